Source: an optimization exercise on an open RTL-to-GDS flow (aim: small area and a short achievable clock period). Production flows keep margins and buffers that such runs may drop. RTL that was checked went through simulation tests only; none was proved equivalent to the original. Order is by start time. A run may have started before the one above it ended, and the first run may already hold edits. Not every run is shown, and edits may drop behaviour that the tests do not exercise. Function not checked in runs 7, 10 to 12 and 14: the RTL went through the layout flow alone. Power is estimated from default activity; no workload was simulated.

**flow/run.sh**
```bash
#!/bin/bash
# synth_recipe.tcl (not shown) runs the flow's synth.tcl, then flattens the netlist and writes it again
# the make line also repeats each setting of config.mk as NAME=value (left out here)
make -C /OpenROAD-flow-scripts/flow DESIGN_CONFIG=/design/flow/config.mk WORK_HOME=/design/flow/orfs CLKGATE_MAP_FILE= SYNTH_SCRIPT=/design/flow/synth_recipe.tcl finish
```
**flow/config.mk**
```make
export PLATFORM = sky130hd
export DESIGN_NAME = ALU
export DESIGN_NICKNAME = ALU
export VERILOG_FILES = /design/flow/design.v
export SDC_FILE = /design/flow/constraint.sdc
export NUM_CORES = 4
export LEC_CHECK = 0
export CAP_MARGIN = 20
export CORE_MARGIN = 2
export CORE_UTILIZATION = 40
export PLACE_DENSITY = 0.6
export SLEW_MARGIN = 20
```
**flow/constraint.sdc**
```tcl
create_clock -name core_clock -period 9.0 [get_ports {clk}]
set_input_delay 1.8000 -clock core_clock [delete_from_list [all_inputs] [get_ports {clk}]]
set_output_delay 1.8000 -clock core_clock [all_outputs]
set_load 0.01 [all_outputs]
```
**flow/design.v**
```verilog
module ALU (
    input         clk,         
    input         rst,         
    input         i_vld,       
    input  [31:0] i_a,         
    input  [31:0] i_b,         
    input         opcode,      
    output reg [31:0] o_res,   
    output reg    o_res_vld,   
    output reg    overflow     
);
reg         i_vld_stage1;
reg [31:0]  i_a_stage1, i_b_stage1;
reg         opcode_stage1;
always @(posedge clk or posedge rst) begin
    if (rst) begin
        i_vld_stage1  <= 1'b0;
        i_a_stage1    <= 32'b0;
        i_b_stage1    <= 32'b0;
        opcode_stage1 <= 1'b0;
    end else begin
        i_vld_stage1  <= i_vld;
        i_a_stage1    <= i_a;
        i_b_stage1    <= i_b;
        opcode_stage1 <= opcode;
    end
end
reg         opcode_stage2, opcode_stage3, opcode_stage4;
always @(posedge clk or posedge rst) begin
    if (rst) begin
        opcode_stage2 <= 1'b0;
        opcode_stage3 <= 1'b0;
        opcode_stage4 <= 1'b0;
    end else begin
        opcode_stage2 <= opcode_stage1;
        opcode_stage3 <= opcode_stage2;
        opcode_stage4 <= opcode_stage3;
    end
end
wire [31:0] add_res, mul_res;
wire        add_vld, mul_vld;
wire        add_ovf,  mul_ovf;
adder_32bit adder_inst (
    .clk        (clk),
    .rst        (rst),
    .i_vld      (i_vld_stage1),
    .i_a        (i_a_stage1),
    .i_b        (i_b_stage1),
    .o_res      (add_res),
    .o_res_vld  (add_vld),
    .overflow   (add_ovf)
);
multiplier_32bit multiplier_inst (
    .clk        (clk),
    .rst        (rst),
    .i_vld      (i_vld_stage1),
    .i_a        (i_a_stage1),
    .i_b        (i_b_stage1),
    .o_res      (mul_res),
    .o_res_vld  (mul_vld),
    .overflow   (mul_ovf)
);
always @(posedge clk or posedge rst) begin
    if (rst) begin
        o_res     <= 32'b0;
        o_res_vld <= 1'b0;
        overflow  <= 1'b0;
    end else begin
        case (opcode_stage4)
            1'b0: begin   
                o_res     <= add_res;
                o_res_vld <= add_vld;
                overflow  <= add_ovf;
            end
            1'b1: begin   
                o_res     <= mul_res;
                o_res_vld <= mul_vld;
                overflow  <= mul_ovf;
            end
            default: begin
                o_res     <= 32'b0;
                o_res_vld <= 1'b0;
                overflow  <= 1'b0;
            end
        endcase
    end
end
endmodule
module adder_32bit (
    input         clk,
    input         rst,
    input  [31:0] i_a,
    input  [31:0] i_b,
    input         i_vld,
    output reg [31:0] o_res,
    output reg    o_res_vld,
    output reg    overflow
);
wire        sign_a, sign_b;
wire [7:0]  exp_a, exp_b;
wire [23:0] man_a, man_b;   
assign sign_a = i_a[31];
assign sign_b = i_b[31];
assign exp_a  = i_a[30:23];
assign exp_b  = i_b[30:23];
assign man_a = (exp_a == 8'b0) ? {1'b0, i_a[22:0]} : {1'b1, i_a[22:0]};
assign man_b = (exp_b == 8'b0) ? {1'b0, i_b[22:0]} : {1'b1, i_b[22:0]};
wire is_nan_a  = (exp_a == 8'hFF) && (|i_a[22:0]);
wire is_nan_b  = (exp_b == 8'hFF) && (|i_b[22:0]);
wire is_inf_a  = (exp_a == 8'hFF) && (i_a[22:0] == 23'b0);
wire is_inf_b  = (exp_b == 8'hFF) && (i_b[22:0] == 23'b0);
wire is_zero_a = (i_a[30:0] == 31'b0);
wire is_zero_b = (i_b[30:0] == 31'b0);
reg         i_vld_r;
reg         sign_a_r, sign_b_r;
reg  [7:0]  exp_a_r, exp_b_r;
reg  [23:0] man_a_r, man_b_r;
reg         is_nan_a_r, is_nan_b_r;
reg         is_inf_a_r, is_inf_b_r;
reg         is_zero_a_r, is_zero_b_r;
always @(posedge clk or posedge rst) begin
    if (rst) begin
        i_vld_r     <= 1'b0;
        sign_a_r    <= 1'b0; sign_b_r    <= 1'b0;
        exp_a_r     <= 8'b0; exp_b_r     <= 8'b0;
        man_a_r     <= 24'b0; man_b_r    <= 24'b0;
        is_nan_a_r  <= 1'b0; is_nan_b_r  <= 1'b0;
        is_inf_a_r  <= 1'b0; is_inf_b_r  <= 1'b0;
        is_zero_a_r <= 1'b0; is_zero_b_r <= 1'b0;
    end else begin
        i_vld_r     <= i_vld;
        sign_a_r    <= sign_a;    sign_b_r    <= sign_b;
        exp_a_r     <= exp_a;     exp_b_r     <= exp_b;
        man_a_r     <= man_a;     man_b_r     <= man_b;
        is_nan_a_r  <= is_nan_a;  is_nan_b_r  <= is_nan_b;
        is_inf_a_r  <= is_inf_a;  is_inf_b_r  <= is_inf_b;
        is_zero_a_r <= is_zero_a; is_zero_b_r <= is_zero_b;
    end
end
wire [7:0]  exp_diff;
wire [7:0]  shift_amt;
wire [23:0] man_a_aligned, man_b_aligned;
assign exp_diff = (exp_a_r > exp_b_r) ? (exp_a_r - exp_b_r) : (exp_b_r - exp_a_r);
assign shift_amt = (exp_diff > 8'd23) ? 8'd23 : exp_diff;   
assign man_a_aligned = (exp_a_r > exp_b_r) ? man_a_r : (man_a_r >> shift_amt);
assign man_b_aligned = (exp_a_r > exp_b_r) ? (man_b_r >> shift_amt) : man_b_r;
wire [7:0]  exp_larger = (exp_a_r > exp_b_r) ? exp_a_r : exp_b_r;
wire        op_add_sub;   
wire [24:0] sum_raw;      
wire        sign_sum;
assign op_add_sub = sign_a_r ^ sign_b_r;   
assign sum_raw = (sign_a_r == sign_b_r) ? 
                 {1'b0, man_a_aligned} + {1'b0, man_b_aligned} :   
                 (man_a_aligned >= man_b_aligned) ? 
                 {1'b0, man_a_aligned - man_b_aligned} :           
                 {1'b0, man_b_aligned - man_a_aligned};            
assign sign_sum = (sign_a_r == sign_b_r) ? sign_a_r :            
                  (man_a_aligned >= man_b_aligned) ? sign_a_r :  
                  sign_b_r;                                      
wire        add_nan = is_nan_a_r || is_nan_b_r ||
                      ((is_inf_a_r && is_inf_b_r) && (sign_a_r != sign_b_r));
reg         i_vld_r2;
reg [24:0]  sum_raw_r;
reg         sign_sum_r;
reg [7:0]   exp_larger_r;
reg         is_nan_r, is_inf_r, is_zero_r;
always @(posedge clk or posedge rst) begin
    if (rst) begin
        i_vld_r2    <= 1'b0;
        sum_raw_r   <= 25'b0;
        sign_sum_r  <= 1'b0;
        exp_larger_r <= 8'b0;
        is_nan_r    <= 1'b0;
        is_inf_r    <= 1'b0;
        is_zero_r   <= 1'b0;
    end else begin
        i_vld_r2    <= i_vld_r;
        sum_raw_r   <= sum_raw;
        sign_sum_r  <= sign_sum;
        exp_larger_r <= exp_larger;
        is_nan_r    <= add_nan;
        is_inf_r    <= (is_inf_a_r || is_inf_b_r) && !add_nan;
        is_zero_r   <= is_zero_a_r && is_zero_b_r;
    end
end
reg  [23:0] man_norm;
reg  [7:0]  exp_norm;
reg         overflow_norm;
always @(*) begin
    man_norm    = sum_raw_r[23:0];
    exp_norm    = exp_larger_r;
    overflow_norm = 1'b0;
    if (sum_raw_r[24:0] == 25'b0) begin
        man_norm = 24'b0;
        exp_norm = 8'b0;
    end
    else if (~sum_raw_r[24] && ~sum_raw_r[23]) begin   
        if (sum_raw_r[22]) begin
            man_norm = sum_raw_r[23:0] << 1;
            exp_norm = exp_larger_r - 1;
        end else if (sum_raw_r[21]) begin
            man_norm = sum_raw_r[23:0] << 2;
            exp_norm = exp_larger_r - 2;
        end else if (sum_raw_r[20]) begin
            man_norm = sum_raw_r[23:0] << 3;
            exp_norm = exp_larger_r - 3;
        end else if (sum_raw_r[19]) begin
            man_norm = sum_raw_r[23:0] << 4;
            exp_norm = exp_larger_r - 4;
        end else if (sum_raw_r[18]) begin
            man_norm = sum_raw_r[23:0] << 5;
            exp_norm = exp_larger_r - 5;
        end else if (sum_raw_r[17]) begin
            man_norm = sum_raw_r[23:0] << 6;
            exp_norm = exp_larger_r - 6;
        end else begin
            man_norm = sum_raw_r[23:0] << 7;
            exp_norm = exp_larger_r - 7;
        end
    end
    else if (sum_raw_r[24]) begin
        man_norm = sum_raw_r[24:1];
        exp_norm = exp_larger_r + 1;
        overflow_norm = (exp_norm == 8'hFF);   
    end
    if (exp_norm == 8'hFF) overflow_norm = 1'b1;
end
always @(posedge clk or posedge rst) begin
    if (rst) begin
        o_res     <= 32'b0;
        o_res_vld <= 1'b0;
        overflow  <= 1'b0;
    end else if (i_vld_r2) begin
        if (is_nan_r) begin
            o_res <= 32'h7FC0_0000;   
            overflow <= 1'b1;
        end
        else if (is_inf_r) begin
            o_res <= {sign_sum_r, 8'hFF, 23'b0};   
            overflow <= 1'b1;
        end
        else if (is_zero_r) begin
            o_res <= {sign_sum_r, 31'b0};   
            overflow <= 1'b0;
        end
        else if (overflow_norm) begin
            o_res <= {sign_sum_r, 8'hFF, 23'b0};   
            overflow <= 1'b1;
        end
        else begin
            o_res <= {sign_sum_r, exp_norm, man_norm[22:0]};
            overflow <= 1'b0;
        end
        o_res_vld <= 1'b1;
    end else begin
        o_res_vld <= 1'b0;
        o_res     <= 32'b0;
        overflow  <= 1'b0;
    end
end
endmodule
module multiplier_32bit (
    input         clk,
    input         rst,
    input  [31:0] i_a,
    input  [31:0] i_b,
    input         i_vld,
    output reg [31:0] o_res,
    output reg    o_res_vld,
    output reg    overflow
);
wire        sign_a, sign_b;
wire [7:0]  exp_a, exp_b;
wire [23:0] man_a, man_b;
assign sign_a = i_a[31];
assign sign_b = i_b[31];
assign exp_a  = i_a[30:23];
assign exp_b  = i_b[30:23];
assign man_a  = (exp_a == 8'b0) ? {1'b0, i_a[22:0]} : {1'b1, i_a[22:0]};
assign man_b  = (exp_b == 8'b0) ? {1'b0, i_b[22:0]} : {1'b1, i_b[22:0]};
wire is_nan_a  = (exp_a == 8'hFF) && (|i_a[22:0]);
wire is_nan_b  = (exp_b == 8'hFF) && (|i_b[22:0]);
wire is_inf_a  = (exp_a == 8'hFF) && (i_a[22:0] == 23'b0);
wire is_inf_b  = (exp_b == 8'hFF) && (i_b[22:0] == 23'b0);
wire is_zero_a = (i_a[30:0] == 31'b0);
wire is_zero_b = (i_b[30:0] == 31'b0);
reg         i_vld_r;
reg         sign_a_r, sign_b_r;
reg  [7:0]  exp_a_r, exp_b_r;
reg  [23:0] man_a_r, man_b_r;
reg         is_nan_a_r, is_nan_b_r;
reg         is_inf_a_r, is_inf_b_r;
reg         is_zero_a_r, is_zero_b_r;
always @(posedge clk or posedge rst) begin
    if (rst) begin
        i_vld_r     <= 1'b0;
        sign_a_r    <= 1'b0; sign_b_r    <= 1'b0;
        exp_a_r     <= 8'b0; exp_b_r     <= 8'b0;
        man_a_r     <= 24'b0; man_b_r    <= 24'b0;
        is_nan_a_r  <= 1'b0; is_nan_b_r  <= 1'b0;
        is_inf_a_r  <= 1'b0; is_inf_b_r  <= 1'b0;
        is_zero_a_r <= 1'b0; is_zero_b_r <= 1'b0;
    end else begin
        i_vld_r     <= i_vld;
        sign_a_r    <= sign_a;    sign_b_r    <= sign_b;
        exp_a_r     <= exp_a;     exp_b_r     <= exp_b;
        man_a_r     <= man_a;     man_b_r     <= man_b;
        is_nan_a_r  <= is_nan_a;  is_nan_b_r  <= is_nan_b;
        is_inf_a_r  <= is_inf_a;  is_inf_b_r  <= is_inf_b;
        is_zero_a_r <= is_zero_a; is_zero_b_r <= is_zero_b;
    end
end
wire [47:0] product_raw;   
wire        sign_res;
wire [7:0]  exp_raw;
wire [7:0]  exp_calc;
wire        overflow_calc;
wire [23:0] man_rounded;
wire [22:0] man_final;
assign sign_res = sign_a_r ^ sign_b_r;   
assign product_raw = man_a_r * man_b_r;  
assign exp_raw = exp_a_r + exp_b_r - 8'd127;
wire product_msb = product_raw[47];   
wire [47:0] product_shifted = product_msb ? product_raw >> 1 : product_raw;
assign exp_calc = product_msb ? exp_raw + 1 : exp_raw;
wire guard_bit    = product_shifted[23];
wire sticky_bit   = |product_shifted[22:0];
wire round_up     = guard_bit && (sticky_bit || product_shifted[24]);
assign man_rounded = product_shifted[47:24] + round_up;
wire carry_round = man_rounded[23];   
assign man_final = carry_round ? man_rounded[23:1] : man_rounded[22:0];
wire [7:0] exp_final = carry_round ? exp_calc + 1 : exp_calc;
assign overflow_calc = (exp_final == 8'hFF) || (exp_raw > 8'd254);
wire        mul_nan = is_nan_a_r || is_nan_b_r ||
                      ((is_inf_a_r && is_zero_b_r) || (is_zero_a_r && is_inf_b_r));
reg         i_vld_r2;
reg         sign_res_r;
reg [7:0]   exp_final_r;
reg [22:0]  man_final_r;
reg         overflow_calc_r;
reg         is_nan_r, is_inf_r, is_zero_r;
always @(posedge clk or posedge rst) begin
    if (rst) begin
        i_vld_r2        <= 1'b0;
        sign_res_r      <= 1'b0;
        exp_final_r     <= 8'b0;
        man_final_r     <= 23'b0;
        overflow_calc_r <= 1'b0;
        is_nan_r        <= 1'b0;
        is_inf_r        <= 1'b0;
        is_zero_r       <= 1'b0;
    end else begin
        i_vld_r2        <= i_vld_r;
        sign_res_r      <= sign_res;
        exp_final_r     <= exp_final;
        man_final_r     <= man_final;
        overflow_calc_r <= overflow_calc;
        is_nan_r        <= mul_nan;
        is_inf_r        <= (is_inf_a_r || is_inf_b_r) && !mul_nan;
        is_zero_r       <= is_zero_a_r || is_zero_b_r;
    end
end
always @(posedge clk or posedge rst) begin
    if (rst) begin
        o_res     <= 32'b0;
        o_res_vld <= 1'b0;
        overflow  <= 1'b0;
    end else if (i_vld_r2) begin
        if (is_nan_r) begin
            o_res <= 32'h7FC0_0000;   
            overflow <= 1'b1;
        end
        else if (is_inf_r) begin
            o_res <= {sign_res_r, 8'hFF, 23'b0};   
            overflow <= 1'b1;
        end
        else if (is_zero_r) begin
            o_res <= {sign_res_r, 31'b0};   
            overflow <= 1'b0;
        end
        else if (overflow_calc_r) begin
            o_res <= {sign_res_r, 8'hFF, 23'b0};   
            overflow <= 1'b1;
        end
        else begin
            o_res <= {sign_res_r, exp_final_r, man_final_r};
            overflow <= 1'b0;
        end
        o_res_vld <= 1'b1;
    end else begin
        o_res_vld <= 1'b0;
        o_res     <= 32'b0;
        overflow  <= 1'b0;
    end
end
endmodule
```
==> results of run 1 <==
## logic make-up (layout without fill, tap and decap cells)
group	count (synthesis)	count (layout)	synth area share
other	0	2	0
xor gates and xnor gates	105	105	0.0227
buffers and inverters	977	1120	0.0909
adders and majority gates	777	777	0.328
and+or+nand+nor	1583	1584	0.189
muxes	148	148	0.0381
DFF	317	317	0.195
AOI/OAI and AO/OA	845	845	0.136
## worst paths after layout
path,cells past startpoint,from,endpoint
setup / recovery,31,adder_inst.man_a_r[9]$_DFF_PP0_,multiplier_inst.overflow_calc_r$_DFF_PP0_
min in group asynchronous,2,rst,adder_inst.o_res[14]$_DFF_PP0_
hold / removal,0,i_b_stage1[22]$_DFF_PP0_,adder_inst.man_b_r[22]$_DFF_PP0_
setup reg to reg,31,adder_inst.man_a_r[9]$_DFF_PP0_,multiplier_inst.overflow_calc_r$_DFF_PP0_
hold reg to reg,0,i_b_stage1[22]$_DFF_PP0_,adder_inst.man_b_r[22]$_DFF_PP0_
max in group asynchronous,4,rst,i_a_stage1[31]$_DFF_PP0_
## synthesized netlist by cell type, drive strengths merged, types with 11 or more instances
master	instances
inv	657
nand2	632
fa	488
and2	338
dfrtp	317
ha	289
clkbuf	265
a21oi	255
nor2	255
o21ai	175
mux2i	91
xnor2	75
nand3	65
nor3	62
mux2	57
buf	53
a21o	43
nand4	42
a31oi	39
and3	35
nor4	34
o21bai	34
xor2	30
o211ai	23
a22oi	22
nand2b	21
o21a	21
o22ai	18
or3	18
a211oi	17
a221oi	17
nor2b	17
or2	17
a32oi	16
a311oi	14
a21boi	13
o31ai	13
a22o	12
and4	12
o211a	11
## metrics by stage
step           std cells  worst slack (ns)   util  hold WS (ns)  TNS (ns)
3_5_place_dp        6198            0.0773  0.440         0.335         0
6_report            6266             0.309  0.454         0.341         0
2_1_floorplan       4752            0.0224      -         0.331         0
4_1_cts             6256            0.0558  0.451         0.348         0
5_1_grt             6264          -0.00389  0.454         0.360  -0.00389
3_3_place_gp        6198             0.204  0.440         0.333         0
## area by class of cell
| type | count | area [sq um] | share of cell area |
|---|---|---|---|
| Sequential cell | 317 | 7970 | 0.173 |
| Antenna cell | 2 | 5.00 | 0.000109 |
| Clock inverter | 10 | 113 | 0.00245 |
| Timing Repair Buffer | 403 | 3470 | 0.0754 |
| Inverter | 659 | 2480 | 0.0538 |
| Multi-Input combinational cell | 3459 | 29300 | 0.636 |
| Tap cell | 1368 | 1710 | 0.0372 |
| Clock buffer | 48 | 985 | 0.0214 |
## placed cells by master (no fill, tap or decap), types with 22 or more instances in the layout
master and count:
nand2_1 631, clkbuf_16 35, clkdlybuf4s50_1 101, o21ai_0 152, a21oi_1 251, and2_1 337
mux2_2 57, dfrtp_2 31, nor4_1 33, o21bai_1 34, a21o_1 43, a22oi_1 22
fa_1 488, mux2i_1 90, ha_1 288, nand4_1 41, and3_1 35, o211ai_1 22
xor2_1 29, xnor2_1 71, dfrtp_1 286, buf_4 281, nor2_1 254, nand3_1 64
a31oi_1 37, nor3_1 60, inv_1 655
## layer usage
layer / global-route usage / share of wire / vias up
met3: 0.0445 / 0.078 / 215
li1: - / - / 15700
met5: 0 / 0 / -
met1: 0.359 / 0.45 / 17000
met2: 0.377 / 0.43 / 1357
met4: 0.0841 / 0.037 / 0
## registers in the layout, summed over array words and instances (netlist names), 8 cells and up
| name | count |
|---|---|
| multiplier_inst.o_res | 32 |
| adder_inst.sum_raw_r | 25 |
| adder_inst.man_a_r | 24 |
| multiplier_inst.exp_a_r | 8 |
| multiplier_inst.exp_final_r | 8 |
| i_b_stage1 | 32 |
| multiplier_inst.man_final_r | 23 |
| adder_inst.exp_larger_r | 8 |
| adder_inst.man_b_r | 24 |
| o_res | 32 |
| adder_inst.o_res | 32 |
| i_a_stage1 | 32 |
| multiplier_inst.exp_b_r | 8 |
## critical path, delay by kind of cell (launching register included)
kind            cells  cell delay (ns)
compound gates      4             1.04
simple gates        8             1.40
mux                 1             0.36
fa+ha+maj           8             3.86
flops               1             0.52
buf+inv             9             1.21
xor+xnor            1             0.18
## repair_timing
| action | 4_1_cts | 5_1_grt |
|---|---|---|
| resized for setup | 0 | 60 |
| endpoints found under the setup margin | 0 | 38 |
| setup buffers | 0 | 7 |
==> qor.csv, run 1 <==
metric,value,unit
status,"complete, no violations",
drc,0,
core-area,101000,sq um
place_hpwl,104,mm
rows,117,
endpoint_kind,register,
synth_top_area_share,0.240,
startpoint_type,register,
cap_violations,0,
arrival,9.14,ns
grt_remaining_overflow,0,
worstPathRequired,9.45,ns
syn-cell-area,40800,sq um
clock.fmax,115,MHz
placed_area,44700,sq um
via_per_inst,5.46,
tightest_slew,1.19,ns
period_minus_slack,8.69,ns
critical-path-max-stage-delay,0.56,ns
crit_fanout,14,
cts.sinks,317,
finalWirelength,129,mm
syn_inst,4752,
cts_tree,yes,
synth_flop_cell,dfrtp_1,
grt_pass1_vias,33900,
grt_antenna_before_repair,0,
post_drt_wl_per_cell,20.6,um
crit_type,reg2reg,
numCtsBuffers,35,
worst_clock_skew,0.0418,ns
slowest_stage,fa_1,
vias,34200,
die_height,323,um
grt_max_degree,156,
track_usage,0.249,
routabilityCongestion,0.988,
n_fill_cell,9936,
dr.pass1.iters,6,
ys_async_sr_fraction,1.00,
first_iter_violations,2861,
htree_levels,2,
drt.antenna.violating_nets,0,
path_clk_slew,0.07,ns
die_x,323,um
avgSynthCellArea,8.58,sq um
finalHoldViolCount,0,
clock_path_buffers,3,
drv_slew,0,
clk_latency,0.60,ns
yosys_warnings,3,
fin_nets,5720,
hold_buffers,0,
initial_utilization,0.402,
drive_gt1_frac,0.106,
synth-edff-count,0,
ys_types,105,
yosys.area.top_type,fa_1,
ff2ff_setup_slack,0.31,ns
hold_class,reg2reg,
syn-num-nets,5597,
min_period_over_period,0.966,
port-buffer-count,101,
final_area,46000,sq um
setup_violations,0,
ys_seq_elements,317,
yosysSeqAreaShare,0.195,
slew_headroom,0.210,
synth_area_leaders,"fa_1 24%, dfrtp_1 19%, ha_1 8.9%",
root_buffer,clkbuf_16,
ios,102,
area_delta_synth_final,12.9,%
crit_top_cell,fa_1,
die-area,104000,sq um
grt_pass1_wl,202,mm
Power of run 1 is not shown: default switching activity piles up to over one toggle a cycle in this logic, so the estimate is an artifact.
==> run 2: too many edits to list; what changed since run 1 <==
flow/design.v: 396 -> 2263 lines; modules unchanged: 0
  ALU: edited, 88 -> 2263 lines, shown in part
  removed: adder_32bit, multiplier_32bit
==> module ALU, changes in run 2, first 56 of 2338 lines <==
@@ -1,87 +1,2262 @@
 module ALU (
-    input         clk,         
-    input         rst,         
-    input         i_vld,       
-    input  [31:0] i_a,         
-    input  [31:0] i_b,         
-    input         opcode,      
-    output reg [31:0] o_res,   
-    output reg    o_res_vld,   
-    output reg    overflow     
+    input             clk,
+    input             rst,
+    input             i_vld,
+    input      [31:0] i_a,
+    input      [31:0] i_b,
+    input             opcode,
+    output reg [31:0] o_res,
+    output reg        o_res_vld,
+    output reg        overflow
 );
-reg         i_vld_stage1;
-reg [31:0]  i_a_stage1, i_b_stage1;
-reg         opcode_stage1;
-always @(posedge clk or posedge rst) begin
+reg        vld1, vld2, vld3;
+reg [31:0] a1, b1;
+reg        op1;
+always @(posedge clk or posedge rst)
     if (rst) begin
-        i_vld_stage1  <= 1'b0;
-        i_a_stage1    <= 32'b0;
-        i_b_stage1    <= 32'b0;
-        opcode_stage1 <= 1'b0;
+        vld1 <= 1'b0; vld2 <= 1'b0; vld3 <= 1'b0; o_res_vld <= 1'b0;
     end else begin
-        i_vld_stage1  <= i_vld;
-        i_a_stage1    <= i_a;
-        i_b_stage1    <= i_b;
-        opcode_stage1 <= opcode;
+        vld1 <= i_vld; vld2 <= vld1; vld3 <= vld2; o_res_vld <= vld3;
     end
+always @(posedge clk) begin
+    a1 <= i_a; b1 <= i_b; op1 <= opcode;
 end
-reg         opcode_stage2, opcode_stage3, opcode_stage4;
-always @(posedge clk or posedge rst) begin
-    if (rst) begin
-        opcode_stage2 <= 1'b0;
-        opcode_stage3 <= 1'b0;
-        opcode_stage4 <= 1'b0;
+wire        sa = a1[31], sb = b1[31];
+wire [7:0]  ea = a1[30:23], eb = b1[30:23];
+wire [22:0] fa = a1[22:0], fb = b1[22:0];
+wire        ha = |ea, hb = |eb;
+wire [23:0] ma1 = {ha, fa};
==> run 2 against run 1 <==
Clock skew rose by 0.017 ns. Non-clock buffer count fell by 168. Sequential cell count rose by 111. Sequential share of layout area rose by 4.0 points. Area after synthesis fell by 9.7%. Critical path depth fell by 15. Highest routed layer is now met5. Critical endpoint is now p3[22]$_DFF_P_. Largest cell class unchanged. Clock-buffer cell count rose by 21. Setup slack improved by 3.0 ns.
==> qor.csv, run 2 <==
metric,value,unit
n_fill_cell,9066,
die_x,307,um
largest_register,t2,
critical-path-max-stage-delay,0.74,ns
final_cell_mix,"424 x a21oi_1, 418 x nor2_1, 394 x dfxtp_1",
cts.sinks,428,
rows,111,
ys_seq_elements,428,
place_hpwl,95.7,mm
status,"complete, no violations",
clk_latency,0.65,ns
drc,0,
setup_slack,3.31,ns
core-area,91400,sq um
root_buffer,clkbuf_16,
first_iter_violations,4374,
post_drt_wl_per_cell,24.8,um
min_period_over_period,0.632,
cts_resized,0,
port-buffer-count,101,
syn_inst,4560,
die-area,94400,sq um
yosysMostFrequentCell,nor2_1,
slew_headroom,0.209,
syn-num-nets,5070,
synth-edff-count,0,
path_clk_slew,0.06,ns
yosys_warnings,1,
largest_reg_flops,179,
register_area,8630,sq um
via_per_inst,6.21,
crit_chain,inv_1 -> fa_1 -> fa_1 -> inv_1 -> ha_1 -> a21oi_1 -> o21ai_0 -> a31oi_1 -> nand2_1 -> a311oi_1 -> o31ai_1 -> a221oi_1 -> o21ai_0 -> a211oi_1 -> mux2i_1 -> o2111ai_1,
yosysSeqAreaShare,0.233,
final_common_cell,a21oi_1,
avgSynthCellArea,8.07,sq um
cap_violations,0,
final_cells,5622,
routabilityCongestion,0.970,
rsz0062_at_grt,no,
dr.pass1.iters,10,
vias,34900,
ys_async_sr_fraction,0.00935,
initial_utilization,0.403,
path_delay_family,compound AO/OA/AOI/OAI gates,
htree_levels,2,
post-place-ws,3.54,ns
syn-cell-area,36800,sq um
die_height,307,um
ys_types,87,
track_usage,0.291,
fin_util,0.442,
crit_type,reg2reg,
area_delta_synth_final,9.75,%
numCtsBuffers,48,
endpoint_kind,register,
post-cts-setup-buffer-count,0,
worst_clock_skew,0.0593,ns
critPathBufInv,2,
tightest_slew,1.18,ns
synth_flop_cell,dfxtp_1,
grt_pass1_vias,33500,
finalSetupTns,0,ns
grt_max_degree,86,
finalHoldViolCount,0,
hold_class,reg2reg,
drv_slew,0,
cts_tree,yes,
grt_pass1_wl,211,mm
yosys.area.top_type,dfxtp_1,
grt_antenna_before_repair,3,
dp_cells,5532,
fin_nets,4906,
hold_buffers,0,
period_minus_slack,5.69,ns
grt_remaining_overflow,0,
synth_top_area_share,0.231,
arrival,6.18,ns
slowest_stage,a311oi_1,
synth_common_cells,"430 x nor2_1, 424 x a21oi_1, 424 x dfxtp_1",
finalWirelength,140,mm
ios,102,
startpoint_type,register,
drive_gt1_frac,0.0692,
clock_path_buffers,3,
drt.antenna.violating_nets,0,
worstPathRequired,9.49,ns
multi_input_area,25200,sq um
crit_fanout,7,
clock.fmax,176,MHz
setup_violations,0,
synth_area_leaders,"dfxtp_1 23%, fa_1 14%, ha_1 6.4%",
[run 2: cell types whose count changed after synthesis, moves of 173 or more]
cell,before,now
dfxtp_1,0,424
nand2_1,631,238
dfrtp_1,317,4
and2_1,337,25
inv_1,656,372
fa_1,488,253
o21ai_0,157,339
nor2_1,255,430
a22oi_1,22,195
[run 2: through the flow]
stage          hold slack [ns]  area, sq um
2_1_floorplan            0.310        36800
3_3_place_gp             0.311        38700
3_5_place_dp             0.313        38700
4_1_cts                  0.326        40400
5_1_grt                  0.329        40400
6_report                 0.325        40400
[run 2: logic make-up after synthesis]
logic type	Yosys count	synth area share
buf+inv	832	0.0851
mux	160	0.0470
compound gates	1565	0.274
flops	428	0.233
fa+ha+maj	450	0.204
simple gates	943	0.113
xor+xnor	182	0.0435
[run 2: cell type report]
type / instances / area share
clock inverters: 20 / 0.00716
well taps: 1186 / 0.0367
clock buffers: 69 / 0.0339
inverters: 383 / 0.0356
diodes: 1 / 0.0000620
multi-input cells: 3300 / 0.623
flip-flops and latches: 428 / 0.214
repair buffers: 235 / 0.0499
[run 2: worst reg2reg max path, delay by kind of cell (launching register included)]
kind	cells	cell delay, ns
adder cells (fa/ha/maj)	3	1.48
AND/OR/NAND/NOR	1	0.09
AO/OA/AOI/OAI	9	3.29
flip-flops	1	0.32
multiplexers	1	0.25
buffers and inverters	2	0.12
[run 2: worst paths after layout]
check                            startpoint             endpoint  slack, ns  cells after the start
max in group asynchronous               rst       vld1$_DFF_PP0_       7.50                      2
min                        expL2[1]$_DFF_P_     expL3[1]$_DFF_P_       0.33                      0
max                          t2[71]$_DFF_P_       p3[22]$_DFF_P_       3.31                     16
min in group asynchronous               rst  o_res_vld$_DFF_PP0_       1.36                      2
min reg2reg                expL2[1]$_DFF_P_     expL3[1]$_DFF_P_       0.33                      0
max reg2reg                  t2[71]$_DFF_P_       p3[22]$_DFF_P_       3.31                     16
[run 2: routing by layer]
layer | track usage | up-vias | routed length [um]
met5 | 0 | - | 24
met4 | 0.171 | 4 | 9340
met1 | 0.370 | 16600 | 54800
met2 | 0.452 | 2037 | 61000
met3 | 0.0655 | 509 | 14600
li1 | - | 15800 | -
Power of run 2 is not shown: the default activity estimate is doubtful for this run.
==> run 3: changes to the inputs <==
--- a/flow/config.mk
+++ b/flow/config.mk
@@ -10,3 +10,4 @@
 export CORE_UTILIZATION = 40
 export PLACE_DENSITY = 0.6
+export SETUP_SLACK_MARGIN = 5
 export SLEW_MARGIN = 20
==> run 3 against run 2 <==
Global-route usage rose by 0.35 points. Sequential share of layout area down 1.1 points. First-iteration DRC count is 8.3% higher. Routed wire length grew 3.5%. Fmax is 24% higher. Design area up 5.8%. Clock skew fell by 0.037 ns. Register-to-register slack gained 1.1 ns.
==> qor.csv, run 3 <==
metric,value,unit
cap_violations,0,
yosys_warnings,1,
path_clk_slew,0.06,ns
yosysSeqAreaShare,0.233,
synth_compound_area_frac,0.274,
grt_pass1_vias,33700,
ys_types,87,
worst_clock_skew,0.0226,ns
met2_usage,0.467,
place_hpwl,94.8,mm
slew_headroom,0.308,
crit_top_cell,or4_1,
port-buffer-count,101,
initial_utilization,0.403,
setup_slack,4.41,ns
setup_violations,0,
worstPathRequired,9.53,ns
use_met1,0.370,
synth_simple_gate_area_share,0.113,
hold_buffers,0,
slowest_stage,or4_1,
first_iter_violations,4735,
dr.pass1.iters,13,
synth_top_family_by_area,compound AO/OA/AOI/OAI gates,
yosysMostFrequentCell,nor2_1,
startpoint_type,register,
cts_tree,yes,
grt_antenna_before_repair,5,
core-area,91400,sq um
synthMuxAreaShare,0.0470,
fin_nets,5012,
hold_ws,0.326,ns
vias,35700,
finalHoldViolCount,0,
path_delay_family,simple AND/OR/NAND/NOR gates,
post-place-ws,4.00,ns
synth_top_area_share,0.231,
syn-cell-area,36800,sq um
largest_register,t2,
numCtsBuffers,47,
rows,111,
clock_path_buffers,3,
critical-path-max-stage-delay,0.52,ns
synth-edff-count,0,
tightest_slew,1.04,ns
via_per_inst,6.23,
root_buffer,clkbuf_16,
yosys.area_share.adder,0.204,
ys_seq_elements,428,
avgSynthCellArea,8.07,sq um
final_cells,5727,
status,"complete, no violations",
grt_max_degree,76,
synth-xor-area-share,0.0435,
clk_latency,0.62,ns
final_common_cell,a21oi_1,
die_x,307,um
crit_chain,nor3_4 -> buf_4 -> nand2_1 -> nor3_4 -> nor2_1 -> xnor2_1 -> ha_1 -> o21a_1 -> o21a_1 -> o21ai_1 -> o21ba_4 -> o31ai_4 -> xor2_1 -> or4_1 -> or4_1 -> or4_1 -> or4b_4 -> nor4b_2,
drv_slew,0,
clock.fmax,218,MHz
syn_inst,4560,
hold_class,reg2reg,
post_drt_wl_per_cell,25.2,um
rsz0062_at_grt,yes,
grt_remaining_overflow,0,
busiest_layer,met2,
synth_area_leaders,"dfxtp_1 23%, fa_1 14%, ha_1 6.4%",
final_cell_mix,"410 x a21oi_1, 407 x nor2_1, 374 x dfxtp_1",
largest_reg_flops,179,
drc,0,
drt.antenna.violating_nets,0,
grt_pass1_wl,213,mm
crit_type,reg2reg,
track_usage,0.294,
synth_flop_cell,dfxtp_1,
period_minus_slack,4.59,ns
critPathBufInv,1,
ios,102,
yosys.area.top_type,dfxtp_1,
dp_cells,5525,
synth_common_cells,"430 x nor2_1, 424 x a21oi_1, 424 x dfxtp_1",
cts.sinks,428,
area_delta_synth_final,16.1,%
min_period_over_period,0.510,
endpoint_kind,register,
die-area,94400,sq um
finalWirelength,145,mm
finalSetupTns,0,ns
ys_async_sr_fraction,0.00935,
arrival,5.12,ns
routabilityCongestion,0.960,
met3_usage,0.0729,
htree_levels,2,
crit_fanout,4,
die_height,307,um
drive_gt1_frac,0.131,
syn-num-nets,5070,
[run 3: worst paths after layout]
kind	startpoint	end	slack, ns	cells after the start
worst max-delay path	S2[4]$_DFF_P_	sz3$_DFF_P_	4.41	18
worst min-delay path	op2$_DFF_P_	op3$_DFF_P_	0.33	0
worst max register to register	S2[4]$_DFF_P_	sz3$_DFF_P_	4.41	18
worst min register to register	op2$_DFF_P_	op3$_DFF_P_	0.33	0
max in group asynchronous	rst	o_res_vld$_DFF_PP0_	7.49	2
min in group asynchronous	rst	vld2$_DFF_PP0_	1.37	2
[run 3: area by class of cell]
type | count | area (sq um)
Fill cell | 8758 | 48600
Multi-Input combinational cell | 3301 | 26300
Sequential cell | 428 | 8670
Timing Repair Buffer | 341 | 3140
Tap cell | 1186 | 1480
Inverter | 383 | 1460
Clock buffer | 70 | 1450
Clock inverter | 17 | 216
Antenna cell | 1 | 2.50
[run 3: routing by layer]
metal	share of wire	up-vias
li1	-	16000
met2	0.44	2206
met5	0.00013	-
met3	0.10	534
met4	0.063	2
met1	0.39	17000
[run 3: kinds of logic after synthesis]
family,after synthesis
muxes,160
xor gates and xnor gates,182
AOI/OAI and AO/OA,1565
adders and majority gates,450
DFF,428
buffers and inverters,832
and+or+nand+nor,943
[run 3: what timing repair did]
item | CTS | global route
pin swaps | 54 | 89
gates cloned | 4 | 8
gates resized for setup | 130 | 157
setup buffers | 39 | 63
setup endpoints to repair | 161 | 124
[run 3: stage by stage]
| stage | util | area [sq um] |
|---|---|---|
| floorplan | - | 36900 |
| detailed placement | 0.424 | 38700 |
| global route | 0.468 | 42700 |
| global placement | 0.424 | 38700 |
| CTS | 0.454 | 41500 |
| finish | 0.468 | 42700 |
[run 3: worst reg2reg max path: stages, from the launching register on]
cell and delay (ns):
dfxtp_2 0.34, nor3_4 0.20, buf_4 0.13, nand2_1 0.09, nor3_4 0.27, nor2_1 0.09
xnor2_1 0.14, ha_1 0.35, o21a_1 0.13, o21a_1 0.16, o21ai_1 0.14, o21ba_4 0.20
o31ai_4 0.07, xor2_1 0.17, or4_1 0.52, or4_1 0.41, or4_1 0.42, or4b_4 0.49
nor4b_2 0.20
Power of run 3 is not shown: the default activity estimate is doubtful for this run.
==> run 4: changes to the inputs <==
--- a/flow/config.mk
+++ b/flow/config.mk
@@ -6,4 +6,5 @@
 export NUM_CORES = 4
 export LEC_CHECK = 0
+export ABC_AREA = 1
 export CAP_MARGIN = 20
 export CORE_MARGIN = 2
==> run 4 against run 3 <==
Design area decreased by 14%. Fmax increased by 14%. Worst hold slack got worse by 0.00071 ns. Utilization decreased by 1.2 points. Synthesized cell count decreased by 11%. Final cell count decreased by 9.6%. Die area decreased by 11%.
==> qor.csv, run 4 <==
metric,value,unit
status,"complete, no violations",
via_per_inst,5.61,
crit_fanout,12,
hold_class,reg2reg,
final_cell_mix,"584 x nand2_1, 524 x inv_1, 421 x dfxtp_1",
setup_violations,0,
arrival,4.51,ns
routabilityCongestion,0.976,
synth_flop_cell,dfxtp_1,
port-buffer-count,101,
endpoint_kind,register,
cap_violations,0,
syn-cell-area,32600,sq um
worstPathRequired,9.49,ns
wl_met2,50.9,mm
initial_utilization,0.405,
dr.pass1.iters,7,
cts.sinks,428,
startpoint_type,register,
syn-num-nets,4569,
finalSetupTns,0,ns
clk_latency,0.63,ns
vias,29000,
ios,102,
tightest_slew,1.20,ns
clock_path_buffers,3,
worst_clock_skew,0.0161,ns
rr_startpoint,b1[14]$_DFF_P_,
die-area,83800,sq um
clock.fmax,248,MHz
syn_inst,4059,
synth-edff-count,0,
grt_pass1_wl,174,mm
ys_async_sr_fraction,0.00935,
grt_pass1_vias,28600,
yosysSeqAreaShare,0.263,
track_usage,0.275,
register_area,8590,sq um
n_fill_cell,7970,
place_hpwl,81.3,mm
finalHoldViolCount,0,
grt_remaining_overflow,0,
yosys.area.top_type,dfxtp_1,
post_drt_wl_per_cell,22.4,um
wl_met1,47.9,mm
top_layer_used,met5,
area_delta_synth_final,12.6,%
synth_area_leaders,"dfxtp_1 26%, fa_1 16%, xor2_1 10%",
met3_length,11.7,mm
drt.antenna.violating_nets,0,
final_common_cell,nand2_1,
largest_reg_flops,179,
slew_headroom,0.199,
yosysMostFrequentCell,nand2_1,
antennaDiodeCount,0,
ff2ff_setup_slack,4.97,ns
die_height,289,um
fin_util,0.456,
drive_gt1_frac,0.0705,
rsz0062_at_grt,yes,
path_clk_slew,0.06,ns
cts_tree,yes,
period_minus_slack,4.03,ns
grt_max_degree,54,
crit_path_end,t2[86]$_DFF_P_,
critical_path.startpoint,b1[14]$_DFF_P_,
yosys_warnings,1,
worstReg2RegEnd,t2[86]$_DFF_P_,
largest_register,t2,
min_period_over_period,0.447,
core-area,80500,sq um
drc,0,
numCtsBuffers,51,
avgSynthCellArea,8.03,sq um
die_x,289,um
grt_antenna_before_repair,2,
synth_common_cells,"586 x nand2_1, 528 x inv_1, 424 x dfxtp_1",
first_iter_violations,3077,
ys_types,63,
root_buffer,clkbuf_16,
fin_nets,4584,
crit_type,reg2reg,
finalWirelength,116,mm
reg2reg_depth,10,
hold_buffers,0,
ys_seq_elements,428,
htree_levels,2,
rows,104,
multi_input_area,21200,sq um
synth_top_area_share,0.260,
drv_slew,0,
[run 4: per-stage QoR]
step / instances / setup slack [ns] / hold slack, ns / instance area, sq um
2_1_floorplan: 4059 / 5.61 / 0.310 / 32600
5_1_grt: 5176 / 4.87 / 0.327 / 36700
4_1_cts: 5164 / 5.00 / 0.326 / 36500
6_report: 5176 / 4.97 / 0.325 / 36700
3_3_place_gp: 5067 / 4.35 / 0.311 / 34600
3_5_place_dp: 5067 / 4.25 / 0.312 / 34600
[run 4: final cells by class]
| cell class | count | area share |
|---|---|---|
| Clock inverter | 25 | 0.00965 |
| Multi-Input combinational cell | 2849 | 0.577 |
| Timing Repair Buffer | 166 | 0.0419 |
| Inverter | 576 | 0.0598 |
| Clock buffer | 70 | 0.0406 |
| Tap cell | 1060 | 0.0361 |
| Timing Repair inverter | 2 | 0.000409 |
| Sequential cell | 428 | 0.234 |
[run 4: kinds of logic (layout without fill, tap and decap cells)]
logic type      after synthesis  after routing  synth area share
fa+ha+maj                   442            442             0.228
compound gates              795            798             0.145
flops                       428            428             0.263
simple gates               1189           1191             0.158
buf+inv                     787            839            0.0935
xor+xnor                    414            414             0.111
mux                           4              4           0.00123
[run 4: critical path: stages (launching register included)]
cell and delay [ns]:
dfxtp_1 0.69, nor2_1 0.21, nor2_1 0.61, clkinvlp_4 0.19, buf_4 0.24, o22ai_1 0.20, xor2_1 0.21, fa_1 0.49
fa_1 0.55, inv_1 0.05, fa_1 0.45
[run 4: per-layer routing]
layer / GRT usage / vias up
met5: 0 / -
met4: 0.115 / 4
met3: 0.0631 / 355
met2: 0.437 / 1538
met1: 0.359 / 13800
li1: - / 13300
[run 4: repair_timing]
action,4_1_cts,5_1_grt
resized for setup,11,42
buffers inserted,0,6
pin swaps,2,2
endpoints found under the setup margin,90,122
gates cloned,2,5
[run 4: worst min-delay path by stage]
stage                     start          endpoint  slack (ns)  cells past startpoint
3_5_place_dp   expL2[6]$_DFF_P_  expL3[6]$_DFF_P_        0.31                      0
2_1_floorplan  expL2[0]$_DFF_P_  expL3[0]$_DFF_P_        0.31                      0
6_report       expm2[7]$_DFF_P_  expm3[7]$_DFF_P_        0.32                      0
4_1_cts             op2$_DFF_P_       op3$_DFF_P_        0.33                      0
5_1_grt             op2$_DFF_P_       op3$_DFF_P_        0.33                      0
3_3_place_gp       inf2$_DFF_P_      inf3$_DFF_P_        0.31                      0
Power of run 4 is not shown: the default activity estimate is doubtful for this run.
==> run 5: changes to the inputs <==
--- a/flow/config.mk
+++ b/flow/config.mk
@@ -9,6 +9,6 @@
 export CAP_MARGIN = 20
 export CORE_MARGIN = 2
-export CORE_UTILIZATION = 40
-export PLACE_DENSITY = 0.6
+export CORE_UTILIZATION = 55
+export PLACE_DENSITY = 0.7
 export SETUP_SLACK_MARGIN = 5
 export SLEW_MARGIN = 20
==> run 5 against run 4 <==
Sequential share of layout area is 0.26 points higher. Critical endpoint is now t2[74]$_DFF_P_. Synthesized cell count stayed put. Still clean on timing, DRC and antenna. Routed wire length is 7.4% lower.
==> qor.csv, run 5 <==
metric,value,unit
synth_common_cells,"586 x nand2_1, 528 x inv_1, 424 x dfxtp_1",
final_cells,4886,
die_x,247,um
ff2ff_setup_slack,4.92,ns
final_common_cell,nand2_1,
first_iter_violations,2982,
synth_compound_area_frac,0.145,
syn-num-nets,4569,
cts_tree,yes,
tightest_slew,1.15,ns
dr.pass1.iters,7,
path_clk_slew,0.07,ns
initial_utilization,0.554,
setup_violations,0,
drive_gt1_frac,0.0715,
hold_buffers,0,
final_cell_mix,"580 x nand2_1, 524 x inv_1, 420 x dfxtp_1",
finalSetupTns,0,ns
routabilityCongestion,1.03,
core-area,58800,sq um
largest_register,t2,
placed_area,34200,sq um
clk_latency,0.60,ns
yosys_warnings,1,
via_per_inst,5.96,
worstReg2RegEnd,t2[74]$_DFF_P_,
final_area,36300,sq um
yosys.area_share.adder,0.228,
ys_seq_elements,428,
crit_chain,buf_4 -> nor2_1 -> nor2_1 -> clkinvlp_2 -> o22ai_1 -> xor2_1 -> ha_1 -> inv_1 -> fa_1 -> inv_1 -> fa_1,
rows,89,
syn_inst,4059,
drv_slew,0,
grt_pass1_wl,163,mm
synth_area_leaders,"dfxtp_1 26%, fa_1 16%, xor2_1 10%",
rr_startpoint,b1[13]$_DFF_P_,
grt_antenna_before_repair,0,
status,"complete, no violations",
synth_top_family_by_area,adder cells,
vias,29100,
grt_pass1_vias,28700,
slew_headroom,0.228,
largest_reg_flops,179,
cap_violations,0,
worstPathRequired,9.48,ns
yosysMostFrequentCell,nand2_1,
reg2reg_depth,11,
synthMuxAreaShare,0.00123,
synth_flop_cell,dfxtp_1,
crit_type,reg2reg,
critical-path-max-stage-delay,0.77,ns
area_delta_synth_final,11.4,%
clock.fmax,245,MHz
rsz0062_at_grt,yes,
min_period_over_period,0.453,
drt.antenna.violating_nets,0,
startpoint_type,register,
path_delay_family,adder cells,
place_hpwl,74.4,mm
setup_slack,4.92,ns
root_buffer,clkbuf_16,
worstHoldStart,nan2$_DFF_P_,
arrival,4.56,ns
avgSynthCellArea,8.03,sq um
post-place-ws,4.14,ns
track_usage,0.349,
syn-cell-area,32600,sq um
endpoint_kind,register,
cts.sinks,428,
multi_input_area,21200,sq um
synth-edff-count,0,
htree_levels,2,
register_area,8590,sq um
port-buffer-count,101,
die-area,61200,sq um
critPathBufInv,4,
finalWirelength,108,mm
ys_async_sr_fraction,0.00935,
crit_fanout,16,
yosysSeqAreaShare,0.263,
die_height,247,um
n_fill_cell,5216,
synth_top_area_share,0.260,
slowest_stage,clkinvlp_2,
dp_cells,4781,
hold_depth,0,
finalHoldViolCount,0,
clock_path_buffers,3,
ys_types,63,
synth-xor-area-share,0.111,
hold_class,reg2reg,
drc,0,
fin_nets,4587,
antennaDiodeCount,0,
worst_clock_skew,0.0209,ns
grt_remaining_overflow,0,
hold-path-endpoint,nan3$_DFF_P_,
synth_simple_gate_area_share,0.158,
ios,102,
numCtsBuffers,46,
grt_max_degree,77,
yosys.area.top_type,dfxtp_1,
post_drt_wl_per_cell,22.0,um
period_minus_slack,4.08,ns
==> run 5: per-stage QoR <==
| step | hold WS, ns | util |
|---|---|---|
| floorplan | 0.310 | - |
| global placement | 0.311 | 0.581 |
| detailed placement | 0.312 | 0.582 |
| CTS | 0.320 | 0.612 |
| global route | 0.325 | 0.618 |
| finish | 0.315 | 0.618 |
==> run 5: cell families (layout without fill, tap and decap cells) <==
group                      Yosys count  in the layout
xor gates and xnor gates           414            414
adders and majority gates          442            442
buffers and inverters              787            836
muxes                                4              4
and+or+nand+nor                   1189           1191
DFF                                428            428
AOI/OAI and AO/OA                  795            798
==> run 5: final cells by class <==
| cell class | instances | share of cell area |
|---|---|---|
| multi-input cells | 2849 | 0.585 |
| flip-flops and latches | 428 | 0.237 |
| inverters | 576 | 0.0603 |
| repair buffers | 173 | 0.0449 |
| clock buffers | 61 | 0.0363 |
| well taps | 773 | 0.0266 |
| clock inverters | 23 | 0.00975 |
| repair inverters | 3 | 0.000482 |
==> run 5: worst reg2reg max path, cell delays in order, from the launching register on <==
cell and delay [ns]:
dfxtp_1 0.33, buf_4 0.33, nor2_1 0.17, nor2_1 0.48, clkinvlp_2 0.77, o22ai_1 0.43
xor2_1 0.11, ha_1 0.30, inv_1 0.05, fa_1 0.50, inv_1 0.05, fa_1 0.44
==> run 5: repair_timing <==
item	in CTS	in global routing
endpoints found under the setup margin	82	106
resized for setup	23	36
pin swaps	3	10
buffers inserted	1	9
cloned	1	8
==> run 5: worst max-delay path by stage <==
stage                    from              end  slack, ns  cells past startpoint
5_1_grt         S2[0]$_DFF_P_      sz3$_DFF_P_       4.87                     22
2_1_floorplan  b1[15]$_DFF_P_  t2[106]$_DFF_P_       5.61                     10
4_1_cts        t2[75]$_DFF_P_   p3[21]$_DFF_P_       5.02                     15
3_5_place_dp   t2[75]$_DFF_P_   p3[21]$_DFF_P_       4.14                     15
3_3_place_gp   t2[71]$_DFF_P_   p3[21]$_DFF_P_       4.11                     15
6_report       b1[13]$_DFF_P_   t2[74]$_DFF_P_       4.92                     11
==> run 5: metal layers <==
layer / routed length, um / vias to the layer above / global-route usage
met5: 0 / - / 0
met4: 8370 / 0 / 0.232
met3: 11600 / 476 / 0.0768
met2: 47400 / 1717 / 0.555
met1: 40300 / 13600 / 0.425
li1: - / 13300 / -
Power of run 5 is not shown: the default activity estimate is doubtful for this run.
==> run 6: changes to the inputs <==
--- a/flow/config.mk
+++ b/flow/config.mk
@@ -9,6 +9,7 @@
 export CAP_MARGIN = 20
 export CORE_MARGIN = 2
-export CORE_UTILIZATION = 55
-export PLACE_DENSITY = 0.7
+export CORE_UTILIZATION = 40
+export CTS_BUF_LIST = sky130_fd_sc_hd__clkbuf_4 sky130_fd_sc_hd__clkbuf_8
+export PLACE_DENSITY = 0.6
 export SETUP_SLACK_MARGIN = 5
 export SLEW_MARGIN = 20
==> run 6 against run 5 <==
Utilization is 16 points lower. Clock-buffer cell count up 54. Routed wire length is 9.1% higher. Critical path depth decreased by 1. Design area up 0.84%. Non-clock buffer count decreased by 4. Die area grew 37%. Fmax up 0.59%. Still clean. Sequential cell count is the same.
==> qor.csv, run 6 <==
metric,value,unit
yosysMostFrequentCell,nand2_1,
n_fill_cell,8001,
rows,104,
initial_utilization,0.405,
largest_register,t2,
numCtsBuffers,79,
worstHoldStart,expm2[7]$_DFF_P_,
drv_slew,0,
crit_top_cell,fa_1,
avgSynthCellArea,8.03,sq um
core-area,80500,sq um
period_minus_slack,4.05,ns
reg2reg_depth,10,
via_per_inst,5.59,
synth_common_cells,"586 x nand2_1, 528 x inv_1, 424 x dfxtp_1",
area_delta_synth_final,12.3,%
syn-num-nets,4569,
final_cell_mix,"584 x nand2_1, 524 x inv_1, 421 x dfxtp_1",
cts.sinks,428,
critPathBufInv,3,
drc,0,
rsz0062_at_grt,yes,
die_x,289,um
post_drt_wl_per_cell,22.5,um
tightest_slew,1.18,ns
critical-path-max-stage-delay,0.83,ns
slowest_stage,a21oi_4,
hold_class,reg2reg,
finalWirelength,117,mm
port-buffer-count,101,
worstPathRequired,9.57,ns
drive_gt1_frac,0.0837,
dr.pass1.iters,6,
crit_type,reg2reg,
startpoint_type,register,
synth-edff-count,0,
yosys.area.top_type,dfxtp_1,
clk_latency,0.73,ns
yosysSeqAreaShare,0.263,
grt_antenna_before_repair,3,
setup_violations,0,
track_usage,0.278,
min_period_over_period,0.450,
final_common_cell,nand2_1,
clock.fmax,247,MHz
worstReg2RegEnd,t2[118]$_DFF_P_,
grt_pass1_vias,28900,
clock_path_buffers,3,
hold_depth,0,
crit_fanout,23,
syn-cell-area,32600,sq um
ff2ff_setup_slack,4.95,ns
synth_top_area_share,0.260,
finalSetupTns,0,ns
largest_reg_flops,179,
cap_violations,0,
grt_max_degree,54,
grt_remaining_overflow,0,
ios,102,
synth_area_leaders,"dfxtp_1 26%, fa_1 16%, xor2_1 10%",
first_iter_violations,2878,
cts_tree,yes,
endpoint_kind,register,
hold_buffers,0,
die-area,83800,sq um
yosys_warnings,1,
finalHoldViolCount,0,
root_buffer,clkbuf_8,
grt_pass1_wl,176,mm
fin_nets,4617,
htree_levels,3,
place_hpwl,81.3,mm
status,"complete, no violations",
ys_async_sr_fraction,0.00935,
worst_clock_skew,0.0607,ns
synth_flop_cell,dfxtp_1,
vias,29300,
register_area,8590,sq um
rr_startpoint,b1[7]$_DFF_P_,
syn_inst,4059,
arrival,4.62,ns
routabilityCongestion,0.976,
drt.antenna.violating_nets,0,
path_clk_slew,0.06,ns
die_height,289,um
ys_types,63,
ys_seq_elements,428,
crit_chain,buf_4 -> nor2_1 -> a21oi_4 -> o22ai_1 -> xor2_1 -> fa_1 -> inv_1 -> fa_1 -> inv_1 -> fa_1,
multi_input_area,21200,sq um
slew_headroom,0.211,
path_delay_family,adder cells,
hold-path-endpoint,expm3[7]$_DFF_P_,
==> run 6: cell counts after synthesis <==
No cell type changed its count.
==> run 6: worst max path at each step <==
stage              startpoint  depth (start not counted)  slack (ns)              end
4_1_cts        a1[24]$_DFF_P_                         10        5.00  t2[114]$_DFF_P_
2_1_floorplan  b1[15]$_DFF_P_                         10        5.61  t2[106]$_DFF_P_
6_report        b1[7]$_DFF_P_                         10        4.95  t2[118]$_DFF_P_
5_1_grt        b1[10]$_DFF_P_                         11        4.87  t2[118]$_DFF_P_
3_3_place_gp   b1[23]$_DFF_P_                         17        4.35    L2[3]$_DFF_P_
3_5_place_dp   b1[23]$_DFF_P_                         17        4.25    S2[9]$_DFF_P_
==> run 6: timing repair <==
action,CTS,global route
setup endpoints to repair,88,126
gates resized for setup,11,43
setup buffers,0,9
pin swaps,2,2
endpoints found under the hold margin,0,0
cloned,2,7
==> run 6: metrics by stage <==
| step | util | instances | area, sq um | hold WS, ns | worst slack (ns) |
|---|---|---|---|---|---|
| final | 0.455 | 5232 | 36600 | 0.325 | 4.95 |
| after detailed placement | 0.429 | 5067 | 34600 | 0.312 | 4.25 |
| after CTS | 0.451 | 5211 | 36300 | 0.327 | 5.00 |
| after global placement | 0.429 | 5067 | 34600 | 0.311 | 4.35 |
| after global routing | 0.455 | 5230 | 36600 | 0.329 | 4.87 |
| after floorplan | - | 4059 | 32600 | 0.310 | 5.61 |
==> run 6: cell families after synthesis <==
family | share of synthesized area
buffers and inverters | 0.0935
AND/OR/NAND/NOR | 0.158
multiplexers | 0.00123
XOR/XNOR | 0.111
adder cells (fa/ha/maj) | 0.228
flip-flops | 0.263
AO/OA/AOI/OAI | 0.145
==> run 6: area by class of cell <==
| cell class | count | share of cell area |
|---|---|---|
| diodes | 4 | 0.000273 |
| flip-flops and latches | 428 | 0.235 |
| clock inverters | 27 | 0.00557 |
| inverters | 576 | 0.0599 |
| well taps | 1060 | 0.0362 |
| multi-input cells | 2850 | 0.579 |
| repair buffers | 169 | 0.0426 |
| clock buffers | 115 | 0.0408 |
| repair inverters | 3 | 0.000615 |
==> run 6: layer usage <==
layer	GRT usage	part of all wire	vias up
li1	-	-	13400
met1	0.359	0.41	13900
met2	0.438	0.44	1589
met3	0.0691	0.10	360
met4	0.125	0.050	2
met5	0	0.000068	-
Power of run 6 is not shown: the default activity estimate is doubtful for this run.
==> run 7: changes to the inputs <==
--- a/flow/design.v
+++ b/flow/design.v
@@ -22,4 +22,25 @@
     a1 <= i_a; b1 <= i_b; op1 <= opcode;
 end
+wire [8:0]  dab_i = {1'b0, i_a[30:23]} - {1'b0, i_b[30:23]};
+wire [7:0]  dba_i = i_b[30:23] - i_a[30:23];
+wire [7:0]  dif_i = dab_i[8] ? dba_i : dab_i[7:0];
+reg         gt1, eqe1, big1;
+reg  [4:0]  sh1r;
+always @(posedge clk) begin
+    gt1  <= ~dab_i[8] & (|dab_i[7:0]);                  
+    eqe1 <= ~|dab_i[7:0];                               
+    big1 <= (|dif_i[7:5]) | (&dif_i[4:3]);              
+    sh1r <= dif_i[4:0];
+end
+wire [25:0] bx = {1'b0, |i_b[30:23], i_b[22:0], 1'b0};    
+reg  [35:0] benc1;
+integer k;
+always @(posedge clk)
+    for (k = 0; k < 12; k = k + 1) begin
+        benc1[3*k]   <= bx[2*k+2];                                   
+        benc1[3*k+1] <= bx[2*k+1] ^ bx[2*k];                         
+        benc1[3*k+2] <= (bx[2*k+2] & ~bx[2*k+1] & ~bx[2*k]) |
+                        (~bx[2*k+2] & bx[2*k+1] & bx[2*k]);          
+    end
 wire        sa = a1[31], sb = b1[31];
 wire [7:0]  ea = a1[30:23], eb = b1[30:23];
@@ -38,12 +59,8 @@
 wire inf1  = (inf_a | inf_b) & ~nan1;
 wire zero1 = op1 ? (zero_a | zero_b) : (zero_a & zero_b);
-wire [8:0]  dab = {1'b0, ea} - {1'b0, eb};
-wire [7:0]  dba = eb - ea;
-wire        gt  = ~dab[8] & (|dab[7:0]);         
-wire        eqe = ~|dab[7:0];
-wire [7:0]  diff = dab[8] ? dba : dab[7:0];
+wire        gt = gt1, eqe = eqe1, big = big1;
+wire [4:0]  diff = sh1r;
 wire [23:0] Lp = gt ? ma1 : mb1;
 wire [23:0] Sp = gt ? mb1 : ma1;
-wire        big = (|diff[7:5]) | (&diff[4:3]);
 wire [23:0] sh0 = diff[0] ? {1'b0, Sp[23:1]} : Sp;
 wire [23:0] sh1 = diff[1] ? {2'b0, sh0[23:2]} : sh0;
@@ -61,7 +78,4 @@
 wire        mul_sign = sa ^ sb;
 wire [7:0]  exp_raw = ea + eb - 8'd127;
-wire bneg0;
-wire bone0;
-wire btwo0;
 wire pp0_0;
 wire pp0_1;
@@ -90,7 +104,4 @@
 wire pp0_24;
 wire pps0;
-wire bneg1;
-wire bone1;
-wire btwo1;
 wire pp1_0;
 wire pp1_1;
@@ -119,7 +130,4 @@
 wire pp1_24;
 wire pps1;
-wire bneg2;
-wire bone2;
-wire btwo2;
 wire pp2_0;
 wire pp2_1;
@@ -148,7 +156,4 @@
 wire pp2_24;
 wire pps2;
-wire bneg3;
-wire bone3;
-wire btwo3;
 wire pp3_0;
 wire pp3_1;
@@ -177,7 +182,4 @@
 wire pp3_24;
 wire pps3;
-wire bneg4;
-wire bone4;
-wire btwo4;
 wire pp4_0;
 wire pp4_1;
@@ -206,7 +208,4 @@
 wire pp4_24;
 wire pps4;
-wire bneg5;
-wire bone5;
-wire btwo5;
 wire pp5_0;
 wire pp5_1;
@@ -235,7 +234,4 @@
 wire pp5_24;
 wire pps5;
-wire bneg6;
-wire bone6;
-wire btwo6;
 wire pp6_0;
 wire pp6_1;
@@ -264,7 +260,4 @@
 wire pp6_24;
 wire pps6;
-wire bneg7;
-wire bone7;
-wire btwo7;
 wire pp7_0;
 wire pp7_1;
@@ -293,7 +286,4 @@
 wire pp7_24;
 wire pps7;
-wire bneg8;
-wire bone8;
-wire btwo8;
 wire pp8_0;
 wire pp8_1;
@@ -322,7 +312,4 @@
 wire pp8_24;
 wire pps8;
-wire bneg9;
-wire bone9;
-wire btwo9;
 wire pp9_0;
 wire pp9_1;
@@ -351,7 +338,4 @@
 wire pp9_24;
 wire pps9;
-wire bneg10;
-wire bone10;
-wire btwo10;
 wire pp10_0;
 wire pp10_1;
@@ -380,7 +364,4 @@
 wire pp10_24;
 wire pps10;
-wire bneg11;
-wire bone11;
-wire btwo11;
 wire pp11_0;
 wire pp11_1;
@@ -1029,352 +1010,316 @@
 wire s595;
 wire c596;
-assign bneg0 = mb1[1];
-assign bone0 = mb1[0] ^ 1'b0;
-assign btwo0 = (mb1[1] & ~mb1[0] & ~1'b0) | (~mb1[1] & mb1[0] & 1'b0);
-assign pp0_0 = ((bone0 & ma1[0]) | (btwo0 & 1'b0)) ^ bneg0;
-assign pp0_1 = ((bone0 & ma1[1]) | (btwo0 & ma1[0])) ^ bneg0;
-assign pp0_2 = ((bone0 & ma1[2]) | (btwo0 & ma1[1])) ^ bneg0;
-assign pp0_3 = ((bone0 & ma1[3]) | (btwo0 & ma1[2])) ^ bneg0;
-assign pp0_4 = ((bone0 & ma1[4]) | (btwo0 & ma1[3])) ^ bneg0;
-assign pp0_5 = ((bone0 & ma1[5]) | (btwo0 & ma1[4])) ^ bneg0;
-assign pp0_6 = ((bone0 & ma1[6]) | (btwo0 & ma1[5])) ^ bneg0;
-assign pp0_7 = ((bone0 & ma1[7]) | (btwo0 & ma1[6])) ^ bneg0;
-assign pp0_8 = ((bone0 & ma1[8]) | (btwo0 & ma1[7])) ^ bneg0;
-assign pp0_9 = ((bone0 & ma1[9]) | (btwo0 & ma1[8])) ^ bneg0;
-assign pp0_10 = ((bone0 & ma1[10]) | (btwo0 & ma1[9])) ^ bneg0;
-assign pp0_11 = ((bone0 & ma1[11]) | (btwo0 & ma1[10])) ^ bneg0;
-assign pp0_12 = ((bone0 & ma1[12]) | (btwo0 & ma1[11])) ^ bneg0;
-assign pp0_13 = ((bone0 & ma1[13]) | (btwo0 & ma1[12])) ^ bneg0;
-assign pp0_14 = ((bone0 & ma1[14]) | (btwo0 & ma1[13])) ^ bneg0;
-assign pp0_15 = ((bone0 & ma1[15]) | (btwo0 & ma1[14])) ^ bneg0;
-assign pp0_16 = ((bone0 & ma1[16]) | (btwo0 & ma1[15])) ^ bneg0;
-assign pp0_17 = ((bone0 & ma1[17]) | (btwo0 & ma1[16])) ^ bneg0;
-assign pp0_18 = ((bone0 & ma1[18]) | (btwo0 & ma1[17])) ^ bneg0;
-assign pp0_19 = ((bone0 & ma1[19]) | (btwo0 & ma1[18])) ^ bneg0;
-assign pp0_20 = ((bone0 & ma1[20]) | (btwo0 & ma1[19])) ^ bneg0;
-assign pp0_21 = ((bone0 & ma1[21]) | (btwo0 & ma1[20])) ^ bneg0;
-assign pp0_22 = ((bone0 & ma1[22]) | (btwo0 & ma1[21])) ^ bneg0;
-assign pp0_23 = ((bone0 & ma1[23]) | (btwo0 & ma1[22])) ^ bneg0;
-assign pp0_24 = ((bone0 & 1'b0) | (btwo0 & ma1[23])) ^ bneg0;
-assign pps0 = ~bneg0;
-assign bneg1 = mb1[3];
-assign bone1 = mb1[2] ^ mb1[1];
-assign btwo1 = (mb1[3] & ~mb1[2] & ~mb1[1]) | (~mb1[3] & mb1[2] & mb1[1]);
-assign pp1_0 = ((bone1 & ma1[0]) | (btwo1 & 1'b0)) ^ bneg1;
-assign pp1_1 = ((bone1 & ma1[1]) | (btwo1 & ma1[0])) ^ bneg1;
-assign pp1_2 = ((bone1 & ma1[2]) | (btwo1 & ma1[1])) ^ bneg1;
-assign pp1_3 = ((bone1 & ma1[3]) | (btwo1 & ma1[2])) ^ bneg1;
-assign pp1_4 = ((bone1 & ma1[4]) | (btwo1 & ma1[3])) ^ bneg1;
-assign pp1_5 = ((bone1 & ma1[5]) | (btwo1 & ma1[4])) ^ bneg1;
-assign pp1_6 = ((bone1 & ma1[6]) | (btwo1 & ma1[5])) ^ bneg1;
-assign pp1_7 = ((bone1 & ma1[7]) | (btwo1 & ma1[6])) ^ bneg1;
-assign pp1_8 = ((bone1 & ma1[8]) | (btwo1 & ma1[7])) ^ bneg1;
-assign pp1_9 = ((bone1 & ma1[9]) | (btwo1 & ma1[8])) ^ bneg1;
-assign pp1_10 = ((bone1 & ma1[10]) | (btwo1 & ma1[9])) ^ bneg1;
-assign pp1_11 = ((bone1 & ma1[11]) | (btwo1 & ma1[10])) ^ bneg1;
-assign pp1_12 = ((bone1 & ma1[12]) | (btwo1 & ma1[11])) ^ bneg1;
-assign pp1_13 = ((bone1 & ma1[13]) | (btwo1 & ma1[12])) ^ bneg1;
-assign pp1_14 = ((bone1 & ma1[14]) | (btwo1 & ma1[13])) ^ bneg1;
-assign pp1_15 = ((bone1 & ma1[15]) | (btwo1 & ma1[14])) ^ bneg1;
-assign pp1_16 = ((bone1 & ma1[16]) | (btwo1 & ma1[15])) ^ bneg1;
-assign pp1_17 = ((bone1 & ma1[17]) | (btwo1 & ma1[16])) ^ bneg1;
-assign pp1_18 = ((bone1 & ma1[18]) | (btwo1 & ma1[17])) ^ bneg1;
-assign pp1_19 = ((bone1 & ma1[19]) | (btwo1 & ma1[18])) ^ bneg1;
-assign pp1_20 = ((bone1 & ma1[20]) | (btwo1 & ma1[19])) ^ bneg1;
-assign pp1_21 = ((bone1 & ma1[21]) | (btwo1 & ma1[20])) ^ bneg1;
-assign pp1_22 = ((bone1 & ma1[22]) | (btwo1 & ma1[21])) ^ bneg1;
-assign pp1_23 = ((bone1 & ma1[23]) | (btwo1 & ma1[22])) ^ bneg1;
-assign pp1_24 = ((bone1 & 1'b0) | (btwo1 & ma1[23])) ^ bneg1;
-assign pps1 = ~bneg1;
-assign bneg2 = mb1[5];
-assign bone2 = mb1[4] ^ mb1[3];
-assign btwo2 = (mb1[5] & ~mb1[4] & ~mb1[3]) | (~mb1[5] & mb1[4] & mb1[3]);
-assign pp2_0 = ((bone2 & ma1[0]) | (btwo2 & 1'b0)) ^ bneg2;
-assign pp2_1 = ((bone2 & ma1[1]) | (btwo2 & ma1[0])) ^ bneg2;
-assign pp2_2 = ((bone2 & ma1[2]) | (btwo2 & ma1[1])) ^ bneg2;
-assign pp2_3 = ((bone2 & ma1[3]) | (btwo2 & ma1[2])) ^ bneg2;
-assign pp2_4 = ((bone2 & ma1[4]) | (btwo2 & ma1[3])) ^ bneg2;
-assign pp2_5 = ((bone2 & ma1[5]) | (btwo2 & ma1[4])) ^ bneg2;
-assign pp2_6 = ((bone2 & ma1[6]) | (btwo2 & ma1[5])) ^ bneg2;
-assign pp2_7 = ((bone2 & ma1[7]) | (btwo2 & ma1[6])) ^ bneg2;
-assign pp2_8 = ((bone2 & ma1[8]) | (btwo2 & ma1[7])) ^ bneg2;
-assign pp2_9 = ((bone2 & ma1[9]) | (btwo2 & ma1[8])) ^ bneg2;
-assign pp2_10 = ((bone2 & ma1[10]) | (btwo2 & ma1[9])) ^ bneg2;
-assign pp2_11 = ((bone2 & ma1[11]) | (btwo2 & ma1[10])) ^ bneg2;
-assign pp2_12 = ((bone2 & ma1[12]) | (btwo2 & ma1[11])) ^ bneg2;
-assign pp2_13 = ((bone2 & ma1[13]) | (btwo2 & ma1[12])) ^ bneg2;
-assign pp2_14 = ((bone2 & ma1[14]) | (btwo2 & ma1[13])) ^ bneg2;
-assign pp2_15 = ((bone2 & ma1[15]) | (btwo2 & ma1[14])) ^ bneg2;
-assign pp2_16 = ((bone2 & ma1[16]) | (btwo2 & ma1[15])) ^ bneg2;
-assign pp2_17 = ((bone2 & ma1[17]) | (btwo2 & ma1[16])) ^ bneg2;
-assign pp2_18 = ((bone2 & ma1[18]) | (btwo2 & ma1[17])) ^ bneg2;
-assign pp2_19 = ((bone2 & ma1[19]) | (btwo2 & ma1[18])) ^ bneg2;
-assign pp2_20 = ((bone2 & ma1[20]) | (btwo2 & ma1[19])) ^ bneg2;
-assign pp2_21 = ((bone2 & ma1[21]) | (btwo2 & ma1[20])) ^ bneg2;
-assign pp2_22 = ((bone2 & ma1[22]) | (btwo2 & ma1[21])) ^ bneg2;
-assign pp2_23 = ((bone2 & ma1[23]) | (btwo2 & ma1[22])) ^ bneg2;
-assign pp2_24 = ((bone2 & 1'b0) | (btwo2 & ma1[23])) ^ bneg2;
-assign pps2 = ~bneg2;
-assign bneg3 = mb1[7];
-assign bone3 = mb1[6] ^ mb1[5];
-assign btwo3 = (mb1[7] & ~mb1[6] & ~mb1[5]) | (~mb1[7] & mb1[6] & mb1[5]);
-assign pp3_0 = ((bone3 & ma1[0]) | (btwo3 & 1'b0)) ^ bneg3;
-assign pp3_1 = ((bone3 & ma1[1]) | (btwo3 & ma1[0])) ^ bneg3;
-assign pp3_2 = ((bone3 & ma1[2]) | (btwo3 & ma1[1])) ^ bneg3;
-assign pp3_3 = ((bone3 & ma1[3]) | (btwo3 & ma1[2])) ^ bneg3;
-assign pp3_4 = ((bone3 & ma1[4]) | (btwo3 & ma1[3])) ^ bneg3;
-assign pp3_5 = ((bone3 & ma1[5]) | (btwo3 & ma1[4])) ^ bneg3;
-assign pp3_6 = ((bone3 & ma1[6]) | (btwo3 & ma1[5])) ^ bneg3;
-assign pp3_7 = ((bone3 & ma1[7]) | (btwo3 & ma1[6])) ^ bneg3;
-assign pp3_8 = ((bone3 & ma1[8]) | (btwo3 & ma1[7])) ^ bneg3;
-assign pp3_9 = ((bone3 & ma1[9]) | (btwo3 & ma1[8])) ^ bneg3;
-assign pp3_10 = ((bone3 & ma1[10]) | (btwo3 & ma1[9])) ^ bneg3;
-assign pp3_11 = ((bone3 & ma1[11]) | (btwo3 & ma1[10])) ^ bneg3;
-assign pp3_12 = ((bone3 & ma1[12]) | (btwo3 & ma1[11])) ^ bneg3;
-assign pp3_13 = ((bone3 & ma1[13]) | (btwo3 & ma1[12])) ^ bneg3;
-assign pp3_14 = ((bone3 & ma1[14]) | (btwo3 & ma1[13])) ^ bneg3;
-assign pp3_15 = ((bone3 & ma1[15]) | (btwo3 & ma1[14])) ^ bneg3;
-assign pp3_16 = ((bone3 & ma1[16]) | (btwo3 & ma1[15])) ^ bneg3;
-assign pp3_17 = ((bone3 & ma1[17]) | (btwo3 & ma1[16])) ^ bneg3;
-assign pp3_18 = ((bone3 & ma1[18]) | (btwo3 & ma1[17])) ^ bneg3;
-assign pp3_19 = ((bone3 & ma1[19]) | (btwo3 & ma1[18])) ^ bneg3;
-assign pp3_20 = ((bone3 & ma1[20]) | (btwo3 & ma1[19])) ^ bneg3;
-assign pp3_21 = ((bone3 & ma1[21]) | (btwo3 & ma1[20])) ^ bneg3;
-assign pp3_22 = ((bone3 & ma1[22]) | (btwo3 & ma1[21])) ^ bneg3;
-assign pp3_23 = ((bone3 & ma1[23]) | (btwo3 & ma1[22])) ^ bneg3;
-assign pp3_24 = ((bone3 & 1'b0) | (btwo3 & ma1[23])) ^ bneg3;
-assign pps3 = ~bneg3;
-assign bneg4 = mb1[9];
-assign bone4 = mb1[8] ^ mb1[7];
-assign btwo4 = (mb1[9] & ~mb1[8] & ~mb1[7]) | (~mb1[9] & mb1[8] & mb1[7]);
-assign pp4_0 = ((bone4 & ma1[0]) | (btwo4 & 1'b0)) ^ bneg4;
-assign pp4_1 = ((bone4 & ma1[1]) | (btwo4 & ma1[0])) ^ bneg4;
-assign pp4_2 = ((bone4 & ma1[2]) | (btwo4 & ma1[1])) ^ bneg4;
-assign pp4_3 = ((bone4 & ma1[3]) | (btwo4 & ma1[2])) ^ bneg4;
-assign pp4_4 = ((bone4 & ma1[4]) | (btwo4 & ma1[3])) ^ bneg4;
-assign pp4_5 = ((bone4 & ma1[5]) | (btwo4 & ma1[4])) ^ bneg4;
-assign pp4_6 = ((bone4 & ma1[6]) | (btwo4 & ma1[5])) ^ bneg4;
-assign pp4_7 = ((bone4 & ma1[7]) | (btwo4 & ma1[6])) ^ bneg4;
-assign pp4_8 = ((bone4 & ma1[8]) | (btwo4 & ma1[7])) ^ bneg4;
-assign pp4_9 = ((bone4 & ma1[9]) | (btwo4 & ma1[8])) ^ bneg4;
-assign pp4_10 = ((bone4 & ma1[10]) | (btwo4 & ma1[9])) ^ bneg4;
-assign pp4_11 = ((bone4 & ma1[11]) | (btwo4 & ma1[10])) ^ bneg4;
-assign pp4_12 = ((bone4 & ma1[12]) | (btwo4 & ma1[11])) ^ bneg4;
-assign pp4_13 = ((bone4 & ma1[13]) | (btwo4 & ma1[12])) ^ bneg4;
-assign pp4_14 = ((bone4 & ma1[14]) | (btwo4 & ma1[13])) ^ bneg4;
-assign pp4_15 = ((bone4 & ma1[15]) | (btwo4 & ma1[14])) ^ bneg4;
-assign pp4_16 = ((bone4 & ma1[16]) | (btwo4 & ma1[15])) ^ bneg4;
-assign pp4_17 = ((bone4 & ma1[17]) | (btwo4 & ma1[16])) ^ bneg4;
-assign pp4_18 = ((bone4 & ma1[18]) | (btwo4 & ma1[17])) ^ bneg4;
-assign pp4_19 = ((bone4 & ma1[19]) | (btwo4 & ma1[18])) ^ bneg4;
-assign pp4_20 = ((bone4 & ma1[20]) | (btwo4 & ma1[19])) ^ bneg4;
-assign pp4_21 = ((bone4 & ma1[21]) | (btwo4 & ma1[20])) ^ bneg4;
-assign pp4_22 = ((bone4 & ma1[22]) | (btwo4 & ma1[21])) ^ bneg4;
-assign pp4_23 = ((bone4 & ma1[23]) | (btwo4 & ma1[22])) ^ bneg4;
-assign pp4_24 = ((bone4 & 1'b0) | (btwo4 & ma1[23])) ^ bneg4;
-assign pps4 = ~bneg4;
-assign bneg5 = mb1[11];
-assign bone5 = mb1[10] ^ mb1[9];
-assign btwo5 = (mb1[11] & ~mb1[10] & ~mb1[9]) | (~mb1[11] & mb1[10] & mb1[9]);
-assign pp5_0 = ((bone5 & ma1[0]) | (btwo5 & 1'b0)) ^ bneg5;
-assign pp5_1 = ((bone5 & ma1[1]) | (btwo5 & ma1[0])) ^ bneg5;
-assign pp5_2 = ((bone5 & ma1[2]) | (btwo5 & ma1[1])) ^ bneg5;
-assign pp5_3 = ((bone5 & ma1[3]) | (btwo5 & ma1[2])) ^ bneg5;
-assign pp5_4 = ((bone5 & ma1[4]) | (btwo5 & ma1[3])) ^ bneg5;
-assign pp5_5 = ((bone5 & ma1[5]) | (btwo5 & ma1[4])) ^ bneg5;
-assign pp5_6 = ((bone5 & ma1[6]) | (btwo5 & ma1[5])) ^ bneg5;
-assign pp5_7 = ((bone5 & ma1[7]) | (btwo5 & ma1[6])) ^ bneg5;
-assign pp5_8 = ((bone5 & ma1[8]) | (btwo5 & ma1[7])) ^ bneg5;
-assign pp5_9 = ((bone5 & ma1[9]) | (btwo5 & ma1[8])) ^ bneg5;
-assign pp5_10 = ((bone5 & ma1[10]) | (btwo5 & ma1[9])) ^ bneg5;
-assign pp5_11 = ((bone5 & ma1[11]) | (btwo5 & ma1[10])) ^ bneg5;
-assign pp5_12 = ((bone5 & ma1[12]) | (btwo5 & ma1[11])) ^ bneg5;
-assign pp5_13 = ((bone5 & ma1[13]) | (btwo5 & ma1[12])) ^ bneg5;
-assign pp5_14 = ((bone5 & ma1[14]) | (btwo5 & ma1[13])) ^ bneg5;
-assign pp5_15 = ((bone5 & ma1[15]) | (btwo5 & ma1[14])) ^ bneg5;
-assign pp5_16 = ((bone5 & ma1[16]) | (btwo5 & ma1[15])) ^ bneg5;
-assign pp5_17 = ((bone5 & ma1[17]) | (btwo5 & ma1[16])) ^ bneg5;
-assign pp5_18 = ((bone5 & ma1[18]) | (btwo5 & ma1[17])) ^ bneg5;
-assign pp5_19 = ((bone5 & ma1[19]) | (btwo5 & ma1[18])) ^ bneg5;
-assign pp5_20 = ((bone5 & ma1[20]) | (btwo5 & ma1[19])) ^ bneg5;
-assign pp5_21 = ((bone5 & ma1[21]) | (btwo5 & ma1[20])) ^ bneg5;
-assign pp5_22 = ((bone5 & ma1[22]) | (btwo5 & ma1[21])) ^ bneg5;
-assign pp5_23 = ((bone5 & ma1[23]) | (btwo5 & ma1[22])) ^ bneg5;
-assign pp5_24 = ((bone5 & 1'b0) | (btwo5 & ma1[23])) ^ bneg5;
-assign pps5 = ~bneg5;
-assign bneg6 = mb1[13];
-assign bone6 = mb1[12] ^ mb1[11];
-assign btwo6 = (mb1[13] & ~mb1[12] & ~mb1[11]) | (~mb1[13] & mb1[12] & mb1[11]);
-assign pp6_0 = ((bone6 & ma1[0]) | (btwo6 & 1'b0)) ^ bneg6;
-assign pp6_1 = ((bone6 & ma1[1]) | (btwo6 & ma1[0])) ^ bneg6;
-assign pp6_2 = ((bone6 & ma1[2]) | (btwo6 & ma1[1])) ^ bneg6;
-assign pp6_3 = ((bone6 & ma1[3]) | (btwo6 & ma1[2])) ^ bneg6;
-assign pp6_4 = ((bone6 & ma1[4]) | (btwo6 & ma1[3])) ^ bneg6;
-assign pp6_5 = ((bone6 & ma1[5]) | (btwo6 & ma1[4])) ^ bneg6;
-assign pp6_6 = ((bone6 & ma1[6]) | (btwo6 & ma1[5])) ^ bneg6;
-assign pp6_7 = ((bone6 & ma1[7]) | (btwo6 & ma1[6])) ^ bneg6;
-assign pp6_8 = ((bone6 & ma1[8]) | (btwo6 & ma1[7])) ^ bneg6;
-assign pp6_9 = ((bone6 & ma1[9]) | (btwo6 & ma1[8])) ^ bneg6;
-assign pp6_10 = ((bone6 & ma1[10]) | (btwo6 & ma1[9])) ^ bneg6;
-assign pp6_11 = ((bone6 & ma1[11]) | (btwo6 & ma1[10])) ^ bneg6;
-assign pp6_12 = ((bone6 & ma1[12]) | (btwo6 & ma1[11])) ^ bneg6;
-assign pp6_13 = ((bone6 & ma1[13]) | (btwo6 & ma1[12])) ^ bneg6;
-assign pp6_14 = ((bone6 & ma1[14]) | (btwo6 & ma1[13])) ^ bneg6;
-assign pp6_15 = ((bone6 & ma1[15]) | (btwo6 & ma1[14])) ^ bneg6;
-assign pp6_16 = ((bone6 & ma1[16]) | (btwo6 & ma1[15])) ^ bneg6;
-assign pp6_17 = ((bone6 & ma1[17]) | (btwo6 & ma1[16])) ^ bneg6;
-assign pp6_18 = ((bone6 & ma1[18]) | (btwo6 & ma1[17])) ^ bneg6;
-assign pp6_19 = ((bone6 & ma1[19]) | (btwo6 & ma1[18])) ^ bneg6;
-assign pp6_20 = ((bone6 & ma1[20]) | (btwo6 & ma1[19])) ^ bneg6;
-assign pp6_21 = ((bone6 & ma1[21]) | (btwo6 & ma1[20])) ^ bneg6;
-assign pp6_22 = ((bone6 & ma1[22]) | (btwo6 & ma1[21])) ^ bneg6;
-assign pp6_23 = ((bone6 & ma1[23]) | (btwo6 & ma1[22])) ^ bneg6;
-assign pp6_24 = ((bone6 & 1'b0) | (btwo6 & ma1[23])) ^ bneg6;
-assign pps6 = ~bneg6;
-assign bneg7 = mb1[15];
-assign bone7 = mb1[14] ^ mb1[13];
-assign btwo7 = (mb1[15] & ~mb1[14] & ~mb1[13]) | (~mb1[15] & mb1[14] & mb1[13]);
-assign pp7_0 = ((bone7 & ma1[0]) | (btwo7 & 1'b0)) ^ bneg7;
-assign pp7_1 = ((bone7 & ma1[1]) | (btwo7 & ma1[0])) ^ bneg7;
-assign pp7_2 = ((bone7 & ma1[2]) | (btwo7 & ma1[1])) ^ bneg7;
-assign pp7_3 = ((bone7 & ma1[3]) | (btwo7 & ma1[2])) ^ bneg7;
-assign pp7_4 = ((bone7 & ma1[4]) | (btwo7 & ma1[3])) ^ bneg7;
-assign pp7_5 = ((bone7 & ma1[5]) | (btwo7 & ma1[4])) ^ bneg7;
-assign pp7_6 = ((bone7 & ma1[6]) | (btwo7 & ma1[5])) ^ bneg7;
-assign pp7_7 = ((bone7 & ma1[7]) | (btwo7 & ma1[6])) ^ bneg7;
-assign pp7_8 = ((bone7 & ma1[8]) | (btwo7 & ma1[7])) ^ bneg7;
-assign pp7_9 = ((bone7 & ma1[9]) | (btwo7 & ma1[8])) ^ bneg7;
-assign pp7_10 = ((bone7 & ma1[10]) | (btwo7 & ma1[9])) ^ bneg7;
-assign pp7_11 = ((bone7 & ma1[11]) | (btwo7 & ma1[10])) ^ bneg7;
-assign pp7_12 = ((bone7 & ma1[12]) | (btwo7 & ma1[11])) ^ bneg7;
-assign pp7_13 = ((bone7 & ma1[13]) | (btwo7 & ma1[12])) ^ bneg7;
-assign pp7_14 = ((bone7 & ma1[14]) | (btwo7 & ma1[13])) ^ bneg7;
-assign pp7_15 = ((bone7 & ma1[15]) | (btwo7 & ma1[14])) ^ bneg7;
-assign pp7_16 = ((bone7 & ma1[16]) | (btwo7 & ma1[15])) ^ bneg7;
-assign pp7_17 = ((bone7 & ma1[17]) | (btwo7 & ma1[16])) ^ bneg7;
-assign pp7_18 = ((bone7 & ma1[18]) | (btwo7 & ma1[17])) ^ bneg7;
-assign pp7_19 = ((bone7 & ma1[19]) | (btwo7 & ma1[18])) ^ bneg7;
-assign pp7_20 = ((bone7 & ma1[20]) | (btwo7 & ma1[19])) ^ bneg7;
-assign pp7_21 = ((bone7 & ma1[21]) | (btwo7 & ma1[20])) ^ bneg7;
-assign pp7_22 = ((bone7 & ma1[22]) | (btwo7 & ma1[21])) ^ bneg7;
-assign pp7_23 = ((bone7 & ma1[23]) | (btwo7 & ma1[22])) ^ bneg7;
-assign pp7_24 = ((bone7 & 1'b0) | (btwo7 & ma1[23])) ^ bneg7;
-assign pps7 = ~bneg7;
-assign bneg8 = mb1[17];
-assign bone8 = mb1[16] ^ mb1[15];
-assign btwo8 = (mb1[17] & ~mb1[16] & ~mb1[15]) | (~mb1[17] & mb1[16] & mb1[15]);
-assign pp8_0 = ((bone8 & ma1[0]) | (btwo8 & 1'b0)) ^ bneg8;
-assign pp8_1 = ((bone8 & ma1[1]) | (btwo8 & ma1[0])) ^ bneg8;
-assign pp8_2 = ((bone8 & ma1[2]) | (btwo8 & ma1[1])) ^ bneg8;
-assign pp8_3 = ((bone8 & ma1[3]) | (btwo8 & ma1[2])) ^ bneg8;
-assign pp8_4 = ((bone8 & ma1[4]) | (btwo8 & ma1[3])) ^ bneg8;
-assign pp8_5 = ((bone8 & ma1[5]) | (btwo8 & ma1[4])) ^ bneg8;
-assign pp8_6 = ((bone8 & ma1[6]) | (btwo8 & ma1[5])) ^ bneg8;
-assign pp8_7 = ((bone8 & ma1[7]) | (btwo8 & ma1[6])) ^ bneg8;
-assign pp8_8 = ((bone8 & ma1[8]) | (btwo8 & ma1[7])) ^ bneg8;
-assign pp8_9 = ((bone8 & ma1[9]) | (btwo8 & ma1[8])) ^ bneg8;
-assign pp8_10 = ((bone8 & ma1[10]) | (btwo8 & ma1[9])) ^ bneg8;
-assign pp8_11 = ((bone8 & ma1[11]) | (btwo8 & ma1[10])) ^ bneg8;
-assign pp8_12 = ((bone8 & ma1[12]) | (btwo8 & ma1[11])) ^ bneg8;
-assign pp8_13 = ((bone8 & ma1[13]) | (btwo8 & ma1[12])) ^ bneg8;
-assign pp8_14 = ((bone8 & ma1[14]) | (btwo8 & ma1[13])) ^ bneg8;
-assign pp8_15 = ((bone8 & ma1[15]) | (btwo8 & ma1[14])) ^ bneg8;
-assign pp8_16 = ((bone8 & ma1[16]) | (btwo8 & ma1[15])) ^ bneg8;
-assign pp8_17 = ((bone8 & ma1[17]) | (btwo8 & ma1[16])) ^ bneg8;
-assign pp8_18 = ((bone8 & ma1[18]) | (btwo8 & ma1[17])) ^ bneg8;
-assign pp8_19 = ((bone8 & ma1[19]) | (btwo8 & ma1[18])) ^ bneg8;
-assign pp8_20 = ((bone8 & ma1[20]) | (btwo8 & ma1[19])) ^ bneg8;
-assign pp8_21 = ((bone8 & ma1[21]) | (btwo8 & ma1[20])) ^ bneg8;
-assign pp8_22 = ((bone8 & ma1[22]) | (btwo8 & ma1[21])) ^ bneg8;
-assign pp8_23 = ((bone8 & ma1[23]) | (btwo8 & ma1[22])) ^ bneg8;
-assign pp8_24 = ((bone8 & 1'b0) | (btwo8 & ma1[23])) ^ bneg8;
-assign pps8 = ~bneg8;
-assign bneg9 = mb1[19];
-assign bone9 = mb1[18] ^ mb1[17];
-assign btwo9 = (mb1[19] & ~mb1[18] & ~mb1[17]) | (~mb1[19] & mb1[18] & mb1[17]);
-assign pp9_0 = ((bone9 & ma1[0]) | (btwo9 & 1'b0)) ^ bneg9;
-assign pp9_1 = ((bone9 & ma1[1]) | (btwo9 & ma1[0])) ^ bneg9;
-assign pp9_2 = ((bone9 & ma1[2]) | (btwo9 & ma1[1])) ^ bneg9;
-assign pp9_3 = ((bone9 & ma1[3]) | (btwo9 & ma1[2])) ^ bneg9;
-assign pp9_4 = ((bone9 & ma1[4]) | (btwo9 & ma1[3])) ^ bneg9;
-assign pp9_5 = ((bone9 & ma1[5]) | (btwo9 & ma1[4])) ^ bneg9;
-assign pp9_6 = ((bone9 & ma1[6]) | (btwo9 & ma1[5])) ^ bneg9;
-assign pp9_7 = ((bone9 & ma1[7]) | (btwo9 & ma1[6])) ^ bneg9;
-assign pp9_8 = ((bone9 & ma1[8]) | (btwo9 & ma1[7])) ^ bneg9;
-assign pp9_9 = ((bone9 & ma1[9]) | (btwo9 & ma1[8])) ^ bneg9;
-assign pp9_10 = ((bone9 & ma1[10]) | (btwo9 & ma1[9])) ^ bneg9;
-assign pp9_11 = ((bone9 & ma1[11]) | (btwo9 & ma1[10])) ^ bneg9;
-assign pp9_12 = ((bone9 & ma1[12]) | (btwo9 & ma1[11])) ^ bneg9;
-assign pp9_13 = ((bone9 & ma1[13]) | (btwo9 & ma1[12])) ^ bneg9;
-assign pp9_14 = ((bone9 & ma1[14]) | (btwo9 & ma1[13])) ^ bneg9;
-assign pp9_15 = ((bone9 & ma1[15]) | (btwo9 & ma1[14])) ^ bneg9;
-assign pp9_16 = ((bone9 & ma1[16]) | (btwo9 & ma1[15])) ^ bneg9;
-assign pp9_17 = ((bone9 & ma1[17]) | (btwo9 & ma1[16])) ^ bneg9;
-assign pp9_18 = ((bone9 & ma1[18]) | (btwo9 & ma1[17])) ^ bneg9;
-assign pp9_19 = ((bone9 & ma1[19]) | (btwo9 & ma1[18])) ^ bneg9;
-assign pp9_20 = ((bone9 & ma1[20]) | (btwo9 & ma1[19])) ^ bneg9;
-assign pp9_21 = ((bone9 & ma1[21]) | (btwo9 & ma1[20])) ^ bneg9;
-assign pp9_22 = ((bone9 & ma1[22]) | (btwo9 & ma1[21])) ^ bneg9;
-assign pp9_23 = ((bone9 & ma1[23]) | (btwo9 & ma1[22])) ^ bneg9;
-assign pp9_24 = ((bone9 & 1'b0) | (btwo9 & ma1[23])) ^ bneg9;
-assign pps9 = ~bneg9;
-assign bneg10 = mb1[21];
-assign bone10 = mb1[20] ^ mb1[19];
-assign btwo10 = (mb1[21] & ~mb1[20] & ~mb1[19]) | (~mb1[21] & mb1[20] & mb1[19]);
-assign pp10_0 = ((bone10 & ma1[0]) | (btwo10 & 1'b0)) ^ bneg10;
-assign pp10_1 = ((bone10 & ma1[1]) | (btwo10 & ma1[0])) ^ bneg10;
-assign pp10_2 = ((bone10 & ma1[2]) | (btwo10 & ma1[1])) ^ bneg10;
-assign pp10_3 = ((bone10 & ma1[3]) | (btwo10 & ma1[2])) ^ bneg10;
-assign pp10_4 = ((bone10 & ma1[4]) | (btwo10 & ma1[3])) ^ bneg10;
-assign pp10_5 = ((bone10 & ma1[5]) | (btwo10 & ma1[4])) ^ bneg10;
-assign pp10_6 = ((bone10 & ma1[6]) | (btwo10 & ma1[5])) ^ bneg10;
-assign pp10_7 = ((bone10 & ma1[7]) | (btwo10 & ma1[6])) ^ bneg10;
-assign pp10_8 = ((bone10 & ma1[8]) | (btwo10 & ma1[7])) ^ bneg10;
-assign pp10_9 = ((bone10 & ma1[9]) | (btwo10 & ma1[8])) ^ bneg10;
-assign pp10_10 = ((bone10 & ma1[10]) | (btwo10 & ma1[9])) ^ bneg10;
-assign pp10_11 = ((bone10 & ma1[11]) | (btwo10 & ma1[10])) ^ bneg10;
-assign pp10_12 = ((bone10 & ma1[12]) | (btwo10 & ma1[11])) ^ bneg10;
-assign pp10_13 = ((bone10 & ma1[13]) | (btwo10 & ma1[12])) ^ bneg10;
-assign pp10_14 = ((bone10 & ma1[14]) | (btwo10 & ma1[13])) ^ bneg10;
-assign pp10_15 = ((bone10 & ma1[15]) | (btwo10 & ma1[14])) ^ bneg10;
-assign pp10_16 = ((bone10 & ma1[16]) | (btwo10 & ma1[15])) ^ bneg10;
-assign pp10_17 = ((bone10 & ma1[17]) | (btwo10 & ma1[16])) ^ bneg10;
-assign pp10_18 = ((bone10 & ma1[18]) | (btwo10 & ma1[17])) ^ bneg10;
-assign pp10_19 = ((bone10 & ma1[19]) | (btwo10 & ma1[18])) ^ bneg10;
-assign pp10_20 = ((bone10 & ma1[20]) | (btwo10 & ma1[19])) ^ bneg10;
-assign pp10_21 = ((bone10 & ma1[21]) | (btwo10 & ma1[20])) ^ bneg10;
-assign pp10_22 = ((bone10 & ma1[22]) | (btwo10 & ma1[21])) ^ bneg10;
-assign pp10_23 = ((bone10 & ma1[23]) | (btwo10 & ma1[22])) ^ bneg10;
-assign pp10_24 = ((bone10 & 1'b0) | (btwo10 & ma1[23])) ^ bneg10;
-assign pps10 = ~bneg10;
-assign bneg11 = mb1[23];
-assign bone11 = mb1[22] ^ mb1[21];
-assign btwo11 = (mb1[23] & ~mb1[22] & ~mb1[21]) | (~mb1[23] & mb1[22] & mb1[21]);
-assign pp11_0 = ((bone11 & ma1[0]) | (btwo11 & 1'b0)) ^ bneg11;
-assign pp11_1 = ((bone11 & ma1[1]) | (btwo11 & ma1[0])) ^ bneg11;
-assign pp11_2 = ((bone11 & ma1[2]) | (btwo11 & ma1[1])) ^ bneg11;
-assign pp11_3 = ((bone11 & ma1[3]) | (btwo11 & ma1[2])) ^ bneg11;
-assign pp11_4 = ((bone11 & ma1[4]) | (btwo11 & ma1[3])) ^ bneg11;
-assign pp11_5 = ((bone11 & ma1[5]) | (btwo11 & ma1[4])) ^ bneg11;
-assign pp11_6 = ((bone11 & ma1[6]) | (btwo11 & ma1[5])) ^ bneg11;
-assign pp11_7 = ((bone11 & ma1[7]) | (btwo11 & ma1[6])) ^ bneg11;
-assign pp11_8 = ((bone11 & ma1[8]) | (btwo11 & ma1[7])) ^ bneg11;
-assign pp11_9 = ((bone11 & ma1[9]) | (btwo11 & ma1[8])) ^ bneg11;
-assign pp11_10 = ((bone11 & ma1[10]) | (btwo11 & ma1[9])) ^ bneg11;
-assign pp11_11 = ((bone11 & ma1[11]) | (btwo11 & ma1[10])) ^ bneg11;
-assign pp11_12 = ((bone11 & ma1[12]) | (btwo11 & ma1[11])) ^ bneg11;
-assign pp11_13 = ((bone11 & ma1[13]) | (btwo11 & ma1[12])) ^ bneg11;
-assign pp11_14 = ((bone11 & ma1[14]) | (btwo11 & ma1[13])) ^ bneg11;
-assign pp11_15 = ((bone11 & ma1[15]) | (btwo11 & ma1[14])) ^ bneg11;
-assign pp11_16 = ((bone11 & ma1[16]) | (btwo11 & ma1[15])) ^ bneg11;
-assign pp11_17 = ((bone11 & ma1[17]) | (btwo11 & ma1[16])) ^ bneg11;
-assign pp11_18 = ((bone11 & ma1[18]) | (btwo11 & ma1[17])) ^ bneg11;
-assign pp11_19 = ((bone11 & ma1[19]) | (btwo11 & ma1[18])) ^ bneg11;
-assign pp11_20 = ((bone11 & ma1[20]) | (btwo11 & ma1[19])) ^ bneg11;
-assign pp11_21 = ((bone11 & ma1[21]) | (btwo11 & ma1[20])) ^ bneg11;
-assign pp11_22 = ((bone11 & ma1[22]) | (btwo11 & ma1[21])) ^ bneg11;
-assign pp11_23 = ((bone11 & ma1[23]) | (btwo11 & ma1[22])) ^ bneg11;
-assign pp11_24 = ((bone11 & 1'b0) | (btwo11 & ma1[23])) ^ bneg11;
-assign pps11 = ~bneg11;
+assign pp0_0 = ((benc1[1] & ma1[0]) | (benc1[2] & 1'b0)) ^ benc1[0];
+assign pp0_1 = ((benc1[1] & ma1[1]) | (benc1[2] & ma1[0])) ^ benc1[0];
+assign pp0_2 = ((benc1[1] & ma1[2]) | (benc1[2] & ma1[1])) ^ benc1[0];
+assign pp0_3 = ((benc1[1] & ma1[3]) | (benc1[2] & ma1[2])) ^ benc1[0];
+assign pp0_4 = ((benc1[1] & ma1[4]) | (benc1[2] & ma1[3])) ^ benc1[0];
+assign pp0_5 = ((benc1[1] & ma1[5]) | (benc1[2] & ma1[4])) ^ benc1[0];
+assign pp0_6 = ((benc1[1] & ma1[6]) | (benc1[2] & ma1[5])) ^ benc1[0];
+assign pp0_7 = ((benc1[1] & ma1[7]) | (benc1[2] & ma1[6])) ^ benc1[0];
+assign pp0_8 = ((benc1[1] & ma1[8]) | (benc1[2] & ma1[7])) ^ benc1[0];
+assign pp0_9 = ((benc1[1] & ma1[9]) | (benc1[2] & ma1[8])) ^ benc1[0];
+assign pp0_10 = ((benc1[1] & ma1[10]) | (benc1[2] & ma1[9])) ^ benc1[0];
+assign pp0_11 = ((benc1[1] & ma1[11]) | (benc1[2] & ma1[10])) ^ benc1[0];
+assign pp0_12 = ((benc1[1] & ma1[12]) | (benc1[2] & ma1[11])) ^ benc1[0];
+assign pp0_13 = ((benc1[1] & ma1[13]) | (benc1[2] & ma1[12])) ^ benc1[0];
+assign pp0_14 = ((benc1[1] & ma1[14]) | (benc1[2] & ma1[13])) ^ benc1[0];
+assign pp0_15 = ((benc1[1] & ma1[15]) | (benc1[2] & ma1[14])) ^ benc1[0];
+assign pp0_16 = ((benc1[1] & ma1[16]) | (benc1[2] & ma1[15])) ^ benc1[0];
+assign pp0_17 = ((benc1[1] & ma1[17]) | (benc1[2] & ma1[16])) ^ benc1[0];
+assign pp0_18 = ((benc1[1] & ma1[18]) | (benc1[2] & ma1[17])) ^ benc1[0];
+assign pp0_19 = ((benc1[1] & ma1[19]) | (benc1[2] & ma1[18])) ^ benc1[0];
+assign pp0_20 = ((benc1[1] & ma1[20]) | (benc1[2] & ma1[19])) ^ benc1[0];
+assign pp0_21 = ((benc1[1] & ma1[21]) | (benc1[2] & ma1[20])) ^ benc1[0];
+assign pp0_22 = ((benc1[1] & ma1[22]) | (benc1[2] & ma1[21])) ^ benc1[0];
+assign pp0_23 = ((benc1[1] & ma1[23]) | (benc1[2] & ma1[22])) ^ benc1[0];
+assign pp0_24 = ((benc1[1] & 1'b0) | (benc1[2] & ma1[23])) ^ benc1[0];
+assign pps0 = ~benc1[0];
+assign pp1_0 = ((benc1[4] & ma1[0]) | (benc1[5] & 1'b0)) ^ benc1[3];
+assign pp1_1 = ((benc1[4] & ma1[1]) | (benc1[5] & ma1[0])) ^ benc1[3];
+assign pp1_2 = ((benc1[4] & ma1[2]) | (benc1[5] & ma1[1])) ^ benc1[3];
+assign pp1_3 = ((benc1[4] & ma1[3]) | (benc1[5] & ma1[2])) ^ benc1[3];
+assign pp1_4 = ((benc1[4] & ma1[4]) | (benc1[5] & ma1[3])) ^ benc1[3];
+assign pp1_5 = ((benc1[4] & ma1[5]) | (benc1[5] & ma1[4])) ^ benc1[3];
+assign pp1_6 = ((benc1[4] & ma1[6]) | (benc1[5] & ma1[5])) ^ benc1[3];
+assign pp1_7 = ((benc1[4] & ma1[7]) | (benc1[5] & ma1[6])) ^ benc1[3];
+assign pp1_8 = ((benc1[4] & ma1[8]) | (benc1[5] & ma1[7])) ^ benc1[3];
+assign pp1_9 = ((benc1[4] & ma1[9]) | (benc1[5] & ma1[8])) ^ benc1[3];
+assign pp1_10 = ((benc1[4] & ma1[10]) | (benc1[5] & ma1[9])) ^ benc1[3];
+assign pp1_11 = ((benc1[4] & ma1[11]) | (benc1[5] & ma1[10])) ^ benc1[3];
+assign pp1_12 = ((benc1[4] & ma1[12]) | (benc1[5] & ma1[11])) ^ benc1[3];
+assign pp1_13 = ((benc1[4] & ma1[13]) | (benc1[5] & ma1[12])) ^ benc1[3];
+assign pp1_14 = ((benc1[4] & ma1[14]) | (benc1[5] & ma1[13])) ^ benc1[3];
+assign pp1_15 = ((benc1[4] & ma1[15]) | (benc1[5] & ma1[14])) ^ benc1[3];
+assign pp1_16 = ((benc1[4] & ma1[16]) | (benc1[5] & ma1[15])) ^ benc1[3];
+assign pp1_17 = ((benc1[4] & ma1[17]) | (benc1[5] & ma1[16])) ^ benc1[3];
+assign pp1_18 = ((benc1[4] & ma1[18]) | (benc1[5] & ma1[17])) ^ benc1[3];
+assign pp1_19 = ((benc1[4] & ma1[19]) | (benc1[5] & ma1[18])) ^ benc1[3];
+assign pp1_20 = ((benc1[4] & ma1[20]) | (benc1[5] & ma1[19])) ^ benc1[3];
+assign pp1_21 = ((benc1[4] & ma1[21]) | (benc1[5] & ma1[20])) ^ benc1[3];
+assign pp1_22 = ((benc1[4] & ma1[22]) | (benc1[5] & ma1[21])) ^ benc1[3];
+assign pp1_23 = ((benc1[4] & ma1[23]) | (benc1[5] & ma1[22])) ^ benc1[3];
+assign pp1_24 = ((benc1[4] & 1'b0) | (benc1[5] & ma1[23])) ^ benc1[3];
+assign pps1 = ~benc1[3];
+assign pp2_0 = ((benc1[7] & ma1[0]) | (benc1[8] & 1'b0)) ^ benc1[6];
+assign pp2_1 = ((benc1[7] & ma1[1]) | (benc1[8] & ma1[0])) ^ benc1[6];
+assign pp2_2 = ((benc1[7] & ma1[2]) | (benc1[8] & ma1[1])) ^ benc1[6];
+assign pp2_3 = ((benc1[7] & ma1[3]) | (benc1[8] & ma1[2])) ^ benc1[6];
+assign pp2_4 = ((benc1[7] & ma1[4]) | (benc1[8] & ma1[3])) ^ benc1[6];
+assign pp2_5 = ((benc1[7] & ma1[5]) | (benc1[8] & ma1[4])) ^ benc1[6];
+assign pp2_6 = ((benc1[7] & ma1[6]) | (benc1[8] & ma1[5])) ^ benc1[6];
+assign pp2_7 = ((benc1[7] & ma1[7]) | (benc1[8] & ma1[6])) ^ benc1[6];
+assign pp2_8 = ((benc1[7] & ma1[8]) | (benc1[8] & ma1[7])) ^ benc1[6];
+assign pp2_9 = ((benc1[7] & ma1[9]) | (benc1[8] & ma1[8])) ^ benc1[6];
+assign pp2_10 = ((benc1[7] & ma1[10]) | (benc1[8] & ma1[9])) ^ benc1[6];
+assign pp2_11 = ((benc1[7] & ma1[11]) | (benc1[8] & ma1[10])) ^ benc1[6];
+assign pp2_12 = ((benc1[7] & ma1[12]) | (benc1[8] & ma1[11])) ^ benc1[6];
+assign pp2_13 = ((benc1[7] & ma1[13]) | (benc1[8] & ma1[12])) ^ benc1[6];
+assign pp2_14 = ((benc1[7] & ma1[14]) | (benc1[8] & ma1[13])) ^ benc1[6];
+assign pp2_15 = ((benc1[7] & ma1[15]) | (benc1[8] & ma1[14])) ^ benc1[6];
+assign pp2_16 = ((benc1[7] & ma1[16]) | (benc1[8] & ma1[15])) ^ benc1[6];
+assign pp2_17 = ((benc1[7] & ma1[17]) | (benc1[8] & ma1[16])) ^ benc1[6];
+assign pp2_18 = ((benc1[7] & ma1[18]) | (benc1[8] & ma1[17])) ^ benc1[6];
+assign pp2_19 = ((benc1[7] & ma1[19]) | (benc1[8] & ma1[18])) ^ benc1[6];
+assign pp2_20 = ((benc1[7] & ma1[20]) | (benc1[8] & ma1[19])) ^ benc1[6];
+assign pp2_21 = ((benc1[7] & ma1[21]) | (benc1[8] & ma1[20])) ^ benc1[6];
+assign pp2_22 = ((benc1[7] & ma1[22]) | (benc1[8] & ma1[21])) ^ benc1[6];
+assign pp2_23 = ((benc1[7] & ma1[23]) | (benc1[8] & ma1[22])) ^ benc1[6];
+assign pp2_24 = ((benc1[7] & 1'b0) | (benc1[8] & ma1[23])) ^ benc1[6];
+assign pps2 = ~benc1[6];
+assign pp3_0 = ((benc1[10] & ma1[0]) | (benc1[11] & 1'b0)) ^ benc1[9];
+assign pp3_1 = ((benc1[10] & ma1[1]) | (benc1[11] & ma1[0])) ^ benc1[9];
+assign pp3_2 = ((benc1[10] & ma1[2]) | (benc1[11] & ma1[1])) ^ benc1[9];
+assign pp3_3 = ((benc1[10] & ma1[3]) | (benc1[11] & ma1[2])) ^ benc1[9];
+assign pp3_4 = ((benc1[10] & ma1[4]) | (benc1[11] & ma1[3])) ^ benc1[9];
+assign pp3_5 = ((benc1[10] & ma1[5]) | (benc1[11] & ma1[4])) ^ benc1[9];
+assign pp3_6 = ((benc1[10] & ma1[6]) | (benc1[11] & ma1[5])) ^ benc1[9];
+assign pp3_7 = ((benc1[10] & ma1[7]) | (benc1[11] & ma1[6])) ^ benc1[9];
+assign pp3_8 = ((benc1[10] & ma1[8]) | (benc1[11] & ma1[7])) ^ benc1[9];
+assign pp3_9 = ((benc1[10] & ma1[9]) | (benc1[11] & ma1[8])) ^ benc1[9];
+assign pp3_10 = ((benc1[10] & ma1[10]) | (benc1[11] & ma1[9])) ^ benc1[9];
+assign pp3_11 = ((benc1[10] & ma1[11]) | (benc1[11] & ma1[10])) ^ benc1[9];
+assign pp3_12 = ((benc1[10] & ma1[12]) | (benc1[11] & ma1[11])) ^ benc1[9];
+assign pp3_13 = ((benc1[10] & ma1[13]) | (benc1[11] & ma1[12])) ^ benc1[9];
+assign pp3_14 = ((benc1[10] & ma1[14]) | (benc1[11] & ma1[13])) ^ benc1[9];
+assign pp3_15 = ((benc1[10] & ma1[15]) | (benc1[11] & ma1[14])) ^ benc1[9];
+assign pp3_16 = ((benc1[10] & ma1[16]) | (benc1[11] & ma1[15])) ^ benc1[9];
+assign pp3_17 = ((benc1[10] & ma1[17]) | (benc1[11] & ma1[16])) ^ benc1[9];
+assign pp3_18 = ((benc1[10] & ma1[18]) | (benc1[11] & ma1[17])) ^ benc1[9];
+assign pp3_19 = ((benc1[10] & ma1[19]) | (benc1[11] & ma1[18])) ^ benc1[9];
+assign pp3_20 = ((benc1[10] & ma1[20]) | (benc1[11] & ma1[19])) ^ benc1[9];
+assign pp3_21 = ((benc1[10] & ma1[21]) | (benc1[11] & ma1[20])) ^ benc1[9];
+assign pp3_22 = ((benc1[10] & ma1[22]) | (benc1[11] & ma1[21])) ^ benc1[9];
+assign pp3_23 = ((benc1[10] & ma1[23]) | (benc1[11] & ma1[22])) ^ benc1[9];
+assign pp3_24 = ((benc1[10] & 1'b0) | (benc1[11] & ma1[23])) ^ benc1[9];
+assign pps3 = ~benc1[9];
+assign pp4_0 = ((benc1[13] & ma1[0]) | (benc1[14] & 1'b0)) ^ benc1[12];
+assign pp4_1 = ((benc1[13] & ma1[1]) | (benc1[14] & ma1[0])) ^ benc1[12];
+assign pp4_2 = ((benc1[13] & ma1[2]) | (benc1[14] & ma1[1])) ^ benc1[12];
+assign pp4_3 = ((benc1[13] & ma1[3]) | (benc1[14] & ma1[2])) ^ benc1[12];
+assign pp4_4 = ((benc1[13] & ma1[4]) | (benc1[14] & ma1[3])) ^ benc1[12];
+assign pp4_5 = ((benc1[13] & ma1[5]) | (benc1[14] & ma1[4])) ^ benc1[12];
+assign pp4_6 = ((benc1[13] & ma1[6]) | (benc1[14] & ma1[5])) ^ benc1[12];
+assign pp4_7 = ((benc1[13] & ma1[7]) | (benc1[14] & ma1[6])) ^ benc1[12];
+assign pp4_8 = ((benc1[13] & ma1[8]) | (benc1[14] & ma1[7])) ^ benc1[12];
+assign pp4_9 = ((benc1[13] & ma1[9]) | (benc1[14] & ma1[8])) ^ benc1[12];
+assign pp4_10 = ((benc1[13] & ma1[10]) | (benc1[14] & ma1[9])) ^ benc1[12];
+assign pp4_11 = ((benc1[13] & ma1[11]) | (benc1[14] & ma1[10])) ^ benc1[12];
+assign pp4_12 = ((benc1[13] & ma1[12]) | (benc1[14] & ma1[11])) ^ benc1[12];
+assign pp4_13 = ((benc1[13] & ma1[13]) | (benc1[14] & ma1[12])) ^ benc1[12];
+assign pp4_14 = ((benc1[13] & ma1[14]) | (benc1[14] & ma1[13])) ^ benc1[12];
+assign pp4_15 = ((benc1[13] & ma1[15]) | (benc1[14] & ma1[14])) ^ benc1[12];
+assign pp4_16 = ((benc1[13] & ma1[16]) | (benc1[14] & ma1[15])) ^ benc1[12];
+assign pp4_17 = ((benc1[13] & ma1[17]) | (benc1[14] & ma1[16])) ^ benc1[12];
+assign pp4_18 = ((benc1[13] & ma1[18]) | (benc1[14] & ma1[17])) ^ benc1[12];
+assign pp4_19 = ((benc1[13] & ma1[19]) | (benc1[14] & ma1[18])) ^ benc1[12];
+assign pp4_20 = ((benc1[13] & ma1[20]) | (benc1[14] & ma1[19])) ^ benc1[12];
+assign pp4_21 = ((benc1[13] & ma1[21]) | (benc1[14] & ma1[20])) ^ benc1[12];
+assign pp4_22 = ((benc1[13] & ma1[22]) | (benc1[14] & ma1[21])) ^ benc1[12];
+assign pp4_23 = ((benc1[13] & ma1[23]) | (benc1[14] & ma1[22])) ^ benc1[12];
+assign pp4_24 = ((benc1[13] & 1'b0) | (benc1[14] & ma1[23])) ^ benc1[12];
+assign pps4 = ~benc1[12];
+assign pp5_0 = ((benc1[16] & ma1[0]) | (benc1[17] & 1'b0)) ^ benc1[15];
+assign pp5_1 = ((benc1[16] & ma1[1]) | (benc1[17] & ma1[0])) ^ benc1[15];
+assign pp5_2 = ((benc1[16] & ma1[2]) | (benc1[17] & ma1[1])) ^ benc1[15];
+assign pp5_3 = ((benc1[16] & ma1[3]) | (benc1[17] & ma1[2])) ^ benc1[15];
+assign pp5_4 = ((benc1[16] & ma1[4]) | (benc1[17] & ma1[3])) ^ benc1[15];
+assign pp5_5 = ((benc1[16] & ma1[5]) | (benc1[17] & ma1[4])) ^ benc1[15];
+assign pp5_6 = ((benc1[16] & ma1[6]) | (benc1[17] & ma1[5])) ^ benc1[15];
+assign pp5_7 = ((benc1[16] & ma1[7]) | (benc1[17] & ma1[6])) ^ benc1[15];
+assign pp5_8 = ((benc1[16] & ma1[8]) | (benc1[17] & ma1[7])) ^ benc1[15];
+assign pp5_9 = ((benc1[16] & ma1[9]) | (benc1[17] & ma1[8])) ^ benc1[15];
+assign pp5_10 = ((benc1[16] & ma1[10]) | (benc1[17] & ma1[9])) ^ benc1[15];
+assign pp5_11 = ((benc1[16] & ma1[11]) | (benc1[17] & ma1[10])) ^ benc1[15];
+assign pp5_12 = ((benc1[16] & ma1[12]) | (benc1[17] & ma1[11])) ^ benc1[15];
+assign pp5_13 = ((benc1[16] & ma1[13]) | (benc1[17] & ma1[12])) ^ benc1[15];
+assign pp5_14 = ((benc1[16] & ma1[14]) | (benc1[17] & ma1[13])) ^ benc1[15];
+assign pp5_15 = ((benc1[16] & ma1[15]) | (benc1[17] & ma1[14])) ^ benc1[15];
+assign pp5_16 = ((benc1[16] & ma1[16]) | (benc1[17] & ma1[15])) ^ benc1[15];
+assign pp5_17 = ((benc1[16] & ma1[17]) | (benc1[17] & ma1[16])) ^ benc1[15];
+assign pp5_18 = ((benc1[16] & ma1[18]) | (benc1[17] & ma1[17])) ^ benc1[15];
+assign pp5_19 = ((benc1[16] & ma1[19]) | (benc1[17] & ma1[18])) ^ benc1[15];
+assign pp5_20 = ((benc1[16] & ma1[20]) | (benc1[17] & ma1[19])) ^ benc1[15];
+assign pp5_21 = ((benc1[16] & ma1[21]) | (benc1[17] & ma1[20])) ^ benc1[15];
+assign pp5_22 = ((benc1[16] & ma1[22]) | (benc1[17] & ma1[21])) ^ benc1[15];
+assign pp5_23 = ((benc1[16] & ma1[23]) | (benc1[17] & ma1[22])) ^ benc1[15];
+assign pp5_24 = ((benc1[16] & 1'b0) | (benc1[17] & ma1[23])) ^ benc1[15];
+assign pps5 = ~benc1[15];
+assign pp6_0 = ((benc1[19] & ma1[0]) | (benc1[20] & 1'b0)) ^ benc1[18];
+assign pp6_1 = ((benc1[19] & ma1[1]) | (benc1[20] & ma1[0])) ^ benc1[18];
+assign pp6_2 = ((benc1[19] & ma1[2]) | (benc1[20] & ma1[1])) ^ benc1[18];
+assign pp6_3 = ((benc1[19] & ma1[3]) | (benc1[20] & ma1[2])) ^ benc1[18];
+assign pp6_4 = ((benc1[19] & ma1[4]) | (benc1[20] & ma1[3])) ^ benc1[18];
+assign pp6_5 = ((benc1[19] & ma1[5]) | (benc1[20] & ma1[4])) ^ benc1[18];
+assign pp6_6 = ((benc1[19] & ma1[6]) | (benc1[20] & ma1[5])) ^ benc1[18];
+assign pp6_7 = ((benc1[19] & ma1[7]) | (benc1[20] & ma1[6])) ^ benc1[18];
+assign pp6_8 = ((benc1[19] & ma1[8]) | (benc1[20] & ma1[7])) ^ benc1[18];
+assign pp6_9 = ((benc1[19] & ma1[9]) | (benc1[20] & ma1[8])) ^ benc1[18];
+assign pp6_10 = ((benc1[19] & ma1[10]) | (benc1[20] & ma1[9])) ^ benc1[18];
+assign pp6_11 = ((benc1[19] & ma1[11]) | (benc1[20] & ma1[10])) ^ benc1[18];
+assign pp6_12 = ((benc1[19] & ma1[12]) | (benc1[20] & ma1[11])) ^ benc1[18];
+assign pp6_13 = ((benc1[19] & ma1[13]) | (benc1[20] & ma1[12])) ^ benc1[18];
+assign pp6_14 = ((benc1[19] & ma1[14]) | (benc1[20] & ma1[13])) ^ benc1[18];
+assign pp6_15 = ((benc1[19] & ma1[15]) | (benc1[20] & ma1[14])) ^ benc1[18];
+assign pp6_16 = ((benc1[19] & ma1[16]) | (benc1[20] & ma1[15])) ^ benc1[18];
+assign pp6_17 = ((benc1[19] & ma1[17]) | (benc1[20] & ma1[16])) ^ benc1[18];
+assign pp6_18 = ((benc1[19] & ma1[18]) | (benc1[20] & ma1[17])) ^ benc1[18];
+assign pp6_19 = ((benc1[19] & ma1[19]) | (benc1[20] & ma1[18])) ^ benc1[18];
+assign pp6_20 = ((benc1[19] & ma1[20]) | (benc1[20] & ma1[19])) ^ benc1[18];
+assign pp6_21 = ((benc1[19] & ma1[21]) | (benc1[20] & ma1[20])) ^ benc1[18];
+assign pp6_22 = ((benc1[19] & ma1[22]) | (benc1[20] & ma1[21])) ^ benc1[18];
+assign pp6_23 = ((benc1[19] & ma1[23]) | (benc1[20] & ma1[22])) ^ benc1[18];
+assign pp6_24 = ((benc1[19] & 1'b0) | (benc1[20] & ma1[23])) ^ benc1[18];
+assign pps6 = ~benc1[18];
+assign pp7_0 = ((benc1[22] & ma1[0]) | (benc1[23] & 1'b0)) ^ benc1[21];
+assign pp7_1 = ((benc1[22] & ma1[1]) | (benc1[23] & ma1[0])) ^ benc1[21];
+assign pp7_2 = ((benc1[22] & ma1[2]) | (benc1[23] & ma1[1])) ^ benc1[21];
+assign pp7_3 = ((benc1[22] & ma1[3]) | (benc1[23] & ma1[2])) ^ benc1[21];
+assign pp7_4 = ((benc1[22] & ma1[4]) | (benc1[23] & ma1[3])) ^ benc1[21];
+assign pp7_5 = ((benc1[22] & ma1[5]) | (benc1[23] & ma1[4])) ^ benc1[21];
+assign pp7_6 = ((benc1[22] & ma1[6]) | (benc1[23] & ma1[5])) ^ benc1[21];
+assign pp7_7 = ((benc1[22] & ma1[7]) | (benc1[23] & ma1[6])) ^ benc1[21];
+assign pp7_8 = ((benc1[22] & ma1[8]) | (benc1[23] & ma1[7])) ^ benc1[21];
+assign pp7_9 = ((benc1[22] & ma1[9]) | (benc1[23] & ma1[8])) ^ benc1[21];
+assign pp7_10 = ((benc1[22] & ma1[10]) | (benc1[23] & ma1[9])) ^ benc1[21];
+assign pp7_11 = ((benc1[22] & ma1[11]) | (benc1[23] & ma1[10])) ^ benc1[21];
+assign pp7_12 = ((benc1[22] & ma1[12]) | (benc1[23] & ma1[11])) ^ benc1[21];
+assign pp7_13 = ((benc1[22] & ma1[13]) | (benc1[23] & ma1[12])) ^ benc1[21];
+assign pp7_14 = ((benc1[22] & ma1[14]) | (benc1[23] & ma1[13])) ^ benc1[21];
+assign pp7_15 = ((benc1[22] & ma1[15]) | (benc1[23] & ma1[14])) ^ benc1[21];
+assign pp7_16 = ((benc1[22] & ma1[16]) | (benc1[23] & ma1[15])) ^ benc1[21];
+assign pp7_17 = ((benc1[22] & ma1[17]) | (benc1[23] & ma1[16])) ^ benc1[21];
+assign pp7_18 = ((benc1[22] & ma1[18]) | (benc1[23] & ma1[17])) ^ benc1[21];
+assign pp7_19 = ((benc1[22] & ma1[19]) | (benc1[23] & ma1[18])) ^ benc1[21];
+assign pp7_20 = ((benc1[22] & ma1[20]) | (benc1[23] & ma1[19])) ^ benc1[21];
+assign pp7_21 = ((benc1[22] & ma1[21]) | (benc1[23] & ma1[20])) ^ benc1[21];
+assign pp7_22 = ((benc1[22] & ma1[22]) | (benc1[23] & ma1[21])) ^ benc1[21];
+assign pp7_23 = ((benc1[22] & ma1[23]) | (benc1[23] & ma1[22])) ^ benc1[21];
+assign pp7_24 = ((benc1[22] & 1'b0) | (benc1[23] & ma1[23])) ^ benc1[21];
+assign pps7 = ~benc1[21];
+assign pp8_0 = ((benc1[25] & ma1[0]) | (benc1[26] & 1'b0)) ^ benc1[24];
+assign pp8_1 = ((benc1[25] & ma1[1]) | (benc1[26] & ma1[0])) ^ benc1[24];
+assign pp8_2 = ((benc1[25] & ma1[2]) | (benc1[26] & ma1[1])) ^ benc1[24];
+assign pp8_3 = ((benc1[25] & ma1[3]) | (benc1[26] & ma1[2])) ^ benc1[24];
+assign pp8_4 = ((benc1[25] & ma1[4]) | (benc1[26] & ma1[3])) ^ benc1[24];
+assign pp8_5 = ((benc1[25] & ma1[5]) | (benc1[26] & ma1[4])) ^ benc1[24];
+assign pp8_6 = ((benc1[25] & ma1[6]) | (benc1[26] & ma1[5])) ^ benc1[24];
+assign pp8_7 = ((benc1[25] & ma1[7]) | (benc1[26] & ma1[6])) ^ benc1[24];
+assign pp8_8 = ((benc1[25] & ma1[8]) | (benc1[26] & ma1[7])) ^ benc1[24];
+assign pp8_9 = ((benc1[25] & ma1[9]) | (benc1[26] & ma1[8])) ^ benc1[24];
+assign pp8_10 = ((benc1[25] & ma1[10]) | (benc1[26] & ma1[9])) ^ benc1[24];
+assign pp8_11 = ((benc1[25] & ma1[11]) | (benc1[26] & ma1[10])) ^ benc1[24];
+assign pp8_12 = ((benc1[25] & ma1[12]) | (benc1[26] & ma1[11])) ^ benc1[24];
+assign pp8_13 = ((benc1[25] & ma1[13]) | (benc1[26] & ma1[12])) ^ benc1[24];
+assign pp8_14 = ((benc1[25] & ma1[14]) | (benc1[26] & ma1[13])) ^ benc1[24];
+assign pp8_15 = ((benc1[25] & ma1[15]) | (benc1[26] & ma1[14])) ^ benc1[24];
+assign pp8_16 = ((benc1[25] & ma1[16]) | (benc1[26] & ma1[15])) ^ benc1[24];
+assign pp8_17 = ((benc1[25] & ma1[17]) | (benc1[26] & ma1[16])) ^ benc1[24];
+assign pp8_18 = ((benc1[25] & ma1[18]) | (benc1[26] & ma1[17])) ^ benc1[24];
+assign pp8_19 = ((benc1[25] & ma1[19]) | (benc1[26] & ma1[18])) ^ benc1[24];
+assign pp8_20 = ((benc1[25] & ma1[20]) | (benc1[26] & ma1[19])) ^ benc1[24];
+assign pp8_21 = ((benc1[25] & ma1[21]) | (benc1[26] & ma1[20])) ^ benc1[24];
+assign pp8_22 = ((benc1[25] & ma1[22]) | (benc1[26] & ma1[21])) ^ benc1[24];
+assign pp8_23 = ((benc1[25] & ma1[23]) | (benc1[26] & ma1[22])) ^ benc1[24];
+assign pp8_24 = ((benc1[25] & 1'b0) | (benc1[26] & ma1[23])) ^ benc1[24];
+assign pps8 = ~benc1[24];
+assign pp9_0 = ((benc1[28] & ma1[0]) | (benc1[29] & 1'b0)) ^ benc1[27];
+assign pp9_1 = ((benc1[28] & ma1[1]) | (benc1[29] & ma1[0])) ^ benc1[27];
+assign pp9_2 = ((benc1[28] & ma1[2]) | (benc1[29] & ma1[1])) ^ benc1[27];
+assign pp9_3 = ((benc1[28] & ma1[3]) | (benc1[29] & ma1[2])) ^ benc1[27];
+assign pp9_4 = ((benc1[28] & ma1[4]) | (benc1[29] & ma1[3])) ^ benc1[27];
+assign pp9_5 = ((benc1[28] & ma1[5]) | (benc1[29] & ma1[4])) ^ benc1[27];
+assign pp9_6 = ((benc1[28] & ma1[6]) | (benc1[29] & ma1[5])) ^ benc1[27];
+assign pp9_7 = ((benc1[28] & ma1[7]) | (benc1[29] & ma1[6])) ^ benc1[27];
+assign pp9_8 = ((benc1[28] & ma1[8]) | (benc1[29] & ma1[7])) ^ benc1[27];
+assign pp9_9 = ((benc1[28] & ma1[9]) | (benc1[29] & ma1[8])) ^ benc1[27];
+assign pp9_10 = ((benc1[28] & ma1[10]) | (benc1[29] & ma1[9])) ^ benc1[27];
+assign pp9_11 = ((benc1[28] & ma1[11]) | (benc1[29] & ma1[10])) ^ benc1[27];
+assign pp9_12 = ((benc1[28] & ma1[12]) | (benc1[29] & ma1[11])) ^ benc1[27];
+assign pp9_13 = ((benc1[28] & ma1[13]) | (benc1[29] & ma1[12])) ^ benc1[27];
+assign pp9_14 = ((benc1[28] & ma1[14]) | (benc1[29] & ma1[13])) ^ benc1[27];
+assign pp9_15 = ((benc1[28] & ma1[15]) | (benc1[29] & ma1[14])) ^ benc1[27];
+assign pp9_16 = ((benc1[28] & ma1[16]) | (benc1[29] & ma1[15])) ^ benc1[27];
+assign pp9_17 = ((benc1[28] & ma1[17]) | (benc1[29] & ma1[16])) ^ benc1[27];
+assign pp9_18 = ((benc1[28] & ma1[18]) | (benc1[29] & ma1[17])) ^ benc1[27];
+assign pp9_19 = ((benc1[28] & ma1[19]) | (benc1[29] & ma1[18])) ^ benc1[27];
+assign pp9_20 = ((benc1[28] & ma1[20]) | (benc1[29] & ma1[19])) ^ benc1[27];
+assign pp9_21 = ((benc1[28] & ma1[21]) | (benc1[29] & ma1[20])) ^ benc1[27];
+assign pp9_22 = ((benc1[28] & ma1[22]) | (benc1[29] & ma1[21])) ^ benc1[27];
+assign pp9_23 = ((benc1[28] & ma1[23]) | (benc1[29] & ma1[22])) ^ benc1[27];
+assign pp9_24 = ((benc1[28] & 1'b0) | (benc1[29] & ma1[23])) ^ benc1[27];
+assign pps9 = ~benc1[27];
+assign pp10_0 = ((benc1[31] & ma1[0]) | (benc1[32] & 1'b0)) ^ benc1[30];
+assign pp10_1 = ((benc1[31] & ma1[1]) | (benc1[32] & ma1[0])) ^ benc1[30];
+assign pp10_2 = ((benc1[31] & ma1[2]) | (benc1[32] & ma1[1])) ^ benc1[30];
+assign pp10_3 = ((benc1[31] & ma1[3]) | (benc1[32] & ma1[2])) ^ benc1[30];
+assign pp10_4 = ((benc1[31] & ma1[4]) | (benc1[32] & ma1[3])) ^ benc1[30];
+assign pp10_5 = ((benc1[31] & ma1[5]) | (benc1[32] & ma1[4])) ^ benc1[30];
+assign pp10_6 = ((benc1[31] & ma1[6]) | (benc1[32] & ma1[5])) ^ benc1[30];
+assign pp10_7 = ((benc1[31] & ma1[7]) | (benc1[32] & ma1[6])) ^ benc1[30];
+assign pp10_8 = ((benc1[31] & ma1[8]) | (benc1[32] & ma1[7])) ^ benc1[30];
+assign pp10_9 = ((benc1[31] & ma1[9]) | (benc1[32] & ma1[8])) ^ benc1[30];
+assign pp10_10 = ((benc1[31] & ma1[10]) | (benc1[32] & ma1[9])) ^ benc1[30];
+assign pp10_11 = ((benc1[31] & ma1[11]) | (benc1[32] & ma1[10])) ^ benc1[30];
+assign pp10_12 = ((benc1[31] & ma1[12]) | (benc1[32] & ma1[11])) ^ benc1[30];
+assign pp10_13 = ((benc1[31] & ma1[13]) | (benc1[32] & ma1[12])) ^ benc1[30];
+assign pp10_14 = ((benc1[31] & ma1[14]) | (benc1[32] & ma1[13])) ^ benc1[30];
+assign pp10_15 = ((benc1[31] & ma1[15]) | (benc1[32] & ma1[14])) ^ benc1[30];
+assign pp10_16 = ((benc1[31] & ma1[16]) | (benc1[32] & ma1[15])) ^ benc1[30];
+assign pp10_17 = ((benc1[31] & ma1[17]) | (benc1[32] & ma1[16])) ^ benc1[30];
+assign pp10_18 = ((benc1[31] & ma1[18]) | (benc1[32] & ma1[17])) ^ benc1[30];
+assign pp10_19 = ((benc1[31] & ma1[19]) | (benc1[32] & ma1[18])) ^ benc1[30];
+assign pp10_20 = ((benc1[31] & ma1[20]) | (benc1[32] & ma1[19])) ^ benc1[30];
+assign pp10_21 = ((benc1[31] & ma1[21]) | (benc1[32] & ma1[20])) ^ benc1[30];
+assign pp10_22 = ((benc1[31] & ma1[22]) | (benc1[32] & ma1[21])) ^ benc1[30];
+assign pp10_23 = ((benc1[31] & ma1[23]) | (benc1[32] & ma1[22])) ^ benc1[30];
+assign pp10_24 = ((benc1[31] & 1'b0) | (benc1[32] & ma1[23])) ^ benc1[30];
+assign pps10 = ~benc1[30];
+assign pp11_0 = ((benc1[34] & ma1[0]) | (benc1[35] & 1'b0)) ^ benc1[33];
+assign pp11_1 = ((benc1[34] & ma1[1]) | (benc1[35] & ma1[0])) ^ benc1[33];
+assign pp11_2 = ((benc1[34] & ma1[2]) | (benc1[35] & ma1[1])) ^ benc1[33];
+assign pp11_3 = ((benc1[34] & ma1[3]) | (benc1[35] & ma1[2])) ^ benc1[33];
+assign pp11_4 = ((benc1[34] & ma1[4]) | (benc1[35] & ma1[3])) ^ benc1[33];
+assign pp11_5 = ((benc1[34] & ma1[5]) | (benc1[35] & ma1[4])) ^ benc1[33];
+assign pp11_6 = ((benc1[34] & ma1[6]) | (benc1[35] & ma1[5])) ^ benc1[33];
+assign pp11_7 = ((benc1[34] & ma1[7]) | (benc1[35] & ma1[6])) ^ benc1[33];
+assign pp11_8 = ((benc1[34] & ma1[8]) | (benc1[35] & ma1[7])) ^ benc1[33];
+assign pp11_9 = ((benc1[34] & ma1[9]) | (benc1[35] & ma1[8])) ^ benc1[33];
+assign pp11_10 = ((benc1[34] & ma1[10]) | (benc1[35] & ma1[9])) ^ benc1[33];
+assign pp11_11 = ((benc1[34] & ma1[11]) | (benc1[35] & ma1[10])) ^ benc1[33];
+assign pp11_12 = ((benc1[34] & ma1[12]) | (benc1[35] & ma1[11])) ^ benc1[33];
+assign pp11_13 = ((benc1[34] & ma1[13]) | (benc1[35] & ma1[12])) ^ benc1[33];
+assign pp11_14 = ((benc1[34] & ma1[14]) | (benc1[35] & ma1[13])) ^ benc1[33];
+assign pp11_15 = ((benc1[34] & ma1[15]) | (benc1[35] & ma1[14])) ^ benc1[33];
+assign pp11_16 = ((benc1[34] & ma1[16]) | (benc1[35] & ma1[15])) ^ benc1[33];
+assign pp11_17 = ((benc1[34] & ma1[17]) | (benc1[35] & ma1[16])) ^ benc1[33];
+assign pp11_18 = ((benc1[34] & ma1[18]) | (benc1[35] & ma1[17])) ^ benc1[33];
+assign pp11_19 = ((benc1[34] & ma1[19]) | (benc1[35] & ma1[18])) ^ benc1[33];
+assign pp11_20 = ((benc1[34] & ma1[20]) | (benc1[35] & ma1[19])) ^ benc1[33];
+assign pp11_21 = ((benc1[34] & ma1[21]) | (benc1[35] & ma1[20])) ^ benc1[33];
+assign pp11_22 = ((benc1[34] & ma1[22]) | (benc1[35] & ma1[21])) ^ benc1[33];
+assign pp11_23 = ((benc1[34] & ma1[23]) | (benc1[35] & ma1[22])) ^ benc1[33];
+assign pp11_24 = ((benc1[34] & 1'b0) | (benc1[35] & ma1[23])) ^ benc1[33];
+assign pps11 = ~benc1[33];
 assign pp12_0 = ma1[0] & mb1[23];
 assign pp12_1 = ma1[1] & mb1[23];
@@ -1537,6 +1482,6 @@
 assign s135 = pp4_8 ^ pp5_6 ^ pp6_4;
 assign c136 = (pp4_8 & pp5_6) | (pp4_8 & pp6_4) | (pp5_6 & pp6_4);
-assign s137 = pp7_2 ^ pp8_0 ^ bneg8;
-assign c138 = (pp7_2 & pp8_0) | (pp7_2 & bneg8) | (pp8_0 & bneg8);
+assign s137 = pp7_2 ^ pp8_0 ^ benc1[24];
+assign c138 = (pp7_2 & pp8_0) | (pp7_2 & benc1[24]) | (pp8_0 & benc1[24]);
 assign s139 = c6 ^ s7 ^ pp2_13;
 assign c140 = (c6 & s7) | (c6 & pp2_13) | (s7 & pp2_13);
@@ -1549,6 +1494,6 @@
 assign s147 = pp5_8 ^ pp6_6 ^ pp7_4;
 assign c148 = (pp5_8 & pp6_6) | (pp5_8 & pp7_4) | (pp6_6 & pp7_4);
-assign s149 = pp8_2 ^ pp9_0 ^ bneg9;
-assign c150 = (pp8_2 & pp9_0) | (pp8_2 & bneg9) | (pp9_0 & bneg9);
+assign s149 = pp8_2 ^ pp9_0 ^ benc1[27];
+assign c150 = (pp8_2 & pp9_0) | (pp8_2 & benc1[27]) | (pp9_0 & benc1[27]);
 assign s151 = c10 ^ c12 ^ s13;
 assign c152 = (c10 & c12) | (c10 & s13) | (c12 & s13);
@@ -1561,6 +1506,6 @@
 assign s159 = s19 ^ s21 ^ pp8_4;
 assign c160 = (s19 & s21) | (s19 & pp8_4) | (s21 & pp8_4);
-assign s161 = pp9_2 ^ pp10_0 ^ bneg10;
-assign c162 = (pp9_2 & pp10_0) | (pp9_2 & bneg10) | (pp10_0 & bneg10);
+assign s161 = pp9_2 ^ pp10_0 ^ benc1[30];
+assign c162 = (pp9_2 & pp10_0) | (pp9_2 & benc1[30]) | (pp10_0 & benc1[30]);
 assign s163 = c18 ^ c20 ^ c22;
 assign c164 = (c18 & c20) | (c18 & c22) | (c20 & c22);
@@ -1573,6 +1518,6 @@
 assign s171 = s29 ^ s31 ^ s33;
 assign c172 = (s29 & s31) | (s29 & s33) | (s31 & s33);
-assign s173 = s35 ^ pp11_0 ^ bneg11;
-assign c174 = (s35 & pp11_0) | (s35 & bneg11) | (pp11_0 & bneg11);
+assign s173 = s35 ^ pp11_0 ^ benc1[33];
+assign c174 = (s35 & pp11_0) | (s35 & benc1[33]) | (pp11_0 & benc1[33]);
 assign s175 = c30 ^ c32 ^ c34;
 assign c176 = (c30 & c32) | (c30 & c34) | (c32 & c34);
@@ -1685,6 +1630,6 @@
 assign s283 = s109 ^ pp2_6 ^ pp3_4;
 assign c284 = (s109 & pp2_6) | (s109 & pp3_4) | (pp2_6 & pp3_4);
-assign s285 = pp4_2 ^ pp5_0 ^ bneg5;
-assign c286 = (pp4_2 & pp5_0) | (pp4_2 & bneg5) | (pp5_0 & bneg5);
+assign s285 = pp4_2 ^ pp5_0 ^ benc1[15];
+assign c286 = (pp4_2 & pp5_0) | (pp4_2 & benc1[15]) | (pp5_0 & benc1[15]);
 assign s287 = c110 ^ s111 ^ pp2_7;
 assign c288 = (c110 & s111) | (c110 & pp2_7) | (s111 & pp2_7);
@@ -1693,6 +1638,6 @@
 assign s291 = c112 ^ s113 ^ s115;
 assign c292 = (c112 & s113) | (c112 & s115) | (s113 & s115);
-assign s293 = pp5_2 ^ pp6_0 ^ bneg6;
-assign c294 = (pp5_2 & pp6_0) | (pp5_2 & bneg6) | (pp6_0 & bneg6);
+assign s293 = pp5_2 ^ pp6_0 ^ benc1[18];
+assign c294 = (pp5_2 & pp6_0) | (pp5_2 & benc1[18]) | (pp6_0 & benc1[18]);
 assign s295 = c114 ^ c116 ^ s117;
 assign c296 = (c114 & c116) | (c114 & s117) | (c116 & s117);
@@ -1701,6 +1646,6 @@
 assign s299 = c118 ^ c120 ^ s121;
 assign c300 = (c118 & c120) | (c118 & s121) | (c120 & s121);
-assign s301 = s123 ^ s125 ^ bneg7;
-assign c302 = (s123 & s125) | (s123 & bneg7) | (s125 & bneg7);
+assign s301 = s123 ^ s125 ^ benc1[21];
+assign c302 = (s123 & s125) | (s123 & benc1[21]) | (s125 & benc1[21]);
 assign s303 = c122 ^ c124 ^ c126;
 assign c304 = (c122 & c124) | (c122 & c126) | (c124 & c126);
@@ -1828,5 +1773,5 @@
     sub2 <= sa ^ sb;
     L2 <= L1; S2 <= S1; expL2 <= expL; expm2 <= exp_raw;
-    t2 <= {pp12_23, pps11, pp12_22, pp11_24, pp12_21, pp11_23, pps10, c418, pp12_20, pp11_22, s417, c416, pp12_19, s415, c414, c412, s413, s411, c410, c408, s409, s407, c406, c404, s405, s403, c402, c400, s401, s399, c398, c396, s397, s395, c394, c392, s393, s391, c390, c388, s389, s387, c386, c384, s385, s383, c382, c380, s381, s379, c378, c376, s377, s375, c374, c372, s373, s371, c370, c368, s369, s367, c366, c364, s365, s363, c362, c360, s361, s359, c358, c356, s357, s355, c354, c352, s353, s351, c350, c348, s349, s347, c346, c344, s345, s343, c342, c340, s341, s339, c338, c336, s337, s335, c334, c332, s333, s331, c330, c328, s329, s327, c326, c324, s325, s323, c322, c320, s321, s319, c318, c316, s317, s315, c314, c312, s313, s311, c310, c308, s309, s307, c306, c304, s305, s303, c302, c300, s301, s299, c298, c296, s297, s295, c294, c292, s293, s291, c290, c288, s289, s287, c286, c284, s285, s283, c282, c280, s281, s279, c278, c276, bneg4, s277, s275, c274, pp3_1, pp2_3, s273, c272, bneg3, pp3_0, pp2_2, s271, pp2_1, pp1_3, pp0_5, bneg2, pp2_0, pp1_2, pp0_4, pp1_1, pp0_3, bneg1, pp1_0, pp0_2, pp0_1, bneg0, pp0_0};
+    t2 <= {pp12_23, pps11, pp12_22, pp11_24, pp12_21, pp11_23, pps10, c418, pp12_20, pp11_22, s417, c416, pp12_19, s415, c414, c412, s413, s411, c410, c408, s409, s407, c406, c404, s405, s403, c402, c400, s401, s399, c398, c396, s397, s395, c394, c392, s393, s391, c390, c388, s389, s387, c386, c384, s385, s383, c382, c380, s381, s379, c378, c376, s377, s375, c374, c372, s373, s371, c370, c368, s369, s367, c366, c364, s365, s363, c362, c360, s361, s359, c358, c356, s357, s355, c354, c352, s353, s351, c350, c348, s349, s347, c346, c344, s345, s343, c342, c340, s341, s339, c338, c336, s337, s335, c334, c332, s333, s331, c330, c328, s329, s327, c326, c324, s325, s323, c322, c320, s321, s319, c318, c316, s317, s315, c314, c312, s313, s311, c310, c308, s309, s307, c306, c304, s305, s303, c302, c300, s301, s299, c298, c296, s297, s295, c294, c292, s293, s291, c290, c288, s289, s287, c286, c284, s285, s283, c282, c280, s281, s279, c278, c276, benc1[12], s277, s275, c274, pp3_1, pp2_3, s273, c272, benc1[9], pp3_0, pp2_2, s271, pp2_1, pp1_3, pp0_5, benc1[6], pp2_0, pp1_2, pp0_4, pp1_1, pp0_3, benc1[3], pp1_0, pp0_2, pp0_1, benc1[0], pp0_0};
 end
 wire t2_0_0 = t2[0];
@@ -2195,5 +2140,5 @@
 wire        st1 = |zt[23:1];    
 wire [24:0] sum = sub2 ? ({1'b0, L2} - {1'b0, S2}) : ({1'b0, L2} + {1'b0, S2});
-wire        sz  = ~|sum;
+wire        sz  = sub2 ? (L2 == S2) : ~|(L2 | S2);    
 reg  [2:0]  lz;
 always @(*) begin
--- a/flow/config.mk
+++ b/flow/config.mk
@@ -10,5 +10,4 @@
 export CORE_MARGIN = 2
 export CORE_UTILIZATION = 40
-export CTS_BUF_LIST = sky130_fd_sc_hd__clkbuf_4 sky130_fd_sc_hd__clkbuf_8
 export PLACE_DENSITY = 0.6
 export SETUP_SLACK_MARGIN = 5
==> run 7 against run 6 <==
Synthesized cell count up 11%. Critical path depth unchanged. Register-to-register slack better by 0.20 ns. Die area up 8.4%. Sequential share of layout area about the same. Utilization down 0.73 points. Clock skew down 0.025 ns. Worst hold slack worse by 0.00057 ns. Sequential cell count up 32. Critical path type unchanged. Critical endpoint is now S2[16]$_DFF_P_.
==> qor.csv, run 7 <==
metric,value,unit
drt.antenna.violating_nets,0,
drv_slew,0,
port-buffer-count,101,
ff2ff_setup_slack,5.15,ns
yosysSeqAreaShare,0.261,
syn-cell-area,35400,sq um
status,"complete, no violations",
hold_buffers,0,
cap_violations,0,
min_period_over_period,0.428,
synth-xor-area-share,0.0988,
critical-path-max-stage-delay,0.95,ns
largest_register,t2,
crit_type,reg2reg,
area_delta_synth_final,11.2,%
place_hpwl,87.0,mm
synth_common_cells,"718 x inv_1, 707 x nand2_1, 456 x dfxtp_1",
antennaDiodeCount,0,
synth_flop_cell,dfxtp_1,
yosysMostFrequentCell,inv_1,
synth_top_area_share,0.258,
crit_chain,inv_2 -> ha_1 -> nand4_1 -> nor4_1 -> nand2_1 -> nand4_1 -> nand2_1 -> buf_4 -> inv_2 -> o21ai_0,
post-cts-setup-buffer-count,0,
grt_remaining_overflow,0,
root_buffer,clkbuf_16,
hold_class,reg2reg,
worstReg2RegEnd,S2[16]$_DFF_P_,
clock.fmax,260,MHz
grt_pass1_vias,29500,
syn_inst,4508,
arrival,4.31,ns
n_fill_cell,8842,
critical_path.startpoint,b1[13]$_DFF_P_,
die_height,301,um
numCtsBuffers,54,
drc,0,
yosys.area.top_type,dfxtp_1,
yosys_warnings,1,
yosys.area_share.adder,0.227,
ys_seq_elements,460,
dr.pass1.iters,6,
reg2reg_depth,10,
finalSetupTns,0,ns
crit_path_end,S2[16]$_DFF_P_,
fin_nets,5058,
grt_antenna_before_repair,2,
vias,30400,
avgSynthCellArea,7.85,sq um
rr_startpoint,b1[13]$_DFF_P_,
htree_levels,2,
initial_utilization,0.402,
setup_violations,0,
drive_gt1_frac,0.0528,
final_cell_mix,"717 x inv_1, 707 x nand2_1, 454 x dfxtp_1",
worst_clock_skew,0.0358,ns
grt_pass1_wl,178,mm
die_x,301,um
clk_latency,0.63,ns
path_clk_slew,0.07,ns
setup_slack,5.15,ns
synthMuxAreaShare,0.0120,
period_minus_slack,3.85,ns
track_usage,0.256,
worstPathRequired,9.46,ns
slew_headroom,0.202,
post_drt_wl_per_cell,20.4,um
crit_fanout,51,
tightest_slew,1.20,ns
finalHoldViolCount,0,
cts_tree,yes,
rows,109,
ios,102,
synth-edff-count,0,
cts.sinks,460,
hold_depth,0,
syn-num-nets,5065,
core-area,88000,sq um
ys_types,61,
finalWirelength,116,mm
ys_async_sr_fraction,0.00870,
via_per_inst,5.32,
first_iter_violations,3362,
clock_path_buffers,3,
routabilityCongestion,0.944,
synth_top_family_by_area,adder cells,
largest_reg_flops,179,
rsz0062_at_grt,no,
endpoint_kind,register,
startpoint_type,register,
grt_max_degree,75,
final_common_cell,inv_1,
synth_compound_area_frac,0.144,
slowest_stage,dfxtp_1,
synth_area_leaders,"dfxtp_1 26%, fa_1 14%, xor2_1 9.4%",
post-place-ws,4.56,ns
die-area,90800,sq um
synth_simple_gate_area_share,0.151,
-- run 7: changes by cell type in the layout (fill, tap and decap cells not counted), sizes merged, moves of 13 or more --
cell,previous run,this run
ha,189,235
xnor2,43,20
nand3,228,121
mux2i,4,30
clkinvlp,16,3
inv,545,739
dfxtp,424,456
clkbuf,115,71
nor2,248,291
buf,68,49
nand2,594,725
o21ai,202,291
-- run 7: logic make-up after synthesis --
kind of cell | after synthesis
compound gates | 884
xor+xnor | 399
fa+ha+maj | 489
buf+inv | 970
flops | 460
mux | 41
simple gates | 1265
-- run 7: per-layer routing --
layer / track usage / share of wire / up-vias
met5: 0 / 0.00058 / -
met1: 0.367 / 0.46 / 14300
li1: - / - / 14500
met2: 0.383 / 0.42 / 1387
met3: 0.0514 / 0.089 / 243
met4: 0.0816 / 0.034 / 4
-- run 7: repair_timing --
item | CTS | global route
gates resized for setup | 0 | 2
endpoints found under the hold margin | 0 | 0
endpoints found under the setup margin | 0 | 20
-- run 7: stage by stage --
stage | cell area [sq um] | hold WS (ns) | cells | util
floorplan | 35400 | 0.310 | 4508 | -
global placement | 37300 | 0.312 | 5607 | 0.424
detailed placement | 37300 | 0.312 | 5607 | 0.424
CTS | 39300 | 0.323 | 5708 | 0.447
global route | 39300 | 0.329 | 5711 | 0.447
finish | 39300 | 0.324 | 5711 | 0.447
-- run 7: area by class of cell --
type                    count  area (sq um)  area share
flip-flops and latches    460          9230       0.235
well taps                1165          1460      0.0370
repair buffers            152          1440      0.0365
inverters                 755          2840      0.0722
clock inverters            32           430      0.0109
multi-input cells        3078         22400       0.570
clock buffers              69          1530      0.0389
-- run 7: worst max-delay path: cells and delay by family, from the launching register on --
kind,cells,cell delay [ns]
compound gates,1,0.20
fa+ha+maj,1,0.46
buf+inv,3,1.39
flops,1,0.95
simple gates,5,0.63
-- run 7: how the worst min path moves through the flow --
stage	from	endpoint	slack (ns)
finish	expL2[2]$_DFF_P_	expL3[2]$_DFF_P_	0.32
global route	op2$_DFF_P_	op3$_DFF_P_	0.33
CTS	sign2$_DFF_P_	sign3$_DFF_P_	0.32
detailed placement	expm2[7]$_DFF_P_	expm3[7]$_DFF_P_	0.31
global placement	expm2[5]$_DFF_P_	expm3[5]$_DFF_P_	0.31
floorplan	expL2[0]$_DFF_P_	expL3[0]$_DFF_P_	0.31
Power of run 7 is not shown: the default activity estimate is doubtful for this run.
==> run 8: changes to the inputs <==
==> flow/design.v: back to that of run 2 <==
==> flow/flow/run.sh (new file) <==
#!/bin/bash
# Standard ORFS layout, with timing repair aiming for a shorter period than
# the clock constraint: repair_timing's setup margin is raised so that the
# resizer keeps working on paths that already meet the 9 ns clock.
set -euo pipefail
MARGIN=$(cat flow/margin.txt)
bash standard.sh synth > synth.log 2>&1
bash standard.sh SETUP_SLACK_MARGIN=$MARGIN finish > layout.log 2>&1
==> flow/flow/margin.txt (new file) <==
5.6
==> flow/standard.sh (new file) <==
#!/bin/bash
# synth_recipe.tcl (not shown) runs the flow's synth.tcl, then flattens the netlist and writes it again
# the make line also repeats each setting of config.mk as NAME=value (left out here)
make -C /OpenROAD-flow-scripts/flow DESIGN_CONFIG=/design/flow/config.mk WORK_HOME=/design/flow/orfs CLKGATE_MAP_FILE= SYNTH_SCRIPT=/design/flow/synth_recipe.tcl "${@:-finish}"
--- a/flow/config.mk
+++ b/flow/config.mk
@@ -9,6 +9,5 @@
 export CAP_MARGIN = 20
 export CORE_MARGIN = 2
-export CORE_UTILIZATION = 40
-export PLACE_DENSITY = 0.6
-export SETUP_SLACK_MARGIN = 5
+export CORE_UTILIZATION = 55
+export PLACE_DENSITY = 0.7
 export SLEW_MARGIN = 20
removed: flow/run.sh
==> run 8 against run 7 <==
Area after synthesis is 7.9% lower. Critical endpoint is now p3[13]$_DFF_P_. Setup slack worse by 0.12 ns. Global-route usage rose by 11 points. Synthesized cell count is 10% lower. First-iteration DRC count shrank 1.1%. Sequential cell count shrank 32. Die area is 33% lower. Via count is 0.38% lower.
==> qor.csv, run 8 <==
metric,value,unit
worst_clock_skew,0.0254,ns
first_iter_violations,3324,
startpoint_type,register,
drc,0,
rsz0062_at_grt,yes,
yosysMostFrequentCell,nand2_1,
clock.fmax,252,MHz
synth-edff-count,0,
arrival,4.51,ns
crit_chain,inv_1 -> fa_1 -> fa_1 -> inv_2 -> ha_4 -> nand2_4 -> nor2_4 -> nand2_4 -> nor4_4 -> a21oi_2 -> o21bai_2 -> a21oi_4 -> o21ai_4 -> buf_4 -> xor2_1,
ios,102,
endpoint_kind,register,
min_period_over_period,0.442,
drive_gt1_frac,0.149,
status,"complete, no violations",
track_usage,0.366,
tightest_slew,0.957,ns
largest_register,t2,
period_minus_slack,3.98,ns
syn-num-nets,4569,
rows,89,
synthMuxAreaShare,0.00123,
slew_headroom,0.360,
syn-cell-area,32600,sq um
worstHoldStart,nan2$_DFF_P_,
synth_top_family_by_area,adder cells,
ff2ff_setup_slack,5.02,ns
yosys.area.top_type,dfxtp_1,
grt_remaining_overflow,0,
hold_class,reg2reg,
area_delta_synth_final,18.9,%
post_drt_wl_per_cell,23.0,um
yosys.area_share.adder,0.228,
worstPathRequired,9.53,ns
drv_slew,0,
worstReg2RegEnd,p3[13]$_DFF_P_,
final_common_cell,nand2_1,
path_clk_slew,0.07,ns
cts.sinks,428,
yosys_warnings,1,
synth-xor-area-share,0.111,
grt_max_degree,51,
routabilityCongestion,1.03,
synth_simple_gate_area_share,0.158,
finalWirelength,115,mm
root_buffer,clkbuf_16,
via_per_inst,6.07,
clk_latency,0.61,ns
dr.pass1.iters,8,
finalHoldViolCount,0,
synth_compound_area_frac,0.145,
ys_seq_elements,428,
setup_violations,0,
final_cell_mix,"559 x nand2_1, 505 x inv_1, 398 x dfxtp_1",
hold_buffers,0,
avgSynthCellArea,8.03,sq um
clock_path_buffers,3,
n_fill_cell,4872,
yosysSeqAreaShare,0.263,
critical-path-max-stage-delay,0.58,ns
cts_tree,yes,
ys_async_sr_fraction,0.00935,
vias,30300,
slowest_stage,fa_1,
place_hpwl,74.4,mm
crit_type,reg2reg,
die_height,247,um
htree_levels,2,
finalSetupTns,0,ns
synth_top_area_share,0.260,
reg2reg_depth,15,
numCtsBuffers,46,
port-buffer-count,101,
grt_antenna_before_repair,1,
die-area,61200,sq um
largest_reg_flops,179,
drt.antenna.violating_nets,0,
fin_util,0.659,
rr_startpoint,t2[67]$_DFF_P_,
synth_common_cells,"586 x nand2_1, 528 x inv_1, 424 x dfxtp_1",
grt_pass1_vias,29500,
antennaDiodeCount,0,
ys_types,63,
hold_depth,0,
grt_pass1_wl,170,mm
hold-path-endpoint,nan3$_DFF_P_,
fin_nets,4687,
crit_fanout,3,
core-area,58800,sq um
die_x,247,um
initial_utilization,0.554,
synth_flop_cell,dfxtp_1,
cap_violations,0,
syn_inst,4059,
synth_area_leaders,"dfxtp_1 26%, fa_1 16%, xor2_1 10%",
==> run 8: cell count changes in the layout (fill, tap and decap cells not counted), moves of 25 or more <==
cell	change
mux2i_1	-26
nand2_1	-148
buf_4	+76
o21ai_0	-134
a21oi_2	+47
ha_1	-79
inv_1	-212
a21oi_1	-46
nand3_1	+85
nor2_1	-62
dfxtp_1	-56
ha_4	+25
==> run 8: final cells by class <==
class | instances | area [sq um] | share of cell area
sequential | 428 | 8640 | 0.223
clock buffer | 61 | 1320 | 0.0340
multi-input combinational | 2854 | 22500 | 0.582
inverter | 576 | 2250 | 0.0581
timing repair buffer | 266 | 2650 | 0.0684
timing repair inverter | 5 | 30.0 | 0.000775
tap | 773 | 967 | 0.0250
clock inverter | 23 | 354 | 0.00914
==> run 8: worst max-delay path by stage <==
stage                        start               to  slack (ns)  depth (start not counted)
floorplan           b1[15]$_DFF_P_  t2[106]$_DFF_P_        5.61                         10
global placement    t2[71]$_DFF_P_   p3[21]$_DFF_P_        4.11                         15
detailed placement  t2[75]$_DFF_P_   p3[21]$_DFF_P_        4.14                         15
CTS                 t2[75]$_DFF_P_   p3[21]$_DFF_P_        5.32                         15
global route        t2[73]$_DFF_P_   p3[21]$_DFF_P_        5.07                         15
finish              t2[67]$_DFF_P_   p3[13]$_DFF_P_        5.02                         15
==> run 8: logic make-up after synthesis <==
family | Yosys count
adder cells (fa/ha/maj) | 442
buffers and inverters | 787
multiplexers | 4
flip-flops | 428
AND/OR/NAND/NOR | 1189
AO/OA/AOI/OAI | 795
XOR/XNOR | 414
==> run 8: metrics by stage <==
stage / worst slack [ns] / instance area [sq um] / hold slack (ns) / instances
finish: 5.02 / 38800 / 0.316 / 4986
global route: 5.07 / 38800 / 0.325 / 4986
CTS: 5.32 / 37200 / 0.320 / 4923
detailed placement: 4.14 / 34200 / 0.312 / 4781
global placement: 4.11 / 34200 / 0.311 / 4781
floorplan: 5.61 / 32600 / 0.310 / 4059
==> run 8: timing repair <==
item                                    4_1_cts  5_1_grt
pin swaps                                    41       82
setup buffers                                40       58
endpoints found under the setup margin      201      166
gates cloned                                 18        5
resized for setup                           197      253
==> run 8: metal layers <==
| metal | routed length (um) | part of all wire | GRT usage |
|---|---|---|---|
| met4 | 9270 | 0.081 | 0.249 |
| met3 | 13700 | 0.12 | 0.0943 |
| met2 | 50500 | 0.44 | 0.577 |
| met1 | 41400 | 0.36 | 0.441 |
| met5 | 14 | 0.00012 | 0.00159 |
==> run 8: critical path, delay by kind of cell (launching register included) <==
| kind | cells | cell delay (ns) |
|---|---|---|
| adders and majority gates | 3 | 1.35 |
| and+or+nand+nor | 4 | 1.06 |
| AOI/OAI and AO/OA | 4 | 0.71 |
| DFF | 1 | 0.33 |
| buffers and inverters | 3 | 0.29 |
| xor gates and xnor gates | 1 | 0.14 |
Power of run 8 is not shown: the default activity estimate is doubtful for this run.
--- run 9: outline of the changes from run 8 ---
flow/design.v: 2263 -> 2327 lines; modules unchanged: 0
  ALU: edited, 2263 -> 2327 lines, shown in part
==> module ALU, changes in run 9, first 89 of 1642 lines <==
@@ -43,7 +43,7 @@
 wire        eqe = ~|dab[7:0];
 wire [7:0]  diff = dab[8] ? dba : dab[7:0];
+wire        big = (|diff[7:5]) | (&diff[4:3]);
 wire [23:0] Lp = gt ? ma1 : mb1;
 wire [23:0] Sp = gt ? mb1 : ma1;
-wire        big = (|diff[7:5]) | (&diff[4:3]);
 wire [23:0] sh0 = diff[0] ? {1'b0, Sp[23:1]} : Sp;
 wire [23:0] sh1 = diff[1] ? {2'b0, sh0[23:2]} : sh0;
@@ -1029,4 +1029,62 @@
 wire s595;
 wire c596;
+wire s597;
+wire c598;
+wire s599;
+wire c600;
+wire s601;
+wire c602;
+wire s603;
+wire c604;
+wire s605;
+wire c606;
+wire s607;
+wire c608;
+wire s609;
+wire c610;
+wire s611;
+wire c612;
+wire s613;
+wire c614;
+wire s615;
+wire c616;
+wire s617;
+wire c618;
+wire s619;
+wire c620;
+wire s621;
+wire c622;
+wire s623;
+wire c624;
+wire s625;
+wire c626;
+wire s627;
+wire c628;
+wire s629;
+wire c630;
+wire s631;
+wire c632;
+wire s633;
+wire c634;
+wire s635;
+wire c636;
+wire s637;
+wire c638;
+wire s639;
+wire c640;
+wire s641;
+wire c642;
+wire s643;
+wire c644;
+wire s645;
+wire c646;
+wire s647;
+wire c648;
+wire s649;
+wire c650;
+wire s651;
+wire c652;
+wire s653;
+wire c654;
 assign bneg0 = mb1[1];
 assign bone0 = mb1[0] ^ 1'b0;
@@ -1401,426 +1459,552 @@
 assign pp12_22 = ma1[22] & mb1[23];
 assign pp12_23 = ma1[23] & mb1[23];
-assign s1 = 1'b1 ^ pps0;
-assign c2 = 1'b1 & pps0;
-assign s3 = 1'b1 ^ pp1_24;
-assign c4 = 1'b1 & pp1_24;
-assign s5 = pp0_16 ^ pp1_14;
-assign c6 = pp0_16 & pp1_14;
-assign s7 = pp0_17 ^ pp1_15;
-assign c8 = pp0_17 & pp1_15;
-assign s9 = pp0_18 ^ pp1_16 ^ pp2_14;
-assign c10 = (pp0_18 & pp1_16) | (pp0_18 & pp2_14) | (pp1_16 & pp2_14);
-assign s11 = pp3_12 ^ pp4_10;
-assign c12 = pp3_12 & pp4_10;
-assign s13 = pp0_19 ^ pp1_17 ^ pp2_15;
-assign c14 = (pp0_19 & pp1_17) | (pp0_19 & pp2_15) | (pp1_17 & pp2_15);
removed: flow/flow/run.sh
removed: flow/flow/margin.txt
removed: flow/standard.sh
==> flow/run.sh (new file) <==
#!/bin/bash
# synth_recipe.tcl (not shown) runs the flow's synth.tcl, then flattens the netlist and writes it again
# the make line also repeats each setting of config.mk as NAME=value (left out here)
make -C /OpenROAD-flow-scripts/flow DESIGN_CONFIG=/design/flow/config.mk WORK_HOME=/design/flow/orfs CLKGATE_MAP_FILE= SYNTH_SCRIPT=/design/flow/synth_recipe.tcl finish
--- a/flow/config.mk
+++ b/flow/config.mk
@@ -9,5 +9,6 @@
 export CAP_MARGIN = 20
 export CORE_MARGIN = 2
-export CORE_UTILIZATION = 55
-export PLACE_DENSITY = 0.7
+export CORE_UTILIZATION = 40
+export PLACE_DENSITY = 0.6
+export SETUP_SLACK_MARGIN = 5
 export SLEW_MARGIN = 20
==> run 9 against run 8 <==
Still clean. Utilization decreased by 20 points. Routed wire length decreased by 5.1%. Area after synthesis decreased by 2.1%. Critical path depth decreased by 3. Via count decreased by 5.2%. Non-clock buffer count decreased by 49. Critical path type unchanged.
==> qor.csv, run 9 <==
metric,value,unit
status,"complete, no violations",
synth_flop_cell,dfxtp_1,
numCtsBuffers,44,
period_minus_slack,3.95,ns
area_delta_synth_final,14.1,%
drt.antenna.violating_nets,0,
tightest_slew,1.03,ns
multi_input_area,21700,sq um
yosys_warnings,1,
crit_fanout,22,
grt_pass1_wl,169,mm
finalSetupTns,0,ns
arrival,4.43,ns
hold_ws,0.321,ns
first_iter_violations,2728,
cts.sinks,376,
grt_antenna_before_repair,2,
via_per_inst,5.55,
cap_violations,0,
root_buffer,clkbuf_16,
ios,102,
synth-edff-count,0,
n_fill_cell,7835,
ys_seq_elements,376,
worstPathRequired,9.48,ns
vias,28700,
slew_headroom,0.315,
htree_levels,2,
path_clk_slew,0.06,ns
syn-num-nets,4568,
grt_pass1_vias,28900,
finalWirelength,109,mm
cts_tree,yes,
syn-cell-area,31900,sq um
endpoint_kind,register,
yosysMostFrequentCell,nand2_1,
startpoint_type,register,
place_hpwl,78.4,mm
drv_slew,0,
port-buffer-count,101,
synth_area_leaders,"dfxtp_1 23%, fa_1 16%, xor2_1 10%",
avgSynthCellArea,7.92,sq um
core-area,79000,sq um
yosysSeqAreaShare,0.237,
ys_types,68,
die_height,286,um
ys_async_sr_fraction,0.0106,
drive_gt1_frac,0.0897,
antennaDiodeCount,0,
largest_register,t2,
finalHoldViolCount,0,
routabilityCongestion,0.930,
post_drt_wl_per_cell,21.1,um
yosys.area.top_type,dfxtp_1,
die-area,82000,sq um
hold_class,reg2reg,
clk_latency,0.61,ns
synth_common_cells,"611 x nand2_1, 525 x inv_1, 372 x dfxtp_1",
worst_clock_skew,0.0240,ns
final_common_cell,nand2_1,
synth_top_area_share,0.233,
grt_remaining_overflow,0,
crit_type,reg2reg,
track_usage,0.267,
syn_inst,4027,
grt_max_degree,79,
clock.fmax,253,MHz
clock_path_buffers,3,
initial_utilization,0.404,
rows,103,
die_x,286,um
register_area,7560,sq um
fin_nets,4632,
rsz0062_at_grt,no,
drc,0,
hold_buffers,0,
dr.pass1.iters,6,
largest_reg_flops,127,
final_cell_mix,"604 x nand2_1, 512 x inv_1, 369 x xor2_1",
setup_violations,0,
min_period_over_period,0.439,
[run 9: per-layer routing]
metal | routed length [um] | GRT usage
met1 | 43800 | 0.332
met2 | 49200 | 0.431
met3 | 9590 | 0.0560
met4 | 6480 | 0.146
met5 | 11 | 0
[run 9: what timing repair did]
action,CTS,global route
setup endpoints to repair,136,99
pin swaps,2,7
resized for setup,80,79
setup buffers,29,22
gates cloned,11,1
[run 9: final cells by class]
type / count / area share
Clock buffer: 53 / 0.0331
Inverter: 568 / 0.0609
Tap cell: 1050 / 0.0361
Clock inverter: 27 / 0.00873
Multi-Input combinational cell: 2874 / 0.596
Timing Repair inverter: 10 / 0.00199
Sequential cell: 376 / 0.208
Timing Repair Buffer: 217 / 0.0555
[run 9: path summary, 6_finish.rpt]
| check | from | to | slack, ns | cells after the start |
|---|---|---|---|---|
| max | b1[5]$_DFF_P_ | t2[27]$_DFF_P_ | 5.05 | 12 |
| min | expm2[2]$_DFF_P_ | expm3[2]$_DFF_P_ | 0.32 | 0 |
| max reg2reg | b1[5]$_DFF_P_ | t2[27]$_DFF_P_ | 5.05 | 12 |
| min reg2reg | expm2[2]$_DFF_P_ | expm3[2]$_DFF_P_ | 0.32 | 0 |
| max in group asynchronous | rst | o_res_vld$_DFF_PP0_ | 7.47 | 2 |
| min in group asynchronous | rst | vld1$_DFF_PP0_ | 1.38 | 2 |
[run 9: kinds of logic (layout without fill, tap and decap cells)]
logic type | Yosys count | count (layout) | synth area share
compound gates | 761 | 762 | 0.143
mux | 6 | 6 | 0.00200
buf+inv | 778 | 875 | 0.0952
fa+ha+maj | 473 | 473 | 0.246
flops | 376 | 376 | 0.237
xor+xnor | 409 | 409 | 0.112
simple gates | 1224 | 1224 | 0.165
[run 9: per-stage QoR]
step	utilization	instances	area [sq um]	setup WS [ns]
after global routing	0.461	5175	36400	4.97
after CTS	0.455	5152	35900	5.01
after detailed placement	0.428	5032	33800	4.32
after global placement	0.428	5032	33800	4.39
after floorplan	-	4027	31900	5.28
final	0.461	5175	36400	5.05
[run 9: worst max-delay path, cell delays in order (launching register included)]
cell        delay (ns)
dfxtp_1           0.36
buf_12            0.23
nor2_1            0.17
nor2_4            0.28
clkinvlp_4        0.14
buf_4             0.22
o22ai_1           0.20
xor2_1            0.22
fa_1              0.44
fa_1              0.48
fa_1              0.52
inv_1             0.07
fa_1              0.46
Power of run 9 is not shown: the default activity estimate is doubtful for this run.
--- run 10: outline of the changes from run 9 ---
flow/design.v: 2327 -> 2374 lines; modules unchanged: 0
  ALU: edited, 2327 -> 2374 lines, shown in part
==> module ALU, changes in run 10, first 45 of 1148 lines <==
@@ -10,16 +10,36 @@
     output reg        overflow
 );
-reg        vld1, vld2, vld3;
+reg        vld1, vld2, vld3, vld4;
 reg [31:0] a1, b1;
 reg        op1;
 always @(posedge clk or posedge rst)
     if (rst) begin
-        vld1 <= 1'b0; vld2 <= 1'b0; vld3 <= 1'b0; o_res_vld <= 1'b0;
+        vld1 <= 1'b0; vld2 <= 1'b0; vld3 <= 1'b0; vld4 <= 1'b0; o_res_vld <= 1'b0;
     end else begin
-        vld1 <= i_vld; vld2 <= vld1; vld3 <= vld2; o_res_vld <= vld3;
+        vld1 <= i_vld; vld2 <= vld1; vld3 <= vld2; vld4 <= vld3; o_res_vld <= vld4;
     end
 always @(posedge clk) begin
     a1 <= i_a; b1 <= i_b; op1 <= opcode;
 end
+wire [25:0] bx = {1'b0, |i_b[30:23], i_b[22:0], 1'b0};    
+reg  [35:0] benc1;
+integer k;
+always @(posedge clk)
+    for (k = 0; k < 12; k = k + 1) begin
+        benc1[3*k]   <= bx[2*k+2];                                   
+        benc1[3*k+1] <= bx[2*k+1] ^ bx[2*k];                         
+        benc1[3*k+2] <= (bx[2*k+2] & ~bx[2*k+1] & ~bx[2*k]) |
+                        (~bx[2*k+2] & bx[2*k+1] & bx[2*k]);          
+    end
+wire [8:0]  dab_i = {1'b0, i_a[30:23]} - {1'b0, i_b[30:23]};
+wire [7:0]  dba_i = i_b[30:23] - i_a[30:23];
+wire [7:0]  dif_i = dab_i[8] ? dba_i : dab_i[7:0];
+wire        big_i = (|dif_i[7:5]) | (&dif_i[4:3]);       
+reg         a_is_L1;
+reg  [4:0]  sh5;
+always @(posedge clk) begin
+    a_is_L1 <= (i_a[30:0] >= i_b[30:0]);                 
+    sh5     <= big_i ? 5'd23 : dif_i[4:0];               
+end
 wire        sa = a1[31], sb = b1[31];
 wire [7:0]  ea = a1[30:23], eb = b1[30:23];
@@ -38,30 +58,16 @@
 wire inf1  = (inf_a | inf_b) & ~nan1;
 wire zero1 = op1 ? (zero_a | zero_b) : (zero_a & zero_b);
-wire [8:0]  dab = {1'b0, ea} - {1'b0, eb};
-wire [7:0]  dba = eb - ea;
==> run 10 against run 9 <==
Still clean. Sequential cell count rose by 141. Die area up 11%. Global-route usage shrank 2.8 points. Utilization down 1.2 points. Critical endpoint is now t2[66]$_DFF_P_.
==> qor.csv, run 10 <==
metric,value,unit
status,"complete, no violations",
grt_pass1_vias,28500,
p_leak,0.0181,uW
grt_antenna_before_repair,1,
top_regs,"t2 x127, t3 x90",
ys_types,63,
ys_seq_elements,517,
worst_clock_skew,0.0486,ns
endpoint_kind,register,
cts_tree,yes,
drt.antenna.violating_nets,0,
clk_latency,0.67,ns
setup_violations,0,
synth_common_cells,"617 x inv_1, 569 x nand2_1, 512 x dfxtp_1",
cp.depth,9,
via_per_inst,5.34,
final_common_cell,inv_1,
synth_area_leaders,"dfxtp_1 29%, fa_1 14%, xor2_1 9.4%",
min_period_over_period,0.428,
slew_headroom,0.198,
ys_async_sr_fraction,0.00967,
rows,109,
synth-edff-count,0,
powerDensity,324,nW/um^2
path_delay_family,adder cells,
port-buffer-count,101,
die-area,91000,sq um
startpoint_type,register,
yosysMostFrequentCell,inv_1,
finalHoldViolCount,0,
reg2reg_depth,9,
period_minus_slack,3.85,ns
crit_type,reg2reg,
vias,29000,
track_usage,0.238,
register_area,10400,sq um
grt_max_degree,102,
crit_top_cell,fa_1,
cap_violations,0,
yosysSeqAreaShare,0.293,
drc,0,
cts.sinks,517,
post-cts-setup-buffer-count,0,
syn-num-nets,4798,
yosys.area.top_type,dfxtp_1,
finalWirelength,109,mm
routabilityCongestion,0.900,
critPathBufInv,3,
drv_slew,0,
avgSynthCellArea,8.38,sq um
yosys_warnings,1,
die_height,302,um
clock_path_buffers,3,
crit_chain,clkinvlp_4 -> o22ai_1 -> xor2_1 -> fa_1 -> fa_1 -> fa_1 -> inv_1 -> fa_1 -> inv_1,
fin_nets,4789,
multi_input_area,21800,sq um
hold_class,reg2reg,
clock.fmax,260,MHz
tightest_slew,1.20,ns
placed_area,37300,sq um
arrival,4.38,ns
synth_top_area_share,0.289,
place_hpwl,79.8,mm
setup_slack,5.15,ns
n_fill_cell,8772,
first_iter_violations,2822,
largest_reg_flops,127,
syn_inst,4229,
crit_fanout,23,
die_x,302,um
initial_utilization,0.402,
synth_flop_cell,dfxtp_1,
final_area,39500,sq um
rsz0062_at_grt,no,
ios,102,
path_clk_slew,0.06,ns
root_buffer,clkbuf_16,
grt_remaining_overflow,0,
critical-path-max-stage-delay,0.63,ns
numCtsBuffers,57,
largest_register,t2,
post_drt_wl_per_cell,20.1,um
syn-cell-area,35400,sq um
finalSetupTns,0,ns
ff2ff_setup_slack,5.15,ns
core-area,88100,sq um
worstReg2RegEnd,t2[66]$_DFF_P_,
rr_startpoint,benc1[11]$_DFF_P_,
critical_path.startpoint,benc1[11]$_DFF_P_,
drive_gt1_frac,0.0532,
dr.pass1.iters,6,
slowest_stage,clkinvlp_4,
grt_pass1_wl,168,mm
hold_buffers,0,
htree_levels,2,
worstPathRequired,9.53,ns
post-place-ws,4.37,ns
vdd_ir_drop_max,175,uV
final_cell_mix,"616 x inv_1, 569 x nand2_1, 510 x dfxtp_1",
area_delta_synth_final,11.5,%
crit_path_end,t2[66]$_DFF_P_,
## run 10: routing by layer
metal / track usage / vias up / share of wire
met5: 0 / - / 0.00012
li1: - / 13800 / -
met2: 0.362 / 1359 / 0.42
met3: 0.0549 / 307 / 0.093
met1: 0.329 / 13600 / 0.44
met4: 0.0912 / 2 / 0.041
## run 10: worst register-to-register path: stages, from the launching register on
cell	delay, ns
dfxtp_1	0.45
clkinvlp_4	0.63
o22ai_1	0.46
xor2_1	0.22
fa_1	0.47
fa_1	0.48
fa_1	0.50
inv_1	0.05
fa_1	0.47
inv_1	0.04
## run 10: area by class of cell
| type | count | area share |
|---|---|---|
| multi-input cells | 2849 | 0.552 |
| flip-flops and latches | 517 | 0.263 |
| inverters | 654 | 0.0627 |
| clock buffers | 75 | 0.0411 |
| well taps | 1165 | 0.0369 |
| repair buffers | 141 | 0.0347 |
| clock inverters | 31 | 0.0102 |
| diodes | 1 | 0.0000633 |
## run 10: how the worst min path moves through the flow
stage / cells after the start / startpoint / slack, ns / to
2_1_floorplan: 0 / exp2[0]$_DFF_P_ / 0.31 / exp3[0]$_DFF_P_
3_3_place_gp: 0 / exp2[5]$_DFF_P_ / 0.31 / exp3[5]$_DFF_P_
3_5_place_dp: 0 / exp2[5]$_DFF_P_ / 0.31 / exp3[5]$_DFF_P_
4_1_cts: 0 / inf2$_DFF_P_ / 0.30 / inf3$_DFF_P_
5_1_grt: 0 / inf2$_DFF_P_ / 0.31 / inf3$_DFF_P_
6_report: 0 / inf2$_DFF_P_ / 0.31 / inf3$_DFF_P_
## run 10: kinds of logic after synthesis
kind of cell	share of synthesized area
buffers and inverters	0.0933
adders and majority gates	0.231
and+or+nand+nor	0.136
DFF	0.293
xor gates and xnor gates	0.101
muxes	0.00763
AOI/OAI and AO/OA	0.138
## run 10: timing repair
| action | CTS | global route |
|---|---|---|
| setup endpoints to repair | 48 | 41 |
| gates resized for setup | 4 | 11 |
| endpoints found under the hold margin | 0 | 0 |
| pin swaps | 0 | 0 |
## run 10: power breakdown
part / switching [uW] / internal, uW / leakage [uW]
Clock: 1010 / 1430 / 0.000982
Sequential: 595 / 3200 / 0.00436
Combinational: 4010 / 2550 / 0.0127
Total: 5620 / 7180 / 0.0181
## run 10: per-stage QoR
step	std cells	power, uW	hold slack [ns]	util
floorplan	4229	8140	0.310	-
global placement	5322	10200	0.310	0.424
detailed placement	5322	10300	0.312	0.424
CTS	5428	12800	0.299	0.447
global route	5432	13900	0.313	0.448
finish	5433	12800	0.311	0.448
==> run 11: changes to the inputs <==
--- a/flow/design.v
+++ b/flow/design.v
@@ -10,26 +10,16 @@
     output reg        overflow
 );
-reg        vld1, vld2, vld3, vld4;
+reg        vld1, vld2, vld3;
 reg [31:0] a1, b1;
 reg        op1;
 always @(posedge clk or posedge rst)
     if (rst) begin
-        vld1 <= 1'b0; vld2 <= 1'b0; vld3 <= 1'b0; vld4 <= 1'b0; o_res_vld <= 1'b0;
+        vld1 <= 1'b0; vld2 <= 1'b0; vld3 <= 1'b0; o_res_vld <= 1'b0;
     end else begin
-        vld1 <= i_vld; vld2 <= vld1; vld3 <= vld2; vld4 <= vld3; o_res_vld <= vld4;
+        vld1 <= i_vld; vld2 <= vld1; vld3 <= vld2; o_res_vld <= vld3;
     end
 always @(posedge clk) begin
     a1 <= i_a; b1 <= i_b; op1 <= opcode;
 end
-wire [25:0] bx = {1'b0, |i_b[30:23], i_b[22:0], 1'b0};    
-reg  [35:0] benc1;
-integer k;
-always @(posedge clk)
-    for (k = 0; k < 12; k = k + 1) begin
-        benc1[3*k]   <= bx[2*k+2];                                   
-        benc1[3*k+1] <= bx[2*k+1] ^ bx[2*k];                         
-        benc1[3*k+2] <= (bx[2*k+2] & ~bx[2*k+1] & ~bx[2*k]) |
-                        (~bx[2*k+2] & bx[2*k+1] & bx[2*k]);          
-    end
 wire [8:0]  dab_i = {1'b0, i_a[30:23]} - {1'b0, i_b[30:23]};
 wire [7:0]  dba_i = i_b[30:23] - i_a[30:23];
@@ -39,6 +29,6 @@
 reg  [4:0]  sh5;
 always @(posedge clk) begin
-    a_is_L1 <= (i_a[30:0] >= i_b[30:0]);                 
-    sh5     <= big_i ? 5'd23 : dif_i[4:0];               
+    a_is_L1 <= (i_a[30:0] >= i_b[30:0]);
+    sh5     <= big_i ? 5'd23 : dif_i[4:0];
 end
 wire        sa = a1[31], sb = b1[31];
@@ -70,4 +60,7 @@
 wire        mul_sign = sa ^ sb;
 wire [7:0]  exp_raw = ea + eb - 8'd127;
+wire bneg0;
+wire bone0;
+wire btwo0;
 wire pp0_0;
 wire pp0_1;
@@ -96,4 +89,7 @@
 wire pp0_24;
 wire pps0;
+wire bneg1;
+wire bone1;
+wire btwo1;
 wire pp1_0;
 wire pp1_1;
@@ -122,4 +118,7 @@
 wire pp1_24;
 wire pps1;
+wire bneg2;
+wire bone2;
+wire btwo2;
 wire pp2_0;
 wire pp2_1;
@@ -148,4 +147,7 @@
 wire pp2_24;
 wire pps2;
+wire bneg3;
+wire bone3;
+wire btwo3;
 wire pp3_0;
 wire pp3_1;
@@ -174,4 +176,7 @@
 wire pp3_24;
 wire pps3;
+wire bneg4;
+wire bone4;
+wire btwo4;
 wire pp4_0;
 wire pp4_1;
@@ -200,4 +205,7 @@
 wire pp4_24;
 wire pps4;
+wire bneg5;
+wire bone5;
+wire btwo5;
 wire pp5_0;
 wire pp5_1;
@@ -226,4 +234,7 @@
 wire pp5_24;
 wire pps5;
+wire bneg6;
+wire bone6;
+wire btwo6;
 wire pp6_0;
 wire pp6_1;
@@ -252,4 +263,7 @@
 wire pp6_24;
 wire pps6;
+wire bneg7;
+wire bone7;
+wire btwo7;
 wire pp7_0;
 wire pp7_1;
@@ -278,4 +292,7 @@
 wire pp7_24;
 wire pps7;
+wire bneg8;
+wire bone8;
+wire btwo8;
 wire pp8_0;
 wire pp8_1;
@@ -304,4 +321,7 @@
 wire pp8_24;
 wire pps8;
+wire bneg9;
+wire bone9;
+wire btwo9;
 wire pp9_0;
 wire pp9_1;
@@ -330,4 +350,7 @@
 wire pp9_24;
 wire pps9;
+wire bneg10;
+wire bone10;
+wire btwo10;
 wire pp10_0;
 wire pp10_1;
@@ -356,4 +379,7 @@
 wire pp10_24;
 wire pps10;
+wire bneg11;
+wire bone11;
+wire btwo11;
 wire pp11_0;
 wire pp11_1;
@@ -1060,316 +1086,352 @@
 wire s653;
 wire c654;
-assign pp0_0 = ((benc1[1] & ma1[0]) | (benc1[2] & 1'b0)) ^ benc1[0];
-assign pp0_1 = ((benc1[1] & ma1[1]) | (benc1[2] & ma1[0])) ^ benc1[0];
-assign pp0_2 = ((benc1[1] & ma1[2]) | (benc1[2] & ma1[1])) ^ benc1[0];
-assign pp0_3 = ((benc1[1] & ma1[3]) | (benc1[2] & ma1[2])) ^ benc1[0];
-assign pp0_4 = ((benc1[1] & ma1[4]) | (benc1[2] & ma1[3])) ^ benc1[0];
-assign pp0_5 = ((benc1[1] & ma1[5]) | (benc1[2] & ma1[4])) ^ benc1[0];
-assign pp0_6 = ((benc1[1] & ma1[6]) | (benc1[2] & ma1[5])) ^ benc1[0];
-assign pp0_7 = ((benc1[1] & ma1[7]) | (benc1[2] & ma1[6])) ^ benc1[0];
-assign pp0_8 = ((benc1[1] & ma1[8]) | (benc1[2] & ma1[7])) ^ benc1[0];
-assign pp0_9 = ((benc1[1] & ma1[9]) | (benc1[2] & ma1[8])) ^ benc1[0];
-assign pp0_10 = ((benc1[1] & ma1[10]) | (benc1[2] & ma1[9])) ^ benc1[0];
-assign pp0_11 = ((benc1[1] & ma1[11]) | (benc1[2] & ma1[10])) ^ benc1[0];
-assign pp0_12 = ((benc1[1] & ma1[12]) | (benc1[2] & ma1[11])) ^ benc1[0];
-assign pp0_13 = ((benc1[1] & ma1[13]) | (benc1[2] & ma1[12])) ^ benc1[0];
-assign pp0_14 = ((benc1[1] & ma1[14]) | (benc1[2] & ma1[13])) ^ benc1[0];
-assign pp0_15 = ((benc1[1] & ma1[15]) | (benc1[2] & ma1[14])) ^ benc1[0];
-assign pp0_16 = ((benc1[1] & ma1[16]) | (benc1[2] & ma1[15])) ^ benc1[0];
-assign pp0_17 = ((benc1[1] & ma1[17]) | (benc1[2] & ma1[16])) ^ benc1[0];
-assign pp0_18 = ((benc1[1] & ma1[18]) | (benc1[2] & ma1[17])) ^ benc1[0];
-assign pp0_19 = ((benc1[1] & ma1[19]) | (benc1[2] & ma1[18])) ^ benc1[0];
-assign pp0_20 = ((benc1[1] & ma1[20]) | (benc1[2] & ma1[19])) ^ benc1[0];
-assign pp0_21 = ((benc1[1] & ma1[21]) | (benc1[2] & ma1[20])) ^ benc1[0];
-assign pp0_22 = ((benc1[1] & ma1[22]) | (benc1[2] & ma1[21])) ^ benc1[0];
-assign pp0_23 = ((benc1[1] & ma1[23]) | (benc1[2] & ma1[22])) ^ benc1[0];
-assign pp0_24 = ((benc1[1] & 1'b0) | (benc1[2] & ma1[23])) ^ benc1[0];
-assign pps0 = ~benc1[0];
-assign pp1_0 = ((benc1[4] & ma1[0]) | (benc1[5] & 1'b0)) ^ benc1[3];
-assign pp1_1 = ((benc1[4] & ma1[1]) | (benc1[5] & ma1[0])) ^ benc1[3];
-assign pp1_2 = ((benc1[4] & ma1[2]) | (benc1[5] & ma1[1])) ^ benc1[3];
-assign pp1_3 = ((benc1[4] & ma1[3]) | (benc1[5] & ma1[2])) ^ benc1[3];
-assign pp1_4 = ((benc1[4] & ma1[4]) | (benc1[5] & ma1[3])) ^ benc1[3];
-assign pp1_5 = ((benc1[4] & ma1[5]) | (benc1[5] & ma1[4])) ^ benc1[3];
-assign pp1_6 = ((benc1[4] & ma1[6]) | (benc1[5] & ma1[5])) ^ benc1[3];
-assign pp1_7 = ((benc1[4] & ma1[7]) | (benc1[5] & ma1[6])) ^ benc1[3];
-assign pp1_8 = ((benc1[4] & ma1[8]) | (benc1[5] & ma1[7])) ^ benc1[3];
-assign pp1_9 = ((benc1[4] & ma1[9]) | (benc1[5] & ma1[8])) ^ benc1[3];
-assign pp1_10 = ((benc1[4] & ma1[10]) | (benc1[5] & ma1[9])) ^ benc1[3];
-assign pp1_11 = ((benc1[4] & ma1[11]) | (benc1[5] & ma1[10])) ^ benc1[3];
-assign pp1_12 = ((benc1[4] & ma1[12]) | (benc1[5] & ma1[11])) ^ benc1[3];
-assign pp1_13 = ((benc1[4] & ma1[13]) | (benc1[5] & ma1[12])) ^ benc1[3];
-assign pp1_14 = ((benc1[4] & ma1[14]) | (benc1[5] & ma1[13])) ^ benc1[3];
-assign pp1_15 = ((benc1[4] & ma1[15]) | (benc1[5] & ma1[14])) ^ benc1[3];
-assign pp1_16 = ((benc1[4] & ma1[16]) | (benc1[5] & ma1[15])) ^ benc1[3];
-assign pp1_17 = ((benc1[4] & ma1[17]) | (benc1[5] & ma1[16])) ^ benc1[3];
-assign pp1_18 = ((benc1[4] & ma1[18]) | (benc1[5] & ma1[17])) ^ benc1[3];
-assign pp1_19 = ((benc1[4] & ma1[19]) | (benc1[5] & ma1[18])) ^ benc1[3];
-assign pp1_20 = ((benc1[4] & ma1[20]) | (benc1[5] & ma1[19])) ^ benc1[3];
-assign pp1_21 = ((benc1[4] & ma1[21]) | (benc1[5] & ma1[20])) ^ benc1[3];
-assign pp1_22 = ((benc1[4] & ma1[22]) | (benc1[5] & ma1[21])) ^ benc1[3];
-assign pp1_23 = ((benc1[4] & ma1[23]) | (benc1[5] & ma1[22])) ^ benc1[3];
-assign pp1_24 = ((benc1[4] & 1'b0) | (benc1[5] & ma1[23])) ^ benc1[3];
-assign pps1 = ~benc1[3];
-assign pp2_0 = ((benc1[7] & ma1[0]) | (benc1[8] & 1'b0)) ^ benc1[6];
-assign pp2_1 = ((benc1[7] & ma1[1]) | (benc1[8] & ma1[0])) ^ benc1[6];
-assign pp2_2 = ((benc1[7] & ma1[2]) | (benc1[8] & ma1[1])) ^ benc1[6];
-assign pp2_3 = ((benc1[7] & ma1[3]) | (benc1[8] & ma1[2])) ^ benc1[6];
-assign pp2_4 = ((benc1[7] & ma1[4]) | (benc1[8] & ma1[3])) ^ benc1[6];
-assign pp2_5 = ((benc1[7] & ma1[5]) | (benc1[8] & ma1[4])) ^ benc1[6];
-assign pp2_6 = ((benc1[7] & ma1[6]) | (benc1[8] & ma1[5])) ^ benc1[6];
-assign pp2_7 = ((benc1[7] & ma1[7]) | (benc1[8] & ma1[6])) ^ benc1[6];
-assign pp2_8 = ((benc1[7] & ma1[8]) | (benc1[8] & ma1[7])) ^ benc1[6];
-assign pp2_9 = ((benc1[7] & ma1[9]) | (benc1[8] & ma1[8])) ^ benc1[6];
-assign pp2_10 = ((benc1[7] & ma1[10]) | (benc1[8] & ma1[9])) ^ benc1[6];
-assign pp2_11 = ((benc1[7] & ma1[11]) | (benc1[8] & ma1[10])) ^ benc1[6];
-assign pp2_12 = ((benc1[7] & ma1[12]) | (benc1[8] & ma1[11])) ^ benc1[6];
-assign pp2_13 = ((benc1[7] & ma1[13]) | (benc1[8] & ma1[12])) ^ benc1[6];
-assign pp2_14 = ((benc1[7] & ma1[14]) | (benc1[8] & ma1[13])) ^ benc1[6];
-assign pp2_15 = ((benc1[7] & ma1[15]) | (benc1[8] & ma1[14])) ^ benc1[6];
-assign pp2_16 = ((benc1[7] & ma1[16]) | (benc1[8] & ma1[15])) ^ benc1[6];
-assign pp2_17 = ((benc1[7] & ma1[17]) | (benc1[8] & ma1[16])) ^ benc1[6];
-assign pp2_18 = ((benc1[7] & ma1[18]) | (benc1[8] & ma1[17])) ^ benc1[6];
-assign pp2_19 = ((benc1[7] & ma1[19]) | (benc1[8] & ma1[18])) ^ benc1[6];
-assign pp2_20 = ((benc1[7] & ma1[20]) | (benc1[8] & ma1[19])) ^ benc1[6];
-assign pp2_21 = ((benc1[7] & ma1[21]) | (benc1[8] & ma1[20])) ^ benc1[6];
-assign pp2_22 = ((benc1[7] & ma1[22]) | (benc1[8] & ma1[21])) ^ benc1[6];
-assign pp2_23 = ((benc1[7] & ma1[23]) | (benc1[8] & ma1[22])) ^ benc1[6];
-assign pp2_24 = ((benc1[7] & 1'b0) | (benc1[8] & ma1[23])) ^ benc1[6];
-assign pps2 = ~benc1[6];
-assign pp3_0 = ((benc1[10] & ma1[0]) | (benc1[11] & 1'b0)) ^ benc1[9];
-assign pp3_1 = ((benc1[10] & ma1[1]) | (benc1[11] & ma1[0])) ^ benc1[9];
-assign pp3_2 = ((benc1[10] & ma1[2]) | (benc1[11] & ma1[1])) ^ benc1[9];
-assign pp3_3 = ((benc1[10] & ma1[3]) | (benc1[11] & ma1[2])) ^ benc1[9];
-assign pp3_4 = ((benc1[10] & ma1[4]) | (benc1[11] & ma1[3])) ^ benc1[9];
-assign pp3_5 = ((benc1[10] & ma1[5]) | (benc1[11] & ma1[4])) ^ benc1[9];
-assign pp3_6 = ((benc1[10] & ma1[6]) | (benc1[11] & ma1[5])) ^ benc1[9];
-assign pp3_7 = ((benc1[10] & ma1[7]) | (benc1[11] & ma1[6])) ^ benc1[9];
-assign pp3_8 = ((benc1[10] & ma1[8]) | (benc1[11] & ma1[7])) ^ benc1[9];
-assign pp3_9 = ((benc1[10] & ma1[9]) | (benc1[11] & ma1[8])) ^ benc1[9];
-assign pp3_10 = ((benc1[10] & ma1[10]) | (benc1[11] & ma1[9])) ^ benc1[9];
-assign pp3_11 = ((benc1[10] & ma1[11]) | (benc1[11] & ma1[10])) ^ benc1[9];
-assign pp3_12 = ((benc1[10] & ma1[12]) | (benc1[11] & ma1[11])) ^ benc1[9];
-assign pp3_13 = ((benc1[10] & ma1[13]) | (benc1[11] & ma1[12])) ^ benc1[9];
-assign pp3_14 = ((benc1[10] & ma1[14]) | (benc1[11] & ma1[13])) ^ benc1[9];
-assign pp3_15 = ((benc1[10] & ma1[15]) | (benc1[11] & ma1[14])) ^ benc1[9];
-assign pp3_16 = ((benc1[10] & ma1[16]) | (benc1[11] & ma1[15])) ^ benc1[9];
-assign pp3_17 = ((benc1[10] & ma1[17]) | (benc1[11] & ma1[16])) ^ benc1[9];
-assign pp3_18 = ((benc1[10] & ma1[18]) | (benc1[11] & ma1[17])) ^ benc1[9];
-assign pp3_19 = ((benc1[10] & ma1[19]) | (benc1[11] & ma1[18])) ^ benc1[9];
-assign pp3_20 = ((benc1[10] & ma1[20]) | (benc1[11] & ma1[19])) ^ benc1[9];
-assign pp3_21 = ((benc1[10] & ma1[21]) | (benc1[11] & ma1[20])) ^ benc1[9];
-assign pp3_22 = ((benc1[10] & ma1[22]) | (benc1[11] & ma1[21])) ^ benc1[9];
-assign pp3_23 = ((benc1[10] & ma1[23]) | (benc1[11] & ma1[22])) ^ benc1[9];
-assign pp3_24 = ((benc1[10] & 1'b0) | (benc1[11] & ma1[23])) ^ benc1[9];
-assign pps3 = ~benc1[9];
-assign pp4_0 = ((benc1[13] & ma1[0]) | (benc1[14] & 1'b0)) ^ benc1[12];
-assign pp4_1 = ((benc1[13] & ma1[1]) | (benc1[14] & ma1[0])) ^ benc1[12];
-assign pp4_2 = ((benc1[13] & ma1[2]) | (benc1[14] & ma1[1])) ^ benc1[12];
-assign pp4_3 = ((benc1[13] & ma1[3]) | (benc1[14] & ma1[2])) ^ benc1[12];
-assign pp4_4 = ((benc1[13] & ma1[4]) | (benc1[14] & ma1[3])) ^ benc1[12];
-assign pp4_5 = ((benc1[13] & ma1[5]) | (benc1[14] & ma1[4])) ^ benc1[12];
-assign pp4_6 = ((benc1[13] & ma1[6]) | (benc1[14] & ma1[5])) ^ benc1[12];
-assign pp4_7 = ((benc1[13] & ma1[7]) | (benc1[14] & ma1[6])) ^ benc1[12];
-assign pp4_8 = ((benc1[13] & ma1[8]) | (benc1[14] & ma1[7])) ^ benc1[12];
-assign pp4_9 = ((benc1[13] & ma1[9]) | (benc1[14] & ma1[8])) ^ benc1[12];
-assign pp4_10 = ((benc1[13] & ma1[10]) | (benc1[14] & ma1[9])) ^ benc1[12];
-assign pp4_11 = ((benc1[13] & ma1[11]) | (benc1[14] & ma1[10])) ^ benc1[12];
-assign pp4_12 = ((benc1[13] & ma1[12]) | (benc1[14] & ma1[11])) ^ benc1[12];
-assign pp4_13 = ((benc1[13] & ma1[13]) | (benc1[14] & ma1[12])) ^ benc1[12];
-assign pp4_14 = ((benc1[13] & ma1[14]) | (benc1[14] & ma1[13])) ^ benc1[12];
-assign pp4_15 = ((benc1[13] & ma1[15]) | (benc1[14] & ma1[14])) ^ benc1[12];
-assign pp4_16 = ((benc1[13] & ma1[16]) | (benc1[14] & ma1[15])) ^ benc1[12];
-assign pp4_17 = ((benc1[13] & ma1[17]) | (benc1[14] & ma1[16])) ^ benc1[12];
-assign pp4_18 = ((benc1[13] & ma1[18]) | (benc1[14] & ma1[17])) ^ benc1[12];
-assign pp4_19 = ((benc1[13] & ma1[19]) | (benc1[14] & ma1[18])) ^ benc1[12];
-assign pp4_20 = ((benc1[13] & ma1[20]) | (benc1[14] & ma1[19])) ^ benc1[12];
-assign pp4_21 = ((benc1[13] & ma1[21]) | (benc1[14] & ma1[20])) ^ benc1[12];
-assign pp4_22 = ((benc1[13] & ma1[22]) | (benc1[14] & ma1[21])) ^ benc1[12];
-assign pp4_23 = ((benc1[13] & ma1[23]) | (benc1[14] & ma1[22])) ^ benc1[12];
-assign pp4_24 = ((benc1[13] & 1'b0) | (benc1[14] & ma1[23])) ^ benc1[12];
-assign pps4 = ~benc1[12];
-assign pp5_0 = ((benc1[16] & ma1[0]) | (benc1[17] & 1'b0)) ^ benc1[15];
-assign pp5_1 = ((benc1[16] & ma1[1]) | (benc1[17] & ma1[0])) ^ benc1[15];
-assign pp5_2 = ((benc1[16] & ma1[2]) | (benc1[17] & ma1[1])) ^ benc1[15];
-assign pp5_3 = ((benc1[16] & ma1[3]) | (benc1[17] & ma1[2])) ^ benc1[15];
-assign pp5_4 = ((benc1[16] & ma1[4]) | (benc1[17] & ma1[3])) ^ benc1[15];
-assign pp5_5 = ((benc1[16] & ma1[5]) | (benc1[17] & ma1[4])) ^ benc1[15];
-assign pp5_6 = ((benc1[16] & ma1[6]) | (benc1[17] & ma1[5])) ^ benc1[15];
-assign pp5_7 = ((benc1[16] & ma1[7]) | (benc1[17] & ma1[6])) ^ benc1[15];
-assign pp5_8 = ((benc1[16] & ma1[8]) | (benc1[17] & ma1[7])) ^ benc1[15];
-assign pp5_9 = ((benc1[16] & ma1[9]) | (benc1[17] & ma1[8])) ^ benc1[15];
-assign pp5_10 = ((benc1[16] & ma1[10]) | (benc1[17] & ma1[9])) ^ benc1[15];
-assign pp5_11 = ((benc1[16] & ma1[11]) | (benc1[17] & ma1[10])) ^ benc1[15];
-assign pp5_12 = ((benc1[16] & ma1[12]) | (benc1[17] & ma1[11])) ^ benc1[15];
-assign pp5_13 = ((benc1[16] & ma1[13]) | (benc1[17] & ma1[12])) ^ benc1[15];
-assign pp5_14 = ((benc1[16] & ma1[14]) | (benc1[17] & ma1[13])) ^ benc1[15];
-assign pp5_15 = ((benc1[16] & ma1[15]) | (benc1[17] & ma1[14])) ^ benc1[15];
-assign pp5_16 = ((benc1[16] & ma1[16]) | (benc1[17] & ma1[15])) ^ benc1[15];
-assign pp5_17 = ((benc1[16] & ma1[17]) | (benc1[17] & ma1[16])) ^ benc1[15];
-assign pp5_18 = ((benc1[16] & ma1[18]) | (benc1[17] & ma1[17])) ^ benc1[15];
-assign pp5_19 = ((benc1[16] & ma1[19]) | (benc1[17] & ma1[18])) ^ benc1[15];
-assign pp5_20 = ((benc1[16] & ma1[20]) | (benc1[17] & ma1[19])) ^ benc1[15];
-assign pp5_21 = ((benc1[16] & ma1[21]) | (benc1[17] & ma1[20])) ^ benc1[15];
-assign pp5_22 = ((benc1[16] & ma1[22]) | (benc1[17] & ma1[21])) ^ benc1[15];
-assign pp5_23 = ((benc1[16] & ma1[23]) | (benc1[17] & ma1[22])) ^ benc1[15];
-assign pp5_24 = ((benc1[16] & 1'b0) | (benc1[17] & ma1[23])) ^ benc1[15];
-assign pps5 = ~benc1[15];
-assign pp6_0 = ((benc1[19] & ma1[0]) | (benc1[20] & 1'b0)) ^ benc1[18];
-assign pp6_1 = ((benc1[19] & ma1[1]) | (benc1[20] & ma1[0])) ^ benc1[18];
-assign pp6_2 = ((benc1[19] & ma1[2]) | (benc1[20] & ma1[1])) ^ benc1[18];
-assign pp6_3 = ((benc1[19] & ma1[3]) | (benc1[20] & ma1[2])) ^ benc1[18];
-assign pp6_4 = ((benc1[19] & ma1[4]) | (benc1[20] & ma1[3])) ^ benc1[18];
-assign pp6_5 = ((benc1[19] & ma1[5]) | (benc1[20] & ma1[4])) ^ benc1[18];
-assign pp6_6 = ((benc1[19] & ma1[6]) | (benc1[20] & ma1[5])) ^ benc1[18];
-assign pp6_7 = ((benc1[19] & ma1[7]) | (benc1[20] & ma1[6])) ^ benc1[18];
-assign pp6_8 = ((benc1[19] & ma1[8]) | (benc1[20] & ma1[7])) ^ benc1[18];
-assign pp6_9 = ((benc1[19] & ma1[9]) | (benc1[20] & ma1[8])) ^ benc1[18];
-assign pp6_10 = ((benc1[19] & ma1[10]) | (benc1[20] & ma1[9])) ^ benc1[18];
-assign pp6_11 = ((benc1[19] & ma1[11]) | (benc1[20] & ma1[10])) ^ benc1[18];
-assign pp6_12 = ((benc1[19] & ma1[12]) | (benc1[20] & ma1[11])) ^ benc1[18];
-assign pp6_13 = ((benc1[19] & ma1[13]) | (benc1[20] & ma1[12])) ^ benc1[18];
-assign pp6_14 = ((benc1[19] & ma1[14]) | (benc1[20] & ma1[13])) ^ benc1[18];
-assign pp6_15 = ((benc1[19] & ma1[15]) | (benc1[20] & ma1[14])) ^ benc1[18];
-assign pp6_16 = ((benc1[19] & ma1[16]) | (benc1[20] & ma1[15])) ^ benc1[18];
-assign pp6_17 = ((benc1[19] & ma1[17]) | (benc1[20] & ma1[16])) ^ benc1[18];
-assign pp6_18 = ((benc1[19] & ma1[18]) | (benc1[20] & ma1[17])) ^ benc1[18];
-assign pp6_19 = ((benc1[19] & ma1[19]) | (benc1[20] & ma1[18])) ^ benc1[18];
-assign pp6_20 = ((benc1[19] & ma1[20]) | (benc1[20] & ma1[19])) ^ benc1[18];
-assign pp6_21 = ((benc1[19] & ma1[21]) | (benc1[20] & ma1[20])) ^ benc1[18];
-assign pp6_22 = ((benc1[19] & ma1[22]) | (benc1[20] & ma1[21])) ^ benc1[18];
-assign pp6_23 = ((benc1[19] & ma1[23]) | (benc1[20] & ma1[22])) ^ benc1[18];
-assign pp6_24 = ((benc1[19] & 1'b0) | (benc1[20] & ma1[23])) ^ benc1[18];
-assign pps6 = ~benc1[18];
-assign pp7_0 = ((benc1[22] & ma1[0]) | (benc1[23] & 1'b0)) ^ benc1[21];
-assign pp7_1 = ((benc1[22] & ma1[1]) | (benc1[23] & ma1[0])) ^ benc1[21];
-assign pp7_2 = ((benc1[22] & ma1[2]) | (benc1[23] & ma1[1])) ^ benc1[21];
-assign pp7_3 = ((benc1[22] & ma1[3]) | (benc1[23] & ma1[2])) ^ benc1[21];
-assign pp7_4 = ((benc1[22] & ma1[4]) | (benc1[23] & ma1[3])) ^ benc1[21];
-assign pp7_5 = ((benc1[22] & ma1[5]) | (benc1[23] & ma1[4])) ^ benc1[21];
-assign pp7_6 = ((benc1[22] & ma1[6]) | (benc1[23] & ma1[5])) ^ benc1[21];
-assign pp7_7 = ((benc1[22] & ma1[7]) | (benc1[23] & ma1[6])) ^ benc1[21];
-assign pp7_8 = ((benc1[22] & ma1[8]) | (benc1[23] & ma1[7])) ^ benc1[21];
-assign pp7_9 = ((benc1[22] & ma1[9]) | (benc1[23] & ma1[8])) ^ benc1[21];
-assign pp7_10 = ((benc1[22] & ma1[10]) | (benc1[23] & ma1[9])) ^ benc1[21];
-assign pp7_11 = ((benc1[22] & ma1[11]) | (benc1[23] & ma1[10])) ^ benc1[21];
-assign pp7_12 = ((benc1[22] & ma1[12]) | (benc1[23] & ma1[11])) ^ benc1[21];
-assign pp7_13 = ((benc1[22] & ma1[13]) | (benc1[23] & ma1[12])) ^ benc1[21];
-assign pp7_14 = ((benc1[22] & ma1[14]) | (benc1[23] & ma1[13])) ^ benc1[21];
-assign pp7_15 = ((benc1[22] & ma1[15]) | (benc1[23] & ma1[14])) ^ benc1[21];
-assign pp7_16 = ((benc1[22] & ma1[16]) | (benc1[23] & ma1[15])) ^ benc1[21];
-assign pp7_17 = ((benc1[22] & ma1[17]) | (benc1[23] & ma1[16])) ^ benc1[21];
-assign pp7_18 = ((benc1[22] & ma1[18]) | (benc1[23] & ma1[17])) ^ benc1[21];
-assign pp7_19 = ((benc1[22] & ma1[19]) | (benc1[23] & ma1[18])) ^ benc1[21];
-assign pp7_20 = ((benc1[22] & ma1[20]) | (benc1[23] & ma1[19])) ^ benc1[21];
-assign pp7_21 = ((benc1[22] & ma1[21]) | (benc1[23] & ma1[20])) ^ benc1[21];
-assign pp7_22 = ((benc1[22] & ma1[22]) | (benc1[23] & ma1[21])) ^ benc1[21];
-assign pp7_23 = ((benc1[22] & ma1[23]) | (benc1[23] & ma1[22])) ^ benc1[21];
-assign pp7_24 = ((benc1[22] & 1'b0) | (benc1[23] & ma1[23])) ^ benc1[21];
-assign pps7 = ~benc1[21];
-assign pp8_0 = ((benc1[25] & ma1[0]) | (benc1[26] & 1'b0)) ^ benc1[24];
-assign pp8_1 = ((benc1[25] & ma1[1]) | (benc1[26] & ma1[0])) ^ benc1[24];
-assign pp8_2 = ((benc1[25] & ma1[2]) | (benc1[26] & ma1[1])) ^ benc1[24];
-assign pp8_3 = ((benc1[25] & ma1[3]) | (benc1[26] & ma1[2])) ^ benc1[24];
-assign pp8_4 = ((benc1[25] & ma1[4]) | (benc1[26] & ma1[3])) ^ benc1[24];
-assign pp8_5 = ((benc1[25] & ma1[5]) | (benc1[26] & ma1[4])) ^ benc1[24];
-assign pp8_6 = ((benc1[25] & ma1[6]) | (benc1[26] & ma1[5])) ^ benc1[24];
-assign pp8_7 = ((benc1[25] & ma1[7]) | (benc1[26] & ma1[6])) ^ benc1[24];
-assign pp8_8 = ((benc1[25] & ma1[8]) | (benc1[26] & ma1[7])) ^ benc1[24];
-assign pp8_9 = ((benc1[25] & ma1[9]) | (benc1[26] & ma1[8])) ^ benc1[24];
-assign pp8_10 = ((benc1[25] & ma1[10]) | (benc1[26] & ma1[9])) ^ benc1[24];
-assign pp8_11 = ((benc1[25] & ma1[11]) | (benc1[26] & ma1[10])) ^ benc1[24];
-assign pp8_12 = ((benc1[25] & ma1[12]) | (benc1[26] & ma1[11])) ^ benc1[24];
-assign pp8_13 = ((benc1[25] & ma1[13]) | (benc1[26] & ma1[12])) ^ benc1[24];
-assign pp8_14 = ((benc1[25] & ma1[14]) | (benc1[26] & ma1[13])) ^ benc1[24];
-assign pp8_15 = ((benc1[25] & ma1[15]) | (benc1[26] & ma1[14])) ^ benc1[24];
-assign pp8_16 = ((benc1[25] & ma1[16]) | (benc1[26] & ma1[15])) ^ benc1[24];
-assign pp8_17 = ((benc1[25] & ma1[17]) | (benc1[26] & ma1[16])) ^ benc1[24];
-assign pp8_18 = ((benc1[25] & ma1[18]) | (benc1[26] & ma1[17])) ^ benc1[24];
-assign pp8_19 = ((benc1[25] & ma1[19]) | (benc1[26] & ma1[18])) ^ benc1[24];
-assign pp8_20 = ((benc1[25] & ma1[20]) | (benc1[26] & ma1[19])) ^ benc1[24];
-assign pp8_21 = ((benc1[25] & ma1[21]) | (benc1[26] & ma1[20])) ^ benc1[24];
-assign pp8_22 = ((benc1[25] & ma1[22]) | (benc1[26] & ma1[21])) ^ benc1[24];
-assign pp8_23 = ((benc1[25] & ma1[23]) | (benc1[26] & ma1[22])) ^ benc1[24];
-assign pp8_24 = ((benc1[25] & 1'b0) | (benc1[26] & ma1[23])) ^ benc1[24];
-assign pps8 = ~benc1[24];
-assign pp9_0 = ((benc1[28] & ma1[0]) | (benc1[29] & 1'b0)) ^ benc1[27];
-assign pp9_1 = ((benc1[28] & ma1[1]) | (benc1[29] & ma1[0])) ^ benc1[27];
-assign pp9_2 = ((benc1[28] & ma1[2]) | (benc1[29] & ma1[1])) ^ benc1[27];
-assign pp9_3 = ((benc1[28] & ma1[3]) | (benc1[29] & ma1[2])) ^ benc1[27];
-assign pp9_4 = ((benc1[28] & ma1[4]) | (benc1[29] & ma1[3])) ^ benc1[27];
-assign pp9_5 = ((benc1[28] & ma1[5]) | (benc1[29] & ma1[4])) ^ benc1[27];
-assign pp9_6 = ((benc1[28] & ma1[6]) | (benc1[29] & ma1[5])) ^ benc1[27];
-assign pp9_7 = ((benc1[28] & ma1[7]) | (benc1[29] & ma1[6])) ^ benc1[27];
-assign pp9_8 = ((benc1[28] & ma1[8]) | (benc1[29] & ma1[7])) ^ benc1[27];
-assign pp9_9 = ((benc1[28] & ma1[9]) | (benc1[29] & ma1[8])) ^ benc1[27];
-assign pp9_10 = ((benc1[28] & ma1[10]) | (benc1[29] & ma1[9])) ^ benc1[27];
-assign pp9_11 = ((benc1[28] & ma1[11]) | (benc1[29] & ma1[10])) ^ benc1[27];
-assign pp9_12 = ((benc1[28] & ma1[12]) | (benc1[29] & ma1[11])) ^ benc1[27];
-assign pp9_13 = ((benc1[28] & ma1[13]) | (benc1[29] & ma1[12])) ^ benc1[27];
-assign pp9_14 = ((benc1[28] & ma1[14]) | (benc1[29] & ma1[13])) ^ benc1[27];
-assign pp9_15 = ((benc1[28] & ma1[15]) | (benc1[29] & ma1[14])) ^ benc1[27];
-assign pp9_16 = ((benc1[28] & ma1[16]) | (benc1[29] & ma1[15])) ^ benc1[27];
-assign pp9_17 = ((benc1[28] & ma1[17]) | (benc1[29] & ma1[16])) ^ benc1[27];
-assign pp9_18 = ((benc1[28] & ma1[18]) | (benc1[29] & ma1[17])) ^ benc1[27];
-assign pp9_19 = ((benc1[28] & ma1[19]) | (benc1[29] & ma1[18])) ^ benc1[27];
-assign pp9_20 = ((benc1[28] & ma1[20]) | (benc1[29] & ma1[19])) ^ benc1[27];
-assign pp9_21 = ((benc1[28] & ma1[21]) | (benc1[29] & ma1[20])) ^ benc1[27];
-assign pp9_22 = ((benc1[28] & ma1[22]) | (benc1[29] & ma1[21])) ^ benc1[27];
-assign pp9_23 = ((benc1[28] & ma1[23]) | (benc1[29] & ma1[22])) ^ benc1[27];
-assign pp9_24 = ((benc1[28] & 1'b0) | (benc1[29] & ma1[23])) ^ benc1[27];
-assign pps9 = ~benc1[27];
-assign pp10_0 = ((benc1[31] & ma1[0]) | (benc1[32] & 1'b0)) ^ benc1[30];
-assign pp10_1 = ((benc1[31] & ma1[1]) | (benc1[32] & ma1[0])) ^ benc1[30];
-assign pp10_2 = ((benc1[31] & ma1[2]) | (benc1[32] & ma1[1])) ^ benc1[30];
-assign pp10_3 = ((benc1[31] & ma1[3]) | (benc1[32] & ma1[2])) ^ benc1[30];
-assign pp10_4 = ((benc1[31] & ma1[4]) | (benc1[32] & ma1[3])) ^ benc1[30];
-assign pp10_5 = ((benc1[31] & ma1[5]) | (benc1[32] & ma1[4])) ^ benc1[30];
-assign pp10_6 = ((benc1[31] & ma1[6]) | (benc1[32] & ma1[5])) ^ benc1[30];
-assign pp10_7 = ((benc1[31] & ma1[7]) | (benc1[32] & ma1[6])) ^ benc1[30];
-assign pp10_8 = ((benc1[31] & ma1[8]) | (benc1[32] & ma1[7])) ^ benc1[30];
-assign pp10_9 = ((benc1[31] & ma1[9]) | (benc1[32] & ma1[8])) ^ benc1[30];
-assign pp10_10 = ((benc1[31] & ma1[10]) | (benc1[32] & ma1[9])) ^ benc1[30];
-assign pp10_11 = ((benc1[31] & ma1[11]) | (benc1[32] & ma1[10])) ^ benc1[30];
-assign pp10_12 = ((benc1[31] & ma1[12]) | (benc1[32] & ma1[11])) ^ benc1[30];
-assign pp10_13 = ((benc1[31] & ma1[13]) | (benc1[32] & ma1[12])) ^ benc1[30];
-assign pp10_14 = ((benc1[31] & ma1[14]) | (benc1[32] & ma1[13])) ^ benc1[30];
-assign pp10_15 = ((benc1[31] & ma1[15]) | (benc1[32] & ma1[14])) ^ benc1[30];
-assign pp10_16 = ((benc1[31] & ma1[16]) | (benc1[32] & ma1[15])) ^ benc1[30];
-assign pp10_17 = ((benc1[31] & ma1[17]) | (benc1[32] & ma1[16])) ^ benc1[30];
-assign pp10_18 = ((benc1[31] & ma1[18]) | (benc1[32] & ma1[17])) ^ benc1[30];
-assign pp10_19 = ((benc1[31] & ma1[19]) | (benc1[32] & ma1[18])) ^ benc1[30];
-assign pp10_20 = ((benc1[31] & ma1[20]) | (benc1[32] & ma1[19])) ^ benc1[30];
-assign pp10_21 = ((benc1[31] & ma1[21]) | (benc1[32] & ma1[20])) ^ benc1[30];
-assign pp10_22 = ((benc1[31] & ma1[22]) | (benc1[32] & ma1[21])) ^ benc1[30];
-assign pp10_23 = ((benc1[31] & ma1[23]) | (benc1[32] & ma1[22])) ^ benc1[30];
-assign pp10_24 = ((benc1[31] & 1'b0) | (benc1[32] & ma1[23])) ^ benc1[30];
-assign pps10 = ~benc1[30];
-assign pp11_0 = ((benc1[34] & ma1[0]) | (benc1[35] & 1'b0)) ^ benc1[33];
-assign pp11_1 = ((benc1[34] & ma1[1]) | (benc1[35] & ma1[0])) ^ benc1[33];
-assign pp11_2 = ((benc1[34] & ma1[2]) | (benc1[35] & ma1[1])) ^ benc1[33];
-assign pp11_3 = ((benc1[34] & ma1[3]) | (benc1[35] & ma1[2])) ^ benc1[33];
-assign pp11_4 = ((benc1[34] & ma1[4]) | (benc1[35] & ma1[3])) ^ benc1[33];
-assign pp11_5 = ((benc1[34] & ma1[5]) | (benc1[35] & ma1[4])) ^ benc1[33];
-assign pp11_6 = ((benc1[34] & ma1[6]) | (benc1[35] & ma1[5])) ^ benc1[33];
-assign pp11_7 = ((benc1[34] & ma1[7]) | (benc1[35] & ma1[6])) ^ benc1[33];
-assign pp11_8 = ((benc1[34] & ma1[8]) | (benc1[35] & ma1[7])) ^ benc1[33];
-assign pp11_9 = ((benc1[34] & ma1[9]) | (benc1[35] & ma1[8])) ^ benc1[33];
-assign pp11_10 = ((benc1[34] & ma1[10]) | (benc1[35] & ma1[9])) ^ benc1[33];
-assign pp11_11 = ((benc1[34] & ma1[11]) | (benc1[35] & ma1[10])) ^ benc1[33];
-assign pp11_12 = ((benc1[34] & ma1[12]) | (benc1[35] & ma1[11])) ^ benc1[33];
-assign pp11_13 = ((benc1[34] & ma1[13]) | (benc1[35] & ma1[12])) ^ benc1[33];
-assign pp11_14 = ((benc1[34] & ma1[14]) | (benc1[35] & ma1[13])) ^ benc1[33];
-assign pp11_15 = ((benc1[34] & ma1[15]) | (benc1[35] & ma1[14])) ^ benc1[33];
-assign pp11_16 = ((benc1[34] & ma1[16]) | (benc1[35] & ma1[15])) ^ benc1[33];
-assign pp11_17 = ((benc1[34] & ma1[17]) | (benc1[35] & ma1[16])) ^ benc1[33];
-assign pp11_18 = ((benc1[34] & ma1[18]) | (benc1[35] & ma1[17])) ^ benc1[33];
-assign pp11_19 = ((benc1[34] & ma1[19]) | (benc1[35] & ma1[18])) ^ benc1[33];
-assign pp11_20 = ((benc1[34] & ma1[20]) | (benc1[35] & ma1[19])) ^ benc1[33];
-assign pp11_21 = ((benc1[34] & ma1[21]) | (benc1[35] & ma1[20])) ^ benc1[33];
-assign pp11_22 = ((benc1[34] & ma1[22]) | (benc1[35] & ma1[21])) ^ benc1[33];
-assign pp11_23 = ((benc1[34] & ma1[23]) | (benc1[35] & ma1[22])) ^ benc1[33];
-assign pp11_24 = ((benc1[34] & 1'b0) | (benc1[35] & ma1[23])) ^ benc1[33];
-assign pps11 = ~benc1[33];
+assign bneg0 = mb1[1];
+assign bone0 = mb1[0] ^ 1'b0;
+assign btwo0 = (mb1[1] & ~mb1[0] & ~1'b0) | (~mb1[1] & mb1[0] & 1'b0);
+assign pp0_0 = ((bone0 & ma1[0]) | (btwo0 & 1'b0)) ^ bneg0;
+assign pp0_1 = ((bone0 & ma1[1]) | (btwo0 & ma1[0])) ^ bneg0;
+assign pp0_2 = ((bone0 & ma1[2]) | (btwo0 & ma1[1])) ^ bneg0;
+assign pp0_3 = ((bone0 & ma1[3]) | (btwo0 & ma1[2])) ^ bneg0;
+assign pp0_4 = ((bone0 & ma1[4]) | (btwo0 & ma1[3])) ^ bneg0;
+assign pp0_5 = ((bone0 & ma1[5]) | (btwo0 & ma1[4])) ^ bneg0;
+assign pp0_6 = ((bone0 & ma1[6]) | (btwo0 & ma1[5])) ^ bneg0;
+assign pp0_7 = ((bone0 & ma1[7]) | (btwo0 & ma1[6])) ^ bneg0;
+assign pp0_8 = ((bone0 & ma1[8]) | (btwo0 & ma1[7])) ^ bneg0;
+assign pp0_9 = ((bone0 & ma1[9]) | (btwo0 & ma1[8])) ^ bneg0;
+assign pp0_10 = ((bone0 & ma1[10]) | (btwo0 & ma1[9])) ^ bneg0;
+assign pp0_11 = ((bone0 & ma1[11]) | (btwo0 & ma1[10])) ^ bneg0;
+assign pp0_12 = ((bone0 & ma1[12]) | (btwo0 & ma1[11])) ^ bneg0;
+assign pp0_13 = ((bone0 & ma1[13]) | (btwo0 & ma1[12])) ^ bneg0;
+assign pp0_14 = ((bone0 & ma1[14]) | (btwo0 & ma1[13])) ^ bneg0;
+assign pp0_15 = ((bone0 & ma1[15]) | (btwo0 & ma1[14])) ^ bneg0;
+assign pp0_16 = ((bone0 & ma1[16]) | (btwo0 & ma1[15])) ^ bneg0;
+assign pp0_17 = ((bone0 & ma1[17]) | (btwo0 & ma1[16])) ^ bneg0;
+assign pp0_18 = ((bone0 & ma1[18]) | (btwo0 & ma1[17])) ^ bneg0;
+assign pp0_19 = ((bone0 & ma1[19]) | (btwo0 & ma1[18])) ^ bneg0;
+assign pp0_20 = ((bone0 & ma1[20]) | (btwo0 & ma1[19])) ^ bneg0;
+assign pp0_21 = ((bone0 & ma1[21]) | (btwo0 & ma1[20])) ^ bneg0;
+assign pp0_22 = ((bone0 & ma1[22]) | (btwo0 & ma1[21])) ^ bneg0;
+assign pp0_23 = ((bone0 & ma1[23]) | (btwo0 & ma1[22])) ^ bneg0;
+assign pp0_24 = ((bone0 & 1'b0) | (btwo0 & ma1[23])) ^ bneg0;
+assign pps0 = ~bneg0;
+assign bneg1 = mb1[3];
+assign bone1 = mb1[2] ^ mb1[1];
+assign btwo1 = (mb1[3] & ~mb1[2] & ~mb1[1]) | (~mb1[3] & mb1[2] & mb1[1]);
+assign pp1_0 = ((bone1 & ma1[0]) | (btwo1 & 1'b0)) ^ bneg1;
+assign pp1_1 = ((bone1 & ma1[1]) | (btwo1 & ma1[0])) ^ bneg1;
+assign pp1_2 = ((bone1 & ma1[2]) | (btwo1 & ma1[1])) ^ bneg1;
+assign pp1_3 = ((bone1 & ma1[3]) | (btwo1 & ma1[2])) ^ bneg1;
+assign pp1_4 = ((bone1 & ma1[4]) | (btwo1 & ma1[3])) ^ bneg1;
+assign pp1_5 = ((bone1 & ma1[5]) | (btwo1 & ma1[4])) ^ bneg1;
+assign pp1_6 = ((bone1 & ma1[6]) | (btwo1 & ma1[5])) ^ bneg1;
+assign pp1_7 = ((bone1 & ma1[7]) | (btwo1 & ma1[6])) ^ bneg1;
+assign pp1_8 = ((bone1 & ma1[8]) | (btwo1 & ma1[7])) ^ bneg1;
+assign pp1_9 = ((bone1 & ma1[9]) | (btwo1 & ma1[8])) ^ bneg1;
+assign pp1_10 = ((bone1 & ma1[10]) | (btwo1 & ma1[9])) ^ bneg1;
+assign pp1_11 = ((bone1 & ma1[11]) | (btwo1 & ma1[10])) ^ bneg1;
+assign pp1_12 = ((bone1 & ma1[12]) | (btwo1 & ma1[11])) ^ bneg1;
+assign pp1_13 = ((bone1 & ma1[13]) | (btwo1 & ma1[12])) ^ bneg1;
+assign pp1_14 = ((bone1 & ma1[14]) | (btwo1 & ma1[13])) ^ bneg1;
+assign pp1_15 = ((bone1 & ma1[15]) | (btwo1 & ma1[14])) ^ bneg1;
+assign pp1_16 = ((bone1 & ma1[16]) | (btwo1 & ma1[15])) ^ bneg1;
+assign pp1_17 = ((bone1 & ma1[17]) | (btwo1 & ma1[16])) ^ bneg1;
+assign pp1_18 = ((bone1 & ma1[18]) | (btwo1 & ma1[17])) ^ bneg1;
+assign pp1_19 = ((bone1 & ma1[19]) | (btwo1 & ma1[18])) ^ bneg1;
+assign pp1_20 = ((bone1 & ma1[20]) | (btwo1 & ma1[19])) ^ bneg1;
+assign pp1_21 = ((bone1 & ma1[21]) | (btwo1 & ma1[20])) ^ bneg1;
+assign pp1_22 = ((bone1 & ma1[22]) | (btwo1 & ma1[21])) ^ bneg1;
+assign pp1_23 = ((bone1 & ma1[23]) | (btwo1 & ma1[22])) ^ bneg1;
+assign pp1_24 = ((bone1 & 1'b0) | (btwo1 & ma1[23])) ^ bneg1;
+assign pps1 = ~bneg1;
+assign bneg2 = mb1[5];
+assign bone2 = mb1[4] ^ mb1[3];
+assign btwo2 = (mb1[5] & ~mb1[4] & ~mb1[3]) | (~mb1[5] & mb1[4] & mb1[3]);
+assign pp2_0 = ((bone2 & ma1[0]) | (btwo2 & 1'b0)) ^ bneg2;
+assign pp2_1 = ((bone2 & ma1[1]) | (btwo2 & ma1[0])) ^ bneg2;
+assign pp2_2 = ((bone2 & ma1[2]) | (btwo2 & ma1[1])) ^ bneg2;
+assign pp2_3 = ((bone2 & ma1[3]) | (btwo2 & ma1[2])) ^ bneg2;
+assign pp2_4 = ((bone2 & ma1[4]) | (btwo2 & ma1[3])) ^ bneg2;
+assign pp2_5 = ((bone2 & ma1[5]) | (btwo2 & ma1[4])) ^ bneg2;
+assign pp2_6 = ((bone2 & ma1[6]) | (btwo2 & ma1[5])) ^ bneg2;
+assign pp2_7 = ((bone2 & ma1[7]) | (btwo2 & ma1[6])) ^ bneg2;
+assign pp2_8 = ((bone2 & ma1[8]) | (btwo2 & ma1[7])) ^ bneg2;
+assign pp2_9 = ((bone2 & ma1[9]) | (btwo2 & ma1[8])) ^ bneg2;
+assign pp2_10 = ((bone2 & ma1[10]) | (btwo2 & ma1[9])) ^ bneg2;
+assign pp2_11 = ((bone2 & ma1[11]) | (btwo2 & ma1[10])) ^ bneg2;
+assign pp2_12 = ((bone2 & ma1[12]) | (btwo2 & ma1[11])) ^ bneg2;
+assign pp2_13 = ((bone2 & ma1[13]) | (btwo2 & ma1[12])) ^ bneg2;
+assign pp2_14 = ((bone2 & ma1[14]) | (btwo2 & ma1[13])) ^ bneg2;
+assign pp2_15 = ((bone2 & ma1[15]) | (btwo2 & ma1[14])) ^ bneg2;
+assign pp2_16 = ((bone2 & ma1[16]) | (btwo2 & ma1[15])) ^ bneg2;
+assign pp2_17 = ((bone2 & ma1[17]) | (btwo2 & ma1[16])) ^ bneg2;
+assign pp2_18 = ((bone2 & ma1[18]) | (btwo2 & ma1[17])) ^ bneg2;
+assign pp2_19 = ((bone2 & ma1[19]) | (btwo2 & ma1[18])) ^ bneg2;
+assign pp2_20 = ((bone2 & ma1[20]) | (btwo2 & ma1[19])) ^ bneg2;
+assign pp2_21 = ((bone2 & ma1[21]) | (btwo2 & ma1[20])) ^ bneg2;
+assign pp2_22 = ((bone2 & ma1[22]) | (btwo2 & ma1[21])) ^ bneg2;
+assign pp2_23 = ((bone2 & ma1[23]) | (btwo2 & ma1[22])) ^ bneg2;
+assign pp2_24 = ((bone2 & 1'b0) | (btwo2 & ma1[23])) ^ bneg2;
+assign pps2 = ~bneg2;
+assign bneg3 = mb1[7];
+assign bone3 = mb1[6] ^ mb1[5];
+assign btwo3 = (mb1[7] & ~mb1[6] & ~mb1[5]) | (~mb1[7] & mb1[6] & mb1[5]);
+assign pp3_0 = ((bone3 & ma1[0]) | (btwo3 & 1'b0)) ^ bneg3;
+assign pp3_1 = ((bone3 & ma1[1]) | (btwo3 & ma1[0])) ^ bneg3;
+assign pp3_2 = ((bone3 & ma1[2]) | (btwo3 & ma1[1])) ^ bneg3;
+assign pp3_3 = ((bone3 & ma1[3]) | (btwo3 & ma1[2])) ^ bneg3;
+assign pp3_4 = ((bone3 & ma1[4]) | (btwo3 & ma1[3])) ^ bneg3;
+assign pp3_5 = ((bone3 & ma1[5]) | (btwo3 & ma1[4])) ^ bneg3;
+assign pp3_6 = ((bone3 & ma1[6]) | (btwo3 & ma1[5])) ^ bneg3;
+assign pp3_7 = ((bone3 & ma1[7]) | (btwo3 & ma1[6])) ^ bneg3;
+assign pp3_8 = ((bone3 & ma1[8]) | (btwo3 & ma1[7])) ^ bneg3;
+assign pp3_9 = ((bone3 & ma1[9]) | (btwo3 & ma1[8])) ^ bneg3;
+assign pp3_10 = ((bone3 & ma1[10]) | (btwo3 & ma1[9])) ^ bneg3;
+assign pp3_11 = ((bone3 & ma1[11]) | (btwo3 & ma1[10])) ^ bneg3;
+assign pp3_12 = ((bone3 & ma1[12]) | (btwo3 & ma1[11])) ^ bneg3;
+assign pp3_13 = ((bone3 & ma1[13]) | (btwo3 & ma1[12])) ^ bneg3;
+assign pp3_14 = ((bone3 & ma1[14]) | (btwo3 & ma1[13])) ^ bneg3;
+assign pp3_15 = ((bone3 & ma1[15]) | (btwo3 & ma1[14])) ^ bneg3;
+assign pp3_16 = ((bone3 & ma1[16]) | (btwo3 & ma1[15])) ^ bneg3;
+assign pp3_17 = ((bone3 & ma1[17]) | (btwo3 & ma1[16])) ^ bneg3;
+assign pp3_18 = ((bone3 & ma1[18]) | (btwo3 & ma1[17])) ^ bneg3;
+assign pp3_19 = ((bone3 & ma1[19]) | (btwo3 & ma1[18])) ^ bneg3;
+assign pp3_20 = ((bone3 & ma1[20]) | (btwo3 & ma1[19])) ^ bneg3;
+assign pp3_21 = ((bone3 & ma1[21]) | (btwo3 & ma1[20])) ^ bneg3;
+assign pp3_22 = ((bone3 & ma1[22]) | (btwo3 & ma1[21])) ^ bneg3;
+assign pp3_23 = ((bone3 & ma1[23]) | (btwo3 & ma1[22])) ^ bneg3;
+assign pp3_24 = ((bone3 & 1'b0) | (btwo3 & ma1[23])) ^ bneg3;
+assign pps3 = ~bneg3;
+assign bneg4 = mb1[9];
+assign bone4 = mb1[8] ^ mb1[7];
+assign btwo4 = (mb1[9] & ~mb1[8] & ~mb1[7]) | (~mb1[9] & mb1[8] & mb1[7]);
+assign pp4_0 = ((bone4 & ma1[0]) | (btwo4 & 1'b0)) ^ bneg4;
+assign pp4_1 = ((bone4 & ma1[1]) | (btwo4 & ma1[0])) ^ bneg4;
+assign pp4_2 = ((bone4 & ma1[2]) | (btwo4 & ma1[1])) ^ bneg4;
+assign pp4_3 = ((bone4 & ma1[3]) | (btwo4 & ma1[2])) ^ bneg4;
+assign pp4_4 = ((bone4 & ma1[4]) | (btwo4 & ma1[3])) ^ bneg4;
+assign pp4_5 = ((bone4 & ma1[5]) | (btwo4 & ma1[4])) ^ bneg4;
+assign pp4_6 = ((bone4 & ma1[6]) | (btwo4 & ma1[5])) ^ bneg4;
+assign pp4_7 = ((bone4 & ma1[7]) | (btwo4 & ma1[6])) ^ bneg4;
+assign pp4_8 = ((bone4 & ma1[8]) | (btwo4 & ma1[7])) ^ bneg4;
+assign pp4_9 = ((bone4 & ma1[9]) | (btwo4 & ma1[8])) ^ bneg4;
+assign pp4_10 = ((bone4 & ma1[10]) | (btwo4 & ma1[9])) ^ bneg4;
+assign pp4_11 = ((bone4 & ma1[11]) | (btwo4 & ma1[10])) ^ bneg4;
+assign pp4_12 = ((bone4 & ma1[12]) | (btwo4 & ma1[11])) ^ bneg4;
+assign pp4_13 = ((bone4 & ma1[13]) | (btwo4 & ma1[12])) ^ bneg4;
+assign pp4_14 = ((bone4 & ma1[14]) | (btwo4 & ma1[13])) ^ bneg4;
+assign pp4_15 = ((bone4 & ma1[15]) | (btwo4 & ma1[14])) ^ bneg4;
+assign pp4_16 = ((bone4 & ma1[16]) | (btwo4 & ma1[15])) ^ bneg4;
+assign pp4_17 = ((bone4 & ma1[17]) | (btwo4 & ma1[16])) ^ bneg4;
+assign pp4_18 = ((bone4 & ma1[18]) | (btwo4 & ma1[17])) ^ bneg4;
+assign pp4_19 = ((bone4 & ma1[19]) | (btwo4 & ma1[18])) ^ bneg4;
+assign pp4_20 = ((bone4 & ma1[20]) | (btwo4 & ma1[19])) ^ bneg4;
+assign pp4_21 = ((bone4 & ma1[21]) | (btwo4 & ma1[20])) ^ bneg4;
+assign pp4_22 = ((bone4 & ma1[22]) | (btwo4 & ma1[21])) ^ bneg4;
+assign pp4_23 = ((bone4 & ma1[23]) | (btwo4 & ma1[22])) ^ bneg4;
+assign pp4_24 = ((bone4 & 1'b0) | (btwo4 & ma1[23])) ^ bneg4;
+assign pps4 = ~bneg4;
+assign bneg5 = mb1[11];
+assign bone5 = mb1[10] ^ mb1[9];
+assign btwo5 = (mb1[11] & ~mb1[10] & ~mb1[9]) | (~mb1[11] & mb1[10] & mb1[9]);
+assign pp5_0 = ((bone5 & ma1[0]) | (btwo5 & 1'b0)) ^ bneg5;
+assign pp5_1 = ((bone5 & ma1[1]) | (btwo5 & ma1[0])) ^ bneg5;
+assign pp5_2 = ((bone5 & ma1[2]) | (btwo5 & ma1[1])) ^ bneg5;
+assign pp5_3 = ((bone5 & ma1[3]) | (btwo5 & ma1[2])) ^ bneg5;
+assign pp5_4 = ((bone5 & ma1[4]) | (btwo5 & ma1[3])) ^ bneg5;
+assign pp5_5 = ((bone5 & ma1[5]) | (btwo5 & ma1[4])) ^ bneg5;
+assign pp5_6 = ((bone5 & ma1[6]) | (btwo5 & ma1[5])) ^ bneg5;
+assign pp5_7 = ((bone5 & ma1[7]) | (btwo5 & ma1[6])) ^ bneg5;
+assign pp5_8 = ((bone5 & ma1[8]) | (btwo5 & ma1[7])) ^ bneg5;
+assign pp5_9 = ((bone5 & ma1[9]) | (btwo5 & ma1[8])) ^ bneg5;
+assign pp5_10 = ((bone5 & ma1[10]) | (btwo5 & ma1[9])) ^ bneg5;
+assign pp5_11 = ((bone5 & ma1[11]) | (btwo5 & ma1[10])) ^ bneg5;
+assign pp5_12 = ((bone5 & ma1[12]) | (btwo5 & ma1[11])) ^ bneg5;
+assign pp5_13 = ((bone5 & ma1[13]) | (btwo5 & ma1[12])) ^ bneg5;
+assign pp5_14 = ((bone5 & ma1[14]) | (btwo5 & ma1[13])) ^ bneg5;
+assign pp5_15 = ((bone5 & ma1[15]) | (btwo5 & ma1[14])) ^ bneg5;
+assign pp5_16 = ((bone5 & ma1[16]) | (btwo5 & ma1[15])) ^ bneg5;
+assign pp5_17 = ((bone5 & ma1[17]) | (btwo5 & ma1[16])) ^ bneg5;
+assign pp5_18 = ((bone5 & ma1[18]) | (btwo5 & ma1[17])) ^ bneg5;
+assign pp5_19 = ((bone5 & ma1[19]) | (btwo5 & ma1[18])) ^ bneg5;
+assign pp5_20 = ((bone5 & ma1[20]) | (btwo5 & ma1[19])) ^ bneg5;
+assign pp5_21 = ((bone5 & ma1[21]) | (btwo5 & ma1[20])) ^ bneg5;
+assign pp5_22 = ((bone5 & ma1[22]) | (btwo5 & ma1[21])) ^ bneg5;
+assign pp5_23 = ((bone5 & ma1[23]) | (btwo5 & ma1[22])) ^ bneg5;
+assign pp5_24 = ((bone5 & 1'b0) | (btwo5 & ma1[23])) ^ bneg5;
+assign pps5 = ~bneg5;
+assign bneg6 = mb1[13];
+assign bone6 = mb1[12] ^ mb1[11];
+assign btwo6 = (mb1[13] & ~mb1[12] & ~mb1[11]) | (~mb1[13] & mb1[12] & mb1[11]);
+assign pp6_0 = ((bone6 & ma1[0]) | (btwo6 & 1'b0)) ^ bneg6;
+assign pp6_1 = ((bone6 & ma1[1]) | (btwo6 & ma1[0])) ^ bneg6;
+assign pp6_2 = ((bone6 & ma1[2]) | (btwo6 & ma1[1])) ^ bneg6;
+assign pp6_3 = ((bone6 & ma1[3]) | (btwo6 & ma1[2])) ^ bneg6;
+assign pp6_4 = ((bone6 & ma1[4]) | (btwo6 & ma1[3])) ^ bneg6;
+assign pp6_5 = ((bone6 & ma1[5]) | (btwo6 & ma1[4])) ^ bneg6;
+assign pp6_6 = ((bone6 & ma1[6]) | (btwo6 & ma1[5])) ^ bneg6;
+assign pp6_7 = ((bone6 & ma1[7]) | (btwo6 & ma1[6])) ^ bneg6;
+assign pp6_8 = ((bone6 & ma1[8]) | (btwo6 & ma1[7])) ^ bneg6;
+assign pp6_9 = ((bone6 & ma1[9]) | (btwo6 & ma1[8])) ^ bneg6;
+assign pp6_10 = ((bone6 & ma1[10]) | (btwo6 & ma1[9])) ^ bneg6;
+assign pp6_11 = ((bone6 & ma1[11]) | (btwo6 & ma1[10])) ^ bneg6;
+assign pp6_12 = ((bone6 & ma1[12]) | (btwo6 & ma1[11])) ^ bneg6;
+assign pp6_13 = ((bone6 & ma1[13]) | (btwo6 & ma1[12])) ^ bneg6;
+assign pp6_14 = ((bone6 & ma1[14]) | (btwo6 & ma1[13])) ^ bneg6;
+assign pp6_15 = ((bone6 & ma1[15]) | (btwo6 & ma1[14])) ^ bneg6;
+assign pp6_16 = ((bone6 & ma1[16]) | (btwo6 & ma1[15])) ^ bneg6;
+assign pp6_17 = ((bone6 & ma1[17]) | (btwo6 & ma1[16])) ^ bneg6;
+assign pp6_18 = ((bone6 & ma1[18]) | (btwo6 & ma1[17])) ^ bneg6;
+assign pp6_19 = ((bone6 & ma1[19]) | (btwo6 & ma1[18])) ^ bneg6;
+assign pp6_20 = ((bone6 & ma1[20]) | (btwo6 & ma1[19])) ^ bneg6;
+assign pp6_21 = ((bone6 & ma1[21]) | (btwo6 & ma1[20])) ^ bneg6;
+assign pp6_22 = ((bone6 & ma1[22]) | (btwo6 & ma1[21])) ^ bneg6;
+assign pp6_23 = ((bone6 & ma1[23]) | (btwo6 & ma1[22])) ^ bneg6;
+assign pp6_24 = ((bone6 & 1'b0) | (btwo6 & ma1[23])) ^ bneg6;
+assign pps6 = ~bneg6;
+assign bneg7 = mb1[15];
+assign bone7 = mb1[14] ^ mb1[13];
+assign btwo7 = (mb1[15] & ~mb1[14] & ~mb1[13]) | (~mb1[15] & mb1[14] & mb1[13]);
+assign pp7_0 = ((bone7 & ma1[0]) | (btwo7 & 1'b0)) ^ bneg7;
+assign pp7_1 = ((bone7 & ma1[1]) | (btwo7 & ma1[0])) ^ bneg7;
+assign pp7_2 = ((bone7 & ma1[2]) | (btwo7 & ma1[1])) ^ bneg7;
+assign pp7_3 = ((bone7 & ma1[3]) | (btwo7 & ma1[2])) ^ bneg7;
+assign pp7_4 = ((bone7 & ma1[4]) | (btwo7 & ma1[3])) ^ bneg7;
+assign pp7_5 = ((bone7 & ma1[5]) | (btwo7 & ma1[4])) ^ bneg7;
+assign pp7_6 = ((bone7 & ma1[6]) | (btwo7 & ma1[5])) ^ bneg7;
+assign pp7_7 = ((bone7 & ma1[7]) | (btwo7 & ma1[6])) ^ bneg7;
+assign pp7_8 = ((bone7 & ma1[8]) | (btwo7 & ma1[7])) ^ bneg7;
+assign pp7_9 = ((bone7 & ma1[9]) | (btwo7 & ma1[8])) ^ bneg7;
+assign pp7_10 = ((bone7 & ma1[10]) | (btwo7 & ma1[9])) ^ bneg7;
+assign pp7_11 = ((bone7 & ma1[11]) | (btwo7 & ma1[10])) ^ bneg7;
+assign pp7_12 = ((bone7 & ma1[12]) | (btwo7 & ma1[11])) ^ bneg7;
+assign pp7_13 = ((bone7 & ma1[13]) | (btwo7 & ma1[12])) ^ bneg7;
+assign pp7_14 = ((bone7 & ma1[14]) | (btwo7 & ma1[13])) ^ bneg7;
+assign pp7_15 = ((bone7 & ma1[15]) | (btwo7 & ma1[14])) ^ bneg7;
+assign pp7_16 = ((bone7 & ma1[16]) | (btwo7 & ma1[15])) ^ bneg7;
+assign pp7_17 = ((bone7 & ma1[17]) | (btwo7 & ma1[16])) ^ bneg7;
+assign pp7_18 = ((bone7 & ma1[18]) | (btwo7 & ma1[17])) ^ bneg7;
+assign pp7_19 = ((bone7 & ma1[19]) | (btwo7 & ma1[18])) ^ bneg7;
+assign pp7_20 = ((bone7 & ma1[20]) | (btwo7 & ma1[19])) ^ bneg7;
+assign pp7_21 = ((bone7 & ma1[21]) | (btwo7 & ma1[20])) ^ bneg7;
+assign pp7_22 = ((bone7 & ma1[22]) | (btwo7 & ma1[21])) ^ bneg7;
+assign pp7_23 = ((bone7 & ma1[23]) | (btwo7 & ma1[22])) ^ bneg7;
+assign pp7_24 = ((bone7 & 1'b0) | (btwo7 & ma1[23])) ^ bneg7;
+assign pps7 = ~bneg7;
+assign bneg8 = mb1[17];
+assign bone8 = mb1[16] ^ mb1[15];
+assign btwo8 = (mb1[17] & ~mb1[16] & ~mb1[15]) | (~mb1[17] & mb1[16] & mb1[15]);
+assign pp8_0 = ((bone8 & ma1[0]) | (btwo8 & 1'b0)) ^ bneg8;
+assign pp8_1 = ((bone8 & ma1[1]) | (btwo8 & ma1[0])) ^ bneg8;
+assign pp8_2 = ((bone8 & ma1[2]) | (btwo8 & ma1[1])) ^ bneg8;
+assign pp8_3 = ((bone8 & ma1[3]) | (btwo8 & ma1[2])) ^ bneg8;
+assign pp8_4 = ((bone8 & ma1[4]) | (btwo8 & ma1[3])) ^ bneg8;
+assign pp8_5 = ((bone8 & ma1[5]) | (btwo8 & ma1[4])) ^ bneg8;
+assign pp8_6 = ((bone8 & ma1[6]) | (btwo8 & ma1[5])) ^ bneg8;
+assign pp8_7 = ((bone8 & ma1[7]) | (btwo8 & ma1[6])) ^ bneg8;
+assign pp8_8 = ((bone8 & ma1[8]) | (btwo8 & ma1[7])) ^ bneg8;
+assign pp8_9 = ((bone8 & ma1[9]) | (btwo8 & ma1[8])) ^ bneg8;
+assign pp8_10 = ((bone8 & ma1[10]) | (btwo8 & ma1[9])) ^ bneg8;
+assign pp8_11 = ((bone8 & ma1[11]) | (btwo8 & ma1[10])) ^ bneg8;
+assign pp8_12 = ((bone8 & ma1[12]) | (btwo8 & ma1[11])) ^ bneg8;
+assign pp8_13 = ((bone8 & ma1[13]) | (btwo8 & ma1[12])) ^ bneg8;
+assign pp8_14 = ((bone8 & ma1[14]) | (btwo8 & ma1[13])) ^ bneg8;
+assign pp8_15 = ((bone8 & ma1[15]) | (btwo8 & ma1[14])) ^ bneg8;
+assign pp8_16 = ((bone8 & ma1[16]) | (btwo8 & ma1[15])) ^ bneg8;
+assign pp8_17 = ((bone8 & ma1[17]) | (btwo8 & ma1[16])) ^ bneg8;
+assign pp8_18 = ((bone8 & ma1[18]) | (btwo8 & ma1[17])) ^ bneg8;
+assign pp8_19 = ((bone8 & ma1[19]) | (btwo8 & ma1[18])) ^ bneg8;
+assign pp8_20 = ((bone8 & ma1[20]) | (btwo8 & ma1[19])) ^ bneg8;
+assign pp8_21 = ((bone8 & ma1[21]) | (btwo8 & ma1[20])) ^ bneg8;
+assign pp8_22 = ((bone8 & ma1[22]) | (btwo8 & ma1[21])) ^ bneg8;
+assign pp8_23 = ((bone8 & ma1[23]) | (btwo8 & ma1[22])) ^ bneg8;
+assign pp8_24 = ((bone8 & 1'b0) | (btwo8 & ma1[23])) ^ bneg8;
+assign pps8 = ~bneg8;
+assign bneg9 = mb1[19];
+assign bone9 = mb1[18] ^ mb1[17];
+assign btwo9 = (mb1[19] & ~mb1[18] & ~mb1[17]) | (~mb1[19] & mb1[18] & mb1[17]);
+assign pp9_0 = ((bone9 & ma1[0]) | (btwo9 & 1'b0)) ^ bneg9;
+assign pp9_1 = ((bone9 & ma1[1]) | (btwo9 & ma1[0])) ^ bneg9;
+assign pp9_2 = ((bone9 & ma1[2]) | (btwo9 & ma1[1])) ^ bneg9;
+assign pp9_3 = ((bone9 & ma1[3]) | (btwo9 & ma1[2])) ^ bneg9;
+assign pp9_4 = ((bone9 & ma1[4]) | (btwo9 & ma1[3])) ^ bneg9;
+assign pp9_5 = ((bone9 & ma1[5]) | (btwo9 & ma1[4])) ^ bneg9;
+assign pp9_6 = ((bone9 & ma1[6]) | (btwo9 & ma1[5])) ^ bneg9;
+assign pp9_7 = ((bone9 & ma1[7]) | (btwo9 & ma1[6])) ^ bneg9;
+assign pp9_8 = ((bone9 & ma1[8]) | (btwo9 & ma1[7])) ^ bneg9;
+assign pp9_9 = ((bone9 & ma1[9]) | (btwo9 & ma1[8])) ^ bneg9;
+assign pp9_10 = ((bone9 & ma1[10]) | (btwo9 & ma1[9])) ^ bneg9;
+assign pp9_11 = ((bone9 & ma1[11]) | (btwo9 & ma1[10])) ^ bneg9;
+assign pp9_12 = ((bone9 & ma1[12]) | (btwo9 & ma1[11])) ^ bneg9;
+assign pp9_13 = ((bone9 & ma1[13]) | (btwo9 & ma1[12])) ^ bneg9;
+assign pp9_14 = ((bone9 & ma1[14]) | (btwo9 & ma1[13])) ^ bneg9;
+assign pp9_15 = ((bone9 & ma1[15]) | (btwo9 & ma1[14])) ^ bneg9;
+assign pp9_16 = ((bone9 & ma1[16]) | (btwo9 & ma1[15])) ^ bneg9;
+assign pp9_17 = ((bone9 & ma1[17]) | (btwo9 & ma1[16])) ^ bneg9;
+assign pp9_18 = ((bone9 & ma1[18]) | (btwo9 & ma1[17])) ^ bneg9;
+assign pp9_19 = ((bone9 & ma1[19]) | (btwo9 & ma1[18])) ^ bneg9;
+assign pp9_20 = ((bone9 & ma1[20]) | (btwo9 & ma1[19])) ^ bneg9;
+assign pp9_21 = ((bone9 & ma1[21]) | (btwo9 & ma1[20])) ^ bneg9;
+assign pp9_22 = ((bone9 & ma1[22]) | (btwo9 & ma1[21])) ^ bneg9;
+assign pp9_23 = ((bone9 & ma1[23]) | (btwo9 & ma1[22])) ^ bneg9;
+assign pp9_24 = ((bone9 & 1'b0) | (btwo9 & ma1[23])) ^ bneg9;
+assign pps9 = ~bneg9;
+assign bneg10 = mb1[21];
+assign bone10 = mb1[20] ^ mb1[19];
+assign btwo10 = (mb1[21] & ~mb1[20] & ~mb1[19]) | (~mb1[21] & mb1[20] & mb1[19]);
+assign pp10_0 = ((bone10 & ma1[0]) | (btwo10 & 1'b0)) ^ bneg10;
+assign pp10_1 = ((bone10 & ma1[1]) | (btwo10 & ma1[0])) ^ bneg10;
+assign pp10_2 = ((bone10 & ma1[2]) | (btwo10 & ma1[1])) ^ bneg10;
+assign pp10_3 = ((bone10 & ma1[3]) | (btwo10 & ma1[2])) ^ bneg10;
+assign pp10_4 = ((bone10 & ma1[4]) | (btwo10 & ma1[3])) ^ bneg10;
+assign pp10_5 = ((bone10 & ma1[5]) | (btwo10 & ma1[4])) ^ bneg10;
+assign pp10_6 = ((bone10 & ma1[6]) | (btwo10 & ma1[5])) ^ bneg10;
+assign pp10_7 = ((bone10 & ma1[7]) | (btwo10 & ma1[6])) ^ bneg10;
+assign pp10_8 = ((bone10 & ma1[8]) | (btwo10 & ma1[7])) ^ bneg10;
+assign pp10_9 = ((bone10 & ma1[9]) | (btwo10 & ma1[8])) ^ bneg10;
+assign pp10_10 = ((bone10 & ma1[10]) | (btwo10 & ma1[9])) ^ bneg10;
+assign pp10_11 = ((bone10 & ma1[11]) | (btwo10 & ma1[10])) ^ bneg10;
+assign pp10_12 = ((bone10 & ma1[12]) | (btwo10 & ma1[11])) ^ bneg10;
+assign pp10_13 = ((bone10 & ma1[13]) | (btwo10 & ma1[12])) ^ bneg10;
+assign pp10_14 = ((bone10 & ma1[14]) | (btwo10 & ma1[13])) ^ bneg10;
+assign pp10_15 = ((bone10 & ma1[15]) | (btwo10 & ma1[14])) ^ bneg10;
+assign pp10_16 = ((bone10 & ma1[16]) | (btwo10 & ma1[15])) ^ bneg10;
+assign pp10_17 = ((bone10 & ma1[17]) | (btwo10 & ma1[16])) ^ bneg10;
+assign pp10_18 = ((bone10 & ma1[18]) | (btwo10 & ma1[17])) ^ bneg10;
+assign pp10_19 = ((bone10 & ma1[19]) | (btwo10 & ma1[18])) ^ bneg10;
+assign pp10_20 = ((bone10 & ma1[20]) | (btwo10 & ma1[19])) ^ bneg10;
+assign pp10_21 = ((bone10 & ma1[21]) | (btwo10 & ma1[20])) ^ bneg10;
+assign pp10_22 = ((bone10 & ma1[22]) | (btwo10 & ma1[21])) ^ bneg10;
+assign pp10_23 = ((bone10 & ma1[23]) | (btwo10 & ma1[22])) ^ bneg10;
+assign pp10_24 = ((bone10 & 1'b0) | (btwo10 & ma1[23])) ^ bneg10;
+assign pps10 = ~bneg10;
+assign bneg11 = mb1[23];
+assign bone11 = mb1[22] ^ mb1[21];
+assign btwo11 = (mb1[23] & ~mb1[22] & ~mb1[21]) | (~mb1[23] & mb1[22] & mb1[21]);
+assign pp11_0 = ((bone11 & ma1[0]) | (btwo11 & 1'b0)) ^ bneg11;
+assign pp11_1 = ((bone11 & ma1[1]) | (btwo11 & ma1[0])) ^ bneg11;
+assign pp11_2 = ((bone11 & ma1[2]) | (btwo11 & ma1[1])) ^ bneg11;
+assign pp11_3 = ((bone11 & ma1[3]) | (btwo11 & ma1[2])) ^ bneg11;
+assign pp11_4 = ((bone11 & ma1[4]) | (btwo11 & ma1[3])) ^ bneg11;
+assign pp11_5 = ((bone11 & ma1[5]) | (btwo11 & ma1[4])) ^ bneg11;
+assign pp11_6 = ((bone11 & ma1[6]) | (btwo11 & ma1[5])) ^ bneg11;
+assign pp11_7 = ((bone11 & ma1[7]) | (btwo11 & ma1[6])) ^ bneg11;
+assign pp11_8 = ((bone11 & ma1[8]) | (btwo11 & ma1[7])) ^ bneg11;
+assign pp11_9 = ((bone11 & ma1[9]) | (btwo11 & ma1[8])) ^ bneg11;
+assign pp11_10 = ((bone11 & ma1[10]) | (btwo11 & ma1[9])) ^ bneg11;
+assign pp11_11 = ((bone11 & ma1[11]) | (btwo11 & ma1[10])) ^ bneg11;
+assign pp11_12 = ((bone11 & ma1[12]) | (btwo11 & ma1[11])) ^ bneg11;
+assign pp11_13 = ((bone11 & ma1[13]) | (btwo11 & ma1[12])) ^ bneg11;
+assign pp11_14 = ((bone11 & ma1[14]) | (btwo11 & ma1[13])) ^ bneg11;
+assign pp11_15 = ((bone11 & ma1[15]) | (btwo11 & ma1[14])) ^ bneg11;
+assign pp11_16 = ((bone11 & ma1[16]) | (btwo11 & ma1[15])) ^ bneg11;
+assign pp11_17 = ((bone11 & ma1[17]) | (btwo11 & ma1[16])) ^ bneg11;
+assign pp11_18 = ((bone11 & ma1[18]) | (btwo11 & ma1[17])) ^ bneg11;
+assign pp11_19 = ((bone11 & ma1[19]) | (btwo11 & ma1[18])) ^ bneg11;
+assign pp11_20 = ((bone11 & ma1[20]) | (btwo11 & ma1[19])) ^ bneg11;
+assign pp11_21 = ((bone11 & ma1[21]) | (btwo11 & ma1[20])) ^ bneg11;
+assign pp11_22 = ((bone11 & ma1[22]) | (btwo11 & ma1[21])) ^ bneg11;
+assign pp11_23 = ((bone11 & ma1[23]) | (btwo11 & ma1[22])) ^ bneg11;
+assign pp11_24 = ((bone11 & 1'b0) | (btwo11 & ma1[23])) ^ bneg11;
+assign pps11 = ~bneg11;
 assign pp12_0 = ma1[0] & mb1[23];
 assign pp12_1 = ma1[1] & mb1[23];
@@ -1396,6 +1458,6 @@
 assign pp12_22 = ma1[22] & mb1[23];
 assign pp12_23 = ma1[23] & mb1[23];
-assign s1 = pp0_2 ^ pp1_0 ^ benc1[3];
-assign c2 = (pp0_2 & pp1_0) | (pp0_2 & benc1[3]) | (pp1_0 & benc1[3]);
+assign s1 = pp0_2 ^ pp1_0 ^ bneg1;
+assign c2 = (pp0_2 & pp1_0) | (pp0_2 & bneg1) | (pp1_0 & bneg1);
 assign s3 = pp0_4 ^ pp1_2 ^ pp2_0;
 assign c4 = (pp0_4 & pp1_2) | (pp0_4 & pp2_0) | (pp1_2 & pp2_0);
@@ -1408,6 +1470,6 @@
 assign s11 = pp0_8 ^ pp1_6 ^ pp2_4;
 assign c12 = (pp0_8 & pp1_6) | (pp0_8 & pp2_4) | (pp1_6 & pp2_4);
-assign s13 = pp3_2 ^ pp4_0 ^ benc1[12];
-assign c14 = (pp3_2 & pp4_0) | (pp3_2 & benc1[12]) | (pp4_0 & benc1[12]);
+assign s13 = pp3_2 ^ pp4_0 ^ bneg4;
+assign c14 = (pp3_2 & pp4_0) | (pp3_2 & bneg4) | (pp4_0 & bneg4);
 assign s15 = pp0_9 ^ pp1_7 ^ pp2_5;
 assign c16 = (pp0_9 & pp1_7) | (pp0_9 & pp2_5) | (pp1_7 & pp2_5);
@@ -1432,6 +1494,6 @@
 assign s35 = pp3_8 ^ pp4_6 ^ pp5_4;
 assign c36 = (pp3_8 & pp4_6) | (pp3_8 & pp5_4) | (pp4_6 & pp5_4);
-assign s37 = pp6_2 ^ pp7_0 ^ benc1[21];
-assign c38 = (pp6_2 & pp7_0) | (pp6_2 & benc1[21]) | (pp7_0 & benc1[21]);
+assign s37 = pp6_2 ^ pp7_0 ^ bneg7;
+assign c38 = (pp6_2 & pp7_0) | (pp6_2 & bneg7) | (pp7_0 & bneg7);
 assign s39 = pp0_15 ^ pp1_13 ^ pp2_11;
 assign c40 = (pp0_15 & pp1_13) | (pp0_15 & pp2_11) | (pp1_13 & pp2_11);
@@ -1456,6 +1518,6 @@
 assign s59 = pp5_8 ^ pp6_6 ^ pp7_4;
 assign c60 = (pp5_8 & pp6_6) | (pp5_8 & pp7_4) | (pp6_6 & pp7_4);
-assign s61 = pp8_2 ^ pp9_0 ^ benc1[27];
-assign c62 = (pp8_2 & pp9_0) | (pp8_2 & benc1[27]) | (pp9_0 & benc1[27]);
+assign s61 = pp8_2 ^ pp9_0 ^ bneg9;
+assign c62 = (pp8_2 & pp9_0) | (pp8_2 & bneg9) | (pp9_0 & bneg9);
 assign s63 = pp0_19 ^ pp1_17;
 assign c64 = pp0_19 & pp1_17;
@@ -1470,6 +1532,6 @@
 assign s73 = pp6_8 ^ pp7_6 ^ pp8_4;
 assign c74 = (pp6_8 & pp7_6) | (pp6_8 & pp8_4) | (pp7_6 & pp8_4);
-assign s75 = pp9_2 ^ pp10_0 ^ benc1[30];
-assign c76 = (pp9_2 & pp10_0) | (pp9_2 & benc1[30]) | (pp10_0 & benc1[30]);
+assign s75 = pp9_2 ^ pp10_0 ^ bneg10;
+assign c76 = (pp9_2 & pp10_0) | (pp9_2 & bneg10) | (pp10_0 & bneg10);
 assign s77 = pp0_21 ^ pp1_19 ^ pp2_17;
 assign c78 = (pp0_21 & pp1_19) | (pp0_21 & pp2_17) | (pp1_19 & pp2_17);
@@ -1626,6 +1688,6 @@
 assign s229 = c22 ^ c24 ^ s25;
 assign c230 = (c22 & c24) | (c22 & s25) | (c24 & s25);
-assign s231 = s27 ^ pp6_0 ^ benc1[18];
-assign c232 = (s27 & pp6_0) | (s27 & benc1[18]) | (pp6_0 & benc1[18]);
+assign s231 = s27 ^ pp6_0 ^ bneg6;
+assign c232 = (s27 & pp6_0) | (s27 & bneg6) | (pp6_0 & bneg6);
 assign s233 = c26 ^ c28 ^ s29;
 assign c234 = (c26 & c28) | (c26 & s29) | (c28 & s29);
@@ -1638,6 +1700,6 @@
 assign s241 = c40 ^ c42 ^ s43;
 assign c242 = (c40 & c42) | (c40 & s43) | (c42 & s43);
-assign s243 = s45 ^ s47 ^ benc1[24];
-assign c244 = (s45 & s47) | (s45 & benc1[24]) | (s47 & benc1[24]);
+assign s243 = s45 ^ s47 ^ bneg8;
+assign c244 = (s45 & s47) | (s45 & bneg8) | (s47 & bneg8);
 assign s245 = c44 ^ c46 ^ c48;
 assign c246 = (c44 & c46) | (c44 & c48) | (c46 & c48);
@@ -1762,10 +1824,10 @@
 assign s365 = c214 ^ pps11 ^ pp12_23;
 assign c366 = (c214 & pps11) | (c214 & pp12_23) | (pps11 & pp12_23);
-assign s367 = c216 ^ s3 ^ benc1[6];
-assign c368 = (c216 & s3) | (c216 & benc1[6]) | (s3 & benc1[6]);
+assign s367 = c216 ^ s3 ^ bneg2;
+assign c368 = (c216 & s3) | (c216 & bneg2) | (s3 & bneg2);
 assign s369 = c222 ^ s223 ^ pp3_3;
 assign c370 = (c222 & s223) | (c222 & pp3_3) | (s223 & pp3_3);
-assign s371 = c224 ^ s225 ^ benc1[15];
-assign c372 = (c224 & s225) | (c224 & benc1[15]) | (s225 & benc1[15]);
+assign s371 = c224 ^ s225 ^ bneg5;
+assign c372 = (c224 & s225) | (c224 & bneg5) | (s225 & bneg5);
 assign s373 = c226 ^ s227 ^ s23;
 assign c374 = (c226 & s227) | (c226 & s23) | (s227 & s23);
@@ -1942,5 +2004,6 @@
 reg        op2, sign2, nan2, inf2, zero2, sub2;
 reg [23:0] L2, S2;
-reg [7:0]  exp2;      
+reg [7:0]  exp2;       
+wire [7:0] expL2 = exp2, expm2 = exp2;
 reg [126:0] t2;
 always @(posedge clk) begin
@@ -1949,5 +2012,5 @@
     sub2 <= sa ^ sb;
     L2 <= L1; S2 <= S1; exp2 <= op1 ? exp_raw : expL;
-    t2 <= {s365, c544, s543, s463, s363, c362, c542, s541, s461, c460, c540, s539, s457, c456, s455, c454, c538, s537, c536, pp12_13, s189, s535, c534, s533, c532, pp12_11, s343, s531, c530, s529, c528, s335, s527, c526, c524, pp12_8, s525, s523, c522, s437, s521, c520, c518, s519, s517, c516, c514, s515, s513, c512, c510, s511, s509, c508, c506, s507, s505, c504, c502, s503, s501, c500, c498, s499, s497, c496, c494, s495, s493, c492, c490, s491, s489, c488, c486, benc1[33], s487, s485, c484, s397, s395, s483, c482, s75, s393, s481, c480, s257, s255, s479, c478, s61, s251, s477, c476, s475, c474, s473, c472, s471, c470, s469, c468, pp6_1, s467, s375, c374, s373, c372, s371, c370, pp4_1, s369, s221, c220, s219, c218, benc1[9], s217, c466, s465, s367, s215, s1, pp0_1, benc1[0], pp0_0};
+    t2 <= {s365, c544, s543, s463, s363, c362, c542, s541, s461, c460, c540, s539, s457, c456, s455, c454, c538, s537, c536, pp12_13, s189, s535, c534, s533, c532, pp12_11, s343, s531, c530, s529, c528, s335, s527, c526, c524, pp12_8, s525, s523, c522, s437, s521, c520, c518, s519, s517, c516, c514, s515, s513, c512, c510, s511, s509, c508, c506, s507, s505, c504, c502, s503, s501, c500, c498, s499, s497, c496, c494, s495, s493, c492, c490, s491, s489, c488, c486, bneg11, s487, s485, c484, s397, s395, s483, c482, s75, s393, s481, c480, s257, s255, s479, c478, s61, s251, s477, c476, s475, c474, s473, c472, s471, c470, s469, c468, pp6_1, s467, s375, c374, s373, c372, s371, c370, pp4_1, s369, s221, c220, s219, c218, bneg3, s217, c466, s465, s367, s215, s1, pp0_1, bneg0, pp0_0};
 end
 wire t2_0_0 = t2[0];
@@ -2188,4 +2251,11 @@
 assign s653 = t2_44_0 ^ t2_44_1;
 assign c654 = t2_44_0 & t2_44_1;
+wire [47:0] X = {t2_47_0, t2_46_0, c654, s653, c652, s651, c650, c648, c646, c644, c642, c640, c638, c636, c634, c632, c630, c628, c626, c624, c622, c620, c618, c616, c614, c612, c610, c608, c606, c604, c602, c600, c598, c596, c594, c592, c590, c588, c586, c584, c582, s581, t2_5_0, t2_4_0, t2_3_0, t2_2_0, t2_1_0, t2_0_0};
+wire [47:0] Y = {t2_47_1, 1'b0, t2_45_0, t2_44_2, t2_43_0, t2_42_2, t2_41_0, s649, s647, s645, s643, s641, s639, s637, s635, s633, s631, s629, s627, s625, s623, s621, s619, s617, s615, s613, s611, s609, s607, s605, s603, s601, s599, s597, s595, s593, s591, s589, s587, s585, s583, t2_6_2, 1'b0, 1'b0, 1'b0, 1'b0, 1'b0, t2_0_1};
+wire [47:0] prod = X + Y;
+wire [47:0] zc = {X[46:1] | Y[46:1], X[0] & Y[0], 1'b0};
+wire [47:0] zt = X ^ Y ^ zc;
+wire        st0 = |zt[22:0];    
+wire        st1 = |zt[23:1];    
 wire [24:0] sum = {1'b0, L2} + ({1'b0, S2} ^ {25{sub2}}) + {24'b0, sub2};
 wire        sz  = sub2 ? (L2 == S2) : ~|(L2 | S2);    
@@ -2201,111 +2271,29 @@
 end
 reg        op3, sign3, nan3, inf3, zero3;
+reg [24:0] p3;           
+reg        st0_3, st1_3;
 reg [7:0]  exp3;
+wire [7:0] expm3 = exp3;
 reg [24:0] sum3;
 reg        sz3;
 reg [2:0]  lz3;
-reg [89:0] t3;
+wire [7:0] expL3 = exp3;
 always @(posedge clk) begin
     op3 <= op2; sign3 <= sign2; nan3 <= nan2; inf3 <= inf2; zero3 <= zero2;
-    exp3 <= exp2; sum3 <= sum; sz3 <= sz; lz3 <= lz;
-    t3 <= {t2_47_1, t2_47_0, t2_46_0, t2_45_0, c654, t2_44_2, s653, t2_43_0, c652, t2_42_2, s651, t2_41_0, c650, s649, c648, s647, c646, s645, c644, s643, c642, s641, c640, s639, c638, s637, c636, s635, c634, s633, c632, s631, c630, s629, c628, s627, c626, s625, c624, s623, c622, s621, c620, s619, c618, s617, c616, s615, c614, s613, c612, s611, c610, s609, c608, s607, c606, s605, c604, s603, c602, s601, c600, s599, c598, s597, c596, s595, c594, s593, c592, s591, c590, s589, c588, s587, c586, s585, c584, s583, c582, t2_6_2, s581, t2_5_0, t2_4_0, t2_3_0, t2_2_0, t2_1_0, t2_0_1, t2_0_0};
+    p3 <= prod[47:23]; st0_3 <= st0; st1_3 <= st1; exp3 <= exp2;
+    sum3 <= sum; sz3 <= sz; lz3 <= lz;
 end
-wire x3_0 = t3[0];
-wire y3_0 = t3[1];
-wire x3_1 = t3[2];
-wire x3_2 = t3[3];
-wire x3_3 = t3[4];
-wire x3_4 = t3[5];
-wire x3_5 = t3[6];
-wire x3_6 = t3[7];
-wire y3_6 = t3[8];
-wire x3_7 = t3[9];
-wire y3_7 = t3[10];
-wire x3_8 = t3[11];
-wire y3_8 = t3[12];
-wire x3_9 = t3[13];
-wire y3_9 = t3[14];
-wire x3_10 = t3[15];
-wire y3_10 = t3[16];
-wire x3_11 = t3[17];
-wire y3_11 = t3[18];
-wire x3_12 = t3[19];
-wire y3_12 = t3[20];
-wire x3_13 = t3[21];
-wire y3_13 = t3[22];
-wire x3_14 = t3[23];
-wire y3_14 = t3[24];
-wire x3_15 = t3[25];
-wire y3_15 = t3[26];
-wire x3_16 = t3[27];
-wire y3_16 = t3[28];
-wire x3_17 = t3[29];
-wire y3_17 = t3[30];
-wire x3_18 = t3[31];
-wire y3_18 = t3[32];
-wire x3_19 = t3[33];
-wire y3_19 = t3[34];
-wire x3_20 = t3[35];
-wire y3_20 = t3[36];
-wire x3_21 = t3[37];
-wire y3_21 = t3[38];
-wire x3_22 = t3[39];
-wire y3_22 = t3[40];
-wire x3_23 = t3[41];
-wire y3_23 = t3[42];
-wire x3_24 = t3[43];
-wire y3_24 = t3[44];
-wire x3_25 = t3[45];
-wire y3_25 = t3[46];
-wire x3_26 = t3[47];
-wire y3_26 = t3[48];
-wire x3_27 = t3[49];
-wire y3_27 = t3[50];
-wire x3_28 = t3[51];
-wire y3_28 = t3[52];
-wire x3_29 = t3[53];
-wire y3_29 = t3[54];
-wire x3_30 = t3[55];
-wire y3_30 = t3[56];
-wire x3_31 = t3[57];
-wire y3_31 = t3[58];
-wire x3_32 = t3[59];
-wire y3_32 = t3[60];
-wire x3_33 = t3[61];
-wire y3_33 = t3[62];
-wire x3_34 = t3[63];
-wire y3_34 = t3[64];
-wire x3_35 = t3[65];
-wire y3_35 = t3[66];
-wire x3_36 = t3[67];
-wire y3_36 = t3[68];
-wire x3_37 = t3[69];
-wire y3_37 = t3[70];
-wire x3_38 = t3[71];
-wire y3_38 = t3[72];
-wire x3_39 = t3[73];
-wire y3_39 = t3[74];
-wire x3_40 = t3[75];
-wire y3_40 = t3[76];
-wire x3_41 = t3[77];
-wire y3_41 = t3[78];
-wire x3_42 = t3[79];
-wire y3_42 = t3[80];
-wire x3_43 = t3[81];
-wire y3_43 = t3[82];
-wire x3_44 = t3[83];
-wire y3_44 = t3[84];
-wire x3_45 = t3[85];
-wire y3_45 = t3[86];
-wire x3_46 = t3[87];
-wire x3_47 = t3[88];
-wire y3_47 = t3[89];
-wire [47:0] X = {x3_47, x3_46, x3_45, x3_44, x3_43, x3_42, x3_41, x3_40, x3_39, x3_38, x3_37, x3_36, x3_35, x3_34, x3_33, x3_32, x3_31, x3_30, x3_29, x3_28, x3_27, x3_26, x3_25, x3_24, x3_23, x3_22, x3_21, x3_20, x3_19, x3_18, x3_17, x3_16, x3_15, x3_14, x3_13, x3_12, x3_11, x3_10, x3_9, x3_8, x3_7, x3_6, x3_5, x3_4, x3_3, x3_2, x3_1, x3_0};
-wire [47:0] Y = {y3_47, 1'b0, y3_45, y3_44, y3_43, y3_42, y3_41, y3_40, y3_39, y3_38, y3_37, y3_36, y3_35, y3_34, y3_33, y3_32, y3_31, y3_30, y3_29, y3_28, y3_27, y3_26, y3_25, y3_24, y3_23, y3_22, y3_21, y3_20, y3_19, y3_18, y3_17, y3_16, y3_15, y3_14, y3_13, y3_12, y3_11, y3_10, y3_9, y3_8, y3_7, y3_6, 1'b0, 1'b0, 1'b0, 1'b0, 1'b0, y3_0};
-wire [47:0] prod = X + Y;
-wire [47:0] zc = {X[46:1] | Y[46:1], X[0] & Y[0], 1'b0};
-wire [47:0] zt = X ^ Y ^ zc;
-wire        st0 = |zt[22:0];    
-wire        st1 = |zt[23:1];    
+wire        msb   = p3[24];
+wire [22:0] T     = msb ? p3[24:2] : p3[23:1];
+wire        guard = msb ? p3[1] : p3[0];
+wire        odd   = msb ? p3[2] : p3[1];
+wire        stk   = msb ? st1_3 : st0_3;
+wire        ru    = guard & (stk | odd);
+wire [23:0] Tinc  = {1'b0, T} + {23'b0, ru};
+wire        crnd  = Tinc[23];
+wire [22:0] mman  = crnd ? 23'h400000 : Tinc[22:0];
+wire [7:0]  em1   = expm3 + {7'b0, msb};
+wire [7:0]  mexp  = crnd ? em1 + 8'd1 : em1;
+wire        movf  = (&mexp) | (&expm3);
 reg  [22:0] aman;
 reg  [7:0]  aexp;
@@ -2314,60 +2302,26 @@
         aman = 23'b0; aexp = 8'b0;
     end else if (sum3[24]) begin
-        aman = sum3[23:1]; aexp = exp3 + 8'd1;
+        aman = sum3[23:1]; aexp = expL3 + 8'd1;
     end else if (sum3[23]) begin
-        aman = sum3[22:0]; aexp = exp3;
+        aman = sum3[22:0]; aexp = expL3;
     end else begin
-        aman = sum3[22:0] << lz3; aexp = exp3 - {5'b0, lz3};
+        aman = sum3[22:0] << lz3; aexp = expL3 - {5'b0, lz3};
     end
 end
-reg        op4, sign4, nan4, inf4, zero4;
-reg [24:0] p4;           
-reg        st0_4, st1_4;
-reg [7:0]  exp4;         
-reg [22:0] aman4;
-always @(posedge clk) begin
-    op4 <= op3; sign4 <= sign3; nan4 <= nan3; inf4 <= inf3; zero4 <= zero3;
-    p4 <= prod[47:23]; st0_4 <= st0; st1_4 <= st1;
-    exp4 <= op3 ? exp3 : aexp;
-    aman4 <= aman;
-end
-wire        msb = p4[24];
-wire [22:0] T0 = p4[23:1], T1 = p4[24:2];
-wire        ru0 = p4[0] & (st0_4 | p4[1]);
-wire        ru1 = p4[1] & (st1_4 | p4[2]);
-wire [22:0] A0, A1;
-genvar gi;
-generate for (gi = 0; gi < 23; gi = gi + 1) begin : incr
-    if (gi == 0) begin : lsb
-        assign A0[gi] = 1'b1;
-        assign A1[gi] = 1'b1;
-    end else begin : upper
-        assign A0[gi] = &T0[gi-1:0];
-        assign A1[gi] = &T1[gi-1:0];
-    end
-end endgenerate
-wire [22:0] I0 = T0 ^ A0, I1 = T1 ^ A1;
-wire        c0 = ru0 & (&T0), c1 = ru1 & (&T1);
-wire [22:0] M0 = ru0 ? (c0 ? 23'h400000 : I0) : T0;
-wire [22:0] M1 = ru1 ? (c1 ? 23'h400000 : I1) : T1;
-wire [22:0] mman = msb ? M1 : M0;
-wire        crnd = msb ? c1 : c0;
-wire [7:0]  e1 = exp4 + 8'd1, e2 = exp4 + 8'd2;
-wire [7:0]  mexp = (msb & crnd) ? e2 : (msb | crnd) ? e1 : exp4;
-wire        movf = (&mexp) | (&exp4);
-wire [22:0] rman = op4 ? mman : aman4;
-wire [7:0]  rexp = op4 ? mexp : exp4;
-wire        rovf = op4 ? movf : (&exp4);
+wire        aovf = &aexp;
+wire [22:0] rman = op3 ? mman : aman;
+wire [7:0]  rexp = op3 ? mexp : aexp;
+wire        rovf = op3 ? movf : aovf;
 always @(posedge clk) begin
-    if (nan4) begin
+    if (nan3) begin
         o_res <= 32'h7FC0_0000; overflow <= 1'b1;
-    end else if (inf4) begin
-        o_res <= {sign4, 8'hFF, 23'b0}; overflow <= 1'b1;
-    end else if (zero4) begin
-        o_res <= {sign4, 31'b0}; overflow <= 1'b0;
+    end else if (inf3) begin
+        o_res <= {sign3, 8'hFF, 23'b0}; overflow <= 1'b1;
+    end else if (zero3) begin
+        o_res <= {sign3, 31'b0}; overflow <= 1'b0;
     end else if (rovf) begin
-        o_res <= {sign4, 8'hFF, 23'b0}; overflow <= 1'b1;
+        o_res <= {sign3, 8'hFF, 23'b0}; overflow <= 1'b1;
     end else begin
-        o_res <= {sign4, rexp, rman}; overflow <= 1'b0;
+        o_res <= {sign3, rexp, rman}; overflow <= 1'b0;
     end
 end
==> run 11 against run 10 <==
Largest power group unchanged. Still clean on timing, DRC and antenna. Sequential share of layout area shrank 5.9 points. Setup slack got worse by 0.075 ns. Clock skew is 0.030 ns lower. Largest cell class unchanged.
==> qor.csv, run 11 <==
metric,value,unit
drc,0,
crit_type,reg2reg,
post-place-ws,4.05,ns
powerDensity,386,nW/um^2
synth-edff-count,0,
rows,103,
first_iter_violations,3093,
min_period_over_period,0.437,
ys_types,61,
largest_register,t2,
crit_chain,inv_1 -> nand2_1 -> inv_1 -> nor2_4 -> clkinvlp_4 -> buf_4 -> o22ai_1 -> xor2_1 -> fa_1 -> fa_1 -> fa_1 -> fa_1 -> inv_1,
cts_tree,yes,
endpoint_kind,register,
slowest_stage,dfxtp_4,
via_per_inst,5.48,
ys_seq_elements,366,
post_drt_wl_per_cell,20.9,um
worstPathRequired,9.48,ns
finalSetupTns,0,ns
swShare,0.504,
critPathBufInv,5,
slew_headroom,0.323,
htree_levels,2,
rr_startpoint,b1[13]$_DFF_P_,
arrival,4.41,ns
synth_top_area_share,0.228,
p_int,6910,uW
critical_path.startpoint,b1[13]$_DFF_P_,
worstHoldStart,exp2[0]$_DFF_P_,
die-area,81800,sq um
grt_pass1_vias,27700,
ios,102,
clock.fmax,255,MHz
hold_ws,0.319,ns
startpoint_type,register,
clkPwrFrac,0.136,
synth_area_leaders,"dfxtp_1 23%, fa_1 16%, xor2_1 10%",
clock_path_buffers,3,
port-buffer-count,101,
area_delta_synth_final,13.6,%
ys_async_sr_fraction,0.0109,
final_cell_mix,"622 x inv_1, 620 x nand2_1, 373 x xor2_1",
switching_power,7020,uW
avgSynthCellArea,7.83,sq um
largest_reg_flops,127,
die_x,286,um
grt_antenna_before_repair,3,
status,"complete, no violations",
yosys.area.top_type,dfxtp_1,
period_minus_slack,3.93,ns
finalWirelength,109,mm
rsz0062_at_grt,no,
yosysMostFrequentCell,inv_1,
drt.antenna.violating_nets,0,
clk_latency,0.60,ns
hold_class,reg2reg,
drive_gt1_frac,0.0627,
place_hpwl,78.6,mm
setup_slack,5.07,ns
fin_nets,4675,
pwr-share-seq,0.191,
core-area,78900,sq um
path_clk_slew,0.06,ns
tightest_slew,1.01,ns
drv_slew,0,
final_common_cell,inv_1,
syn-num-nets,4626,
grt_remaining_overflow,0,
vdd_ir_drop_max,299,uV
syn-cell-area,31800,sq um
initial_utilization,0.403,
cts.sinks,366,
crit_fanout,12,
crit_top_cell,fa_1,
n_fill_cell,7790,
routabilityCongestion,0.945,
p_leak,0.0169,uW
yosys_warnings,1,
hold_depth,0,
numCtsBuffers,42,
track_usage,0.261,
combPwrFrac,0.673,
die_height,286,um
syn_inst,4065,
finalHoldViolCount,0,
cp.depth,13,
grt_max_degree,76,
grt_pass1_wl,166,mm
root_buffer,clkbuf_16,
dr.pass1.iters,9,
reg2reg_depth,13,
cap_violations,0,
synth_flop_cell,dfxtp_1,
yosysSeqAreaShare,0.231,
synth_common_cells,"634 x inv_1, 623 x nand2_1, 374 x xor2_1",
critical-path-max-stage-delay,0.52,ns
worst_clock_skew,0.0186,ns
vias,28500,
setup_violations,0,
path_delay_family,adder cells,
run 11: cell count changes after synthesis, moves of 13 or more:
cell	delta
buf_1	-34
inv_1	+17
dfxtp_1	-150
nor2_4	-22
nand3_1	-25
nand2_1	+54
clkbuf_1	+36
nor2_1	+13
run 11: layout make-up:
| type | count | area (sq um) | area share |
|---|---|---|---|
| multi-input combinational | 2822 | 21300 | 0.589 |
| sequential | 366 | 7360 | 0.204 |
| inverter | 669 | 2630 | 0.0727 |
| timing repair buffer | 203 | 1960 | 0.0542 |
| tap | 1050 | 1310 | 0.0364 |
| clock buffer | 54 | 1160 | 0.0320 |
| clock inverter | 24 | 375 | 0.0104 |
| timing repair inverter | 10 | 75.1 | 0.00208 |
| antenna | 1 | 2.50 | 0.0000693 |
run 11: through the flow:
| step | instances | total power, uW | utilization | area [sq um] |
|---|---|---|---|---|
| 6_report | 5199 | 13900 | 0.458 | 36100 |
| 5_1_grt | 5198 | 15300 | 0.458 | 36100 |
| 4_1_cts | 5176 | 13800 | 0.454 | 35800 |
| 3_5_place_dp | 5057 | 11800 | 0.427 | 33700 |
| 3_3_place_gp | 5056 | 11700 | 0.427 | 33700 |
| 2_1_floorplan | 4065 | 9120 | - | 31800 |
run 11: power groups by stage:
| stage | Sequential (uW) | Combinational [uW] | Clock (uW) |
|---|---|---|---|
| after floorplan | 2530 | 6590 | 0 |
| after global placement | 2680 | 9060 | 0 |
| after detailed placement | 2680 | 9160 | 0 |
| after CTS | 2650 | 9260 | 1940 |
| after global routing | 2710 | 10600 | 2000 |
| final | 2660 | 9380 | 1900 |
run 11: kinds of logic (layout without fill, tap and decap cells):
logic type | Yosys count | count (layout) | synth area share
muxes | 16 | 16 | 0.00503
buffers and inverters | 878 | 960 | 0.105
DFF | 366 | 366 | 0.231
xor gates and xnor gates | 400 | 400 | 0.110
other | 0 | 1 | 0
adders and majority gates | 493 | 493 | 0.254
AOI/OAI and AO/OA | 843 | 844 | 0.155
and+or+nand+nor | 1069 | 1069 | 0.139
run 11: final timing paths:
kind                                        to  slack (ns)
min in group asynchronous  o_res_vld$_DFF_PP0_        1.40
max                             t2[78]$_DFF_P_        5.07
min                            exp3[0]$_DFF_P_        0.32
min reg2reg                    exp3[0]$_DFF_P_        0.32
max in group asynchronous       vld1$_DFF_PP0_        7.46
max reg2reg                     t2[78]$_DFF_P_        5.07
run 11: metal layers:
metal / up-vias / track usage / wire [um]
met4: 4 / 0.131 / 6560
met1: 13200 / 0.356 / 46100
li1: 13300 / - / -
met5: - / 0 / 29
met3: 404 / 0.0587 / 11200
met2: 1631 / 0.388 / 44900
run 11: worst register-to-register path, cell delays in order (launching register included):
cell        delay, ns
dfxtp_4          0.52
inv_1            0.10
nand2_1          0.12
inv_1            0.10
nor2_4           0.19
clkinvlp_4       0.11
buf_4            0.20
o22ai_1          0.19
xor2_1           0.34
fa_1             0.50
fa_1             0.44
fa_1             0.47
fa_1             0.51
inv_1            0.04
run 11: what timing repair did:
action,in CTS,in global routing
pin swaps,2,7
cloned,10,2
buffers inserted,31,20
resized for setup,68,40
hold buffers,0,0
endpoints found under the setup margin,99,54
--- run 12: outline of the changes from run 11 ---
flow/design.v: 2328 -> 2380 lines; modules unchanged: 0
  ALU: edited, 2328 -> 2380 lines, shown in part
==> module ALU, changes in run 12, first 57 of 1768 lines <==
@@ -10,16 +10,26 @@
     output reg        overflow
 );
-reg        vld1, vld2, vld3;
+reg        vld1, vld2, vld3, vld4;
 reg [31:0] a1, b1;
 reg        op1;
 always @(posedge clk or posedge rst)
     if (rst) begin
-        vld1 <= 1'b0; vld2 <= 1'b0; vld3 <= 1'b0; o_res_vld <= 1'b0;
+        vld1 <= 1'b0; vld2 <= 1'b0; vld3 <= 1'b0; vld4 <= 1'b0; o_res_vld <= 1'b0;
     end else begin
-        vld1 <= i_vld; vld2 <= vld1; vld3 <= vld2; o_res_vld <= vld3;
+        vld1 <= i_vld; vld2 <= vld1; vld3 <= vld2; vld4 <= vld3; o_res_vld <= vld4;
     end
 always @(posedge clk) begin
     a1 <= i_a; b1 <= i_b; op1 <= opcode;
 end
+wire [25:0] bx = {1'b0, |i_b[30:23], i_b[22:0], 1'b0};    
+reg  [35:0] benc1;
+integer k;
+always @(posedge clk)
+    for (k = 0; k < 12; k = k + 1) begin
+        benc1[3*k]   <= bx[2*k+2];                                   
+        benc1[3*k+1] <= bx[2*k+1] ^ bx[2*k];                         
+        benc1[3*k+2] <= (bx[2*k+2] & ~bx[2*k+1] & ~bx[2*k]) |
+                        (~bx[2*k+2] & bx[2*k+1] & bx[2*k]);          
+    end
 wire [8:0]  dab_i = {1'b0, i_a[30:23]} - {1'b0, i_b[30:23]};
 wire [7:0]  dba_i = i_b[30:23] - i_a[30:23];
@@ -29,6 +39,6 @@
 reg  [4:0]  sh5;
 always @(posedge clk) begin
-    a_is_L1 <= (i_a[30:0] >= i_b[30:0]);
-    sh5     <= big_i ? 5'd23 : dif_i[4:0];
+    a_is_L1 <= (i_a[30:0] >= i_b[30:0]);                 
+    sh5     <= big_i ? 5'd23 : dif_i[4:0];               
 end
 wire        sa = a1[31], sb = b1[31];
@@ -60,7 +70,4 @@
 wire        mul_sign = sa ^ sb;
 wire [7:0]  exp_raw = ea + eb - 8'd127;
-wire bneg0;
-wire bone0;
-wire btwo0;
 wire pp0_0;
 wire pp0_1;
@@ -89,7 +96,4 @@
 wire pp0_24;
 wire pps0;
-wire bneg1;
-wire bone1;
-wire btwo1;
 wire pp1_0;
 wire pp1_1;
@@ -118,7 +122,4 @@
 wire pp1_24;
==> run 12 against run 11 <==
Total power decreased by 3.1%. Largest cell class unchanged. Global-route usage fell by 2.6 points. Critical endpoint is now sh5[2]$_SDFF_PP1_. Combinational power shrank 27%. Still clean. Clock power rose by 38%.
==> qor.csv, run 12 <==
metric,value,unit
post_drt_wl_per_cell,20.0,um
routabilityCongestion,0.912,
critical-path-max-stage-delay,0.52,ns
crit_top_cell,nand2_1,
period_minus_slack,3.75,ns
yosysSeqAreaShare,0.306,
final_area,40200,sq um
final_common_cell,inv_1,
synthMuxAreaShare,0.00474,
grt_pass1_vias,29200,
drc,0,
hold_class,reg2reg,
dr.pass1.iters,6,
worstReg2RegEnd,t2[31]$_DFF_P_,
numCtsBuffers,59,
drive_gt1_frac,0.0468,
hold-path-endpoint,sign4$_DFF_P_,
grt_max_degree,59,
crit_type,in2reg,
vias,29500,
critPathBufInv,3,
drv_slew,0,
synth-edff-count,0,
antennaDiodeCount,0,
synth_area_leaders,"dfxtp_1 30%, fa_1 14%, xor2_1 9.6%",
finalHoldViolCount,0,
yosysMostFrequentCell,inv_1,
hold_ws,0.321,ns
cts_tree,yes,
synth_simple_gate_area_share,0.130,
synth_top_family_by_area,adder cells,
final_cell_mix,"661 x inv_1, 609 x nand2_1, 545 x dfxtp_1",
synth_common_cells,"661 x inv_1, 610 x nand2_1, 546 x dfxtp_1",
slowest_stage,clkdlybuf4s50_1,
yosys.area.top_type,dfxtp_1,
ys_async_sr_fraction,0.00907,
grt_pass1_wl,171,mm
first_iter_violations,2642,
root_buffer,clkbuf_16,
syn-cell-area,36200,sq um
placed_area,38100,sq um
area_delta_synth_final,11.2,%
synth_top_area_share,0.302,
cap_violations,0,
port-buffer-count,101,
worst_clock_skew,0.0239,ns
min_period_over_period,0.417,
ios,102,
tightest_slew,1.19,ns
powerDensity,336,nW/um^2
clk_latency,0.66,ns
crit_chain,clkdlybuf4s50_1 -> inv_1 -> ha_1 -> fa_1 -> o21ai_1 -> nand2_1 -> nand2_2 -> clkinv_2 -> nand2_1 -> nand2_1 -> nor2_1 -> nand3_1 -> or2_2,
grt_remaining_overflow,0,
top_regs,"t2 x159, t3 x92",
hold_depth,0,
vdd_ir_drop_max,173,uV
ys_seq_elements,551,
synth_compound_area_frac,0.138,
ys_types,62,
crit_fanout,9,
hold_buffers,0,
yosys.area_share.adder,0.224,
ff2ff_setup_slack,5.27,ns
rsz0062_at_grt,no,
via_per_inst,5.31,
finalSetupTns,0,ns
largest_reg_flops,159,
yosys_warnings,1,
arrival,4.30,ns
rows,110,
drt.antenna.violating_nets,0,
die_x,305,um
finalWirelength,111,mm
synth_flop_cell,dfxtp_1,
dp_cells,5446,
die_height,305,um
place_hpwl,82.1,mm
slew_headroom,0.205,
cts_resized,1,
track_usage,0.235,
clock.fmax,266,MHz
status,"complete, no violations",
reg2reg_depth,7,
fin_util,0.448,
initial_utilization,0.403,
avgSynthCellArea,8.33,sq um
p_leak,0.0187,uW
fin_nets,4895,
syn-num-nets,4905,
worstPathRequired,9.54,ns
largest_register,t2,
setup_violations,0,
worstHoldStart,sign3$_DFF_P_,
cts.sinks,551,
die-area,92800,sq um
syn_inst,4341,
path_delay_family,simple AND/OR/NAND/NOR gates,
grt_antenna_before_repair,4,
final_cells,5556,
synth-xor-area-share,0.101,
rr_startpoint,b1[5]$_DFF_P_,
clock_path_buffers,3,
path_clk_slew,0.06,ns
post-cts-setup-buffer-count,0,
core-area,89700,sq um
endpoint_kind,register,
startpoint_type,primary input,
htree_levels,2,
-- run 12: power by group --
group          internal (uW)  total [uW]  leakage [uW]  switching (uW)
sequential              3420        4000       0.00465             588
combinational           2630        6880        0.0130            4250
clock                   1560        2620       0.00105            1060
-- run 12: kinds of logic (layout without fill, tap and decap cells) --
| group | Yosys count | count (layout) |
|---|---|---|
| simple gates | 1106 | 1106 |
| buf+inv | 908 | 947 |
| fa+ha+maj | 496 | 496 |
| mux | 17 | 17 |
| flops | 551 | 551 |
| compound gates | 845 | 845 |
| xor+xnor | 418 | 418 |
-- run 12: layout make-up --
type | count | area (sq um)
Fill cell | 8840 | 49500
Inverter | 693 | 2600
Sequential cell | 551 | 11100
Tap cell | 1176 | 1470
Multi-Input combinational cell | 2882 | 21600
Clock inverter | 34 | 474
Clock buffer | 76 | 1650
Timing Repair Buffer | 144 | 1330
-- run 12: per-layer routing --
layer | global-route usage | routed length, um | share of wire | vias to the layer above
met5 | 0 | 26 | 0.00023 | -
met4 | 0.0919 | 4420 | 0.040 | 4
met3 | 0.0549 | 9620 | 0.087 | 291
met2 | 0.363 | 47800 | 0.43 | 1328
met1 | 0.319 | 49100 | 0.44 | 13800
li1 | - | - | - | 14000
-- run 12: worst reg2reg max path: cells and delay by family, from the launching register on --
family | cells | cell delay [ns]
adders and majority gates | 3 | 1.48
buffers and inverters | 3 | 1.32
DFF | 1 | 0.30
xor gates and xnor gates | 1 | 0.50
-- run 12: worst max path at each step --
stage	from	end	slack (ns)	cells after the start
floorplan	i_a[23]	sh5[2]$_SDFF_PP1_	5.21	12
global placement	i_a[23]	sh5[2]$_SDFF_PP1_	4.26	13
detailed placement	i_a[23]	sh5[2]$_SDFF_PP1_	4.31	13
CTS	i_a[23]	sh5[2]$_SDFF_PP1_	5.10	13
global route	i_a[23]	sh5[2]$_SDFF_PP1_	5.10	13
finish	i_a[23]	sh5[2]$_SDFF_PP1_	5.25	13
-- run 12: stage by stage --
step,worst slack (ns),total power [uW]
6_report,5.25,13500
4_1_cts,5.10,13500
3_5_place_dp,4.31,10800
3_3_place_gp,4.26,10800
2_1_floorplan,5.21,8450
5_1_grt,5.10,14700
==> run 13: changes to the inputs <==
==> flow/design.v: back to that of run 9 <==
--- a/flow/config.mk
+++ b/flow/config.mk
@@ -10,4 +10,6 @@
 export CORE_MARGIN = 2
 export CORE_UTILIZATION = 40
+export CTS_CLUSTER_DIAMETER = 100
+export CTS_CLUSTER_SIZE = 30
 export PLACE_DENSITY = 0.6
 export SETUP_SLACK_MARGIN = 5
==> run 13 against run 12 <==
Sequential share of layout area is 6.3 points lower. Critical path depth unchanged. Area after synthesis decreased by 12%. First-iteration DRC count is 9.1% higher. Highest routed layer unchanged. Setup slack got worse by 0.16 ns. Utilization rose by 0.28 points.
==> qor.csv, run 13 <==
metric,value,unit
status,"complete, no violations",
reg2reg_depth,13,
antennaDiodeCount,0,
crit_chain,buf_12 -> nor2_1 -> nor2_4 -> clkinvlp_4 -> buf_4 -> o22ai_1 -> xor2_1 -> fa_1 -> inv_1 -> fa_1 -> fa_1 -> inv_1 -> fa_1,
syn_inst,4027,
rsz0062_at_grt,yes,
place_hpwl,78.4,mm
slew_headroom,0.314,
final_common_cell,nand2_1,
die-area,82000,sq um
tightest_slew,1.03,ns
synth_area_leaders,"dfxtp_1 23%, fa_1 16%, xor2_1 10%",
yosys.area.top_type,dfxtp_1,
setup_slack,5.08,ns
via_per_inst,5.59,
root_buffer,clkbuf_16,
arrival,4.39,ns
routabilityCongestion,0.930,
min_period_over_period,0.435,
critical-path-max-stage-delay,0.51,ns
worst_clock_skew,0.0247,ns
clock_path_buffers,3,
finalHoldViolCount,0,
first_iter_violations,2883,
syn-cell-area,31900,sq um
grt_max_degree,79,
synth_top_area_share,0.233,
path_delay_family,adder cells,
ys_seq_elements,376,
cap_violations,0,
slowest_stage,fa_1,
fin_nets,4600,
avgSynthCellArea,7.92,sq um
grt_pass1_vias,28600,
ys_types,68,
hold_class,reg2reg,
initial_utilization,0.404,
largest_register,t2,
drc,0,
grt_antenna_before_repair,1,
core-area,79000,sq um
post_drt_wl_per_cell,21.2,um
syn-num-nets,4568,
yosys_warnings,1,
hold_buffers,0,
yosysSeqAreaShare,0.237,
rows,103,
track_usage,0.263,
grt_pass1_wl,167,mm
die_height,286,um
ys_async_sr_fraction,0.0106,
crit_fanout,22,
startpoint_type,register,
yosysMostFrequentCell,nand2_1,
n_fill_cell,7897,
port-buffer-count,101,
largest_reg_flops,127,
crit_type,reg2reg,
clock.fmax,255,MHz
drv_slew,0,
crit_top_cell,fa_1,
clk_latency,0.60,ns
endpoint_kind,register,
synth-edff-count,0,
cts_tree,yes,
period_minus_slack,3.92,ns
path_clk_slew,0.10,ns
cp.depth,13,
grt_remaining_overflow,0,
drive_gt1_frac,0.0786,
synth_flop_cell,dfxtp_1,
setup_violations,0,
ff2ff_setup_slack,5.08,ns
drt.antenna.violating_nets,0,
post-place-ws,4.32,ns
vias,28600,
finalWirelength,108,mm
area_delta_synth_final,11.7,%
numCtsBuffers,22,
finalSetupTns,0,ns
die_x,286,um
htree_levels,1,
ios,102,
dr.pass1.iters,7,
critPathBufInv,5,
synth_common_cells,"611 x nand2_1, 525 x inv_1, 372 x dfxtp_1",
final_cell_mix,"604 x nand2_1, 513 x inv_1, 369 x xor2_1",
worstPathRequired,9.48,ns
hold_depth,0,
cts.sinks,376,
[run 13: changes by cell type after synthesis, sizes merged, moves of 14 or more]
cell,before,now
nand3,128,235
dfxtp,546,372
inv,664,535
xor2,396,370
o21bai,20,6
o21ai,222,181
ha,242,217
xnor2,22,39
[run 13: worst paths after layout]
check / start / end
worst max-delay path: b1[19]$_DFF_P_ / t2[115]$_DFF_P_
worst min-delay path: expm2[2]$_DFF_P_ / expm3[2]$_DFF_P_
worst max register to register: b1[19]$_DFF_P_ / t2[115]$_DFF_P_
worst min register to register: expm2[2]$_DFF_P_ / expm3[2]$_DFF_P_
max in group asynchronous: rst / o_res_vld$_DFF_PP0_
min in group asynchronous: rst / vld1$_DFF_PP0_
[run 13: cell type report]
cell class / count / area [sq um] / area share
Clock inverter: 11 / 175 / 0.00492
Timing Repair inverter: 10 / 72.6 / 0.00204
Sequential cell: 376 / 7560 / 0.212
Timing Repair Buffer: 206 / 1960 / 0.0551
Multi-Input combinational cell: 2875 / 21700 / 0.610
Clock buffer: 26 / 608 / 0.0171
Tap cell: 1050 / 1310 / 0.0369
Inverter: 568 / 2210 / 0.0622
[run 13: layer usage]
layer  GRT usage  part of all wire
met4       0.135             0.063
met1       0.332              0.40
met3      0.0483             0.087
met2       0.429              0.45
met5           0           0.00011
[run 13: kinds of logic after synthesis]
kind of cell | Yosys count | synth area share
AO/OA/AOI/OAI | 761 | 0.143
XOR/XNOR | 409 | 0.112
adder cells (fa/ha/maj) | 473 | 0.246
buffers and inverters | 778 | 0.0952
flip-flops | 376 | 0.237
multiplexers | 6 | 0.00200
AND/OR/NAND/NOR | 1224 | 0.165
[run 13: per-stage QoR]
| stage | instance area, sq um | cells | hold WS [ns] | util |
|---|---|---|---|---|
| 2_1_floorplan | 31900 | 4027 | 0.310 | - |
| 3_3_place_gp | 33800 | 5032 | 0.310 | 0.428 |
| 3_5_place_dp | 33800 | 5032 | 0.312 | 0.428 |
| 4_1_cts | 35200 | 5107 | 0.339 | 0.445 |
| 5_1_grt | 35600 | 5122 | 0.343 | 0.451 |
| 6_report | 35600 | 5122 | 0.338 | 0.451 |
[run 13: repair_timing]
action,in CTS,in global routing
gates cloned,11,3
gates resized for setup,79,88
pin swaps,2,6
setup endpoints to repair,135,103
setup buffers,27,12
Power of run 13 is not shown: the default activity estimate is doubtful for this run.
## Run 14: large edit since run 13, in outline
flow/design.v: 2327 -> 2384 lines; modules unchanged: 0
  ALU: edited, 2327 -> 2384 lines, shown in part
==> module ALU, changes in run 14, first 46 of 2028 lines <==
@@ -10,16 +10,37 @@
     output reg        overflow
 );
-reg        vld1, vld2, vld3;
+reg        vld1, vld2, vld3, vld4;
 reg [31:0] a1, b1;
 reg        op1;
 always @(posedge clk or posedge rst)
     if (rst) begin
-        vld1 <= 1'b0; vld2 <= 1'b0; vld3 <= 1'b0; o_res_vld <= 1'b0;
+        vld1 <= 1'b0; vld2 <= 1'b0; vld3 <= 1'b0; vld4 <= 1'b0; o_res_vld <= 1'b0;
     end else begin
-        vld1 <= i_vld; vld2 <= vld1; vld3 <= vld2; o_res_vld <= vld3;
+        vld1 <= i_vld; vld2 <= vld1; vld3 <= vld2; vld4 <= vld3; o_res_vld <= vld4;
     end
 always @(posedge clk) begin
     a1 <= i_a; b1 <= i_b; op1 <= opcode;
 end
+wire [25:0] bx = {1'b0, |i_b[30:23], i_b[22:0], 1'b0};    
+reg  [35:0] benc1;
+integer k;
+always @(posedge clk)
+    for (k = 0; k < 12; k = k + 1) begin
+        benc1[3*k]   <= bx[2*k+2];                                   
+        benc1[3*k+1] <= bx[2*k+1] ^ bx[2*k];                         
+        benc1[3*k+2] <= (bx[2*k+2] & ~bx[2*k+1] & ~bx[2*k]) |
+                        (~bx[2*k+2] & bx[2*k+1] & bx[2*k]);          
+    end
+wire [8:0]  dab_i = {1'b0, i_a[30:23]} - {1'b0, i_b[30:23]};
+wire [7:0]  dba_i = i_b[30:23] - i_a[30:23];
+wire [7:0]  dif_i = dab_i[8] ? dba_i : dab_i[7:0];
+wire        big_i = (|dif_i[7:5]) | (&dif_i[4:3]);       
+reg         a_is_L1, big1;
+reg  [4:0]  dif1;
+always @(posedge clk) begin
+    a_is_L1 <= (i_a[30:0] >= i_b[30:0]);                 
+    big1    <= big_i;
+    dif1    <= dif_i[4:0];
+end
 wire        sa = a1[31], sb = b1[31];
 wire [7:0]  ea = a1[30:23], eb = b1[30:23];
@@ -38,30 +59,17 @@
 wire inf1  = (inf_a | inf_b) & ~nan1;
 wire zero1 = op1 ? (zero_a | zero_b) : (zero_a & zero_b);
-wire [8:0]  dab = {1'b0, ea} - {1'b0, eb};
-wire [7:0]  dba = eb - ea;
==> run 14 against run 13 <==
Still clean on timing, DRC and antenna. Sequential cell count is 214 higher. Routed wire length is 2.5% higher. Setup slack improved by 0.29 ns. First-iteration DRC count rose by 7.4%. Clock skew increased by 0.017 ns.
==> qor.csv, run 14 <==
metric,value,unit
grt_antenna_before_repair,3,
min_period_over_period,0.403,
dp_cells,5437,
die_height,307,um
powerDensity,332,nW/um^2
finalWirelength,111,mm
period_minus_slack,3.62,ns
clock.fmax,276,MHz
post-cts-setup-buffer-count,0,
drive_gt1_frac,0.0381,
fin_util,0.436,
n_fill_cell,9035,
crit_top_cell,nand2_1,
slew_headroom,0.176,
endpoint_kind,register,
tightest_slew,1.23,ns
rsz0062_at_grt,no,
track_usage,0.232,
finalSetupTns,0,ns
syn-num-nets,4882,
grt_max_degree,96,
port-buffer-count,101,
grt_pass1_vias,28700,
htree_levels,1,
vias,29400,
cts_tree,yes,
path_delay_family,buffers and inverters,
drc,0,
via_per_inst,5.35,
startpoint_type,primary input,
die-area,94400,sq um
grt_remaining_overflow,0,
arrival,4.19,ns
dr.pass1.iters,6,
ios,102,
final_cells,5495,
hold_buffers,0,
status,"complete, no violations",
ys_async_sr_fraction,0.00847,
core-area,91400,sq um
synth_area_leaders,"dfxtp_1 32%, fa_1 14%, xor2_1 9.2%",
critPathBufInv,3,
ys_seq_elements,590,
post_drt_wl_per_cell,20.2,um
setup_violations,0,
synth_flop_cell,dfxtp_1,
slowest_stage,clkdlybuf4s50_1,
clk_latency,0.65,ns
fin_nets,4844,
yosysSeqAreaShare,0.322,
final_common_cell,inv_1,
p_leak,0.0182,uW
ys_types,61,
cts.sinks,590,
vdd_ir_drop_max,200,uV
yosys_warnings,1,
clock_path_buffers,3,
crit_fanout,9,
critical-path-max-stage-delay,0.52,ns
hold_depth,0,
worst_clock_skew,0.0414,ns
cp.depth,13,
numCtsBuffers,30,
yosys.area.top_type,dfxtp_1,
first_iter_violations,3096,
area_delta_synth_final,8.46,%
yosysMostFrequentCell,inv_1,
synth-edff-count,0,
synth_common_cells,"607 x inv_1, 585 x dfxtp_1, 580 x nand2_1",
reg2reg_depth,5,
cts_resized,1,
largest_reg_flops,196,
rows,111,
place_hpwl,81.7,mm
worstPathRequired,9.56,ns
top_regs,"t2 x196, t3 x93",
hold_class,reg2reg,
largest_register,t2,
avgSynthCellArea,8.50,sq um
drv_slew,0,
die_x,307,um
syn_inst,4326,
final_cell_mix,"607 x inv_1, 584 x dfxtp_1, 580 x nand2_1",
grt_pass1_wl,171,mm
routabilityCongestion,0.929,
root_buffer,clkbuf_16,
cap_violations,0,
syn-cell-area,36800,sq um
initial_utilization,0.402,
crit_chain,clkdlybuf4s50_1 -> inv_1 -> ha_1 -> a21oi_1 -> nor2_1 -> a211oi_4 -> nand2_2 -> mux2i_1 -> inv_1 -> nand2_1 -> nand2_1 -> nand2_1 -> nand2_1,
synth_top_area_share,0.318,
drt.antenna.violating_nets,0,
crit_type,in2reg,
path_clk_slew,0.11,ns
finalHoldViolCount,0,
## run 14: cell types whose count changed after synthesis, moves of 20 or more
cell     change
dfxtp_1    +213
o21ai_0     +95
a21oi_1     +20
inv_1       +82
o21ai_1     -20
nand2_1     -31
nor2_4      +27
nand3_1     -78
## run 14: layer usage
| metal | part of all wire | vias to the layer above | global-route usage |
|---|---|---|---|
| met2 | 0.42 | 1373 | 0.352 |
| met4 | 0.038 | 4 | 0.0765 |
| met3 | 0.087 | 301 | 0.0394 |
| met1 | 0.45 | 13700 | 0.334 |
| li1 | - | 14000 | - |
| met5 | 0.00026 | - | 0 |
## run 14: area by class of cell
class / instances / area, sq um / area share
Antenna cell: 1 / 2.50 / 0.0000627
Tap cell: 1186 / 1480 / 0.0372
Timing Repair Buffer: 139 / 1390 / 0.0348
Clock buffer: 31 / 754 / 0.0189
Clock inverter: 21 / 305 / 0.00765
Inverter: 646 / 2420 / 0.0608
Sequential cell: 590 / 11800 / 0.297
Multi-Input combinational cell: 2881 / 21700 / 0.544
## run 14: worst paths after layout
kind | start | endpoint | slack, ns
setup / recovery | i_a[28] | big1$_DFF_P_ | 5.38
setup reg to reg | b1[15]$_DFF_P_ | t2[144]$_DFF_P_ | 5.68
hold / removal | t2[195]$_DFF_P_ | t3[92]$_DFF_P_ | 0.34
hold reg to reg | t2[195]$_DFF_P_ | t3[92]$_DFF_P_ | 0.34
min in group asynchronous | rst | o_res_vld$_DFF_PP0_ | 1.37
max in group asynchronous | rst | vld1$_DFF_PP0_ | 7.47
## run 14: cell families after synthesis
logic type	Yosys count	synth area share
and+or+nand+nor	1125	0.136
muxes	17	0.00466
AOI/OAI and AO/OA	840	0.133
buffers and inverters	855	0.0889
DFF	590	0.322
adders and majority gates	488	0.218
xor gates and xnor gates	411	0.0979
## run 14: metrics by stage
step	worst slack, ns	power, uW	area [sq um]	hold slack (ns)
2_1_floorplan	5.31	8960	36800	0.310
3_3_place_gp	4.23	11500	38700	0.310
3_5_place_dp	4.26	11500	38700	0.312
4_1_cts	5.30	13200	39800	0.338
5_1_grt	5.07	14500	39900	0.347
6_report	5.38	13200	39900	0.338
## run 14: report_power, final
part / internal [uW] / switching (uW)
registers: 3620 / 602
clock network: 698 / 995
logic: 2810 / 4520
total: 7130 / 6120
==> run 15: changes to the inputs <==
--- a/flow/design.v
+++ b/flow/design.v
@@ -32,14 +32,11 @@
                         (~bx[2*k+2] & bx[2*k+1] & bx[2*k]);          
     end
-wire [8:0]  dab_i = {1'b0, i_a[30:23]} - {1'b0, i_b[30:23]};
-wire [7:0]  dba_i = i_b[30:23] - i_a[30:23];
-wire [7:0]  dif_i = dab_i[8] ? dba_i : dab_i[7:0];
-wire        big_i = (|dif_i[7:5]) | (&dif_i[4:3]);       
-reg         a_is_L1, big1;
-reg  [4:0]  dif1;
+reg  [8:0]  dab1;        
+reg  [7:0]  dba1;        
+reg         fge1;        
 always @(posedge clk) begin
-    a_is_L1 <= (i_a[30:0] >= i_b[30:0]);                 
-    big1    <= big_i;
-    dif1    <= dif_i[4:0];
+    dab1 <= {1'b0, i_a[30:23]} - {1'b0, i_b[30:23]};
+    dba1 <= i_b[30:23] - i_a[30:23];
+    fge1 <= (i_a[22:0] >= i_b[22:0]);
 end
 wire        sa = a1[31], sb = b1[31];
@@ -59,13 +56,17 @@
 wire inf1  = (inf_a | inf_b) & ~nan1;
 wire zero1 = op1 ? (zero_a | zero_b) : (zero_a & zero_b);
-wire        a_is_L = a_is_L1;
-wire [4:0]  sh5 = big1 ? 5'd23 : dif1;                   
+wire        eqe = ~|dab1[7:0];
+wire        a_is_L = (~dab1[8] & ~eqe) | (eqe & fge1);
+wire [7:0]  dif = dab1[8] ? dba1 : dab1[7:0];
+wire        big = (|dif[7:5]) | (&dif[4:3]);
 wire [23:0] L1 = a_is_L ? ma1 : mb1;
 wire [23:0] Sp = a_is_L ? mb1 : ma1;
+wire [4:0]  sh5 = dif[4:0];
 wire [23:0] sh0 = sh5[0] ? {1'b0, Sp[23:1]} : Sp;
 wire [23:0] sh1 = sh5[1] ? {2'b0, sh0[23:2]} : sh0;
 wire [23:0] sh2 = sh5[2] ? {4'b0, sh1[23:4]} : sh1;
 wire [23:0] sh3 = sh5[3] ? {8'b0, sh2[23:8]} : sh2;
-wire [23:0] S1  = sh5[4] ? {16'b0, sh3[23:16]} : sh3;
+wire [23:0] sh4 = sh5[4] ? {16'b0, sh3[23:16]} : sh3;
+wire [23:0] S1  = big ? {23'b0, Sp[23]} : sh4;
 wire        add_sign = a_is_L ? sa : sb;
 wire [7:0]  expL = a_is_L ? ea : eb;
==> run 15 against run 14 <==
Area after synthesis up 0.52%. Utilization is essentially flat. Sequential power increased by 2%. Still clean on timing, DRC and antenna. Largest power group unchanged. Worst hold slack got worse by 0.0081 ns. Design area is 0.28% higher. Global-route usage up 0.72 points. Largest cell class unchanged. Die area rose by 0.52%. Total power decreased by 0.42%.
==> qor.csv, run 15 <==
metric,value,unit
routabilityCongestion,0.915,
die_height,308,um
htree_levels,1,
worstPathRequired,7.20,ns
grt_antenna_before_repair,6,
setup_slack,5.64,ns
post_drt_wl_per_cell,20.5,um
dr.pass1.iters,7,
track_usage,0.239,
period_minus_slack,3.36,ns
drt.antenna.violating_nets,0,
finalSetupTns,0,ns
path_clk_slew,0.11,ns
slew_headroom,0.199,
hold_buffers,0,
post-place-ws,5.07,ns
drive_gt1_frac,0.0328,
largest_reg_flops,196,
endpoint_kind,primary output,
ys_types,57,
avgSynthCellArea,8.39,sq um
numCtsBuffers,29,
synth_flop_cell,dfxtp_1,
synth-edff-count,0,
root_buffer,clkbuf_16,
core-area,91700,sq um
finalWirelength,115,mm
ys_async_sr_fraction,0.00833,
slowest_stage,clkdlybuf4s50_1,
min_period_over_period,0.373,
final_common_cell,nand2_1,
area_delta_synth_final,8.20,%
powerDensity,330,nW/um^2
vdd_ir_drop_max,181,uV
largest_register,t2,
clkPwrFrac,0.125,
drc,0,
finalHoldViolCount,0,
syn-cell-area,37000,sq um
path_delay_family,buffers and inverters,
fin_nets,4934,
synth_area_leaders,"dfxtp_1 32%, fa_1 14%, xor2_1 9.1%",
grt_pass1_wl,177,mm
pwr-share-seq,0.327,
port-buffer-count,101,
cts_resized,0,
clock.fmax,298,MHz
die_x,308,um
first_iter_violations,2708,
yosys.area.top_type,dfxtp_1,
switching_power,6090,uW
drv_slew,0,
rows,111,
grt_remaining_overflow,0,
critPathBufInv,1,
yosysSeqAreaShare,0.326,
vias,30100,
worst_clock_skew,0.0360,ns
ios,102,
cts.sinks,600,
hold_class,reg2reg,
crit_chain,clkdlybuf4s50_1,
synth_top_area_share,0.322,
place_hpwl,83.4,mm
status,"complete, no violations",
yosys_warnings,1,
clk_latency,0.64,ns
final_cell_mix,"623 x nand2_1, 611 x inv_1, 595 x dfxtp_1",
crit_fanout,1,
hold_ws,0.329,ns
critical-path-max-stage-delay,0.59,ns
register_area,12000,sq um
rsz0062_at_grt,no,
crit_type,reg2out,
cts_tree,yes,
grt_pass1_vias,30200,
swShare,0.462,
syn_inst,4407,
via_per_inst,5.40,
n_fill_cell,9160,
synth_common_cells,"624 x nand2_1, 611 x inv_1, 595 x dfxtp_1",
die-area,94900,sq um
combPwrFrac,0.548,
startpoint_type,register,
top_regs,"t2 x196, t3 x93",
ys_seq_elements,600,
setup_violations,0,
multi_input_area,21700,sq um
post-cts-setup-buffer-count,0,
p_int,7100,uW
clock_path_buffers,3,
tightest_slew,1.20,ns
initial_utilization,0.403,
arrival,1.56,ns
p_leak,0.0184,uW
grt_max_degree,62,
syn-num-nets,4963,
yosysMostFrequentCell,nand2_1,
cap_violations,0,
## run 15: final cells by class
class,instances,share of cell area
multi-input cells,2952,0.542
flip-flops and latches,600,0.301
inverters,648,0.0608
well taps,1186,0.0371
repair buffers,147,0.0344
clock buffers,31,0.0186
clock inverters,16,0.00616
diodes,3,0.000188
## run 15: final timing paths
kind / from / end / slack, ns / cells after the start
setup / recovery: o_res[3]$_SDFF_PP0_ / o_res[3] / 5.64 / 1
min in group asynchronous: rst / o_res_vld$_DFF_PP0_ / 1.37 / 2
hold / removal: exp2[7]$_DFF_P_ / exp3[7]$_DFF_P_ / 0.33 / 0
setup reg to reg: b1[17]$_DFF_P_ / t2[158]$_DFF_P_ / 5.79 / 6
hold reg to reg: exp2[7]$_DFF_P_ / exp3[7]$_DFF_P_ / 0.33 / 0
max in group asynchronous: rst / vld1$_DFF_PP0_ / 7.47 / 2
## run 15: cells by family (layout without fill, tap and decap cells)
group,count (synthesis),after routing,share of synthesized area
DFF,600,600,0.326
xor gates and xnor gates,420,420,0.0995
muxes,5,5,0.00139
and+or+nand+nor,1266,1266,0.146
other,0,3,0
AOI/OAI and AO/OA,773,773,0.122
adders and majority gates,488,488,0.217
buffers and inverters,855,842,0.0883
## run 15: metrics by stage
stage               utilization  std cells  cell area, sq um  total power (uW)
global placement          0.425       5532             39000             11400
floorplan                     -       4407             37000              8950
detailed placement        0.425       5532             39000             11500
global route              0.436       5582             40000             14400
CTS                       0.436       5579             40000             13200
finish                    0.436       5583             40000             13200
## run 15: routing by layer
layer	wire length [um]	vias up	global-route usage
li1	-	14200	-
met1	50100	14200	0.329
met2	48700	1436	0.369
met3	10600	319	0.0475
met4	5050	0	0.0953
met5	0	-	0
## run 15: power groups by stage
stage	clock, uW	combinational (uW)	sequential, uW
floorplan	0	4830	4120
global placement	0	7060	4370
detailed placement	0	7140	4380
CTS	1690	7160	4310
global route	1770	8210	4410
finish	1640	7240	4310
==> run 16: changes to the inputs <==
==> flow/flow/run.sh (new file) <==
#!/bin/bash
# Standard ORFS layout, with timing repair aiming for a shorter period than
# the clock constraint: repair_timing's setup margin is raised so that the
# resizer keeps working on paths that already meet the 9 ns clock.
set -euo pipefail
MARGIN=$(cat flow/margin.txt)
bash standard.sh synth > synth.log 2>&1
bash standard.sh SETUP_SLACK_MARGIN=$MARGIN finish > layout.log 2>&1
==> flow/flow/margin.txt (new file) <==
5.8
==> flow/standard.sh (new file) <==
#!/bin/bash
# synth_recipe.tcl (not shown) runs the flow's synth.tcl, then flattens the netlist and writes it again
# the make line also repeats each setting of config.mk as NAME=value (left out here)
make -C /OpenROAD-flow-scripts/flow DESIGN_CONFIG=/design/flow/config.mk WORK_HOME=/design/flow/orfs CLKGATE_MAP_FILE= SYNTH_SCRIPT=/design/flow/synth_recipe.tcl "${@:-finish}"
--- a/flow/config.mk
+++ b/flow/config.mk
@@ -13,4 +13,3 @@
 export CTS_CLUSTER_SIZE = 30
 export PLACE_DENSITY = 0.6
-export SETUP_SLACK_MARGIN = 5
 export SLEW_MARGIN = 20
removed: flow/run.sh
==> run 16 against run 15 <==
Global-route usage grew 0.15 points. Register-to-register slack gained 0.06 ns. Clock skew shrank 0.012 ns. Critical path depth grew 5. Final cell count shrank 0.16%. Sequential cell count is the same. Routed wire length grew 1.1%. Fmax grew 6.5%. Sequential power is essentially flat. Via count grew 0.48%. Critical path type is now reg2reg. Largest cell class unchanged.
==> qor.csv, run 16 <==
metric,value,unit
status,"complete, no violations",
p_leak,0.0184,uW
wl_met1,50.9,mm
clk_latency,0.65,ns
root_buffer,clkbuf_16,
hold_buffers,0,
routabilityCongestion,0.929,
swShare,0.464,
die-area,94900,sq um
grt_max_degree,62,
largest_reg_flops,196,
vdd_ir_drop_max,169,uV
finalSetupTns,0,ns
htree_levels,1,
tightest_slew,1.21,ns
combPwrFrac,0.548,
grt_antenna_before_repair,2,
initial_utilization,0.403,
ys_async_sr_fraction,0.00833,
ys_types,57,
rr_startpoint,b1[11]$_DFF_P_,
final_common_cell,nand2_1,
port-buffer-count,101,
yosys.area.top_type,dfxtp_1,
met3_length,10.5,mm
cts.sinks,600,
rsz0062_at_grt,no,
endpoint_kind,register,
vias,30300,
ys_seq_elements,600,
crit_type,reg2reg,
dr.pass1.iters,7,
post_drt_wl_per_cell,20.8,um
top_layer_used,met5,
post-cts-setup-buffer-count,0,
synth_flop_cell,dfxtp_1,
crit_fanout,17,
hold_depth,0,
synth_top_area_share,0.322,
rows,111,
crit_path_end,t2[84]$_DFF_P_,
finalHoldViolCount,0,
critical_path.startpoint,b1[11]$_DFF_P_,
finalWirelength,116,mm
drt.antenna.violating_nets,0,
pwr-share-seq,0.327,
arrival,3.69,ns
min_period_over_period,0.350,
antennaDiodeCount,0,
final_cell_mix,"623 x nand2_1, 610 x inv_1, 593 x dfxtp_1",
syn-cell-area,37000,sq um
ios,102,
grt_pass1_wl,178,mm
drv_slew,0,
powerDensity,330,nW/um^2
ff2ff_setup_slack,5.85,ns
yosysSeqAreaShare,0.326,
path_clk_slew,0.12,ns
yosys_warnings,1,
die_height,308,um
worstPathRequired,9.54,ns
top_regs,"t2 x196, t3 x93",
numCtsBuffers,28,
fin_util,0.436,
p_int,7070,uW
slew_headroom,0.194,
first_iter_violations,2836,
place_hpwl,84.0,mm
via_per_inst,5.43,
grt_remaining_overflow,0,
drc,0,
switching_power,6120,uW
syn_inst,4407,
cts_tree,yes,
worstReg2RegEnd,t2[84]$_DFF_P_,
clock.fmax,317,MHz
fin_nets,4930,
synth_area_leaders,"dfxtp_1 32%, fa_1 14%, xor2_1 9.1%",
wl_met2,49.0,mm
syn-num-nets,4963,
reg2reg_depth,6,
clock_path_buffers,3,
yosysMostFrequentCell,nand2_1,
drive_gt1_frac,0.0342,
clkPwrFrac,0.124,
synth_common_cells,"624 x nand2_1, 611 x inv_1, 595 x dfxtp_1",
period_minus_slack,3.15,ns
avgSynthCellArea,8.39,sq um
track_usage,0.241,
die_x,308,um
hold_class,reg2reg,
cap_violations,0,
area_delta_synth_final,8.08,%
largest_register,t2,
setup_violations,0,
n_fill_cell,9152,
startpoint_type,register,
core-area,91700,sq um
synth-edff-count,0,
grt_pass1_vias,30100,
worst_clock_skew,0.0244,ns
==> run 16: worst min path at each step <==
stage / startpoint / endpoint / slack [ns]
after floorplan: exp2[0]$_DFF_P_ / exp3[0]$_DFF_P_ / 0.31
after global placement: t2[2]$_DFF_P_ / t3[2]$_DFF_P_ / 0.31
after detailed placement: exp2[4]$_DFF_P_ / exp3[4]$_DFF_P_ / 0.31
after CTS: exp2[7]$_DFF_P_ / exp3[7]$_DFF_P_ / 0.33
after global routing: exp2[2]$_DFF_P_ / exp3[2]$_DFF_P_ / 0.33
final: exp2[7]$_DFF_P_ / exp3[7]$_DFF_P_ / 0.33
==> run 16: layer usage <==
layer	track usage	up-vias
li1	-	14200
met1	0.332	14300
met2	0.368	1441
met3	0.0484	342
met4	0.0991	2
met5	0	-
==> run 16: area by class of cell <==
class	instances	area, sq um	area share
Inverter	648	2450	0.0613
Multi-Input combinational cell	2952	21700	0.543
Clock inverter	14	236	0.00592
Sequential cell	600	12000	0.301
Timing Repair Buffer	144	1320	0.0330
Tap cell	1186	1480	0.0371
Clock buffer	30	729	0.0183
==> run 16: worst max-delay path, cell delays in order, from the launching register on <==
cell and delay [ns]:
dfxtp_1 0.32, buf_4 0.35, clkinv_1 0.85, xor2_1 0.43, fa_1 0.56, inv_1 0.05, fa_1 0.47
==> run 16: per-stage QoR <==
step	hold WS (ns)	instance area [sq um]	cells	power [uW]	setup slack, ns
final	0.329	39900	5574	13200	5.85
after global routing	0.333	39900	5574	14400	5.80
after CTS	0.327	39900	5574	13100	5.83
after detailed placement	0.313	39000	5530	11500	5.16
after global placement	0.312	38900	5527	11500	5.16
after floorplan	0.310	37000	4407	8950	5.84
==> run 16: power by group through the flow <==
stage | sequential (uW) | clock (uW) | combinational, uW
final | 4320 | 1640 | 7230
after global routing | 4420 | 1770 | 8220
after CTS | 4310 | 1670 | 7160
after detailed placement | 4380 | 0 | 7170
after global placement | 4370 | 0 | 7080
after floorplan | 4120 | 0 | 4830
==> run 16: cells by family (layout without fill, tap and decap cells) <==
logic type,after synthesis,count (layout),share of synthesized area
muxes,5,5,0.00139
buffers and inverters,855,836,0.0883
DFF,600,600,0.326
xor gates and xnor gates,420,420,0.0995
and+or+nand+nor,1266,1266,0.146
AOI/OAI and AO/OA,773,773,0.122
adders and majority gates,488,488,0.217
==> run 16: repair_timing <==
item,in CTS,in global routing
hold endpoints to repair,0,0
resized for setup,34,15
pin swaps,0,1
endpoints found under the setup margin,34,74
==> run 17: changes to the inputs <==
--- a/flow/design.v
+++ b/flow/design.v
@@ -2210,12 +2210,10 @@
 reg        op3, sign3, nan3, inf3, zero3;
 reg [7:0]  exp3;
-reg [24:0] sum3;
-reg        sz3;
-reg [2:0]  lz3;
+wire [28:0] addv = {sz, lz, sum};
 reg [92:0] t3;
 always @(posedge clk) begin
     op3 <= op2; sign3 <= sign2; nan3 <= nan2; inf3 <= inf2; zero3 <= zero2;
-    exp3 <= exp2; sum3 <= sum; sz3 <= sz; lz3 <= lz;
-    t3 <= {t2_47_0, c622, s621, c620, s619, c618, s617, c616, s615, c614, s613, c612, s611, c610, s609, c608, s607, c606, s605, c604, s603, c602, s601, c600, s599, c598, s597, c596, s595, c594, s593, c592, s591, c590, s589, c588, s587, c586, s585, c584, s583, c582, s581, c580, s579, c578, s577, c576, s575, c574, s573, c572, s571, c570, s569, c568, s567, c566, s565, c564, s563, c562, s561, c560, s559, c558, s557, c556, s555, c554, s553, c552, s551, c550, s549, c548, s547, c546, s545, c544, s543, c542, s541, c540, s539, c538, t2_4_2, s537, t2_3_0, t2_2_0, t2_1_0, t2_0_1, t2_0_0};
+    exp3 <= exp2;
+    t3 <= {t2_47_0, c622, s621, c620, s619, c618, s617, c616, s615, c614, s613, c612, s611, c610, s609, c608, s607, c606, s605, c604, s603, c602, s601, c600, s599, c598, s597, c596, s595, c594, s593, c592, s591, c590, s589, c588, s587, c586, s585, c584, s583, c582, s581, c580, s579, c578, s577, c576, s575, c574, s573, c572, s571, c570, s569, c568, s567, c566, s565, c564, s563, c562, s561, c560, (op2 ? s559 : addv[28]), (op2 ? c558 : addv[27]), (op2 ? s557 : addv[26]), (op2 ? c556 : addv[25]), (op2 ? s555 : addv[24]), (op2 ? c554 : addv[23]), (op2 ? s553 : addv[22]), (op2 ? c552 : addv[21]), (op2 ? s551 : addv[20]), (op2 ? c550 : addv[19]), (op2 ? s549 : addv[18]), (op2 ? c548 : addv[17]), (op2 ? s547 : addv[16]), (op2 ? c546 : addv[15]), (op2 ? s545 : addv[14]), (op2 ? c544 : addv[13]), (op2 ? s543 : addv[12]), (op2 ? c542 : addv[11]), (op2 ? s541 : addv[10]), (op2 ? c540 : addv[9]), (op2 ? s539 : addv[8]), (op2 ? c538 : addv[7]), (op2 ? t2_4_2 : addv[6]), (op2 ? s537 : addv[5]), (op2 ? t2_3_0 : addv[4]), (op2 ? t2_2_0 : addv[3]), (op2 ? t2_1_0 : addv[2]), (op2 ? t2_0_1 : addv[1]), (op2 ? t2_0_0 : addv[0])};
 end
 wire x3_0 = t3[0];
@@ -2312,4 +2310,7 @@
 wire x3_47 = t3[91];
 wire y3_47 = t3[92];
+wire [24:0] sum3 = t3[24:0];
+wire [2:0]  lz3 = t3[27:25];
+wire        sz3 = t3[28];
 wire [47:0] X = {x3_47, x3_46, x3_45, x3_44, x3_43, x3_42, x3_41, x3_40, x3_39, x3_38, x3_37, x3_36, x3_35, x3_34, x3_33, x3_32, x3_31, x3_30, x3_29, x3_28, x3_27, x3_26, x3_25, x3_24, x3_23, x3_22, x3_21, x3_20, x3_19, x3_18, x3_17, x3_16, x3_15, x3_14, x3_13, x3_12, x3_11, x3_10, x3_9, x3_8, x3_7, x3_6, x3_5, x3_4, x3_3, x3_2, x3_1, x3_0};
 wire [47:0] Y = {y3_47, y3_46, y3_45, y3_44, y3_43, y3_42, y3_41, y3_40, y3_39, y3_38, y3_37, y3_36, y3_35, y3_34, y3_33, y3_32, y3_31, y3_30, y3_29, y3_28, y3_27, y3_26, y3_25, y3_24, y3_23, y3_22, y3_21, y3_20, y3_19, y3_18, y3_17, y3_16, y3_15, y3_14, y3_13, y3_12, y3_11, y3_10, y3_9, y3_8, y3_7, y3_6, y3_5, y3_4, 1'b0, 1'b0, 1'b0, y3_0};
@@ -2336,10 +2337,9 @@
 reg        st0_4, st1_4;
 reg [7:0]  exp4;         
-reg [22:0] aman4;
 always @(posedge clk) begin
     op4 <= op3; sign4 <= sign3; nan4 <= nan3; inf4 <= inf3; zero4 <= zero3;
-    p4 <= prod[47:23]; st0_4 <= st0; st1_4 <= st1;
+    p4 <= op3 ? prod[47:23] : {2'b00, aman};    
+    st0_4 <= st0; st1_4 <= st1;
     exp4 <= op3 ? exp3 : aexp;
-    aman4 <= aman;
 end
 wire        msb = p4[24];
@@ -2367,5 +2367,5 @@
 wire [7:0]  mexp = (msb & crnd) ? e2 : (msb | crnd) ? e1 : exp4;
 wire        movf = (&mexp) | (&exp4);
-wire [22:0] rman = op4 ? mman : aman4;
+wire [22:0] rman = op4 ? mman : p4[22:0];
 wire [7:0]  rexp = op4 ? mexp : exp4;
 wire        rovf = op4 ? movf : (&exp4);
==> flow/flow/margin.txt (replaced) <==
6.1
--- a/flow/config.mk
+++ b/flow/config.mk
@@ -10,6 +10,6 @@
 export CORE_MARGIN = 2
 export CORE_UTILIZATION = 40
-export CTS_CLUSTER_DIAMETER = 100
-export CTS_CLUSTER_SIZE = 30
+export CTS_CLUSTER_DIAMETER = 60
+export CTS_CLUSTER_SIZE = 20
 export PLACE_DENSITY = 0.6
 export SLEW_MARGIN = 20
==> run 17 against run 16 <==
Die area fell by 1.5%. Global-route usage rose by 0.65 points. Register-to-register slack improved by 0.30 ns. Clock skew rose by 0.011 ns. Critical endpoint is now o_res_vld. Highest routed layer unchanged.
==> qor.csv, run 17 <==
metric,value,unit
ys_seq_elements,548,
swShare,0.468,
finalSetupTns,0,ns
setup_violations,0,
antennaDiodeCount,0,
post_drt_wl_per_cell,20.7,um
drt.antenna.violating_nets,0,
routabilityCongestion,0.946,
multi_input_area,22400,sq um
final_cells,5683,
place_hpwl,84.8,mm
die_x,306,um
cts_tree,yes,
rows,110,
critical-path-max-stage-delay,0.35,ns
crit_type,reg2out,
p_int,7550,uW
startpoint_type,register,
initial_utilization,0.404,
port-buffer-count,101,
tightest_slew,1.22,ns
crit_chain,buf_2,
synth_flop_cell,dfxtp_1,
syn-cell-area,36400,sq um
worstPathRequired,7.20,ns
hold_depth,0,
final_cell_mix,"642 x nand2_1, 601 x inv_1, 529 x dfxtp_1",
n_fill_cell,8802,
ys_types,61,
slowest_stage,dfrtp_1,
cap_violations,0,
critPathBufInv,1,
synth_common_cells,"645 x nand2_1, 610 x inv_1, 543 x dfxtp_1",
clk_latency,0.65,ns
crit_fanout,1,
ff2ff_setup_slack,6.15,ns
dr.pass1.iters,6,
syn_inst,4443,
yosysSeqAreaShare,0.302,
ios,102,
via_per_inst,5.45,
slew_headroom,0.187,
synth_top_area_share,0.299,
finalHoldViolCount,0,
endpoint_kind,primary output,
clkPwrFrac,0.186,
p_leak,0.0188,uW
vdd_ir_drop_max,236,uV
power.total,14200,uW
combPwrFrac,0.544,
vias,31000,
min_period_over_period,0.323,
clock_path_buffers,3,
core-area,90100,sq um
register_area,11000,sq um
path_delay_family,flip-flops,
synth-edff-count,0,
largest_reg_flops,196,
ys_async_sr_fraction,0.00912,
yosysMostFrequentCell,nand2_1,
area_delta_synth_final,12.9,%
dp_cells,5551,
top_regs,"t2 x196, t3 x93",
status,"complete, no violations",
grt_pass1_vias,30400,
grt_antenna_before_repair,3,
die-area,93500,sq um
root_buffer,clkbuf_16,
syn-num-nets,4999,
finalWirelength,118,mm
cts.sinks,548,
final_common_cell,nand2_1,
track_usage,0.247,
path_clk_slew,0.07,ns
powerDensity,345,nW/um^2
synth_area_leaders,"dfxtp_1 30%, fa_1 14%, xor2_1 8.8%",
drv_slew,0,
worst_clock_skew,0.0353,ns
drive_gt1_frac,0.0834,
hold_class,reg2reg,
grt_pass1_wl,180,mm
rsz0062_at_grt,yes,
switching_power,6630,uW
drc,0,
period_minus_slack,2.91,ns
yosys.area.top_type,dfxtp_1,
pwr-share-seq,0.269,
htree_levels,2,
numCtsBuffers,58,
fin_nets,5015,
largest_register,t2,
clock.fmax,344,MHz
grt_remaining_overflow,0,
reg2reg_depth,11,
cp.depth,1,
grt_max_degree,69,
yosys_warnings,1,
hold_buffers,0,
hold_ws,0.329,ns
avgSynthCellArea,8.20,sq um
first_iter_violations,2737,
arrival,1.11,ns
die_height,306,um
[run 17: worst paths after layout]
| check | from | to |
|---|---|---|
| worst max-delay path | o_res_vld$_DFF_PP0_ | o_res_vld |
| worst min-delay path | inf3$_DFF_P_ | inf4$_DFF_P_ |
| worst max register to register | b1[17]$_DFF_P_ | inf2$_DFF_P_ |
| worst min register to register | inf3$_DFF_P_ | inf4$_DFF_P_ |
| max in group asynchronous | rst | vld4$_DFF_PP0_ |
| min in group asynchronous | rst | vld3$_DFF_PP0_ |
[run 17: metrics by stage]
stage	setup WS [ns]	utilization	instance area (sq um)
finish	6.09	0.456	41100
global route	6.06	0.456	41100
CTS	6.05	0.452	40800
detailed placement	5.08	0.428	38600
global placement	5.09	0.427	38500
floorplan	5.87	-	36600
[run 17: power groups by stage]
stage	Combinational (uW)	Clock (uW)	Sequential [uW]
finish	7720	2640	3820
global route	8580	2780	3910
CTS	7510	2700	3820
detailed placement	7500	0	3870
global placement	7460	0	3860
floorplan	4790	0	3710
[run 17: per-layer routing]
| metal | up-vias | wire length, um | share of wire | global-route usage |
|---|---|---|---|---|
| met5 | - | 27 | 0.00023 | 0 |
| met4 | 4 | 5600 | 0.048 | 0.102 |
| met3 | 370 | 10300 | 0.088 | 0.0461 |
| met2 | 1527 | 52200 | 0.44 | 0.396 |
| met1 | 14500 | 49500 | 0.42 | 0.328 |
| li1 | 14600 | - | - | - |
[run 17: cell type report]
type                            instances  area share
Clock buffer                           61      0.0363
Clock inverter                         47      0.0164
Inverter                              649      0.0612
Multi-Input combinational cell       3031       0.546
Sequential cell                       548       0.268
Tap cell                             1176      0.0358
Timing Repair Buffer                  167      0.0364
Timing Repair inverter                  4    0.000548
[run 17: what timing repair did]
action	4_1_cts	5_1_grt
endpoints found under the setup margin	218	120
buffers inserted	4	15
cloned	3	2
pin swaps	6	6
resized for setup	192	74
[run 17: logic make-up after synthesis]
group                      Yosys count  synth area share
AOI/OAI and AO/OA                  846             0.139
xor gates and xnor gates           385            0.0926
adders and majority gates          488             0.220
buffers and inverters              865            0.0909
DFF                                548             0.302
muxes                                5           0.00141
and+or+nand+nor                   1306             0.154
==> run 18: changes to the inputs <==
==> flow/design.v: back to that of run 15 <==
--- a/flow/config.mk
+++ b/flow/config.mk
@@ -10,6 +10,6 @@
 export CORE_MARGIN = 2
 export CORE_UTILIZATION = 40
-export CTS_CLUSTER_DIAMETER = 60
-export CTS_CLUSTER_SIZE = 20
+export CTS_CLUSTER_DIAMETER = 100
+export CTS_CLUSTER_SIZE = 30
 export PLACE_DENSITY = 0.6
 export SLEW_MARGIN = 20
==> run 18 against run 17 <==
Utilization is 1.5 points lower. Worst hold slack better by 0.0069 ns. Clock power is 39% lower. Sequential share of layout area is 3.0 points higher. Critical endpoint unchanged. Synthesized cell count is 0.81% lower. Sequential cell count is 52 higher. Largest power group unchanged.
==> qor.csv, run 18 <==
metric,value,unit
cts.sinks,600,
final_cells,5596,
cap_violations,0,
rsz0062_at_grt,yes,
grt_max_degree,58,
tightest_slew,1.19,ns
vias,30300,
syn_inst,4407,
first_iter_violations,2894,
port-buffer-count,101,
drive_gt1_frac,0.0592,
swShare,0.465,
finalSetupTns,0,ns
period_minus_slack,2.92,ns
largest_register,t2,
grt_antenna_before_repair,9,
largest_reg_flops,196,
track_usage,0.243,
root_buffer,clkbuf_16,
routabilityCongestion,0.913,
area_delta_synth_final,9.46,%
clock.fmax,342,MHz
yosysSeqAreaShare,0.326,
slowest_stage,dfrtp_1,
hold_buffers,0,
ys_async_sr_fraction,0.00833,
path_clk_slew,0.11,ns
drt.antenna.violating_nets,0,
startpoint_type,register,
die-area,94900,sq um
top_regs,"t2 x196, t3 x93",
path_delay_family,flip-flops,
multi_input_area,22000,sq um
finalHoldViolCount,0,
combPwrFrac,0.550,
post-place-ws,5.15,ns
synth-edff-count,0,
via_per_inst,5.41,
vdd_ir_drop_max,176,uV
core-area,91700,sq um
yosys_warnings,1,
ys_types,57,
numCtsBuffers,29,
hold_class,reg2reg,
htree_levels,1,
switching_power,6150,uW
syn-num-nets,4963,
finalWirelength,116,mm
die_x,308,um
final_common_cell,nand2_1,
critPathBufInv,1,
worstPathRequired,7.20,ns
drc,0,
cts_tree,yes,
die_height,308,um
syn-cell-area,37000,sq um
grt_remaining_overflow,0,
yosysMostFrequentCell,nand2_1,
synth_top_area_share,0.322,
grt_pass1_wl,178,mm
arrival,1.12,ns
slew_headroom,0.205,
fin_util,0.441,
powerDensity,327,nW/um^2
setup_violations,0,
synth_area_leaders,"dfxtp_1 32%, fa_1 14%, xor2_1 9.1%",
place_hpwl,84.2,mm
register_area,12100,sq um
avgSynthCellArea,8.39,sq um
pwr-share-seq,0.328,
critical-path-max-stage-delay,0.36,ns
clkPwrFrac,0.122,
setup_slack,6.08,ns
p_leak,0.0187,uW
clock_path_buffers,3,
clk_latency,0.67,ns
status,"complete, no violations",
dr.pass1.iters,6,
fin_nets,4947,
drv_slew,0,
grt_pass1_vias,30100,
rows,111,
crit_chain,buf_2,
worst_clock_skew,0.0371,ns
min_period_over_period,0.324,
yosys.area.top_type,dfxtp_1,
synth_common_cells,"624 x nand2_1, 611 x inv_1, 595 x dfxtp_1",
final_cell_mix,"622 x nand2_1, 605 x inv_1, 570 x dfxtp_1",
p_int,7090,uW
endpoint_kind,primary output,
ys_seq_elements,600,
synth_flop_cell,dfxtp_1,
post_drt_wl_per_cell,20.8,um
ios,102,
crit_type,reg2out,
dp_cells,5534,
n_fill_cell,9191,
initial_utilization,0.403,
crit_fanout,1,
-- run 18: layer usage --
metal  wire length, um  track usage
met1             50900        0.331
met2             50300        0.376
met3             10600       0.0487
met4              4710       0.0964
met5                 0            0
-- run 18: repair_timing --
| item | CTS | global route |
|---|---|---|
| cloned | 0 | 2 |
| pin swaps | 8 | 12 |
| endpoints found under the setup margin | 142 | 118 |
| gates resized for setup | 203 | 80 |
| hold endpoints to repair | 0 | 0 |
| buffers inserted | 4 | 5 |
-- run 18: through the flow --
step / hold WS [ns] / cell area, sq um / power, uW
final: 0.336 / 40500 / 13200
after floorplan: 0.310 / 37100 / 8950
after detailed placement: 0.312 / 39100 / 11600
after CTS: 0.335 / 40100 / 13200
after global routing: 0.332 / 40500 / 14500
after global placement: 0.310 / 39100 / 11500
-- run 18: final timing paths --
check,start,to,slack [ns],depth (start not counted)
setup / recovery,o_res_vld$_DFF_PP0_,o_res_vld,6.08,1
hold / removal,op2$_DFF_P_,op3$_DFF_P_,0.34,0
setup reg to reg,b1[0]$_DFF_P_,t2[64]$_DFF_P_,6.12,5
hold reg to reg,op2$_DFF_P_,op3$_DFF_P_,0.34,0
max in group asynchronous,rst,vld3$_DFF_PP0_,7.47,2
min in group asynchronous,rst,vld2$_DFF_PP0_,1.36,2
-- run 18: power groups by stage --
stage / Clock [uW] / Combinational, uW / Sequential (uW)
floorplan: 0 / 4840 / 4120
global placement: 0 / 7090 / 4370
detailed placement: 0 / 7180 / 4380
CTS: 1660 / 7180 / 4330
global route: 1750 / 8270 / 4440
finish: 1620 / 7280 / 4340
-- run 18: cell families after synthesis --
logic type	share of synthesized area
buffers and inverters	0.0883
multiplexers	0.00139
AO/OA/AOI/OAI	0.122
adder cells (fa/ha/maj)	0.217
XOR/XNOR	0.0995
flip-flops	0.326
AND/OR/NAND/NOR	0.146
-- run 18: area by class of cell --
cell class | instances | share of cell area
multi-input combinational | 2953 | 0.543
antenna | 4 | 0.000247
timing repair inverter | 1 | 0.000124
clock inverter | 15 | 0.00520
inverter | 648 | 0.0612
timing repair buffer | 158 | 0.0371
sequential | 600 | 0.298
clock buffer | 31 | 0.0184
tap | 1186 | 0.0367
==> run 19: changes to the inputs <==
==> flow/flow/margin.txt (replaced) <==
6.2
==> run 19 against run 18 <==
Register-to-register slack improved by 0.06 ns. Design area up 0.50%. Worst hold slack got worse by 0.0072 ns. Total power increased by 0.54%. Sequential power is essentially flat. Critical path depth stayed put. Still clean on timing, DRC and antenna. Synthesized cell count stayed put. Setup slack got worse by 0.017 ns.
==> qor.csv, run 19 <==
metric,value,unit
status,"complete, no violations",
endpoint_kind,primary output,
dr.pass1.iters,6,
yosysMostFrequentCell,nand2_1,
crit_type,reg2out,
startpoint_type,register,
grt_remaining_overflow,0,
root_buffer,clkbuf_16,
critical_path.startpoint,o_res_vld$_DFF_PP0_,
ys_seq_elements,600,
final_area,40700,sq um
synth_flop_cell,dfxtp_1,
crit_path_end,o_res_vld,
critPathBufInv,1,
avgSynthCellArea,8.39,sq um
routabilityCongestion,0.915,
clock_path_buffers,3,
finalSetupTns,0,ns
initial_utilization,0.403,
drive_gt1_frac,0.0710,
hold_class,reg2reg,
die_x,308,um
drc,0,
post-place-ws,5.14,ns
vias,30400,
arrival,1.14,ns
yosysSeqAreaShare,0.326,
syn-num-nets,4963,
ios,102,
hold_buffers,0,
crit_fanout,1,
ff2ff_setup_slack,6.18,ns
cts_tree,yes,
powerDensity,327,nW/um^2
fin_nets,4961,
syn_inst,4407,
ys_types,57,
place_hpwl,83.8,mm
numCtsBuffers,30,
path_clk_slew,0.11,ns
worstPathRequired,7.20,ns
synth_common_cells,"624 x nand2_1, 611 x inv_1, 595 x dfxtp_1",
worstReg2RegEnd,t2[45]$_DFF_P_,
power.total,13300,uW
p_leak,0.0187,uW
track_usage,0.243,
ys_async_sr_fraction,0.00833,
largest_reg_flops,196,
final_common_cell,nand2_1,
critical-path-max-stage-delay,0.37,ns
rows,111,
top_regs,"t2 x196, t3 x93",
setup_violations,0,
port-buffer-count,101,
synth_top_area_share,0.322,
slew_headroom,0.221,
period_minus_slack,2.94,ns
cts.sinks,600,
die_height,308,um
finalWirelength,118,mm
yosys.area.top_type,dfxtp_1,
rsz0062_at_grt,yes,
cp.depth,1,
synth_area_leaders,"dfxtp_1 32%, fa_1 14%, xor2_1 9.1%",
drv_slew,0,
final_cell_mix,"620 x nand2_1, 596 x inv_1, 565 x dfxtp_1",
synth-edff-count,0,
hold_depth,0,
reg2reg_depth,6,
tightest_slew,1.17,ns
grt_pass1_wl,178,mm
htree_levels,1,
crit_chain,buf_2,
drt.antenna.violating_nets,0,
worstHoldStart,exp2[4]$_DFF_P_,
rr_startpoint,benc1[19]$_DFF_P_,
hold_ws,0.328,ns
vdd_ir_drop_max,170,uV
worst_clock_skew,0.0580,ns
via_per_inst,5.43,
largest_register,t2,
finalHoldViolCount,0,
post_drt_wl_per_cell,21.0,um
path_delay_family,flip-flops,
grt_pass1_vias,30000,
cap_violations,0,
grt_max_degree,62,
grt_antenna_before_repair,9,
clk_latency,0.67,ns
die-area,94900,sq um
placed_area,39100,sq um
setup_slack,6.06,ns
slowest_stage,dfrtp_1,
clock.fmax,340,MHz
min_period_over_period,0.326,
syn-cell-area,37000,sq um
first_iter_violations,3005,
core-area,91700,sq um
area_delta_synth_final,10.0,%
yosys_warnings,1,
[run 19: cells by family after synthesis]
kind of cell	synth area share
xor gates and xnor gates	0.0995
and+or+nand+nor	0.146
DFF	0.326
muxes	0.00139
buffers and inverters	0.0883
adders and majority gates	0.217
AOI/OAI and AO/OA	0.122
[run 19: area by class of cell]
type / instances / area [sq um]
diodes: 2 / 5.00
clock buffers: 31 / 776
clock inverters: 16 / 255
fillers: 9066 / 51000
inverters: 648 / 2510
multi-input cells: 2955 / 22100
flip-flops and latches: 600 / 12100
well taps: 1186 / 1480
repair buffers: 164 / 1460
repair inverters: 6 / 42.5
[run 19: how the worst min path moves through the flow]
| stage | end | slack (ns) |
|---|---|---|
| after CTS | exp3[4]$_DFF_P_ | 0.33 |
| after global routing | exp3[7]$_DFF_P_ | 0.34 |
| after global placement | nan4$_DFF_P_ | 0.31 |
| after floorplan | exp3[0]$_DFF_P_ | 0.31 |
| final | exp3[4]$_DFF_P_ | 0.33 |
| after detailed placement | nan3$_DFF_P_ | 0.31 |
[run 19: where the power goes]
group / internal [uW] / switching, uW
Combinational: 2770 / 4520
Clock: 678 / 1000
Sequential: 3680 / 662
Total: 7130 / 6190
[run 19: metrics by stage]
step,util,instances
global route,0.444,5608
detailed placement,0.426,5531
floorplan,-,4407
global placement,0.426,5531
finish,0.444,5608
CTS,0.439,5589
[run 19: routing by layer]
metal / share of wire / up-vias / track usage
met1: 0.43 / 14300 / 0.331
li1: - / 14300 / -
met2: 0.43 / 1481 / 0.370
met5: 0.000085 / - / 0
met3: 0.095 / 333 / 0.0509
met4: 0.046 / 2 / 0.106
[run 19: repair_timing]
item,in CTS,in global routing
pin swaps,18,15
resized for setup,241,96
endpoints found under the setup margin,190,158
setup buffers,10,7
gates cloned,1,9
==> run 20: changes to the inputs <==
==> flow/design.v: back to that of run 17 <==
==> flow/flow/margin.txt (replaced) <==
6.1
--- a/flow/config.mk
+++ b/flow/config.mk
@@ -10,6 +10,6 @@
 export CORE_MARGIN = 2
 export CORE_UTILIZATION = 40
-export CTS_CLUSTER_DIAMETER = 100
-export CTS_CLUSTER_SIZE = 30
+export CTS_CLUSTER_DIAMETER = 90
+export CTS_CLUSTER_SIZE = 26
 export PLACE_DENSITY = 0.6
 export SLEW_MARGIN = 20
==> run 20 against run 19 <==
Highest routed layer unchanged. Sequential power decreased by 12%. Still clean. First-iteration DRC count decreased by 12%. Design area decreased by 1.4%. Utilization increased by 0.11 points. Setup slack improved by 0.039 ns. Fmax increased by 1.4%. Via count increased by 1.1%. Die area decreased by 1.5%. Synthesized cell count increased by 0.82%. Largest power group unchanged. Clock-buffer cell count increased by 7.
==> qor.csv, run 20 <==
metric,value,unit
setup_violations,0,
hold_depth,0,
crit_chain,clkdlybuf4s50_1 -> inv_1 -> ha_2 -> inv_1 -> o21bai_2 -> a21oi_1 -> nor2_1 -> nor2_1 -> xnor2_1,
final_cell_mix,"643 x nand2_1, 600 x inv_1, 541 x dfxtp_1",
track_usage,0.246,
place_hpwl,84.8,mm
vdd_ir_drop_max,238,uV
setup_slack,6.10,ns
post-place-ws,5.08,ns
synth_flop_cell,dfxtp_1,
synth-edff-count,0,
rows,110,
synth_common_cells,"645 x nand2_1, 610 x inv_1, 543 x dfxtp_1",
path_clk_slew,0.09,ns
critical_path.startpoint,i_a[27],
grt_remaining_overflow,0,
synth_area_leaders,"dfxtp_1 30%, fa_1 14%, xor2_1 8.8%",
yosys_warnings,1,
die_x,306,um
period_minus_slack,2.90,ns
worstReg2RegEnd,t2[77]$_DFF_P_,
clock_path_buffers,3,
rr_startpoint,a1[9]$_DFF_P_,
ff2ff_setup_slack,6.16,ns
ys_types,61,
powerDensity,332,nW/um^2
rsz0062_at_grt,yes,
root_buffer,clkbuf_16,
startpoint_type,primary input,
cts.sinks,548,
drc,0,
hold-path-endpoint,inf3$_DFF_P_,
finalWirelength,118,mm
grt_pass1_wl,179,mm
top_regs,"t2 x196, t3 x93",
grt_antenna_before_repair,4,
critPathBufInv,3,
arrival,3.39,ns
initial_utilization,0.404,
slowest_stage,clkdlybuf4s50_1,
drive_gt1_frac,0.0705,
htree_levels,2,
fin_nets,4986,
synth_top_area_share,0.299,
tightest_slew,1.21,ns
antennaDiodeCount,0,
critical-path-max-stage-delay,0.51,ns
status,"complete, no violations",
syn-cell-area,36400,sq um
clock.fmax,345,MHz
path_delay_family,buffers and inverters,
min_period_over_period,0.322,
die_height,306,um
crit_fanout,5,
grt_max_degree,69,
via_per_inst,5.47,
power.total,13300,uW
first_iter_violations,2655,
routabilityCongestion,0.946,
worst_clock_skew,0.0446,ns
slew_headroom,0.193,
dr.pass1.iters,8,
avgSynthCellArea,8.20,sq um
final_cells,5629,
crit_type,in2reg,
worstPathRequired,9.50,ns
clk_latency,0.61,ns
numCtsBuffers,35,
hold_class,reg2reg,
finalSetupTns,0,ns
port-buffer-count,101,
area_delta_synth_final,10.1,%
fin_util,0.445,
cap_violations,0,
reg2reg_depth,6,
yosys.area.top_type,dfxtp_1,
syn-num-nets,4999,
yosysSeqAreaShare,0.302,
die-area,93500,sq um
yosysMostFrequentCell,nand2_1,
drt.antenna.violating_nets,0,
largest_reg_flops,196,
post_drt_wl_per_cell,20.9,um
ys_async_sr_fraction,0.00912,
cts_tree,yes,
ios,102,
endpoint_kind,register,
finalHoldViolCount,0,
ys_seq_elements,548,
core-area,90100,sq um
dp_cells,5551,
syn_inst,4443,
drv_slew,0,
vias,30800,
final_common_cell,nand2_1,
grt_pass1_vias,30200,
largest_register,t2,
worstHoldStart,inf2$_DFF_P_,
p_leak,0.0183,uW
## run 20: logic make-up (layout without fill, tap and decap cells)
kind of cell / Yosys count / after routing / synth area share
compound gates: 846 / 846 / 0.139
xor+xnor: 385 / 385 / 0.0926
fa+ha+maj: 488 / 488 / 0.220
buf+inv: 865 / 874 / 0.0909
flops: 548 / 548 / 0.302
mux: 5 / 5 / 0.00141
simple gates: 1306 / 1307 / 0.154
## run 20: through the flow
step,area [sq um],hold slack (ns)
final,40100,0.329
after global routing,40100,0.342
after CTS,39800,0.327
after detailed placement,38600,0.312
after global placement,38500,0.311
after floorplan,36600,0.310
## run 20: layer usage
metal	share of wire	vias to the layer above	global-route usage	wire length, um
li1	-	14500	-	-
met1	0.43	14400	0.327	50000
met2	0.44	1509	0.395	52200
met3	0.085	356	0.0449	9960
met4	0.045	4	0.0985	5330
met5	0.00021	-	0	25
## run 20: worst reg2reg max path, stage by stage, from the launching register on
cell and delay (ns):
dfxtp_1 0.45, clkinv_1 0.46, buf_8 0.35, o22ai_1 0.22, xor2_1 0.24, fa_1 0.49
fa_1 0.51
## run 20: timing repair
action                                  CTS  global route
pin swaps                                 6             5
endpoints found under the setup margin  225           106
cloned                                    3             3
buffers inserted                          6             6
hold endpoints to repair                  0             0
gates resized for setup                 187            64
hold buffers                              0             0
## run 20: area by class of cell
cell class	count	area, sq um
clock buffer	38	897
clock inverter	22	329
fill	8857	50100
inverter	649	2520
multi-input combinational	3031	22400
sequential	548	11000
tap	1176	1470
timing repair buffer	161	1410
timing repair inverter	4	22.5
## run 20: power breakdown
group	leakage, uW	internal [uW]	switching, uW	total, uW
clock	0.000584	821	1010	1830
combinational	0.0131	2820	4860	7680
sequential	0.00462	3290	521	3810
total	0.0183	6940	6390	13300
## run 20: how the worst max path moves through the flow
stage,cells past startpoint,end
2_1_floorplan,11,dba1[7]$_DFF_P_
3_3_place_gp,11,dba1[7]$_DFF_P_
3_5_place_dp,11,dba1[7]$_DFF_P_
4_1_cts,1,o_res_vld
5_1_grt,8,dab1[7]$_DFF_P_
6_report,9,dba1[7]$_DFF_P_
==> run 21: changes to the inputs <==
==> flow/flow/run.sh (replaced) <==
#!/bin/bash
# Standard ORFS layout with two additions:
#  - after the standard synthesis, flow/invopt.py rewrites the netlist's
#    inverter/full-adder polarities (full adders are self-dual), removing
#    inverters; registers, ports and every other cell are unchanged;
#  - timing repair aims for a shorter period than the 9 ns clock (raised
#    setup margin), so the resizer keeps working on paths that meet 9 ns.
set -euo pipefail
MARGIN=$(cat flow/margin.txt)
bash standard.sh synth > synth.log 2>&1
R=orfs/results/sky130hd/ALU/base
cp $R/1_2_yosys.v $R/1_2_yosys.orig.v
python3 flow/invopt.py $R/1_2_yosys.orig.v $R/1_2_yosys.v > invopt.log 2>&1
rm -f $R/1_synth.odb $R/1_synth.sdc
bash standard.sh synth > synth2.log 2>&1
bash standard.sh SETUP_SLACK_MARGIN=$MARGIN finish > layout.log 2>&1
==> flow/flow/invopt.py (new file) <==
#!/usr/bin/env python3
"""Polarity optimisation of a flat sky130 netlist written by Yosys.

Yosys's full-adder extraction often leaves inverters between full adders
(and between flip-flops and full adders).  A full adder is self-dual:
FA(~a,~b,~c) = (~sum, ~cout), so each full adder may instead be built on the
complements of its inputs, producing complemented outputs.  This script picks,
for every full adder, whether to do so, so that as few nets as possible need
an inverter, then rewrites the netlist: all plain inverters are removed and
one inverter is added for each net whose complement is still needed.
Flip-flops, ports and every other cell keep their function and names.

usage: invopt.py in.v out.v
"""
import re
import sys
from collections import defaultdict

src = open(sys.argv[1]).read()

m = re.search(r'^module\s+(\w+)\s*\((.*?)\);', src, re.S | re.M)
hdr_end = m.end()
end = src.rindex('endmodule')

CELL_RE = re.compile(r'^(\s*)(sky130_fd_sc_hd__\w+)\s+(\S+)\s*\((.*?)\);[ \t]*\n', re.S | re.M)
PIN_RE = re.compile(r'\.(\w+)\(\s*(.*?)\s*\)(?=\s*[,)]|\s*$)', re.S)
OUTPINS = {'X', 'Y', 'Q', 'Q_N', 'SUM', 'COUT', 'HI', 'LO'}

cells = []
first = None
last = None
for cm in CELL_RE.finditer(src, hdr_end, end):
    if first is None:
        first = cm.start()
    last = cm.end()
    body = cm.group(4)
    pins = []
    for pm in re.finditer(r'\.(\w+)\(([^()]*)\)', body):
        net = pm.group(2).strip()
        # keep the trailing space of escaped identifiers
        if net.startswith('\\'):
            net = net + ' '
        pins.append([pm.group(1), net])
    cells.append({'type': cm.group(2), 'name': cm.group(3), 'pins': pins, 'indent': cm.group(1)})

pre = src[:first]
post = src[last:]

# port bits
ports = set()
for d in re.finditer(r'^\s*(input|output)\s+(\[(\d+):(\d+)\]\s+)?(\w+)\s*;', src[:first], re.M):
    if d.group(2):
        hi, lo = int(d.group(3)), int(d.group(4))
        for i in range(min(hi, lo), max(hi, lo) + 1):
            ports.add('%s[%d]' % (d.group(5), i))
    else:
        ports.add(d.group(5))


def key(n):
    return n.strip()


def is_inv(t):
    return re.match(r'sky130_fd_sc_hd__(clk)?inv_\d+$', t) is not None


def is_fa(t):
    return re.match(r'sky130_fd_sc_hd__fa_\d+$', t) is not None


driver = {}
for i, c in enumerate(cells):
    for p, n in c['pins']:
        if p in OUTPINS:
            driver[key(n)] = (i, p)

removable = set()
for i, c in enumerate(cells):
    if is_inv(c['type']):
        pd = dict(c['pins'])
        if key(pd['Y']) in ports:
            continue
        removable.add(i)

netname = {}
for c in cells:
    for p, n in c['pins']:
        netname.setdefault(key(n), n)


def resolve(n):
    par = 0
    k = key(n)
    seen = 0
    while k in driver and driver[k][0] in removable and seen < 100:
        ci = driver[k][0]
        k = key(dict(cells[ci]['pins'])['A'])
        par ^= 1
        seen += 1
    return k, par


# loads: (cell index, pin index, base, parity)
loads = []
loads_of = defaultdict(list)
fa_loads = defaultdict(list)
for i, c in enumerate(cells):
    if i in removable:
        continue
    for j, (p, n) in enumerate(c['pins']):
        if p in OUTPINS:
            continue
        b, par = resolve(n)
        li = len(loads)
        loads.append((i, j, b, par))
        loads_of[b].append(li)
        if is_fa(c['type']):
            fa_loads[i].append(li)

x = defaultdict(int)          # flip of each full adder
fixed = set()
fa_out = defaultdict(list)    # fa index -> base nets it drives
for i, c in enumerate(cells):
    if is_fa(c['type']):
        for p, n in c['pins']:
            if p in OUTPINS:
                fa_out[i].append(key(n))
                if key(n) in ports:
                    fixed.add(i)


def avail(b):
    d = driver.get(b)
    if d is None:
        return 0
    ci = d[0]
    return x[ci] if is_fa(cells[ci]['type']) else 0


def need(li):
    ci, j, b, par = loads[li]
    return par ^ (x[ci] if is_fa(cells[ci]['type']) else 0)


def mism(b):
    a = avail(b)
    return sum(1 for li in loads_of[b] if need(li) != a)


def cost_nets(nets):
    return sum(1 for b in nets if mism(b) > 0)


fas = [i for i, c in enumerate(cells) if is_fa(c['type']) and i not in fixed]
before = sum(1 for b in loads_of if mism(b) > 0)
improved = True
rounds = 0
while improved and rounds < 50:
    improved = False
    rounds += 1
    for f in fas:
        nets = set(fa_out[f]) | {loads[li][2] for li in fa_loads[f]}
        c0 = cost_nets(nets)
        x[f] ^= 1
        c1 = cost_nets(nets)
        if c1 < c0:
            improved = True
        else:
            x[f] ^= 1
after = sum(1 for b in loads_of if mism(b) > 0)

# rewrite
inv_net = {}
newcells = []
k = 0
for b in sorted(loads_of):
    if mism(b) > 0:
        k += 1
        nn = '_invopt_%d_' % k
        inv_net[b] = nn
        newcells.append({'type': 'sky130_fd_sc_hd__inv_1', 'name': '_invopt_cell_%d_' % k,
                         'pins': [['A', netname.get(b, b)], ['Y', nn]], 'indent': '  '})
for li, (ci, j, b, par) in enumerate(loads):
    a = avail(b)
    cells[ci]['pins'][j][1] = netname.get(b, b) if need(li) == a else inv_net[b]

# full adders whose inputs changed polarity keep the same pins; their outputs
# now carry the complement, which the loads above already account for.
decl = ''.join('  wire %s;\n' % c['pins'][1][1] for c in newcells)
body = []
for i, c in enumerate(cells):
    if i in removable:
        continue
    body.append(c)
body += newcells
txt = []
for c in body:
    pins = ',\n'.join('    .%s(%s)' % (p, n) for p, n in c['pins'])
    txt.append('  %s %s (\n%s\n  );\n' % (c['type'], c['name'], pins))
res = pre + decl + ''.join(txt) + post
open(sys.argv[2], 'w').write(res)
nflip = sum(1 for f in fas if x[f])
sys.stderr.write('invopt: %d inverters removed, %d added; nets needing complement %d -> %d; '
                 '%d of %d full adders flipped\n' % (len(removable), len(newcells), before, after,
                                                      nflip, len(fas)))
==> run 21 against run 20 <==
Sequential cell count unchanged. Fmax increased by 0.43%. Still clean on timing, DRC and antenna. Routed wire length decreased by 0.59%. Setup slack improved by 0.012 ns. Clock skew decreased by 0.0048 ns. Critical path depth decreased by 8. Worst hold slack got worse by 0.015 ns. Synthesized cell count decreased by 2.5%. Design area decreased by 0.38%. Combinational power increased by 0.5%. Die area decreased by 1.1%. Critical endpoint is now o_res_vld. Total power increased by 0.22%.
==> qor.csv, run 21 <==
metric,value,unit
use_met1,0.327,
crit_type,reg2out,
routabilityCongestion,0.942,
fin_nets,4913,
combPwrFrac,0.578,
worstHoldStart,inf2$_DFF_P_,
p_leak,0.0180,uW
syn-num-nets,4889,
worstPathRequired,7.20,ns
path_clk_slew,0.10,ns
syn_inst,4333,
vias,30500,
crit_fanout,1,
area_delta_synth_final,10.9,%
worstReg2RegEnd,t2[53]$_DFF_P_,
vdd_ir_drop_max,218,uV
top_regs,"t2 x196, t3 x93",
placed_area,38200,sq um
port-buffer-count,101,
hold_depth,0,
die-area,92400,sq um
critical-path-max-stage-delay,0.37,ns
slowest_stage,dfrtp_1,
grt_pass1_vias,29800,
htree_levels,2,
die_x,304,um
grt_antenna_before_repair,2,
avgSynthCellArea,8.31,sq um
largest_register,t2,
dr.pass1.iters,6,
numCtsBuffers,34,
post-place-ws,5.11,ns
switching_power,6300,uW
finalWirelength,117,mm
drv_slew,0,
slew_headroom,0.147,
root_buffer,clkbuf_16,
yosys_warnings,1,
ios,102,
setup_slack,6.12,ns
via_per_inst,5.49,
largest_reg_flops,196,
period_minus_slack,2.88,ns
powerDensity,334,nW/um^2
grt_pass1_wl,177,mm
reg2reg_depth,6,
status,"complete, no violations",
drive_gt1_frac,0.0754,
arrival,1.08,ns
drc,0,
clock_path_buffers,3,
cts_tree,yes,
clkPwrFrac,0.135,
finalSetupTns,0,ns
final_common_cell,nand2_1,
final_area,39900,sq um
critPathBufInv,1,
hold-path-endpoint,inf3$_DFF_P_,
place_hpwl,84.7,mm
min_period_over_period,0.321,
core-area,89600,sq um
clk_latency,0.61,ns
endpoint_kind,primary output,
rsz0062_at_grt,yes,
drt.antenna.violating_nets,0,
track_usage,0.246,
crit_chain,buf_2,
die_height,304,um
grt_remaining_overflow,0,
pwr-share-seq,0.286,
power.total,13400,uW
cp.depth,1,
worst_clock_skew,0.0399,ns
p_int,7050,uW
met3_usage,0.0564,
finalHoldViolCount,0,
setup_violations,0,
rows,110,
grt_max_degree,59,
initial_utilization,0.402,
path_delay_family,flip-flops,
first_iter_violations,3103,
hold_buffers,0,
rr_startpoint,benc1[8]$_DFF_P_,
post_drt_wl_per_cell,21.0,um
final_cell_mix,"641 x nand2_1, 532 x dfxtp_1, 525 x inv_1",
syn-cell-area,36000,sq um
tightest_slew,1.27,ns
clock.fmax,347,MHz
startpoint_type,register,
met2_usage,0.387,
swShare,0.472,
cts.sinks,548,
cap_violations,0,
ff2ff_setup_slack,6.14,ns
hold_class,reg2reg,
busiest_layer,met2,
-- run 21: worst max path at each step --
stage,startpoint,endpoint
finish,o_res_vld$_DFF_PP0_,o_res_vld
global placement,i_a[24],dba1[7]$_DFF_P_
detailed placement,i_a[24],dba1[7]$_DFF_P_
floorplan,i_a[25],dba1[7]$_DFF_P_
CTS,o_res[8]$_SDFF_PP0_,o_res[8]
global route,dab1[8]$_DFF_P_,S2[1]$_SDFF_PP0_
-- run 21: timing repair --
action                                  in CTS  in global routing
gates cloned                                 2                  6
setup buffers                               10                 25
pin swaps                                    6                  9
endpoints found under the setup margin     120                103
gates resized for setup                    178                 65
-- run 21: area by class of cell --
class                      count  area, sq um
clock inverter                18          309
timing repair buffer         197         1680
multi-input combinational   3032        22500
fill                        8872        49700
inverter                     539         2090
clock buffer                  37          893
sequential                   548        11000
tap                         1176         1470
antenna                        1         2.50
timing repair inverter         5         30.0
-- run 21: power by group through the flow --
stage          clock, uW  sequential [uW]  combinational [uW]
2_1_floorplan          0             3720                4720
3_5_place_dp           0             3880                7530
6_report            1810             3830                7720
4_1_cts             1850             3820                7520
5_1_grt             1940             3910                8580
3_3_place_gp           0             3870                7430
-- run 21: metrics by stage --
step	utilization	hold slack, ns	cells
final	0.446	0.314	5553
after global routing	0.446	0.328	5552
after CTS	0.440	0.318	5520
after detailed placement	0.427	0.312	5453
after global placement	0.426	0.310	5452
after floorplan	-	0.310	4333
-- run 21: per-layer routing --
layer,up-vias,part of all wire
met2,1482,0.44
met4,0,0.042
met3,351,0.094
met1,14300,0.43
met5,-,0
li1,14300,-

## static timing again, ports no longer ideal
The flow's constraints put no driver on any port. The routed layouts listed below were extracted and timed again, unchanged, in two steps. Step 1 (the two cells are an assumption about what drives the block):
set clk [get_ports {clk}]
set_driving_cell -lib_cell sky130_fd_sc_hd__clkbuf_16 $clk
set_driving_cell -lib_cell sky130_fd_sc_hd__buf_2 [delete_from_list [all_inputs] $clk]
Step 2 adds t to the input delays and takes it off the output delays; t is the mean of the earliest and latest rising clock arrival at the registers after step 1. Input paths then give back, and output paths get back, about the clock's delay inside the block. Slacks: ideal ports / drivers / drivers and shift; pairs: ideal ports / drivers.
run | shift t [ns] | setup slack, ns | slew at the worst register clock pin (ns) | pins driven straight from the clock port
run 1 | 0.642 | 0.309 / 0.309 / 0.309 | 0.07 / 0.07 | 1
run 2 | 0.682 | 3.309 / 3.309 / 3.309 | 0.08 / 0.08 | 1
run 3 | 0.677 | 4.406 / 4.406 / 4.406 | 0.07 / 0.07 | 1
run 4 | 0.688 | 4.974 / 4.974 / 4.974 | 0.07 / 0.07 | 1
run 5 | 0.659 | 4.922 / 4.922 / 4.922 | 0.07 / 0.07 | 1
run 6 | 0.760 | 4.946 / 4.946 / 4.946 | 0.07 / 0.07 | 1
run 7 | 0.674 | 5.150 / 5.150 / 4.668 | 0.07 / 0.07 | 1
run 8 | 0.659 | 5.025 / 5.025 / 5.025 | 0.07 / 0.07 | 1
run 9 | 0.663 | 5.053 / 5.053 / 5.053 | 0.07 / 0.07 | 1
run 10 | 0.704 | 5.147 / 5.147 / 4.518 | 0.07 / 0.07 | 1
run 11 | 0.649 | 5.071 / 5.071 / 4.581 | 0.07 / 0.07 | 1
run 12 | 0.710 | 5.246 / 5.266 / 4.570 | 0.07 / 0.07 | 1
run 13 | 0.646 | 5.084 / 5.084 / 5.084 | 0.12 / 0.12 | 1
run 14 | 0.699 | 5.377 / 5.415 / 4.717 | 0.11 / 0.11 | 1
run 15 | 0.702 | 5.641 / 5.567 / 5.068 | 0.12 / 0.12 | 1
run 16 | 0.705 | 5.846 / 5.846 / 5.212 | 0.12 / 0.12 | 1
run 17 | 0.704 | 6.091 / 6.026 / 5.481 | 0.08 / 0.08 | 1
run 18 | 0.705 | 6.080 / 6.022 / 5.485 | 0.12 / 0.12 | 1
run 19 | 0.716 | 6.063 / 5.991 / 5.530 | 0.12 / 0.12 | 1
run 20 | 0.656 | 6.103 / 6.063 / 5.487 | 0.11 / 0.11 | 1
run 21 | 0.657 | 6.115 / 6.049 / 5.552 | 0.11 / 0.11 | 1
After both steps setup and hold are still met in every run listed. For run 12, which loses most, drivers alone change the setup slack by +0.020 ns; drivers and shift together by -0.676 ns.
